What follows belongs to an exercise in optimizing a design on an open flow for small area, a short achievable clock period and few clock cycles; a production flow would make more cautious choices. Where RTL was checked, it was by simulation tests only, not by an equivalence proof against the original. Order is by start time. A run may have started before the one above it ended, and the first run may already hold edits. The series may have gaps, and a smaller design here may also do less where the tests do not look. The RTL of runs 2 to 7, 10, 11, 13, 14, 20, 21, 24, 26 and 27 was laid out without a check of its function. The flow treats the clock pin as an ideal source, which a real chip does not have. No activity file was given, so power comes from the tool's default toggle rates.

$ cat design/flow/design.v
module fpu(
    input  logic [31:0] op_A_in, 
    input  logic [31:0] op_B_in,
    input  logic clk, 
    input  logic reset, 
    input  logic start,            
    output logic [31:0] data_out, 
    output logic [3:0]  status_out,
    output logic done              
);
    typedef enum logic [3:0] { 
        PREPARACAO,          
        CALC_DIFERENCA,      
        ALINHAMENTO,         
        OPERACAO,            
        ANALISE_NORMALIZACAO,  
        NORMALIZACAO,        
        VERIFICA_ESTADO,     
        PRE_ARREDONDAMENTO,  
        ARREDONDAMENTO,      
        POS_ARREDONDAMENTO,  
        SAIDA_FINAL          
    } state_t;
    state_t current_state;   
    logic [7:0] expA, expB;       
    logic [7:0] exp_result;       
    logic [7:0] exp_dif;          
    logic [23:0] mant_result;     
    logic [25:0] mantA, mantB;    
    logic [25:0] mantA_shifted;   
    logic [25:0] mantB_shifted;   
    logic [26:0] mant_result_temp;  
    logic sinalA, sinalB;         
    logic sinal_result;           
    logic bit_overflow;           
    logic bit_inexact;            
    logic bit_underflow;          
    logic mantissa_zero_flag;     
    logic [7:0] counter;          
    always_comb begin
        sinalA = op_A_in[31];
        sinalB = op_B_in[31];
        expA   = op_A_in[30:23];
        expB   = op_B_in[30:23];
        mantA = (expA == 8'd0) ? {1'b0, op_A_in[22:0], 2'b00} : {1'b1, op_A_in[22:0], 2'b00};
        mantB = (expB == 8'd0) ? {1'b0, op_B_in[22:0], 2'b00} : {1'b1, op_B_in[22:0], 2'b00};
    end
    always @(posedge clk or negedge reset) begin
        if (!reset) begin
            current_state     <= PREPARACAO;
            {bit_inexact, bit_overflow, bit_underflow} <= 3'b0;
            sinal_result      <= 1'b0;
            status_out        <= 4'b0;
            exp_dif           <= 8'b0;
            exp_result        <= 8'b0;
            mant_result       <= 24'b0;
            mantA_shifted     <= 26'b0;
            mantB_shifted     <= 26'b0;
            mant_result_temp  <= 27'b0;
            data_out          <= 32'b0;
            mantissa_zero_flag <= 1'b0;
            counter           <= 8'b0;
            done              <= 1'b0;
        end else begin
            done <= 1'b0;
            case (current_state)
                PREPARACAO: begin
                    if (start) begin
                        bit_overflow  <= 1'b0;
                        bit_inexact   <= 1'b0;
                        bit_underflow <= 1'b0;
                        mantissa_zero_flag <= 1'b0;
                        current_state <= CALC_DIFERENCA;   
                    end
                end
                CALC_DIFERENCA: begin
                    if (expA > expB) begin
                        exp_dif <= expA - expB;
                    end else if (expB > expA) begin
                        exp_dif <= expB - expA;
                    end else begin
                        exp_dif <= 8'd0;   
                    end
                    current_state <= ALINHAMENTO;
                end
                ALINHAMENTO: begin
                    if (expA > expB) begin
                        if (exp_dif > 8'd24) begin
                            mantB_shifted <= 26'd0;
                            if (mantB != 0) bit_inexact <= 1'b1;  
                        end else begin
                            mantB_shifted <= mantB >> exp_dif;
                            for (int i = 0; i < 26; i++) begin
                                if (i < exp_dif && mantB[i]) bit_inexact <= 1'b1;  
                            end
                        end
                        mantA_shifted <= mantA;
                        exp_result    <= expA;   
                    end else if (expB > expA) begin
                        if (exp_dif > 8'd24) begin
                            mantA_shifted <= 26'd0;
                            if (mantA != 0) bit_inexact <= 1'b1;
                        end else begin
                            mantA_shifted <= mantA >> exp_dif;
                            for (int i = 0; i < 26; i++) begin
                                if (i < exp_dif && mantA[i]) bit_inexact <= 1'b1;
                            end
                        end
                        mantB_shifted <= mantB;
                        exp_result    <= expB;
                    end else begin
                        mantA_shifted <= mantA;
                        mantB_shifted <= mantB;
                        exp_result    <= expA;
                    end
                    current_state <= OPERACAO;
                end
                OPERACAO: begin
                    if (sinalA == sinalB) begin
                        mant_result_temp <= {1'b0, mantA_shifted} + {1'b0, mantB_shifted};
                        sinal_result     <= sinalA;   
                    end else begin
                        if (mantA_shifted >= mantB_shifted) begin
                            mant_result_temp <= {1'b0, mantA_shifted} - {1'b0, mantB_shifted};
                            sinal_result     <= sinalA;
                        end else begin
                            mant_result_temp <= {1'b0, mantB_shifted} - {1'b0, mantA_shifted};
                            sinal_result     <= sinalB;
                        end
                    end
                    current_state <= ANALISE_NORMALIZACAO;
                end
                ANALISE_NORMALIZACAO: begin
                    if (mant_result_temp == 27'd0) begin
                        mantissa_zero_flag <= 1'b1;   
                        current_state <= SAIDA_FINAL;
                    end else if (exp_result >= 8'd255) begin
                        bit_overflow <= 1'b1;          
                        current_state <= SAIDA_FINAL;
                    end else begin
                        counter <= 8'd0;               
                        current_state <= NORMALIZACAO;  
                    end
                end
                NORMALIZACAO: begin
                    if (mant_result_temp[26]) begin
                        mant_result_temp <= mant_result_temp >> 1;
                        exp_result <= exp_result + 1;
                    end else if (!mant_result_temp[25]) begin
                        if (exp_result == 8'd0) begin
                            bit_underflow <= 1'b1;
                            current_state <= SAIDA_FINAL;
                        end else begin
                            mant_result_temp <= mant_result_temp << 1;
                            exp_result <= exp_result - 1;
                            counter <= counter + 1;   
                            if (counter > 8'd24) begin
                                bit_underflow <= 1'b1;
                                current_state <= SAIDA_FINAL;
                            end
                        end
                    end else begin
                        current_state <= VERIFICA_ESTADO;
                    end
                end
                VERIFICA_ESTADO: begin
                    if (exp_result == 8'd0) begin
                        bit_underflow <= 1'b1;
                        current_state <= SAIDA_FINAL;
                    end else begin
                        mant_result <= mant_result_temp[25:2];
                        current_state <= PRE_ARREDONDAMENTO;
                    end
                end
                PRE_ARREDONDAMENTO: begin
                    current_state <= ARREDONDAMENTO;
                end
                ARREDONDAMENTO: begin
                    if (mant_result_temp[0] && |mant_result_temp[1:0]) begin
                        bit_inexact <= 1'b1;   
                        if (mant_result == 24'hFFFFFF) begin
                            mant_result <= 24'h800000;  
                            exp_result <= exp_result + 1;  
                        end else begin
                            mant_result <= mant_result + 1;  
                        end
                    end
                    current_state <= POS_ARREDONDAMENTO;
                end
                POS_ARREDONDAMENTO: begin
                    if (exp_result >= 8'd255) begin
                        bit_overflow <= 1'b1;
                    end
                    current_state <= SAIDA_FINAL;
                end
                SAIDA_FINAL: begin
                    if (bit_overflow) begin
                        data_out   <= {sinal_result, 8'hFF, 23'd0};
                        status_out <= 4'b0100;  
                    end else if (bit_underflow || mantissa_zero_flag) begin
                        data_out   <= 32'd0;   
                        status_out <= (mantissa_zero_flag && !bit_underflow) ? 
                                      4'b0001 :  
                                      4'b1000;   
                    end else begin 
                        data_out <= {sinal_result, exp_result, mant_result[22:0]};
                        status_out <= bit_inexact ? 
                                      4'b0010 :  
                                      4'b0001;   
                    end
                    done          <= 1'b1;         
                    current_state <= PREPARACAO;   
                end
                default: current_state <= PREPARACAO;  
            endcase
        end
    end
endmodule
$ cat design/flow/run.sh
#!/bin/bash
# synth_recipe.tcl (not shown) runs the flow's synth.tcl, then flattens the netlist and writes it again
# the make line also repeats each setting of config.mk as NAME=value (left out here)
make -C /OpenROAD-flow-scripts/flow DESIGN_CONFIG=/design/flow/config.mk WORK_HOME=/design/flow/orfs CLKGATE_MAP_FILE= SYNTH_SCRIPT=/design/flow/synth_recipe.tcl finish
$ cat design/flow/config.mk
export PLATFORM = sky130hd
export DESIGN_NAME = fpu
export DESIGN_NICKNAME = fpu
export VERILOG_FILES = /design/flow/design.v
export SDC_FILE = /design/flow/constraint.sdc
export NUM_CORES = 4
export LEC_CHECK = 0
export CAP_MARGIN = 20
export CORE_MARGIN = 2
export CORE_UTILIZATION = 40
export SLEW_MARGIN = 20
$ cat design/flow/constraint.sdc
create_clock -name core_clock -period 10.0 [get_ports {clk}]
set_input_delay 2.0000 -clock core_clock [delete_from_list [all_inputs] [get_ports {clk}]]
set_output_delay 2.0000 -clock core_clock [all_outputs]
set_load 0.01 [all_outputs]
==> results of run 1 <==
cell usage in the layout (no fill, tap or decap), types with 25 or more instances in the layout:
cell type,count
a211oi_1,28
a21o_1,38
a21oi_1,224
a221oi_1,44
a22o_1,28
a31oi_1,30
clkdlybuf4s50_1,102
dfrtp_1,171
ha_1,99
inv_1,121
mux2i_1,50
nand2_1,211
nand3_1,47
nor2_1,186
nor3_1,49
nor4_1,26
o21ai_0,187
o21bai_1,27
o22ai_1,25
registers in the layout (all words and copies together), names as in the netlist:
signal	count
data_out	32
mant_result_temp	27
mantA_shifted	26
mantB_shifted	26
mant_result	24
counter	8
exp_dif	8
exp_result	8
current_state	4
status_out	4
bit_inexact	1
bit_overflow	1
bit_underflow	1
done	1
mantissa_zero_flag	1
sinal_result	1
report_power, final:
group          switching [mW]  internal, mW  leakage, nW  total, mW
registers               0.421          1.01         2.16       1.43
clock network           0.321         0.356        0.293      0.677
logic                    3.21          1.81         5.19       5.02
critical path, delay by kind of cell:
family                   cells  cell delay, ns
adder cells (fa/ha/maj)      1            0.43
buffers and inverters        2            0.62
AO/OA/AOI/OAI                5            1.76
AND/OR/NAND/NOR              2            0.95
layer usage:
layer  wire (µm)  up-vias
li1            -     7828
met1       26200     8013
met2       27700      754
met3        4220      159
met4        2900        0
met5           0        -
stage by stage:
stage               std cells  hold WS (ns)  setup WS [ns]
floorplan                2129         0.464           5.52
global placement         2629         0.462           4.21
detailed placement       2629         0.472           4.04
CTS                      2661         0.488           4.53
global route             2662         0.516           4.27
finish                   2662         0.482           4.54
final timing paths:
check | end | slack [ns] | cells after the start
setup / recovery | mantB_shifted[5] | 4.54 | 10
hold / removal | data_out[23] | 0.48 | 2
setup reg to reg | mant_result_temp[25] | 5.61 | 13
hold reg to reg | data_out[23] | 0.48 | 2
max in group asynchronous | exp_dif[0] | 7.19 | 2
min in group asynchronous | status_out[3] | 1.51 | 1
logic make-up after synthesis:
group	share of synthesized area (%)
AND/OR/NAND/NOR	18.6
multiplexers	5.93
XOR/XNOR	1.89
adder cells (fa/ha/maj)	8.26
AO/OA/AOI/OAI	32.0
buffers and inverters	6.54
flip-flops	26.7
final cells by class:
cell class	instances	area share [%]
inverter	122	2.53
timing repair buffer	127	6.67
multi-input combinational	1683	60.0
tap	525	3.62
sequential	173	23.9
clock inverter	15	0.946
clock buffer	17	2.35
==> flow_summary.yaml, run 1 <==
finish:
  regArea_mm2: 0.00433
  nNetsFinal: 2295
  final_core_util_pct: 45.4
  filler_cell_count: 4021
  multi_input_area_mm2: 0.0109
  finalInstanceArea_mm2: 0.0181
  num_antenna_cells: 0
  layout-drive-gt1-share_pct: 5.62
  synthToLayoutAreaGrowth_pct: 11.8
timing:
  worstMarginPinSlew_ns: 1.06
  setup_violations: 0
  drv_slew: 0
  period_needed_ns: 5.46
  grt_setup_unrepaired: "false"
  fmax_mhz: 183
  hold_viol_final: 0
  slew_headroom_pct: 29.3
  skew_ns: 0.0108
  finalSetupTns_ns: 0
  period_share_pct: 54.6
min_path:
  hold_start: "data_out[23]"
  hold_path_class: "flop to flop"
cts:
  cts_setup_buffers: 0
  cts_resized: 0
  cts-root-buf: "clkbuf_16"
  clockBufferDepth: 2
  cts_hold_buf: 0
  clkTransAtPathRegs_ns: 0.07
  cts_max_level: 4
  cts_sinks: 173
  cts_tree: "yes"
  numCtsBuffers: 17
  clock_latency_ns: 0.45
worst_setup_path:
  cp_cell_sequence: "clkdlybuf4s50_1 -> inv_1 -> ha_1 -> a21o_1 -> a21o_1 -> a221oi_1 -> or2_2 -> nor2_1 -> a221oi_1 -> a21oi_1"
  cp-start-kind: "primary input"
  slowest_stage: "a221oi_1"
  arrival_ns: 5.77
  r2r_start: "mantA_shifted[18]"
  end_kind: "flop"
  cp_max_fo: 33
  critPathLaunch: "op_A_in[28]"
  critPathMaxStageDelay_ns: 0.81
  crit_type: "primary input to flop"
  required_ns: 10.31
floorplan:
  fp.dieH_um: 205
  io_pins: 104
  die-area_mm2: 0.0422
  start_util_pct: 40.6
  fp-row-count: 73
  core_area_mm2: 0.0399
  fp.dieW_um: 205
grt:
  overflow: 0
  grtUsageTotal_pct: 29.3
  gr-usage-met2_pct: 46.9
  antenna_found_initial: 0
  grt_util_met3_pct: 3.98
  grt_busiest_layer: "met2"
  grt_max_degree: 90
  grt_use_met1_pct: 39.0
  grt_pass1_wl_mm: 96.1
  grt_pass1_vias: 16193
routing:
  drtIter0Drc: 1701
  wire_per_inst_um: 23.0
  dr.pass1.iters: 6
  vias_per_cell: 6.29
  ant_nets: 0
  drc: 0
  wl_mm: 61.1
  vias: 16754
placement:
  port_buffers: 103
  place_congestion: 1.01
  place_area_mm2: 0.0175
  place_hpwl_mm: 46.9
yosys:
  synth_cell_types: 88
  synth-edff-count: 0
  avgSynthCellArea_um2: 7.62
  syn_inst: 2129
  async_flop_share_pct: 100
  ys.flop_type: "dfrtp_1"
  synth_area_mm2: 0.0162
  yosys.area.top_type: "dfrtp_1"
  synth_common_cells: "a21oi_1 (224), nand2_1 (213), o21ai_0 (188)"
  synth_area_leaders: "dfrtp_1 (27%), ha_1 (7.6%), a21oi_1 (6.9%)"
  ys_seq_area_share_pct: 26.7
  synth.most_common_cell: "a21oi_1"
  ys_ff_latch: 173
  synth-warning-count: 1
  yosys.area.top_type_share_pct: 26.7
outcome:
  status: "no timing/DRC/antenna violations"
job:
  drv_cap: 0
power:
  powerDensity_mw_per_mm2: 393
  power_mw: 7.13
  ir_drop_uv: 160
  p_leak_nw: 7.64
Testbench counts, summed over its fixed seeds: cycles 42,951.
==> run 2, diff against run 1 <==
==> design/flow/design.v (replaced) <==
module fpu(
    input  logic [31:0] op_A_in,
    input  logic [31:0] op_B_in,
    input  logic clk,
    input  logic reset,
    input  logic start,
    output logic [31:0] data_out,
    output logic [3:0]  status_out,
    output logic done
);
    logic        a_ge;
    logic        s_l;
    logic [7:0]  e_l, e_s, dif;
    logic [25:0] m_l, m_s, m_s_sh, lost_mask;
    logic        sticky, eff_sub;
    logic [26:0] sum;
    logic [4:0]  sh_amt;
    always_comb begin
        a_ge = op_A_in[30:0] >= op_B_in[30:0];
        s_l  = a_ge ? op_A_in[31]    : op_B_in[31];
        e_l  = a_ge ? op_A_in[30:23] : op_B_in[30:23];
        e_s  = a_ge ? op_B_in[30:23] : op_A_in[30:23];
        m_l  = a_ge ? {|op_A_in[30:23], op_A_in[22:0], 2'b00} : {|op_B_in[30:23], op_B_in[22:0], 2'b00};
        m_s  = a_ge ? {|op_B_in[30:23], op_B_in[22:0], 2'b00} : {|op_A_in[30:23], op_A_in[22:0], 2'b00};
        dif  = e_l - e_s;
        sh_amt    = (dif > 8'd24) ? 5'd26 : dif[4:0];
        m_s_sh    = m_s >> sh_amt;
        lost_mask = ~(26'h3ffffff << sh_amt);
        sticky    = |(m_s & lost_mask);
        eff_sub   = op_A_in[31] ^ op_B_in[31];
        sum       = eff_sub ? {1'b0, m_l} - {1'b0, m_s_sh} : {1'b0, m_l} + {1'b0, m_s_sh};
    end
    logic [26:0] r;
    logic [7:0]  e_q;
    logic        s_q, sticky_q;
    always_ff @(posedge clk) begin
        r        <= sum;
        e_q      <= e_l;
        s_q      <= s_l;
        sticky_q <= sticky;
    end
    always_ff @(posedge clk or negedge reset) begin
        if (!reset) done <= 1'b0;
        else        done <= start;
    end
    logic        zero, ovf_in;
    logic [25:0] w;
    logic [24:0] inc;
    logic [7:0]  e_nr;
    logic [25:0] n0, n1, n2, n3, n4;
    logic [4:0]  k;
    logic [8:0]  e_left;
    logic        left, uf, ovf, inexact;
    logic [7:0]  e_out;
    logic [22:0] f_out;
    always_comb begin
        zero   = (r == 27'd0);
        ovf_in = &e_q;
        left   = ~r[26] & ~r[25];
        w      = r[26] ? r[26:1] : r[25:0];
        inc    = {1'b0, w[25:2]} + {24'd0, w[0]};
        e_nr   = e_q + {7'd0, r[26]} + {7'd0, inc[24]};
        k[4] = ~|r[25:10]; n1 = k[4] ? {r[9:0], 16'd0} : r[25:0];
        k[3] = ~|n1[25:18]; n2 = k[3] ? {n1[17:0], 8'd0} : n1;
        k[2] = ~|n2[25:22]; n3 = k[2] ? {n2[21:0], 4'd0} : n2;
        k[1] = ~|n3[25:24]; n4 = k[1] ? {n3[23:0], 2'd0} : n3;
        k[0] = ~n4[25];     n0 = k[0] ? {n4[24:0], 1'd0} : n4;
        e_left = {1'b0, e_q} - {4'd0, k};
        uf      = left ? (e_left[8] | (e_left[7:0] == 8'd0)) : (e_q == 8'd0);
        ovf     = ~left & (&e_nr);
        inexact = sticky_q | w[0];
        e_out   = left ? e_left[7:0] : e_nr;
        f_out   = left ? n0[24:2] : inc[22:0];
        if (zero) begin
            data_out = 32'd0;                   status_out = 4'b0001;
        end else if (ovf_in || (!uf && ovf)) begin
            data_out = {s_q, 8'hFF, 23'd0};     status_out = 4'b0100;
        end else if (uf) begin
            data_out = 32'd0;                   status_out = 4'b1000;
        end else begin
            data_out = {s_q, e_out, f_out};
            status_out = (inexact && !left) || sticky_q ? 4'b0010 : 4'b0001;
        end
    end
endmodule
==> run 2 against run 1 <==
  * Maximum frequency decreased by 43%
  * Utilization increased by 9.9 points
  * Count of clock-buffer cells in the layout decreased by 12
  * Wire length decreased by 35%
  * Synthesized area decreased by 40%
  * Hold slack improved by 1.4 ns
  * Clock power decreased by about 70%
  * Combinational power decreased by 44%
  * Highest routed layer unchanged
==> flow_summary.yaml, run 2 <==
cts:
  cts_hold_buf: 0
  cts_max_level: 2
  clockBufferDepth: 2
  cts-root-buf: "clkbuf_16"
  cts_sinks: 38
  clkTransAtPathRegs_ns: 0.06
  numCtsBuffers: 5
  cts_tree: "yes"
finish:
  synthToLayoutAreaGrowth_pct: 36.6
  regMostFlops: "r"
  filler_cell_count: 2378
  nNetsFinal: 1847
  finalInstanceArea_mm2: 0.0133
  most-common-layout-cells: "buf_4 (241), nand2_1 (155), a21oi_1 (154), nor2_1 (122), clkdlybuf4s50_1 (103)"
  largestRegisters: "r: 27 flops, e_q: 8 flops"
  num_antenna_cells: 0
  layout-drive-gt1-share_pct: 23.6
  largest_reg_flops: 27
  final_core_util_pct: 55.3
  stdcell_count: 2033
  final_common_cell: "buf_4"
placement:
  dp_cells: 2004
  place_congestion: 1.01
  port_buffers: 103
  pre_cts_slack_ns: -0.382
  place_area_mm2: 0.0127
  place_hpwl_mm: 32.5
yosys:
  synth_cell_types: 91
  async_flop_share_pct: 2.63
  synth_area_mm2: 0.00976
  yosys.area.top_type: "ha_1"
  syn_inst: 1441
  ys.flop_type: "dfxtp_1"
  synth_area_leaders: "ha_1 (9.0%), a21oi_1 (8.3%), dfxtp_1 (7.6%)"
  ys_seq_area_share_pct: 7.85
  avgSynthCellArea_um2: 6.77
  yosys.area.top_type_share_pct: 8.98
  synth.most_common_cell: "a21oi_1"
  synth-edff-count: 0
  ys_ff_latch: 38
  synth-warning-count: 1
  synth_common_cells: "a21oi_1 (162), nand2_1 (159), nor2_1 (129)"
power:
  ir_drop_uv: 149
  powerDensity_mw_per_mm2: 258
  switchingPower_mw: 1.72
  p_clk_share_pct: 6.0
  p_leak_nw: 5.72
  pwr-share-seq_pct: 11.7
  combinationalPowerShare_pct: 82.3
  swShare_pct: 50.2
  internal_power_mw: 1.71
  power_mw: 3.43
worst_setup_path:
  cp.buffers_inverters: 9
  cp-start-kind: "primary input"
  cp_max_fo: 8
  end_kind: "flop"
  crit_type: "primary input to flop"
  required_ns: 10.21
  critPathMaxStageDelay_ns: 0.47
  crit_cells: 50
  arrival_ns: 9.85
  critPathTopFamily: "compound AO/OA/AOI/OAI gates"
  slowest_stage: "clkdlybuf4s50_1"
timing:
  setup_violations: 0
  hold_viol_final: 0
  period_share_pct: 96.4
  slew_headroom_pct: 47.5
  drv_slew: 0
  finalSetupTns_ns: 0
  grt_setup_unrepaired: "true"
  fmax_mhz: 104
  hold_ws_ns: 1.87
  layout_setup_ws_ns: 0.365
  worstMarginPinSlew_ns: 0.785
  period_needed_ns: 9.64
routing:
  vias: 12094
  vias_per_cell: 5.95
  drc: 0
  wl_mm: 39.8
  ant_nets: 0
  wire_per_inst_um: 19.6
  drtIter0Drc: 1008
  dr.pass1.iters: 6
grt:
  grt_pass1_wl_mm: 62.0
  grt_max_degree: 71
  overflow: 0
  antenna_found_initial: 1
  grtUsageTotal_pct: 30.0
  grt_pass1_vias: 11220
floorplan:
  fp-row-count: 57
  io_pins: 104
  fp.dieW_um: 160
  fp.dieH_um: 160
  start_util_pct: 40.5
  core_area_mm2: 0.0241
  die-area_mm2: 0.0257
min_path:
  hold_path_class: "primary input to asynchronous set/reset pin"
outcome:
  status: "no timing/DRC/antenna violations"
job:
  drv_cap: 0
[run 2: cell types whose count changed after synthesis, moves of 29 or more]
cell      change
inv_1        -49
a21oi_1      -62
nand2_1      -54
dfrtp_1     -172
ha_1         -29
dfxtp_1      +37
clkbuf_1     -52
nor2_1       -57
a221oi_1     -41
o21ai_0     -100
[run 2: power by group through the flow]
stage | sequential (mW) | combinational (mW) | clock [mW]
floorplan | 0.263 | 1.76 | 0
global placement | 0.393 | 2.70 | 0
detailed placement | 0.396 | 2.72 | 0
CTS | 0.391 | 2.73 | 0.210
global route | 0.409 | 3.09 | 0.216
finish | 0.400 | 2.82 | 0.206
[run 2: timing repair]
action | in CTS | in global routing
pin swaps | 0 | 35
resized for setup | 1 | 56
setup endpoints to repair | 1 | 24
buffers inserted | 0 | 21
cloned | 0 | 1
[run 2: worst max-delay path by stage]
stage                      from    end  slack [ns]
global route        op_B_in[11]  r[26]       -0.21
floorplan           op_B_in[28]  r[26]       0.005
finish              op_B_in[14]  r[26]        0.36
global placement     op_B_in[6]  r[26]       -0.35
detailed placement  op_B_in[10]  r[26]       -0.38
CTS                 op_B_in[12]  r[26]        0.07
[run 2: cell families after synthesis]
group           count (synthesis)  share of synthesized area (%)
compound gates                469                           31.1
xor+xnor                       66                           6.00
fa+ha+maj                      72                           9.39
buf+inv                       171                           7.17
flops                          38                           7.85
mux                           117                           13.0
simple gates                  508                           25.5
[run 2: routing by layer]
metal / wire, µm / track usage, % / vias up
met3: 2410 / 2.34 / 67
met1: 17400 / 40.6 / 5675
met2: 18200 / 48.7 / 491
li1: - / - / 5861
met4: 1740 / 13.3 / 0
met5: 0 / 0 / -
[run 2: cell type report]
type	instances	area, µm²	area share [%]
inverters	75	287	2.15
multi-input cells	1233	8660	65.0
repair buffers	355	3010	22.6
clock buffers	5	125	0.939
well taps	324	405	3.04
clock inverters	3	68.8	0.517
flip-flops and latches	38	767	5.76
==> run 3, diff against run 2 <==
==> design/flow/design.v (replaced) <==
module fpu(
    input  logic [31:0] op_A_in,
    input  logic [31:0] op_B_in,
    input  logic clk,
    input  logic reset,
    input  logic start,
    output logic [31:0] data_out,
    output logic [3:0]  status_out,
    output logic done
);
    logic [7:0]  ea, eb, e_l, e_s, dif;
    logic [8:0]  d_ab, d_ba;
    logic        a_ge_e, e_eq, fa_lt, a_big, s_l, eff_sub, swap_f;
    logic [25:0] m_a, m_b, m_l, m_s, m_s_sh, lost_mask;
    logic        sticky;
    logic [26:0] t;
    logic [4:0]  sh_amt;
    always_comb begin
        ea   = op_A_in[30:23];
        eb   = op_B_in[30:23];
        m_a  = {|ea, op_A_in[22:0], 2'b00};
        m_b  = {|eb, op_B_in[22:0], 2'b00};
        d_ab = {1'b0, ea} - {1'b0, eb};
        d_ba = {1'b0, eb} - {1'b0, ea};
        a_ge_e = ~d_ab[8];
        e_eq   = (ea == eb);
        fa_lt  = op_A_in[22:0] < op_B_in[22:0];
        e_l  = a_ge_e ? ea  : eb;
        m_l  = a_ge_e ? m_a : m_b;
        m_s  = a_ge_e ? m_b : m_a;
        dif  = a_ge_e ? d_ab[7:0] : d_ba[7:0];
        a_big = e_eq ? ~fa_lt : a_ge_e;
        s_l   = a_big ? op_A_in[31] : op_B_in[31];
        sh_amt    = (dif > 8'd24) ? 5'd26 : dif[4:0];
        m_s_sh    = m_s >> sh_amt;
        lost_mask = ~(26'h3ffffff << sh_amt);
        sticky    = |(m_s & lost_mask);
        eff_sub   = op_A_in[31] ^ op_B_in[31];
        swap_f    = eff_sub & e_eq & fa_lt;
        t = {1'b0, m_l} + ({1'b0, m_s_sh} ^ {27{eff_sub}}) + {26'd0, eff_sub & ~swap_f};
    end
    logic [26:0] t_q;
    logic [7:0]  e_q;
    logic        s_q, sticky_q, swap_q;
    always_ff @(posedge clk) begin
        t_q      <= t;
        e_q      <= e_l;
        s_q      <= s_l;
        sticky_q <= sticky;
        swap_q   <= swap_f;
    end
    always_ff @(posedge clk or negedge reset) begin
        if (!reset) done <= 1'b0;
        else        done <= start;
    end
    logic [26:0] r;
    logic        zero, ovf_in;
    logic [25:0] w;
    logic [24:0] inc;
    logic [7:0]  e_nr;
    logic [25:0] n0, n1, n2, n3, n4;
    logic [4:0]  k;
    logic [8:0]  e_left;
    logic        left, uf, ovf;
    logic [7:0]  e_out;
    logic [22:0] f_out;
    always_comb begin
        r      = t_q ^ {27{swap_q}};
        zero   = (r == 27'd0);
        ovf_in = &e_q;
        left   = ~r[26] & ~r[25];
        w      = r[26] ? r[26:1] : r[25:0];
        inc    = {1'b0, w[25:2]} + {24'd0, w[0]};
        e_nr   = e_q + {7'd0, r[26]} + {7'd0, inc[24]};
        k[4] = ~|r[25:10]; n1 = k[4] ? {r[9:0], 16'd0} : r[25:0];
        k[3] = ~|n1[25:18]; n2 = k[3] ? {n1[17:0], 8'd0} : n1;
        k[2] = ~|n2[25:22]; n3 = k[2] ? {n2[21:0], 4'd0} : n2;
        k[1] = ~|n3[25:24]; n4 = k[1] ? {n3[23:0], 2'd0} : n3;
        k[0] = ~n4[25];     n0 = k[0] ? {n4[24:0], 1'd0} : n4;
        e_left = {1'b0, e_q} - {4'd0, k};
        uf      = left ? (e_left[8] | (e_left[7:0] == 8'd0)) : (e_q == 8'd0);
        ovf     = ~left & (&e_nr);
        e_out   = left ? e_left[7:0] : e_nr;
        f_out   = left ? n0[24:2] : inc[22:0];
        if (zero) begin
            data_out = 32'd0;                   status_out = 4'b0001;
        end else if (ovf_in || (!uf && ovf)) begin
            data_out = {s_q, 8'hFF, 23'd0};     status_out = 4'b0100;
        end else if (uf) begin
            data_out = 32'd0;                   status_out = 4'b1000;
        end else begin
            data_out = {s_q, e_out, f_out};
            status_out = (w[0] && !left) || sticky_q ? 4'b0010 : 4'b0001;
        end
    end
endmodule
--- a/design/flow/config.mk
+++ b/design/flow/config.mk
@@ -5,7 +5,9 @@
 export SDC_FILE = /design/flow/constraint.sdc
 export NUM_CORES = 4
 export LEC_CHECK = 0
+export ABC_AREA = 1
 export CAP_MARGIN = 20
 export CORE_MARGIN = 2
-export CORE_UTILIZATION = 40
+export CORE_UTILIZATION = 45
+export GPL_TIMING_DRIVEN = 0
 export SLEW_MARGIN = 20
==> run 3 against run 2 <==
  * Synthesized area is 3.4% lower
  * Hold slack worse by 0.035 ns
  * Worst setup slack better by 0.16 ns
  * Maximum frequency is 1.7% higher
  * Synthesized cell count is 21% higher
  * Count of clock-buffer cells in the layout stayed put
  * Sequential power is 37% lower
  * Cell area is 17% lower
  * Still clean
  * Clock power is 5% higher
==> flow_summary.yaml, run 3 <==
outcome:
  status: "no timing/DRC/antenna violations"
routing:
  dr.max_layer_used: "met4"
  wl_met2_mm: 16.7
  drtIter0Drc: 1052
  vias_per_cell: 5.56
  met3_wirelength_mm: 2.76
  dr.pass1.iters: 6
  wl_mm: 36.7
  wire_per_inst_um: 17.3
  drc: 0
  vias: 11773
  ant_nets: 0
  drt-met1-wl_mm: 15.8
grt:
  antenna_found_initial: 0
  overflow: 0
  grtUsageTotal_pct: 33.2
  grt_max_degree: 15
  grt_pass1_vias: 10853
  grt_pass1_wl_mm: 57.8
timing:
  period_share_pct: 94.7
  hold_ws_ns: 1.83
  worstMarginPinSlew_ns: 0.933
  slew_headroom_pct: 37.6
  setup_violations: 0
  hold_viol_final: 0
  finalSetupTns_ns: 0
  fmax_mhz: 106
  period_needed_ns: 9.47
  drv_slew: 0
  grt_setup_unrepaired: "false"
worst_setup_path:
  slowest_stage: "clkdlybuf4s50_1"
  cp.buffers_inverters: 8
  arrival_ns: 9.63
  crit_type: "primary input to flop"
  critPathMaxStageDelay_ns: 0.57
  required_ns: 10.15
  critPathTopFamily: "compound AO/OA/AOI/OAI gates"
  cp_max_fo: 10
  cp_common_cell: "nand2_1"
  critPathLaunch: "op_A_in[23]"
  crit_cells: 41
  end_kind: "flop"
  cp-start-kind: "primary input"
  endpoint: "t_q[26]"
yosys:
  ys.flop_type: "dfxtp_1"
  async_flop_share_pct: 2.56
  synth-edff-count: 0
  ys_ff_latch: 39
  yosys.area.top_type: "nand2_1"
  synth.most_common_cell: "nand2_1"
  yosys.area.top_type_share_pct: 19.8
  synth_area_mm2: 0.00943
  synth_cell_types: 54
  synth-warning-count: 1
  ys_seq_area_share_pct: 8.34
  synth_area_leaders: "nand2_1 (20%), ha_1 (9.8%), o21ai_0 (9.6%)"
  syn_inst: 1737
  synth_common_cells: "nand2_1 (497), inv_1 (235), o21ai_0 (181)"
  avgSynthCellArea_um2: 5.43
cts:
  cts-root-buf: "clkbuf_16"
  numCtsBuffers: 5
  cts_max_level: 2
  cts_setup_buffers: 0
  cts_tree: "yes"
  clkTransAtPathRegs_ns: 0.06
  cts_sinks: 39
  clockBufferDepth: 2
floorplan:
  fp-row-count: 52
  io_pins: 104
  start_util_pct: 46.3
  fp.dieH_um: 149
  core_area_mm2: 0.0204
  fp.dieW_um: 149
  die-area_mm2: 0.0221
finish:
  filler_cell_count: 2252
  num_antenna_cells: 0
  final_common_cell: "nand2_1"
  multi_input_area_mm2: 0.00736
  regArea_um2: 786
  most-common-layout-cells: "nand2_1 (497), inv_1 (235), o21ai_0 (177), nand3_1 (154), nor2_1 (150)"
  largest_reg_flops: 27
  synthToLayoutAreaGrowth_pct: 16.7
  largestRegisters: "t_q: 27 flops, e_q: 8 flops"
  layout-drive-gt1-share_pct: 4.22
  regMostFlops: "t_q"
  nNetsFinal: 1991
min_path:
  hold_path_class: "primary input to asynchronous set/reset pin"
placement:
  place_congestion: 1.02
  place_hpwl_mm: 31.0
  port_buffers: 103
job:
  drv_cap: 0
power:
  p_leak_nw: 5.49
  powerDensity_mw_per_mm2: 243
  ir_drop_uv: 96.8
-- run 3: changes by cell type after synthesis, moves of 31 or more --
cell / previous run / this run
nand2_1: 159 / 497
nand3_1: 43 / 154
mux2_2: 40 / 0
o21ai_0: 88 / 181
inv_1: 72 / 235
a21oi_1: 162 / 92
mux2i_1: 72 / 3
a211oi_1: 33 / 2
-- run 3: stage by stage --
step           worst slack [ns]  util (%)  power, mW  area, µm²  instances
2_1_floorplan              2.35         -       1.68       9430       1737
3_3_place_gp            -0.0817      53.0       2.40      10800       2110
3_5_place_dp             -0.192      53.0       2.41      10800       2110
4_1_cts                   0.111      54.0       2.64      11000       2118
5_1_grt                  0.0452      54.0       2.92      11000       2117
6_report                  0.525      54.0       2.68      11000       2117
-- run 3: report_power, final --
part           switching, mW  total, mW  internal [mW]
clock                 0.0713      0.216          0.145
combinational           1.39       2.21          0.815
sequential            0.0353      0.254          0.218
-- run 3: final cells by class --
| cell class | count | area share [%] |
|---|---|---|
| multi-input cells | 1384 | 66.9 |
| flip-flops and latches | 39 | 7.14 |
| well taps | 270 | 3.07 |
| plain buffers | 67 | 3.32 |
| clock inverters | 3 | 0.648 |
| clock buffers | 5 | 1.14 |
| repair buffers | 103 | 9.37 |
| inverters | 246 | 8.42 |
-- run 3: logic make-up after synthesis --
family | count (synthesis) | share of synthesized area [%]
multiplexers | 3 | 0.319
AND/OR/NAND/NOR | 869 | 38.7
flip-flops | 39 | 8.34
buffers and inverters | 314 | 13.7
XOR/XNOR | 84 | 7.96
adder cells (fa/ha/maj) | 78 | 10.7
AO/OA/AOI/OAI | 350 | 20.3
-- run 3: worst min path at each step --
stage	endpoint	slack, ns
4_1_cts	done	1.83
5_1_grt	done	1.82
6_report	done	1.83
3_3_place_gp	done	2.15
3_5_place_dp	done	2.15
2_1_floorplan	done	1.70
-- run 3: layer usage --
metal  global-route usage [%]  vias to the layer above
li1                         -                     5879
met2                     55.9                      542
met1                     42.6                     5270
met4                     12.7                        0
met5                        0                        -
met3                     5.09                       82
-- run 3: what timing repair did --
| action | CTS | global route |
|---|---|---|
| hold buffers | 0 | 0 |
| resized for setup | 0 | 8 |
| endpoints found under the setup margin | 0 | 24 |
==> run 4, diff against run 3 <==
--- a/design/flow/config.mk
+++ b/design/flow/config.mk
@@ -10,4 +10,5 @@
 export CORE_MARGIN = 2
 export CORE_UTILIZATION = 45
 export GPL_TIMING_DRIVEN = 0
+export SETUP_SLACK_MARGIN = 2
 export SLEW_MARGIN = 20
==> run 4 against run 3 <==
  * Still clean
  * Largest cell class unchanged
  * Synthesized cell count unchanged
  * Hold slack worse by 0.0025 ns
  * Wire length is 10% higher
  * First-iteration DRC count is 9.1% higher
  * Critical path type is now flop to output pin
  * Combinational power up 16%
  * Utilization grew 9.2 points
  * Count of clock-buffer cells in the layout unchanged
  * Sequential power is 16% higher
  * Non-clock buffer count is 109 higher
==> flow_summary.yaml, run 4 <==
outcome:
  status: "no timing/DRC/antenna violations"
timing:
  slew_headroom_pct: 36.3
  setup_violations: 0
  grt_setup_unrepaired: "true"
  drv_slew: 0
  worstMarginPinSlew_ns: 0.951
  fmax_mhz: 125
  period_share_pct: 80.3
  period_needed_ns: 8.03
  hold_viol_final: 0
  layout_setup_ws_ns: 1.97
power:
  ir_drop_uv: 94.7
  powerDensity_mw_per_mm2: 240
  p_leak_nw: 6.45
  power_mw: 3.09
yosys:
  ys_seq_area_share_pct: 8.34
  synth_area_mm2: 0.00943
  async_flop_share_pct: 2.56
  ys.flop_type: "dfxtp_1"
  synth_common_cells: "nand2_1 (497), inv_1 (235), o21ai_0 (181)"
  yosys.area.top_type_share_pct: 19.8
  ys_ff_latch: 39
  syn_inst: 1737
  synth.most_common_cell: "nand2_1"
  yosys.area.top_type: "nand2_1"
  synth-warning-count: 1
  avgSynthCellArea_um2: 5.43
  synth-edff-count: 0
  synth_cell_types: 54
  synth_area_leaders: "nand2_1 (20%), ha_1 (9.8%), o21ai_0 (9.6%)"
floorplan:
  start_util_pct: 46.3
  die-area_mm2: 0.0221
  io_pins: 104
  fp.dieW_um: 149
  fp-row-count: 52
  fp.dieH_um: 149
  core_area_mm2: 0.0204
routing:
  ant_nets: 0
  dr.pass1.iters: 6
  drc: 0
  vias: 12658
  wl_mm: 40.4
  drtIter0Drc: 1148
  wire_per_inst_um: 18.2
  vias_per_cell: 5.69
finish:
  nNetsFinal: 2100
  num_antenna_cells: 0
  stdcell_count: 2226
  most-common-layout-cells: "nand2_1 (477), inv_1 (229), o21ai_0 (158), nand3_1 (149), nor2_1 (119)"
  layout-drive-gt1-share_pct: 17.1
  final_core_util_pct: 63.3
  largest_reg_flops: 27
  largestRegisters: "t_q: 27 flops, e_q: 8 flops"
  synthToLayoutAreaGrowth_pct: 36.7
  regMostFlops: "t_q"
  final_common_cell: "nand2_1"
grt:
  grt_use_met1_pct: 43.6
  grtUsageTotal_pct: 34.5
  grt_pass1_vias: 11334
  antenna_found_initial: 0
  grt_max_degree: 15
  gr-usage-met2_pct: 58.8
  grt_busiest_layer: "met2"
  overflow: 0
  grt_pass1_wl_mm: 60.3
  grt_util_met3_pct: 5.34
placement:
  dp_cells: 2110
  place_congestion: 1.02
  place_hpwl_mm: 31.0
  pre_cts_slack_ns: -0.192
  port_buffers: 103
worst_setup_path:
  cp_common_cell: "buf_4"
  slowest_stage: "xnor2_1"
  end_kind: "output pin"
  critPathMaxStageDelay_ns: 0.45
  cp.buffers_inverters: 16
  cp_max_fo: 10
  crit_type: "flop to output pin"
  cp-start-kind: "flop"
  arrival_ns: 6.03
  critPathTopFamily: "buffers and inverters"
  required_ns: 8.00
cts:
  cts_hold_buf: 0
  cts-root-buf: "clkbuf_16"
  cts_max_level: 2
  numCtsBuffers: 5
  clockBufferDepth: 2
  cts_sinks: 39
  cts_tree: "yes"
  clkTransAtPathRegs_ns: 0.07
job:
  drv_cap: 0
min_path:
  hold_path_class: "primary input to asynchronous set/reset pin"
-- run 4: cells by family (layout without fill, tap and decap cells) --
kind of cell	after synthesis	in the layout	synth area share [%]
AND/OR/NAND/NOR	869	869	38.7
AO/OA/AOI/OAI	350	350	20.3
buffers and inverters	314	533	13.7
XOR/XNOR	84	84	7.96
adder cells (fa/ha/maj)	78	78	10.7
flip-flops	39	39	8.34
multiplexers	3	3	0.319
-- run 4: per-stage QoR --
step / area (µm²) / hold WS, ns / setup TNS, ns
finish: 12900 / 1.83 / 0
CTS: 11800 / 1.83 / 0
detailed placement: 10800 / 2.15 / -0.192
floorplan: 9430 / 1.70 / 0
global route: 12900 / 1.83 / 0
global placement: 10800 / 2.15 / -0.0817
-- run 4: worst paths after layout --
kind	cells past startpoint	to	slack (ns)	start
max in group asynchronous	1	done	8.07	reset
max	41	status_out[0]	1.97	swap_q
min in group core_clock	3	e_q[0]	2.00	op_A_in[23]
min	1	done	1.83	reset
-- run 4: where the power goes --
group | internal, mW | switching, mW | leakage, nW | total, mW
registers | 0.218 | 0.0772 | 0.332 | 0.295
clock network | 0.145 | 0.0744 | 0.0959 | 0.219
logic | 1.01 | 1.56 | 6.02 | 2.57
total | 1.37 | 1.72 | 6.45 | 3.09
-- run 4: final cells by class --
| type | instances | area (µm²) |
|---|---|---|
| multi-input cells | 1384 | 8230 |
| fillers | 1997 | 7480 |
| repair buffers | 211 | 1860 |
| inverters | 246 | 931 |
| flip-flops and latches | 39 | 790 |
| plain buffers | 68 | 536 |
| well taps | 270 | 338 |
| clock buffers | 5 | 125 |
| clock inverters | 3 | 71.3 |
-- run 4: per-layer routing --
layer  up-vias  part of all wire, %
li1       6113                    -
met1      5694                   41
met2       692                   46
met3       159                  8.0
met4         0                  4.9
met5         -                    0
-- run 4: timing repair --
| item | CTS | global route |
|---|---|---|
| endpoints found under the setup margin | 43 | 42 |
| setup buffers | 47 | 58 |
| cloned | 1 | 2 |
| pin swaps | 16 | 74 |
| gates resized for setup | 151 | 176 |
==> run 5, diff against run 4 <==
==> design/flow/design.v (replaced) <==
module fpu(
    input  logic [31:0] op_A_in,
    input  logic [31:0] op_B_in,
    input  logic clk,
    input  logic reset,
    input  logic start,
    output logic [31:0] data_out,
    output logic [3:0]  status_out,
    output logic done
);
    logic [7:0]  ea, eb, e_l, dif;
    logic [8:0]  d_ab, d_ba;
    logic        a_ge_e, e_eq, fa_lt, a_big, s_l, eff_sub, swap_f, big;
    logic [25:0] m_a, m_b, m_l, m_s, m_s_sh, lost_mask;
    logic        sticky;
    logic [26:0] x, y, g, p, gg, pp, sum;
    always_comb begin
        ea   = op_A_in[30:23];
        eb   = op_B_in[30:23];
        m_a  = {|ea, op_A_in[22:0], 2'b00};
        m_b  = {|eb, op_B_in[22:0], 2'b00};
        d_ab = {1'b0, ea} - {1'b0, eb};
        d_ba = {1'b0, eb} - {1'b0, ea};
        a_ge_e = ~d_ab[8];
        e_eq   = (ea == eb);
        fa_lt  = op_A_in[22:0] < op_B_in[22:0];
        e_l  = a_ge_e ? ea  : eb;
        m_l  = a_ge_e ? m_a : m_b;
        m_s  = a_ge_e ? m_b : m_a;
        dif  = a_ge_e ? d_ab[7:0] : d_ba[7:0];
        a_big = e_eq ? ~fa_lt : a_ge_e;
        s_l   = a_big ? op_A_in[31] : op_B_in[31];
        eff_sub = op_A_in[31] ^ op_B_in[31];
        swap_f  = eff_sub & e_eq & fa_lt;
        big       = dif > 8'd24;
        m_s_sh    = big ? 26'd0 : (m_s >> dif[4:0]);
        lost_mask = big ? 26'h3ffffff : ~(26'h3ffffff << dif[4:0]);
        sticky    = |(m_s & lost_mask);
        x = {1'b0, m_l};
        y = {1'b0, m_s_sh} ^ {27{eff_sub}};
        g = x & y;
        p = x ^ y;
        gg = g;
        pp = p;
        gg[0] = g[0] | (p[0] & eff_sub & ~swap_f);
        for (int l = 0; l < 5; l++)
            for (int i = 0; i < 27; i++)
                if (i[l]) begin
                    gg[i] = gg[i] | (pp[i] & gg[((i >> (l + 1)) << (l + 1)) + (1 << l) - 1]);
                    pp[i] = pp[i] & pp[((i >> (l + 1)) << (l + 1)) + (1 << l) - 1];
                end
        sum = (p ^ {27{swap_f}}) ^ {gg[25:0], eff_sub & ~swap_f};
    end
    logic [26:0] r;
    logic [7:0]  e_q;
    logic        s_q, sticky_q;
    always_ff @(posedge clk) begin
        r        <= sum;
        e_q      <= e_l;
        s_q      <= s_l;
        sticky_q <= sticky;
    end
    always_ff @(posedge clk or negedge reset) begin
        if (!reset) done <= 1'b0;
        else        done <= start;
    end
    logic        zero, left, c_out, uf, ovf;
    logic [25:0] w, n0, n1, n2, n3, n4, keep;
    logic [23:0] ca;
    logic [22:0] inc, f_out;
    logic [4:0]  k;
    logic [7:0]  e_p1, e_p2, e_nr, e_left, e_out;
    always_comb begin
        zero = ~|r;
        left = ~r[26] & ~r[25];
        w  = r[26] ? r[26:1] : r[25:0];
        ca = w[25:2];
        for (int l = 0; l < 5; l++)
            for (int i = 0; i < 24; i++)
                if (i[l]) ca[i] = ca[i] & ca[((i >> (l + 1)) << (l + 1)) + (1 << l) - 1];
        inc   = w[24:2] ^ ({ca[21:0], 1'b1} & {23{w[0]}});
        c_out = w[0] & ca[23];
        e_p1  = e_q + 8'd1;
        e_p2  = e_q + 8'd2;
        e_nr  = (r[26] & c_out) ? e_p2 : (r[26] | c_out) ? e_p1 : e_q;
        k[4] = ~|r[25:10]; n1 = k[4] ? {r[9:0], 16'd0} : r[25:0];
        k[3] = ~|n1[25:18]; n2 = k[3] ? {n1[17:0], 8'd0} : n1;
        k[2] = ~|n2[25:22]; n3 = k[2] ? {n2[21:0], 4'd0} : n2;
        k[1] = ~|n3[25:24]; n4 = k[1] ? {n3[23:0], 2'd0} : n3;
        k[0] = ~n4[25];     n0 = k[0] ? {n4[24:0], 1'd0} : n4;
        e_left = e_q - {3'd0, k};
        keep = ~(26'h3ffffff >> e_q);
        uf   = ~r[26] & ~|(r[25:0] & keep);
        ovf  = (&e_q) | (~left & ((e_q == 8'd254 & (r[26] | c_out)) | (e_q == 8'd253 & r[26] & c_out)));
        e_out = left ? e_left : e_nr;
        f_out = left ? n0[24:2] : inc;
        if (zero) begin
            data_out = 32'd0;                   status_out = 4'b0001;
        end else if (ovf) begin
            data_out = {s_q, 8'hFF, 23'd0};     status_out = 4'b0100;
        end else if (uf) begin
            data_out = 32'd0;                   status_out = 4'b1000;
        end else begin
            data_out = {s_q, e_out, f_out};
            status_out = (w[0] && !left) || sticky_q ? 4'b0010 : 4'b0001;
        end
    end
endmodule
--- a/design/flow/config.mk
+++ b/design/flow/config.mk
@@ -10,5 +10,4 @@
 export CORE_MARGIN = 2
 export CORE_UTILIZATION = 45
 export GPL_TIMING_DRIVEN = 0
-export SETUP_SLACK_MARGIN = 2
 export SLEW_MARGIN = 20
==> run 5 against run 4 <==
  * Final cell count is 3.3% lower
  * Sequential power is 7.1% higher
  * Worst setup slack worse by 0.66 ns
  * Global-route usage is 1.2 points lower
  * Hold slack better by 0.023 ns
  * Count of clock-buffer cells in the layout stayed put
  * Largest cell class unchanged
==> flow_summary.yaml, run 5 <==
yosys:
  avgSynthCellArea_um2: 5.49
  yosys.area.top_type: "nand2_1"
  synth_area_mm2: 0.00970
  synth_cell_types: 63
  ys_ff_latch: 38
  yosys.area.top_type_share_pct: 19.2
  syn_inst: 1767
  synth-edff-count: 0
  ys_seq_area_share_pct: 7.90
  synth_area_leaders: "nand2_1 (19%), nand3_1 (12%), ha_1 (9.7%)"
  async_flop_share_pct: 2.63
  synth-warning-count: 1
  synth.most_common_cell: "nand2_1"
  synth_common_cells: "nand2_1 (496), nand3_1 (231), inv_1 (203)"
  ys.flop_type: "dfxtp_1"
worst_setup_path:
  cp_max_fo: 10
  cp-start-kind: "primary input"
  crit_type: "primary input to flop"
  end_kind: "flop"
  arrival_ns: 8.86
  slowest_stage: "clkdlybuf4s50_1"
  critPathMaxStageDelay_ns: 0.64
  cp_common_cell: "nor2_1"
  required_ns: 10.17
routing:
  wire_per_inst_um: 17.6
  dr.pass1.iters: 5
  vias: 11957
  wl_mm: 38.0
  drc: 0
  drtIter0Drc: 831
  vias_per_cell: 5.55
  ant_nets: 0
floorplan:
  fp-row-count: 53
  die-area_mm2: 0.0227
  fp.dieW_um: 151
  fp.dieH_um: 151
  io_pins: 104
  start_util_pct: 46.0
  core_area_mm2: 0.0211
timing:
  setup_violations: 0
  period_needed_ns: 8.68
  finalSetupTns_ns: 0
  slew_headroom_pct: 40.6
  fmax_mhz: 115
  period_share_pct: 86.8
  layout_setup_ws_ns: 1.32
  hold_viol_final: 0
  drv_slew: 0
  grt_setup_unrepaired: "false"
  worstMarginPinSlew_ns: 0.888
placement:
  pre_cts_slack_ns: 1.27
  port_buffers: 103
  place_congestion: 1.05
  dp_cells: 2145
  place_hpwl_mm: 31.7
cts:
  cts_sinks: 38
  cts-root-buf: "clkbuf_16"
  clkTransAtPathRegs_ns: 0.06
  cts_tree: "yes"
  cts_setup_buffers: 0
  numCtsBuffers: 5
  cts_max_level: 2
  cts_resized: 0
  cts_hold_buf: 0
  clockBufferDepth: 2
min_path:
  hold_path_class: "primary input to asynchronous set/reset pin"
grt:
  overflow: 0
  antenna_found_initial: 0
  grt_pass1_wl_mm: 59.2
  grt_max_degree: 14
  grt_pass1_vias: 11202
  grtUsageTotal_pct: 33.4
finish:
  most-common-layout-cells: "nand2_1 (496), nand3_1 (231), inv_1 (203), o21ai_0 (165), nor2_1 (117)"
  synthToLayoutAreaGrowth_pct: 16.2
  nNetsFinal: 2022
  final_common_cell: "nand2_1"
  multi_input_area_mm2: 0.00772
  largestRegisters: "r: 27 flops, e_q: 8 flops"
  stdcell_count: 2153
  filler_cell_count: 2298
  num_antenna_cells: 0
  regArea_um2: 766
  largest_reg_flops: 27
  layout-drive-gt1-share_pct: 5.38
  regMostFlops: "r"
outcome:
  status: "no timing/DRC/antenna violations"
power:
  p_leak_nw: 5.69
  ir_drop_uv: 83.7
  power_mw: 2.61
  powerDensity_mw_per_mm2: 231
job:
  drv_cap: 0
==> run 5: changes by cell type after synthesis, moves of 9 or more <==
| cell | delta |
|---|---|
| nand3_1 | +77 |
| nor2_1 | -34 |
| inv_1 | -32 |
| xor2_1 | +27 |
| xnor2_1 | -22 |
| nand2_2 | +18 |
| o21ai_0 | -16 |
| a21oi_1 | -14 |
| clkbuf_1 | +10 |
| o211ai_1 | +10 |
| buf_2 | +9 |
==> run 5: cell families (layout without fill, tap and decap cells) <==
logic type	Yosys count	after routing	synth area share (%)
compound gates	318	318	18.4
xor+xnor	87	87	7.86
fa+ha+maj	78	78	10.3
buf+inv	299	410	12.5
flops	38	38	7.90
mux	7	7	0.736
simple gates	940	940	42.3
==> run 5: metrics by stage <==
stage                     cell area, µm²  utilization, %  hold WS, ns
after CTS                          11300            53.4         1.85
after detailed placement           11100            52.5         2.15
after global routing               11300            53.4         1.85
final                              11300            53.4         1.85
after global placement             11100            52.5         2.15
after floorplan                     9700               -         1.70
==> run 5: final cells by class <==
type	instances	area share, %
multi-input cells	1430	68.6
repair buffers	103	9.15
inverters	214	7.15
flip-flops and latches	38	6.80
plain buffers	85	3.57
well taps	275	3.05
clock buffers	5	1.11
clock inverters	3	0.611
==> run 5: path summary, 6_finish.rpt <==
kind	from	to	slack, ns
worst max-delay path	op_A_in[23]	r[26]	1.32
worst min-delay path	reset	done	1.85
max in group asynchronous	reset	done	8.05
min in group core_clock	start	done	2.15
==> run 5: power breakdown <==
| part | leakage [nW] | switching, mW | internal (mW) |
|---|---|---|---|
| sequential | 0.323 | 0.104 | 0.212 |
| combinational | 5.27 | 1.32 | 0.768 |
| clock | 0.0940 | 0.0614 | 0.143 |
| total | 5.69 | 1.48 | 1.12 |
==> run 5: critical path, delay by kind of cell <==
| family | cells | cell delay [ns] |
|---|---|---|
| XOR/XNOR | 1 | 0.18 |
| AO/OA/AOI/OAI | 4 | 0.99 |
| adder cells (fa/ha/maj) | 3 | 0.75 |
| buffers and inverters | 9 | 2.13 |
| AND/OR/NAND/NOR | 22 | 2.79 |
==> run 5: routing by layer <==
metal,up-vias,wire length [µm],track usage [%]
li1,6033,-,-
met1,5348,15500,40.2
met2,461,18400,59.3
met3,115,1860,2.05
met4,0,2160,18.1
met5,-,0,0
==> run 6, diff against run 5 <==
==> design/flow/flow/run.sh (new file) <==
#!/bin/bash
# The standard layout, with plain buffers (sky130_fd_sc_hd__buf_2) on the
# ports in place of the delay cells that buffer_ports picks by default.
set -euo pipefail
export BUFFER_PORTS_ARGS="-buffer_cell sky130_fd_sc_hd__buf_2"
bash standard.sh > standard_make.log 2>&1
==> design/flow/standard.sh (new file) <==
#!/bin/bash
# synth_recipe.tcl (not shown) runs the flow's synth.tcl, then flattens the netlist and writes it again
# the make line also repeats each setting of config.mk as NAME=value (left out here)
make -C /OpenROAD-flow-scripts/flow DESIGN_CONFIG=/design/flow/config.mk WORK_HOME=/design/flow/orfs CLKGATE_MAP_FILE= SYNTH_SCRIPT=/design/flow/synth_recipe.tcl "${@:-finish}"
removed: design/flow/run.sh
==> run 6 against run 5 <==
  * Final cell count unchanged
  * Synthesized area is the same
  * Power decreased by 5.9%
  * Still clean on timing, DRC and antenna
  * Largest cell class unchanged
  * Non-clock buffer count did not move
  * Via count up 0.59%
  * Critical endpoint unchanged
  * Die area is the same
  * Worst setup slack better by 0.59 ns
  * Combinational power fell by 5%
  * First-iteration DRC count increased by 6.4%
  * Clock power decreased by 23%
  * Synthesized cell count is the same
  * Utilization shrank 2.6 points
==> flow_summary.yaml, run 6 <==
timing:
  drv_slew: 0
  setup_violations: 0
  finalSetupTns_ns: 0
  hold_ws_ns: 1.49
  period_share_pct: 80.9
  period_needed_ns: 8.09
  fmax_mhz: 124
  slew_headroom_pct: 39.2
  hold_viol_final: 0
  grt_setup_unrepaired: "false"
  worstMarginPinSlew_ns: 0.909
yosys:
  yosys.area.top_type: "nand2_1"
  yosys.area_share.simple_pct: 42.3
  synthAdderAreaFrac_pct: 10.3
  synthMuxAreaShare_pct: 0.736
  syn_inst: 1767
  synth-warning-count: 1
  ys_seq_area_share_pct: 7.90
  synth_cell_types: 63
  ys_ff_latch: 38
  ys.flop_type: "dfxtp_1"
  async_flop_share_pct: 2.63
  synth-edff-count: 0
  synth_area_mm2: 0.00970
  synth_compound_area_share_pct: 18.4
  synth_area_leaders: "nand2_1 (19%), nand3_1 (12%), ha_1 (9.7%)"
  yosys.area.top_type_share_pct: 19.2
  synth_top_family_by_area: "simple AND/OR/NAND/NOR gates"
  avgSynthCellArea_um2: 5.49
  synth_xor_area_share_pct: 7.86
  synth_common_cells: "nand2_1 (496), nand3_1 (231), inv_1 (203)"
  synth.most_common_cell: "nand2_1"
cts:
  cts-root-buf: "clkbuf_16"
  cts_resized: 0
  clkTransAtPathRegs_ns: 0.06
  cts_setup_buffers: 0
  cts_tree: "yes"
  cts_hold_buf: 0
  numCtsBuffers: 5
  cts_max_level: 2
  clockBufferDepth: 2
  cts_sinks: 38
worst_setup_path:
  cp-start-kind: "primary input"
  critPathMaxStageDelay_ns: 0.53
  required_ns: 10.17
  slowest_stage: "clkbuf_1"
  arrival_ns: 8.25
  endpoint: "r[26]"
  cp_max_fo: 10
  crit_type: "primary input to flop"
  end_kind: "flop"
  critPathLaunch: "op_A_in[23]"
  cp_common_cell: "nor2_1"
finish:
  regMostFlops: "r"
  final_common_cell: "nand2_1"
  layout-drive-gt1-share_pct: 10.9
  synthToLayoutAreaGrowth_pct: 10.4
  nNetsFinal: 2022
  largestRegisters: "r: 27 flops, e_q: 8 flops"
  largest_reg_flops: 27
  final_core_util_pct: 50.8
  most-common-layout-cells: "nand2_1 (496), nand3_1 (231), inv_1 (203), o21ai_0 (165), buf_2 (127)"
  finalInstanceArea_mm2: 0.0107
  num_antenna_cells: 0
power:
  combinationalPowerShare_pct: 80.8
  ir_drop_uv: 79.8
  powerDensity_mw_per_mm2: 229
  p_leak_nw: 5.67
  switchingPower_mw: 1.49
  pwr-share-seq_pct: 12.8
  p_clk_share_pct: 6.4
  swShare_pct: 60.8
  internal_power_mw: 0.962
floorplan:
  die-area_mm2: 0.0227
  start_util_pct: 46.0
  fp.dieH_um: 151
  fp-row-count: 53
  io_pins: 104
  core_area_mm2: 0.0211
  fp.dieW_um: 151
routing:
  ant_nets: 0
  drc: 0
  vias_per_cell: 5.59
  wl_mm: 38.3
  vias: 12027
  drtIter0Drc: 884
  dr.pass1.iters: 6
  wire_per_inst_um: 17.8
grt:
  overflow: 0
  grt_pass1_wl_mm: 58.9
  grt_max_degree: 13
  grt_pass1_vias: 11119
  antenna_found_initial: 0
  grtUsageTotal_pct: 33.4
placement:
  place_congestion: 0.981
  place_area_mm2: 0.0106
  place_hpwl_mm: 32.0
  port_buffers: 103
min_path:
  hold_path_class: "primary input to asynchronous set/reset pin"
job:
  drv_cap: 0
outcome:
  status: "no timing/DRC/antenna violations"
run 6: cell counts after synthesis:
Identical to the previous run, type by type.
run 6: cell families after synthesis:
| kind of cell | after synthesis |
|---|---|
| simple gates | 940 |
| mux | 7 |
| flops | 38 |
| buf+inv | 299 |
| xor+xnor | 87 |
| compound gates | 318 |
| fa+ha+maj | 78 |
run 6: how the worst min path moves through the flow:
stage | to | slack, ns
final | done | 1.49
after global routing | done | 1.49
after CTS | done | 1.48
after detailed placement | done | 1.78
after global placement | done | 1.77
after floorplan | done | 1.70
run 6: layout make-up:
type | instances | area, µm²
clock buffer | 6 | 139
buffer | 85 | 402
inverter | 214 | 806
tap | 275 | 344
sequential | 38 | 766
clock inverter | 2 | 12.5
timing repair buffer | 103 | 515
fill | 2384 | 10400
multi-input combinational | 1430 | 7720
run 6: stage by stage:
| stage | power [mW] | worst slack [ns] | instances |
|---|---|---|---|
| floorplan | 1.65 | 3.35 | 1767 |
| global placement | 2.24 | 1.75 | 2145 |
| detailed placement | 2.25 | 1.77 | 2145 |
| CTS | 2.41 | 2.05 | 2153 |
| global route | 2.70 | 1.44 | 2153 |
| finish | 2.45 | 1.91 | 2153 |
run 6: worst max-delay path: cells and delay by family:
kind	cells	cell delay, ns
AND/OR/NAND/NOR	22	2.57
buffers and inverters	9	1.74
XOR/XNOR	1	0.19
AO/OA/AOI/OAI	4	0.83
adder cells (fa/ha/maj)	3	0.91
run 6: per-layer routing:
metal	global-route usage, %	wire length (µm)	vias to the layer above
met1	39.5	15500	5382
met4	19.3	2340	0
li1	-	-	6036
met3	2.20	2080	115
met5	0	0	-
met2	59.7	18300	494
run 6: power groups by stage:
stage / Clock, mW / Combinational [mW] / Sequential, mW
floorplan: 0 / 1.39 / 0.260
global placement: 0 / 1.92 / 0.317
CTS: 0.162 / 1.94 / 0.309
global route: 0.167 / 2.22 / 0.318
finish: 0.158 / 1.98 / 0.314
detailed placement: 0 / 1.93 / 0.313
==> run 7, diff against run 6 <==
==> design/flow/flow/run.sh (replaced) <==
#!/bin/bash
# The standard layout, with plain buffers (sky130_fd_sc_hd__buf_1) on the
# ports in place of the delay cells that buffer_ports picks by default.
set -euo pipefail
export BUFFER_PORTS_ARGS="-buffer_cell sky130_fd_sc_hd__buf_1"
bash standard.sh > standard_make.log 2>&1
==> run 7 against run 6 <==
  * Sequential power barely moved
  * First-iteration DRC count is 4.9% lower
  * Utilization shrank 0.41 points
  * Global-route usage fell by 0.54 points
  * Clock power is about 30% higher
  * Combinational power shrank 2%
  * Flip-flop and latch count unchanged
  * Hold slack got worse by 0.018 ns
  * Worst setup slack lost 0.11 ns
  * Critical endpoint unchanged
  * Largest cell class unchanged
  * Highest routed layer unchanged
==> flow_summary.yaml, run 7 <==
outcome:
  status: "no timing/DRC/antenna violations"
routing:
  vias: 12055
  wl_mm: 38.2
  drtIter0Drc: 841
  ant_nets: 0
  wire_per_inst_um: 17.7
  drc: 0
  dr.pass1.iters: 8
  vias_per_cell: 5.60
grt:
  grt_util_met3_pct: 1.51
  grt_use_met1_pct: 38.8
  grt_max_degree: 14
  grt_busiest_layer: "met2"
  overflow: 0
  grt_pass1_vias: 11012
  grtUsageTotal_pct: 32.9
  grt_pass1_wl_mm: 58.1
  gr-usage-met2_pct: 59.4
  antenna_found_initial: 0
floorplan:
  core_area_mm2: 0.0211
  fp.dieW_um: 151
  fp.dieH_um: 151
  start_util_pct: 46.0
  io_pins: 104
  fp-row-count: 53
  die-area_mm2: 0.0227
worst_setup_path:
  arrival_ns: 8.37
  cp.buffers_inverters: 9
  required_ns: 10.17
  slowest_stage: "a21oi_1"
  crit_type: "primary input to flop"
  cp-start-kind: "primary input"
  endpoint: "r[26]"
  critPathLaunch: "op_A_in[23]"
  cp_max_fo: 10
  crit_cells: 39
  critPathTopFamily: "simple AND/OR/NAND/NOR gates"
  cp_common_cell: "nor2_1"
  end_kind: "flop"
  critPathMaxStageDelay_ns: 0.32
finish:
  layout-drive-gt1-share_pct: 5.38
  regMostFlops: "r"
  synthToLayoutAreaGrowth_pct: 9.54
  regArea_um2: 766
  final_common_cell: "nand2_1"
  most-common-layout-cells: "nand2_1 (496), nand3_1 (231), inv_1 (203), o21ai_0 (165), nor2_1 (117)"
  nNetsFinal: 2022
  filler_cell_count: 2393
  largest_reg_flops: 27
  multi_input_area_mm2: 0.00772
  num_antenna_cells: 0
  largestRegisters: "r: 27 flops, e_q: 8 flops"
timing:
  hold_ws_ns: 1.47
  fmax_mhz: 122
  grt_setup_unrepaired: "false"
  setup_violations: 0
  hold_viol_final: 0
  drv_slew: 0
  slew_headroom_pct: 39.3
  worstMarginPinSlew_ns: 0.907
  period_share_pct: 82.0
  period_needed_ns: 8.20
  finalSetupTns_ns: 0
cts:
  cts_hold_buf: 0
  cts_resized: 0
  numCtsBuffers: 5
  cts_sinks: 38
  cts_setup_buffers: 0
  clkTransAtPathRegs_ns: 0.06
  cts_max_level: 2
  clockBufferDepth: 2
  cts-root-buf: "clkbuf_16"
  cts_tree: "yes"
yosys:
  yosys.area.top_type: "nand2_1"
  synth_top_family_by_area: "simple AND/OR/NAND/NOR gates"
  synthAdderAreaFrac_pct: 10.3
  synth_common_cells: "nand2_1 (496), nand3_1 (231), inv_1 (203)"
  ys_ff_latch: 38
  synth_area_mm2: 0.00970
  synth_cell_types: 63
  yosys.area.top_type_share_pct: 19.2
  synth.most_common_cell: "nand2_1"
  avgSynthCellArea_um2: 5.49
  ys_seq_area_share_pct: 7.90
  synth_compound_area_share_pct: 18.4
  synth_xor_area_share_pct: 7.86
  synth-warning-count: 1
  synth-edff-count: 0
  synthMuxAreaShare_pct: 0.736
  ys.flop_type: "dfxtp_1"
  async_flop_share_pct: 2.63
  syn_inst: 1767
  synth_area_leaders: "nand2_1 (19%), nand3_1 (12%), ha_1 (9.7%)"
  yosys.area_share.simple_pct: 42.3
power:
  ir_drop_uv: 85.0
  p_leak_nw: 5.40
  powerDensity_mw_per_mm2: 232
min_path:
  hold_path_class: "primary input to asynchronous set/reset pin"
placement:
  place_congestion: 1.04
  port_buffers: 103
  place_hpwl_mm: 31.9
job:
  drv_cap: 0
run 7: cell types whose count changed in the layout (fill, tap and decap cells not counted):
cell,delta
clkbuf_8,-1
clkinv_4,+1
buf_2,-103
bufinv_16,+2
clkinvlp_4,-1
buf_1,+103
clkinv_2,-1
run 7: layout make-up:
type / instances / share of cell area [%]
clock buffer: 5 / 1.18
buffer: 85 / 3.78
sequential: 38 / 7.21
clock inverter: 3 / 0.648
timing repair buffer: 103 / 3.64
tap: 275 / 3.24
inverter: 214 / 7.59
multi-input combinational: 1430 / 72.7
run 7: worst min-delay path by stage:
stage / from / endpoint / slack [ns]
after floorplan: reset / done / 1.70
after global placement: reset / done / 1.76
after detailed placement: reset / done / 1.77
after CTS: reset / done / 1.46
after global routing: reset / done / 1.47
final: reset / done / 1.47
run 7: logic make-up after synthesis:
| family | Yosys count |
|---|---|
| compound gates | 318 |
| xor+xnor | 87 |
| fa+ha+maj | 78 |
| buf+inv | 299 |
| flops | 38 |
| mux | 7 |
| simple gates | 940 |
run 7: power breakdown:
| part | total [mW] | switching [mW] | internal [mW] |
|---|---|---|---|
| registers | 0.315 | 0.103 | 0.212 |
| logic | 1.94 | 1.32 | 0.620 |
| clock network | 0.205 | 0.0615 | 0.143 |
run 7: through the flow:
step,instance area [µm²],utilization [%],setup WS [ns],std cells,total power [mW]
6_report,10600,50.4,1.80,2153,2.46
5_1_grt,10600,50.4,1.26,2153,2.70
4_1_cts,10600,50.4,1.91,2153,2.43
3_5_place_dp,10400,49.4,1.63,2145,2.22
3_3_place_gp,10400,49.4,1.55,2145,2.21
2_1_floorplan,9700,-,3.35,1767,1.65
run 7: metal layers:
metal  up-vias  part of all wire (%)
met4         0                   5.7
met2       490                    49
met3       117                   5.2
met5         -                     0
met1      5419                    40
li1       6029                     -
==> run 8, diff against run 7 <==
--- a/design/flow/design.v
+++ b/design/flow/design.v
@@ -8,8 +8,9 @@
     output logic [3:0]  status_out,
     output logic done
 );
-    logic [7:0]  ea, eb, e_l, dif;
+    logic [7:0]  ea, eb, e_l, gt, eq;
     logic [8:0]  d_ab, d_ba;
+    logic [4:0]  sh;
     logic        a_ge_e, e_eq, fa_lt, a_big, s_l, eff_sub, swap_f, big;
     logic [25:0] m_a, m_b, m_l, m_s, m_s_sh, lost_mask;
     logic        sticky;
@@ -21,20 +22,27 @@
         m_b  = {|eb, op_B_in[22:0], 2'b00};
         d_ab = {1'b0, ea} - {1'b0, eb};
         d_ba = {1'b0, eb} - {1'b0, ea};
-        a_ge_e = ~d_ab[8];
-        e_eq   = (ea == eb);
+        gt = ea & ~eb;
+        eq = ~(ea ^ eb);
+        for (int l = 0; l < 3; l++)
+            for (int i = 0; i < 8; i += 2 << l) begin
+                gt[i] = gt[i + (1 << l)] | (eq[i + (1 << l)] & gt[i]);
+                eq[i] = eq[i + (1 << l)] & eq[i];
+            end
+        a_ge_e = gt[0] | eq[0];
+        e_eq   = eq[0];
         fa_lt  = op_A_in[22:0] < op_B_in[22:0];
         e_l  = a_ge_e ? ea  : eb;
         m_l  = a_ge_e ? m_a : m_b;
         m_s  = a_ge_e ? m_b : m_a;
-        dif  = a_ge_e ? d_ab[7:0] : d_ba[7:0];
+        sh   = a_ge_e ? ea[4:0] - eb[4:0] : eb[4:0] - ea[4:0];
         a_big = e_eq ? ~fa_lt : a_ge_e;
         s_l   = a_big ? op_A_in[31] : op_B_in[31];
         eff_sub = op_A_in[31] ^ op_B_in[31];
         swap_f  = eff_sub & e_eq & fa_lt;
-        big       = dif > 8'd24;
-        m_s_sh    = big ? 26'd0 : (m_s >> dif[4:0]);
-        lost_mask = big ? 26'h3ffffff : ~(26'h3ffffff << dif[4:0]);
+        big       = a_ge_e ? d_ab[7:0] > 8'd24 : d_ba[7:0] > 8'd24;
+        m_s_sh    = big ? 26'd0 : (m_s >> sh);
+        lost_mask = big ? 26'h3ffffff : ~(26'h3ffffff << sh);
         sticky    = |(m_s & lost_mask);
         x = {1'b0, m_l};
         y = {1'b0, m_s_sh} ^ {27{eff_sub}};
@@ -44,11 +52,10 @@
         pp = p;
         gg[0] = g[0] | (p[0] & eff_sub & ~swap_f);
         for (int l = 0; l < 5; l++)
-            for (int i = 0; i < 27; i++)
-                if (i[l]) begin
-                    gg[i] = gg[i] | (pp[i] & gg[((i >> (l + 1)) << (l + 1)) + (1 << l) - 1]);
-                    pp[i] = pp[i] & pp[((i >> (l + 1)) << (l + 1)) + (1 << l) - 1];
-                end
+            for (int i = 26; i >= (1 << l); i--) begin
+                gg[i] = gg[i] | (pp[i] & gg[i - (1 << l)]);
+                pp[i] = pp[i] & pp[i - (1 << l)];
+            end
         sum = (p ^ {27{swap_f}}) ^ {gg[25:0], eff_sub & ~swap_f};
     end
     logic [26:0] r;
--- a/design/flow/config.mk
+++ b/design/flow/config.mk
@@ -10,4 +10,5 @@
 export CORE_MARGIN = 2
 export CORE_UTILIZATION = 45
 export GPL_TIMING_DRIVEN = 0
+export SETUP_SLACK_MARGIN = 4.0
 export SLEW_MARGIN = 20
==> run 8 against run 7 <==
  * Cell area rose by 20%
  * Die area rose by 4.7%
  * Via count rose by 11%
  * Sequential share of layout area fell by 0.87 points
  * Critical endpoint is now data_out[30]
  * Still clean on timing, DRC and antenna
  * Critical path type is now flop to output pin
==> flow_summary.yaml, run 8 <==
outcome:
  status: "no timing/DRC/antenna violations"
yosys:
  synth_xor_area_share_pct: 6.55
  avgSynthCellArea_um2: 5.40
  yosys.area_share.simple_pct: 44.1
  synth_common_cells: "nand2_1 (560), inv_1 (220), nand3_1 (202)"
  ys_ff_latch: 38
  synth_area_leaders: "nand2_1 (21%), nand3_1 (9.9%), ha_1 (9.1%)"
  synth-warning-count: 1
  yosys.area.top_type_share_pct: 20.7
  ys.flop_type: "dfxtp_1"
  synthMuxAreaShare_pct: 0.308
  synth.most_common_cell: "nand2_1"
  yosys.area.top_type: "nand2_1"
  synth_top_family_by_area: "simple AND/OR/NAND/NOR gates"
  async_flop_share_pct: 2.63
  synthAdderAreaFrac_pct: 9.70
  synth_area_mm2: 0.0102
  ys_seq_area_share_pct: 7.53
  syn_inst: 1884
  synth_compound_area_share_pct: 19.5
  synth_cell_types: 58
  synth-edff-count: 0
power:
  switchingPower_mw: 1.73
  p_leak_nw: 6.26
  power_mw: 2.96
  swShare_pct: 58.3
  p_clk_share_pct: 7.2
  combinationalPowerShare_pct: 81.3
  powerDensity_mw_per_mm2: 233
  ir_drop_uv: 116
  internal_power_mw: 1.24
  pwr-share-seq_pct: 11.5
job:
  drv_cap: 0
finish:
  synthToLayoutAreaGrowth_pct: 25.1
  regMostFlops: "r"
  most-common-layout-cells: "nand2_1 (530), inv_1 (204), nand3_1 (193), nor2_1 (140), o21ai_0 (131)"
  largest_reg_flops: 27
  final_common_cell: "nand2_1"
  nNetsFinal: 2222
  regArea_um2: 806
  filler_cell_count: 2352
  largestRegisters: "r: 27 flops, e_q: 8 flops"
  multi_input_area_mm2: 0.00889
  layout-drive-gt1-share_pct: 19.0
  finalInstanceArea_mm2: 0.0127
min_path:
  hold_path_class: "primary input to asynchronous set/reset pin"
routing:
  dr.pass1.iters: 7
  vias: 13390
  wl_mm: 42.7
  drtIter0Drc: 1412
  wire_per_inst_um: 18.1
  drc: 0
  ant_nets: 0
  vias_per_cell: 5.67
worst_setup_path:
  crit_type: "flop to output pin"
  cp_max_fo: 6
  cp-start-kind: "flop"
  critPathMaxStageDelay_ns: 0.40
  arrival_ns: 3.99
  end_kind: "output pin"
  slowest_stage: "dfxtp_4"
  required_ns: 8.00
placement:
  place_hpwl_mm: 34.2
  place_congestion: 1.07
  port_buffers: 103
  place_area_mm2: 0.0109
grt:
  gr-usage-met2_pct: 58.3
  grt_max_degree: 14
  overflow: 0
  antenna_found_initial: 1
  grt_util_met3_pct: 4.71
  grt_use_met1_pct: 46.6
  grtUsageTotal_pct: 35.1
  grt_pass1_wl_mm: 66.6
  grt_busiest_layer: "met2"
  grt_pass1_vias: 12442
timing:
  hold_viol_final: 0
  drv_slew: 0
  fmax_mhz: 167
  grt_setup_unrepaired: "true"
  slew_headroom_pct: 30.5
  period_share_pct: 59.9
  period_needed_ns: 5.99
  setup_violations: 0
  worstMarginPinSlew_ns: 1.03
  finalSetupTns_ns: 0
cts:
  clockBufferDepth: 2
  numCtsBuffers: 5
  cts-root-buf: "clkbuf_16"
  cts_tree: "yes"
  cts_max_level: 2
  cts_sinks: 38
  clkTransAtPathRegs_ns: 0.06
floorplan:
  die-area_mm2: 0.0238
  fp-row-count: 54
  fp.dieH_um: 154
  fp.dieW_um: 154
  io_pins: 104
  start_util_pct: 46.1
  core_area_mm2: 0.0220
run 8: repair_timing:
item                                    CTS  global route
endpoints found under the hold margin     0             0
pin swaps                                38            85
setup buffers                            34            49
cloned                                    0             1
endpoints found under the setup margin   30            26
hold buffers                              0             0
resized for setup                       163           170
run 8: area by class of cell:
cell class / count / share of cell area [%]
diodes: 1 / 0.0197
plain buffers: 71 / 3.71
clock buffers: 5 / 0.984
clock inverters: 3 / 0.541
inverters: 239 / 7.25
multi-input cells: 1536 / 69.9
flip-flops and latches: 38 / 6.34
well taps: 280 / 2.76
repair buffers: 187 / 8.45
run 8: final timing paths:
path / startpoint / end / cells past startpoint
hold / removal: reset / done / 1
max in group asynchronous: reset / done / 1
min in group core_clock: start / done / 1
setup / recovery: r[24] / data_out[30] / 32
run 8: cells by family after synthesis:
family,after synthesis
buf+inv,310
xor+xnor,76
simple gates,1034
flops,38
fa+ha+maj,77
mux,3
compound gates,346
run 8: power by group through the flow:
| stage | logic, mW | clock network, mW | registers [mW] |
|---|---|---|---|
| final | 2.41 | 0.212 | 0.341 |
| after global routing | 2.65 | 0.222 | 0.340 |
| after CTS | 2.17 | 0.214 | 0.326 |
| after detailed placement | 1.97 | 0 | 0.315 |
| after global placement | 1.97 | 0 | 0.316 |
| after floorplan | 1.43 | 0 | 0.260 |
run 8: metal layers:
layer | routed length (µm) | vias to the layer above | part of all wire [%]
li1 | - | 6578 | -
met1 | 18300 | 6071 | 43
met2 | 19000 | 630 | 44
met3 | 3820 | 111 | 8.9
met4 | 1650 | 0 | 3.8
met5 | 0 | - | 0
run 8: worst max-delay path, delay by kind of cell (launching register included):
kind                     cells  cell delay [ns]
AO/OA/AOI/OAI                3             0.43
adder cells (fa/ha/maj)      1             0.27
buffers and inverters        7             0.70
flip-flops                   1             0.40
AND/OR/NAND/NOR             21             1.88
run 8: per-stage QoR:
step / std cells / worst slack, ns / hold WS (ns) / util (%)
detailed placement: 2267 / 3.00 / 1.76 / 49.5
global route: 2359 / 3.74 / 1.46 / 57.7
global placement: 2267 / 2.97 / 1.76 / 49.5
finish: 2360 / 4.01 / 1.46 / 57.7
CTS: 2309 / 3.99 / 1.46 / 53.6
floorplan: 1884 / 4.43 / 1.70 / -
Testbench counts for the RTL of run 8, summed over its fixed seeds: cycles 3,200.
==> run 9, diff against run 8 <==
--- a/design/flow/config.mk
+++ b/design/flow/config.mk
@@ -10,5 +10,4 @@
 export CORE_MARGIN = 2
 export CORE_UTILIZATION = 45
 export GPL_TIMING_DRIVEN = 0
-export SETUP_SLACK_MARGIN = 4.0
 export SLEW_MARGIN = 20
==> run 9 against run 8 <==
  * Power fell by 14%
  * Flip-flop and latch count is the same
  * Wire length shrank 4.8%
  * Combinational power decreased by 16%
  * Sequential share of layout area grew 0.56 points
  * Critical endpoint is now r[23]
  * Highest routed layer is now met5
==> flow_summary.yaml, run 9 <==
placement:
  place_congestion: 1.07
  pre_cts_slack_ns: 3.00
  port_buffers: 103
  dp_cells: 2267
  place_hpwl_mm: 34.2
  place_area_mm2: 0.0109
power:
  p_leak_nw: 5.61
  pwr-share-seq_pct: 12.4
  ir_drop_uv: 107
  swShare_pct: 61.2
  power_mw: 2.55
  p_clk_share_pct: 8.3
  combinationalPowerShare_pct: 79.3
  internal_power_mw: 0.992
  powerDensity_mw_per_mm2: 230
  switchingPower_mw: 1.56
worst_setup_path:
  cp_common_cell: "nand2_1"
  cp.buffers_inverters: 6
  cp_max_fo: 10
  end_kind: "flop"
  crit_type: "primary input to flop"
  critPathTopFamily: "compound AO/OA/AOI/OAI gates"
  arrival_ns: 7.08
  required_ns: 10.18
  cp-start-kind: "primary input"
  crit_cells: 25
  critPathMaxStageDelay_ns: 0.42
  slowest_stage: "clkinv_1"
grt:
  grt_max_degree: 14
  grt_pass1_vias: 12063
  grtUsageTotal_pct: 34.0
  antenna_found_initial: 2
  overflow: 0
  grt_pass1_wl_mm: 64.6
cts:
  clkTransAtPathRegs_ns: 0.06
  clockBufferDepth: 2
  cts_tree: "yes"
  cts-root-buf: "clkbuf_16"
  cts_max_level: 2
  cts_sinks: 38
  numCtsBuffers: 5
  cts_hold_buf: 0
  cts_setup_buffers: 0
  cts_resized: 0
finish:
  most-common-layout-cells: "nand2_1 (560), inv_1 (220), nand3_1 (202), o21ai_0 (171), nor2_1 (151)"
  largest_reg_flops: 27
  nNetsFinal: 2138
  layout-drive-gt1-share_pct: 5.86
  synthToLayoutAreaGrowth_pct: 9.18
  final_core_util_pct: 50.4
  finalInstanceArea_mm2: 0.0111
  regMostFlops: "r"
  final_common_cell: "nand2_1"
  largestRegisters: "r: 27 flops, e_q: 8 flops"
  stdcell_count: 2276
timing:
  period_share_pct: 69.0
  period_needed_ns: 6.90
  grt_setup_unrepaired: "false"
  hold_viol_final: 0
  fmax_mhz: 145
  worstMarginPinSlew_ns: 1.04
  slew_headroom_pct: 30.5
  setup_violations: 0
  hold_ws_ns: 1.46
  drv_slew: 0
  finalSetupTns_ns: 0
  layout_setup_ws_ns: 3.10
routing:
  drc: 0
  wire_per_inst_um: 17.9
  vias_per_cell: 5.67
  wl_mm: 40.7
  ant_nets: 0
  drtIter0Drc: 1328
  vias: 12908
  dr.pass1.iters: 6
yosys:
  synth-warning-count: 1
  synth_area_leaders: "nand2_1 (21%), nand3_1 (9.9%), ha_1 (9.1%)"
  ys.flop_type: "dfxtp_1"
  synth_area_mm2: 0.0102
  synth.most_common_cell: "nand2_1"
  ys_ff_latch: 38
  syn_inst: 1884
  synth_common_cells: "nand2_1 (560), inv_1 (220), nand3_1 (202)"
  yosys.area.top_type_share_pct: 20.7
  avgSynthCellArea_um2: 5.40
  yosys.area.top_type: "nand2_1"
  synth-edff-count: 0
  async_flop_share_pct: 2.63
  ys_seq_area_share_pct: 7.53
  synth_cell_types: 58
floorplan:
  fp-row-count: 54
  fp.dieH_um: 154
  io_pins: 104
  die-area_mm2: 0.0238
  start_util_pct: 46.1
  fp.dieW_um: 154
  core_area_mm2: 0.0220
job:
  drv_cap: 0
outcome:
  status: "no timing/DRC/antenna violations"
min_path:
  hold_path_class: "primary input to asynchronous set/reset pin"
==> run 9: cell counts after synthesis <==
Identical to the previous run, type by type.
==> run 9: logic make-up (layout without fill, tap and decap cells) <==
family,count (synthesis),after routing,share of synthesized area (%)
buf+inv,310,421,12.3
simple gates,1034,1034,44.1
xor+xnor,76,76,6.55
flops,38,38,7.53
mux,3,3,0.308
other cells,0,1,0
fa+ha+maj,77,77,9.70
compound gates,346,346,19.5
==> run 9: final cells by class <==
type / count / area (µm²)
fillers: 2525 / 10900
multi-input cells: 1536 / 8150
inverters: 239 / 897
flip-flops and latches: 38 / 766
repair buffers: 103 / 387
plain buffers: 71 / 354
well taps: 280 / 350
clock buffers: 5 / 125
clock inverters: 3 / 68.8
diodes: 1 / 2.50
==> run 9: path summary, 6_finish.rpt <==
check,start,end,slack (ns)
max,op_A_in[23],r[23],3.10
min,reset,done,1.46
max in group asynchronous,reset,done,8.44
min in group core_clock,start,done,1.81
==> run 9: per-layer routing <==
metal  global-route usage [%]  vias to the layer above  part of all wire [%]
li1                         -                     6410                     -
met1                     45.8                     5794                    44
met2                     55.9                      615                    44
met3                     4.48                       87                   8.4
met4                     12.1                        2                   3.4
met5                        0                        -                 0.032
==> run 9: power groups by stage <==
stage	Combinational [mW]	Sequential, mW	Clock [mW]
floorplan	1.43	0.260	0
global placement	1.97	0.316	0
detailed placement	1.97	0.315	0
CTS	1.98	0.311	0.214
global route	2.26	0.318	0.221
finish	2.02	0.317	0.212
==> run 10, diff against run 9 <==
--- a/design/flow/design.v
+++ b/design/flow/design.v
@@ -76,7 +76,7 @@
     logic [23:0] ca;
     logic [22:0] inc, f_out;
     logic [4:0]  k;
-    logic [7:0]  e_p1, e_p2, e_nr, e_left, e_out;
+    logic [7:0]  e_p1, e_p2, e_nr, e_left, e_out, e4, e3, e2, e1;
     always_comb begin
         zero = ~|r;
         left = ~r[26] & ~r[25];
@@ -91,11 +91,15 @@
         e_p2  = e_q + 8'd2;
         e_nr  = (r[26] & c_out) ? e_p2 : (r[26] | c_out) ? e_p1 : e_q;
         k[4] = ~|r[25:10]; n1 = k[4] ? {r[9:0], 16'd0} : r[25:0];
+        e4 = k[4] ? e_q - 8'd16 : e_q;
         k[3] = ~|n1[25:18]; n2 = k[3] ? {n1[17:0], 8'd0} : n1;
+        e3 = k[3] ? e4 - 8'd8 : e4;
         k[2] = ~|n2[25:22]; n3 = k[2] ? {n2[21:0], 4'd0} : n2;
+        e2 = k[2] ? e3 - 8'd4 : e3;
         k[1] = ~|n3[25:24]; n4 = k[1] ? {n3[23:0], 2'd0} : n3;
+        e1 = k[1] ? e2 - 8'd2 : e2;
         k[0] = ~n4[25];     n0 = k[0] ? {n4[24:0], 1'd0} : n4;
-        e_left = e_q - {3'd0, k};
+        e_left = k[0] ? e1 - 8'd1 : e1;
         keep = ~(26'h3ffffff >> e_q);
         uf   = ~r[26] & ~|(r[25:0] & keep);
         ovf  = (&e_q) | (~left & ((e_q == 8'd254 & (r[26] | c_out)) | (e_q == 8'd253 & r[26] & c_out)));
==> run 10 against run 9 <==
  * Critical path depth increased by 1
  * Count of clock-buffer cells in the layout unchanged
  * Critical endpoint is now r[26]
  * Power rose by 9.7%
  * Highest routed layer is now met4
==> flow_summary.yaml, run 10 <==
placement:
  dp_cells: 2255
  place_hpwl_mm: 35.0
  port_buffers: 103
  place_congestion: 1.00
  pre_cts_slack_ns: 2.65
finish:
  most-common-layout-cells: "nand2_1 (505), inv_1 (206), o21ai_0 (189), nor2_1 (139), buf_1 (107)"
  final_common_cell: "nand2_1"
  final_core_util_pct: 50.5
  largest_reg_flops: 27
  layout-drive-gt1-share_pct: 7.74
  nNetsFinal: 2093
  stdcell_count: 2263
  largestRegisters: "r: 27 flops, e_q: 8 flops"
  regMostFlops: "r"
  num_antenna_cells: 0
  synthToLayoutAreaGrowth_pct: 9.23
cts:
  numCtsBuffers: 5
  clockBufferDepth: 2
  cts_sinks: 38
  cts_resized: 0
  cts_tree: "yes"
  cts-root-buf: "clkbuf_16"
  cts_max_level: 2
  clkTransAtPathRegs_ns: 0.06
  cts_hold_buf: 0
  cts_setup_buffers: 0
routing:
  drc: 0
  vias_per_cell: 5.63
  wire_per_inst_um: 18.3
  drtIter0Drc: 1206
  ant_nets: 0
  dr.pass1.iters: 6
  wl_mm: 41.3
  vias: 12745
yosys:
  synth-edff-count: 0
  synth-warning-count: 1
  ys.flop_type: "dfxtp_1"
  ys_seq_area_share_pct: 7.27
  synth_area_mm2: 0.0105
  ys_ff_latch: 38
  avgSynthCellArea_um2: 5.73
  synth_area_leaders: "nand2_1 (18%), o21ai_0 (9.0%), ha_1 (8.9%)"
  async_flop_share_pct: 2.63
  synth_cell_types: 61
  yosys.area.top_type_share_pct: 18.0
  syn_inst: 1839
  yosys.area.top_type: "nand2_1"
  synth_common_cells: "nand2_1 (505), inv_1 (206), o21ai_0 (189)"
  synth.most_common_cell: "nand2_1"
worst_setup_path:
  crit_type: "primary input to flop"
  end_kind: "flop"
  required_ns: 10.20
  endpoint: "r[26]"
  cp_max_fo: 10
  critPathLaunch: "op_A_in[28]"
  slowest_stage: "o21ai_0"
  critPathMaxStageDelay_ns: 0.76
  arrival_ns: 7.50
  cp-start-kind: "primary input"
timing:
  hold_ws_ns: 1.45
  setup_violations: 0
  period_share_pct: 73.0
  fmax_mhz: 137
  slew_headroom_pct: 37.5
  grt_setup_unrepaired: "false"
  period_needed_ns: 7.30
  finalSetupTns_ns: 0
  worstMarginPinSlew_ns: 0.928
  hold_viol_final: 0
  drv_slew: 0
  layout_setup_ws_ns: 2.70
grt:
  grt_pass1_vias: 11495
  antenna_found_initial: 0
  grt_pass1_wl_mm: 63.9
  grtUsageTotal_pct: 33.3
  overflow: 0
  grt_max_degree: 14
floorplan:
  io_pins: 104
  fp.dieH_um: 157
  fp.dieW_um: 157
  fp-row-count: 55
  core_area_mm2: 0.0228
  start_util_pct: 46.2
  die-area_mm2: 0.0246
min_path:
  hold_path_class: "primary input to asynchronous set/reset pin"
power:
  powerDensity_mw_per_mm2: 243
  p_leak_nw: 5.49
  ir_drop_uv: 93.1
outcome:
  status: "no timing/DRC/antenna violations"
job:
  drv_cap: 0
run 10: worst min-delay path by stage:
| stage | from | endpoint | slack, ns | depth (start not counted) |
|---|---|---|---|---|
| 2_1_floorplan | reset | done | 1.70 | 0 |
| 3_3_place_gp | reset | done | 1.76 | 1 |
| 3_5_place_dp | reset | done | 1.76 | 1 |
| 4_1_cts | reset | done | 1.45 | 1 |
| 5_1_grt | reset | done | 1.45 | 1 |
| 6_report | reset | done | 1.45 | 1 |
run 10: cell type report:
| cell class | instances | area [µm²] |
|---|---|---|
| clock buffer | 5 | 125 |
| buffer | 81 | 454 |
| tap | 313 | 392 |
| fill | 2562 | 11300 |
| sequential | 38 | 766 |
| multi-input combinational | 1503 | 8490 |
| clock inverter | 3 | 68.8 |
| timing repair buffer | 103 | 387 |
| inverter | 217 | 820 |
run 10: stage by stage:
stage	power [mW]	instance area, µm²
global placement	2.53	11300
floorplan	1.89	10500
global route	3.05	11500
CTS	2.76	11500
finish	2.80	11500
detailed placement	2.54	11300
run 10: worst max-delay path: cells and delay by family:
| family | cells | cell delay, ns |
|---|---|---|
| AOI/OAI and AO/OA | 6 | 1.74 |
| xor gates and xnor gates | 2 | 0.49 |
| adders and majority gates | 2 | 0.65 |
| buffers and inverters | 9 | 1.71 |
| and+or+nand+nor | 7 | 0.90 |
run 10: logic make-up (layout without fill, tap and decap cells):
kind of cell / after synthesis / in the layout / share of synthesized area [%]
multiplexers: 24 / 24 / 2.28
flip-flops: 38 / 38 / 7.27
adder cells (fa/ha/maj): 77 / 77 / 9.29
AO/OA/AOI/OAI: 439 / 439 / 24.7
buffers and inverters: 298 / 409 / 12.1
XOR/XNOR: 106 / 106 / 8.89
AND/OR/NAND/NOR: 857 / 857 / 35.5
run 10: metal layers:
metal	track usage (%)	routed length [µm]
met5	0	0
met4	11.3	1530
met3	1.98	2470
met2	56.3	18900
met1	44.9	18400
run 10: power breakdown:
part | total [mW] | internal [mW] | leakage, nW | switching, mW
sequential | 0.311 | 0.215 | 0.323 | 0.0960
combinational | 2.27 | 0.747 | 5.07 | 1.53
clock | 0.216 | 0.144 | 0.0940 | 0.0728
total | 2.80 | 1.11 | 5.49 | 1.70
==> run 11, diff against run 10 <==
--- a/design/flow/design.v
+++ b/design/flow/design.v
@@ -44,19 +44,19 @@
         m_s_sh    = big ? 26'd0 : (m_s >> sh);
         lost_mask = big ? 26'h3ffffff : ~(26'h3ffffff << sh);
         sticky    = |(m_s & lost_mask);
-        x = {1'b0, m_l};
-        y = {1'b0, m_s_sh} ^ {27{eff_sub}};
+        x = {1'b0, m_l} ^ {27{eff_sub}};
+        y = {1'b0, m_s_sh};
         g = x & y;
         p = x ^ y;
         gg = g;
         pp = p;
-        gg[0] = g[0] | (p[0] & eff_sub & ~swap_f);
+        gg[0] = g[0] | (p[0] & swap_f);
         for (int l = 0; l < 5; l++)
             for (int i = 26; i >= (1 << l); i--) begin
                 gg[i] = gg[i] | (pp[i] & gg[i - (1 << l)]);
                 pp[i] = pp[i] & pp[i - (1 << l)];
             end
-        sum = (p ^ {27{swap_f}}) ^ {gg[25:0], eff_sub & ~swap_f};
+        sum = (p ^ {27{eff_sub & ~swap_f}}) ^ {gg[25:0], swap_f};
     end
     logic [26:0] r;
     logic [7:0]  e_q;
==> run 11 against run 10 <==
  * Still clean
  * Count of clock-buffer cells in the layout unchanged
  * Synthesized area decreased by 3.6%
  * Flip-flop and latch count unchanged
  * Utilization hardly changed
  * Worst setup slack worse by 0.19 ns
  * Non-clock buffer count decreased by 2
  * Critical path depth decreased by 1
  * Sequential power fell by 4%
  * Clock power down 6%
  * Final cell count fell by 2.5%
  * Global-route usage down 0.33 points
  * Synthesized cell count shrank 1.3%
  * Critical path type unchanged
  * Largest cell class unchanged
  * Highest routed layer unchanged
==> flow_summary.yaml, run 11 <==
floorplan:
  io_pins: 104
  fp-row-count: 54
  core_area_mm2: 0.0220
  fp.dieW_um: 154
  fp.dieH_um: 154
  die-area_mm2: 0.0238
  start_util_pct: 46.2
power:
  p_leak_nw: 5.44
  power_mw: 2.38
  powerDensity_mw_per_mm2: 215
  ir_drop_uv: 72.8
finish:
  finalInstanceArea_mm2: 0.0111
  largestRegisters: "r: 27 flops, e_q: 8 flops"
  layout-drive-gt1-share_pct: 4.62
  most-common-layout-cells: "nand2_1 (449), o21ai_0 (238), inv_1 (231), nor2_1 (150), buf_1 (112)"
  largest_reg_flops: 27
  final_common_cell: "nand2_1"
  stdcell_count: 2206
  final_core_util_pct: 50.5
  nNetsFinal: 2069
  regMostFlops: "r"
  synthToLayoutAreaGrowth_pct: 9.17
  num_antenna_cells: 0
routing:
  vias_per_cell: 5.60
  vias: 12357
  wl_mm: 39.3
  dr.pass1.iters: 8
  drtIter0Drc: 1271
  wire_per_inst_um: 17.8
  ant_nets: 0
  drc: 0
yosys:
  yosys.area.top_type: "nand2_1"
  ys_ff_latch: 38
  synth_cell_types: 59
  syn_inst: 1815
  synth_area_leaders: "nand2_1 (17%), o21ai_0 (12%), ha_1 (9.2%)"
  avgSynthCellArea_um2: 5.59
  synth-warning-count: 1
  synth-edff-count: 0
  yosys.area.top_type_share_pct: 16.6
  ys_seq_area_share_pct: 7.54
  synth_common_cells: "nand2_1 (449), o21ai_0 (238), inv_1 (231)"
  synth.most_common_cell: "nand2_1"
  async_flop_share_pct: 2.63
  synth_area_mm2: 0.0102
  ys.flop_type: "dfxtp_1"
placement:
  place_congestion: 1.01
  port_buffers: 103
  place_hpwl_mm: 33.5
  dp_cells: 2198
  place_area_mm2: 0.0109
cts:
  cts_max_level: 2
  cts_resized: 0
  cts_sinks: 38
  cts_setup_buffers: 0
  cts-root-buf: "clkbuf_16"
  cts_hold_buf: 0
  clkTransAtPathRegs_ns: 0.06
  numCtsBuffers: 5
  cts_tree: "yes"
  clockBufferDepth: 2
timing:
  drv_slew: 0
  hold_viol_final: 0
  grt_setup_unrepaired: "false"
  finalSetupTns_ns: 0
  period_share_pct: 74.9
  setup_violations: 0
  period_needed_ns: 7.49
  fmax_mhz: 134
  slew_headroom_pct: 24.3
  worstMarginPinSlew_ns: 1.12
worst_setup_path:
  arrival_ns: 7.67
  cp_max_fo: 10
  crit_type: "primary input to flop"
  cp-start-kind: "primary input"
  required_ns: 10.18
  endpoint: "r[24]"
  critPathLaunch: "op_A_in[28]"
  end_kind: "flop"
job:
  drv_cap: 0
grt:
  overflow: 0
  grt_pass1_wl_mm: 62.1
  grt_pass1_vias: 11653
  antenna_found_initial: 1
  grtUsageTotal_pct: 32.9
  grt_max_degree: 14
min_path:
  hold_path_class: "primary input to asynchronous set/reset pin"
outcome:
  status: "no timing/DRC/antenna violations"
==> run 11: cell types whose count changed in the layout (fill, tap and decap cells not counted), moves of 8 or more <==
cell | previous run | this run
buf_6 | 12 | 4
nand2_1 | 505 | 449
o21ai_0 | 189 | 238
nor2_2 | 16 | 5
o21ai_2 | 11 | 2
o21a_1 | 12 | 4
nor3_1 | 19 | 27
inv_1 | 206 | 231
nand2_2 | 24 | 15
nor2_1 | 139 | 150
a221oi_2 | 9 | 0
clkbuf_1 | 35 | 43
==> run 11: per-layer routing <==
layer / vias to the layer above / part of all wire, % / GRT usage [%]
met4: 0 / 6.6 / 19.4
met2: 497 / 46 / 57.0
met5: - / 0 / 0
met3: 113 / 5.1 / 1.79
met1: 5531 / 42 / 40.6
li1: 6216 / - / -
==> run 11: worst min-delay path by stage <==
stage	start	to	slack (ns)	cells past startpoint
finish	reset	done	1.47	1
global route	reset	done	1.46	1
CTS	reset	done	1.47	1
detailed placement	reset	done	1.77	1
global placement	reset	done	1.76	1
floorplan	reset	done	1.70	0
==> run 11: through the flow <==
| step | hold slack, ns | worst slack, ns |
|---|---|---|
| 2_1_floorplan | 1.70 | 3.98 |
| 3_5_place_dp | 1.77 | 2.39 |
| 5_1_grt | 1.46 | 1.96 |
| 3_3_place_gp | 1.76 | 2.30 |
| 4_1_cts | 1.47 | 2.68 |
| 6_report | 1.47 | 2.51 |
==> run 11: logic make-up after synthesis <==
kind of cell             share of synthesized area, %
multiplexers                                     2.07
AND/OR/NAND/NOR                                  33.7
buffers and inverters                            12.6
XOR/XNOR                                         9.31
adder cells (fa/ha/maj)                          9.64
AO/OA/AOI/OAI                                    25.1
flip-flops                                       7.54
==> run 11: area by class of cell <==
cell class                      instances  area, µm²
Buffer                                 79        370
Fill cell                            2461      10900
Timing Repair Buffer                  103        387
Sequential cell                        38        766
Inverter                              241        906
Tap cell                              280        350
Multi-Input combinational cell       1457       8110
Clock inverter                          3       68.8
Clock buffer                            5        125
==> run 11: critical path: stages <==
cell and delay [ns]:
buf_1 0.18, inv_1 0.08, ha_1 0.35, inv_1 0.18, o21bai_1 0.11, inv_1 0.06
nor2_1 0.03, a211oi_1 0.25, nand3_1 0.22, inv_1 0.15, clkbuf_1 0.38, o21a_1 0.36
clkbuf_1 0.37, buf_1 0.47, o21ai_0 0.28, o21ai_0 0.34, ha_1 0.29, clkbuf_1 0.19
a21o_1 0.23, a21oi_1 0.32, o21ai_0 0.16, a221oi_1 0.43, nand2_1 0.10, nand2_1 0.07
nand2_1 0.05
==> run 11: power by group <==
| part | switching, mW | internal (mW) |
|---|---|---|
| clock network | 0.0612 | 0.143 |
| logic | 1.30 | 0.586 |
| registers | 0.0880 | 0.211 |
| total | 1.44 | 0.940 |
==> run 12, diff against run 11 <==
--- a/design/flow/design.v
+++ b/design/flow/design.v
@@ -44,19 +44,19 @@
         m_s_sh    = big ? 26'd0 : (m_s >> sh);
         lost_mask = big ? 26'h3ffffff : ~(26'h3ffffff << sh);
         sticky    = |(m_s & lost_mask);
-        x = {1'b0, m_l} ^ {27{eff_sub}};
-        y = {1'b0, m_s_sh};
+        x = {1'b0, m_l};
+        y = {1'b0, m_s_sh} ^ {27{eff_sub}};
         g = x & y;
         p = x ^ y;
         gg = g;
         pp = p;
-        gg[0] = g[0] | (p[0] & swap_f);
+        gg[0] = g[0] | (p[0] & eff_sub & ~swap_f);
         for (int l = 0; l < 5; l++)
             for (int i = 26; i >= (1 << l); i--) begin
                 gg[i] = gg[i] | (pp[i] & gg[i - (1 << l)]);
                 pp[i] = pp[i] & pp[i - (1 << l)];
             end
-        sum = (p ^ {27{eff_sub & ~swap_f}}) ^ {gg[25:0], swap_f};
+        sum = (p ^ {27{swap_f}}) ^ {gg[25:0], eff_sub & ~swap_f};
     end
     logic [26:0] r;
     logic [7:0]  e_q;
@@ -76,7 +76,7 @@
     logic [23:0] ca;
     logic [22:0] inc, f_out;
     logic [4:0]  k;
-    logic [7:0]  e_p1, e_p2, e_nr, e_left, e_out, e4, e3, e2, e1;
+    logic [7:0]  e_p1, e_p2, e_nr, e_left, e_out;
     always_comb begin
         zero = ~|r;
         left = ~r[26] & ~r[25];
@@ -91,15 +91,11 @@
         e_p2  = e_q + 8'd2;
         e_nr  = (r[26] & c_out) ? e_p2 : (r[26] | c_out) ? e_p1 : e_q;
         k[4] = ~|r[25:10]; n1 = k[4] ? {r[9:0], 16'd0} : r[25:0];
-        e4 = k[4] ? e_q - 8'd16 : e_q;
         k[3] = ~|n1[25:18]; n2 = k[3] ? {n1[17:0], 8'd0} : n1;
-        e3 = k[3] ? e4 - 8'd8 : e4;
         k[2] = ~|n2[25:22]; n3 = k[2] ? {n2[21:0], 4'd0} : n2;
-        e2 = k[2] ? e3 - 8'd4 : e3;
         k[1] = ~|n3[25:24]; n4 = k[1] ? {n3[23:0], 2'd0} : n3;
-        e1 = k[1] ? e2 - 8'd2 : e2;
         k[0] = ~n4[25];     n0 = k[0] ? {n4[24:0], 1'd0} : n4;
-        e_left = k[0] ? e1 - 8'd1 : e1;
+        e_left = e_q - {3'd0, k};
         keep = ~(26'h3ffffff >> e_q);
         uf   = ~r[26] & ~|(r[25:0] & keep);
         ovf  = (&e_q) | (~left & ((e_q == 8'd254 & (r[26] | c_out)) | (e_q == 8'd253 & r[26] & c_out)));
--- a/design/flow/config.mk
+++ b/design/flow/config.mk
@@ -10,4 +10,5 @@
 export CORE_MARGIN = 2
 export CORE_UTILIZATION = 45
 export GPL_TIMING_DRIVEN = 0
+export SETUP_SLACK_MARGIN = 3.3
 export SLEW_MARGIN = 20
==> run 12 against run 11 <==
  * Still clean on timing, DRC and antenna
  * Sequential share of layout area is essentially flat
  * Flip-flop and latch count is the same
  * Critical path depth shrank 3
  * Sequential power rose by 9.0%
  * Combinational power rose by 11%
  * Global-route usage grew 1.1 points
  * Critical path type unchanged
  * Largest cell class unchanged
==> flow_summary.yaml, run 12 <==
outcome:
  status: "no timing/DRC/antenna violations"
routing:
  vias: 12987
  vias_per_cell: 5.68
  wl_mm: 40.9
  dr.pass1.iters: 8
  drtIter0Drc: 1335
  ant_nets: 0
  drc: 0
  wire_per_inst_um: 17.9
placement:
  place_hpwl_mm: 34.2
  port_buffers: 103
  place_congestion: 1.07
job:
  drv_cap: 0
power:
  ir_drop_uv: 107
  powerDensity_mw_per_mm2: 231
  p_leak_nw: 5.71
  power_mw: 2.62
worst_setup_path:
  cp_cell_sequence: "buf_1 -> inv_1 -> ha_1 -> buf_2 -> nand2_2 -> nor2_2 -> nand2_4 -> nand3_4 -> buf_6 -> buf_6 -> clkbuf_1 -> clkbuf_1 -> o21ai_0 -> ha_1 -> a21oi_1 -> o21ai_0 -> a21oi_1 -> o21ai_0 -> a21oi_1 -> nand2_1 -> nand2_1 -> nand2_1"
  critPathMaxStageDelay_ns: 0.61
  required_ns: 10.16
  end_kind: "flop"
  cp-start-kind: "primary input"
  crit_type: "primary input to flop"
  slowest_stage: "clkbuf_1"
  arrival_ns: 6.57
  cp_max_fo: 10
cts:
  cts_tree: "yes"
  clockBufferDepth: 2
  cts-root-buf: "clkbuf_16"
  numCtsBuffers: 5
  cts_sinks: 38
  cts_max_level: 2
  clkTransAtPathRegs_ns: 0.06
timing:
  grt_setup_unrepaired: "true"
  finalSetupTns_ns: 0
  worstMarginPinSlew_ns: 1.05
  drv_slew: 0
  hold_viol_final: 0
  period_needed_ns: 6.42
  slew_headroom_pct: 29.5
  period_share_pct: 64.2
  fmax_mhz: 156
  setup_violations: 0
yosys:
  yosys.area.top_type_share_pct: 20.7
  synth.most_common_cell: "nand2_1"
  ys_ff_latch: 38
  avgSynthCellArea_um2: 5.40
  syn_inst: 1884
  async_flop_share_pct: 2.63
  synth-edff-count: 0
  yosys.area.top_type: "nand2_1"
  synth-warning-count: 1
  synth_area_leaders: "nand2_1 (21%), nand3_1 (9.9%), ha_1 (9.1%)"
  synth_cell_types: 58
  ys_seq_area_share_pct: 7.53
  ys.flop_type: "dfxtp_1"
  synth_area_mm2: 0.0102
  synth_common_cells: "nand2_1 (560), inv_1 (220), nand3_1 (202)"
grt:
  antenna_found_initial: 2
  grtUsageTotal_pct: 34.1
  grt_pass1_wl_mm: 64.6
  overflow: 0
  grt_max_degree: 14
  grt_pass1_vias: 12084
min_path:
  hold_path_class: "primary input to asynchronous set/reset pin"
finish:
  synthToLayoutAreaGrowth_pct: 11.6
  filler_cell_count: 2513
  regMostFlops: "r"
  nNetsFinal: 2147
  layout-drive-gt1-share_pct: 8.78
  largestRegisters: "r: 27 flops, e_q: 8 flops"
  most-common-layout-cells: "nand2_1 (554), inv_1 (217), nand3_1 (202), o21ai_0 (160), nor2_1 (150)"
  final_common_cell: "nand2_1"
  largest_reg_flops: 27
floorplan:
  fp.dieW_um: 154
  io_pins: 104
  start_util_pct: 46.1
  fp.dieH_um: 154
  die-area_mm2: 0.0238
  fp-row-count: 54
  core_area_mm2: 0.0220
## run 12: cell families (layout without fill, tap and decap cells)
| logic type | Yosys count | count (layout) | synth area share (%) |
|---|---|---|---|
| flops | 38 | 38 | 7.53 |
| fa+ha+maj | 77 | 77 | 9.70 |
| mux | 3 | 3 | 0.308 |
| simple gates | 1034 | 1034 | 44.1 |
| compound gates | 346 | 346 | 19.5 |
| buf+inv | 310 | 430 | 12.3 |
| xor+xnor | 76 | 76 | 6.55 |
| other cells | 0 | 2 | 0 |
## run 12: per-stage QoR
step                      utilization, %  cells  setup slack (ns)  hold WS (ns)  area, µm²
after global placement              49.5   2267              2.97          1.76      10900
after detailed placement            49.5   2267              3.00          1.76      10900
final                               51.5   2286              3.58          1.46      11300
after CTS                           50.5   2279              3.28          1.46      11100
after floorplan                        -   1884              4.43          1.70      10200
after global routing                51.5   2284              3.21          1.46      11300
## run 12: power by group
| group | internal, mW | switching (mW) |
|---|---|---|
| Sequential | 0.217 | 0.109 |
| Clock | 0.143 | 0.0691 |
| Combinational | 0.673 | 1.41 |
| Total | 1.03 | 1.59 |
## run 12: path summary, 6_finish.rpt
path,slack (ns),start,depth (start not counted),to
setup / recovery,3.58,op_A_in[25],22,r[25]
hold / removal,1.46,reset,1,done
max in group asynchronous,8.44,reset,1,done
min in group core_clock,1.81,start,1,done
## run 12: timing repair
item / in CTS / in global routing
cloned: 0 / 0
endpoints found under the setup margin: 2 / 23
pin swaps: 2 / 8
setup buffers: 4 / 5
resized for setup: 2 / 79
hold buffers: 0 / 0
## run 12: layout make-up
class                      count  area (µm²)  area share (%)
timing repair buffer         112         457            4.03
inverter                     239         901            7.94
clock inverter                 3        68.8           0.607
multi-input combinational   1536        8260            72.9
sequential                    38         779            6.87
buffer                        71         389            3.43
clock buffer                   5         125            1.10
tap                          280         350            3.09
antenna                        2        5.00          0.0441
## run 12: worst max-delay path: cells and delay by family
family	cells	cell delay, ns
buffers and inverters	7	1.70
AOI/OAI and AO/OA	6	1.36
adders and majority gates	2	0.76
and+or+nand+nor	7	0.74
## run 12: per-layer routing
| metal | GRT usage, % | vias to the layer above | share of wire (%) |
|---|---|---|---|
| met3 | 4.54 | 92 | 8.1 |
| met1 | 45.8 | 5851 | 44 |
| met2 | 55.9 | 610 | 44 |
| li1 | - | 6432 | - |
| met4 | 12.2 | 2 | 3.6 |
| met5 | 0 | - | 0.032 |
Testbench counts for the RTL of run 12, summed over its fixed seeds: cycles 3,200.
==> run 13, diff against run 12 <==
--- a/design/flow/design.v
+++ b/design/flow/design.v
@@ -44,19 +44,19 @@
         m_s_sh    = big ? 26'd0 : (m_s >> sh);
         lost_mask = big ? 26'h3ffffff : ~(26'h3ffffff << sh);
         sticky    = |(m_s & lost_mask);
-        x = {1'b0, m_l};
-        y = {1'b0, m_s_sh} ^ {27{eff_sub}};
+        x = {1'b0, m_l} ^ {27{eff_sub}};
+        y = {1'b0, m_s_sh};
         g = x & y;
         p = x ^ y;
         gg = g;
         pp = p;
-        gg[0] = g[0] | (p[0] & eff_sub & ~swap_f);
+        gg[0] = g[0] | (p[0] & swap_f);
         for (int l = 0; l < 5; l++)
             for (int i = 26; i >= (1 << l); i--) begin
                 gg[i] = gg[i] | (pp[i] & gg[i - (1 << l)]);
                 pp[i] = pp[i] & pp[i - (1 << l)];
             end
-        sum = (p ^ {27{swap_f}}) ^ {gg[25:0], eff_sub & ~swap_f};
+        sum = (p ^ {27{eff_sub & ~swap_f}}) ^ {gg[25:0], swap_f};
     end
     logic [26:0] r;
     logic [7:0]  e_q;
@@ -76,7 +76,7 @@
     logic [23:0] ca;
     logic [22:0] inc, f_out;
     logic [4:0]  k;
-    logic [7:0]  e_p1, e_p2, e_nr, e_left, e_out;
+    logic [7:0]  e_p1, e_p2, e_nr, e_left, e_out, e4, e3, e2, e1;
     always_comb begin
         zero = ~|r;
         left = ~r[26] & ~r[25];
@@ -91,11 +91,15 @@
         e_p2  = e_q + 8'd2;
         e_nr  = (r[26] & c_out) ? e_p2 : (r[26] | c_out) ? e_p1 : e_q;
         k[4] = ~|r[25:10]; n1 = k[4] ? {r[9:0], 16'd0} : r[25:0];
+        e4 = k[4] ? e_q - 8'd16 : e_q;
         k[3] = ~|n1[25:18]; n2 = k[3] ? {n1[17:0], 8'd0} : n1;
+        e3 = k[3] ? e4 - 8'd8 : e4;
         k[2] = ~|n2[25:22]; n3 = k[2] ? {n2[21:0], 4'd0} : n2;
+        e2 = k[2] ? e3 - 8'd4 : e3;
         k[1] = ~|n3[25:24]; n4 = k[1] ? {n3[23:0], 2'd0} : n3;
+        e1 = k[1] ? e2 - 8'd2 : e2;
         k[0] = ~n4[25];     n0 = k[0] ? {n4[24:0], 1'd0} : n4;
-        e_left = e_q - {3'd0, k};
+        e_left = k[0] ? e1 - 8'd1 : e1;
         keep = ~(26'h3ffffff >> e_q);
         uf   = ~r[26] & ~|(r[25:0] & keep);
         ovf  = (&e_q) | (~left & ((e_q == 8'd254 & (r[26] | c_out)) | (e_q == 8'd253 & r[26] & c_out)));
==> run 13 against run 12 <==
  * Still clean on timing, DRC and antenna
  * Maximum frequency down 1.9%
  * Non-clock buffer count rose by 6
  * Via count fell by 4.4%
  * Die area about the same
  * Wire length shrank 2.8%
  * Synthesized cell count shrank 3.7%
  * Worst setup slack worse by 0.12 ns
  * Combinational power decreased by 7%
  * Clock power decreased by 4%
  * Critical path type unchanged
  * Largest cell class unchanged
  * Highest routed layer is now met4
==> flow_summary.yaml, run 13 <==
cts:
  cts_sinks: 38
  cts-root-buf: "clkbuf_16"
  clkTransAtPathRegs_ns: 0.06
  numCtsBuffers: 5
  cts_hold_buf: 0
  cts_tree: "yes"
  cts_max_level: 2
  clockBufferDepth: 2
yosys:
  avgSynthCellArea_um2: 5.59
  ys_seq_area_share_pct: 7.54
  synth_common_cells: "nand2_1 (449), o21ai_0 (238), inv_1 (231)"
  async_flop_share_pct: 2.63
  synth-edff-count: 0
  synth_area_leaders: "nand2_1 (17%), o21ai_0 (12%), ha_1 (9.2%)"
  synth_area_mm2: 0.0102
  synth_cell_types: 59
  syn_inst: 1815
  synth.most_common_cell: "nand2_1"
  ys_ff_latch: 38
  yosys.area.top_type: "nand2_1"
  synth-warning-count: 1
  ys.flop_type: "dfxtp_1"
  yosys.area.top_type_share_pct: 16.6
routing:
  wl_mm: 39.8
  ant_nets: 0
  vias_per_cell: 5.61
  drc: 0
  wire_per_inst_um: 18.0
  drtIter0Drc: 1201
  vias: 12416
  dr.pass1.iters: 8
finish:
  num_antenna_cells: 0
  regMostFlops: "r"
  layout-drive-gt1-share_pct: 8.69
  final_common_cell: "nand2_1"
  nNetsFinal: 2076
  final_core_util_pct: 51.9
  finalInstanceArea_mm2: 0.0114
  largestRegisters: "r: 27 flops, e_q: 8 flops"
  synthToLayoutAreaGrowth_pct: 12.2
  largest_reg_flops: 27
  most-common-layout-cells: "nand2_1 (446), inv_1 (228), o21ai_0 (185), nor2_1 (149), buf_1 (105)"
  stdcell_count: 2213
worst_setup_path:
  critPathMaxStageDelay_ns: 0.39
  cp-start-kind: "primary input"
  required_ns: 10.17
  crit_cells: 27
  critPathTopFamily: "simple AND/OR/NAND/NOR gates"
  crit_type: "primary input to flop"
  end_kind: "flop"
  cp.buffers_inverters: 9
  slowest_stage: "ha_2"
  critPathLaunch: "op_A_in[28]"
  arrival_ns: 6.72
  cp_common_cell: "inv_1"
  cp_max_fo: 10
grt:
  antenna_found_initial: 1
  grt_max_degree: 14
  overflow: 0
  grtUsageTotal_pct: 33.0
  grt_pass1_wl_mm: 62.3
  grt_pass1_vias: 11644
timing:
  fmax_mhz: 153
  period_share_pct: 65.4
  slew_headroom_pct: 50.4
  grt_setup_unrepaired: "false"
  hold_viol_final: 0
  drv_slew: 0
  worstMarginPinSlew_ns: 0.744
  finalSetupTns_ns: 0
  layout_setup_ws_ns: 3.46
  period_needed_ns: 6.54
  hold_ws_ns: 1.47
  setup_violations: 0
floorplan:
  io_pins: 104
  core_area_mm2: 0.0220
  die-area_mm2: 0.0238
  fp-row-count: 54
  fp.dieW_um: 154
  fp.dieH_um: 154
  start_util_pct: 46.2
job:
  drv_cap: 0
power:
  power_mw: 2.44
  powerDensity_mw_per_mm2: 214
  p_leak_nw: 5.59
  ir_drop_uv: 72.8
placement:
  place_congestion: 1.01
  pre_cts_slack_ns: 2.39
  dp_cells: 2198
  port_buffers: 103
  place_hpwl_mm: 33.5
  place_area_mm2: 0.0109
min_path:
  hold_path_class: "primary input to asynchronous set/reset pin"
outcome:
  status: "no timing/DRC/antenna violations"
run 13: changes by cell type after synthesis, sizes merged, moves of 7 or more:
cell    previous run  this run
o21a              11         4
nand4             30        23
o21ai            182       263
clkbuf            27        43
nand3            208        86
a31oi              8        17
nand2            588       469
mux2i              2        21
a21oi             98       106
xor2              54        85
a211oi             6        15
buf               44        36
run 13: final cells by class:
class	count	area (µm²)
plain buffers	79	419
multi-input cells	1457	8320
clock buffers	5	125
inverters	241	906
clock inverters	3	68.8
well taps	280	350
repair buffers	110	443
fillers	2448	10600
flip-flops and latches	38	766
run 13: layer usage:
metal  vias up  wire length [µm]  global-route usage (%)
li1       6234                 -                       -
met1      5623             16800                    40.9
met2       458             18700                    57.4
met3       101              1920                    1.82
met4         0              2410                    18.6
met5         -                 0                       0
run 13: cells by family (layout without fill, tap and decap cells):
group	after synthesis	in the layout	share of synthesized area [%]
AO/OA/AOI/OAI	461	461	25.1
buffers and inverters	320	438	12.6
flip-flops	38	38	7.54
XOR/XNOR	108	108	9.31
multiplexers	21	21	2.07
AND/OR/NAND/NOR	790	790	33.7
adder cells (fa/ha/maj)	77	77	9.64
run 13: repair_timing:
action                                  in CTS  in global routing
endpoints found under the setup margin      23                 23
pin swaps                                    2                  6
gates resized for setup                     68                 81
setup buffers                                1                  6
run 13: final timing paths:
kind | end | slack (ns)
setup / recovery | r[13] | 3.46
hold / removal | done | 1.47
max in group asynchronous | done | 8.43
min in group core_clock | done | 1.82
run 13: report_power, final:
| part | switching, mW | total (mW) | internal (mW) |
|---|---|---|---|
| combinational | 1.32 | 1.93 | 0.612 |
| clock | 0.0612 | 0.204 | 0.143 |
| sequential | 0.0879 | 0.299 | 0.211 |
==> run 14, diff against run 13 <==
==> design/flow/flow/run.sh (replaced) <==
#!/bin/bash
# The standard layout, with plain buffers (sky130_fd_sc_hd__buf_1) on the
# ports in place of the delay cells that buffer_ports picks by default, and
# the buffers that synthesis inserted removed at floorplan (the resizer
# buffers the nets again where they need it).
set -euo pipefail
export BUFFER_PORTS_ARGS="-buffer_cell sky130_fd_sc_hd__buf_1"
export REMOVE_ABC_BUFFERS=1
bash standard.sh > standard_make.log 2>&1
--- a/design/flow/config.mk
+++ b/design/flow/config.mk
@@ -10,5 +10,4 @@
 export CORE_MARGIN = 2
 export CORE_UTILIZATION = 45
 export GPL_TIMING_DRIVEN = 0
-export SETUP_SLACK_MARGIN = 3.3
 export SLEW_MARGIN = 20
==> run 14 against run 13 <==
  * Die area stayed put
  * Power is 9.4% lower
  * Maximum frequency is 27% lower
  * Cell area is 5.5% lower
  * Sequential share of layout area is 0.40 points higher
  * Global-route usage is 5.1 points lower
  * Critical path type unchanged
  * Largest power group unchanged
==> flow_summary.yaml, run 14 <==
floorplan:
  fp-row-count: 54
  start_util_pct: 46.2
  die-area_mm2: 0.0238
  io_pins: 104
  fp.dieW_um: 154
  fp.dieH_um: 154
  core_area_mm2: 0.0220
timing:
  grt_setup_unrepaired: "false"
  setup_violations: 0
  slew_headroom_pct: 30.3
  worstMarginPinSlew_ns: 1.05
  fmax_mhz: 111
  period_needed_ns: 8.98
  drv_slew: 0
  period_share_pct: 89.8
  hold_viol_final: 0
yosys:
  avgSynthCellArea_um2: 5.59
  yosys.area.top_type: "nand2_1"
  synth.most_common_cell: "nand2_1"
  synth_cell_types: 59
  synth-edff-count: 0
  ys_ff_latch: 38
  synth_area_mm2: 0.0102
  async_flop_share_pct: 2.63
  ys_seq_area_share_pct: 7.54
  ys.flop_type: "dfxtp_1"
  yosys.area.top_type_share_pct: 16.6
  syn_inst: 1815
  synth_area_leaders: "nand2_1 (17%), o21ai_0 (12%), ha_1 (9.2%)"
  synth_common_cells: "nand2_1 (449), o21ai_0 (238), inv_1 (231)"
  synth-warning-count: 1
routing:
  vias: 11746
  drc: 0
  ant_nets: 0
  wl_mm: 34.0
  vias_per_cell: 5.51
  wire_per_inst_um: 16.0
  drtIter0Drc: 674
  dr.pass1.iters: 5
worst_setup_path:
  cp_common_cell: "inv_1"
  crit_type: "primary input to flop"
  cp-start-kind: "primary input"
  cp.buffers_inverters: 5
  crit_cells: 21
  critPathTopFamily: "simple AND/OR/NAND/NOR gates"
  required_ns: 10.21
  slowest_stage: "o21ai_0"
  arrival_ns: 9.19
  cp_max_fo: 29
  critPathLaunch: "op_A_in[23]"
  end_kind: "flop"
  cp_cell_sequence: "buf_1 -> inv_1 -> ha_1 -> nand4_1 -> nand3_4 -> inv_1 -> o21ai_0 -> inv_1 -> nand2_1 -> inv_1 -> nand2_1 -> a21oi_1 -> o21bai_1 -> ha_1 -> nand2_1 -> nor3_1 -> nand3_1 -> o21ai_0 -> nand3b_1 -> nand3_1 -> xor2_1"
  critPathMaxStageDelay_ns: 0.92
power:
  internal_power_mw: 0.879
  pwr-share-seq_pct: 13.8
  powerDensity_mw_per_mm2: 205
  combinationalPowerShare_pct: 79.1
  p_leak_nw: 5.26
  swShare_pct: 60.2
  p_clk_share_pct: 7.1
  ir_drop_uv: 71.2
  switchingPower_mw: 1.33
finish:
  num_antenna_cells: 0
  largest_reg_flops: 27
  regMostFlops: "r"
  nNetsFinal: 1993
  largestRegisters: "r: 27 flops, e_q: 8 flops"
  final_core_util_pct: 49.0
  finalInstanceArea_mm2: 0.0108
  final_common_cell: "nand2_1"
  most-common-layout-cells: "nand2_1 (448), o21ai_0 (237), inv_1 (231), nor2_1 (149), a21oi_1 (106)"
  synthToLayoutAreaGrowth_pct: 6.06
  layout-drive-gt1-share_pct: 3.84
placement:
  place_hpwl_mm: 28.3
  port_buffers: 103
  place_congestion: 0.992
  place_area_mm2: 0.0106
cts:
  cts_max_level: 2
  cts_resized: 0
  numCtsBuffers: 5
  cts_hold_buf: 0
  cts_sinks: 38
  cts_setup_buffers: 0
  cts_tree: "yes"
  cts-root-buf: "clkbuf_16"
  clkTransAtPathRegs_ns: 0.05
  clockBufferDepth: 2
outcome:
  status: "no timing/DRC/antenna violations"
grt:
  grt_max_degree: 81
  grt_pass1_wl_mm: 54.6
  grt_pass1_vias: 10822
  overflow: 0
  antenna_found_initial: 0
  grtUsageTotal_pct: 28.0
min_path:
  hold_path_class: "primary input to asynchronous set/reset pin"
job:
  drv_cap: 0
run 14: cell counts after synthesis:
No cell type changed its count.
run 14: final cells by class:
type | instances | area [µm²]
inverter | 241 | 906
clock inverter | 2 | 12.5
sequential | 38 | 767
fill | 2501 | 11200
multi-input combinational | 1457 | 8140
tap | 280 | 350
timing repair buffer | 106 | 453
clock buffer | 6 | 139
run 14: logic make-up after synthesis:
logic type | count (synthesis) | synth area share, %
multiplexers | 21 | 2.07
XOR/XNOR | 108 | 9.31
flip-flops | 38 | 7.54
AO/OA/AOI/OAI | 461 | 25.1
buffers and inverters | 320 | 12.6
adder cells (fa/ha/maj) | 77 | 9.64
AND/OR/NAND/NOR | 790 | 33.7
run 14: power groups by stage:
stage	Clock [mW]	Combinational, mW	Sequential, mW
detailed placement	0	1.72	0.305
global placement	0	1.71	0.304
floorplan	0	1.27	0.259
finish	0.157	1.74	0.305
global route	0.168	1.95	0.310
CTS	0.162	1.73	0.302
run 14: worst paths after layout:
kind / endpoint / slack (ns)
setup / recovery: r[25] / 1.02
hold / removal: done / 1.47
max in group asynchronous: done / 8.44
min in group core_clock: done / 1.81
run 14: metal layers:
metal	global-route usage (%)	share of wire [%]	up-vias
li1	-	-	6066
met4	13.7	4.8	0
met2	52.0	50	330
met5	0	0	-
met3	0.785	3.3	75
met1	33.0	42	5275
run 14: stage by stage:
step / hold slack [ns] / TNS (ns) / std cells / total power, mW / setup WS, ns
2_1_floorplan: 1.70 / 0 / 1736 / 1.53 / 0.998
3_3_place_gp: 1.76 / -59.34 / 2119 / 2.02 / -2.63
3_5_place_dp: 1.77 / 0 / 2122 / 2.03 / 1.02
4_1_cts: 1.46 / 0 / 2130 / 2.20 / 1.28
5_1_grt: 1.47 / 0 / 2130 / 2.43 / 0.608
6_report: 1.47 / 0 / 2130 / 2.21 / 1.02
==> run 15, diff against run 14 <==
--- a/design/flow/design.v
+++ b/design/flow/design.v
@@ -76,7 +76,7 @@
     logic [23:0] ca;
     logic [22:0] inc, f_out;
     logic [4:0]  k;
-    logic [7:0]  e_p1, e_p2, e_nr, e_left, e_out, e4, e3, e2, e1;
+    logic [7:0]  e_p1, e_p2, e_nr, e_left, e_out;
     always_comb begin
         zero = ~|r;
         left = ~r[26] & ~r[25];
@@ -91,15 +91,11 @@
         e_p2  = e_q + 8'd2;
         e_nr  = (r[26] & c_out) ? e_p2 : (r[26] | c_out) ? e_p1 : e_q;
         k[4] = ~|r[25:10]; n1 = k[4] ? {r[9:0], 16'd0} : r[25:0];
-        e4 = k[4] ? e_q - 8'd16 : e_q;
         k[3] = ~|n1[25:18]; n2 = k[3] ? {n1[17:0], 8'd0} : n1;
-        e3 = k[3] ? e4 - 8'd8 : e4;
         k[2] = ~|n2[25:22]; n3 = k[2] ? {n2[21:0], 4'd0} : n2;
-        e2 = k[2] ? e3 - 8'd4 : e3;
         k[1] = ~|n3[25:24]; n4 = k[1] ? {n3[23:0], 2'd0} : n3;
-        e1 = k[1] ? e2 - 8'd2 : e2;
         k[0] = ~n4[25];     n0 = k[0] ? {n4[24:0], 1'd0} : n4;
-        e_left = k[0] ? e1 - 8'd1 : e1;
+        e_left = e_q - {3'd0, k};
         keep = ~(26'h3ffffff >> e_q);
         uf   = ~r[26] & ~|(r[25:0] & keep);
         ovf  = (&e_q) | (~left & ((e_q == 8'd254 & (r[26] | c_out)) | (e_q == 8'd253 & r[26] & c_out)));
==> design/flow/flow/run.sh (replaced) <==
#!/bin/bash
# The standard layout, with plain buffers (sky130_fd_sc_hd__buf_1) on the
# ports in place of the delay cells that buffer_ports picks by default.
set -euo pipefail
export BUFFER_PORTS_ARGS="-buffer_cell sky130_fd_sc_hd__buf_1"
bash standard.sh > standard_make.log 2>&1
--- a/design/flow/config.mk
+++ b/design/flow/config.mk
@@ -10,4 +10,5 @@
 export CORE_MARGIN = 2
 export CORE_UTILIZATION = 45
 export GPL_TIMING_DRIVEN = 0
+export SETUP_SLACK_MARGIN = 2.8
 export SLEW_MARGIN = 20
==> run 15 against run 14 <==
  * First-iteration DRC count grew 32%
  * Worst setup slack gained 2.3 ns
  * Non-clock buffer count grew 75
  * Critical path type is now flop to output pin
  * Critical endpoint is now data_out[29]
==> flow_summary.yaml, run 15 <==
yosys:
  syn_inst: 1839
  ys_seq_area_share_pct: 7.68
  synth-edff-count: 0
  synth-warning-count: 1
  yosys.area.top_type_share_pct: 18.7
  ys.flop_type: "dfxtp_1"
  synth_area_leaders: "nand2_1 (19%), o21ai_0 (9.9%), ha_1 (9.3%)"
  synth.most_common_cell: "nand2_1"
  ys_ff_latch: 38
  yosys.area.top_type: "nand2_1"
  synth_common_cells: "nand2_1 (496), inv_1 (227), o21ai_0 (197)"
  synth_area_mm2: 0.00998
  async_flop_share_pct: 2.63
  synth_cell_types: 56
  avgSynthCellArea_um2: 5.42
timing:
  hold_viol_final: 0
  fmax_mhz: 151
  period_needed_ns: 6.63
  drv_slew: 0
  slew_headroom_pct: 50.5
  grt_setup_unrepaired: "false"
  period_share_pct: 66.3
  finalSetupTns_ns: 0
  worstMarginPinSlew_ns: 0.743
  setup_violations: 0
cts:
  cts_setup_buffers: 0
  numCtsBuffers: 5
  clkTransAtPathRegs_ns: 0.06
  cts-root-buf: "clkbuf_16"
  cts_hold_buf: 0
  clockBufferDepth: 2
  cts_tree: "yes"
  cts_resized: 0
  cts_max_level: 2
  cts_sinks: 38
finish:
  regArea_um2: 766
  layout-drive-gt1-share_pct: 5.13
  filler_cell_count: 2471
  most-common-layout-cells: "nand2_1 (496), inv_1 (227), o21ai_0 (194), nand3_1 (185), nor2_1 (149)"
  num_antenna_cells: 0
  largest_reg_flops: 27
  largestRegisters: "r: 27 flops, e_q: 8 flops"
  nNetsFinal: 2093
  synthToLayoutAreaGrowth_pct: 9.22
  multi_input_area_mm2: 0.00793
  final_common_cell: "nand2_1"
  finalInstanceArea_mm2: 0.0109
  final_core_util_pct: 49.9
  regMostFlops: "r"
power:
  ir_drop_uv: 77.7
  pwr-share-seq_pct: 12.9
  p_clk_share_pct: 7.9
  p_leak_nw: 5.55
  combinationalPowerShare_pct: 79.2
  powerDensity_mw_per_mm2: 219
  swShare_pct: 60.3
  internal_power_mw: 0.947
  switchingPower_mw: 1.44
floorplan:
  die-area_mm2: 0.0234
  io_pins: 104
  start_util_pct: 45.7
  core_area_mm2: 0.0218
  fp.dieH_um: 153
  fp-row-count: 54
  fp.dieW_um: 153
routing:
  dr.max_layer_used: "met4"
  drt-met1-wl_mm: 16.4
  drtIter0Drc: 892
  met3_wirelength_mm: 1.88
  vias: 12497
  wl_mm: 37.5
  vias_per_cell: 5.60
  wire_per_inst_um: 16.8
  dr.pass1.iters: 9
  drc: 0
  ant_nets: 0
  wl_met2_mm: 17.7
worst_setup_path:
  end_kind: "output pin"
  arrival_ns: 4.63
  cp_common_cell: "nand2_1"
  critPathTopFamily: "simple AND/OR/NAND/NOR gates"
  critPathMaxStageDelay_ns: 0.45
  required_ns: 8.00
  slowest_stage: "fa_1"
  cp-start-kind: "flop"
  crit_type: "flop to output pin"
  cp_max_fo: 10
  cp.buffers_inverters: 6
grt:
  overflow: 0
  grt_pass1_vias: 11441
  grtUsageTotal_pct: 31.3
  grt_max_degree: 14
  antenna_found_initial: 0
  grt_pass1_wl_mm: 59.7
placement:
  place_congestion: 0.993
  port_buffers: 103
  place_area_mm2: 0.0107
  place_hpwl_mm: 31.5
min_path:
  hold_path_class: "primary input to asynchronous set/reset pin"
outcome:
  status: "no timing/DRC/antenna violations"
job:
  drv_cap: 0
-- run 15: how the worst max path moves through the flow --
stage                           start      endpoint  slack [ns]  depth (start not counted)
after floorplan           op_A_in[29]         r[21]        4.35                         27
after global placement    op_A_in[28]         r[24]        3.03                         24
after detailed placement  op_A_in[28]         r[24]        3.04                         24
after CTS                 op_A_in[28]         r[24]        3.34                         24
after global routing      op_A_in[28]         r[24]        2.85                         25
final                           r[24]  data_out[29]        3.37                         31
-- run 15: layout make-up --
type                            count  area share, %
Multi-Input combinational cell   1488           72.8
Inverter                          235           8.12
Sequential cell                    38           7.03
Buffer                             78           3.77
Timing Repair Buffer              103           3.55
Tap cell                          280           3.22
Clock buffer                        5           1.15
Clock inverter                      3          0.413
-- run 15: cell families after synthesis --
family / count (synthesis) / synth area share, %
AOI/OAI and AO/OA: 399 / 21.7
xor gates and xnor gates: 91 / 7.99
adders and majority gates: 77 / 9.88
buffers and inverters: 313 / 12.9
DFF: 38 / 7.68
muxes: 2 / 0.201
and+or+nand+nor: 919 / 39.6
-- run 15: metal layers --
layer,up-vias,track usage [%]
met5,-,0
met3,81,1.56
li1,6255,-
met1,5657,40.4
met4,0,12.5
met2,504,54.9
-- run 15: per-stage QoR --
stage	setup slack, ns	power, mW	std cells	hold WS, ns
after global routing	2.85	2.62	2230	1.47
after CTS	3.34	2.35	2230	1.46
after floorplan	4.35	1.62	1839	1.70
after global placement	3.03	2.15	2222	1.76
after detailed placement	3.04	2.16	2222	1.76
final	3.37	2.39	2230	1.46
-- run 15: power groups by stage --
stage                     Sequential, mW  Combinational [mW]  Clock, mW
after floorplan                    0.254                1.37          0
after global placement             0.305                1.85          0
after detailed placement           0.306                1.85          0
after CTS                          0.303                1.86      0.191
after global routing               0.307                2.12      0.196
final                              0.308                1.89      0.188
Testbench counts for the RTL of run 15, summed over its fixed seeds: cycles 3,200.
==> run 16, diff against run 15 <==
--- a/design/flow/config.mk
+++ b/design/flow/config.mk
@@ -10,5 +10,5 @@
 export CORE_MARGIN = 2
 export CORE_UTILIZATION = 45
 export GPL_TIMING_DRIVEN = 0
-export SETUP_SLACK_MARGIN = 2.8
+export SETUP_SLACK_MARGIN = 3.8
 export SLEW_MARGIN = 20
==> run 16 against run 15 <==
  * Via count rose by 1.8%
  * Hold slack got worse by 0.0014 ns
  * Combinational power rose by 14%
  * Flip-flop and latch count did not move
  * Cell area rose by 11%
  * First-iteration DRC count rose by 11%
  * Power rose by 11%
  * Utilization rose by 5.3 points
  * Critical path type unchanged
  * Critical endpoint unchanged
  * Largest cell class unchanged
==> flow_summary.yaml, run 16 <==
power:
  internal_power_mw: 1.11
  p_leak_nw: 5.99
  swShare_pct: 58.3
  p_clk_share_pct: 7.2
  combinationalPowerShare_pct: 81.2
  switchingPower_mw: 1.55
  ir_drop_uv: 83.4
  pwr-share-seq_pct: 11.6
  powerDensity_mw_per_mm2: 221
timing:
  setup_violations: 0
  slew_headroom_pct: 50.1
  hold_viol_final: 0
  period_share_pct: 60.6
  period_needed_ns: 6.06
  grt_setup_unrepaired: "true"
  worstMarginPinSlew_ns: 0.749
  fmax_mhz: 165
  finalSetupTns_ns: 0
  drv_slew: 0
grt:
  grtUsageTotal_pct: 31.5
  overflow: 0
  grt_max_degree: 14
  grt_pass1_wl_mm: 60.0
  grt_pass1_vias: 11547
  antenna_found_initial: 0
yosys:
  synth_area_leaders: "nand2_1 (19%), o21ai_0 (9.9%), ha_1 (9.3%)"
  synth-warning-count: 1
  avgSynthCellArea_um2: 5.42
  synth_cell_types: 56
  async_flop_share_pct: 2.63
  ys_ff_latch: 38
  synth_area_mm2: 0.00998
  ys.flop_type: "dfxtp_1"
  ys_seq_area_share_pct: 7.68
  synth_common_cells: "nand2_1 (496), inv_1 (227), o21ai_0 (197)"
  synth.most_common_cell: "nand2_1"
  syn_inst: 1839
  synth-edff-count: 0
  yosys.area.top_type: "nand2_1"
  yosys.area.top_type_share_pct: 18.7
routing:
  ant_nets: 0
  drc: 0
  wire_per_inst_um: 16.9
  wl_mm: 38.7
  dr.pass1.iters: 6
  vias_per_cell: 5.57
  drtIter0Drc: 994
  vias: 12726
worst_setup_path:
  cp.buffers_inverters: 6
  cp_max_fo: 9
  end_kind: "output pin"
  crit_type: "flop to output pin"
  slowest_stage: "fa_2"
  crit_cells: 28
  cp-start-kind: "flop"
  arrival_ns: 4.06
  required_ns: 8.00
  cp_common_cell: "nand2_8"
  critPathMaxStageDelay_ns: 0.37
  critPathTopFamily: "simple AND/OR/NAND/NOR gates"
placement:
  place_congestion: 0.993
  place_hpwl_mm: 31.5
  place_area_mm2: 0.0107
  port_buffers: 103
  dp_cells: 2222
cts:
  cts_max_level: 2
  numCtsBuffers: 5
  clkTransAtPathRegs_ns: 0.06
  cts_tree: "yes"
  cts_sinks: 38
  cts_hold_buf: 0
  clockBufferDepth: 2
  cts-root-buf: "clkbuf_16"
finish:
  regMostFlops: "r"
  layout-drive-gt1-share_pct: 14.8
  synthToLayoutAreaGrowth_pct: 20.8
  num_antenna_cells: 0
  nNetsFinal: 2146
  most-common-layout-cells: "nand2_1 (470), inv_1 (223), nand3_1 (179), nor2_1 (141), o21ai_0 (132)"
  final_common_cell: "nand2_1"
  largest_reg_flops: 27
  filler_cell_count: 2375
  largestRegisters: "r: 27 flops, e_q: 8 flops"
  final_core_util_pct: 55.2
  finalInstanceArea_mm2: 0.0121
  stdcell_count: 2283
floorplan:
  fp-row-count: 54
  start_util_pct: 45.7
  core_area_mm2: 0.0218
  fp.dieW_um: 153
  io_pins: 104
  fp.dieH_um: 153
  die-area_mm2: 0.0234
job:
  drv_cap: 0
min_path:
  hold_path_class: "primary input to asynchronous set/reset pin"
outcome:
  status: "no timing/DRC/antenna violations"
## run 16: kinds of logic after synthesis
logic type / share of synthesized area [%]
adder cells (fa/ha/maj): 9.88
flip-flops: 7.68
AO/OA/AOI/OAI: 21.7
AND/OR/NAND/NOR: 39.6
buffers and inverters: 12.9
multiplexers: 0.201
XOR/XNOR: 7.99
## run 16: layout make-up
class	count	area, µm²	area share (%)
timing repair buffer	156	817	6.78
clock buffer	5	125	1.04
inverter	235	906	7.52
sequential	38	798	6.62
tap	280	350	2.91
buffer	78	493	4.09
clock inverter	3	45.0	0.374
multi-input combinational	1488	8520	70.7
## run 16: final timing paths
kind	startpoint	endpoint	slack, ns
worst max-delay path	r[12]	data_out[29]	3.94
worst min-delay path	reset	done	1.46
max in group asynchronous	reset	done	8.44
min in group core_clock	start	done	1.83
## run 16: power groups by stage
stage | clock, mW | sequential, mW | combinational (mW)
CTS | 0.191 | 0.309 | 1.90
global placement | 0 | 0.305 | 1.85
global route | 0.197 | 0.311 | 2.39
finish | 0.191 | 0.310 | 2.16
floorplan | 0 | 0.254 | 1.37
detailed placement | 0 | 0.306 | 1.85
## run 16: per-stage QoR
| stage | setup slack, ns | hold slack (ns) | power, mW |
|---|---|---|---|
| floorplan | 4.35 | 1.70 | 1.62 |
| global placement | 3.03 | 1.76 | 2.15 |
| detailed placement | 3.04 | 1.76 | 2.16 |
| CTS | 3.80 | 1.46 | 2.40 |
| global route | 3.71 | 1.47 | 2.90 |
| finish | 3.94 | 1.46 | 2.66 |
## run 16: what timing repair did
item                                    CTS  global route
setup buffers                             5            46
pin swaps                                 7            61
endpoints found under the setup margin   22            29
gates resized for setup                  85           214
gates cloned                              0             2
## run 16: layer usage
metal	GRT usage [%]	part of all wire [%]	vias to the layer above
li1	-	-	6386
met1	40.4	43	5759
met2	55.2	48	476
met3	1.62	5.1	105
met4	12.9	4.7	0
met5	0	0	-
==> run 17, diff against run 16 <==
--- a/design/flow/config.mk
+++ b/design/flow/config.mk
@@ -10,5 +10,5 @@
 export CORE_MARGIN = 2
 export CORE_UTILIZATION = 45
 export GPL_TIMING_DRIVEN = 0
-export SETUP_SLACK_MARGIN = 3.8
+export SETUP_SLACK_MARGIN = 3.3
 export SLEW_MARGIN = 20
==> run 17 against run 16 <==
  * Still clean
  * Clock power about the same
  * Utilization fell by 4.3 points
  * Count of clock-buffer cells in the layout is the same
  * Combinational power decreased by 11%
  * Critical path depth is 3 higher
  * Non-clock buffer count down 43
  * Sequential share of layout area grew 0.35 points
  * Synthesized area unchanged
  * Die area unchanged
  * Via count decreased by 2.1%
  * Critical path type unchanged
==> flow_summary.yaml, run 17 <==
power:
  powerDensity_mw_per_mm2: 218
  ir_drop_uv: 79.2
  combinationalPowerShare_pct: 79.3
  internal_power_mw: 0.966
  p_leak_nw: 5.64
  pwr-share-seq_pct: 12.9
  swShare_pct: 60.1
  p_clk_share_pct: 7.8
  switchingPower_mw: 1.46
worst_setup_path:
  endpoint: "data_out[29]"
  crit_type: "flop to output pin"
  critPathMaxStageDelay_ns: 0.47
  arrival_ns: 4.38
  cp-start-kind: "flop"
  critPathTopFamily: "simple AND/OR/NAND/NOR gates"
  cp_max_fo: 10
  crit_cells: 31
  required_ns: 8.00
  critPathLaunch: "r[11]"
  slowest_stage: "dfxtp_1"
  cp.buffers_inverters: 7
  end_kind: "output pin"
finish:
  regMostFlops: "r"
  num_antenna_cells: 0
  layout-drive-gt1-share_pct: 7.19
  largest_reg_flops: 27
  filler_cell_count: 2453
  synthToLayoutAreaGrowth_pct: 11.3
  largestRegisters: "r: 27 flops, e_q: 8 flops"
  final_common_cell: "nand2_1"
  most-common-layout-cells: "nand2_1 (495), inv_1 (227), nand3_1 (185), o21ai_0 (174), nor2_1 (146)"
  nNetsFinal: 2103
placement:
  place_congestion: 0.993
  place_hpwl_mm: 31.5
  port_buffers: 103
yosys:
  synth_top_family_by_area: "simple AND/OR/NAND/NOR gates"
  synthAdderAreaFrac_pct: 9.88
  async_flop_share_pct: 2.63
  synth_area_mm2: 0.00998
  synth.most_common_cell: "nand2_1"
  synth_compound_area_share_pct: 21.7
  synth-edff-count: 0
  synth_area_leaders: "nand2_1 (19%), o21ai_0 (9.9%), ha_1 (9.3%)"
  ys_seq_area_share_pct: 7.68
  yosys.area.top_type: "nand2_1"
  avgSynthCellArea_um2: 5.42
  syn_inst: 1839
  ys_ff_latch: 38
  synth-warning-count: 1
  synth_cell_types: 56
  ys.flop_type: "dfxtp_1"
  yosys.area.top_type_share_pct: 18.7
  synth_xor_area_share_pct: 7.99
  yosys.area_share.simple_pct: 39.6
  synth_common_cells: "nand2_1 (496), inv_1 (227), o21ai_0 (197)"
  synthMuxAreaShare_pct: 0.201
cts:
  cts_tree: "yes"
  cts_max_level: 2
  clkTransAtPathRegs_ns: 0.06
  cts_sinks: 38
  cts-root-buf: "clkbuf_16"
  clockBufferDepth: 2
  numCtsBuffers: 5
min_path:
  hold_path_class: "primary input to asynchronous set/reset pin"
floorplan:
  fp-row-count: 54
  fp.dieW_um: 153
  start_util_pct: 45.7
  fp.dieH_um: 153
  die-area_mm2: 0.0234
  core_area_mm2: 0.0218
  io_pins: 104
timing:
  worstMarginPinSlew_ns: 0.737
  slew_headroom_pct: 50.8
  period_needed_ns: 6.38
  grt_setup_unrepaired: "false"
  period_share_pct: 63.8
  finalSetupTns_ns: 0
  hold_ws_ns: 1.46
  setup_violations: 0
  fmax_mhz: 157
  hold_viol_final: 0
  drv_slew: 0
routing:
  vias_per_cell: 5.56
  drtIter0Drc: 894
  ant_nets: 0
  dr.pass1.iters: 8
  vias: 12457
  drc: 0
  wl_mm: 37.6
  wire_per_inst_um: 16.8
grt:
  overflow: 0
  grtUsageTotal_pct: 31.3
  antenna_found_initial: 0
  grt_pass1_wl_mm: 59.7
  grt_max_degree: 14
  grt_pass1_vias: 11441
job:
  drv_cap: 0
outcome:
  status: "no timing/DRC/antenna violations"
==> run 17: logic make-up (layout without fill, tap and decap cells) <==
kind of cell             Yosys count  in the layout
AND/OR/NAND/NOR                  919            919
XOR/XNOR                          91             91
buffers and inverters            313            434
adder cells (fa/ha/maj)           77             77
AO/OA/AOI/OAI                    399            399
multiplexers                       2              2
flip-flops                        38             38
==> run 17: power by group through the flow <==
stage | clock (mW) | sequential, mW | combinational [mW]
final | 0.190 | 0.312 | 1.92
after global routing | 0.196 | 0.312 | 2.15
after CTS | 0.191 | 0.303 | 1.86
after detailed placement | 0 | 0.306 | 1.85
after global placement | 0 | 0.305 | 1.85
after floorplan | 0 | 0.254 | 1.37
==> run 17: what timing repair did <==
item,in CTS,in global routing
buffers inserted,0,10
hold endpoints to repair,0,0
hold buffers,0,0
resized for setup,0,84
endpoints found under the setup margin,0,23
==> run 17: layout make-up <==
type	instances	area, µm²	area share [%]
Multi-Input combinational cell	1488	8020	72.3
Clock buffer	5	125	1.13
Timing Repair Buffer	113	464	4.18
Sequential cell	38	774	6.98
Clock inverter	3	45.0	0.406
Inverter	235	892	8.04
Buffer	78	429	3.87
Tap cell	280	350	3.16
==> run 17: worst min-delay path by stage <==
stage                     start   end  slack, ns
after detailed placement  reset  done       1.76
after floorplan           reset  done       1.70
final                     reset  done       1.46
after CTS                 reset  done       1.46
after global placement    reset  done       1.76
after global routing      reset  done       1.47
==> run 17: per-stage QoR <==
stage	cells	util [%]	area (µm²)	worst slack, ns	power [mW]
3_5_place_dp	2222	49.1	10700	3.04	2.16
3_3_place_gp	2222	49.1	10700	3.03	2.15
4_1_cts	2230	49.9	10900	3.34	2.35
5_1_grt	2240	50.9	11100	3.28	2.66
2_1_floorplan	1839	-	9980	4.35	1.62
6_report	2240	50.9	11100	3.62	2.42
==> run 17: metal layers <==
layer,global-route usage [%],share of wire (%),vias to the layer above
met5,0,0,-
met4,12.5,4.5,0
met3,1.56,4.3,90
met2,54.9,47,443
met1,40.4,44,5647
li1,-,-,6277
==> run 18, diff against run 17 <==
==> design/flow/flow/run.sh (replaced) <==
#!/bin/bash
# The standard layout, with plain buffers (sky130_fd_sc_hd__buf_1) on the
# ports in place of the delay cells that buffer_ports picks by default.
# Timing repair aims at 4.0 ns of setup slack up to clock tree synthesis,
# and at 3.3 ns in the repair after global routing.
set -euo pipefail
export BUFFER_PORTS_ARGS="-buffer_cell sky130_fd_sc_hd__buf_1"
SETUP_SLACK_MARGIN=4.0 bash standard.sh cts > standard_make_to_cts.log 2>&1
SETUP_SLACK_MARGIN=3.3 bash standard.sh > standard_make.log 2>&1
--- a/design/flow/config.mk
+++ b/design/flow/config.mk
@@ -10,5 +10,4 @@
 export CORE_MARGIN = 2
 export CORE_UTILIZATION = 45
 export GPL_TIMING_DRIVEN = 0
-export SETUP_SLACK_MARGIN = 3.3
 export SLEW_MARGIN = 20
==> run 18 against run 17 <==
  * Synthesized area is the same
  * Non-clock buffer count increased by 23
  * Clock power about the same
  * Power increased by 5.7%
  * Hold slack is essentially flat
  * Via count up 1.4%
  * First-iteration DRC count rose by 1.9%
  * Cell area up 4.0%
  * Die area stayed put
  * Sequential share of layout area is 0.051 points lower
  * Maximum frequency up 3.9%
  * Largest cell class unchanged
==> flow_summary.yaml, run 18 <==
yosys:
  synth_top_family_by_area: "simple AND/OR/NAND/NOR gates"
  synth_area_leaders: "nand2_1 (19%), o21ai_0 (9.9%), ha_1 (9.3%)"
  avgSynthCellArea_um2: 5.42
  synth_cell_types: 56
  synth.most_common_cell: "nand2_1"
  synth_xor_area_share_pct: 7.99
  syn_inst: 1839
  ys_ff_latch: 38
  synth_compound_area_share_pct: 21.7
  ys_seq_area_share_pct: 7.68
  synthMuxAreaShare_pct: 0.201
  synth_area_mm2: 0.00998
  yosys.area.top_type: "nand2_1"
  synth-edff-count: 0
  async_flop_share_pct: 2.63
  yosys.area_share.simple_pct: 39.6
  synth-warning-count: 1
  synthAdderAreaFrac_pct: 9.88
  yosys.area.top_type_share_pct: 18.7
  synth_common_cells: "nand2_1 (496), inv_1 (227), o21ai_0 (197)"
  ys.flop_type: "dfxtp_1"
grt:
  grtUsageTotal_pct: 32.0
  grt_max_degree: 14
  grt_pass1_wl_mm: 61.1
  overflow: 0
  grt_pass1_vias: 11786
  antenna_found_initial: 0
timing:
  period_share_pct: 61.4
  hold_viol_final: 0
  grt_setup_unrepaired: "false"
  finalSetupTns_ns: 0
  fmax_mhz: 163
  hold_ws_ns: 1.46
  slew_headroom_pct: 51.7
  worstMarginPinSlew_ns: 0.724
  period_needed_ns: 6.14
  drv_slew: 0
  setup_violations: 0
finish:
  largest_reg_flops: 27
  most-common-layout-cells: "nand2_1 (480), inv_1 (227), nand3_1 (179), o21ai_0 (164), nor2_1 (141)"
  synthToLayoutAreaGrowth_pct: 15.7
  regMostFlops: "r"
  final_common_cell: "nand2_1"
  layout-drive-gt1-share_pct: 10.9
  num_antenna_cells: 0
  nNetsFinal: 2126
  filler_cell_count: 2413
  largestRegisters: "r: 27 flops, e_q: 8 flops"
cts:
  cts_hold_buf: 0
  cts_tree: "yes"
  numCtsBuffers: 5
  clockBufferDepth: 2
  cts-root-buf: "clkbuf_16"
  cts_sinks: 38
  cts_max_level: 2
  clkTransAtPathRegs_ns: 0.06
job:
  drv_cap: 0
placement:
  place_congestion: 0.993
  port_buffers: 103
  place_hpwl_mm: 31.5
floorplan:
  start_util_pct: 45.7
  fp.dieW_um: 153
  fp-row-count: 54
  die-area_mm2: 0.0234
  io_pins: 104
  fp.dieH_um: 153
  core_area_mm2: 0.0218
routing:
  ant_nets: 0
  wl_mm: 38.1
  vias: 12632
  wire_per_inst_um: 16.8
  vias_per_cell: 5.58
  drc: 0
  drtIter0Drc: 911
  dr.pass1.iters: 7
worst_setup_path:
  cp_common_cell: "inv_1"
  cp-start-kind: "primary input"
  required_ns: 10.17
  critPathMaxStageDelay_ns: 0.34
  slowest_stage: "ha_1"
  critPathLaunch: "op_A_in[29]"
  arrival_ns: 6.31
  crit_type: "primary input to flop"
  cp_max_fo: 10
  end_kind: "flop"
power:
  p_leak_nw: 5.81
  power_mw: 2.56
  powerDensity_mw_per_mm2: 222
  ir_drop_uv: 77.0
min_path:
  hold_path_class: "primary input to asynchronous set/reset pin"
outcome:
  status: "no timing/DRC/antenna violations"
==> run 18: cell type report <==
class,instances,area (µm²),area share [%]
multi-input cells,1488,8220,71.2
inverters,235,896,7.76
flip-flops and latches,38,800,6.93
repair buffers,136,649,5.62
plain buffers,78,463,4.01
well taps,280,350,3.03
clock buffers,5,125,1.08
clock inverters,3,45.0,0.390
==> run 18: what timing repair did <==
item / CTS / global route
resized for setup: 165 / 0
buffers inserted: 32 / 0
setup endpoints to repair: 29 / 0
==> run 18: critical path: cells and delay by family <==
kind,cells,cell delay (ns)
compound gates,5,0.94
simple gates,11,1.34
buf+inv,9,1.26
fa+ha+maj,2,0.62
xor+xnor,1,0.14
==> run 18: cell families after synthesis <==
logic type      count (synthesis)
xor+xnor                       91
flops                          38
fa+ha+maj                      77
simple gates                  919
mux                             2
buf+inv                       313
compound gates                399
==> run 18: where the power goes <==
group	internal [mW]	switching, mW
combinational	0.714	1.35
clock	0.118	0.0731
sequential	0.222	0.0804
total	1.05	1.51
==> run 18: metrics by stage <==
step / std cells / worst slack [ns] / util, % / cell area, µm²
final: 2263 / 3.86 / 52.9 / 11500
after global routing: 2263 / 3.35 / 52.9 / 11500
after CTS: 2263 / 4.00 / 52.9 / 11500
after detailed placement: 2222 / 3.04 / 49.1 / 10700
after global placement: 2222 / 3.03 / 49.1 / 10700
after floorplan: 1839 / 4.35 / - / 9980
==> run 18: routing by layer <==
| metal | wire length (µm) | up-vias | track usage, % | share of wire, % |
|---|---|---|---|---|
| met5 | 0 | - | 0 | 0 |
| met4 | 1990 | 0 | 14.4 | 5.2 |
| met3 | 1860 | 112 | 1.79 | 4.9 |
| met2 | 17900 | 470 | 55.9 | 47 |
| met1 | 16400 | 5714 | 40.7 | 43 |
| li1 | - | 6336 | - | - |
==> run 18: path summary, 6_finish.rpt <==
kind / end / slack, ns / depth (start not counted)
max: r[26] / 3.86 / 28
min: done / 1.46 / 1
max in group asynchronous: done / 8.44 / 1
min in group core_clock: done / 1.82 / 1
==> run 19, diff against run 18 <==
--- a/design/flow/config.mk
+++ b/design/flow/config.mk
@@ -8,6 +8,7 @@
 export ABC_AREA = 1
 export CAP_MARGIN = 20
 export CORE_MARGIN = 2
-export CORE_UTILIZATION = 45
+export CORE_UTILIZATION = 55
 export GPL_TIMING_DRIVEN = 0
+export PLACE_DENSITY = 0.8
 export SLEW_MARGIN = 20
==> run 19 against run 18 <==
  * Still clean
  * Via count is 4.4% higher
  * Hold slack better by 0.0065 ns
  * Sequential power hardly changed
  * Flip-flop and latch count stayed put
  * Worst setup slack worse by 0.14 ns
  * Combinational power is 2% higher
  * Maximum frequency is 2.2% lower
  * Clock power is 9.9% higher
  * Critical endpoint is now data_out[22]
==> flow_summary.yaml, run 19 <==
routing:
  dr.pass1.iters: 8
  wl_mm: 37.2
  vias: 13189
  dr.max_layer_used: "met4"
  drt-met1-wl_mm: 14.8
  wire_per_inst_um: 16.7
  vias_per_cell: 5.92
  ant_nets: 0
  wl_met2_mm: 16.6
  met3_wirelength_mm: 3.19
  drtIter0Drc: 1504
  drc: 0
grt:
  antenna_found_initial: 0
  grt_pass1_wl_mm: 60.6
  grt_max_degree: 14
  grtUsageTotal_pct: 38.0
  overflow: 0
  grt_pass1_vias: 12545
placement:
  place_hpwl_mm: 29.2
  place_congestion: 1.05
  port_buffers: 103
floorplan:
  die-area_mm2: 0.0192
  fp.dieH_um: 139
  core_area_mm2: 0.0179
  io_pins: 104
  start_util_pct: 55.7
  fp.dieW_um: 139
  fp-row-count: 49
yosys:
  ys_ff_latch: 38
  synth-edff-count: 0
  yosys.area.top_type: "nand2_1"
  yosys.area_share.simple_pct: 39.6
  synth-warning-count: 1
  synthAdderAreaFrac_pct: 9.88
  synth_top_family_by_area: "simple AND/OR/NAND/NOR gates"
  synth_area_mm2: 0.00998
  ys.flop_type: "dfxtp_1"
  syn_inst: 1839
  async_flop_share_pct: 2.63
  synth_compound_area_share_pct: 21.7
  avgSynthCellArea_um2: 5.42
  synth_xor_area_share_pct: 7.99
  synth_area_leaders: "nand2_1 (19%), o21ai_0 (9.9%), ha_1 (9.3%)"
  yosys.area.top_type_share_pct: 18.7
  ys_seq_area_share_pct: 7.68
  synth_common_cells: "nand2_1 (496), inv_1 (227), o21ai_0 (197)"
  synthMuxAreaShare_pct: 0.201
  synth_cell_types: 56
  synth.most_common_cell: "nand2_1"
finish:
  synthToLayoutAreaGrowth_pct: 16.3
  num_antenna_cells: 0
  regMostFlops: "r"
  largestRegisters: "r: 27 flops, e_q: 8 flops"
  final_common_cell: "nand2_1"
  nNetsFinal: 2143
  most-common-layout-cells: "nand2_1 (482), inv_1 (225), nand3_1 (178), o21ai_0 (160), nor2_1 (141)"
  largest_reg_flops: 27
  layout-drive-gt1-share_pct: 11.3
worst_setup_path:
  cp_common_cell: "buf_4"
  slowest_stage: "dfxtp_4"
  required_ns: 8.00
  arrival_ns: 4.27
  cp_max_fo: 10
  crit_type: "flop to output pin"
  critPathMaxStageDelay_ns: 0.36
  end_kind: "output pin"
  cp-start-kind: "flop"
power:
  power_mw: 2.63
  ir_drop_uv: 190
  p_leak_nw: 5.91
  powerDensity_mw_per_mm2: 227
timing:
  fmax_mhz: 159
  slew_headroom_pct: 49.0
  drv_slew: 0
  worstMarginPinSlew_ns: 0.763
  period_share_pct: 62.7
  setup_violations: 0
  hold_viol_final: 0
  period_needed_ns: 6.27
  grt_setup_unrepaired: "false"
  finalSetupTns_ns: 0
outcome:
  status: "no timing/DRC/antenna violations"
min_path:
  hold_path_class: "primary input to asynchronous set/reset pin"
cts:
  cts_tree: "yes"
  cts-root-buf: "clkbuf_16"
  clockBufferDepth: 2
  cts_sinks: 38
  clkTransAtPathRegs_ns: 0.07
  cts_max_level: 2
  numCtsBuffers: 5
  cts_hold_buf: 0
job:
  drv_cap: 0
==> run 19: cell counts after synthesis <==
No cell type changed its count.
==> run 19: critical path, delay by kind of cell (launching register included) <==
family,cells,cell delay [ns]
DFF,1,0.36
buffers and inverters,17,2.26
AOI/OAI and AO/OA,4,0.58
and+or+nand+nor,8,0.78
==> run 19: cell families after synthesis <==
family,Yosys count
AOI/OAI and AO/OA,399
xor gates and xnor gates,91
adders and majority gates,77
buffers and inverters,313
DFF,38
muxes,2
and+or+nand+nor,919
==> run 19: report_power, final <==
group / switching [mW] / total [mW] / internal [mW]
Combinational: 1.38 / 2.12 / 0.745
Clock: 0.0669 / 0.210 / 0.143
Sequential: 0.0787 / 0.300 / 0.221
==> run 19: final timing paths <==
check	start	end	slack [ns]
min in group core_clock	start	done	1.85
max in group asynchronous	reset	done	8.44
worst max-delay path	r[25]	data_out[22]	3.73
worst min-delay path	reset	done	1.47
==> run 19: through the flow <==
step	utilization [%]	setup slack, ns	hold WS, ns	cell area (µm²)	instances
2_1_floorplan	-	4.35	1.70	9980	1839
3_3_place_gp	59.5	2.99	1.76	10600	2171
3_5_place_dp	59.5	3.00	1.76	10600	2171
4_1_cts	64.8	4.00	1.46	11600	2229
5_1_grt	64.8	3.39	1.46	11600	2229
6_report	64.8	3.73	1.47	11600	2229
==> run 19: layout make-up <==
type / count / area, µm²
flip-flops and latches: 38 / 795
fillers: 1774 / 6300
clock buffers: 5 / 125
plain buffers: 78 / 472
clock inverters: 3 / 68.8
multi-input cells: 1488 / 8180
repair buffers: 153 / 779
inverters: 235 / 897
well taps: 229 / 287
==> run 19: metal layers <==
metal / vias to the layer above / track usage (%)
met3: 209 / 5.01
met4: 0 / 22.8
met1: 5874 / 47.0
li1: 6363 / -
met5: - / 0
met2: 743 / 63.3
==> run 19: timing repair <==
item / in CTS / in global routing
setup buffers: 49 / 0
setup endpoints to repair: 27 / 0
gates resized for setup: 165 / 0
==> run 20, diff against run 19 <==
--- a/design/flow/design.v
+++ b/design/flow/design.v
@@ -76,7 +76,7 @@
     logic [23:0] ca;
     logic [22:0] inc, f_out;
     logic [4:0]  k;
-    logic [7:0]  e_p1, e_p2, e_nr, e_left, e_out;
+    logic [7:0]  e_p1, e_p2, e_nr, e_left, e_out, e4, e3, e2, e1;
     always_comb begin
         zero = ~|r;
         left = ~r[26] & ~r[25];
@@ -91,11 +91,15 @@
         e_p2  = e_q + 8'd2;
         e_nr  = (r[26] & c_out) ? e_p2 : (r[26] | c_out) ? e_p1 : e_q;
         k[4] = ~|r[25:10]; n1 = k[4] ? {r[9:0], 16'd0} : r[25:0];
+        e4 = k[4] ? e_q - 8'd16 : e_q;
         k[3] = ~|n1[25:18]; n2 = k[3] ? {n1[17:0], 8'd0} : n1;
+        e3 = k[3] ? e4 - 8'd8 : e4;
         k[2] = ~|n2[25:22]; n3 = k[2] ? {n2[21:0], 4'd0} : n2;
+        e2 = k[2] ? e3 - 8'd4 : e3;
         k[1] = ~|n3[25:24]; n4 = k[1] ? {n3[23:0], 2'd0} : n3;
+        e1 = k[1] ? e2 - 8'd2 : e2;
         k[0] = ~n4[25];     n0 = k[0] ? {n4[24:0], 1'd0} : n4;
-        e_left = e_q - {3'd0, k};
+        e_left = k[0] ? e1 - 8'd1 : e1;
         keep = ~(26'h3ffffff >> e_q);
         uf   = ~r[26] & ~|(r[25:0] & keep);
         ovf  = (&e_q) | (~left & ((e_q == 8'd254 & (r[26] | c_out)) | (e_q == 8'd253 & r[26] & c_out)));
--- a/design/flow/config.mk
+++ b/design/flow/config.mk
@@ -8,7 +8,6 @@
 export ABC_AREA = 1
 export CAP_MARGIN = 20
 export CORE_MARGIN = 2
-export CORE_UTILIZATION = 55
+export CORE_UTILIZATION = 45
 export GPL_TIMING_DRIVEN = 0
-export PLACE_DENSITY = 0.8
 export SLEW_MARGIN = 20
==> run 20 against run 19 <==
  * Still clean
  * Via count fell by 4.4%
  * First-iteration DRC count down 25%
  * Sequential share of layout area decreased by 0.45 points
  * Critical endpoint is now r[23]
==> flow_summary.yaml, run 20 <==
yosys:
  synth_common_cells: "nand2_1 (449), o21ai_0 (238), inv_1 (231)"
  synth-warning-count: 1
  syn_inst: 1815
  synth_area_leaders: "nand2_1 (17%), o21ai_0 (12%), ha_1 (9.2%)"
  ys_seq_area_share_pct: 7.54
  ys.flop_type: "dfxtp_1"
  async_flop_share_pct: 2.63
  yosys.area.top_type_share_pct: 16.6
  synth-edff-count: 0
  synth_area_mm2: 0.0102
  synth_cell_types: 59
  synth.most_common_cell: "nand2_1"
  ys_ff_latch: 38
  avgSynthCellArea_um2: 5.59
  yosys.area.top_type: "nand2_1"
floorplan:
  io_pins: 104
  fp-row-count: 54
  fp.dieH_um: 154
  core_area_mm2: 0.0220
  start_util_pct: 46.2
  die-area_mm2: 0.0238
  fp.dieW_um: 154
routing:
  wire_per_inst_um: 17.8
  ant_nets: 0
  drc: 0
  vias: 12615
  drtIter0Drc: 1127
  dr.pass1.iters: 6
  wl_mm: 40.0
  vias_per_cell: 5.63
worst_setup_path:
  required_ns: 10.21
  critPathMaxStageDelay_ns: 0.39
  end_kind: "flop"
  cp-start-kind: "primary input"
  slowest_stage: "ha_1"
  critPathLaunch: "op_B_in[27]"
  arrival_ns: 6.40
  cp_max_fo: 10
  crit_type: "primary input to flop"
  cp_common_cell: "inv_1"
placement:
  pre_cts_slack_ns: 2.31
  place_area_mm2: 0.0109
  place_congestion: 1.04
  port_buffers: 103
  place_hpwl_mm: 33.5
timing:
  fmax_mhz: 162
  period_needed_ns: 6.19
  setup_violations: 0
  finalSetupTns_ns: 0
  grt_setup_unrepaired: "false"
  layout_setup_ws_ns: 3.81
  worstMarginPinSlew_ns: 0.755
  hold_viol_final: 0
  drv_slew: 0
  period_share_pct: 61.9
  slew_headroom_pct: 49.7
min_path:
  hold_path_class: "primary input to asynchronous set/reset pin"
finish:
  synthToLayoutAreaGrowth_pct: 18.0
  nNetsFinal: 2103
  largestRegisters: "r: 27 flops, e_q: 8 flops"
  regMostFlops: "r"
  most-common-layout-cells: "nand2_1 (440), inv_1 (227), o21ai_0 (171), nor2_1 (146), buf_1 (101)"
  largest_reg_flops: 27
  final_common_cell: "nand2_1"
  final_core_util_pct: 54.6
  finalInstanceArea_mm2: 0.0120
  layout-drive-gt1-share_pct: 13.0
  num_antenna_cells: 0
cts:
  cts_max_level: 2
  cts_sinks: 38
  clockBufferDepth: 2
  clkTransAtPathRegs_ns: 0.05
  cts_tree: "yes"
  cts-root-buf: "clkbuf_16"
  numCtsBuffers: 5
grt:
  antenna_found_initial: 0
  grt_pass1_vias: 11910
  grtUsageTotal_pct: 33.0
  grt_pass1_wl_mm: 62.6
  grt_max_degree: 14
  overflow: 0
power:
  ir_drop_uv: 85.9
  powerDensity_mw_per_mm2: 212
  power_mw: 2.54
  p_leak_nw: 5.83
job:
  drv_cap: 0
outcome:
  status: "no timing/DRC/antenna violations"
==> run 20: cell types whose count changed in the layout (fill, tap and decap cells not counted), sizes merged, moves of 7 or more <==
| cell | change |
|---|---|
| clkbuf | +11 |
| buf | -27 |
| nand2 | -39 |
| mux2i | +19 |
| a21oi | -12 |
| xor2 | +18 |
| o21ai | +49 |
| a211oi | +13 |
| nor3 | +10 |
| or2 | -9 |
| nand3 | -101 |
| nor2 | +7 |
==> run 20: logic make-up (layout without fill, tap and decap cells) <==
kind of cell | Yosys count | count (layout) | synth area share (%)
mux | 21 | 21 | 2.07
simple gates | 790 | 790 | 33.7
xor+xnor | 108 | 108 | 9.31
compound gates | 461 | 461 | 25.1
fa+ha+maj | 77 | 77 | 9.64
flops | 38 | 38 | 7.54
buf+inv | 320 | 465 | 12.6
==> run 20: how the worst max path moves through the flow <==
stage	end	depth (start not counted)	slack, ns
5_1_grt	r[16]	33	3.46
6_report	r[23]	30	3.81
3_5_place_dp	r[13]	26	2.31
2_1_floorplan	r[26]	25	4.01
3_3_place_gp	r[13]	26	2.31
4_1_cts	r[13]	28	3.99
==> run 20: what timing repair did <==
| item | in CTS | in global routing |
|---|---|---|
| setup buffers | 32 | 0 |
| endpoints found under the setup margin | 30 | 0 |
| hold buffers | 0 | 0 |
| gates resized for setup | 235 | 0 |
==> run 20: routing by layer <==
metal | vias up | GRT usage (%) | share of wire, %
met3 | 132 | 2.02 | 5.0
met4 | 0 | 25.2 | 8.5
met2 | 531 | 56.0 | 45
met5 | - | 0 | 0
li1 | 6311 | - | -
met1 | 5641 | 39.3 | 41
==> run 20: where the power goes <==
| group | switching, mW | internal (mW) |
|---|---|---|
| Combinational | 1.36 | 0.673 |
| Sequential | 0.0898 | 0.211 |
| Clock | 0.0625 | 0.143 |
| Total | 1.51 | 1.03 |
==> run 20: final cells by class <==
cell class                 instances  area (µm²)
fill                            2347        9970
multi-input combinational       1457        8630
inverter                         241         911
sequential                        38         767
timing repair buffer             137         673
buffer                            79         459
tap                              280         350
clock buffer                       5         125
clock inverter                     3        68.8
==> run 20: through the flow <==
step / instances / hold WS, ns
finish: 2240 / 1.47
global route: 2240 / 1.47
CTS: 2240 / 1.47
detailed placement: 2198 / 1.77
global placement: 2198 / 1.76
floorplan: 1815 / 1.70
==> run 20: critical path, delay by kind of cell <==
kind | cells | cell delay, ns
AOI/OAI and AO/OA | 8 | 1.37
and+or+nand+nor | 9 | 1.05
xor gates and xnor gates | 1 | 0.15
adders and majority gates | 2 | 0.59
buffers and inverters | 10 | 1.25
==> run 21, diff against run 20 <==
--- a/design/flow/design.v
+++ b/design/flow/design.v
@@ -9,7 +9,7 @@
     output logic done
 );
     logic [7:0]  ea, eb, e_l, gt, eq;
-    logic [8:0]  d_ab, d_ba;
+    logic [8:0]  d_ab;
     logic [4:0]  sh;
     logic        a_ge_e, e_eq, fa_lt, a_big, s_l, eff_sub, swap_f, big;
     logic [25:0] m_a, m_b, m_l, m_s, m_s_sh, lost_mask;
@@ -21,7 +21,6 @@
         m_a  = {|ea, op_A_in[22:0], 2'b00};
         m_b  = {|eb, op_B_in[22:0], 2'b00};
         d_ab = {1'b0, ea} - {1'b0, eb};
-        d_ba = {1'b0, eb} - {1'b0, ea};
         gt = ea & ~eb;
         eq = ~(ea ^ eb);
         for (int l = 0; l < 3; l++)
@@ -35,12 +34,12 @@
         e_l  = a_ge_e ? ea  : eb;
         m_l  = a_ge_e ? m_a : m_b;
         m_s  = a_ge_e ? m_b : m_a;
-        sh   = a_ge_e ? ea[4:0] - eb[4:0] : eb[4:0] - ea[4:0];
+        sh   = a_ge_e ? d_ab[4:0] : eb[4:0] - ea[4:0];
         a_big = e_eq ? ~fa_lt : a_ge_e;
         s_l   = a_big ? op_A_in[31] : op_B_in[31];
         eff_sub = op_A_in[31] ^ op_B_in[31];
         swap_f  = eff_sub & e_eq & fa_lt;
-        big       = a_ge_e ? d_ab[7:0] > 8'd24 : d_ba[7:0] > 8'd24;
+        big       = d_ab[8] ? (d_ab[7:0] <= 8'd231) : (d_ab[7:0] >= 8'd25);
         m_s_sh    = big ? 26'd0 : (m_s >> sh);
         lost_mask = big ? 26'h3ffffff : ~(26'h3ffffff << sh);
         sticky    = |(m_s & lost_mask);
@@ -76,7 +75,7 @@
     logic [23:0] ca;
     logic [22:0] inc, f_out;
     logic [4:0]  k;
-    logic [7:0]  e_p1, e_p2, e_nr, e_left, e_out, e4, e3, e2, e1;
+    logic [7:0]  e_p1, e_p2, e_nr, e_left, e_out;
     always_comb begin
         zero = ~|r;
         left = ~r[26] & ~r[25];
@@ -91,15 +90,11 @@
         e_p2  = e_q + 8'd2;
         e_nr  = (r[26] & c_out) ? e_p2 : (r[26] | c_out) ? e_p1 : e_q;
         k[4] = ~|r[25:10]; n1 = k[4] ? {r[9:0], 16'd0} : r[25:0];
-        e4 = k[4] ? e_q - 8'd16 : e_q;
         k[3] = ~|n1[25:18]; n2 = k[3] ? {n1[17:0], 8'd0} : n1;
-        e3 = k[3] ? e4 - 8'd8 : e4;
         k[2] = ~|n2[25:22]; n3 = k[2] ? {n2[21:0], 4'd0} : n2;
-        e2 = k[2] ? e3 - 8'd4 : e3;
         k[1] = ~|n3[25:24]; n4 = k[1] ? {n3[23:0], 2'd0} : n3;
-        e1 = k[1] ? e2 - 8'd2 : e2;
         k[0] = ~n4[25];     n0 = k[0] ? {n4[24:0], 1'd0} : n4;
-        e_left = k[0] ? e1 - 8'd1 : e1;
+        e_left = e_q - {3'd0, k};
         keep = ~(26'h3ffffff >> e_q);
         uf   = ~r[26] & ~|(r[25:0] & keep);
         ovf  = (&e_q) | (~left & ((e_q == 8'd254 & (r[26] | c_out)) | (e_q == 8'd253 & r[26] & c_out)));
==> run 21 against run 20 <==
  * Still clean on timing, DRC and antenna
  * Synthesized cell count increased by 2.4%
  * Clock power increased by 3%
  * Worst setup slack got worse by 0.051 ns
  * Final cell count increased by 3.6%
  * Die area decreased by 2.7%
==> flow_summary.yaml, run 21 <==
outcome:
  status: "no timing/DRC/antenna violations"
yosys:
  synth_area_leaders: "nand2_1 (21%), nand3_1 (11%), ha_1 (9.0%)"
  synth.most_common_cell: "nand2_1"
  synth_common_cells: "nand2_1 (544), inv_1 (233), nand3_1 (210)"
  synth_area_mm2: 0.00988
  synth-warning-count: 1
  ys_seq_area_share_pct: 7.75
  syn_inst: 1859
  ys.flop_type: "dfxtp_1"
  yosys.area.top_type_share_pct: 20.7
  avgSynthCellArea_um2: 5.31
  yosys.area.top_type: "nand2_1"
  async_flop_share_pct: 2.63
  ys_ff_latch: 38
  synth_cell_types: 53
  synth-edff-count: 0
floorplan:
  fp.dieH_um: 152
  start_util_pct: 45.5
  die-area_mm2: 0.0232
  fp.dieW_um: 152
  fp-row-count: 54
  core_area_mm2: 0.0217
  io_pins: 104
timing:
  grt_setup_unrepaired: "false"
  slew_headroom_pct: 44.1
  period_needed_ns: 6.24
  worstMarginPinSlew_ns: 0.836
  period_share_pct: 62.4
  layout_setup_ws_ns: 3.76
  finalSetupTns_ns: 0
  setup_violations: 0
  drv_slew: 0
  hold_viol_final: 0
  fmax_mhz: 160
worst_setup_path:
  cp_common_cell: "buf_4"
  critPathMaxStageDelay_ns: 0.35
  arrival_ns: 4.24
  critPathLaunch: "r[16]"
  end_kind: "output pin"
  required_ns: 8.00
  cp-start-kind: "flop"
  slowest_stage: "dfxtp_4"
  cp_max_fo: 7
  crit_type: "flop to output pin"
routing:
  dr.pass1.iters: 6
  wl_mm: 40.1
  ant_nets: 0
  vias: 12895
  wire_per_inst_um: 17.3
  drtIter0Drc: 1329
  drc: 0
  vias_per_cell: 5.56
cts:
  clockBufferDepth: 2
  cts_hold_buf: 0
  clkTransAtPathRegs_ns: 0.06
  cts-root-buf: "clkbuf_16"
  cts_tree: "yes"
  cts_max_level: 2
  cts_sinks: 38
  numCtsBuffers: 5
power:
  ir_drop_uv: 108
  power_mw: 2.64
  powerDensity_mw_per_mm2: 223
  p_leak_nw: 6.08
grt:
  grt_pass1_wl_mm: 63.3
  antenna_found_initial: 0
  grtUsageTotal_pct: 33.6
  overflow: 0
  grt_pass1_vias: 11931
  grt_max_degree: 14
min_path:
  hold_path_class: "primary input to asynchronous set/reset pin"
placement:
  place_hpwl_mm: 32.4
  port_buffers: 103
  place_area_mm2: 0.0106
  dp_cells: 2242
  place_congestion: 0.996
  pre_cts_slack_ns: 2.68
finish:
  finalInstanceArea_mm2: 0.0118
  multi_input_area_mm2: 0.00818
  stdcell_count: 2321
  regArea_um2: 801
  largest_reg_flops: 27
  filler_cell_count: 2367
  layout-drive-gt1-share_pct: 12.2
  most-common-layout-cells: "nand2_1 (527), inv_1 (230), nand3_1 (202), nor2_1 (154), o21ai_0 (143)"
  final_common_cell: "nand2_1"
  regMostFlops: "r"
  synthToLayoutAreaGrowth_pct: 19.8
  largestRegisters: "r: 27 flops, e_q: 8 flops"
  num_antenna_cells: 0
  nNetsFinal: 2181
job:
  drv_cap: 0
-- run 21: cells by family (layout without fill, tap and decap cells) --
family	Yosys count	after routing	synth area share [%]
AOI/OAI and AO/OA	356	356	19.5
DFF	38	38	7.75
xor gates and xnor gates	87	87	7.71
buffers and inverters	318	500	12.9
adders and majority gates	74	74	9.60
and+or+nand+nor	986	986	42.4
-- run 21: area by class of cell --
class | instances | area share, %
Timing Repair Buffer | 174 | 8.15
Buffer | 77 | 3.62
Multi-Input combinational cell | 1503 | 69.1
Inverter | 241 | 7.72
Sequential cell | 38 | 6.77
Clock inverter | 3 | 0.582
Tap cell | 280 | 2.96
Clock buffer | 5 | 1.06
-- run 21: timing repair --
item,CTS,global route
cloned,1,0
endpoints found under the setup margin,31,1
setup buffers,70,0
pin swaps,44,0
gates resized for setup,185,2
-- run 21: power by group --
part / internal (mW) / total (mW) / switching, mW / leakage [nW]
combinational: 0.762 / 2.15 / 1.38 / 5.66
sequential: 0.221 / 0.283 / 0.0618 / 0.326
clock: 0.143 / 0.213 / 0.0697 / 0.0940
total: 1.13 / 2.64 / 1.52 / 6.08
-- run 21: worst max-delay path by stage --
stage,depth (start not counted),endpoint,slack (ns)
floorplan,26,r[21],4.32
global placement,22,r[21],2.67
detailed placement,22,r[21],2.68
CTS,28,r[21],3.96
global route,28,r[21],3.33
finish,30,data_out[22],3.76
-- run 21: routing by layer --
metal  global-route usage, %  part of all wire (%)  wire (µm)  vias up
met2                    58.2                    46      18600      520
met5                       0                     0          0        -
met4                    9.21                   3.1       1250        0
li1                        -                     -          -     6408
met3                    3.01                   6.5       2600       92
met1                    44.5                    44      17600     5875
-- run 21: worst max-delay path: cells and delay by family (launching register included) --
kind                   cells  cell delay (ns)
AOI/OAI and AO/OA          4             0.62
buffers and inverters     18             2.13
DFF                        1             0.35
and+or+nand+nor            8             0.83
-- run 21: per-stage QoR --
step / hold slack, ns / utilization [%]
after floorplan: 1.70 / -
after global placement: 1.76 / 48.9
after detailed placement: 1.76 / 48.9
after CTS: 1.45 / 54.5
after global routing: 1.46 / 54.6
final: 1.45 / 54.6
==> run 22, diff against run 21 <==
--- a/design/flow/design.v
+++ b/design/flow/design.v
@@ -51,7 +51,12 @@
         pp = p;
         gg[0] = g[0] | (p[0] & swap_f);
         for (int l = 0; l < 5; l++)
-            for (int i = 26; i >= (1 << l); i--) begin
+            for (int i = (2 << l) - 1; i < 27; i += (2 << l)) begin
+                gg[i] = gg[i] | (pp[i] & gg[i - (1 << l)]);
+                pp[i] = pp[i] & pp[i - (1 << l)];
+            end
+        for (int l = 3; l >= 0; l--)
+            for (int i = (3 << l) - 1; i < 27; i += (2 << l)) begin
                 gg[i] = gg[i] | (pp[i] & gg[i - (1 << l)]);
                 pp[i] = pp[i] & pp[i - (1 << l)];
             end
==> design/flow/flow/run.sh (replaced) <==
#!/bin/bash
# The standard layout, with plain buffers (sky130_fd_sc_hd__buf_1) on the
# ports in place of the delay cells that buffer_ports picks by default.
# Timing repair aims at 4.4 ns of setup slack up to clock tree synthesis,
# and at 3.6 ns in the repair after global routing.
set -euo pipefail
export BUFFER_PORTS_ARGS="-buffer_cell sky130_fd_sc_hd__buf_1"
SETUP_SLACK_MARGIN=4.4 bash standard.sh cts > standard_make_to_cts.log 2>&1
SETUP_SLACK_MARGIN=3.6 bash standard.sh > standard_make.log 2>&1
==> run 22 against run 21 <==
  * Clock power is 6% lower
  * Global-route usage is 1.8 points lower
  * Utilization is 4.5 points higher
  * Critical path depth unchanged
  * Hold slack improved by 0.020 ns
  * Synthesized cell count down 5.6%
  * Worst setup slack better by 0.20 ns
==> flow_summary.yaml, run 22 <==
outcome:
  status: "no timing/DRC/antenna violations"
routing:
  drc: 0
  wl_mm: 35.3
  ant_nets: 0
  wire_per_inst_um: 15.9
  vias_per_cell: 5.30
  dr.pass1.iters: 5
  drtIter0Drc: 774
  vias: 11778
floorplan:
  start_util_pct: 46.2
  fp.dieH_um: 149
  fp.dieW_um: 149
  die-area_mm2: 0.0222
  io_pins: 104
  fp-row-count: 52
  core_area_mm2: 0.0204
power:
  pwr-share-seq_pct: 11.7
  internal_power_mw: 1.14
  p_clk_share_pct: 7.8
  switchingPower_mw: 1.44
  combinationalPowerShare_pct: 80.6
  powerDensity_mw_per_mm2: 214
  p_leak_nw: 6.12
  swShare_pct: 55.7
  ir_drop_uv: 84.2
worst_setup_path:
  cp_common_cell: "nand2_1"
  required_ns: 8.00
  cp-start-kind: "flop"
  arrival_ns: 4.04
  crit_type: "flop to output pin"
  critPathMaxStageDelay_ns: 0.40
  end_kind: "output pin"
  cp_max_fo: 5
  slowest_stage: "dfxtp_2"
timing:
  drv_slew: 0
  worstMarginPinSlew_ns: 0.755
  period_share_pct: 60.4
  hold_viol_final: 0
  finalSetupTns_ns: 0
  slew_headroom_pct: 49.7
  setup_violations: 0
  period_needed_ns: 6.04
  layout_setup_ws_ns: 3.96
  fmax_mhz: 165
  grt_setup_unrepaired: "false"
finish:
  largest_reg_flops: 27
  multi_input_area_mm2: 0.00807
  stdcell_count: 2221
  synthToLayoutAreaGrowth_pct: 27.8
  filler_cell_count: 2142
  nNetsFinal: 2091
  largestRegisters: "r: 27 flops, e_q: 8 flops"
  most-common-layout-cells: "nand2_1 (473), inv_1 (224), nand3_1 (154), nor2_1 (143), o21ai_0 (116)"
  finalInstanceArea_mm2: 0.0121
  layout-drive-gt1-share_pct: 18.3
  num_antenna_cells: 0
  regMostFlops: "r"
  regArea_um2: 802
  final_common_cell: "nand2_1"
placement:
  place_congestion: 0.991
  dp_cells: 2127
  port_buffers: 103
  pre_cts_slack_ns: 2.98
  place_hpwl_mm: 28.0
  place_area_mm2: 0.0103
yosys:
  synth_cell_types: 56
  syn_inst: 1754
  synth-warning-count: 1
  yosys.area.top_type_share_pct: 20.2
  synth.most_common_cell: "nand2_1"
  synth_area_leaders: "nand2_1 (20%), o21ai_0 (9.7%), inv_1 (9.5%)"
  synth-edff-count: 0
  ys_seq_area_share_pct: 8.11
  avgSynthCellArea_um2: 5.38
  ys.flop_type: "dfxtp_1"
  yosys.area.top_type: "nand2_1"
  ys_ff_latch: 38
  async_flop_share_pct: 2.63
  synth_area_mm2: 0.00944
  synth_common_cells: "nand2_1 (507), inv_1 (238), o21ai_0 (183)"
cts:
  cts_tree: "yes"
  clockBufferDepth: 2
  cts_max_level: 2
  cts-root-buf: "clkbuf_16"
  numCtsBuffers: 5
  cts_sinks: 38
  clkTransAtPathRegs_ns: 0.06
grt:
  grt_pass1_vias: 11124
  overflow: 0
  grt_pass1_wl_mm: 56.5
  grt_max_degree: 14
  grtUsageTotal_pct: 31.7
  antenna_found_initial: 1
job:
  drv_cap: 0
min_path:
  hold_path_class: "primary input to asynchronous set/reset pin"
[run 22: per-stage QoR]
step | utilization, % | total power [mW] | hold WS, ns
after floorplan | - | 1.54 | 1.70
after global placement | 50.6 | 2.01 | 1.76
after detailed placement | 50.6 | 2.02 | 1.77
after CTS | 59.1 | 2.54 | 1.47
after global routing | 59.1 | 2.82 | 1.47
final | 59.1 | 2.58 | 1.47
[run 22: area by class of cell]
class                           count  share of cell area [%]
Buffer                             77                    4.54
Timing Repair Buffer              188                    9.57
Clock buffer                        5                    1.04
Tap cell                          270                    2.80
Inverter                          248                    7.94
Sequential cell                    38                    6.65
Clock inverter                      3                   0.570
Multi-Input combinational cell   1392                    66.9
[run 22: cell families (layout without fill, tap and decap cells)]
| family | after synthesis | in the layout | synth area share (%) |
|---|---|---|---|
| AO/OA/AOI/OAI | 337 | 337 | 19.4 |
| flip-flops | 38 | 38 | 8.11 |
| AND/OR/NAND/NOR | 884 | 885 | 39.6 |
| buffers and inverters | 325 | 521 | 13.8 |
| adder cells (fa/ha/maj) | 74 | 74 | 10.0 |
| XOR/XNOR | 89 | 89 | 8.25 |
| multiplexers | 7 | 7 | 0.742 |
[run 22: worst max-delay path: cells and delay by family (launching register included)]
kind | cells | cell delay [ns]
AOI/OAI and AO/OA | 3 | 0.48
xor gates and xnor gates | 1 | 0.15
adders and majority gates | 1 | 0.27
buffers and inverters | 4 | 0.44
DFF | 1 | 0.40
and+or+nand+nor | 21 | 1.99
[run 22: power by group through the flow]
stage / Combinational (mW) / Clock (mW) / Sequential, mW
CTS: 2.03 / 0.205 / 0.298
detailed placement: 1.72 / 0 / 0.294
global placement: 1.72 / 0 / 0.295
finish: 2.08 / 0.201 / 0.301
floorplan: 1.29 / 0 / 0.251
global route: 2.31 / 0.210 / 0.303
[run 22: worst max-delay path by stage]
stage,slack [ns],startpoint,endpoint
6_report,3.96,r[18],data_out[30]
5_1_grt,3.63,r[17],data_out[30]
4_1_cts,4.08,r[25],data_out[29]
3_5_place_dp,2.98,op_A_in[24],r[26]
3_3_place_gp,2.92,op_A_in[24],r[26]
2_1_floorplan,4.40,op_A_in[28],r[26]
[run 22: timing repair]
| item | CTS | global route |
|---|---|---|
| hold buffers | 0 | 0 |
| buffers inserted | 82 | 0 |
| gates resized for setup | 290 | 0 |
| setup endpoints to repair | 34 | 0 |
[run 22: layer usage]
metal	GRT usage (%)	part of all wire (%)
met5	0	0
met4	15.0	5.2
met3	1.65	4.5
met2	57.2	48
met1	38.7	42
Testbench counts for the RTL of run 22, summed over its fixed seeds: cycles 3,200.
==> run 23, diff against run 22 <==
==> design/flow/flow/run.sh (replaced) <==
#!/bin/bash
# The standard layout, with plain buffers (sky130_fd_sc_hd__buf_1) on the
# ports in place of the delay cells that buffer_ports picks by default.
# Timing repair aims at 4.0 ns of setup slack up to clock tree synthesis,
# and at 3.3 ns in the repair after global routing.
set -euo pipefail
export BUFFER_PORTS_ARGS="-buffer_cell sky130_fd_sc_hd__buf_1"
SETUP_SLACK_MARGIN=4.0 bash standard.sh cts > standard_make_to_cts.log 2>&1
SETUP_SLACK_MARGIN=3.3 bash standard.sh > standard_make.log 2>&1
==> run 23 against run 22 <==
  * First-iteration DRC count fell by 3.7%
  * Highest routed layer unchanged
  * Non-clock buffer count shrank 51
  * Final cell count is 2.3% lower
  * Global-route usage down 2.0 points
  * Synthesized cell count did not move
  * Power fell by 6.8%
  * Maximum frequency is 0.93% lower
  * Hold slack worse by 0.0011 ns
  * Via count is 2.1% lower
  * Utilization is 4.2 points lower
  * Wire length decreased by 5.2%
  * Critical path type is now primary input to flop
==> flow_summary.yaml, run 23 <==
outcome:
  status: "no timing/DRC/antenna violations"
floorplan:
  io_pins: 104
  fp.dieW_um: 149
  start_util_pct: 46.2
  die-area_mm2: 0.0222
  core_area_mm2: 0.0204
  fp-row-count: 52
  fp.dieH_um: 149
yosys:
  synth-warning-count: 1
  synth_area_mm2: 0.00944
  synth_cell_types: 56
  ys.flop_type: "dfxtp_1"
  ys_seq_area_share_pct: 8.11
  ys_ff_latch: 38
  synth.most_common_cell: "nand2_1"
  synth_common_cells: "nand2_1 (507), inv_1 (238), o21ai_0 (183)"
  synth-edff-count: 0
  avgSynthCellArea_um2: 5.38
  async_flop_share_pct: 2.63
  syn_inst: 1754
  yosys.area.top_type: "nand2_1"
  yosys.area.top_type_share_pct: 20.2
  synth_area_leaders: "nand2_1 (20%), o21ai_0 (9.7%), inv_1 (9.5%)"
worst_setup_path:
  end_kind: "flop"
  critPathMaxStageDelay_ns: 0.35
  cp_common_cell: "nand2_1"
  cp.buffers_inverters: 8
  arrival_ns: 6.27
  critPathTopFamily: "compound AO/OA/AOI/OAI gates"
  slowest_stage: "ha_1"
  cp_max_fo: 10
  cp-start-kind: "primary input"
  crit_type: "primary input to flop"
  required_ns: 10.17
grt:
  grt_pass1_wl_mm: 53.2
  grt_max_degree: 13
  overflow: 0
  antenna_found_initial: 0
  grt_pass1_vias: 10513
  grtUsageTotal_pct: 29.8
timing:
  drv_slew: 0
  finalSetupTns_ns: 0
  setup_violations: 0
  hold_viol_final: 0
  worstMarginPinSlew_ns: 0.776
  period_share_pct: 61.0
  grt_setup_unrepaired: "false"
  period_needed_ns: 6.10
  layout_setup_ws_ns: 3.90
  slew_headroom_pct: 48.3
  fmax_mhz: 164
  hold_ws_ns: 1.47
power:
  p_leak_nw: 5.74
  ir_drop_uv: 83.1
  powerDensity_mw_per_mm2: 214
  power_mw: 2.40
routing:
  vias: 11533
  drtIter0Drc: 745
  drc: 0
  vias_per_cell: 5.31
  wl_mm: 33.5
  dr.pass1.iters: 5
  wire_per_inst_um: 15.4
  ant_nets: 0
finish:
  final_common_cell: "nand2_1"
  most-common-layout-cells: "nand2_1 (492), inv_1 (230), nand3_1 (156), nor2_1 (142), o21ai_0 (138)"
  layout-drive-gt1-share_pct: 12.3
  nNetsFinal: 2040
  regMostFlops: "r"
  regArea_um2: 787
  filler_cell_count: 2243
  largestRegisters: "r: 27 flops, e_q: 8 flops"
  synthToLayoutAreaGrowth_pct: 18.6
  largest_reg_flops: 27
  num_antenna_cells: 0
  multi_input_area_mm2: 0.00776
cts:
  cts_tree: "yes"
  cts-root-buf: "clkbuf_16"
  cts_sinks: 38
  cts_max_level: 2
  numCtsBuffers: 5
  clkTransAtPathRegs_ns: 0.05
  cts_hold_buf: 0
  clockBufferDepth: 2
placement:
  place_hpwl_mm: 27.6
  port_buffers: 103
  pre_cts_slack_ns: 2.55
  place_congestion: 0.969
min_path:
  hold_path_class: "primary input to asynchronous set/reset pin"
job:
  drv_cap: 0
run 23: per-stage QoR:
step | utilization [%] | std cells | cell area (µm²)
after global placement | 49.8 | 2127 | 10200
after CTS | 54.8 | 2170 | 11200
after global routing | 54.8 | 2170 | 11200
final | 54.8 | 2170 | 11200
after detailed placement | 49.8 | 2127 | 10200
after floorplan | - | 1754 | 9450
run 23: kinds of logic after synthesis:
| family | share of synthesized area [%] |
|---|---|
| adder cells (fa/ha/maj) | 10.0 |
| multiplexers | 0.742 |
| AO/OA/AOI/OAI | 19.4 |
| flip-flops | 8.11 |
| buffers and inverters | 13.8 |
| AND/OR/NAND/NOR | 39.6 |
| XOR/XNOR | 8.25 |
run 23: metal layers:
layer / up-vias / wire (µm) / track usage (%)
met5: - / 0 / 0
met2: 398 / 16200 / 54.1
li1: 5960 / - / -
met4: 0 / 1320 / 11.6
met1: 5086 / 14600 / 37.2
met3: 89 / 1430 / 1.19
run 23: timing repair:
item / CTS / global route
buffers inserted: 33 / 0
resized for setup: 208 / 0
endpoints found under the setup margin: 32 / 0
run 23: worst paths after layout:
check | cells past startpoint | to | startpoint | slack, ns
min | 1 | done | reset | 1.47
min in group core_clock | 1 | done | start | 1.82
max | 32 | r[26] | op_A_in[24] | 3.90
max in group asynchronous | 1 | done | reset | 8.43
run 23: where the power goes:
| group | switching (mW) | internal [mW] | total, mW | leakage (nW) |
|---|---|---|---|---|
| sequential | 0.0853 | 0.216 | 0.302 | 0.324 |
| clock | 0.0552 | 0.149 | 0.205 | 0.0971 |
| combinational | 1.22 | 0.672 | 1.90 | 5.32 |
| total | 1.36 | 1.04 | 2.40 | 5.74 |
run 23: area by class of cell:
class / count / share of cell area [%]
buffer: 77 / 4.31
tap: 270 / 3.02
sequential: 38 / 7.03
timing repair buffer: 137 / 6.13
clock buffer: 6 / 1.24
inverter: 248 / 8.45
clock inverter: 2 / 0.536
multi-input combinational: 1392 / 69.3
==> run 24, diff against run 23 <==
--- a/design/flow/design.v
+++ b/design/flow/design.v
@@ -80,7 +80,7 @@
     logic [23:0] ca;
     logic [22:0] inc, f_out;
     logic [4:0]  k;
-    logic [7:0]  e_p1, e_p2, e_nr, e_left, e_out;
+    logic [7:0]  e_p1, e_p2, e_nr, e_left, e_out, e4, e3, e2, e1;
     always_comb begin
         zero = ~|r;
         left = ~r[26] & ~r[25];
@@ -95,11 +95,15 @@
         e_p2  = e_q + 8'd2;
         e_nr  = (r[26] & c_out) ? e_p2 : (r[26] | c_out) ? e_p1 : e_q;
         k[4] = ~|r[25:10]; n1 = k[4] ? {r[9:0], 16'd0} : r[25:0];
+        e4 = k[4] ? e_q - 8'd16 : e_q;
         k[3] = ~|n1[25:18]; n2 = k[3] ? {n1[17:0], 8'd0} : n1;
+        e3 = k[3] ? e4 - 8'd8 : e4;
         k[2] = ~|n2[25:22]; n3 = k[2] ? {n2[21:0], 4'd0} : n2;
+        e2 = k[2] ? e3 - 8'd4 : e3;
         k[1] = ~|n3[25:24]; n4 = k[1] ? {n3[23:0], 2'd0} : n3;
+        e1 = k[1] ? e2 - 8'd2 : e2;
         k[0] = ~n4[25];     n0 = k[0] ? {n4[24:0], 1'd0} : n4;
-        e_left = e_q - {3'd0, k};
+        e_left = k[0] ? e1 - 8'd1 : e1;
         keep = ~(26'h3ffffff >> e_q);
         uf   = ~r[26] & ~|(r[25:0] & keep);
         ovf  = (&e_q) | (~left & ((e_q == 8'd254 & (r[26] | c_out)) | (e_q == 8'd253 & r[26] & c_out)));
==> run 24 against run 23 <==
  * Count of clock-buffer cells in the layout decreased by 1
  * Largest cell class unchanged
  * Final cell count decreased by 0.78%
  * Critical path depth unchanged
  * Utilization decreased by 0.49 points
==> flow_summary.yaml, run 24 <==
worst_setup_path:
  cp-start-kind: "primary input"
  cp_max_fo: 8
  cp_common_cell: "nand2_1"
  slowest_stage: "o21ai_0"
  arrival_ns: 6.38
  crit_type: "primary input to flop"
  required_ns: 10.16
  end_kind: "flop"
  critPathMaxStageDelay_ns: 0.36
timing:
  period_needed_ns: 6.22
  slew_headroom_pct: 47.4
  drv_slew: 0
  fmax_mhz: 161
  setup_violations: 0
  grt_setup_unrepaired: "false"
  finalSetupTns_ns: 0
  hold_viol_final: 0
  worstMarginPinSlew_ns: 0.789
  period_share_pct: 62.2
yosys:
  synth.most_common_cell: "nand2_1"
  synth_cell_types: 60
  ys_seq_area_share_pct: 7.98
  async_flop_share_pct: 2.63
  yosys.area.top_type_share_pct: 18.3
  yosys.area.top_type: "nand2_1"
  ys_ff_latch: 38
  ys.flop_type: "dfxtp_1"
  synth_area_leaders: "nand2_1 (18%), o21ai_0 (11%), ha_1 (9.4%)"
  synth-edff-count: 0
  synth-warning-count: 1
  avgSynthCellArea_um2: 5.55
  syn_inst: 1729
  synth_area_mm2: 0.00960
  synth_common_cells: "nand2_1 (469), o21ai_0 (220), inv_1 (204)"
finish:
  most-common-layout-cells: "nand2_1 (451), inv_1 (192), o21ai_0 (158), nor2_1 (150), buf_1 (98)"
  synthToLayoutAreaGrowth_pct: 18.6
  largestRegisters: "r: 27 flops, e_q: 8 flops"
  filler_cell_count: 2325
  layout-drive-gt1-share_pct: 13.8
  final_core_util_pct: 54.3
  regMostFlops: "r"
  final_common_cell: "nand2_1"
  nNetsFinal: 2018
  num_antenna_cells: 0
  finalInstanceArea_mm2: 0.0114
  largest_reg_flops: 27
cts:
  cts_max_level: 2
  numCtsBuffers: 5
  clkTransAtPathRegs_ns: 0.06
  cts-root-buf: "clkbuf_16"
  clockBufferDepth: 2
  cts_hold_buf: 0
  cts_tree: "yes"
  cts_sinks: 38
routing:
  vias: 11826
  vias_per_cell: 5.49
  wire_per_inst_um: 17.3
  drc: 0
  ant_nets: 0
  wl_mm: 37.2
  drtIter0Drc: 868
  dr.pass1.iters: 5
power:
  p_clk_share_pct: 5.7
  combinationalPowerShare_pct: 82.7
  ir_drop_uv: 73.9
  internal_power_mw: 1.07
  switchingPower_mw: 1.60
  swShare_pct: 60.0
  powerDensity_mw_per_mm2: 234
  p_leak_nw: 5.45
  pwr-share-seq_pct: 11.6
grt:
  antenna_found_initial: 0
  overflow: 0
  grt_pass1_wl_mm: 58.3
  grtUsageTotal_pct: 32.8
  grt_pass1_vias: 11140
  grt_max_degree: 14
floorplan:
  fp.dieW_um: 150
  die-area_mm2: 0.0225
  io_pins: 104
  core_area_mm2: 0.0210
  fp-row-count: 53
  fp.dieH_um: 150
  start_util_pct: 45.8
placement:
  place_hpwl_mm: 30.8
  port_buffers: 103
  place_area_mm2: 0.0104
  place_congestion: 0.996
outcome:
  status: "no timing/DRC/antenna violations"
min_path:
  hold_path_class: "primary input to asynchronous set/reset pin"
job:
  drv_cap: 0
==> run 24: cell count changes in the layout (fill, tap and decap cells not counted), moves of 9 or more <==
cell,change
a21oi_1,+15
o21ai_2,+9
a31oi_1,+17
o21ai_0,+20
xor2_1,+17
nand2_2,+12
nand2_1,-41
a211oi_1,+15
dfxtp_1,+11
nand3_1,-83
inv_1,-38
==> run 24: layer usage <==
| layer | wire length (µm) | GRT usage (%) | vias up |
|---|---|---|---|
| met1 | 15100 | 39.3 | 5276 |
| met4 | 2050 | 17.2 | 0 |
| met2 | 18000 | 58.9 | 455 |
| li1 | - | - | 5997 |
| met5 | 0 | 0 | - |
| met3 | 2020 | 1.59 | 98 |
==> run 24: worst max path at each step <==
| stage | end | from | slack [ns] |
|---|---|---|---|
| after floorplan | r[26] | op_B_in[29] | 4.01 |
| after global placement | r[26] | op_A_in[23] | 2.17 |
| after detailed placement | r[26] | op_A_in[23] | 2.16 |
| after CTS | r[26] | op_A_in[28] | 3.94 |
| after global routing | r[26] | op_B_in[27] | 3.39 |
| final | r[26] | op_B_in[30] | 3.78 |
==> run 24: power by group through the flow <==
stage | registers [mW] | clock network, mW | logic (mW)
6_report | 0.309 | 0.151 | 2.20
5_1_grt | 0.315 | 0.158 | 2.44
4_1_cts | 0.308 | 0.154 | 2.17
3_5_place_dp | 0.312 | 0 | 2.03
3_3_place_gp | 0.312 | 0 | 2.02
2_1_floorplan | 0.263 | 0 | 1.49
==> run 24: through the flow <==
stage               setup WS [ns]  instances  hold WS [ns]  total power [mW]
finish                       3.78       2153          1.47              2.66
CTS                          3.94       2153          1.46              2.63
detailed placement           2.16       2107          1.76              2.34
floorplan                    4.01       1729          1.70              1.75
global placement             2.17       2107          1.76              2.33
global route                 3.39       2153          1.46              2.92
==> run 24: layout make-up <==
type                       instances  area [µm²]  share of cell area [%]
tap                              275         344                    3.02
inverter                         215         818                    7.19
sequential                        38         766                    6.73
clock inverter                     3        21.3                   0.187
buffer                            76         483                    4.24
clock buffer                       5         125                    1.10
timing repair buffer             141         712                    6.25
multi-input combinational       1400        8120                    71.3
==> run 24: worst max-delay path, delay by kind of cell <==
kind | cells | cell delay (ns)
fa+ha+maj | 2 | 0.61
buf+inv | 5 | 0.56
simple gates | 18 | 1.72
compound gates | 7 | 1.48
==> run 24: timing repair <==
| action | in CTS | in global routing |
|---|---|---|
| endpoints found under the setup margin | 47 | 0 |
| gates resized for setup | 214 | 0 |
| setup buffers | 36 | 0 |
==> run 24: kinds of logic after synthesis <==
| group | Yosys count | share of synthesized area [%] |
|---|---|---|
| multiplexers | 6 | 0.665 |
| XOR/XNOR | 106 | 9.67 |
| AO/OA/AOI/OAI | 433 | 25.4 |
| buffers and inverters | 291 | 12.0 |
| adder cells (fa/ha/maj) | 74 | 9.80 |
| flip-flops | 38 | 7.98 |
| AND/OR/NAND/NOR | 781 | 34.5 |
==> run 25, diff against run 24 <==
--- a/design/flow/design.v
+++ b/design/flow/design.v
@@ -80,7 +80,7 @@
     logic [23:0] ca;
     logic [22:0] inc, f_out;
     logic [4:0]  k;
-    logic [7:0]  e_p1, e_p2, e_nr, e_left, e_out, e4, e3, e2, e1;
+    logic [7:0]  e_p1, e_p2, e_nr, e_left, e_out;
     always_comb begin
         zero = ~|r;
         left = ~r[26] & ~r[25];
@@ -95,15 +95,11 @@
         e_p2  = e_q + 8'd2;
         e_nr  = (r[26] & c_out) ? e_p2 : (r[26] | c_out) ? e_p1 : e_q;
         k[4] = ~|r[25:10]; n1 = k[4] ? {r[9:0], 16'd0} : r[25:0];
-        e4 = k[4] ? e_q - 8'd16 : e_q;
         k[3] = ~|n1[25:18]; n2 = k[3] ? {n1[17:0], 8'd0} : n1;
-        e3 = k[3] ? e4 - 8'd8 : e4;
         k[2] = ~|n2[25:22]; n3 = k[2] ? {n2[21:0], 4'd0} : n2;
-        e2 = k[2] ? e3 - 8'd4 : e3;
         k[1] = ~|n3[25:24]; n4 = k[1] ? {n3[23:0], 2'd0} : n3;
-        e1 = k[1] ? e2 - 8'd2 : e2;
         k[0] = ~n4[25];     n0 = k[0] ? {n4[24:0], 1'd0} : n4;
-        e_left = k[0] ? e1 - 8'd1 : e1;
+        e_left = e_q - {3'd0, k};
         keep = ~(26'h3ffffff >> e_q);
         uf   = ~r[26] & ~|(r[25:0] & keep);
         ovf  = (&e_q) | (~left & ((e_q == 8'd254 & (r[26] | c_out)) | (e_q == 8'd253 & r[26] & c_out)));
==> design/flow/flow/run.sh (replaced) <==
#!/bin/bash
# The standard layout, with plain buffers (sky130_fd_sc_hd__buf_1) on the
# ports in place of the delay cells that buffer_ports picks by default.
# Timing repair aims at 3.6 ns of setup slack up to clock tree synthesis,
# and at 3.0 ns in the repair after global routing.
set -euo pipefail
export BUFFER_PORTS_ARGS="-buffer_cell sky130_fd_sc_hd__buf_1"
SETUP_SLACK_MARGIN=3.6 bash standard.sh cts > standard_make_to_cts.log 2>&1
SETUP_SLACK_MARGIN=3.0 bash standard.sh > standard_make.log 2>&1
==> run 25 against run 24 <==
  * Still clean on timing, DRC and antenna
  * Flip-flop and latch count unchanged
  * Sequential power decreased by 4%
  * First-iteration DRC count increased by 1.0%
  * Die area decreased by 1.6%
  * Critical path depth decreased by 3
  * Combinational power decreased by about 20%
  * Clock power increased by 36%
  * Global-route usage decreased by 3.6 points
  * Final cell count decreased by 0.60%
  * Utilization decreased by 2.4 points
  * Synthesized cell count increased by 1.4%
  * Critical endpoint is now data_out[29]
  * Largest cell class unchanged
  * Highest routed layer unchanged
==> flow_summary.yaml, run 25 <==
yosys:
  ys_ff_latch: 38
  synth-edff-count: 0
  yosys.area.top_type_share_pct: 20.2
  synth_cell_types: 56
  async_flop_share_pct: 2.63
  syn_inst: 1754
  avgSynthCellArea_um2: 5.38
  synth_common_cells: "nand2_1 (507), inv_1 (238), o21ai_0 (183)"
  synth-warning-count: 1
  ys.flop_type: "dfxtp_1"
  synth_area_mm2: 0.00944
  yosys.area.top_type: "nand2_1"
  ys_seq_area_share_pct: 8.11
  synth.most_common_cell: "nand2_1"
  synth_area_leaders: "nand2_1 (20%), o21ai_0 (9.7%), inv_1 (9.5%)"
cts:
  cts_hold_buf: 0
  cts_max_level: 2
  cts_sinks: 38
  cts-root-buf: "clkbuf_16"
  clockBufferDepth: 2
  cts_tree: "yes"
  numCtsBuffers: 5
  clkTransAtPathRegs_ns: 0.05
power:
  powerDensity_mw_per_mm2: 214
  internal_power_mw: 0.960
  p_clk_share_pct: 9.0
  ir_drop_uv: 74.5
  switchingPower_mw: 1.31
  combinationalPowerShare_pct: 77.9
  swShare_pct: 57.7
  p_leak_nw: 5.48
  power_mw: 2.27
  pwr-share-seq_pct: 13.0
grt:
  overflow: 0
  gr-usage-met2_pct: 52.2
  grt_util_met3_pct: 1.77
  antenna_found_initial: 0
  grt_busiest_layer: "met2"
  grt_pass1_vias: 10371
  grtUsageTotal_pct: 29.2
  grt_max_degree: 13
  grt_use_met1_pct: 36.2
  grt_pass1_wl_mm: 52.2
timing:
  drv_slew: 0
  fmax_mhz: 155
  grt_setup_unrepaired: "false"
  setup_violations: 0
  worstMarginPinSlew_ns: 0.765
  finalSetupTns_ns: 0
  hold_viol_final: 0
  period_needed_ns: 6.46
  hold_ws_ns: 1.47
  slew_headroom_pct: 49.0
  period_share_pct: 64.6
  layout_setup_ws_ns: 3.54
floorplan:
  fp.dieH_um: 149
  die-area_mm2: 0.0222
  core_area_mm2: 0.0204
  io_pins: 104
  fp.dieW_um: 149
  fp-row-count: 52
  start_util_pct: 46.2
placement:
  place_congestion: 0.994
  place_hpwl_mm: 27.9
  pre_cts_slack_ns: 2.39
  port_buffers: 103
outcome:
  status: "no timing/DRC/antenna violations"
finish:
  most-common-layout-cells: "nand2_1 (499), inv_1 (236), nand3_1 (160), o21ai_0 (159), nor2_1 (146)"
  layout-drive-gt1-share_pct: 7.54
  num_antenna_cells: 0
  nNetsFinal: 2010
  final_common_cell: "nand2_1"
  synthToLayoutAreaGrowth_pct: 12.3
  largestRegisters: "r: 27 flops, e_q: 8 flops"
  regMostFlops: "r"
  largest_reg_flops: 27
routing:
  vias: 11372
  drc: 0
  drtIter0Drc: 877
  vias_per_cell: 5.31
  wl_mm: 32.9
  wire_per_inst_um: 15.4
  dr.pass1.iters: 5
  ant_nets: 0
worst_setup_path:
  cp.buffers_inverters: 8
  crit_type: "flop to output pin"
  end_kind: "output pin"
  cp_max_fo: 10
  arrival_ns: 4.46
  slowest_stage: "fa_1"
  critPathMaxStageDelay_ns: 0.43
  cp-start-kind: "flop"
  critPathTopFamily: "simple AND/OR/NAND/NOR gates"
  required_ns: 8.00
min_path:
  hold_path_class: "primary input to asynchronous set/reset pin"
job:
  drv_cap: 0
run 25: cell count changes after synthesis, moves of 34 or more:
cell / previous run / this run
nand2_1: 469 / 507
o21ai_0: 220 / 183
nand3_1: 75 / 160
inv_1: 204 / 238
run 25: area by class of cell:
class	instances	area (µm²)
Buffer	77	412
Clock buffer	6	139
Clock inverter	2	60.1
Fill cell	2306	9820
Inverter	248	937
Multi-Input combinational cell	1391	7520
Sequential cell	38	774
Tap cell	270	338
Timing Repair Buffer	108	429
run 25: power by group through the flow:
| stage | Clock (mW) | Combinational (mW) | Sequential, mW |
|---|---|---|---|
| floorplan | 0 | 1.27 | 0.251 |
| global placement | 0 | 1.70 | 0.292 |
| detailed placement | 0 | 1.71 | 0.291 |
| CTS | 0.210 | 1.75 | 0.293 |
| global route | 0.218 | 1.99 | 0.298 |
| finish | 0.205 | 1.77 | 0.296 |
run 25: what timing repair did:
item | CTS | global route
hold endpoints to repair | 0 | 0
setup endpoints to repair | 24 | 1
pin swaps | 4 | 0
gates resized for setup | 91 | 1
setup buffers | 5 | 0
run 25: worst paths after layout:
kind,cells past startpoint,from,slack (ns),end
setup / recovery,29,r[23],3.54,data_out[29]
max in group asynchronous,1,reset,8.43,done
hold / removal,1,reset,1.47,done
min in group core_clock,1,start,1.82,done
run 25: cells by family after synthesis:
logic type               Yosys count  share of synthesized area, %
AO/OA/AOI/OAI                    337                          19.4
XOR/XNOR                          89                          8.25
adder cells (fa/ha/maj)           74                          10.0
buffers and inverters            325                          13.8
flip-flops                        38                          8.11
multiplexers                       7                         0.742
AND/OR/NAND/NOR                  884                          39.6
run 25: stage by stage:
stage / cells / area, µm² / util, %
2_1_floorplan: 1754 / 9440 / -
3_3_place_gp: 2127 / 10200 / 49.8
3_5_place_dp: 2127 / 10200 / 49.8
4_1_cts: 2140 / 10600 / 51.9
5_1_grt: 2140 / 10600 / 51.9
6_report: 2140 / 10600 / 51.9
run 25: metal layers:
layer	wire, µm	part of all wire [%]
met1	14200	43
met2	15600	47
met5	0	0
met4	1500	4.6
met3	1660	5.0
Testbench counts for the RTL of run 25, summed over its fixed seeds: cycles 3,200.
==> run 26, diff against run 25 <==
--- a/design/flow/design.v
+++ b/design/flow/design.v
@@ -76,7 +76,8 @@
         else        done <= start;
     end
     logic        zero, left, c_out, uf, ovf;
-    logic [25:0] w, n0, n1, n2, n3, n4, keep;
+    logic [25:0] w, n0, n1, n2, n3, n4;
+    logic        uf_le, uf_eq;
     logic [23:0] ca;
     logic [22:0] inc, f_out;
     logic [4:0]  k;
@@ -100,8 +101,13 @@
         k[1] = ~|n3[25:24]; n4 = k[1] ? {n3[23:0], 2'd0} : n3;
         k[0] = ~n4[25];     n0 = k[0] ? {n4[24:0], 1'd0} : n4;
         e_left = e_q - {3'd0, k};
-        keep = ~(26'h3ffffff >> e_q);
-        uf   = ~r[26] & ~|(r[25:0] & keep);
+        uf_le = 1'b0;
+        uf_eq = ~|e_q[7:5];
+        for (int i = 4; i >= 0; i--) begin
+            uf_le = uf_le | (uf_eq & ~e_q[i] & k[i]);
+            uf_eq = uf_eq & ~(e_q[i] ^ k[i]);
+        end
+        uf   = ~r[26] & (uf_le | uf_eq);
         ovf  = (&e_q) | (~left & ((e_q == 8'd254 & (r[26] | c_out)) | (e_q == 8'd253 & r[26] & c_out)));
         e_out = left ? e_left : e_nr;
         f_out = left ? n0[24:2] : inc;
==> design/flow/flow/run.sh (replaced) <==
#!/bin/bash
# The standard layout, with plain buffers (sky130_fd_sc_hd__buf_1) on the
# ports in place of the delay cells that buffer_ports picks by default.
# Timing repair aims at 4.0 ns of setup slack up to clock tree synthesis,
# and at 3.3 ns in the repair after global routing.
set -euo pipefail
export BUFFER_PORTS_ARGS="-buffer_cell sky130_fd_sc_hd__buf_1"
SETUP_SLACK_MARGIN=4.0 bash standard.sh cts > standard_make_to_cts.log 2>&1
SETUP_SLACK_MARGIN=3.3 bash standard.sh > standard_make.log 2>&1
==> run 26 against run 25 <==
  * Still clean on timing, DRC and antenna
  * Die area shrank 3.1%
  * Utilization grew 3.8 points
  * Count of clock-buffer cells in the layout is the same
  * Clock power shrank 22%
  * Power grew 19%
  * Via count shrank 0.47%
  * Non-clock buffer count grew 47
  * Combinational power grew 28%
  * Synthesized area shrank 3.2%
  * Cell area grew 5.6%
  * Worst setup slack gained 0.23 ns
==> flow_summary.yaml, run 26 <==
outcome:
  status: "no timing/DRC/antenna violations"
placement:
  place_congestion: 0.982
  port_buffers: 103
  dp_cells: 2059
  place_hpwl_mm: 28.5
job:
  drv_cap: 0
timing:
  period_needed_ns: 6.23
  hold_ws_ns: 1.47
  hold_viol_final: 0
  drv_slew: 0
  finalSetupTns_ns: 0
  slew_headroom_pct: 42.8
  setup_violations: 0
  period_share_pct: 62.3
  fmax_mhz: 161
  grt_setup_unrepaired: "false"
  worstMarginPinSlew_ns: 0.857
finish:
  largestRegisters: "r: 27 flops, e_q: 8 flops"
  regMostFlops: "r"
  stdcell_count: 2119
  filler_cell_count: 2191
  largest_reg_flops: 27
  final_core_util_pct: 55.7
  synthToLayoutAreaGrowth_pct: 22.5
  regArea_um2: 773
  nNetsFinal: 1989
  layout-drive-gt1-share_pct: 14.8
  most-common-layout-cells: "nand2_1 (464), inv_1 (185), o21ai_0 (146), nor2_1 (137), nand3_1 (131)"
  final_common_cell: "nand2_1"
  num_antenna_cells: 0
  multi_input_area_mm2: 0.00777
yosys:
  yosys.area_share.simple_pct: 39.8
  ys.flop_type: "dfxtp_1"
  synthMuxAreaShare_pct: 0.328
  ys_ff_latch: 38
  synth_common_cells: "nand2_1 (492), o21ai_0 (194), inv_1 (192)"
  synth-warning-count: 1
  synth-edff-count: 0
  yosys.area.top_type: "nand2_1"
  syn_inst: 1686
  async_flop_share_pct: 2.63
  avgSynthCellArea_um2: 5.42
  synth_compound_area_share_pct: 19.7
  synth_xor_area_share_pct: 9.00
  synthAdderAreaFrac_pct: 10.4
  ys_seq_area_share_pct: 8.37
  yosys.area.top_type_share_pct: 20.2
  synth_area_mm2: 0.00915
  synth_area_leaders: "nand2_1 (20%), o21ai_0 (11%), ha_1 (9.7%)"
  synth_top_family_by_area: "simple AND/OR/NAND/NOR gates"
  synth.most_common_cell: "nand2_1"
  synth_cell_types: 51
floorplan:
  fp.dieH_um: 147
  io_pins: 104
  die-area_mm2: 0.0215
  core_area_mm2: 0.0201
  fp.dieW_um: 147
  start_util_pct: 45.5
  fp-row-count: 52
power:
  power_mw: 2.71
  p_leak_nw: 5.67
  ir_drop_uv: 101
  powerDensity_mw_per_mm2: 242
routing:
  dr.pass1.iters: 5
  drc: 0
  ant_nets: 0
  wire_per_inst_um: 16.5
  drtIter0Drc: 733
  vias_per_cell: 5.34
  vias: 11319
  wl_mm: 35.0
cts:
  numCtsBuffers: 5
  cts_hold_buf: 0
  cts_max_level: 2
  cts-root-buf: "clkbuf_16"
  clkTransAtPathRegs_ns: 0.06
  cts_sinks: 38
  clockBufferDepth: 2
  cts_tree: "yes"
min_path:
  hold_path_class: "primary input to asynchronous set/reset pin"
worst_setup_path:
  critPathMaxStageDelay_ns: 0.35
  arrival_ns: 4.23
  cp_max_fo: 8
  cp_common_cell: "nand2_4"
  slowest_stage: "dfxtp_4"
  required_ns: 8.00
  cp-start-kind: "flop"
  end_kind: "output pin"
  crit_type: "flop to output pin"
grt:
  grtUsageTotal_pct: 32.2
  grt_pass1_wl_mm: 55.7
  grt_max_degree: 13
  antenna_found_initial: 0
  grt_pass1_vias: 10831
  overflow: 0
==> run 26: power by group <==
part           total [mW]  internal, mW  switching [mW]
Clock               0.160        0.0986          0.0617
Combinational        2.27         0.810            1.46
Sequential          0.283         0.219          0.0634
==> run 26: kinds of logic (layout without fill, tap and decap cells) <==
logic type                 after synthesis  in the layout
and+or+nand+nor                        856            856
buffers and inverters                  287            450
DFF                                     38             38
AOI/OAI and AO/OA                      334            334
xor gates and xnor gates                94             94
muxes                                    3              3
adders and majority gates               74             74
==> run 26: how the worst max path moves through the flow <==
| stage | start | to | cells after the start |
|---|---|---|---|
| after floorplan | op_A_in[26] | r[25] | 36 |
| after global placement | op_A_in[23] | r[26] | 40 |
| after detailed placement | op_A_in[23] | r[26] | 40 |
| after CTS | r[10] | data_out[29] | 31 |
| after global routing | op_A_in[26] | r[23] | 36 |
| final | r[10] | data_out[29] | 30 |
==> run 26: cell type report <==
cell class / count / share of cell area, %
sequential: 38 / 6.90
timing repair buffer: 155 / 7.75
tap: 270 / 3.01
buffer: 77 / 4.58
clock buffer: 6 / 1.24
multi-input combinational: 1361 / 69.3
inverter: 210 / 7.10
clock inverter: 2 / 0.112
==> run 26: metrics by stage <==
| step | cell area, µm² | setup WS [ns] |
|---|---|---|
| floorplan | 9150 | 4.02 |
| global placement | 9880 | 2.24 |
| detailed placement | 9880 | 2.22 |
| CTS | 11200 | 3.85 |
| global route | 11200 | 3.36 |
| finish | 11200 | 3.77 |
==> run 26: repair_timing <==
item	4_1_cts	5_1_grt
setup endpoints to repair	61	0
gates resized for setup	251	0
hold endpoints to repair	0	0
setup buffers	50	0
==> run 26: worst max-delay path: cells and delay by family, from the launching register on <==
kind                       cells  cell delay, ns
AOI/OAI and AO/OA              6            0.95
adders and majority gates      2            0.36
buffers and inverters          8            0.76
DFF                            1            0.35
and+or+nand+nor               14            1.50
==> run 26: metal layers <==
layer  part of all wire (%)  wire, µm  global-route usage [%]
met5                      0         0                       0
met4                    6.4      2240                    18.0
met3                    4.3      1500                    1.66
met2                     48     16700                    58.2
met1                     41     14500                    38.2
==> run 27, diff against run 26 <==
==> design/flow/flow/run.sh (replaced) <==
#!/bin/bash
# The standard layout, with plain buffers (sky130_fd_sc_hd__buf_1) on the
# ports in place of the delay cells that buffer_ports picks by default.
# Timing repair aims at 3.6 ns of setup slack up to clock tree synthesis,
# and at 3.0 ns in the repair after global routing.
set -euo pipefail
export BUFFER_PORTS_ARGS="-buffer_cell sky130_fd_sc_hd__buf_1"
SETUP_SLACK_MARGIN=3.6 bash standard.sh cts > standard_make_to_cts.log 2>&1
SETUP_SLACK_MARGIN=3.0 bash standard.sh > standard_make.log 2>&1
==> run 27 against run 26 <==
  * Still clean on timing, DRC and antenna
  * Non-clock buffer count is 44 lower
  * Count of clock-buffer cells in the layout is 1 lower
  * Hold slack better by 0.0041 ns
  * Critical path depth is 13 higher
  * Flip-flop and latch count stayed put
  * Global-route usage is 0.88 points lower
  * Synthesized cell count stayed put
  * Sequential share of layout area is 0.55 points higher
  * Power is 7.7% lower
  * Combinational power is 8.8% lower
  * Utilization is 4.3 points lower
  * Final cell count is 2.1% lower
  * Critical path type is now primary input to flop
  * Critical endpoint is now r[26]
  * Largest cell class unchanged
==> flow_summary.yaml, run 27 <==
timing:
  drv_slew: 0
  period_needed_ns: 6.51
  grt_setup_unrepaired: "false"
  hold_viol_final: 0
  finalSetupTns_ns: 0
  slew_headroom_pct: 44.3
  fmax_mhz: 154
  worstMarginPinSlew_ns: 0.835
  period_share_pct: 65.1
  setup_violations: 0
min_path:
  hold_path_class: "primary input to asynchronous set/reset pin"
floorplan:
  die-area_mm2: 0.0215
  fp.dieH_um: 147
  io_pins: 104
  fp.dieW_um: 147
  start_util_pct: 45.5
  fp-row-count: 52
  core_area_mm2: 0.0201
worst_setup_path:
  crit_type: "primary input to flop"
  critPathLaunch: "op_A_in[26]"
  crit_cells: 43
  critPathTopFamily: "simple AND/OR/NAND/NOR gates"
  cp-start-kind: "primary input"
  end_kind: "flop"
  critPathMaxStageDelay_ns: 0.29
  cp_common_cell: "nand2_1"
  required_ns: 10.17
  arrival_ns: 6.68
  slowest_stage: "ha_1"
  cp.buffers_inverters: 7
  cp_max_fo: 10
grt:
  overflow: 0
  grt_pass1_vias: 10600
  grt_max_degree: 14
  antenna_found_initial: 0
  grt_pass1_wl_mm: 54.2
  grtUsageTotal_pct: 31.4
cts:
  clockBufferDepth: 2
  cts-root-buf: "clkbuf_16"
  cts_max_level: 2
  cts_sinks: 38
  clkTransAtPathRegs_ns: 0.06
  cts_tree: "yes"
  cts_hold_buf: 0
  numCtsBuffers: 5
yosys:
  ys_ff_latch: 38
  synth-warning-count: 1
  ys_seq_area_share_pct: 8.37
  synth.most_common_cell: "nand2_1"
  ys.flop_type: "dfxtp_1"
  syn_inst: 1686
  synth_common_cells: "nand2_1 (492), o21ai_0 (194), inv_1 (192)"
  yosys.area.top_type_share_pct: 20.2
  avgSynthCellArea_um2: 5.42
  synth-edff-count: 0
  async_flop_share_pct: 2.63
  synth_area_mm2: 0.00915
  yosys.area.top_type: "nand2_1"
  synth_area_leaders: "nand2_1 (20%), o21ai_0 (11%), ha_1 (9.7%)"
  synth_cell_types: 51
routing:
  wl_mm: 33.8
  ant_nets: 0
  wire_per_inst_um: 16.3
  vias: 11049
  drtIter0Drc: 718
  dr.pass1.iters: 6
  vias_per_cell: 5.32
  drc: 0
placement:
  place_congestion: 0.966
  port_buffers: 103
  place_hpwl_mm: 28.7
finish:
  largest_reg_flops: 27
  largestRegisters: "r: 27 flops, e_q: 8 flops"
  filler_cell_count: 2316
  synthToLayoutAreaGrowth_pct: 13.0
  layout-drive-gt1-share_pct: 8.70
  multi_input_area_mm2: 0.00743
  nNetsFinal: 1945
  num_antenna_cells: 0
  most-common-layout-cells: "nand2_1 (482), inv_1 (188), o21ai_0 (161), nor2_1 (142), nand3_1 (135)"
  regMostFlops: "r"
  regArea_um2: 769
  final_common_cell: "nand2_1"
job:
  drv_cap: 0
power:
  power_mw: 2.50
  ir_drop_uv: 84.6
  p_leak_nw: 5.29
  powerDensity_mw_per_mm2: 242
outcome:
  status: "no timing/DRC/antenna violations"
run 27: cell counts after synthesis:
Identical to the previous run, type by type.
run 27: cells by family (layout without fill, tap and decap cells):
| group | Yosys count | after routing | synth area share [%] |
|---|---|---|---|
| AND/OR/NAND/NOR | 856 | 856 | 39.8 |
| multiplexers | 3 | 3 | 0.328 |
| AO/OA/AOI/OAI | 334 | 334 | 19.7 |
| adder cells (fa/ha/maj) | 74 | 74 | 10.4 |
| XOR/XNOR | 94 | 94 | 9.00 |
| flip-flops | 38 | 38 | 8.37 |
| buffers and inverters | 287 | 406 | 12.4 |
run 27: timing repair:
| action | CTS | global route |
|---|---|---|
| pin swaps | 13 | 0 |
| gates resized for setup | 119 | 1 |
| buffers inserted | 8 | 0 |
| endpoints found under the setup margin | 49 | 1 |
run 27: metal layers:
layer / wire (µm) / GRT usage, % / vias to the layer above / share of wire (%)
met5: 0 / 0 / - / 0
met4: 1950 / 16.7 / 0 / 5.8
met3: 1430 / 2.03 / 79 / 4.2
met1: 14100 / 37.5 / 4906 / 42
met2: 16300 / 56.3 / 364 / 48
li1: - / - / 5700 / -
run 27: final timing paths:
check | end | slack, ns
worst max-delay path | r[26] | 3.49
worst min-delay path | done | 1.47
max in group asynchronous | done | 8.43
min in group core_clock | done | 1.82
run 27: through the flow:
step / utilization (%) / hold WS (ns) / instance area (µm²) / instances / setup WS (ns)
after global routing: 51.4 / 1.46 / 10300 / 2075 / 3.01
after global placement: 49.1 / 1.76 / 9870 / 2059 / 2.03
final: 51.4 / 1.47 / 10300 / 2075 / 3.49
after detailed placement: 49.1 / 1.77 / 9870 / 2059 / 2.10
after floorplan: - / 1.70 / 9150 / 1686 / 3.97
after CTS: 51.4 / 1.46 / 10300 / 2075 / 3.60
run 27: where the power goes:
part           leakage, nW  total [mW]  internal, mW  switching [mW]
Clock               0.0698       0.151        0.0920          0.0589
Sequential           0.323       0.282         0.218          0.0637
Combinational         4.90        2.07         0.688            1.38
Total                 5.29        2.50         0.998            1.50
run 27: area by class of cell:
type	instances	area share, %
buffer	77	3.98
clock buffer	5	1.21
clock inverter	3	0.206
inverter	210	7.64
multi-input combinational	1361	71.9
sequential	38	7.45
tap	270	3.27
timing repair buffer	111	4.37
==> run 28, diff against run 27 <==
--- a/design/flow/design.v
+++ b/design/flow/design.v
@@ -81,7 +81,7 @@
     logic [23:0] ca;
     logic [22:0] inc, f_out;
     logic [4:0]  k;
-    logic [7:0]  e_p1, e_p2, e_nr, e_left, e_out;
+    logic [7:0]  e_p1, e_nr, e_left, e_out;
     always_comb begin
         zero = ~|r;
         left = ~r[26] & ~r[25];
@@ -93,8 +93,7 @@
         inc   = w[24:2] ^ ({ca[21:0], 1'b1} & {23{w[0]}});
         c_out = w[0] & ca[23];
         e_p1  = e_q + 8'd1;
-        e_p2  = e_q + 8'd2;
-        e_nr  = (r[26] & c_out) ? e_p2 : (r[26] | c_out) ? e_p1 : e_q;
+        e_nr  = (r[26] | c_out) ? e_p1 : e_q;
         k[4] = ~|r[25:10]; n1 = k[4] ? {r[9:0], 16'd0} : r[25:0];
         k[3] = ~|n1[25:18]; n2 = k[3] ? {n1[17:0], 8'd0} : n1;
         k[2] = ~|n2[25:22]; n3 = k[2] ? {n2[21:0], 4'd0} : n2;
@@ -108,7 +107,7 @@
             uf_eq = uf_eq & ~(e_q[i] ^ k[i]);
         end
         uf   = ~r[26] & (uf_le | uf_eq);
-        ovf  = (&e_q) | (~left & ((e_q == 8'd254 & (r[26] | c_out)) | (e_q == 8'd253 & r[26] & c_out)));
+        ovf  = (&e_q) | (~left & e_q == 8'd254 & (r[26] | c_out));
         e_out = left ? e_left : e_nr;
         f_out = left ? n0[24:2] : inc;
         if (zero) begin
==> design/flow/flow/run.sh (replaced) <==
#!/bin/bash
# The standard layout, with plain buffers (sky130_fd_sc_hd__buf_1) on the
# ports in place of the delay cells that buffer_ports picks by default.
# Timing repair aims at 3.2 ns of setup slack up to clock tree synthesis,
# and at 2.8 ns in the repair after global routing.
set -euo pipefail
export BUFFER_PORTS_ARGS="-buffer_cell sky130_fd_sc_hd__buf_1"
SETUP_SLACK_MARGIN=3.2 bash standard.sh cts > standard_make_to_cts.log 2>&1
SETUP_SLACK_MARGIN=2.8 bash standard.sh > standard_make.log 2>&1
==> run 28 against run 27 <==
  * Sequential power rose by 7.1%
  * Worst setup slack got worse by 0.32 ns
  * First-iteration DRC count increased by 7.1%
  * Count of clock-buffer cells in the layout up 1
  * Flip-flop and latch count is the same
  * Wire length down 3.2%
  * Maximum frequency shrank 4.6%
  * Via count down 2.8%
  * Final cell count down 2.7%
  * Utilization fell by 0.69 points
  * Critical path type unchanged
  * Largest cell class unchanged
  * Largest power group unchanged
==> flow_summary.yaml, run 28 <==
outcome:
  status: "no timing/DRC/antenna violations"
finish:
  stdcell_count: 2019
  num_antenna_cells: 0
  nNetsFinal: 1892
  finalInstanceArea_mm2: 0.00987
  final_common_cell: "nand2_1"
  largest_reg_flops: 27
  layout-drive-gt1-share_pct: 7.41
  filler_cell_count: 2229
  most-common-layout-cells: "nand2_1 (509), inv_1 (171), o21ai_0 (153), nor2_1 (143), nand3_1 (110)"
  synthToLayoutAreaGrowth_pct: 10.7
  largestRegisters: "r: 27 flops, e_q: 8 flops"
  final_core_util_pct: 50.7
  regMostFlops: "r"
yosys:
  ys.flop_type: "dfxtp_1"
  synth-edff-count: 0
  synthAdderAreaFrac_pct: 10.4
  synth_area_leaders: "nand2_1 (22%), ha_1 (9.7%), o21ai_0 (9.7%)"
  syn_inst: 1641
  synth_area_mm2: 0.00891
  synth_cell_types: 51
  synth_common_cells: "nand2_1 (513), inv_1 (172), o21ai_0 (172)"
  synth_top_family_by_area: "simple AND/OR/NAND/NOR gates"
  synth_xor_area_share_pct: 8.25
  yosys.area.top_type: "nand2_1"
  yosys.area_share.simple_pct: 41.8
  synth-warning-count: 1
  avgSynthCellArea_um2: 5.43
  ys_ff_latch: 38
  async_flop_share_pct: 2.63
  synth_compound_area_share_pct: 18.9
  synthMuxAreaShare_pct: 0.337
  yosys.area.top_type_share_pct: 21.6
  ys_seq_area_share_pct: 8.59
  synth.most_common_cell: "nand2_1"
placement:
  place_area_mm2: 0.00963
  place_congestion: 1.01
  pre_cts_slack_ns: 2.10
  place_hpwl_mm: 28.0
  port_buffers: 103
  dp_cells: 2009
worst_setup_path:
  cp-start-kind: "primary input"
  critPathMaxStageDelay_ns: 0.47
  slowest_stage: "o21ai_0"
  cp_max_fo: 10
  end_kind: "flop"
  cp_common_cell: "nand2_1"
  arrival_ns: 7.01
  crit_type: "primary input to flop"
  required_ns: 10.17
floorplan:
  fp.dieH_um: 145
  core_area_mm2: 0.0195
  fp-row-count: 51
  start_util_pct: 45.8
  io_pins: 104
  fp.dieW_um: 145
  die-area_mm2: 0.0210
routing:
  drc: 0
  ant_nets: 0
  drtIter0Drc: 769
  vias_per_cell: 5.32
  dr.pass1.iters: 7
  vias: 10741
  wire_per_inst_um: 16.2
  wl_mm: 32.7
timing:
  period_share_pct: 68.3
  hold_viol_final: 0
  layout_setup_ws_ns: 3.17
  setup_violations: 0
  grt_setup_unrepaired: "false"
  fmax_mhz: 146
  drv_slew: 0
  finalSetupTns_ns: 0
  period_needed_ns: 6.83
  slew_headroom_pct: 38.9
  hold_ws_ns: 1.47
  worstMarginPinSlew_ns: 0.913
cts:
  numCtsBuffers: 5
  cts-root-buf: "clkbuf_16"
  clkTransAtPathRegs_ns: 0.06
  cts_max_level: 2
  cts_sinks: 38
  cts_hold_buf: 0
  cts_tree: "yes"
  clockBufferDepth: 2
grt:
  antenna_found_initial: 0
  overflow: 0
  grt_max_degree: 13
  grt_pass1_vias: 9776
  grtUsageTotal_pct: 31.4
  grt_pass1_wl_mm: 51.6
min_path:
  hold_path_class: "primary input to asynchronous set/reset pin"
power:
  powerDensity_mw_per_mm2: 253
  ir_drop_uv: 87.3
  p_leak_nw: 5.01
  power_mw: 2.49
job:
  drv_cap: 0
run 28: worst max-delay path: cells and delay by family:
kind | cells | cell delay, ns
adder cells (fa/ha/maj) | 2 | 0.65
AND/OR/NAND/NOR | 21 | 2.10
buffers and inverters | 4 | 0.62
AO/OA/AOI/OAI | 7 | 1.62
run 28: per-layer routing:
layer,track usage (%),share of wire [%],vias up
met4,13.4,4.7,0
met2,56.8,48,324
met5,0,0,-
met3,1.05,3.8,71
li1,-,-,5552
met1,39.1,43,4794
run 28: path summary, 6_finish.rpt:
kind / start / endpoint
setup / recovery: op_A_in[28] / r[25]
hold / removal: reset / done
max in group asynchronous: reset / done
min in group core_clock: start / done
run 28: cell families after synthesis:
family                     after synthesis
and+or+nand+nor                        873
AOI/OAI and AO/OA                      313
buffers and inverters                  258
xor gates and xnor gates                84
adders and majority gates               72
DFF                                     38
muxes                                    3
run 28: where the power goes:
part,switching [mW],leakage [nW],internal (mW)
clock,0.0621,0.0729,0.0987
combinational,1.35,4.61,0.676
sequential,0.0846,0.323,0.217
total,1.50,5.01,0.992
run 28: what timing repair did:
action	CTS	global route
setup endpoints to repair	20	6
pin swaps	2	2
setup buffers	2	0
gates resized for setup	33	11
run 28: layout make-up:
cell class | count | area [µm²] | area share [%]
tap | 265 | 332 | 3.36
inverter | 185 | 698 | 7.07
clock buffer | 6 | 139 | 1.41
buffer | 73 | 367 | 3.71
timing repair buffer | 105 | 404 | 4.09
clock inverter | 2 | 12.5 | 0.127
multi-input combinational | 1345 | 7150 | 72.5
sequential | 38 | 766 | 7.76
Testbench counts for the RTL of run 28, summed over its fixed seeds: cycles 3,200.
==> run 29, diff against run 28 <==
==> design/flow/flow/run.sh (replaced) <==
#!/bin/bash
# The standard layout, with plain buffers (sky130_fd_sc_hd__buf_1) on the
# ports in place of the delay cells that buffer_ports picks by default.
# Timing repair aims at 3.6 ns of setup slack up to clock tree synthesis,
# and at 3.0 ns in the repair after global routing.
set -euo pipefail
export BUFFER_PORTS_ARGS="-buffer_cell sky130_fd_sc_hd__buf_1"
SETUP_SLACK_MARGIN=3.6 bash standard.sh cts > standard_make_to_cts.log 2>&1
SETUP_SLACK_MARGIN=3.0 bash standard.sh > standard_make.log 2>&1
==> run 29 against run 28 <==
  * Critical path depth increased by 5
  * Largest cell class unchanged
  * Global-route usage up 0.21 points
  * Final cell count about the same
  * First-iteration DRC count increased by 1.4%
  * Critical path type unchanged
  * Largest power group unchanged
  * Highest routed layer unchanged
==> flow_summary.yaml, run 29 <==
timing:
  hold_viol_final: 0
  slew_headroom_pct: 39.9
  grt_setup_unrepaired: "false"
  period_share_pct: 65.2
  finalSetupTns_ns: 0
  setup_violations: 0
  drv_slew: 0
  worstMarginPinSlew_ns: 0.898
  fmax_mhz: 153
  layout_setup_ws_ns: 3.48
  period_needed_ns: 6.52
  hold_ws_ns: 1.47
grt:
  grt_pass1_wl_mm: 52.0
  antenna_found_initial: 0
  grt_max_degree: 13
  overflow: 0
  grt_pass1_vias: 9822
  grtUsageTotal_pct: 31.7
power:
  p_leak_nw: 5.04
  powerDensity_mw_per_mm2: 252
  ir_drop_uv: 88.2
  power_mw: 2.51
cts:
  cts_tree: "yes"
  cts_max_level: 2
  numCtsBuffers: 5
  clkTransAtPathRegs_ns: 0.06
  cts_sinks: 38
  clockBufferDepth: 2
  cts-root-buf: "clkbuf_16"
worst_setup_path:
  end_kind: "flop"
  required_ns: 10.17
  cp_max_fo: 10
  crit_type: "primary input to flop"
  critPathTopFamily: "simple AND/OR/NAND/NOR gates"
  cp-start-kind: "primary input"
  slowest_stage: "ha_1"
  arrival_ns: 6.69
  cp.buffers_inverters: 5
  critPathMaxStageDelay_ns: 0.31
  cp_common_cell: "nand2_1"
routing:
  wl_met2_mm: 15.9
  drc: 0
  drt-met1-wl_mm: 14.3
  wl_mm: 32.8
  dr.pass1.iters: 7
  vias: 10735
  drtIter0Drc: 780
  met3_wirelength_mm: 1.13
  dr.max_layer_used: "met4"
  wire_per_inst_um: 16.2
  vias_per_cell: 5.31
  ant_nets: 0
yosys:
  ys.flop_type: "dfxtp_1"
  async_flop_share_pct: 2.63
  synth_area_mm2: 0.00891
  yosys.area_share.simple_pct: 41.8
  syn_inst: 1641
  synth-warning-count: 1
  synthMuxAreaShare_pct: 0.337
  ys_seq_area_share_pct: 8.59
  synth_area_leaders: "nand2_1 (22%), ha_1 (9.7%), o21ai_0 (9.7%)"
  ys_ff_latch: 38
  synth_compound_area_share_pct: 18.9
  avgSynthCellArea_um2: 5.43
  yosys.area.top_type_share_pct: 21.6
  synthAdderAreaFrac_pct: 10.4
  synth-edff-count: 0
  synth.most_common_cell: "nand2_1"
  synth_xor_area_share_pct: 8.25
  synth_common_cells: "nand2_1 (513), inv_1 (172), o21ai_0 (172)"
  synth_top_family_by_area: "simple AND/OR/NAND/NOR gates"
  synth_cell_types: 51
  yosys.area.top_type: "nand2_1"
finish:
  layout-drive-gt1-share_pct: 8.26
  largestRegisters: "r: 27 flops, e_q: 8 flops"
  most-common-layout-cells: "nand2_1 (507), inv_1 (171), o21ai_0 (146), nor2_1 (142), nand3_1 (109)"
  num_antenna_cells: 0
  largest_reg_flops: 27
  final_core_util_pct: 51.3
  finalInstanceArea_mm2: 0.00999
  final_common_cell: "nand2_1"
  nNetsFinal: 1893
  synthToLayoutAreaGrowth_pct: 12.1
  stdcell_count: 2020
  regMostFlops: "r"
floorplan:
  die-area_mm2: 0.0210
  fp.dieH_um: 145
  fp.dieW_um: 145
  io_pins: 104
  fp-row-count: 51
  core_area_mm2: 0.0195
  start_util_pct: 45.8
min_path:
  hold_path_class: "primary input to asynchronous set/reset pin"
placement:
  place_hpwl_mm: 28.0
  dp_cells: 2009
  port_buffers: 103
  pre_cts_slack_ns: 2.10
  place_area_mm2: 0.00963
  place_congestion: 1.01
outcome:
  status: "no timing/DRC/antenna violations"
job:
  drv_cap: 0
[run 29: cells by family after synthesis]
logic type	Yosys count
XOR/XNOR	84
AO/OA/AOI/OAI	313
multiplexers	3
AND/OR/NAND/NOR	873
buffers and inverters	258
adder cells (fa/ha/maj)	72
flip-flops	38
[run 29: where the power goes]
group / internal [mW] / leakage (nW) / switching [mW]
combinational: 0.688 / 4.64 / 1.36
sequential: 0.217 / 0.323 / 0.0839
clock: 0.0987 / 0.0729 / 0.0620
[run 29: final cells by class]
| type | count | area, µm² |
|---|---|---|
| Buffer | 73 | 380 |
| Clock buffer | 6 | 139 |
| Clock inverter | 2 | 12.5 |
| Fill cell | 2220 | 9470 |
| Inverter | 185 | 698 |
| Multi-Input combinational cell | 1345 | 7250 |
| Sequential cell | 38 | 766 |
| Tap cell | 265 | 332 |
| Timing Repair Buffer | 106 | 413 |
[run 29: worst paths after layout]
| kind | startpoint | end | slack [ns] | cells past startpoint |
|---|---|---|---|---|
| max in group asynchronous | reset | done | 8.42 | 1 |
| hold / removal | reset | done | 1.47 | 1 |
| setup / recovery | op_B_in[28] | r[25] | 3.48 | 39 |
| min in group core_clock | start | done | 1.82 | 1 |
[run 29: repair_timing]
item | CTS | global route
resized for setup | 72 | 1
hold buffers | 0 | 0
buffers inserted | 3 | 0
endpoints found under the setup margin | 29 | 2
pin swaps | 4 | 0
[run 29: per-layer routing]
| layer | GRT usage (%) | vias to the layer above |
|---|---|---|
| met2 | 57.3 | 287 |
| li1 | - | 5553 |
| met1 | 39.3 | 4829 |
| met4 | 13.1 | 0 |
| met5 | 0 | - |
| met3 | 1.05 | 66 |
==> run 30, diff against run 29 <==
==> design/flow/flow/run.sh (replaced) <==
#!/bin/bash
# The standard layout, with plain buffers (sky130_fd_sc_hd__buf_1) on the
# ports in place of the delay cells that buffer_ports picks by default.
# Timing repair aims at 3.8 ns of setup slack up to clock tree synthesis,
# and at 3.0 ns in the repair after global routing.
set -euo pipefail
export BUFFER_PORTS_ARGS="-buffer_cell sky130_fd_sc_hd__buf_1"
SETUP_SLACK_MARGIN=3.8 bash standard.sh cts > standard_make_to_cts.log 2>&1
SETUP_SLACK_MARGIN=3.0 bash standard.sh > standard_make.log 2>&1
==> run 30 against run 29 <==
  * Combinational power increased by 2%
  * Sequential share of layout area about the same
  * Synthesized cell count unchanged
  * Critical path depth down 2
  * Wire length is 1.3% higher
  * Maximum frequency up 2.9%
  * Global-route usage is 0.24 points higher
  * Flip-flop and latch count did not move
  * Largest cell class unchanged
  * Largest power group unchanged
==> flow_summary.yaml, run 30 <==
grt:
  grtUsageTotal_pct: 31.9
  overflow: 0
  grt_pass1_vias: 9899
  grt_pass1_wl_mm: 52.4
  grt_max_degree: 13
  antenna_found_initial: 0
timing:
  layout_setup_ws_ns: 3.67
  period_needed_ns: 6.33
  fmax_mhz: 158
  period_share_pct: 63.3
  grt_setup_unrepaired: "false"
  hold_ws_ns: 1.47
  hold_viol_final: 0
  finalSetupTns_ns: 0
  worstMarginPinSlew_ns: 0.911
  drv_slew: 0
  slew_headroom_pct: 39.0
  setup_violations: 0
cts:
  cts_sinks: 38
  cts_tree: "yes"
  cts-root-buf: "clkbuf_16"
  cts_hold_buf: 0
  clkTransAtPathRegs_ns: 0.06
  clockBufferDepth: 2
  numCtsBuffers: 5
  cts_max_level: 2
floorplan:
  start_util_pct: 45.8
  core_area_mm2: 0.0195
  io_pins: 104
  fp-row-count: 51
  die-area_mm2: 0.0210
  fp.dieW_um: 145
  fp.dieH_um: 145
routing:
  drc: 0
  wire_per_inst_um: 16.4
  dr.pass1.iters: 5
  ant_nets: 0
  vias_per_cell: 5.36
  wl_mm: 33.2
  drtIter0Drc: 768
  vias: 10862
power:
  ir_drop_uv: 88.0
  combinationalPowerShare_pct: 81.8
  power_mw: 2.57
  p_leak_nw: 5.12
  pwr-share-seq_pct: 11.9
  powerDensity_mw_per_mm2: 251
  swShare_pct: 59.7
  switchingPower_mw: 1.53
  p_clk_share_pct: 6.2
  internal_power_mw: 1.03
yosys:
  yosys.area.top_type: "nand2_1"
  synth-warning-count: 1
  avgSynthCellArea_um2: 5.43
  async_flop_share_pct: 2.63
  synth.most_common_cell: "nand2_1"
  synth_common_cells: "nand2_1 (513), inv_1 (172), o21ai_0 (172)"
  synth_area_leaders: "nand2_1 (22%), ha_1 (9.7%), o21ai_0 (9.7%)"
  synth_cell_types: 51
  ys_seq_area_share_pct: 8.59
  ys_ff_latch: 38
  synth-edff-count: 0
  synth_area_mm2: 0.00891
  ys.flop_type: "dfxtp_1"
  syn_inst: 1641
  yosys.area.top_type_share_pct: 21.6
finish:
  regArea_um2: 777
  filler_cell_count: 2200
  largestRegisters: "r: 27 flops, e_q: 8 flops"
  multi_input_area_mm2: 0.00736
  regMostFlops: "r"
  largest_reg_flops: 27
  most-common-layout-cells: "nand2_1 (504), inv_1 (169), nor2_1 (139), o21ai_0 (138), nand3_1 (109)"
  final_common_cell: "nand2_1"
  stdcell_count: 2026
  num_antenna_cells: 0
  synthToLayoutAreaGrowth_pct: 14.5
  layout-drive-gt1-share_pct: 10.6
  final_core_util_pct: 52.4
  finalInstanceArea_mm2: 0.0102
  nNetsFinal: 1899
worst_setup_path:
  end_kind: "flop"
  crit_cells: 37
  critPathMaxStageDelay_ns: 0.31
  crit_type: "primary input to flop"
  required_ns: 10.17
  cp_max_fo: 10
  cp.buffers_inverters: 5
  critPathTopFamily: "simple AND/OR/NAND/NOR gates"
  arrival_ns: 6.51
  cp-start-kind: "primary input"
  slowest_stage: "ha_1"
  cp_common_cell: "nand2_1"
min_path:
  hold_path_class: "primary input to asynchronous set/reset pin"
placement:
  place_congestion: 1.01
  place_area_mm2: 0.00963
  place_hpwl_mm: 28.0
  dp_cells: 2009
  pre_cts_slack_ns: 2.10
  port_buffers: 103
outcome:
  status: "no timing/DRC/antenna violations"
job:
  drv_cap: 0
[run 30: cell counts after synthesis]
Identical to the previous run, type by type.
[run 30: worst max-delay path by stage]
stage	endpoint	from	slack, ns
after floorplan	r[25]	op_B_in[28]	3.98
after global placement	r[26]	op_A_in[23]	2.15
after detailed placement	r[25]	op_A_in[23]	2.10
after CTS	r[26]	op_A_in[23]	3.81
after global routing	r[26]	op_A_in[23]	3.16
final	r[25]	op_B_in[28]	3.67
[run 30: what timing repair did]
item                                    CTS  global route
setup buffers                             8             0
resized for setup                       136             0
endpoints found under the setup margin   49             0
[run 30: layout make-up]
cell class                      instances  share of cell area [%]
Tap cell                              265                    3.25
Buffer                                 73                    4.07
Inverter                              185                    6.92
Multi-Input combinational cell       1345                    72.1
Clock buffer                            6                    1.36
Sequential cell                        38                    7.61
Timing Repair Buffer                  112                    4.56
Clock inverter                          2                   0.123
[run 30: power groups by stage]
stage                     clock network, mW  registers [mW]  logic [mW]
final                                 0.160           0.306        2.10
after global routing                  0.169           0.312        2.37
after CTS                             0.164           0.303        2.07
after detailed placement                  0           0.301        1.98
after global placement                    0           0.301        1.98
after floorplan                           0           0.262        1.48
[run 30: per-layer routing]
layer  wire length, µm  track usage [%]  vias up
met2             16100             57.8      344
met3              1330             1.12       71
met4              1490             13.5        0
met5                 0                0        -
met1             14300             39.5     4880
li1                  -                -     5567
[run 30: kinds of logic (layout without fill, tap and decap cells)]
kind of cell / count (synthesis) / after routing / share of synthesized area (%)
and+or+nand+nor: 873 / 873 / 41.8
DFF: 38 / 38 / 8.59
buffers and inverters: 258 / 378 / 11.8
xor gates and xnor gates: 84 / 84 / 8.25
adders and majority gates: 72 / 72 / 10.4
muxes: 3 / 3 / 0.337
AOI/OAI and AO/OA: 313 / 313 / 18.9
==> run 31, diff against run 30 <==
--- a/design/flow/config.mk
+++ b/design/flow/config.mk
@@ -9,5 +9,6 @@
 export CAP_MARGIN = 20
 export CORE_MARGIN = 2
 export CORE_UTILIZATION = 45
+export CTS_BUF_LIST = sky130_fd_sc_hd__clkbuf_4 sky130_fd_sc_hd__clkbuf_8
 export GPL_TIMING_DRIVEN = 0
 export SLEW_MARGIN = 20
==> run 31 against run 30 <==
  * Non-clock buffer count rose by 2
  * Critical path depth fell by 3
  * Power is 1.4% lower
  * Count of clock-buffer cells in the layout unchanged
  * First-iteration DRC count decreased by 2.9%
  * Cell area is 0.39% lower
  * Synthesized area unchanged
  * Critical path type unchanged
  * Flip-flop and latch count unchanged
  * Largest cell class unchanged
  * Maximum frequency fell by 0.29%
==> flow_summary.yaml, run 31 <==
power:
  powerDensity_mw_per_mm2: 249
  p_leak_nw: 5.10
  ir_drop_uv: 90.1
yosys:
  ys_seq_area_share_pct: 8.59
  avgSynthCellArea_um2: 5.43
  yosys.area.top_type_share_pct: 21.6
  syn_inst: 1641
  synthAdderAreaFrac_pct: 10.4
  synth-warning-count: 1
  synth-edff-count: 0
  synth.most_common_cell: "nand2_1"
  yosys.area_share.simple_pct: 41.8
  synthMuxAreaShare_pct: 0.337
  synth_xor_area_share_pct: 8.25
  synth_area_leaders: "nand2_1 (22%), ha_1 (9.7%), o21ai_0 (9.7%)"
  yosys.area.top_type: "nand2_1"
  synth_compound_area_share_pct: 18.9
  synth_common_cells: "nand2_1 (513), inv_1 (172), o21ai_0 (172)"
  ys.flop_type: "dfxtp_1"
  async_flop_share_pct: 2.63
  synth_area_mm2: 0.00891
  synth_top_family_by_area: "simple AND/OR/NAND/NOR gates"
  ys_ff_latch: 38
  synth_cell_types: 51
cts:
  cts_hold_buf: 0
  cts_max_level: 2
  numCtsBuffers: 5
  cts_sinks: 38
  clockBufferDepth: 2
  cts-root-buf: "clkbuf_8"
  clkTransAtPathRegs_ns: 0.08
  cts_tree: "yes"
placement:
  port_buffers: 103
  place_hpwl_mm: 28.0
  place_congestion: 1.01
finish:
  synthToLayoutAreaGrowth_pct: 14.0
  largestRegisters: "r: 27 flops, e_q: 8 flops"
  num_antenna_cells: 0
  regMostFlops: "r"
  most-common-layout-cells: "nand2_1 (503), inv_1 (167), nor2_1 (139), o21ai_0 (138), nand3_1 (109)"
  nNetsFinal: 1901
  largest_reg_flops: 27
  filler_cell_count: 2203
  final_common_cell: "nand2_1"
  layout-drive-gt1-share_pct: 10.8
  final_core_util_pct: 52.2
routing:
  drtIter0Drc: 746
  wl_mm: 33.3
  vias: 10836
  drc: 0
  vias_per_cell: 5.34
  wire_per_inst_um: 16.4
  ant_nets: 0
  dr.pass1.iters: 8
grt:
  grt_use_met1_pct: 39.6
  grtUsageTotal_pct: 31.9
  antenna_found_initial: 0
  overflow: 0
  grt_pass1_vias: 9912
  gr-usage-met2_pct: 57.6
  grt_busiest_layer: "met2"
  grt_pass1_wl_mm: 52.5
  grt_util_met3_pct: 1.02
  grt_max_degree: 13
timing:
  hold_viol_final: 0
  fmax_mhz: 157
  finalSetupTns_ns: 0
  slew_headroom_pct: 41.3
  worstMarginPinSlew_ns: 0.878
  setup_violations: 0
  period_needed_ns: 6.35
  drv_slew: 0
  period_share_pct: 63.5
  grt_setup_unrepaired: "false"
worst_setup_path:
  required_ns: 10.19
  cp_max_fo: 10
  critPathTopFamily: "simple AND/OR/NAND/NOR gates"
  critPathLaunch: "op_A_in[23]"
  slowest_stage: "clkbuf_1"
  cp-start-kind: "primary input"
  cp.buffers_inverters: 7
  critPathMaxStageDelay_ns: 0.42
  cp_common_cell: "nand2_1"
  crit_type: "primary input to flop"
  arrival_ns: 6.54
  end_kind: "flop"
floorplan:
  io_pins: 104
  core_area_mm2: 0.0195
  fp.dieH_um: 145
  fp-row-count: 51
  fp.dieW_um: 145
  die-area_mm2: 0.0210
  start_util_pct: 45.8
min_path:
  hold_path_class: "primary input to asynchronous set/reset pin"
job:
  drv_cap: 0
outcome:
  status: "no timing/DRC/antenna violations"
## run 31: cell counts after synthesis
No cell type changed its count.
## run 31: stage by stage
| stage | hold slack [ns] | instance area [µm²] | setup WS, ns | instances | total power [mW] |
|---|---|---|---|---|---|
| after floorplan | 1.70 | 8910 | 3.98 | 1641 | 1.74 |
| after global routing | 1.45 | 10200 | 3.16 | 2028 | 2.82 |
| after global placement | 1.76 | 9630 | 2.15 | 2009 | 2.28 |
| after CTS | 1.45 | 10200 | 3.80 | 2028 | 2.50 |
| after detailed placement | 1.77 | 9630 | 2.10 | 2009 | 2.29 |
| final | 1.45 | 10200 | 3.65 | 2028 | 2.53 |
## run 31: area by class of cell
class	count	area [µm²]	share of cell area, %
Timing Repair Buffer	114	480	4.73
Clock buffer	6	82.6	0.812
Clock inverter	2	12.5	0.123
Tap cell	265	332	3.26
Sequential cell	38	776	7.63
Multi-Input combinational cell	1345	7360	72.4
Buffer	73	415	4.09
Inverter	185	706	6.94
## run 31: logic make-up (layout without fill, tap and decap cells)
group	after synthesis	after routing
fa+ha+maj	72	72
xor+xnor	84	84
flops	38	38
buf+inv	258	380
compound gates	313	313
simple gates	873	873
mux	3	3
## run 31: worst max path at each step
stage	endpoint	slack, ns	cells past startpoint
final	r[25]	3.65	34
after global routing	r[26]	3.16	32
after CTS	data_out[30]	3.80	28
after detailed placement	r[25]	2.10	36
after global placement	r[26]	2.15	36
after floorplan	r[25]	3.98	38
## run 31: routing by layer
| layer | part of all wire [%] | vias up |
|---|---|---|
| met5 | 0 | - |
| met4 | 4.7 | 0 |
| met3 | 4.0 | 69 |
| met2 | 48 | 328 |
| met1 | 43 | 4870 |
| li1 | - | 5569 |
## run 31: report_power, final
group          leakage [nW]  internal, mW  switching, mW
registers             0.323         0.221         0.0852
logic                  4.73         0.720           1.39
clock network        0.0472        0.0555         0.0574
## run 31: repair_timing
item / CTS / global route
setup endpoints to repair: 50 / 0
gates resized for setup: 138 / 0
buffers inserted: 10 / 0
==> run 32, diff against run 31 <==
--- a/design/flow/design.v
+++ b/design/flow/design.v
@@ -88,8 +88,11 @@
         w  = r[26] ? r[26:1] : r[25:0];
         ca = w[25:2];
         for (int l = 0; l < 5; l++)
-            for (int i = 0; i < 24; i++)
-                if (i[l]) ca[i] = ca[i] & ca[((i >> (l + 1)) << (l + 1)) + (1 << l) - 1];
+            for (int i = (2 << l) - 1; i < 24; i += (2 << l))
+                ca[i] = ca[i] & ca[i - (1 << l)];
+        for (int l = 3; l >= 0; l--)
+            for (int i = (3 << l) - 1; i < 24; i += (2 << l))
+                ca[i] = ca[i] & ca[i - (1 << l)];
         inc   = w[24:2] ^ ({ca[21:0], 1'b1} & {23{w[0]}});
         c_out = w[0] & ca[23];
         e_p1  = e_q + 8'd1;
==> design/flow/flow/run.sh (replaced) <==
#!/bin/bash
# The standard layout, with plain buffers (sky130_fd_sc_hd__buf_1) on the
# ports in place of the delay cells that buffer_ports picks by default.
# Timing repair aims at 3.6 ns of setup slack up to clock tree synthesis,
# and at 3.0 ns in the repair after global routing.
set -euo pipefail
export BUFFER_PORTS_ARGS="-buffer_cell sky130_fd_sc_hd__buf_1"
SETUP_SLACK_MARGIN=3.6 bash standard.sh cts > standard_make_to_cts.log 2>&1
SETUP_SLACK_MARGIN=3.0 bash standard.sh > standard_make.log 2>&1
--- a/design/flow/config.mk
+++ b/design/flow/config.mk
@@ -9,6 +9,5 @@
 export CAP_MARGIN = 20
 export CORE_MARGIN = 2
 export CORE_UTILIZATION = 45
-export CTS_BUF_LIST = sky130_fd_sc_hd__clkbuf_4 sky130_fd_sc_hd__clkbuf_8
 export GPL_TIMING_DRIVEN = 0
 export SLEW_MARGIN = 20
==> run 32 against run 31 <==
  * Clock power increased by about 50%
  * Sequential share of layout area increased by 0.082 points
  * Non-clock buffer count decreased by 6
  * Cell area decreased by 2.3%
  * Combinational power decreased by 19%
  * Utilization decreased by 1.1 points
  * Synthesized area decreased by 0.56%
  * Synthesized cell count decreased by 1.6%
==> flow_summary.yaml, run 32 <==
outcome:
  status: "no timing/DRC/antenna violations"
worst_setup_path:
  critPathMaxStageDelay_ns: 0.31
  arrival_ns: 6.72
  cp-start-kind: "primary input"
  cp_max_fo: 10
  crit_type: "primary input to flop"
  end_kind: "flop"
  cp.buffers_inverters: 6
  required_ns: 10.16
  cp_common_cell: "nand2_1"
  critPathTopFamily: "simple AND/OR/NAND/NOR gates"
  slowest_stage: "ha_2"
finish:
  num_antenna_cells: 0
  final_common_cell: "nand2_1"
  regMostFlops: "r"
  stdcell_count: 1996
  synthToLayoutAreaGrowth_pct: 12.0
  nNetsFinal: 1869
  finalInstanceArea_mm2: 0.00993
  largest_reg_flops: 27
  largestRegisters: "r: 27 flops, e_q: 8 flops"
  most-common-layout-cells: "nand2_1 (453), inv_1 (168), nor2_1 (162), o21ai_0 (160), nand3_1 (152)"
  filler_cell_count: 2235
  layout-drive-gt1-share_pct: 7.28
  final_core_util_pct: 51.2
power:
  internal_power_mw: 0.894
  p_clk_share_pct: 7.9
  combinationalPowerShare_pct: 79.8
  switchingPower_mw: 1.26
  swShare_pct: 58.4
  p_leak_nw: 4.94
  power_mw: 2.15
  powerDensity_mw_per_mm2: 216
  ir_drop_uv: 84.1
  pwr-share-seq_pct: 12.4
yosys:
  yosys.area.top_type_share_pct: 19.3
  synth_cell_types: 55
  ys.flop_type: "dfxtp_1"
  synth_area_mm2: 0.00886
  ys_ff_latch: 38
  synth_area_leaders: "nand2_1 (19%), o21ai_0 (11%), ha_1 (9.7%)"
  async_flop_share_pct: 2.63
  syn_inst: 1614
  ys_seq_area_share_pct: 8.64
  synthAdderAreaFrac_pct: 10.4
  synth.most_common_cell: "nand2_1"
  synth-edff-count: 0
  synth_common_cells: "nand2_1 (455), o21ai_0 (186), inv_1 (168)"
  avgSynthCellArea_um2: 5.49
  synth_compound_area_share_pct: 19.0
  yosys.area_share.simple_pct: 40.7
  synth_top_family_by_area: "simple AND/OR/NAND/NOR gates"
  synth_xor_area_share_pct: 8.50
  synthMuxAreaShare_pct: 0.790
  yosys.area.top_type: "nand2_1"
  synth-warning-count: 1
cts:
  cts_max_level: 2
  numCtsBuffers: 5
  cts_sinks: 38
  cts_tree: "yes"
  cts-root-buf: "clkbuf_16"
  clockBufferDepth: 2
  clkTransAtPathRegs_ns: 0.05
timing:
  fmax_mhz: 152
  period_needed_ns: 6.56
  slew_headroom_pct: 53.1
  finalSetupTns_ns: 0
  grt_setup_unrepaired: "false"
  worstMarginPinSlew_ns: 0.697
  period_share_pct: 65.6
  setup_violations: 0
  drv_slew: 0
  hold_viol_final: 0
floorplan:
  core_area_mm2: 0.0194
  io_pins: 104
  fp.dieH_um: 144
  fp-row-count: 51
  die-area_mm2: 0.0208
  fp.dieW_um: 144
  start_util_pct: 45.7
routing:
  wl_mm: 31.6
  wire_per_inst_um: 15.9
  vias_per_cell: 5.35
  drtIter0Drc: 605
  vias: 10671
  ant_nets: 0
  dr.pass1.iters: 5
  drc: 0
placement:
  place_congestion: 1.01
  place_area_mm2: 0.00958
  place_hpwl_mm: 26.9
  port_buffers: 103
  dp_cells: 1982
min_path:
  hold_path_class: "primary input to asynchronous set/reset pin"
grt:
  grt_pass1_wl_mm: 49.7
  grt_max_degree: 12
  grt_pass1_vias: 9830
  antenna_found_initial: 0
  grtUsageTotal_pct: 30.3
  overflow: 0
job:
  drv_cap: 0
## run 32: cell types whose count changed after synthesis, moves of 5 or more
cell,change
o211ai_1,-6
clkbuf_1,+7
buf_2,-5
nand3_1,+41
nor2_1,+19
nand2_1,-58
nand3b_1,-8
o21ai_0,+14
inv_2,+5
nor3_1,-10
nor2_2,-11
buf_4,-5
a21oi_1,-19
## run 32: what timing repair did
item / in CTS / in global routing
endpoints found under the setup margin: 23 / 3
pin swaps: 6 / 1
hold buffers: 0 / 0
gates resized for setup: 63 / 3
setup buffers: 6 / 0
## run 32: area by class of cell
cell class | count | area, µm² | share of cell area (%)
Inverter | 186 | 703 | 7.08
Multi-Input combinational cell | 1318 | 7140 | 71.9
Tap cell | 265 | 332 | 3.34
Timing Repair Buffer | 109 | 435 | 4.39
Clock buffer | 7 | 133 | 1.34
Clock inverter | 1 | 30.0 | 0.302
Sequential cell | 38 | 766 | 7.71
Buffer | 72 | 388 | 3.91
## run 32: cells by family (layout without fill, tap and decap cells)
kind of cell,count (synthesis),after routing
AND/OR/NAND/NOR,845,845
adder cells (fa/ha/maj),72,72
buffers and inverters,258,375
flip-flops,38,38
multiplexers,7,7
XOR/XNOR,86,86
AO/OA/AOI/OAI,308,308
## run 32: worst max-delay path by stage
stage	cells past startpoint	start	endpoint	slack (ns)
after detailed placement	37	op_B_in[28]	r[26]	2.53
after global routing	40	op_B_in[28]	r[25]	3.00
after global placement	37	op_B_in[28]	r[26]	2.59
after CTS	41	op_B_in[28]	r[26]	3.60
final	41	op_B_in[28]	r[26]	3.44
after floorplan	36	op_B_in[28]	r[25]	3.94
## run 32: metrics by stage
stage          hold WS (ns)  setup WS, ns
2_1_floorplan          1.70          3.94
3_3_place_gp           1.76          2.59
3_5_place_dp           1.77          2.53
4_1_cts                1.48          3.60
5_1_grt                1.48          3.00
6_report               1.48          3.44
## run 32: power groups by stage
stage | clock network, mW | registers [mW] | logic, mW
after floorplan | 0 | 0.248 | 1.22
after global placement | 0 | 0.265 | 1.66
after detailed placement | 0 | 0.266 | 1.66
after CTS | 0.174 | 0.264 | 1.69
after global routing | 0.180 | 0.272 | 1.92
final | 0.170 | 0.265 | 1.71
## run 32: per-layer routing
layer	wire length (µm)	track usage [%]	part of all wire, %	up-vias
li1	-	-	-	5504
met1	13400	37.0	42	4677
met2	15000	54.2	47	407
met3	1670	1.36	5.3	83
met4	1610	15.3	5.1	0
met5	0	0	0	-
Testbench counts for the RTL of run 32, summed over its fixed seeds: cycles 3,200.
==> run 33, diff against run 32 <==
==> design/flow/flow/run.sh (replaced) <==
#!/bin/bash
# The standard layout, with plain buffers (sky130_fd_sc_hd__buf_1) on the
# ports in place of the delay cells that buffer_ports picks by default.
# Timing repair aims at 3.8 ns of setup slack up to clock tree synthesis,
# and at 3.0 ns in the repair after global routing.
set -euo pipefail
export BUFFER_PORTS_ARGS="-buffer_cell sky130_fd_sc_hd__buf_1"
SETUP_SLACK_MARGIN=3.8 bash standard.sh cts > standard_make_to_cts.log 2>&1
SETUP_SLACK_MARGIN=3.0 bash standard.sh > standard_make.log 2>&1
==> run 33 against run 32 <==
  * Utilization is 1.2 points higher
  * Worst setup slack better by 0.23 ns
  * Die area is the same
  * Hold slack hardly changed
  * Sequential share of layout area is 0.16 points lower
  * Cell area up 2.3%
  * Critical path type unchanged
  * Wire length up 1.0%
  * Sequential power barely moved
  * Power is 1.8% higher
  * Critical endpoint unchanged
  * Synthesized cell count unchanged
  * Clock power is essentially flat
  * Still clean on timing, DRC and antenna
==> flow_summary.yaml, run 33 <==
worst_setup_path:
  cp_max_fo: 10
  crit_type: "primary input to flop"
  arrival_ns: 6.49
  critPathTopFamily: "compound AO/OA/AOI/OAI gates"
  slowest_stage: "o21ai_0"
  cp.buffers_inverters: 6
  cp-start-kind: "primary input"
  end_kind: "flop"
  cp_common_cell: "nand2_1"
  required_ns: 10.16
  critPathMaxStageDelay_ns: 0.34
yosys:
  synth_area_leaders: "nand2_1 (19%), o21ai_0 (11%), ha_1 (9.7%)"
  synth_cell_types: 55
  syn_inst: 1614
  async_flop_share_pct: 2.63
  synth.most_common_cell: "nand2_1"
  ys_ff_latch: 38
  avgSynthCellArea_um2: 5.49
  synth-warning-count: 1
  synth_area_mm2: 0.00886
  yosys.area.top_type: "nand2_1"
  synth_common_cells: "nand2_1 (455), o21ai_0 (186), inv_1 (168)"
  yosys.area.top_type_share_pct: 19.3
  ys_seq_area_share_pct: 8.64
  ys.flop_type: "dfxtp_1"
  synth-edff-count: 0
routing:
  drc: 0
  ant_nets: 0
  vias: 10666
  drtIter0Drc: 673
  vias_per_cell: 5.31
  wire_per_inst_um: 15.9
  dr.pass1.iters: 7
  wl_mm: 32.0
timing:
  grt_setup_unrepaired: "false"
  period_share_pct: 63.3
  slew_headroom_pct: 55.1
  hold_viol_final: 0
  finalSetupTns_ns: 0
  drv_slew: 0
  setup_violations: 0
  period_needed_ns: 6.33
  layout_setup_ws_ns: 3.67
  worstMarginPinSlew_ns: 0.666
  fmax_mhz: 158
cts:
  cts_tree: "yes"
  cts_max_level: 2
  cts-root-buf: "clkbuf_16"
  cts_sinks: 38
  cts_hold_buf: 0
  clockBufferDepth: 2
  numCtsBuffers: 5
  clkTransAtPathRegs_ns: 0.05
finish:
  num_antenna_cells: 0
  most-common-layout-cells: "nand2_1 (441), inv_1 (168), nor2_1 (161), o21ai_0 (155), nand3_1 (152)"
  final_common_cell: "nand2_1"
  nNetsFinal: 1880
  largest_reg_flops: 27
  largestRegisters: "r: 27 flops, e_q: 8 flops"
  layout-drive-gt1-share_pct: 9.64
  synthToLayoutAreaGrowth_pct: 14.6
  stdcell_count: 2007
  final_core_util_pct: 52.4
  regMostFlops: "r"
power:
  ir_drop_uv: 75.4
  p_leak_nw: 5.04
  powerDensity_mw_per_mm2: 215
grt:
  grt_pass1_vias: 9932
  overflow: 0
  grt_pass1_wl_mm: 50.0
  grtUsageTotal_pct: 30.5
  grt_max_degree: 12
  antenna_found_initial: 0
placement:
  place_hpwl_mm: 26.9
  pre_cts_slack_ns: 2.53
  place_congestion: 1.01
  dp_cells: 1982
  port_buffers: 103
floorplan:
  fp-row-count: 51
  die-area_mm2: 0.0208
  io_pins: 104
  start_util_pct: 45.7
  fp.dieW_um: 144
  fp.dieH_um: 144
  core_area_mm2: 0.0194
outcome:
  status: "no timing/DRC/antenna violations"
job:
  drv_cap: 0
min_path:
  hold_path_class: "primary input to asynchronous set/reset pin"
-- run 33: cell counts after synthesis --
Identical to the previous run, type by type.
-- run 33: area by class of cell --
class | count | area (µm²)
Clock inverter | 1 | 30.0
Timing Repair Buffer | 120 | 546
Clock buffer | 7 | 133
Multi-Input combinational cell | 1318 | 7240
Sequential cell | 38 | 767
Fill cell | 2216 | 9240
Buffer | 72 | 399
Inverter | 186 | 707
Tap cell | 265 | 332
-- run 33: repair_timing --
action,CTS,global route
setup buffers,16,0
gates resized for setup,108,0
endpoints found under the hold margin,0,0
endpoints found under the setup margin,44,0
-- run 33: how the worst max path moves through the flow --
| stage | start | endpoint | cells past startpoint |
|---|---|---|---|
| finish | op_A_in[25] | r[26] | 32 |
| global route | op_A_in[25] | r[25] | 41 |
| CTS | op_A_in[25] | r[14] | 30 |
| detailed placement | op_B_in[28] | r[26] | 37 |
| global placement | op_B_in[28] | r[26] | 37 |
| floorplan | op_B_in[28] | r[25] | 36 |
-- run 33: kinds of logic (layout without fill, tap and decap cells) --
kind of cell,after synthesis,in the layout,synth area share [%]
mux,7,7,0.790
xor+xnor,86,86,8.50
buf+inv,258,386,12.0
flops,38,38,8.64
fa+ha+maj,72,72,10.4
simple gates,845,845,40.7
compound gates,308,308,19.0
-- run 33: per-layer routing --
layer,up-vias,GRT usage [%],share of wire (%)
met5,-,0,0
met4,0,15.9,5.2
met3,91,1.75,4.7
met2,379,54.6,48
met1,4670,36.8,43
li1,5526,-,-
-- run 33: report_power, final --
part / switching (mW) / internal, mW / total, mW / leakage [nW]
combinational: 1.16 / 0.590 / 1.75 / 4.64
sequential: 0.0571 / 0.210 / 0.268 / 0.323
clock: 0.0522 / 0.118 / 0.170 / 0.0781
total: 1.27 / 0.918 / 2.19 / 5.04
-- run 33: stage by stage --
step	hold WS, ns	power [mW]	instance area, µm²
3_3_place_gp	1.76	1.92	9580
6_report	1.48	2.19	10200
4_1_cts	1.48	2.17	10200
2_1_floorplan	1.70	1.47	8860
3_5_place_dp	1.77	1.92	9580
5_1_grt	1.48	2.41	10200
==> run 34, diff against run 33 <==
--- a/design/flow/design.v
+++ b/design/flow/design.v
@@ -9,6 +9,7 @@
     output logic done
 );
     logic [7:0]  ea, eb, e_l, gt, eq;
+    logic [22:0] fl, fe;
     logic [8:0]  d_ab;
     logic [4:0]  sh;
     logic        a_ge_e, e_eq, fa_lt, a_big, s_l, eff_sub, swap_f, big;
@@ -30,7 +31,14 @@
             end
         a_ge_e = gt[0] | eq[0];
         e_eq   = eq[0];
-        fa_lt  = op_A_in[22:0] < op_B_in[22:0];
+        fl = ~op_A_in[22:0] & op_B_in[22:0];
+        fe = ~(op_A_in[22:0] ^ op_B_in[22:0]);
+        for (int w = 1; w < 23; w <<= 1)
+            for (int i = 0; i + w < 23; i += 2 * w) begin
+                fl[i] = fl[i + w] | (fe[i + w] & fl[i]);
+                fe[i] = fe[i + w] & fe[i];
+            end
+        fa_lt  = fl[0];
         e_l  = a_ge_e ? ea  : eb;
         m_l  = a_ge_e ? m_a : m_b;
         m_s  = a_ge_e ? m_b : m_a;
==> design/flow/flow/run.sh (replaced) <==
#!/bin/bash
# The standard layout, with plain buffers (sky130_fd_sc_hd__buf_1) on the
# ports in place of the delay cells that buffer_ports picks by default.
# Timing repair aims at 3.6 ns of setup slack up to clock tree synthesis,
# and at 3.0 ns in the repair after global routing.
set -euo pipefail
export BUFFER_PORTS_ARGS="-buffer_cell sky130_fd_sc_hd__buf_1"
SETUP_SLACK_MARGIN=3.6 bash standard.sh cts > standard_make_to_cts.log 2>&1
SETUP_SLACK_MARGIN=3.0 bash standard.sh > standard_make.log 2>&1
==> run 34 against run 33 <==
  * Still clean on timing, DRC and antenna
  * Sequential power grew 3%
  * Count of clock-buffer cells in the layout shrank 2
  * Power shrank 2.9%
  * Largest power group unchanged
==> flow_summary.yaml, run 34 <==
cts:
  clkTransAtPathRegs_ns: 0.05
  numCtsBuffers: 5
  cts-root-buf: "clkbuf_16"
  clockBufferDepth: 2
  cts_tree: "yes"
  cts_hold_buf: 0
  cts_sinks: 38
  cts_max_level: 2
routing:
  wire_per_inst_um: 15.8
  vias_per_cell: 5.38
  wl_met2_mm: 14.7
  wl_mm: 30.2
  met3_wirelength_mm: 1.04
  dr.max_layer_used: "met4"
  drtIter0Drc: 732
  drc: 0
  ant_nets: 0
  dr.pass1.iters: 8
  drt-met1-wl_mm: 13.1
  vias: 10262
timing:
  grt_setup_unrepaired: "false"
  period_share_pct: 64.8
  layout_setup_ws_ns: 3.52
  period_needed_ns: 6.48
  hold_viol_final: 0
  drv_slew: 0
  slew_headroom_pct: 41.3
  setup_violations: 0
  hold_ws_ns: 1.47
  fmax_mhz: 154
  worstMarginPinSlew_ns: 0.878
  finalSetupTns_ns: 0
worst_setup_path:
  cp-start-kind: "primary input"
  crit_cells: 31
  critPathMaxStageDelay_ns: 0.32
  required_ns: 10.18
  cp.buffers_inverters: 5
  cp_common_cell: "nand2_1"
  end_kind: "flop"
  crit_type: "primary input to flop"
  cp_max_fo: 10
  critPathTopFamily: "compound AO/OA/AOI/OAI gates"
  slowest_stage: "ha_1"
  arrival_ns: 6.65
floorplan:
  io_pins: 104
  fp.dieW_um: 142
  fp.dieH_um: 142
  die-area_mm2: 0.0201
  core_area_mm2: 0.0186
  fp-row-count: 50
  start_util_pct: 45.9
yosys:
  yosys.area.top_type_share_pct: 18.8
  synth-edff-count: 0
  async_flop_share_pct: 2.63
  synth_area_leaders: "nand2_1 (19%), o21ai_0 (11%), ha_1 (10%)"
  synth_cell_types: 51
  avgSynthCellArea_um2: 5.51
  synth.most_common_cell: "nand2_1"
  synth-warning-count: 1
  ys_ff_latch: 38
  yosys.area.top_type: "nand2_1"
  synth_area_mm2: 0.00855
  ys.flop_type: "dfxtp_1"
  ys_seq_area_share_pct: 8.96
  syn_inst: 1550
  synth_common_cells: "nand2_1 (428), o21ai_0 (192), inv_1 (170)"
grt:
  grt_max_degree: 14
  antenna_found_initial: 0
  overflow: 0
  grt_pass1_vias: 9643
  grtUsageTotal_pct: 30.0
  grt_pass1_wl_mm: 48.8
min_path:
  hold_path_class: "primary input to asynchronous set/reset pin"
finish:
  nNetsFinal: 1813
  largestRegisters: "r: 27 flops, e_q: 8 flops"
  regMostFlops: "r"
  largest_reg_flops: 27
  most-common-layout-cells: "nand2_1 (420), inv_1 (166), o21ai_0 (158), nor2_1 (139), nand3_1 (130)"
  multi_input_area_mm2: 0.00707
  filler_cell_count: 2084
  final_core_util_pct: 53.0
  layout-drive-gt1-share_pct: 8.66
  synthToLayoutAreaGrowth_pct: 15.5
  regArea_um2: 777
  final_common_cell: "nand2_1"
  num_antenna_cells: 0
power:
  ir_drop_uv: 87.2
  powerDensity_mw_per_mm2: 215
  p_leak_nw: 4.83
  power_mw: 2.12
outcome:
  status: "no timing/DRC/antenna violations"
placement:
  place_hpwl_mm: 25.5
  pre_cts_slack_ns: 2.22
  place_congestion: 0.979
  port_buffers: 103
job:
  drv_cap: 0
run 34: path summary, 6_finish.rpt:
kind                       endpoint  slack [ns]   startpoint
min in group core_clock        done        1.82        start
worst min-delay path           done        1.47        reset
worst max-delay path          r[26]        3.52  op_B_in[29]
max in group asynchronous      done        8.43        reset
run 34: what timing repair did:
item                       CTS  global route
pin swaps                   11             0
hold endpoints to repair     0             0
buffers inserted            14             0
gates resized for setup    136             4
setup endpoints to repair   59             2
cloned                       0             0
run 34: metal layers:
metal / GRT usage, % / vias up
met2: 54.3 / 314
met3: 1.32 / 77
met5: 0 / -
met4: 13.8 / 0
met1: 36.6 / 4536
li1: - / 5335
run 34: cells by family (layout without fill, tap and decap cells):
logic type	after synthesis	in the layout	share of synthesized area (%)
AO/OA/AOI/OAI	331	331	21.4
flip-flops	38	38	8.96
AND/OR/NAND/NOR	762	762	37.3
multiplexers	5	5	0.586
buffers and inverters	248	373	11.3
adder cells (fa/ha/maj)	72	72	10.8
XOR/XNOR	94	94	9.63
run 34: metrics by stage:
stage / area [µm²] / std cells
finish: 9870 / 1909
global route: 9870 / 1909
CTS: 9860 / 1909
detailed placement: 9230 / 1887
global placement: 9230 / 1887
floorplan: 8550 / 1550
run 34: final cells by class:
type,count,area share [%]
Multi-Input combinational cell,1264,71.6
Sequential cell,38,7.87
Inverter,179,6.92
Timing Repair Buffer,117,5.03
Buffer,69,3.62
Tap cell,234,2.97
Clock buffer,5,1.27
Clock inverter,3,0.697
run 34: report_power, final:
part           switching (mW)  internal, mW
combinational            1.09         0.558
clock                  0.0598         0.143
sequential             0.0619         0.214
total                    1.21         0.916
Testbench counts for the RTL of run 34, summed over its fixed seeds: cycles 3,200.
==> run 35, diff against run 34 <==
==> design/flow/flow/run.sh (replaced) <==
#!/bin/bash
# The standard layout, with plain buffers (sky130_fd_sc_hd__buf_1) on the
# ports in place of the delay cells that buffer_ports picks by default.
# Timing repair aims at 3.8 ns of setup slack up to clock tree synthesis,
# and at 3.0 ns in the repair after global routing.
set -euo pipefail
export BUFFER_PORTS_ARGS="-buffer_cell sky130_fd_sc_hd__buf_1"
SETUP_SLACK_MARGIN=3.8 bash standard.sh cts > standard_make_to_cts.log 2>&1
SETUP_SLACK_MARGIN=3.0 bash standard.sh > standard_make.log 2>&1
==> run 35 against run 34 <==
  * Worst setup slack gained 0.18 ns
  * Synthesized cell count is the same
  * Wire length grew 1.1%
  * Combinational power grew 4%
  * Flip-flop and latch count is the same
  * Largest cell class unchanged
  * Sequential share of layout area shrank 0.20 points
==> flow_summary.yaml, run 35 <==
placement:
  port_buffers: 103
  pre_cts_slack_ns: 2.22
  place_congestion: 0.979
  place_hpwl_mm: 25.5
  dp_cells: 1887
routing:
  ant_nets: 0
  vias: 10329
  wire_per_inst_um: 15.9
  wl_mm: 30.5
  drtIter0Drc: 730
  vias_per_cell: 5.37
  dr.pass1.iters: 5
  drc: 0
timing:
  hold_ws_ns: 1.47
  grt_setup_unrepaired: "false"
  setup_violations: 0
  hold_viol_final: 0
  worstMarginPinSlew_ns: 0.900
  slew_headroom_pct: 39.8
  drv_slew: 0
  period_needed_ns: 6.30
  layout_setup_ws_ns: 3.70
  period_share_pct: 63.0
  fmax_mhz: 159
  finalSetupTns_ns: 0
yosys:
  synth_cell_types: 51
  avgSynthCellArea_um2: 5.51
  synth.most_common_cell: "nand2_1"
  synth_area_mm2: 0.00855
  ys_ff_latch: 38
  synth-edff-count: 0
  async_flop_share_pct: 2.63
  syn_inst: 1550
  ys.flop_type: "dfxtp_1"
  yosys.area.top_type: "nand2_1"
  ys_seq_area_share_pct: 8.96
  synth_area_leaders: "nand2_1 (19%), o21ai_0 (11%), ha_1 (10%)"
  synth_common_cells: "nand2_1 (428), o21ai_0 (192), inv_1 (170)"
  synth-warning-count: 1
  yosys.area.top_type_share_pct: 18.8
grt:
  gr-usage-met2_pct: 55.1
  grtUsageTotal_pct: 30.5
  grt_util_met3_pct: 1.05
  grt_use_met1_pct: 37.3
  antenna_found_initial: 0
  grt_pass1_vias: 9766
  grt_busiest_layer: "met2"
  overflow: 0
  grt_pass1_wl_mm: 49.7
  grt_max_degree: 14
worst_setup_path:
  required_ns: 10.17
  crit_type: "primary input to flop"
  critPathMaxStageDelay_ns: 0.31
  slowest_stage: "ha_1"
  end_kind: "flop"
  cp-start-kind: "primary input"
  arrival_ns: 6.47
  cp_common_cell: "nand2_1"
  cp_max_fo: 8
outcome:
  status: "no timing/DRC/antenna violations"
floorplan:
  die-area_mm2: 0.0201
  fp.dieH_um: 142
  fp.dieW_um: 142
  core_area_mm2: 0.0186
  fp-row-count: 50
  start_util_pct: 45.9
  io_pins: 104
cts:
  cts_hold_buf: 0
  cts_sinks: 38
  cts_max_level: 2
  clkTransAtPathRegs_ns: 0.06
  clockBufferDepth: 2
  cts_tree: "yes"
  cts-root-buf: "clkbuf_16"
  numCtsBuffers: 5
power:
  powerDensity_mw_per_mm2: 216
  p_leak_nw: 5.01
  ir_drop_uv: 88.0
finish:
  num_antenna_cells: 0
  largestRegisters: "r: 27 flops, e_q: 8 flops"
  final_common_cell: "nand2_1"
  synthToLayoutAreaGrowth_pct: 19.3
  stdcell_count: 1922
  layout-drive-gt1-share_pct: 12.9
  largest_reg_flops: 27
  most-common-layout-cells: "nand2_1 (417), inv_1 (165), o21ai_0 (145), nor2_1 (136), nand3_1 (129)"
  nNetsFinal: 1826
  regMostFlops: "r"
  final_core_util_pct: 54.7
min_path:
  hold_path_class: "primary input to asynchronous set/reset pin"
job:
  drv_cap: 0
run 35: timing repair:
item                       4_1_cts  5_1_grt
setup endpoints to repair       61        0
buffers inserted                26        0
gates resized for setup        231        0
hold endpoints to repair         0        0
run 35: final cells by class:
class / instances / area [µm²]
fill: 2045 / 8450
multi-input combinational: 1264 / 7200
clock inverter: 3 / 68.8
tap: 234 / 293
timing repair buffer: 130 / 628
inverter: 179 / 693
clock buffer: 5 / 125
sequential: 38 / 782
buffer: 69 / 408
run 35: path summary, 6_finish.rpt:
path                        startpoint  slack [ns]  endpoint
worst max-delay path       op_B_in[29]        3.70     r[25]
worst min-delay path             reset        1.47      done
max in group asynchronous        reset        8.43      done
min in group core_clock          start        1.81      done
run 35: layer usage:
metal	up-vias	wire length, µm
met2	326	14800
met5	-	0
li1	5351	-
met3	76	1010
met4	0	1430
met1	4576	13200
run 35: critical path, delay by kind of cell:
kind                     cells  cell delay [ns]
AO/OA/AOI/OAI                9             1.73
adder cells (fa/ha/maj)      2             0.60
AND/OR/NAND/NOR             15             1.34
buffers and inverters        4             0.53
multiplexers                 1             0.26
run 35: through the flow:
stage | power [mW] | cell area (µm²)
floorplan | 1.39 | 8550
detailed placement | 1.82 | 9230
finish | 2.20 | 10200
global route | 2.42 | 10200
global placement | 1.81 | 9230
CTS | 2.18 | 10200
run 35: cells by family after synthesis:
kind of cell             after synthesis  synth area share (%)
AO/OA/AOI/OAI                        331                  21.4
buffers and inverters                248                  11.3
XOR/XNOR                              94                  9.63
multiplexers                           5                 0.586
AND/OR/NAND/NOR                      762                  37.3
flip-flops                            38                  8.96
adder cells (fa/ha/maj)               72                  10.8
run 35: power by group:
group / leakage (nW) / switching (mW) / internal (mW)
clock network: 0.0940 / 0.0599 / 0.143
registers: 0.324 / 0.0676 / 0.216
logic: 4.59 / 1.11 / 0.613
total: 5.01 / 1.23 / 0.972
==> run 36, diff against run 35 <==
--- a/design/flow/config.mk
+++ b/design/flow/config.mk
@@ -9,5 +9,5 @@
 export CAP_MARGIN = 20
 export CORE_MARGIN = 2
 export CORE_UTILIZATION = 45
-export GPL_TIMING_DRIVEN = 0
+export GPL_TIMING_DRIVEN = 1
 export SLEW_MARGIN = 20
==> run 36 against run 35 <==
  * Critical path type unchanged
  * Critical path depth up 7
  * Cell area is 4.3% higher
  * Via count rose by 2.0%
  * Clock power about the same
==> flow_summary.yaml, run 36 <==
timing:
  slew_headroom_pct: 33.9
  worstMarginPinSlew_ns: 0.985
  fmax_mhz: 157
  period_share_pct: 63.6
  grt_setup_unrepaired: "false"
  period_needed_ns: 6.36
  setup_violations: 0
  hold_viol_final: 0
  drv_slew: 0
  finalSetupTns_ns: 0
finish:
  multi_input_area_mm2: 0.00750
  final_common_cell: "nand2_1"
  layout-drive-gt1-share_pct: 14.6
  regArea_um2: 774
  nNetsFinal: 1822
  num_antenna_cells: 0
  finalInstanceArea_mm2: 0.0106
  largestRegisters: "r: 27 flops, e_q: 8 flops"
  largest_reg_flops: 27
  synthToLayoutAreaGrowth_pct: 24.4
  regMostFlops: "r"
  most-common-layout-cells: "nand2_1 (412), inv_1 (163), o21ai_0 (142), nand3_1 (130), nor2_1 (129)"
  filler_cell_count: 1909
routing:
  ant_nets: 0
  wl_mm: 30.8
  drtIter0Drc: 651
  drc: 0
  wire_per_inst_um: 16.0
  vias_per_cell: 5.49
  dr.pass1.iters: 5
  vias: 10539
worst_setup_path:
  crit_type: "primary input to flop"
  slowest_stage: "ha_4"
  cp_common_cell: "nand2_1"
  arrival_ns: 6.54
  cp.buffers_inverters: 5
  critPathLaunch: "op_B_in[28]"
  critPathTopFamily: "simple AND/OR/NAND/NOR gates"
  critPathMaxStageDelay_ns: 0.30
  cp-start-kind: "primary input"
  end_kind: "flop"
  required_ns: 10.17
  cp_max_fo: 25
cts:
  numCtsBuffers: 5
  clkTransAtPathRegs_ns: 0.06
  cts_tree: "yes"
  cts_sinks: 38
  clockBufferDepth: 2
  cts-root-buf: "clkbuf_16"
  cts_max_level: 2
yosys:
  ys.flop_type: "dfxtp_1"
  syn_inst: 1550
  avgSynthCellArea_um2: 5.51
  synth_common_cells: "nand2_1 (428), o21ai_0 (192), inv_1 (170)"
  synth_cell_types: 51
  ys_ff_latch: 38
  ys_seq_area_share_pct: 8.96
  yosys.area.top_type_share_pct: 18.8
  async_flop_share_pct: 2.63
  synth-edff-count: 0
  synth-warning-count: 1
  synth.most_common_cell: "nand2_1"
  synth_area_leaders: "nand2_1 (19%), o21ai_0 (11%), ha_1 (10%)"
  synth_area_mm2: 0.00855
  yosys.area.top_type: "nand2_1"
power:
  combinationalPowerShare_pct: 79.2
  p_leak_nw: 5.14
  internal_power_mw: 1.00
  swShare_pct: 56.2
  powerDensity_mw_per_mm2: 216
  pwr-share-seq_pct: 12.0
  switchingPower_mw: 1.29
  p_clk_share_pct: 8.9
  ir_drop_uv: 91.4
grt:
  overflow: 0
  grt_pass1_wl_mm: 49.4
  grt_pass1_vias: 9719
  grt_max_degree: 51
  grtUsageTotal_pct: 30.4
  antenna_found_initial: 0
min_path:
  hold_path_class: "primary input to asynchronous set/reset pin"
placement:
  place_hpwl_mm: 22.8
  place_area_mm2: 0.00902
  port_buffers: 103
  place_congestion: 0.963
job:
  drv_cap: 0
floorplan:
  fp.dieH_um: 142
  fp.dieW_um: 142
  start_util_pct: 45.9
  io_pins: 104
  fp-row-count: 50
  core_area_mm2: 0.0186
  die-area_mm2: 0.0201
outcome:
  status: "no timing/DRC/antenna violations"
==> run 36: cell type report <==
type / count / area share (%)
multi-input combinational: 1274 / 70.5
sequential: 38 / 7.28
inverter: 179 / 6.79
clock buffer: 5 / 1.18
timing repair buffer: 181 / 10.6
tap: 234 / 2.75
timing repair inverter: 4 / 0.224
clock inverter: 3 / 0.647
==> run 36: what timing repair did <==
item,in CTS,in global routing
endpoints found under the setup margin,63,0
hold buffers,0,0
gates resized for setup,236,0
setup buffers,63,0
==> run 36: final timing paths <==
| check | to | slack, ns | cells past startpoint |
|---|---|---|---|
| min in group core_clock | done | 1.81 | 1 |
| worst min-delay path | done | 1.47 | 1 |
| max in group asynchronous | done | 8.43 | 1 |
| worst max-delay path | r[26] | 3.64 | 38 |
==> run 36: cell families after synthesis <==
kind of cell	synth area share, %
buffers and inverters	11.3
XOR/XNOR	9.63
multiplexers	0.586
adder cells (fa/ha/maj)	10.8
AND/OR/NAND/NOR	37.3
flip-flops	8.96
AO/OA/AOI/OAI	21.4
==> run 36: power groups by stage <==
stage	registers, mW	logic (mW)	clock network, mW
floorplan	0.247	1.14	0
global placement	0.265	1.52	0
detailed placement	0.267	1.51	0
CTS	0.273	1.79	0.207
global route	0.281	2.01	0.212
finish	0.275	1.82	0.204
==> run 36: metal layers <==
layer  vias to the layer above  GRT usage [%]  wire length, µm
met2                       438           54.1            14600
li1                       5355              -                -
met5                         -              0                0
met3                       105           1.75             1590
met4                         0           15.8             1690
met1                      4641           37.0            12900
==> run 36: metrics by stage <==
stage	power (mW)	setup slack, ns	hold WS (ns)	util, %	cells
3_5_place_dp	1.78	1.51	1.76	48.4	1829
2_1_floorplan	1.39	3.81	1.70	-	1550
6_report	2.29	3.64	1.47	57.0	1918
3_3_place_gp	1.78	1.74	1.76	48.4	1829
5_1_grt	2.50	3.19	1.46	57.0	1918
4_1_cts	2.27	3.80	1.46	57.0	1918
==> run 37, diff against run 36 <==
==> design/flow/flow/run.sh (replaced) <==
#!/bin/bash
# The standard layout, with plain buffers (sky130_fd_sc_hd__buf_1) on the
# ports in place of the delay cells that buffer_ports picks by default.
# Timing repair aims at 3.8 ns of setup slack up to clock tree synthesis,
# and at 3.0 ns after global routing, followed by power recovery.
set -euo pipefail
export BUFFER_PORTS_ARGS="-buffer_cell sky130_fd_sc_hd__buf_1"
SETUP_SLACK_MARGIN=3.8 bash standard.sh cts > standard_make_to_cts.log 2>&1
SETUP_SLACK_MARGIN=3.0 RECOVER_POWER=100 bash standard.sh > standard_make.log 2>&1
--- a/design/flow/config.mk
+++ b/design/flow/config.mk
@@ -9,5 +9,5 @@
 export CAP_MARGIN = 20
 export CORE_MARGIN = 2
 export CORE_UTILIZATION = 45
-export GPL_TIMING_DRIVEN = 1
+export GPL_TIMING_DRIVEN = 0
 export SLEW_MARGIN = 20
==> run 37 against run 36 <==
  * Worst setup slack worse by 1.5 ns
  * Synthesized area unchanged
  * Power decreased by 5.3%
  * Sequential power up 3%
  * Critical path depth is 7 lower
  * Maximum frequency decreased by 19%
==> flow_summary.yaml, run 37 <==
floorplan:
  fp.dieH_um: 142
  fp.dieW_um: 142
  core_area_mm2: 0.0186
  fp-row-count: 50
  die-area_mm2: 0.0201
  start_util_pct: 45.9
  io_pins: 104
worst_setup_path:
  cp-start-kind: "flop"
  crit_type: "flop to output pin"
  cp_common_cell: "nand2_1"
  end_kind: "output pin"
  slowest_stage: "clkinvlp_2"
  arrival_ns: 5.82
  critPathMaxStageDelay_ns: 0.43
  required_ns: 8.00
  cp_max_fo: 10
finish:
  largestRegisters: "r: 27 flops, e_q: 8 flops"
  stdcell_count: 1922
  final_common_cell: "nand2_1"
  layout-drive-gt1-share_pct: 10.2
  regArea_um2: 782
  final_core_util_pct: 53.7
  regMostFlops: "r"
  num_antenna_cells: 0
  filler_cell_count: 2088
  synthToLayoutAreaGrowth_pct: 17.2
  most-common-layout-cells: "nand2_1 (428), inv_1 (165), o21ai_0 (148), nor2_1 (139), nand3_1 (131)"
  finalInstanceArea_mm2: 0.0100
  largest_reg_flops: 27
  nNetsFinal: 1826
  multi_input_area_mm2: 0.00708
timing:
  layout_setup_ws_ns: 2.18
  worstMarginPinSlew_ns: 0.886
  drv_slew: 0
  slew_headroom_pct: 40.7
  period_needed_ns: 7.82
  fmax_mhz: 128
  hold_ws_ns: 1.47
  setup_violations: 0
  grt_setup_unrepaired: "false"
  hold_viol_final: 0
  period_share_pct: 78.2
  finalSetupTns_ns: 0
yosys:
  synth-warning-count: 1
  ys.flop_type: "dfxtp_1"
  syn_inst: 1550
  synth_cell_types: 51
  synth_area_leaders: "nand2_1 (19%), o21ai_0 (11%), ha_1 (10%)"
  avgSynthCellArea_um2: 5.51
  ys_seq_area_share_pct: 8.96
  synth_common_cells: "nand2_1 (428), o21ai_0 (192), inv_1 (170)"
  async_flop_share_pct: 2.63
  yosys.area.top_type: "nand2_1"
  synth.most_common_cell: "nand2_1"
  synth_area_mm2: 0.00855
  yosys.area.top_type_share_pct: 18.8
  synth-edff-count: 0
  ys_ff_latch: 38
power:
  internal_power_mw: 0.946
  power_mw: 2.17
  powerDensity_mw_per_mm2: 217
  pwr-share-seq_pct: 13.0
  ir_drop_uv: 87.1
  swShare_pct: 56.4
  p_leak_nw: 4.87
  p_clk_share_pct: 9.3
  switchingPower_mw: 1.23
  combinationalPowerShare_pct: 77.6
job:
  drv_cap: 0
grt:
  grt_pass1_wl_mm: 49.7
  grt_pass1_vias: 9766
  antenna_found_initial: 0
  grtUsageTotal_pct: 30.5
  grt_max_degree: 14
  overflow: 0
min_path:
  hold_path_class: "primary input to asynchronous set/reset pin"
cts:
  cts_tree: "yes"
  clockBufferDepth: 2
  cts_sinks: 38
  cts-root-buf: "clkbuf_16"
  cts_hold_buf: 0
  numCtsBuffers: 5
  clkTransAtPathRegs_ns: 0.06
  cts_max_level: 2
placement:
  place_congestion: 0.979
  port_buffers: 103
  pre_cts_slack_ns: 2.22
  place_area_mm2: 0.00923
  place_hpwl_mm: 25.5
  dp_cells: 1887
routing:
  wl_mm: 30.6
  drtIter0Drc: 699
  wire_per_inst_um: 15.9
  dr.pass1.iters: 7
  vias: 10337
  vias_per_cell: 5.38
  ant_nets: 0
  drc: 0
outcome:
  status: "no timing/DRC/antenna violations"
[run 37: cell counts after synthesis]
No cell type changed its count.
[run 37: cells by family (layout without fill, tap and decap cells)]
family	after synthesis	count (layout)	share of synthesized area [%]
AO/OA/AOI/OAI	331	331	21.4
XOR/XNOR	94	94	9.63
adder cells (fa/ha/maj)	72	72	10.8
buffers and inverters	248	386	11.3
flip-flops	38	38	8.96
multiplexers	5	5	0.586
AND/OR/NAND/NOR	762	762	37.3
[run 37: cell type report]
| cell class | count | share of cell area, % |
|---|---|---|
| well taps | 234 | 2.92 |
| clock inverters | 3 | 0.687 |
| plain buffers | 69 | 3.77 |
| flip-flops and latches | 38 | 7.81 |
| clock buffers | 5 | 1.25 |
| inverters | 179 | 6.84 |
| multi-input cells | 1264 | 70.7 |
| repair buffers | 130 | 6.01 |
[run 37: power by group through the flow]
stage	sequential, mW	clock (mW)	combinational [mW]
finish	0.283	0.203	1.69
global route	0.288	0.213	1.88
CTS	0.281	0.206	1.69
detailed placement	0.272	0	1.54
global placement	0.272	0	1.54
floorplan	0.247	0	1.14
[run 37: final timing paths]
check                      slack [ns]  depth (start not counted)  startpoint           end
min in group core_clock          1.82                          1       start          done
max in group asynchronous        8.43                          1       reset          done
worst min-delay path             1.47                          1       reset          done
worst max-delay path             2.18                         31       r[23]  data_out[18]
[run 37: metal layers]
metal	share of wire, %	global-route usage, %	wire, µm
met1	43	37.3	13200
met5	0	0	0
met2	49	55.1	14900
met3	3.5	1.05	1070
met4	4.7	14.7	1430
[run 37: critical path, delay by kind of cell (launching register included)]
kind / cells / cell delay [ns]
AOI/OAI and AO/OA: 3 / 0.48
and+or+nand+nor: 19 / 2.90
adders and majority gates: 1 / 0.30
DFF: 1 / 0.39
buffers and inverters: 8 / 1.47
[run 37: what timing repair did]
item | in CTS | in global routing
setup buffers | 26 | 0
endpoints found under the setup margin | 61 | 0
hold endpoints to repair | 0 | 0
resized for setup | 231 | 0
==> run 38, diff against run 37 <==
==> design/flow/flow/run.sh (replaced) <==
#!/bin/bash
# The standard layout, with plain buffers (sky130_fd_sc_hd__buf_1) on the
# ports in place of the delay cells that buffer_ports picks by default.
# Timing repair aims at 4.6 ns of setup slack up to clock tree synthesis;
# then cells are sized down where that keeps the worst slack (recover_area.tcl),
# and the repair after global routing aims at 3.0 ns.
set -euo pipefail
export BUFFER_PORTS_ARGS="-buffer_cell sky130_fd_sc_hd__buf_1"
SETUP_SLACK_MARGIN=4.6 bash standard.sh cts > standard_make_to_cts.log 2>&1
RESULTS=orfs/results/sky130hd/fpu/base openroad -no_init -exit flow/recover_area.tcl > recover_area.log 2>&1
SETUP_SLACK_MARGIN=3.0 bash standard.sh > standard_make.log 2>&1
==> design/flow/flow/recover_area.tcl (new file) <==
# Area recovery after clock tree synthesis: give each logic cell the smallest
# drive strength of its function that keeps the worst setup slack where the
# timing repair left it. Flip-flops, clock-tree cells and port buffers are
# kept; cell functions and connections do not change.
set results $::env(RESULTS)
set platform $::env(FLOW_HOME)/platforms/sky130hd
read_liberty $platform/lib/sky130_fd_sc_hd__tt_025C_1v80.lib
read_db $results/4_cts.odb
read_sdc $results/4_cts.sdc
source $platform/setRC.tcl
estimate_parasitics -placement
set_propagated_clock [all_clocks]

set block [ord::get_db_block]
set dbu [$block getDbUnitsPerMicron]
set target [expr {[sta::worst_slack_cmd max] - 5e-12}]
puts "worst setup slack before: [expr {[sta::worst_slack_cmd max] * 1e9}] ns"
report_design_area
set saved 0.0
set n 0
foreach inst [$block getInsts] {
  set m [$inst getMaster]
  if { [$m getType] ne "CORE" } { continue }
  set name [$inst getName]
  set mname [$m getName]
  if { [regexp {df|dl|clk|conb|tap|fill|decap} $mname] } { continue }
  if { [regexp {^(input|output)} $name] } { continue }
  if { ![regexp {^(sky130_fd_sc_hd__.*)_([0-9]+)$} $mname -> base size] } { continue }
  set cur_area [expr {[$m getWidth] * [$m getHeight]}]
  set cands {}
  foreach lc [get_lib_cells ${base}_*] {
    set lname [get_name $lc]
    if { ![regexp "^${base}_\[0-9\]+\$" $lname] } { continue }
    set lm [[ord::get_db] findMaster $lname]
    if { $lm == "NULL" } { continue }
    set a [expr {[$lm getWidth] * [$lm getHeight]}]
    if { $a < $cur_area } { lappend cands [list $a $lname] }
  }
  foreach c [lsort -real -index 0 $cands] {
    set lname [lindex $c 1]
    replace_cell $name $lname
    estimate_parasitics -placement
    if { [sta::worst_slack_cmd max] >= $target } {
      set saved [expr {$saved + $cur_area - [lindex $c 0]}]
      incr n
      break
    }
    replace_cell $name $mname
    estimate_parasitics -placement
  }
}
puts "resized $n cells down, [expr {$saved / ($dbu * $dbu)}] um2 saved"
puts "worst setup slack after: [expr {[sta::worst_slack_cmd max] * 1e9}] ns"
report_design_area
check_placement
write_db $results/4_cts.odb
==> run 38 against run 37 <==
  * Critical path depth is 1 lower
  * Power is 6.3% higher
  * Die area stayed put
  * Largest cell class unchanged
  * Highest routed layer unchanged
==> flow_summary.yaml, run 38 <==
routing:
  drc: 0
  dr.pass1.iters: 7
  wire_per_inst_um: 16.8
  wl_mm: 34.1
  vias_per_cell: 5.55
  ant_nets: 0
  drtIter0Drc: 732
  vias: 11247
placement:
  place_congestion: 0.972
  place_area_mm2: 0.00959
  pre_cts_slack_ns: 2.70
  place_hpwl_mm: 25.7
  port_buffers: 103
worst_setup_path:
  crit_cells: 30
  crit_type: "primary input to flop"
  cp_common_cell: "nand2_1"
  cp-start-kind: "primary input"
  cp_max_fo: 10
  required_ns: 10.20
  end_kind: "flop"
  critPathLaunch: "op_A_in[26]"
  arrival_ns: 6.38
  critPathTopFamily: "compound AO/OA/AOI/OAI gates"
  slowest_stage: "ha_1"
  cp.buffers_inverters: 7
  critPathMaxStageDelay_ns: 0.33
grt:
  grtUsageTotal_pct: 33.8
  grt_max_degree: 14
  overflow: 0
  grt_pass1_wl_mm: 55.0
  antenna_found_initial: 0
  grt_pass1_vias: 11004
yosys:
  yosys.area.top_type: "nand2_1"
  avgSynthCellArea_um2: 5.51
  synth_common_cells: "nand2_1 (428), o21ai_0 (192), inv_1 (170)"
  ys_seq_area_share_pct: 8.96
  syn_inst: 1550
  synth_cell_types: 51
  async_flop_share_pct: 2.63
  ys.flop_type: "dfxtp_1"
  synth.most_common_cell: "nand2_1"
  yosys.area.top_type_share_pct: 18.8
  synth-edff-count: 0
  synth_area_mm2: 0.00855
  synth_area_leaders: "nand2_1 (19%), o21ai_0 (11%), ha_1 (10%)"
  synth-warning-count: 1
  ys_ff_latch: 38
floorplan:
  core_area_mm2: 0.0186
  fp-row-count: 50
  io_pins: 104
  die-area_mm2: 0.0201
  start_util_pct: 45.9
  fp.dieH_um: 142
  fp.dieW_um: 142
power:
  powerDensity_mw_per_mm2: 215
  ir_drop_uv: 67.3
  p_leak_nw: 5.12
timing:
  hold_ws_ns: 1.48
  grt_setup_unrepaired: "false"
  worstMarginPinSlew_ns: 0.909
  hold_viol_final: 0
  layout_setup_ws_ns: 3.81
  period_needed_ns: 6.19
  setup_violations: 0
  slew_headroom_pct: 39.2
  fmax_mhz: 162
  finalSetupTns_ns: 0
  drv_slew: 0
  period_share_pct: 61.9
job:
  drv_cap: 0
outcome:
  status: "no timing/DRC/antenna violations"
cts:
  cts-root-buf: "clkbuf_16"
  numCtsBuffers: 5
  cts_sinks: 38
  clockBufferDepth: 2
  clkTransAtPathRegs_ns: 0.06
  cts_tree: "yes"
  cts_max_level: 2
finish:
  regMostFlops: "r"
  synthToLayoutAreaGrowth_pct: 26.0
  final_common_cell: "nand2_1"
  finalInstanceArea_mm2: 0.0108
  largest_reg_flops: 27
  nNetsFinal: 1931
  largestRegisters: "r: 27 flops, e_q: 8 flops"
  layout-drive-gt1-share_pct: 13.8
  num_antenna_cells: 0
  most-common-layout-cells: "nand2_1 (411), buf_1 (204), inv_1 (150), nor2_1 (132), nand3_1 (126)"
min_path:
  hold_path_class: "primary input to asynchronous set/reset pin"
==> run 38: cell counts after synthesis <==
Identical to the previous run, type by type.
==> run 38: cells by family (layout without fill, tap and decap cells) <==
kind of cell / after synthesis / count (layout) / synth area share [%]
muxes: 5 / 5 / 0.586
DFF: 38 / 38 / 8.96
and+or+nand+nor: 762 / 762 / 37.3
buffers and inverters: 248 / 491 / 11.3
AOI/OAI and AO/OA: 331 / 331 / 21.4
adders and majority gates: 72 / 72 / 10.8
xor gates and xnor gates: 94 / 94 / 9.63
==> run 38: routing by layer <==
| layer | vias to the layer above | GRT usage (%) | wire, µm |
|---|---|---|---|
| met5 | - | 0 | 0 |
| met1 | 5087 | 38.7 | 13800 |
| met3 | 124 | 1.82 | 1500 |
| met2 | 466 | 63.0 | 16900 |
| li1 | 5570 | - | - |
| met4 | 0 | 18.1 | 1890 |
==> run 38: path summary, 6_finish.rpt <==
path	endpoint	slack [ns]
min in group core_clock	done	1.83
max in group asynchronous	done	8.42
max	r[11]	3.81
min	done	1.48
==> run 38: per-stage QoR <==
stage | instances | power, mW | utilization (%)
6_report | 2027 | 2.31 | 57.8
2_1_floorplan | 1550 | 1.47 | -
4_1_cts | 2027 | 2.51 | 64.4
5_1_grt | 2027 | 2.52 | 57.8
3_5_place_dp | 1887 | 1.90 | 51.4
3_3_place_gp | 1887 | 1.90 | 51.4
==> run 38: cell type report <==
class	instances	area, µm²
buffer	69	482
clock buffer	5	125
clock inverter	3	43.8
fill	2082	7880
inverter	179	683
multi-input combinational	1264	7300
sequential	38	797
tap	234	293
timing repair buffer	235	1040
==> run 38: timing repair <==
action | in CTS | in global routing
gates resized for setup | 373 | 0
setup endpoints to repair | 63 | 0
hold buffers | 0 | 0
setup buffers | 129 | 0
==> run 38: power breakdown <==
part           switching (mW)  internal, mW  leakage [nW]
clock                  0.0568         0.117        0.0912
combinational            1.19         0.667          4.71
sequential             0.0580         0.220         0.325
==> run 39, diff against run 38 <==
==> design/flow/flow/run.sh (replaced) <==
#!/bin/bash
# The standard layout, with plain buffers (sky130_fd_sc_hd__buf_1) on the
# ports in place of the delay cells that buffer_ports picks by default.
# Timing repair aims at 4.2 ns of setup slack up to clock tree synthesis;
# then cells are sized down where that keeps the worst slack (recover_area.tcl),
# and the repair after global routing aims at 3.0 ns.
set -euo pipefail
export BUFFER_PORTS_ARGS="-buffer_cell sky130_fd_sc_hd__buf_1"
SETUP_SLACK_MARGIN=4.2 bash standard.sh cts > standard_make_to_cts.log 2>&1
RESULTS=orfs/results/sky130hd/fpu/base openroad -no_init -exit flow/recover_area.tcl > recover_area.log 2>&1
SETUP_SLACK_MARGIN=3.0 bash standard.sh > standard_make.log 2>&1
==> run 39 against run 38 <==
  * Synthesized area is the same
  * Critical path type unchanged
  * Via count shrank 3.6%
  * Worst setup slack gained 0.0025 ns
  * Synthesized cell count is the same
  * Critical path depth grew 2
  * Power shrank 2.5%
  * Flip-flop and latch count is the same
  * Die area is the same
  * Count of clock-buffer cells in the layout is the same
  * Combinational power shrank 3%
  * Largest power group unchanged
  * Largest cell class unchanged
  * Clock power is essentially flat
  * Global-route usage shrank 1.7 points
==> flow_summary.yaml, run 39 <==
yosys:
  syn_inst: 1550
  yosys.area.top_type: "nand2_1"
  ys.flop_type: "dfxtp_1"
  synth_area_leaders: "nand2_1 (19%), o21ai_0 (11%), ha_1 (10%)"
  yosys.area.top_type_share_pct: 18.8
  async_flop_share_pct: 2.63
  synth_area_mm2: 0.00855
  ys_ff_latch: 38
  synth-warning-count: 1
  avgSynthCellArea_um2: 5.51
  synth.most_common_cell: "nand2_1"
  ys_seq_area_share_pct: 8.96
  synth_common_cells: "nand2_1 (428), o21ai_0 (192), inv_1 (170)"
  synth_cell_types: 51
  synth-edff-count: 0
routing:
  drtIter0Drc: 636
  dr.pass1.iters: 5
  wl_mm: 32.7
  wire_per_inst_um: 16.4
  drc: 0
  vias_per_cell: 5.43
  ant_nets: 0
  vias: 10839
cts:
  cts_sinks: 38
  cts-root-buf: "clkbuf_16"
  clkTransAtPathRegs_ns: 0.06
  clockBufferDepth: 2
  numCtsBuffers: 5
  cts_tree: "yes"
  cts_hold_buf: 0
  cts_max_level: 2
floorplan:
  fp.dieW_um: 142
  start_util_pct: 45.9
  fp-row-count: 50
  io_pins: 104
  fp.dieH_um: 142
  die-area_mm2: 0.0201
  core_area_mm2: 0.0186
grt:
  grt_busiest_layer: "met2"
  antenna_found_initial: 0
  grt_pass1_vias: 10397
  grt_util_met3_pct: 1.99
  grt_max_degree: 14
  grt_pass1_wl_mm: 52.1
  grtUsageTotal_pct: 32.1
  gr-usage-met2_pct: 57.8
  overflow: 0
  grt_use_met1_pct: 37.5
worst_setup_path:
  slowest_stage: "o21ai_1"
  crit_type: "primary input to flop"
  critPathMaxStageDelay_ns: 0.37
  end_kind: "flop"
  required_ns: 10.14
  cp_max_fo: 5
  cp_common_cell: "nand2_1"
  arrival_ns: 6.32
  cp-start-kind: "primary input"
timing:
  hold_ws_ns: 1.47
  worstMarginPinSlew_ns: 1.12
  setup_violations: 0
  period_needed_ns: 6.18
  slew_headroom_pct: 24.5
  grt_setup_unrepaired: "false"
  fmax_mhz: 162
  hold_viol_final: 0
  layout_setup_ws_ns: 3.82
  finalSetupTns_ns: 0
  period_share_pct: 61.8
  drv_slew: 0
min_path:
  hold_path_class: "primary input to asynchronous set/reset pin"
finish:
  nNetsFinal: 1899
  final_common_cell: "nand2_1"
  num_antenna_cells: 0
  most-common-layout-cells: "nand2_1 (415), buf_1 (163), inv_1 (150), nor2_1 (137), nand3_1 (129)"
  synthToLayoutAreaGrowth_pct: 24.5
  layout-drive-gt1-share_pct: 13.9
  final_core_util_pct: 57.1
  filler_cell_count: 2065
  multi_input_area_mm2: 0.00726
  regArea_um2: 795
  regMostFlops: "r"
  largest_reg_flops: 27
  largestRegisters: "r: 27 flops, e_q: 8 flops"
power:
  powerDensity_mw_per_mm2: 212
  p_leak_nw: 5.13
  ir_drop_uv: 85.1
placement:
  port_buffers: 103
  place_congestion: 1.01
  pre_cts_slack_ns: 2.46
  place_hpwl_mm: 25.5
job:
  drv_cap: 0
outcome:
  status: "no timing/DRC/antenna violations"
==> run 39: where the power goes <==
part | switching [mW] | internal (mW)
logic | 1.15 | 0.648
registers | 0.0615 | 0.220
clock network | 0.0547 | 0.117
==> run 39: routing by layer <==
metal / vias up / part of all wire, % / wire length (µm)
met2: 430 / 49 / 15900
met4: 0 / 6.0 / 1960
li1: 5494 / - / -
met3: 113 / 4.5 / 1460
met5: - / 0 / 0
met1: 4802 / 41 / 13400
==> run 39: cell families after synthesis <==
kind of cell,after synthesis,synth area share (%)
AOI/OAI and AO/OA,331,21.4
and+or+nand+nor,762,37.3
adders and majority gates,72,10.8
muxes,5,0.586
buffers and inverters,248,11.3
xor gates and xnor gates,94,9.63
DFF,38,8.96
==> run 39: final cells by class <==
type	instances	area share [%]
Timing Repair Buffer	203	8.80
Clock buffer	5	1.18
Clock inverter	3	0.411
Inverter	179	6.39
Multi-Input combinational cell	1264	68.2
Sequential cell	38	7.46
Tap cell	234	2.75
Buffer	69	4.77
==> run 39: worst max-delay path by stage <==
stage	from	end	slack, ns	cells past startpoint
4_1_cts	r[11]	data_out[27]	4.04	30
5_1_grt	op_B_in[28]	r[26]	3.56	35
6_report	op_B_in[28]	r[18]	3.82	32
3_3_place_gp	op_A_in[23]	r[25]	2.42	34
2_1_floorplan	op_B_in[28]	r[26]	4.20	37
3_5_place_dp	op_A_in[23]	r[26]	2.46	34
==> run 39: per-stage QoR <==
step	total power, mW	cells	area (µm²)
floorplan	1.40	1550	8630
global placement	1.82	1887	9310
detailed placement	1.82	1887	9310
finish	2.25	1995	10600
global route	2.46	1995	10600
CTS	2.39	1995	11500
==> run 39: worst max-delay path, delay by kind of cell <==
kind            cells  cell delay (ns)
compound gates     11             1.81
simple gates       12             1.14
buf+inv             6             0.74
fa+ha+maj           2             0.45
xor+xnor            1             0.14
==> run 39: repair_timing <==
action / CTS / global route
hold endpoints to repair: 0 / 0
setup buffers: 95 / 0
endpoints found under the setup margin: 61 / 0
resized for setup: 400 / 0
==> run 40, diff against run 39 <==
==> design/flow/flow/run.sh (replaced) <==
#!/bin/bash
# The standard layout, with plain buffers (sky130_fd_sc_hd__buf_1) on the
# ports in place of the delay cells that buffer_ports picks by default.
# Timing repair aims at 3.5 ns of setup slack up to clock tree synthesis;
# then cells are sized down where that keeps the worst slack (recover_area.tcl),
# and the repair after global routing aims at 3.0 ns.
set -euo pipefail
export BUFFER_PORTS_ARGS="-buffer_cell sky130_fd_sc_hd__buf_1"
SETUP_SLACK_MARGIN=3.5 bash standard.sh cts > standard_make_to_cts.log 2>&1
RESULTS=orfs/results/sky130hd/fpu/base openroad -no_init -exit flow/recover_area.tcl > recover_area.log 2>&1
SETUP_SLACK_MARGIN=3.0 bash standard.sh > standard_make.log 2>&1
==> run 40 against run 39 <==
  * Flip-flop and latch count is the same
  * Sequential power is 2% lower
  * Clock power is essentially flat
  * Die area stayed put
  * Synthesized area stayed put
  * Sequential share of layout area rose by 0.53 points
  * Wire length down 7.7%
  * Combinational power down 11%
  * Synthesized cell count unchanged
  * Critical path depth fell by 3
  * Still clean
  * Utilization is 5.5 points lower
==> flow_summary.yaml, run 40 <==
outcome:
  status: "no timing/DRC/antenna violations"
finish:
  nNetsFinal: 1812
  final_core_util_pct: 51.6
  synthToLayoutAreaGrowth_pct: 12.6
  largestRegisters: "r: 27 flops, e_q: 8 flops"
  final_common_cell: "nand2_1"
  regMostFlops: "r"
  largest_reg_flops: 27
  most-common-layout-cells: "nand2_1 (426), inv_1 (169), o21ai_0 (157), nor2_1 (144), nand3_1 (130)"
  num_antenna_cells: 0
  layout-drive-gt1-share_pct: 5.79
worst_setup_path:
  cp-start-kind: "flop"
  crit_type: "flop to output pin"
  cp_max_fo: 10
  arrival_ns: 4.54
  slowest_stage: "dfxtp_1"
  required_ns: 8.00
  end_kind: "output pin"
  critPathMaxStageDelay_ns: 0.42
yosys:
  synth-warning-count: 1
  yosys.area.top_type_share_pct: 18.8
  synth_area_leaders: "nand2_1 (19%), o21ai_0 (11%), ha_1 (10%)"
  synth.most_common_cell: "nand2_1"
  async_flop_share_pct: 2.63
  ys.flop_type: "dfxtp_1"
  ys_ff_latch: 38
  synth_area_mm2: 0.00855
  yosys.area.top_type: "nand2_1"
  syn_inst: 1550
  avgSynthCellArea_um2: 5.51
  synth_cell_types: 51
  synth_common_cells: "nand2_1 (428), o21ai_0 (192), inv_1 (170)"
  synth-edff-count: 0
  ys_seq_area_share_pct: 8.96
floorplan:
  fp.dieW_um: 142
  core_area_mm2: 0.0186
  start_util_pct: 45.9
  io_pins: 104
  fp.dieH_um: 142
  die-area_mm2: 0.0201
  fp-row-count: 50
power:
  ir_drop_uv: 84.4
  powerDensity_mw_per_mm2: 214
  p_leak_nw: 4.71
grt:
  overflow: 0
  grt_pass1_wl_mm: 48.7
  grt_max_degree: 14
  antenna_found_initial: 0
  grt_pass1_vias: 9566
  grtUsageTotal_pct: 29.9
job:
  drv_cap: 0
placement:
  port_buffers: 103
  place_hpwl_mm: 25.5
  place_congestion: 0.979
cts:
  cts_sinks: 38
  cts-root-buf: "clkbuf_16"
  numCtsBuffers: 5
  cts_tree: "yes"
  clkTransAtPathRegs_ns: 0.05
  cts_max_level: 2
  clockBufferDepth: 2
  cts_hold_buf: 0
routing:
  vias_per_cell: 5.37
  dr.pass1.iters: 6
  wire_per_inst_um: 15.8
  vias: 10244
  ant_nets: 0
  drtIter0Drc: 750
  wl_mm: 30.2
  drc: 0
min_path:
  hold_path_class: "primary input to asynchronous set/reset pin"
timing:
  worstMarginPinSlew_ns: 0.879
  setup_violations: 0
  hold_ws_ns: 1.48
  hold_viol_final: 0
  fmax_mhz: 153
  drv_slew: 0
  finalSetupTns_ns: 0
  slew_headroom_pct: 41.2
  grt_setup_unrepaired: "true"
  period_share_pct: 65.4
  period_needed_ns: 6.54
run 40: layout make-up:
type / instances / area [µm²]
Buffer: 69 / 324
Clock inverter: 3 / 43.8
Timing Repair Buffer: 116 / 439
Multi-Input combinational cell: 1264 / 6950
Tap cell: 234 / 293
Clock buffer: 5 / 125
Fill cell: 2124 / 9020
Sequential cell: 38 / 769
Inverter: 179 / 681
run 40: stage by stage:
stage | std cells | total power [mW] | instance area, µm² | setup slack [ns]
after floorplan | 1550 | 1.39 | 8550 | 3.81
final | 1908 | 2.06 | 9630 | 3.46
after global routing | 1908 | 2.27 | 9630 | 3.00
after CTS | 1908 | 2.08 | 9770 | 3.53
after global placement | 1887 | 1.81 | 9230 | 2.19
after detailed placement | 1887 | 1.82 | 9230 | 2.22
run 40: layer usage:
metal	vias up	GRT usage, %	wire [µm]
li1	5331	-	-
met3	77	1.15	1100
met5	-	0	0
met2	346	54.5	14700
met4	0	12.4	1320
met1	4490	37.0	13200
run 40: report_power, final:
part / leakage (nW) / total (mW) / internal (mW) / switching (mW)
registers: 0.323 / 0.275 / 0.212 / 0.0629
logic: 4.29 / 1.61 / 0.537 / 1.07
clock network: 0.0912 / 0.173 / 0.117 / 0.0564
run 40: timing repair:
| action | in CTS | in global routing |
|---|---|---|
| buffers inserted | 13 | 0 |
| pin swaps | 8 | 4 |
| resized for setup | 112 | 24 |
| endpoints found under the hold margin | 0 | 0 |
| setup endpoints to repair | 58 | 4 |
run 40: worst max-delay path, delay by kind of cell, from the launching register on:
family                   cells  cell delay (ns)
buffers and inverters        9             1.44
AO/OA/AOI/OAI                4             0.54
flip-flops                   1             0.42
AND/OR/NAND/NOR             15             1.55
adder cells (fa/ha/maj)      1             0.34
run 40: final timing paths:
check | from | to | slack (ns) | depth (start not counted)
worst max-delay path | r[19] | data_out[25] | 3.46 | 29
worst min-delay path | reset | done | 1.48 | 1
max in group asynchronous | reset | done | 8.43 | 1
min in group core_clock | start | done | 1.82 | 1
run 40: logic make-up (layout without fill, tap and decap cells):
| family | after synthesis | in the layout | synth area share, % |
|---|---|---|---|
| AND/OR/NAND/NOR | 762 | 762 | 37.3 |
| AO/OA/AOI/OAI | 331 | 331 | 21.4 |
| buffers and inverters | 248 | 372 | 11.3 |
| XOR/XNOR | 94 | 94 | 9.63 |
| adder cells (fa/ha/maj) | 72 | 72 | 10.8 |
| flip-flops | 38 | 38 | 8.96 |
| multiplexers | 5 | 5 | 0.586 |
==> run 41, diff against run 40 <==
==> design/flow/flow/run.sh (replaced) <==
#!/bin/bash
# The standard layout, with plain buffers (sky130_fd_sc_hd__buf_1) on the
# ports in place of the delay cells that buffer_ports picks by default.
# Timing repair aims at 3.0 ns of setup slack up to clock tree synthesis;
# then cells are sized down where that keeps the worst slack (recover_area.tcl),
# and the repair after global routing aims at 3.0 ns.
set -euo pipefail
export BUFFER_PORTS_ARGS="-buffer_cell sky130_fd_sc_hd__buf_1"
SETUP_SLACK_MARGIN=3.0 bash standard.sh cts > standard_make_to_cts.log 2>&1
RESULTS=orfs/results/sky130hd/fpu/base openroad -no_init -exit flow/recover_area.tcl > recover_area.log 2>&1
SETUP_SLACK_MARGIN=3.0 bash standard.sh > standard_make.log 2>&1
==> run 41 against run 40 <==
  * Final cell count barely moved
  * Synthesized area did not move
  * Clock power barely moved
  * Flip-flop and latch count did not move
  * Worst setup slack got worse by 0.063 ns
  * Global-route usage fell by 0.26 points
  * Die area did not move
  * Hold slack barely moved
  * Still clean on timing, DRC and antenna
  * Synthesized cell count did not move
  * Power rose by 0.96%
  * Utilization rose by 0.56 points
  * First-iteration DRC count fell by 5.1%
==> flow_summary.yaml, run 41 <==
routing:
  wire_per_inst_um: 15.9
  ant_nets: 0
  dr.pass1.iters: 6
  wl_mm: 30.3
  drtIter0Drc: 712
  vias: 10293
  drc: 0
  vias_per_cell: 5.39
outcome:
  status: "no timing/DRC/antenna violations"
yosys:
  ys_seq_area_share_pct: 8.96
  synth-edff-count: 0
  synth.most_common_cell: "nand2_1"
  ys_ff_latch: 38
  ys.flop_type: "dfxtp_1"
  synth-warning-count: 1
  synth_common_cells: "nand2_1 (428), o21ai_0 (192), inv_1 (170)"
  async_flop_share_pct: 2.63
  yosys.area.top_type: "nand2_1"
  avgSynthCellArea_um2: 5.51
  synth_area_leaders: "nand2_1 (19%), o21ai_0 (11%), ha_1 (10%)"
  synth_area_mm2: 0.00855
  syn_inst: 1550
  yosys.area.top_type_share_pct: 18.8
  synth_cell_types: 51
worst_setup_path:
  required_ns: 8.00
  slowest_stage: "dfxtp_1"
  critPathMaxStageDelay_ns: 0.38
  cp-start-kind: "flop"
  arrival_ns: 4.60
  end_kind: "output pin"
  critPathTopFamily: "simple AND/OR/NAND/NOR gates"
  crit_type: "flop to output pin"
  cp.buffers_inverters: 8
  cp_max_fo: 10
power:
  power_mw: 2.08
  ir_drop_uv: 84.2
  powerDensity_mw_per_mm2: 214
  p_leak_nw: 4.80
timing:
  finalSetupTns_ns: 0
  drv_slew: 0
  period_share_pct: 66.0
  grt_setup_unrepaired: "false"
  fmax_mhz: 151
  worstMarginPinSlew_ns: 0.887
  hold_viol_final: 0
  setup_violations: 0
  period_needed_ns: 6.60
  slew_headroom_pct: 40.7
  layout_setup_ws_ns: 3.40
floorplan:
  fp-row-count: 50
  core_area_mm2: 0.0186
  io_pins: 104
  fp.dieH_um: 142
  start_util_pct: 45.9
  fp.dieW_um: 142
  die-area_mm2: 0.0201
grt:
  grt_max_degree: 14
  grt_pass1_vias: 9450
  overflow: 0
  grtUsageTotal_pct: 29.7
  antenna_found_initial: 0
  grt_pass1_wl_mm: 48.2
cts:
  cts_max_level: 2
  cts_sinks: 38
  numCtsBuffers: 5
  clkTransAtPathRegs_ns: 0.05
  cts_tree: "yes"
  cts-root-buf: "clkbuf_16"
  clockBufferDepth: 2
finish:
  num_antenna_cells: 0
  final_common_cell: "nand2_1"
  layout-drive-gt1-share_pct: 7.10
  largestRegisters: "r: 27 flops, e_q: 8 flops"
  nNetsFinal: 1813
  synthToLayoutAreaGrowth_pct: 13.8
  final_core_util_pct: 52.2
  largest_reg_flops: 27
  regMostFlops: "r"
  most-common-layout-cells: "nand2_1 (430), inv_1 (169), o21ai_0 (155), nor2_1 (143), nand3_1 (130)"
placement:
  place_hpwl_mm: 25.5
  place_congestion: 0.979
  port_buffers: 103
  pre_cts_slack_ns: 2.22
job:
  drv_cap: 0
min_path:
  hold_path_class: "primary input to asynchronous set/reset pin"
==> run 41: cell counts after synthesis <==
No cell type changed its count.
==> run 41: how the worst max path moves through the flow <==
stage,endpoint,start,cells after the start
after floorplan,r[26],op_B_in[28],29
after global placement,r[26],op_A_in[23],35
after detailed placement,r[26],op_A_in[23],35
after CTS,r[26],op_B_in[28],36
after global routing,r[26],op_B_in[28],33
final,data_out[18],r[18],31
==> run 41: final cells by class <==
cell class	instances	area (µm²)
plain buffers	69	334
clock buffers	5	125
clock inverters	3	43.8
fillers	2111	8910
inverters	179	683
multi-input cells	1264	6990
flip-flops and latches	38	768
well taps	234	293
repair buffers	117	494
==> run 41: kinds of logic (layout without fill, tap and decap cells) <==
kind of cell | after synthesis | after routing | synth area share [%]
xor gates and xnor gates | 94 | 94 | 9.63
AOI/OAI and AO/OA | 331 | 331 | 21.4
adders and majority gates | 72 | 72 | 10.8
buffers and inverters | 248 | 373 | 11.3
and+or+nand+nor | 762 | 762 | 37.3
muxes | 5 | 5 | 0.586
DFF | 38 | 38 | 8.96
==> run 41: metrics by stage <==
step / hold WS [ns] / std cells / cell area, µm²
final: 1.48 / 1909 / 9730
after global routing: 1.47 / 1909 / 9730
after CTS: 1.47 / 1895 / 9460
after detailed placement: 1.77 / 1887 / 9230
after global placement: 1.76 / 1887 / 9230
after floorplan: 1.70 / 1550 / 8550
==> run 41: timing repair <==
| item | CTS | global route |
|---|---|---|
| pin swaps | 0 | 10 |
| hold buffers | 0 | 0 |
| endpoints found under the setup margin | 36 | 49 |
| buffers inserted | 0 | 14 |
| gates resized for setup | 28 | 132 |
==> run 41: report_power, final <==
part	switching [mW]	internal [mW]	leakage [nW]	total (mW)
logic	1.08	0.553	4.38	1.63
registers	0.0634	0.211	0.323	0.275
clock network	0.0559	0.117	0.0912	0.173
==> run 41: metal layers <==
| metal | GRT usage [%] | share of wire, % | up-vias |
|---|---|---|---|
| met5 | 0 | 0 | - |
| met4 | 12.8 | 3.9 | 0 |
| met3 | 1.32 | 3.8 | 76 |
| met2 | 53.8 | 49 | 334 |
| met1 | 36.5 | 44 | 4562 |
| li1 | - | - | 5321 |
==> run 42, diff against run 41 <==
==> design/flow/flow/run.sh (replaced) <==
#!/bin/bash
# The standard layout, with plain buffers (sky130_fd_sc_hd__buf_1) on the
# ports in place of the delay cells that buffer_ports picks by default.
# Timing repair aims at 3.8 ns of setup slack up to clock tree synthesis;
# then cells are sized down where that keeps the worst slack (recover_area.tcl),
# and the repair after global routing aims at 3.0 ns.
set -euo pipefail
export BUFFER_PORTS_ARGS="-buffer_cell sky130_fd_sc_hd__buf_1"
SETUP_SLACK_MARGIN=3.8 bash standard.sh cts > standard_make_to_cts.log 2>&1
RESULTS=orfs/results/sky130hd/fpu/base openroad -no_init -exit flow/recover_area.tcl > recover_area.log 2>&1
SETUP_SLACK_MARGIN=3.0 bash standard.sh > standard_make.log 2>&1
==> run 42 against run 41 <==
  * Count of clock-buffer cells in the layout did not move
  * Largest power group unchanged
  * Wire length increased by 1.0%
  * Clock power about the same
  * Combinational power about the same
  * Still clean
==> flow_summary.yaml, run 42 <==
yosys:
  synth_area_leaders: "nand2_1 (19%), o21ai_0 (11%), ha_1 (10%)"
  synth.most_common_cell: "nand2_1"
  synth-edff-count: 0
  synth_cell_types: 51
  yosys.area.top_type: "nand2_1"
  avgSynthCellArea_um2: 5.51
  ys_ff_latch: 38
  yosys.area.top_type_share_pct: 18.8
  synth-warning-count: 1
  synth_common_cells: "nand2_1 (428), o21ai_0 (192), inv_1 (170)"
  synth_area_mm2: 0.00855
  syn_inst: 1550
  async_flop_share_pct: 2.63
  ys.flop_type: "dfxtp_1"
  ys_seq_area_share_pct: 8.96
timing:
  hold_ws_ns: 1.48
  grt_setup_unrepaired: "false"
  slew_headroom_pct: 41.0
  worstMarginPinSlew_ns: 0.882
  finalSetupTns_ns: 0
  drv_slew: 0
  setup_violations: 0
  period_share_pct: 63.4
  period_needed_ns: 6.34
  fmax_mhz: 158
  hold_viol_final: 0
cts:
  cts_sinks: 38
  cts_tree: "yes"
  numCtsBuffers: 5
  clockBufferDepth: 2
  clkTransAtPathRegs_ns: 0.05
  cts_max_level: 2
  cts_hold_buf: 0
  cts-root-buf: "clkbuf_16"
routing:
  ant_nets: 0
  drtIter0Drc: 827
  vias_per_cell: 5.35
  vias: 10283
  wire_per_inst_um: 15.9
  wl_mm: 30.6
  dr.pass1.iters: 6
  drc: 0
grt:
  grt_pass1_vias: 9763
  grt_use_met1_pct: 37.1
  grt_max_degree: 14
  grt_util_met3_pct: 1.08
  antenna_found_initial: 0
  grtUsageTotal_pct: 30.4
  gr-usage-met2_pct: 55.5
  overflow: 0
  grt_busiest_layer: "met2"
  grt_pass1_wl_mm: 49.6
floorplan:
  start_util_pct: 45.9
  fp.dieH_um: 142
  core_area_mm2: 0.0186
  io_pins: 104
  fp-row-count: 50
  die-area_mm2: 0.0201
  fp.dieW_um: 142
job:
  drv_cap: 0
finish:
  synthToLayoutAreaGrowth_pct: 15.5
  nNetsFinal: 1826
  num_antenna_cells: 0
  largest_reg_flops: 27
  final_common_cell: "nand2_1"
  largestRegisters: "r: 27 flops, e_q: 8 flops"
  regMostFlops: "r"
  finalInstanceArea_mm2: 0.00987
  most-common-layout-cells: "nand2_1 (422), inv_1 (166), o21ai_0 (146), nor2_1 (139), nand3_1 (130)"
  layout-drive-gt1-share_pct: 9.48
  final_core_util_pct: 52.9
worst_setup_path:
  required_ns: 10.18
  crit_type: "primary input to flop"
  cp_max_fo: 8
  end_kind: "flop"
  cp_common_cell: "nand2_1"
  slowest_stage: "o21ai_0"
  cp-start-kind: "primary input"
  critPathMaxStageDelay_ns: 0.36
  arrival_ns: 6.52
placement:
  place_congestion: 0.979
  port_buffers: 103
  place_area_mm2: 0.00923
  place_hpwl_mm: 25.5
power:
  switchingPower_mw: 1.21
  internal_power_mw: 0.910
  powerDensity_mw_per_mm2: 215
  pwr-share-seq_pct: 13.3
  p_clk_share_pct: 8.2
  swShare_pct: 57.0
  p_leak_nw: 4.84
  ir_drop_uv: 86.0
  combinationalPowerShare_pct: 78.5
outcome:
  status: "no timing/DRC/antenna violations"
min_path:
  hold_path_class: "primary input to asynchronous set/reset pin"
run 42: cell counts after synthesis:
No cell type changed its count.
run 42: final timing paths:
check,start,to,slack (ns),depth (start not counted)
setup / recovery,op_A_in[28],r[26],3.66,31
hold / removal,reset,done,1.48,1
max in group asynchronous,reset,done,8.43,1
min in group core_clock,start,done,1.82,1
run 42: repair_timing:
item                                    4_1_cts  5_1_grt
endpoints found under the setup margin       61        0
buffers inserted                             26        0
resized for setup                           231        0
run 42: area by class of cell:
type                    instances  area [µm²]
flip-flops and latches         38         782
well taps                     234         293
clock inverters                 3        43.8
inverters                     179         683
clock buffers                   5         125
multi-input cells            1264        7030
fillers                      2127        8770
repair buffers                130         532
plain buffers                  69         379
run 42: cell families (layout without fill, tap and decap cells):
kind of cell | count (synthesis) | after routing | share of synthesized area [%]
AND/OR/NAND/NOR | 762 | 762 | 37.3
multiplexers | 5 | 5 | 0.586
flip-flops | 38 | 38 | 8.96
XOR/XNOR | 94 | 94 | 9.63
buffers and inverters | 248 | 386 | 11.3
adder cells (fa/ha/maj) | 72 | 72 | 10.8
AO/OA/AOI/OAI | 331 | 331 | 21.4
run 42: stage by stage:
stage          cells  total power [mW]  setup slack, ns
4_1_cts         1922              2.18             3.78
3_5_place_dp    1887              1.82             2.22
5_1_grt         1922              2.33             3.13
6_report        1922              2.12             3.66
3_3_place_gp    1887              1.81             2.19
2_1_floorplan   1550              1.39             3.81
run 42: worst max-delay path: cells and delay by family:
| kind | cells | cell delay [ns] |
|---|---|---|
| buffers and inverters | 3 | 0.49 |
| and+or+nand+nor | 16 | 1.42 |
| adders and majority gates | 2 | 0.59 |
| AOI/OAI and AO/OA | 10 | 2.01 |
run 42: power by group through the flow:
stage / clock (mW) / combinational [mW] / sequential, mW
2_1_floorplan: 0 / 1.14 / 0.247
3_3_place_gp: 0 / 1.54 / 0.272
3_5_place_dp: 0 / 1.54 / 0.272
4_1_cts: 0.206 / 1.69 / 0.281
5_1_grt: 0.184 / 1.86 / 0.287
6_report: 0.174 / 1.66 / 0.282
run 42: routing by layer:
layer / share of wire (%) / vias up
li1: - / 5355
met1: 43 / 4532
met2: 49 / 323
met3: 3.4 / 73
met4: 4.2 / 0
met5: 0 / -
==> run 43, diff against run 42 <==
==> design/flow/flow/run.sh (replaced) <==
#!/bin/bash
# The standard layout, with plain buffers (sky130_fd_sc_hd__buf_1) on the
# ports in place of the delay cells that buffer_ports picks by default.
# Timing repair aims at 3.9 ns of setup slack up to clock tree synthesis;
# then cells are sized down where that keeps the worst slack (recover_area.tcl),
# and the repair after global routing aims at 3.0 ns.
set -euo pipefail
export BUFFER_PORTS_ARGS="-buffer_cell sky130_fd_sc_hd__buf_1"
SETUP_SLACK_MARGIN=3.9 bash standard.sh cts > standard_make_to_cts.log 2>&1
RESULTS=orfs/results/sky130hd/fpu/base openroad -no_init -exit flow/recover_area.tcl > recover_area.log 2>&1
SETUP_SLACK_MARGIN=3.0 bash standard.sh > standard_make.log 2>&1
==> run 43 against run 42 <==
  * Still clean
  * Power is 2.0% higher
  * Cell area is 2.8% higher
  * Non-clock buffer count is 34 higher
  * Critical endpoint is now r[18]
  * Highest routed layer unchanged
==> flow_summary.yaml, run 43 <==
worst_setup_path:
  critPathLaunch: "op_B_in[28]"
  crit_type: "primary input to flop"
  required_ns: 10.14
  arrival_ns: 6.40
  cp-start-kind: "primary input"
  end_kind: "flop"
  cp_common_cell: "nand2_1"
  critPathMaxStageDelay_ns: 0.31
  slowest_stage: "o21ai_2"
  cp_max_fo: 10
finish:
  nNetsFinal: 1860
  finalInstanceArea_mm2: 0.0101
  regMostFlops: "r"
  largestRegisters: "r: 27 flops, e_q: 8 flops"
  num_antenna_cells: 0
  synthToLayoutAreaGrowth_pct: 18.7
  final_common_cell: "nand2_1"
  most-common-layout-cells: "nand2_1 (424), inv_1 (161), buf_1 (141), nor2_1 (140), o21ai_0 (137)"
  layout-drive-gt1-share_pct: 10.7
  largest_reg_flops: 27
yosys:
  synth_area_mm2: 0.00855
  synth_area_leaders: "nand2_1 (19%), o21ai_0 (11%), ha_1 (10%)"
  synth_cell_types: 51
  ys.flop_type: "dfxtp_1"
  async_flop_share_pct: 2.63
  synth_common_cells: "nand2_1 (428), o21ai_0 (192), inv_1 (170)"
  avgSynthCellArea_um2: 5.51
  yosys.area.top_type: "nand2_1"
  syn_inst: 1550
  synth.most_common_cell: "nand2_1"
  synth-warning-count: 1
  ys_ff_latch: 38
  ys_seq_area_share_pct: 8.96
  synth-edff-count: 0
  yosys.area.top_type_share_pct: 18.8
placement:
  port_buffers: 103
  place_congestion: 1.02
  place_hpwl_mm: 25.3
  place_area_mm2: 0.00924
  pre_cts_slack_ns: 2.27
timing:
  slew_headroom_pct: 39.6
  period_share_pct: 62.6
  grt_setup_unrepaired: "false"
  finalSetupTns_ns: 0
  hold_viol_final: 0
  fmax_mhz: 160
  period_needed_ns: 6.26
  hold_ws_ns: 1.47
  drv_slew: 0
  worstMarginPinSlew_ns: 0.902
  setup_violations: 0
  layout_setup_ws_ns: 3.74
cts:
  cts_tree: "yes"
  cts_hold_buf: 0
  cts-root-buf: "clkbuf_16"
  cts_max_level: 2
  numCtsBuffers: 5
  cts_sinks: 38
  clkTransAtPathRegs_ns: 0.05
  clockBufferDepth: 2
routing:
  wl_mm: 31.4
  vias: 10682
  vias_per_cell: 5.46
  drtIter0Drc: 791
  drt-met1-wl_mm: 13.0
  wire_per_inst_um: 16.1
  drc: 0
  wl_met2_mm: 15.0
  ant_nets: 0
  met3_wirelength_mm: 1.56
  dr.pass1.iters: 6
  dr.max_layer_used: "met4"
min_path:
  hold_path_class: "primary input to asynchronous set/reset pin"
floorplan:
  core_area_mm2: 0.0186
  die-area_mm2: 0.0201
  fp-row-count: 50
  start_util_pct: 45.9
  io_pins: 104
  fp.dieH_um: 142
  fp.dieW_um: 142
power:
  powerDensity_mw_per_mm2: 213
  ir_drop_uv: 80.1
  power_mw: 2.16
  p_leak_nw: 4.94
grt:
  grt_pass1_wl_mm: 50.7
  grtUsageTotal_pct: 31.1
  grt_max_degree: 14
  overflow: 0
  antenna_found_initial: 0
  grt_pass1_vias: 9968
job:
  drv_cap: 0
outcome:
  status: "no timing/DRC/antenna violations"
-- run 43: metal layers --
layer  vias up  GRT usage [%]
met5         -              0
met1      4736           37.4
li1       5429              -
met4         0           18.1
met3       108           1.89
met2       409           55.0
-- run 43: timing repair --
item,in CTS,in global routing
gates resized for setup,289,0
hold endpoints to repair,0,0
setup endpoints to repair,61,0
setup buffers,58,0
-- run 43: cell type report --
type	count	area (µm²)
well taps	234	293
inverters	179	681
plain buffers	69	403
flip-flops and latches	38	787
repair buffers	164	694
multi-input cells	1264	7120
clock buffers	5	125
fillers	2066	8500
clock inverters	3	43.8
-- run 43: power by group --
part           total (mW)  switching, mW  internal [mW]  leakage, nW
clock               0.172         0.0552          0.117       0.0912
combinational        1.71           1.11          0.602         4.52
sequential          0.279         0.0615          0.218        0.324
-- run 43: worst max path at each step --
| stage | slack, ns | end | cells after the start |
|---|---|---|---|
| 6_report | 3.74 | r[18] | 31 |
| 5_1_grt | 3.29 | r[26] | 33 |
| 4_1_cts | 3.90 | r[18] | 30 |
| 3_5_place_dp | 2.27 | r[25] | 34 |
| 3_3_place_gp | 2.29 | r[25] | 34 |
| 2_1_floorplan | 3.91 | r[25] | 32 |
-- run 43: metrics by stage --
step / utilization (%) / instances
floorplan: - / 1550
global placement: 49.5 / 1887
detailed placement: 49.5 / 1887
CTS: 57.6 / 1956
global route: 54.4 / 1956
finish: 54.4 / 1956
-- run 43: critical path: cells and delay by family --
family	cells	cell delay, ns
adders and majority gates	2	0.54
muxes	1	0.14
xor gates and xnor gates	1	0.14
buffers and inverters	5	0.67
and+or+nand+nor	12	1.16
AOI/OAI and AO/OA	10	1.75
-- run 43: cells by family (layout without fill, tap and decap cells) --
kind of cell | Yosys count | in the layout | synth area share [%]
DFF | 38 | 38 | 8.96
xor gates and xnor gates | 94 | 94 | 9.63
and+or+nand+nor | 762 | 762 | 37.3
AOI/OAI and AO/OA | 331 | 331 | 21.4
adders and majority gates | 72 | 72 | 10.8
muxes | 5 | 5 | 0.586
buffers and inverters | 248 | 420 | 11.3
==> run 44, diff against run 43 <==
==> design/flow/flow/run.sh (replaced) <==
#!/bin/bash
# The standard layout, with plain buffers (sky130_fd_sc_hd__buf_1) on the
# ports in place of the delay cells that buffer_ports picks by default.
# Timing repair aims at 4.0 ns of setup slack up to clock tree synthesis;
# then cells are sized down where that keeps the worst slack (recover_area.tcl),
# and the repair after global routing aims at 3.0 ns.
set -euo pipefail
export BUFFER_PORTS_ARGS="-buffer_cell sky130_fd_sc_hd__buf_1"
SETUP_SLACK_MARGIN=4.0 bash standard.sh cts > standard_make_to_cts.log 2>&1
RESULTS=orfs/results/sky130hd/fpu/base openroad -no_init -exit flow/recover_area.tcl > recover_area.log 2>&1
SETUP_SLACK_MARGIN=3.0 bash standard.sh > standard_make.log 2>&1
==> run 44 against run 43 <==
  * Still clean
  * Count of clock-buffer cells in the layout unchanged
  * Die area unchanged
  * Via count up 2.6%
  * Critical path type is now flop to output pin
  * Highest routed layer unchanged
==> flow_summary.yaml, run 44 <==
yosys:
  yosys.area.top_type: "nand2_1"
  synth_top_family_by_area: "simple AND/OR/NAND/NOR gates"
  ys_seq_area_share_pct: 8.96
  synth_xor_area_share_pct: 9.63
  synth-edff-count: 0
  syn_inst: 1550
  synth_compound_area_share_pct: 21.4
  synth_area_leaders: "nand2_1 (19%), o21ai_0 (11%), ha_1 (10%)"
  synth_area_mm2: 0.00855
  synthMuxAreaShare_pct: 0.585
  synth.most_common_cell: "nand2_1"
  synth-warning-count: 1
  yosys.area_share.simple_pct: 37.3
  synth_cell_types: 51
  ys_ff_latch: 38
  async_flop_share_pct: 2.63
  yosys.area.top_type_share_pct: 18.8
  ys.flop_type: "dfxtp_1"
  synth_common_cells: "nand2_1 (428), o21ai_0 (192), inv_1 (170)"
  synthAdderAreaFrac_pct: 10.8
  avgSynthCellArea_um2: 5.51
floorplan:
  core_area_mm2: 0.0186
  fp-row-count: 50
  fp.dieH_um: 142
  die-area_mm2: 0.0201
  io_pins: 104
  fp.dieW_um: 142
  start_util_pct: 45.9
timing:
  worstMarginPinSlew_ns: 0.926
  slew_headroom_pct: 38.1
  fmax_mhz: 159
  period_needed_ns: 6.29
  drv_slew: 0
  setup_violations: 0
  finalSetupTns_ns: 0
  layout_setup_ws_ns: 3.71
  hold_viol_final: 0
  grt_setup_unrepaired: "false"
  period_share_pct: 62.9
worst_setup_path:
  cp_max_fo: 7
  cp_common_cell: "nand2_2"
  end_kind: "output pin"
  critPathTopFamily: "simple AND/OR/NAND/NOR gates"
  critPathMaxStageDelay_ns: 0.34
  slowest_stage: "dfxtp_4"
  cp.buffers_inverters: 8
  crit_type: "flop to output pin"
  required_ns: 8.00
  arrival_ns: 4.29
  cp-start-kind: "flop"
finish:
  num_antenna_cells: 0
  most-common-layout-cells: "nand2_1 (413), buf_1 (188), inv_1 (155), nor2_1 (141), o21ai_0 (129)"
  nNetsFinal: 1910
  regMostFlops: "r"
  final_core_util_pct: 56.1
  largest_reg_flops: 27
  filler_cell_count: 2133
  multi_input_area_mm2: 0.00720
  layout-drive-gt1-share_pct: 12.0
  regArea_um2: 793
  largestRegisters: "r: 27 flops, e_q: 8 flops"
  final_common_cell: "nand2_1"
  synthToLayoutAreaGrowth_pct: 22.3
cts:
  clockBufferDepth: 2
  cts_sinks: 38
  clkTransAtPathRegs_ns: 0.06
  cts_tree: "yes"
  cts_max_level: 2
  cts_hold_buf: 0
  cts-root-buf: "clkbuf_16"
  numCtsBuffers: 5
routing:
  wl_mm: 33.2
  wire_per_inst_um: 16.5
  dr.pass1.iters: 6
  vias_per_cell: 5.46
  ant_nets: 0
  drtIter0Drc: 809
  drc: 0
  vias: 10957
placement:
  place_congestion: 1.02
  pre_cts_slack_ns: 2.37
  place_hpwl_mm: 25.6
  port_buffers: 103
outcome:
  status: "no timing/DRC/antenna violations"
grt:
  grt_pass1_vias: 10546
  antenna_found_initial: 0
  grtUsageTotal_pct: 32.9
  overflow: 0
  grt_pass1_wl_mm: 53.1
  grt_max_degree: 14
power:
  switchingPower_mw: 1.27
  combinationalPowerShare_pct: 80.0
  p_leak_nw: 5.03
  ir_drop_uv: 78.9
  swShare_pct: 56.9
  pwr-share-seq_pct: 12.3
  p_clk_share_pct: 7.7
  internal_power_mw: 0.962
  power_mw: 2.23
  powerDensity_mw_per_mm2: 214
job:
  drv_cap: 0
min_path:
  hold_path_class: "primary input to asynchronous set/reset pin"
[run 44: changes by cell type in the layout (fill, tap and decap cells not counted), sizes merged]
| cell | previous run | this run |
|---|---|---|
| buf | 184 | 235 |
| clkinvlp | 0 | 1 |
| inv | 176 | 175 |
| bufbuf | 1 | 0 |
[run 44: power by group through the flow]
stage	Sequential [mW]	Combinational [mW]	Clock (mW)
after global routing	0.282	1.98	0.183
after detailed placement	0.273	1.55	0
final	0.276	1.79	0.172
after floorplan	0.247	1.14	0
after global placement	0.273	1.55	0
after CTS	0.280	1.89	0.205
[run 44: routing by layer]
layer | vias up | wire length [µm] | global-route usage (%)
met3 | 118 | 1590 | 1.96
met5 | - | 0 | 0
met4 | 0 | 1990 | 17.0
met1 | 4896 | 13400 | 37.7
met2 | 419 | 16200 | 61.4
li1 | 5524 | - | -
[run 44: cells by family after synthesis]
logic type | Yosys count
and+or+nand+nor | 762
buffers and inverters | 248
DFF | 38
xor gates and xnor gates | 94
AOI/OAI and AO/OA | 331
adders and majority gates | 72
muxes | 5
[run 44: worst max-delay path by stage]
stage	cells past startpoint	end	from
floorplan	35	r[25]	op_B_in[28]
global placement	34	r[26]	op_A_in[23]
detailed placement	33	r[26]	op_A_in[23]
CTS	32	r[26]	op_B_in[28]
global route	25	data_out[10]	r[26]
finish	33	data_out[26]	r[15]
[run 44: area by class of cell]
type	instances	area share, %
Clock buffer	5	1.20
Multi-Input combinational cell	1264	68.9
Tap cell	234	2.80
Sequential cell	38	7.59
Inverter	179	6.53
Timing Repair Buffer	214	8.65
Buffer	69	3.92
Clock inverter	3	0.419
[run 44: metrics by stage]
stage | instances | instance area [µm²] | hold WS (ns)
6_report | 2006 | 10500 | 1.47
5_1_grt | 2006 | 10500 | 1.47
4_1_cts | 2006 | 11400 | 1.47
3_5_place_dp | 1887 | 9250 | 1.77
3_3_place_gp | 1887 | 9240 | 1.76
2_1_floorplan | 1550 | 8560 | 1.70
[run 44: timing repair]
item,4_1_cts,5_1_grt
resized for setup,368,0
endpoints found under the hold margin,0,0
endpoints found under the setup margin,60,0
buffers inserted,108,0

==> separate check: timing with driven ports <==
The results above use ideal ports. As a check the final layouts listed here were re-extracted and re-timed, cells and wires unchanged. Step 1: set_driving_cell puts a clkbuf_16 on clk and a buf_2 on each other input, an assumption about the parent block. Step 2 also shifts input and output timing later by t, the mid clock arrival at the registers, as if the neighbouring blocks saw the same clock. Slacks: no drivers / after step 1 / after step 2; pairs: no drivers / after step 1.
run | t (ns) | setup WS [ns] | worst setup path after step 2 | worst slew at a driven data input, ns | pins driven straight from the clock port
run 1 | 0.502 | 4.538 / 4.560 / 4.057 | input to register | 0.04 | 1
run 2 | 0.321 | 0.365 / 0.338 / 0.017 | input to register | 0.08 | 1
run 3 | 0.343 | 0.525 / 0.548 / 0.205 | input to register | 0.05 | 1
run 4 | 0.338 | 1.974 / 1.933 / 1.940 | input to register | 0.05 | 1
run 5 | 0.316 | 1.317 / 1.324 / 1.009 | input to register | 0.06 | 1
run 6 | 0.312 | 1.912 / 1.930 / 1.617 | input to register | 0.03 | 1
run 7 | 0.317 | 1.801 / 1.813 / 1.497 | input to register | 0.05 | 1
run 8 | 0.328 | 4.007 / 3.966 / 3.824 | input to register | 0.07 | 1
run 9 | 0.329 | 3.104 / 3.109 / 2.795 | input to register | 0.07 | 1
run 10 | 0.331 | 2.702 / 2.716 / 2.385 | input to register | 0.04 | 1
run 11 | 0.321 | 2.511 / 2.529 / 2.208 | input to register | 0.04 | 1
run 12 | 0.329 | 3.582 / 3.595 / 3.266 | input to register | 0.08 | 1
run 13 | 0.321 | 3.458 / 3.472 / 3.151 | input to register | 0.04 | 1
run 14 | 0.318 | 1.022 / 1.034 / 0.716 | input to register | 0.04 | 1
run 15 | 0.333 | 3.366 / 3.322 / 3.056 | input to register | 0.03 | 1
run 16 | 0.336 | 3.943 / 3.897 / 3.742 | input to register | 0.03 | 1
run 17 | 0.334 | 3.622 / 3.578 / 3.317 | input to register | 0.03 | 1
run 18 | 0.334 | 3.862 / 3.877 / 3.546 | input to register | 0.03 | 1
run 19 | 0.332 | 3.725 / 3.679 / 3.439 | input to register | 0.03 | 1
run 20 | 0.324 | 3.810 / 3.828 / 3.504 | input to register | 0.04 | 1
run 21 | 0.342 | 3.759 / 3.713 / 3.501 | input to register | 0.04 | 1
run 22 | 0.313 | 3.956 / 3.919 / 3.714 | input to register | 0.04 | 1
run 23 | 0.309 | 3.900 / 3.882 / 3.601 | input to register | 0.04 | 1
run 24 | 0.310 | 3.775 / 3.788 / 3.478 | input to register | 0.04 | 1
run 25 | 0.309 | 3.540 / 3.505 / 3.291 | input to register | 0.04 | 1
run 26 | 0.318 | 3.770 / 3.733 / 3.594 | input to register | 0.03 | 1
run 27 | 0.318 | 3.486 / 3.493 / 3.185 | input to register | 0.04 | 1
run 28 | 0.317 | 3.169 / 3.183 / 2.867 | input to register | 0.05 | 1
run 29 | 0.315 | 3.480 / 3.496 / 3.181 | input to register | 0.05 | 1
run 30 | 0.315 | 3.665 / 3.681 / 3.366 | input to register | 0.05 | 1
run 31 | 0.324 | 3.647 / 3.649 / 3.325 | input to register | 0.04 | 1
run 32 | 0.308 | 3.442 / 3.455 / 3.147 | input to register | 0.04 | 1
run 33 | 0.308 | 3.667 / 3.683 / 3.375 | input to register | 0.04 | 1
run 34 | 0.314 | 3.524 / 3.518 / 3.221 | input to register | 0.03 | 1
run 35 | 0.314 | 3.704 / 3.676 / 3.400 | input to register | 0.04 | 1
run 36 | 0.315 | 3.638 / 3.643 / 3.329 | input to register | 0.04 | 1
run 37 | 0.314 | 2.179 / 2.144 / 2.097 | input to register | 0.04 | 1
run 38 | 0.309 | 3.815 / 3.825 / 3.515 | input to register | 0.06 | 1
run 39 | 0.310 | 3.817 / 3.811 / 3.500 | input to register | 0.05 | 1
run 40 | 0.310 | 3.460 / 3.425 / 3.200 | input to register | 0.04 | 1
run 41 | 0.311 | 3.397 / 3.361 / 3.134 | input to register | 0.04 | 1
run 42 | 0.311 | 3.658 / 3.664 / 3.353 | input to register | 0.04 | 1
run 43 | 0.309 | 3.739 / 3.746 / 3.437 | input to register | 0.04 | 1
run 44 | 0.314 | 3.707 / 3.671 / 3.405 | input to register | 0.05 | 1
After both steps every run listed still meets setup and hold. The setup slack of run 1, which loses most, moves by +0.022 ns with the drivers and by -0.481 ns with both steps.
